This design comes from an exercise in tuning for small area, a short achievable clock period and few clock cycles per item on the open sky130 flow, not from production work.
RTL that was checked went through simulation tests only; none was proved equivalent to the original.
The runs stand in the order in which they began. Some may have run side by side, so a run need not build on the results above it, and the first need not be the original design.
Some runs may be left out. An edit can pass the tests and still lose a function that they never use.
Function not checked in run 2: the RTL went through the layout flow alone.
Power figures rest on the tool's default switching activity, not on a simulated workload.

--- config.mk ---
export PLATFORM = sky130hd
export DESIGN_NAME = fpu_top
export DESIGN_NICKNAME = fpu_top
export VERILOG_FILES = /design/flow/design.v
export SDC_FILE = /design/flow/constraint.sdc
export NUM_CORES = 8
export LEC_CHECK = 0
export CAP_MARGIN = 20
export CORE_MARGIN = 2
export CORE_UTILIZATION = 40
export SLEW_MARGIN = 20
--- constraint.sdc ---
create_clock -name core_clock -period 17.5 [get_ports {clk}]
set_input_delay 3.5000 -clock core_clock [delete_from_list [all_inputs] [get_ports {clk}]]
set_output_delay 3.5000 -clock core_clock [all_outputs]
set_load 0.01 [all_outputs]
--- design.v ---
`default_nettype none
module fadd
   (  input wire [31:0]  x1,
      input wire [31:0]  x2,
		input wire         clk,
		input wire         rstn,
		input wire         enable_in,
		output wire        enable_out,
      output wire [31:0] y,
      output wire        ovf);
   wire s1 = x1[31:31];
   wire [7:0] e1 = x1[30:23];
   wire [22:0] m1 = x1[22:0];
   wire s2 = x2[31:31];
   wire [7:0] e2 = x2[30:23];
   wire [22:0] m2 = x2[22:0];
   wire [24:0] m1a = (e1 == 8'b0) ? {2'b0,m1} : {2'b1,m1};
   wire [24:0] m2a = (e2 == 8'b0) ? {2'b0,m2} : {2'b1,m2};
   wire [7:0] e1a = (e1 == 8'b0) ? 8'b1 : e1;
   wire [7:0] e2a = (e2 == 8'b0) ? 8'b1 : e2;
   wire [7:0] e2ai = ~e2a;
   wire [8:0] te = {1'b0,e1a}+{1'b0,e2ai};
   wire ce = (te[8:8] == 1'b1) ? 1'b0 : 1'b1;
   wire [8:0] te1 = te[8:0] + 9'b1;
   wire [8:0] te2 = ~te[8:0];
   wire [7:0] tde = (te[8:8] == 1'b1) ? te1[7:0] : te2[7:0];
   wire [4:0] de = (|(tde[7:5])) ? 5'd31 : tde[4:0];
   wire sel = (de[4:0] > 5'b0) ? ce : (m1a > m2a) ? 1'b0 : 1'b1;
	logic [24:0] m1a1;
	logic s21;
	logic s11;
	logic [4:0] de1;
	logic [22:0] m11;
	logic [7:0] e2a1;
	logic [22:0] m21;
	logic [7:0] e1a1;
	logic sel1;
	logic [7:0] e11;
	logic [24:0] m2a1;
	logic [7:0] e21;
	logic enable_in1;
	always @(posedge clk) begin
		m1a1 <= m1a;
		s21 <= s2;
		s11 <= s1;
		de1 <= de;
		m11 <= m1;
		e2a1 <= e2a;
		m21 <= m2;
		e1a1 <= e1a;
		sel1 <= sel;
		e11 <= e1;
		m2a1 <= m2a;
		e21 <= e2;
		enable_in1 <= rstn && enable_in;
	end
   wire [24:0] ms = (sel1 == 1'b0) ? m1a1 : m2a1;
   wire [24:0] mi = (sel1 == 1'b0) ? m2a1 : m1a1;
   wire [7:0] es = (sel1 == 1'b0) ? e1a1 : e2a1;
   wire ss = (sel1 == 1'b0) ? s11 : s21;
   wire [55:0] mie = {mi,31'b0};
   wire [55:0] mia = mie >> de1;
   wire tstck = |(mia[28:0]);
   wire [26:0] mye = (s11 == s21) ? {ms,2'b0} + mia[55:29] : {ms,2'b0} - mia[55:29];
   wire [7:0] esi = es + 8'b1;
   wire [7:0] eyd = (mye[26:26] == 1'b0) ? es : (esi == 8'd255) ? 8'd255 : esi;
   wire [26:0] myd = (mye[26:26] == 1'b0) ? mye : (esi == 8'd255) ? {2'b1,25'b0} : mye >> 1;
   wire stck = (mye[26:26] == 1'b0) ? tstck : (esi == 8'd255) ? 1'b0 : tstck | mye[0:0];
   wire [4:0] se = (myd[25:25]) ? 5'd0 :
                   (myd[24:24]) ? 5'd1 :
                   (myd[23:23]) ? 5'd2 :
                   (myd[22:22]) ? 5'd3 :
                   (myd[21:21]) ? 5'd4 :
                   (myd[20:20]) ? 5'd5 :
                   (myd[19:19]) ? 5'd6 :
                   (myd[18:18]) ? 5'd7 :
                   (myd[17:17]) ? 5'd8 :
                   (myd[16:16]) ? 5'd9 :
                   (myd[15:15]) ? 5'd10 :
                   (myd[14:14]) ? 5'd11 :
                   (myd[13:13]) ? 5'd12 :
                   (myd[12:12]) ? 5'd13 :
                   (myd[11:11]) ? 5'd14 :
                   (myd[10:10]) ? 5'd15 :
                   (myd[9:9]) ? 5'd16 :
                   (myd[8:8]) ? 5'd17 :
                   (myd[7:7]) ? 5'd18 :
                   (myd[6:6]) ? 5'd19 :
                   (myd[5:5]) ? 5'd20 :
                   (myd[4:4]) ? 5'd21 :
                   (myd[3:3]) ? 5'd22 :
                   (myd[2:2]) ? 5'd23 :
                   (myd[1:1]) ? 5'd24 :
                   (myd[0:0]) ? 5'd25 : 5'd27;
	logic stck1;
	logic [7:0] eyd1;
	logic ss1;
	logic s22;
	logic s12;
	logic [26:0] mye1;
	logic [22:0] m12;
	logic [7:0] esi1;
	logic [22:0] m22;
	logic [7:0] e12;
	logic [26:0] myd1;
	logic [4:0] se1;
	logic [7:0] e22;
	logic enable_in2;
	always @(posedge clk) begin
		stck1 <= stck;
		eyd1 <= eyd;
		ss1 <= ss;
		s22 <= s21;
		s12 <= s11;
		mye1 <= mye;
		m12 <= m11;
		esi1 <= esi;
		m22 <= m21;
		e12 <= e11;
		myd1 <= myd;
		se1 <= se;
		e22 <= e21;
		enable_in2 <= rstn && enable_in1;
	end
   wire [8:0] eyf = {1'b0,eyd1} - {4'b0,se1};
   wire [7:0] eyr = (eyf[8:8] == 1'b0 && eyf > 1'b0) ? eyf[7:0] : 8'b0;
   wire [26:0] myf = (eyf[8:8] == 1'b0 && eyf > 1'b0) ? myd1 << se1 : myd1 << (eyd1[4:0] - 5'b1);
   wire [24:0] myr = ((myf[1:1] == 1'b1 && myf[0:0] == 1'b0 && stck1 == 1'b0 && myf[2:2] == 1'b1) || (myf[1:1] == 1'b1 && myf[0:0] == 1'b0 && s12 == s22 && stck1 == 1'b1) || (myf[1:1] == 1'b1 && myf[0:0] == 1'b1)) ? myf[26:2] + 25'b1 : myf[26:2];
   wire [7:0] eyri = eyr + 8'b1;
   wire [7:0] ey = (myr[24:24] == 1'b1) ? eyri : (|myr[23:0] == 1'b0) ? 8'b0 : eyr;
   wire [22:0] my = (myr[24:24] == 1'b1) ? 23'b0 : (|myr[23:0] == 1'b0) ? 23'b0 : myr[22:0];
   wire sy = (ey == 8'b0 && my == 23'b0) ? s12 & s22 : ss1;
   wire nzm1 = |m12;
   wire nzm2 = |m22;
   assign y = (e12 == 8'd255 && e22 != 8'd255) ? {s12,8'd255,nzm1,m12[21:0]} :
              (e22 == 8'd255 && e12 != 8'd255) ? {s22,8'd255,nzm2,m22[21:0]} :
              (e12 == 8'd255 && e22 == 8'd255 && nzm2) ? {s22,8'd255,1'b1,m22[21:0]} :
              (e12 == 8'd255 && e22 == 8'd255 && nzm1) ? {s12,8'd255,1'b1,m12[21:0]} :
              (e12 == 8'd255 && e22 == 8'd255 && s12 == s22) ? {s12,8'd255,23'b0} :
              (e12 == 8'd255 && e22 == 8'd255) ? {1'b1,8'd255,1'b1,22'b0} : {sy,ey,my};
   assign ovf = (e12 < 8'd255 && e22 < 8'd255 && ((mye1[26:26] == 1'b1 && esi1 == 8'd255) || (myr[24:24] == 1'b1 && eyri == 8'd255))) ? 1'b1 : 1'b0;
	assign enable_out = enable_in2;
endmodule                                                                         
`default_nettype wire
`default_nettype none
module fsub
   (  input wire [31:0]  x1,
      input wire [31:0]  x2,
		input wire         clk,
		input wire         rstn,
		input wire         enable_in,
		output wire        enable_out,
      output wire [31:0] y,
      output wire        ovf);
   fadd u1(x1,{~x2[31:31],x2[30:0]},clk,rstn,enable_in,enable_out,y,ovf);
endmodule                                                                         
`default_nettype wire
`default_nettype none
module fmul
   (  input wire [31:0]  x1,
      input wire [31:0]  x2,
      output wire [31:0] y,
      output wire        ovf);
   wire [7:0] e1 = x1[30:23];
   wire [7:0] e2 = x2[30:23];
   wire [47:0] mye = {25'b1,x1[22:0]} * {25'b1,x2[22:0]};
   wire [9:0] ey = (mye[47:47] || &mye[46:22]) ? {2'b0,e1} + {2'b0,e2} - 10'd126 : {2'b0,e1} + {2'b0,e2} - 10'd127;
   wire [22:0] my = (mye[47:47]) ? ((&mye[46:23]) ? {23'b0} : (mye[23:23] && (mye[24:24] || |mye[22:0])) ? mye[46:24] + 23'b1 : mye[46:24]) :
                    ((&mye[45:22]) ? {23'b0} : (mye[22:22] && (mye[23:23] || |mye[21:0])) ? mye[45:23] + 23'b1 : mye[45:23]);
   wire sy = x1[31:31] ^ x2[31:31];
   assign y = (~&e1 && ~&e2 && ~|ey && &mye[46:23]) ? {sy,8'b1,23'b0} :  
              (~&e1 && ~&e2 && (ey[9:9] || ~|ey)) ? {sy,31'b0} :
              (~&e1 && ~&e2 && ey[8:8]) ? {sy,8'd255,23'b0} : {sy,ey[7:0],my};  
   assign ovf = (~&e1 && ~&e2 && ~ey[9:9] && ey[8:8]) ? 1'b1 : 1'b0;
endmodule                                                                         
`default_nettype wire
`default_nettype none
module finv
   (  input wire [31:0]  x,
		input wire clk,
      output wire [31:0] y,
      output wire        exception);
   wire s = x[31:31];
   wire [7:0] e = x[30:23];
   wire [23:0] ma = {1'b1,x[22:0]};
   wire [25:0] x_in = (ma[22:15] == 8'b00000000) ? {26'b11111111100000000011111111} :
                      (ma[22:15] == 8'b00000001) ? {26'b11111110100000100011110010} :
                      (ma[22:15] == 8'b00000010) ? {26'b11111101100001100011000010} :
                      (ma[22:15] == 8'b00000011) ? {26'b11111100100011000001010110} :
                      (ma[22:15] == 8'b00000100) ? {26'b11111011100100111110011001} :
                      (ma[22:15] == 8'b00000101) ? {26'b11111010100111011001110100} :
                      (ma[22:15] == 8'b00000110) ? {26'b11111001101010010011010000} :
                      (ma[22:15] == 8'b00000111) ? {26'b11111000101101101010011000} :
                      (ma[22:15] == 8'b00001000) ? {26'b11110111110001011110110110} :
                      (ma[22:15] == 8'b00001001) ? {26'b11110110110101110000010101} :
                      (ma[22:15] == 8'b00001010) ? {26'b11110101111010011110011111} :
                      (ma[22:15] == 8'b00001011) ? {26'b11110100111111101001000010} :
                      (ma[22:15] == 8'b00001100) ? {26'b11110100000101001111100111} :
                      (ma[22:15] == 8'b00001101) ? {26'b11110011001011010001111011} :
                      (ma[22:15] == 8'b00001110) ? {26'b11110010010001101111101011} :
                      (ma[22:15] == 8'b00001111) ? {26'b11110001011000101000100010} :
                      (ma[22:15] == 8'b00010000) ? {26'b11110000011111111100001111} :
                      (ma[22:15] == 8'b00010001) ? {26'b11101111100111101010011110} :
                      (ma[22:15] == 8'b00010010) ? {26'b11101110101111110010111100} :
                      (ma[22:15] == 8'b00010011) ? {26'b11101101111000010101010111} :
                      (ma[22:15] == 8'b00010100) ? {26'b11101101000001010001011110} :
                      (ma[22:15] == 8'b00010101) ? {26'b11101100001010100110111110} :
                      (ma[22:15] == 8'b00010110) ? {26'b11101011010100010101100110} :
                      (ma[22:15] == 8'b00010111) ? {26'b11101010011110011101000101} :
                      (ma[22:15] == 8'b00011000) ? {26'b11101001101000111101001001} :
                      (ma[22:15] == 8'b00011001) ? {26'b11101000110011110101100010} :
                      (ma[22:15] == 8'b00011010) ? {26'b11100111111111000110000000} :
                      (ma[22:15] == 8'b00011011) ? {26'b11100111001010101110010001} :
                      (ma[22:15] == 8'b00011100) ? {26'b11100110010110101110000111} :
                      (ma[22:15] == 8'b00011101) ? {26'b11100101100011000101010001} :
                      (ma[22:15] == 8'b00011110) ? {26'b11100100101111110011011111} :
                      (ma[22:15] == 8'b00011111) ? {26'b11100011111100111000100010} :
                      (ma[22:15] == 8'b00100000) ? {26'b11100011001010010100001011} :
                      (ma[22:15] == 8'b00100001) ? {26'b11100010011000000110001100} :
                      (ma[22:15] == 8'b00100010) ? {26'b11100001100110001110010100} :
                      (ma[22:15] == 8'b00100011) ? {26'b11100000110100101100010110} :
                      (ma[22:15] == 8'b00100100) ? {26'b11100000000011100000000011} :
                      (ma[22:15] == 8'b00100101) ? {26'b11011111010010101001001101} :
                      (ma[22:15] == 8'b00100110) ? {26'b11011110100010000111100110} :
                      (ma[22:15] == 8'b00100111) ? {26'b11011101110001111011000001} :
                      (ma[22:15] == 8'b00101000) ? {26'b11011101000010000011001111} :
                      (ma[22:15] == 8'b00101001) ? {26'b11011100010010100000000011} :
                      (ma[22:15] == 8'b00101010) ? {26'b11011011100011010001010000} :
                      (ma[22:15] == 8'b00101011) ? {26'b11011010110100010110101001} :
                      (ma[22:15] == 8'b00101100) ? {26'b11011010000101110000000001} :
                      (ma[22:15] == 8'b00101101) ? {26'b11011001010111011101001011} :
                      (ma[22:15] == 8'b00101110) ? {26'b11011000101001011101111011} :
                      (ma[22:15] == 8'b00101111) ? {26'b11010111111011110010000101} :
                      (ma[22:15] == 8'b00110000) ? {26'b11010111001110011001011011} :
                      (ma[22:15] == 8'b00110001) ? {26'b11010110100001010011110011} :
                      (ma[22:15] == 8'b00110010) ? {26'b11010101110100100000111111} :
                      (ma[22:15] == 8'b00110011) ? {26'b11010101001000000000110101} :
                      (ma[22:15] == 8'b00110100) ? {26'b11010100011011110011001000} :
                      (ma[22:15] == 8'b00110101) ? {26'b11010011101111110111101110} :
                      (ma[22:15] == 8'b00110110) ? {26'b11010011000100001110011011} :
                      (ma[22:15] == 8'b00110111) ? {26'b11010010011000110111000100} :
                      (ma[22:15] == 8'b00111000) ? {26'b11010001101101110001011101} :
                      (ma[22:15] == 8'b00111001) ? {26'b11010001000010111101011100} :
                      (ma[22:15] == 8'b00111010) ? {26'b11010000011000011010110111} :
                      (ma[22:15] == 8'b00111011) ? {26'b11001111101110001001100010} :
                      (ma[22:15] == 8'b00111100) ? {26'b11001111000100001001010011} :
                      (ma[22:15] == 8'b00111101) ? {26'b11001110011010011010000000} :
                      (ma[22:15] == 8'b00111110) ? {26'b11001101110000111011011110} :
                      (ma[22:15] == 8'b00111111) ? {26'b11001101000111101101100100} :
                      (ma[22:15] == 8'b01000000) ? {26'b11001100011110110000000111} :
                      (ma[22:15] == 8'b01000001) ? {26'b11001011110110000010111111} :
                      (ma[22:15] == 8'b01000010) ? {26'b11001011001101100110000000} :
                      (ma[22:15] == 8'b01000011) ? {26'b11001010100101011001000001} :
                      (ma[22:15] == 8'b01000100) ? {26'b11001001111101011011111010} :
                      (ma[22:15] == 8'b01000101) ? {26'b11001001010101101110100000} :
                      (ma[22:15] == 8'b01000110) ? {26'b11001000101110010000101010} :
                      (ma[22:15] == 8'b01000111) ? {26'b11001000000111000010001111} :
                      (ma[22:15] == 8'b01001000) ? {26'b11000111100000000011000111} :
                      (ma[22:15] == 8'b01001001) ? {26'b11000110111001010011001000} :
                      (ma[22:15] == 8'b01001010) ? {26'b11000110010010110010001001} :
                      (ma[22:15] == 8'b01001011) ? {26'b11000101101100100000000011} :
                      (ma[22:15] == 8'b01001100) ? {26'b11000101000110011100101011} :
                      (ma[22:15] == 8'b01001101) ? {26'b11000100100000100111111010} :
                      (ma[22:15] == 8'b01001110) ? {26'b11000011111011000001101000} :
                      (ma[22:15] == 8'b01001111) ? {26'b11000011010101101001101011} :
                      (ma[22:15] == 8'b01010000) ? {26'b11000010110000011111111100} :
                      (ma[22:15] == 8'b01010001) ? {26'b11000010001011100100010100} :
                      (ma[22:15] == 8'b01010010) ? {26'b11000001100110110110101001} :
                      (ma[22:15] == 8'b01010011) ? {26'b11000001000010010110110011} :
                      (ma[22:15] == 8'b01010100) ? {26'b11000000011110000100101100} :
                      (ma[22:15] == 8'b01010101) ? {26'b10111111111010000000001011} :
                      (ma[22:15] == 8'b01010110) ? {26'b10111111010110001001001001} :
                      (ma[22:15] == 8'b01010111) ? {26'b10111110110010011111011111} :
                      (ma[22:15] == 8'b01011000) ? {26'b10111110001111000011000100} :
                      (ma[22:15] == 8'b01011001) ? {26'b10111101101011110011110001} :
                      (ma[22:15] == 8'b01011010) ? {26'b10111101001000110001100000} :
                      (ma[22:15] == 8'b01011011) ? {26'b10111100100101111100001000} :
                      (ma[22:15] == 8'b01011100) ? {26'b10111100000011010011100011} :
                      (ma[22:15] == 8'b01011101) ? {26'b10111011100000110111101010} :
                      (ma[22:15] == 8'b01011110) ? {26'b10111010111110101000010110} :
                      (ma[22:15] == 8'b01011111) ? {26'b10111010011100100101100000} :
                      (ma[22:15] == 8'b01100000) ? {26'b10111001111010101111000001} :
                      (ma[22:15] == 8'b01100001) ? {26'b10111001011001000100110011} :
                      (ma[22:15] == 8'b01100010) ? {26'b10111000110111100110101110} :
                      (ma[22:15] == 8'b01100011) ? {26'b10111000010110010100101101} :
                      (ma[22:15] == 8'b01100100) ? {26'b10110111110101001110101000} :
                      (ma[22:15] == 8'b01100101) ? {26'b10110111010100010100011010} :
                      (ma[22:15] == 8'b01100110) ? {26'b10110110110011100101111011} :
                      (ma[22:15] == 8'b01100111) ? {26'b10110110010011000011000111} :
                      (ma[22:15] == 8'b01101000) ? {26'b10110101110010101011110110} :
                      (ma[22:15] == 8'b01101001) ? {26'b10110101010010100000000010} :
                      (ma[22:15] == 8'b01101010) ? {26'b10110100110010011111100110} :
                      (ma[22:15] == 8'b01101011) ? {26'b10110100010010101010011011} :
                      (ma[22:15] == 8'b01101100) ? {26'b10110011110011000000011100} :
                      (ma[22:15] == 8'b01101101) ? {26'b10110011010011100001100010} :
                      (ma[22:15] == 8'b01101110) ? {26'b10110010110100001101100111} :
                      (ma[22:15] == 8'b01101111) ? {26'b10110010010101000100100111} :
                      (ma[22:15] == 8'b01110000) ? {26'b10110001110110000110011011} :
                      (ma[22:15] == 8'b01110001) ? {26'b10110001010111010010111101} :
                      (ma[22:15] == 8'b01110010) ? {26'b10110000111000101010001001} :
                      (ma[22:15] == 8'b01110011) ? {26'b10110000011010001011111000} :
                      (ma[22:15] == 8'b01110100) ? {26'b10101111111011111000000110} :
                      (ma[22:15] == 8'b01110101) ? {26'b10101111011101101110101100} :
                      (ma[22:15] == 8'b01110110) ? {26'b10101110111111101111100110} :
                      (ma[22:15] == 8'b01110111) ? {26'b10101110100001111010101101} :
                      (ma[22:15] == 8'b01111000) ? {26'b10101110000100001111111110} :
                      (ma[22:15] == 8'b01111001) ? {26'b10101101100110101111010011} :
                      (ma[22:15] == 8'b01111010) ? {26'b10101101001001011000100110} :
                      (ma[22:15] == 8'b01111011) ? {26'b10101100101100001011110011} :
                      (ma[22:15] == 8'b01111100) ? {26'b10101100001111001000110101} :
                      (ma[22:15] == 8'b01111101) ? {26'b10101011110010001111100110} :
                      (ma[22:15] == 8'b01111110) ? {26'b10101011010101100000000010} :
                      (ma[22:15] == 8'b01111111) ? {26'b10101010111000111010000100} :
                      (ma[22:15] == 8'b10000000) ? {26'b10101010011100011101101000} :
                      (ma[22:15] == 8'b10000001) ? {26'b10101010000000001010101000} :
                      (ma[22:15] == 8'b10000010) ? {26'b10101001100100000000111111} :
                      (ma[22:15] == 8'b10000011) ? {26'b10101001001000000000101010} :
                      (ma[22:15] == 8'b10000100) ? {26'b10101000101100001001100011} :
                      (ma[22:15] == 8'b10000101) ? {26'b10101000010000011011100110} :
                      (ma[22:15] == 8'b10000110) ? {26'b10100111110100110110101111} :
                      (ma[22:15] == 8'b10000111) ? {26'b10100111011001011010111001} :
                      (ma[22:15] == 8'b10001000) ? {26'b10100110111110000111111111} :
                      (ma[22:15] == 8'b10001001) ? {26'b10100110100010111101111101} :
                      (ma[22:15] == 8'b10001010) ? {26'b10100110000111111100110000} :
                      (ma[22:15] == 8'b10001011) ? {26'b10100101101101000100010010} :
                      (ma[22:15] == 8'b10001100) ? {26'b10100101010010010100011111} :
                      (ma[22:15] == 8'b10001101) ? {26'b10100100110111101101010100} :
                      (ma[22:15] == 8'b10001110) ? {26'b10100100011101001110101100} :
                      (ma[22:15] == 8'b10001111) ? {26'b10100100000010111000100011} :
                      (ma[22:15] == 8'b10010000) ? {26'b10100011101000101010110100} :
                      (ma[22:15] == 8'b10010001) ? {26'b10100011001110100101011101} :
                      (ma[22:15] == 8'b10010010) ? {26'b10100010110100101000011000} :
                      (ma[22:15] == 8'b10010011) ? {26'b10100010011010110011100011} :
                      (ma[22:15] == 8'b10010100) ? {26'b10100010000001000110111000} :
                      (ma[22:15] == 8'b10010101) ? {26'b10100001100111100010010100} :
                      (ma[22:15] == 8'b10010110) ? {26'b10100001001110000101110100} :
                      (ma[22:15] == 8'b10010111) ? {26'b10100000110100110001010100} :
                      (ma[22:15] == 8'b10011000) ? {26'b10100000011011100100101111} :
                      (ma[22:15] == 8'b10011001) ? {26'b10100000000010100000000010} :
                      (ma[22:15] == 8'b10011010) ? {26'b10011111101001100011001010} :
                      (ma[22:15] == 8'b10011011) ? {26'b10011111010000101110000010} :
                      (ma[22:15] == 8'b10011100) ? {26'b10011110111000000000100111} :
                      (ma[22:15] == 8'b10011101) ? {26'b10011110011111011010110110} :
                      (ma[22:15] == 8'b10011110) ? {26'b10011110000110111100101011} :
                      (ma[22:15] == 8'b10011111) ? {26'b10011101101110100110000010} :
                      (ma[22:15] == 8'b10100000) ? {26'b10011101010110010110111001} :
                      (ma[22:15] == 8'b10100001) ? {26'b10011100111110001111001011} :
                      (ma[22:15] == 8'b10100010) ? {26'b10011100100110001110110101} :
                      (ma[22:15] == 8'b10100011) ? {26'b10011100001110010101110100} :
                      (ma[22:15] == 8'b10100100) ? {26'b10011011110110100100000100} :
                      (ma[22:15] == 8'b10100101) ? {26'b10011011011110111001100010} :
                      (ma[22:15] == 8'b10100110) ? {26'b10011011000111010110001100} :
                      (ma[22:15] == 8'b10100111) ? {26'b10011010101111111001111101} :
                      (ma[22:15] == 8'b10101000) ? {26'b10011010011000100100110010} :
                      (ma[22:15] == 8'b10101001) ? {26'b10011010000001010110101000} :
                      (ma[22:15] == 8'b10101010) ? {26'b10011001101010001111011101} :
                      (ma[22:15] == 8'b10101011) ? {26'b10011001010011001111001100} :
                      (ma[22:15] == 8'b10101100) ? {26'b10011000111100010101110011} :
                      (ma[22:15] == 8'b10101101) ? {26'b10011000100101100011001111} :
                      (ma[22:15] == 8'b10101110) ? {26'b10011000001110110111011100} :
                      (ma[22:15] == 8'b10101111) ? {26'b10010111111000010010011001} :
                      (ma[22:15] == 8'b10110000) ? {26'b10010111100001110100000000} :
                      (ma[22:15] == 8'b10110001) ? {26'b10010111001011011100010001} :
                      (ma[22:15] == 8'b10110010) ? {26'b10010110110101001011000111} :
                      (ma[22:15] == 8'b10110011) ? {26'b10010110011111000000100000} :
                      (ma[22:15] == 8'b10110100) ? {26'b10010110001000111100011010} :
                      (ma[22:15] == 8'b10110101) ? {26'b10010101110010111110110000} :
                      (ma[22:15] == 8'b10110110) ? {26'b10010101011101000111100001} :
                      (ma[22:15] == 8'b10110111) ? {26'b10010101000111010110101001} :
                      (ma[22:15] == 8'b10111000) ? {26'b10010100110001101100000110} :
                      (ma[22:15] == 8'b10111001) ? {26'b10010100011100000111110100} :
                      (ma[22:15] == 8'b10111010) ? {26'b10010100000110101001110011} :
                      (ma[22:15] == 8'b10111011) ? {26'b10010011110001010001111101} :
                      (ma[22:15] == 8'b10111100) ? {26'b10010011011100000000010010} :
                      (ma[22:15] == 8'b10111101) ? {26'b10010011000110110100101110} :
                      (ma[22:15] == 8'b10111110) ? {26'b10010010110001101111001110} :
                      (ma[22:15] == 8'b10111111) ? {26'b10010010011100101111110001} :
                      (ma[22:15] == 8'b11000000) ? {26'b10010010000111110110010010} :
                      (ma[22:15] == 8'b11000001) ? {26'b10010001110011000010110001} :
                      (ma[22:15] == 8'b11000010) ? {26'b10010001011110010101001010} :
                      (ma[22:15] == 8'b11000011) ? {26'b10010001001001101101011011} :
                      (ma[22:15] == 8'b11000100) ? {26'b10010000110101001011100001} :
                      (ma[22:15] == 8'b11000101) ? {26'b10010000100000101111011010} :
                      (ma[22:15] == 8'b11000110) ? {26'b10010000001100011001000100} :
                      (ma[22:15] == 8'b11000111) ? {26'b10001111111000001000011011} :
                      (ma[22:15] == 8'b11001000) ? {26'b10001111100011111101011110} :
                      (ma[22:15] == 8'b11001001) ? {26'b10001111001111111000001010} :
                      (ma[22:15] == 8'b11001010) ? {26'b10001110111011111000011101} :
                      (ma[22:15] == 8'b11001011) ? {26'b10001110100111111110010101} :
                      (ma[22:15] == 8'b11001100) ? {26'b10001110010100001001101110} :
                      (ma[22:15] == 8'b11001101) ? {26'b10001110000000011010101000} :
                      (ma[22:15] == 8'b11001110) ? {26'b10001101101100110000111111} :
                      (ma[22:15] == 8'b11001111) ? {26'b10001101011001001100110001} :
                      (ma[22:15] == 8'b11010000) ? {26'b10001101000101101101111100} :
                      (ma[22:15] == 8'b11010001) ? {26'b10001100110010010100011111} :
                      (ma[22:15] == 8'b11010010) ? {26'b10001100011111000000010101} :
                      (ma[22:15] == 8'b11010011) ? {26'b10001100001011110001011111} :
                      (ma[22:15] == 8'b11010100) ? {26'b10001011111000100111111000} :
                      (ma[22:15] == 8'b11010101) ? {26'b10001011100101100011100000} :
                      (ma[22:15] == 8'b11010110) ? {26'b10001011010010100100010100} :
                      (ma[22:15] == 8'b11010111) ? {26'b10001010111111101010010010} :
                      (ma[22:15] == 8'b11011000) ? {26'b10001010101100110101010111} :
                      (ma[22:15] == 8'b11011001) ? {26'b10001010011010000101100010} :
                      (ma[22:15] == 8'b11011010) ? {26'b10001010000111011010110001} :
                      (ma[22:15] == 8'b11011011) ? {26'b10001001110100110101000001} :
                      (ma[22:15] == 8'b11011100) ? {26'b10001001100010010100010001} :
                      (ma[22:15] == 8'b11011101) ? {26'b10001001001111111000011111} :
                      (ma[22:15] == 8'b11011110) ? {26'b10001000111101100001101000} :
                      (ma[22:15] == 8'b11011111) ? {26'b10001000101011001111101011} :
                      (ma[22:15] == 8'b11100000) ? {26'b10001000011001000010100110} :
                      (ma[22:15] == 8'b11100001) ? {26'b10001000000110111010010110} :
                      (ma[22:15] == 8'b11100010) ? {26'b10000111110100110110111010} :
                      (ma[22:15] == 8'b11100011) ? {26'b10000111100010111000010000} :
                      (ma[22:15] == 8'b11100100) ? {26'b10000111010000111110010110} :
                      (ma[22:15] == 8'b11100101) ? {26'b10000110111111001001001010} :
                      (ma[22:15] == 8'b11100110) ? {26'b10000110101101011000101010} :
                      (ma[22:15] == 8'b11100111) ? {26'b10000110011011101100110101} :
                      (ma[22:15] == 8'b11101000) ? {26'b10000110001010000101101000} :
                      (ma[22:15] == 8'b11101001) ? {26'b10000101111000100011000010} :
                      (ma[22:15] == 8'b11101010) ? {26'b10000101100111000101000001} :
                      (ma[22:15] == 8'b11101011) ? {26'b10000101010101101011100011} :
                      (ma[22:15] == 8'b11101100) ? {26'b10000101000100010110100111} :
                      (ma[22:15] == 8'b11101101) ? {26'b10000100110011000110001010} :
                      (ma[22:15] == 8'b11101110) ? {26'b10000100100001111010001011} :
                      (ma[22:15] == 8'b11101111) ? {26'b10000100010000110010101000} :
                      (ma[22:15] == 8'b11110000) ? {26'b10000011111111101111100000} :
                      (ma[22:15] == 8'b11110001) ? {26'b10000011101110110000110000} :
                      (ma[22:15] == 8'b11110010) ? {26'b10000011011101110110010111} :
                      (ma[22:15] == 8'b11110011) ? {26'b10000011001101000000010100} :
                      (ma[22:15] == 8'b11110100) ? {26'b10000010111100001110100100} :
                      (ma[22:15] == 8'b11110101) ? {26'b10000010101011100001000111} :
                      (ma[22:15] == 8'b11110110) ? {26'b10000010011010110111111010} :
                      (ma[22:15] == 8'b11110111) ? {26'b10000010001010010010111100} :
                      (ma[22:15] == 8'b11111000) ? {26'b10000001111001110010001011} :
                      (ma[22:15] == 8'b11111001) ? {26'b10000001101001010101100101} :
                      (ma[22:15] == 8'b11111010) ? {26'b10000001011000111101001010} :
                      (ma[22:15] == 8'b11111011) ? {26'b10000001001000101000110110} :
                      (ma[22:15] == 8'b11111100) ? {26'b10000000111000011000101010} :
                      (ma[22:15] == 8'b11111101) ? {26'b10000000101000001100100011} :
                      (ma[22:15] == 8'b11111110) ? {26'b10000000011000000100100000} : {26'b10000000001000000000100000};
   wire [49:0] k1 = {26'b0,ma} * {24'b0,x_in};
	logic [7:0] e1;
	logic s1;
	logic [25:0] x_in1;
	logic [49:0] k11;
	logic [31:0] x3;
	logic [23:0] ma1;
	always @(posedge clk) begin
		e1 <= e;
		s1 <= s;
		x_in1 <= x_in;
		k11 <= k1;
		x3 <= x;
		ma1 <= ma;
	end
   wire [25:0] l1 = ~k11[49:24] + {26'b1};
   wire [49:0] p1 = {25'b0,l1[25:1]} * {25'b0,x_in1[25:1]};
	logic [7:0] e2;
	logic s2;
	logic [49:0] p11;
	logic [23:0] ma2;
	logic [31:0] x4;
	always @(posedge clk) begin
		e2 <= e1;
		s2 <= s1;
		p11 <= p1;
		ma2 <= ma1;
		x4 <= x3;
	end
   wire [25:0] x_out1 = (p11[22:22] && (|p11[21:0] || p11[23:23])) ? {p11[48:23]} + 26'b1 : {p11[48:23]};
   wire [49:0] k2 = {26'b0,ma2} * {24'b0,x_out1};
	logic [25:0] x_out11;
	logic [49:0] k21;
	logic s3;
	logic [7:0] e3;
	logic [31:0] x5;
	always @(posedge clk) begin
		x_out11 <= x_out1;
		k21 <= k2;
		s3 <= s2;
		e3 <= e2;
		x5 <= x4;
	end
   wire [25:0] l2 = ~k21[49:24] + {26'b1};
   wire [49:0] p2 = {25'b0,l2[25:1]} * {25'b0,x_out11[25:1]};
   wire [25:0] x_out2 = (p2[22:22] && (|p2[21:0] || p2[23:23])) ? {p2[48:23]} + 26'b1 : {p2[48:23]};
   wire [22:0] my = (e3 == 8'd254) ? ((x_out2[3:3]) ? {1'b0,x_out2[25:4]} + 23'b1 : {1'b0,x_out2[25:4]}) :
                    (e3 == 8'd253) ? ((x_out2[2:2]) ? x_out2[25:3] + 23'b1 : x_out2[25:3]) :
                    (x_out2[1:1]) ? x_out2[24:2] + 23'b1 : x_out2[24:2];
   wire [7:0] ey = (e3 == 8'd254) ? 0 : 8'd253 - e3;
   wire [7:0] ey2 = (e3 == 8'd253) ? 0 : ey + 8'b1;
   wire nzm = |x5[22:0];
   assign y = (e3 == 8'd255 && nzm) ? {s3,8'd255,1'b1,x5[21:0]} :  
              (e3 == 8'd255 && ~nzm) ? {s3,8'd0,23'b0} :  
              (~|x5) ? {s3,8'd255,23'b0} :  
              (~|x5[22:0]) ? ((e3 == 8'd254) ? {s3,8'b0,1'b1,22'b0} : (e3 == 8'd253) ? {s3,8'b1,23'b0} : {s3,ey2,23'b0}) : {s3,ey,my};
   assign exception = (e3 == 8'd255 && nzm) ? 1'b1 : 1'b0;
endmodule
module fdiv
   (  input wire [31:0]  x1,
      input wire [31:0]  x2,
		input wire         clk,
		input wire         rstn,
		input wire         enable_in,
		output wire        enable_out,
      output wire [31:0] y,
      output wire        ovf);
   wire [9:0] e = {2'b0,x1[30:23]} - {2'b0,x2[30:23]};
   wire exception;
   wire [31:0] x2i;
   finv u1({x2[31:31],8'd127,x2[22:0]},clk,x2i,exception);
	logic [31:0] x11;
	logic [9:0] e4;
	logic enable_in1;
	always @(posedge clk) begin
		x11 <= x1;
		e4 <= e;
		enable_in1 <= rstn && enable_in;
	end
	logic [31:0] x12;
	logic [9:0] e5;
	logic enable_in2;
	always @(posedge clk) begin
		x12 <= x11;
		e5 <= e4;
		enable_in2 <= rstn && enable_in1;
	end
	logic [31:0] x13;
	logic [9:0] e6;
	logic enable_in3;
	always @(posedge clk) begin
		x13 <= x12;
		e6 <= e5;
		enable_in3 <= rstn && enable_in2;
	end
	logic [31:0] x14;
	logic [9:0] e7;
	logic enable_in4;
   logic [31:0] x2i1;
	always @(posedge clk) begin
		x14 <= x13;
		e7 <= e6;
		enable_in4 <= rstn && enable_in3;
      x2i1 <= x2i;
	end
   wire [31:0] my;
   fmul u2(x2i1,{x14[31:31],8'd127,x14[22:0]},my,ovf);
   wire [9:0] ey = e7 + {2'b0,my[30:23]};
   assign y = (ey[9:9]) ? {my[31:31],31'b0} :
              (ey[8:8]) ? {my[31:31],8'd255,23'b0} : {my[31:31],ey[7:0],my[22:0]};
	assign enable_out = enable_in4;
endmodule                                                                         
`default_nettype wire
`default_nettype none
module fsqrt
   (  input wire [31:0]  x,
		input wire         clk,
		input wire         rstn,
		input wire         enable_in,
		output wire        enable_out,
      output wire [31:0] y,
      output wire        exception);
   wire s = x[31:31];
   wire [7:0] e = x[30:23];
   wire [22:0] m = x[22:0];
   wire [24:0] ma = (|e && ~e[0:0]) ? {2'b1,m} : {1'b1,m,1'b0};
   wire [7:0] ea = {{1'b0,e[7:7]} + 2'd1,e[6:1]};
   wire [26:0] x_in = (ma[24:17] == 8'b1000000) ? 27'b101101000101000011111100000 :
                      (ma[24:17] == 8'b1000001) ? 27'b101100101110111101000001010 :
                      (ma[24:17] == 8'b1000010) ? 27'b101100011001010110001001000 :
                      (ma[24:17] == 8'b1000011) ? 27'b101100000100001110000110110 :
                      (ma[24:17] == 8'b1000100) ? 27'b101011101111100011110010010 :
                      (ma[24:17] == 8'b1000101) ? 27'b101011011011010110000111000 :
                      (ma[24:17] == 8'b1000110) ? 27'b101011000111100100000011101 :
                      (ma[24:17] == 8'b1000111) ? 27'b101010110100001100101010010 :
                      (ma[24:17] == 8'b1001000) ? 27'b101010100001001110111111101 :
                      (ma[24:17] == 8'b1001001) ? 27'b101010001110101010001011101 :
                      (ma[24:17] == 8'b1001010) ? 27'b101001111100011101011000101 :
                      (ma[24:17] == 8'b1001011) ? 27'b101001101010100111110011110 :
                      (ma[24:17] == 8'b1001100) ? 27'b101001011001001000101100001 :
                      (ma[24:17] == 8'b1001101) ? 27'b101001000111111111010011010 :
                      (ma[24:17] == 8'b1001110) ? 27'b101000110111001010111100110 :
                      (ma[24:17] == 8'b1001111) ? 27'b101000100110101010111110001 :
                      (ma[24:17] == 8'b1010000) ? 27'b101000010110011110101110110 :
                      (ma[24:17] == 8'b1010001) ? 27'b101000000110100101100111110 :
                      (ma[24:17] == 8'b1010010) ? 27'b100111110110111111000011111 :
                      (ma[24:17] == 8'b1010011) ? 27'b100111100111101010011111100 :
                      (ma[24:17] == 8'b1010100) ? 27'b100111011000100111011000100 :
                      (ma[24:17] == 8'b1010101) ? 27'b100111001001110101001110001 :
                      (ma[24:17] == 8'b1010110) ? 27'b100110111011010011100000111 :
                      (ma[24:17] == 8'b1010111) ? 27'b100110101101000001110010100 :
                      (ma[24:17] == 8'b1011000) ? 27'b100110011110111111100110001 :
                      (ma[24:17] == 8'b1011001) ? 27'b100110010001001100011111111 :
                      (ma[24:17] == 8'b1011010) ? 27'b100110000011101000000101001 :
                      (ma[24:17] == 8'b1011011) ? 27'b100101110110010001111011111 :
                      (ma[24:17] == 8'b1011100) ? 27'b100101101001001001101011100 :
                      (ma[24:17] == 8'b1011101) ? 27'b100101011100001110111100010 :
                      (ma[24:17] == 8'b1011110) ? 27'b100101001111100001010111001 :
                      (ma[24:17] == 8'b1011111) ? 27'b100101000011000000100101111 :
                      (ma[24:17] == 8'b1100000) ? 27'b100100110110101100010011011 :
                      (ma[24:17] == 8'b1100001) ? 27'b100100101010100100001011001 :
                      (ma[24:17] == 8'b1100010) ? 27'b100100011110100111111001001 :
                      (ma[24:17] == 8'b1100011) ? 27'b100100010010110111001010011 :
                      (ma[24:17] == 8'b1100100) ? 27'b100100000111010001101100100 :
                      (ma[24:17] == 8'b1100101) ? 27'b100011111011110111001101110 :
                      (ma[24:17] == 8'b1100110) ? 27'b100011110000100111011100101 :
                      (ma[24:17] == 8'b1100111) ? 27'b100011100101100010001000111 :
                      (ma[24:17] == 8'b1101000) ? 27'b100011011010100111000010011 :
                      (ma[24:17] == 8'b1101001) ? 27'b100011001111110101111001011 :
                      (ma[24:17] == 8'b1101010) ? 27'b100011000101001110011111001 :
                      (ma[24:17] == 8'b1101011) ? 27'b100010111010110000100101000 :
                      (ma[24:17] == 8'b1101100) ? 27'b100010110000011011111101000 :
                      (ma[24:17] == 8'b1101101) ? 27'b100010100110010000011001100 :
                      (ma[24:17] == 8'b1101110) ? 27'b100010011100001101101101011 :
                      (ma[24:17] == 8'b1101111) ? 27'b100010010010010011101011110 :
                      (ma[24:17] == 8'b1110000) ? 27'b100010001000100010001000100 :
                      (ma[24:17] == 8'b1110001) ? 27'b100001111110111000110111011 :
                      (ma[24:17] == 8'b1110010) ? 27'b100001110101010111101101000 :
                      (ma[24:17] == 8'b1110011) ? 27'b100001101011111110011110001 :
                      (ma[24:17] == 8'b1110100) ? 27'b100001100010101100111111101 :
                      (ma[24:17] == 8'b1110101) ? 27'b100001011001100011000111001 :
                      (ma[24:17] == 8'b1110110) ? 27'b100001010000100000101010010 :
                      (ma[24:17] == 8'b1110111) ? 27'b100001000111100101011111000 :
                      (ma[24:17] == 8'b1111000) ? 27'b100000111110110001011011111 :
                      (ma[24:17] == 8'b1111001) ? 27'b100000110110000100010111010 :
                      (ma[24:17] == 8'b1111010) ? 27'b100000101101011110001000000 :
                      (ma[24:17] == 8'b1111011) ? 27'b100000100100111110100101100 :
                      (ma[24:17] == 8'b1111100) ? 27'b100000011100100101100110111 :
                      (ma[24:17] == 8'b1111101) ? 27'b100000010100010011000011110 :
                      (ma[24:17] == 8'b1111110) ? 27'b100000001100000110110100010 :
                      (ma[24:17] == 8'b1111111) ? 27'b100000000100000000110000001 :
                      (ma[24:17] == 8'b10000000) ? 27'b11111111100000000101111110 :
                      (ma[24:17] == 8'b10000001) ? 27'b11111110100000110101011110 :
                      (ma[24:17] == 8'b10000010) ? 27'b11111101100010010011100110 :
                      (ma[24:17] == 8'b10000011) ? 27'b11111100100100011111011101 :
                      (ma[24:17] == 8'b10000100) ? 27'b11111011100111011000001011 :
                      (ma[24:17] == 8'b10000101) ? 27'b11111010101010111100111100 :
                      (ma[24:17] == 8'b10000110) ? 27'b11111001101111001100111010 :
                      (ma[24:17] == 8'b10000111) ? 27'b11111000110100000111010010 :
                      (ma[24:17] == 8'b10001000) ? 27'b11110111111001101011010011 :
                      (ma[24:17] == 8'b10001001) ? 27'b11110110111111111000001100 :
                      (ma[24:17] == 8'b10001010) ? 27'b11110110000110101101001101 :
                      (ma[24:17] == 8'b10001011) ? 27'b11110101001110001001101001 :
                      (ma[24:17] == 8'b10001100) ? 27'b11110100010110001100110011 :
                      (ma[24:17] == 8'b10001101) ? 27'b11110011011110110101111110 :
                      (ma[24:17] == 8'b10001110) ? 27'b11110010101000000100100000 :
                      (ma[24:17] == 8'b10001111) ? 27'b11110001110001110111101111 :
                      (ma[24:17] == 8'b10010000) ? 27'b11110000111100001111000011 :
                      (ma[24:17] == 8'b10010001) ? 27'b11110000000111001001110100 :
                      (ma[24:17] == 8'b10010010) ? 27'b11101111010010100111011011 :
                      (ma[24:17] == 8'b10010011) ? 27'b11101110011110100111010001 :
                      (ma[24:17] == 8'b10010100) ? 27'b11101101101011001000110011 :
                      (ma[24:17] == 8'b10010101) ? 27'b11101100111000001011011100 :
                      (ma[24:17] == 8'b10010110) ? 27'b11101100000101101110101001 :
                      (ma[24:17] == 8'b10010111) ? 27'b11101011010011110001111000 :
                      (ma[24:17] == 8'b10011000) ? 27'b11101010100010010100100101 :
                      (ma[24:17] == 8'b10011001) ? 27'b11101001110001010110010010 :
                      (ma[24:17] == 8'b10011010) ? 27'b11101001000000110110011110 :
                      (ma[24:17] == 8'b10011011) ? 27'b11101000010000110100101000 :
                      (ma[24:17] == 8'b10011100) ? 27'b11100111100001010000010100 :
                      (ma[24:17] == 8'b10011101) ? 27'b11100110110010001001000010 :
                      (ma[24:17] == 8'b10011110) ? 27'b11100110000011011110010101 :
                      (ma[24:17] == 8'b10011111) ? 27'b11100101010101001111110000 :
                      (ma[24:17] == 8'b10100000) ? 27'b11100100100111011100111000 :
                      (ma[24:17] == 8'b10100001) ? 27'b11100011111010000101010001 :
                      (ma[24:17] == 8'b10100010) ? 27'b11100011001101001000100000 :
                      (ma[24:17] == 8'b10100011) ? 27'b11100010100000100110001010 :
                      (ma[24:17] == 8'b10100100) ? 27'b11100001110100011101110111 :
                      (ma[24:17] == 8'b10100101) ? 27'b11100001001000101111001100 :
                      (ma[24:17] == 8'b10100110) ? 27'b11100000011101011001110001 :
                      (ma[24:17] == 8'b10100111) ? 27'b11011111110010011101001110 :
                      (ma[24:17] == 8'b10101000) ? 27'b11011111000111111001001100 :
                      (ma[24:17] == 8'b10101001) ? 27'b11011110011101101101010010 :
                      (ma[24:17] == 8'b10101010) ? 27'b11011101110011111001001011 :
                      (ma[24:17] == 8'b10101011) ? 27'b11011101001010011100100000 :
                      (ma[24:17] == 8'b10101100) ? 27'b11011100100001010110111100 :
                      (ma[24:17] == 8'b10101101) ? 27'b11011011111000101000001001 :
                      (ma[24:17] == 8'b10101110) ? 27'b11011011010000001111110010 :
                      (ma[24:17] == 8'b10101111) ? 27'b11011010101000001101100010 :
                      (ma[24:17] == 8'b10110000) ? 27'b11011010000000100001000110 :
                      (ma[24:17] == 8'b10110001) ? 27'b11011001011001001010001010 :
                      (ma[24:17] == 8'b10110010) ? 27'b11011000110010001000011011 :
                      (ma[24:17] == 8'b10110011) ? 27'b11011000001011011011100110 :
                      (ma[24:17] == 8'b10110100) ? 27'b11010111100101000011010111 :
                      (ma[24:17] == 8'b10110101) ? 27'b11010110111110111111011110 :
                      (ma[24:17] == 8'b10110110) ? 27'b11010110011001001111100111 :
                      (ma[24:17] == 8'b10110111) ? 27'b11010101110011110011100010 :
                      (ma[24:17] == 8'b10111000) ? 27'b11010101001110101010111110 :
                      (ma[24:17] == 8'b10111001) ? 27'b11010100101001110101101001 :
                      (ma[24:17] == 8'b10111010) ? 27'b11010100000101010011010100 :
                      (ma[24:17] == 8'b10111011) ? 27'b11010011100001000011101101 :
                      (ma[24:17] == 8'b10111100) ? 27'b11010010111101000110100101 :
                      (ma[24:17] == 8'b10111101) ? 27'b11010010011001011011101100 :
                      (ma[24:17] == 8'b10111110) ? 27'b11010001110110000010110100 :
                      (ma[24:17] == 8'b10111111) ? 27'b11010001010010111011101100 :
                      (ma[24:17] == 8'b11000000) ? 27'b11010000110000000110000110 :
                      (ma[24:17] == 8'b11000001) ? 27'b11010000001101100001110100 :
                      (ma[24:17] == 8'b11000010) ? 27'b11001111101011001110100111 :
                      (ma[24:17] == 8'b11000011) ? 27'b11001111001001001100010010 :
                      (ma[24:17] == 8'b11000100) ? 27'b11001110100111011010100110 :
                      (ma[24:17] == 8'b11000101) ? 27'b11001110000101111001010110 :
                      (ma[24:17] == 8'b11000110) ? 27'b11001101100100101000010101 :
                      (ma[24:17] == 8'b11000111) ? 27'b11001101000011100111010110 :
                      (ma[24:17] == 8'b11001000) ? 27'b11001100100010110110001011 :
                      (ma[24:17] == 8'b11001001) ? 27'b11001100000010010100101010 :
                      (ma[24:17] == 8'b11001010) ? 27'b11001011100010000010100100 :
                      (ma[24:17] == 8'b11001011) ? 27'b11001011000001111111101110 :
                      (ma[24:17] == 8'b11001100) ? 27'b11001010100010001011111100 :
                      (ma[24:17] == 8'b11001101) ? 27'b11001010000010100111000010 :
                      (ma[24:17] == 8'b11001110) ? 27'b11001001100011010000110101 :
                      (ma[24:17] == 8'b11001111) ? 27'b11001001000100001001001001 :
                      (ma[24:17] == 8'b11010000) ? 27'b11001000100101001111110011 :
                      (ma[24:17] == 8'b11010001) ? 27'b11001000000110100100101000 :
                      (ma[24:17] == 8'b11010010) ? 27'b11000111101000000111011110 :
                      (ma[24:17] == 8'b11010011) ? 27'b11000111001001111000001010 :
                      (ma[24:17] == 8'b11010100) ? 27'b11000110101011110110100000 :
                      (ma[24:17] == 8'b11010101) ? 27'b11000110001110000010011000 :
                      (ma[24:17] == 8'b11010110) ? 27'b11000101110000011011100111 :
                      (ma[24:17] == 8'b11010111) ? 27'b11000101010011000010000011 :
                      (ma[24:17] == 8'b11011000) ? 27'b11000100110101110101100011 :
                      (ma[24:17] == 8'b11011001) ? 27'b11000100011000110101111011 :
                      (ma[24:17] == 8'b11011010) ? 27'b11000011111100000011000101 :
                      (ma[24:17] == 8'b11011011) ? 27'b11000011011111011100110101 :
                      (ma[24:17] == 8'b11011100) ? 27'b11000011000011000011000011 :
                      (ma[24:17] == 8'b11011101) ? 27'b11000010100110110101100101 :
                      (ma[24:17] == 8'b11011110) ? 27'b11000010001010110100010100 :
                      (ma[24:17] == 8'b11011111) ? 27'b11000001101110111111000101 :
                      (ma[24:17] == 8'b11100000) ? 27'b11000001010011010101110001 :
                      (ma[24:17] == 8'b11100001) ? 27'b11000000110111111000001111 :
                      (ma[24:17] == 8'b11100010) ? 27'b11000000011100100110010111 :
                      (ma[24:17] == 8'b11100011) ? 27'b11000000000001100000000001 :
                      (ma[24:17] == 8'b11100100) ? 27'b10111111100110100101000100 :
                      (ma[24:17] == 8'b11100101) ? 27'b10111111001011110101011000 :
                      (ma[24:17] == 8'b11100110) ? 27'b10111110110001010000110110 :
                      (ma[24:17] == 8'b11100111) ? 27'b10111110010110110111010110 :
                      (ma[24:17] == 8'b11101000) ? 27'b10111101111100101000110000 :
                      (ma[24:17] == 8'b11101001) ? 27'b10111101100010100100111101 :
                      (ma[24:17] == 8'b11101010) ? 27'b10111101001000101011110110 :
                      (ma[24:17] == 8'b11101011) ? 27'b10111100101110111101010011 :
                      (ma[24:17] == 8'b11101100) ? 27'b10111100010101011001001101 :
                      (ma[24:17] == 8'b11101101) ? 27'b10111011111011111111011101 :
                      (ma[24:17] == 8'b11101110) ? 27'b10111011100010101111111100 :
                      (ma[24:17] == 8'b11101111) ? 27'b10111011001001101010100100 :
                      (ma[24:17] == 8'b11110000) ? 27'b10111010110000101111001101 :
                      (ma[24:17] == 8'b11110001) ? 27'b10111010010111111101110000 :
                      (ma[24:17] == 8'b11110010) ? 27'b10111001111111010110001000 :
                      (ma[24:17] == 8'b11110011) ? 27'b10111001100110111000001110 :
                      (ma[24:17] == 8'b11110100) ? 27'b10111001001110100011111011 :
                      (ma[24:17] == 8'b11110101) ? 27'b10111000110110011001001010 :
                      (ma[24:17] == 8'b11110110) ? 27'b10111000011110010111110011 :
                      (ma[24:17] == 8'b11110111) ? 27'b10111000000110011111110010 :
                      (ma[24:17] == 8'b11111000) ? 27'b10110111101110110000111111 :
                      (ma[24:17] == 8'b11111001) ? 27'b10110111010111001011010101 :
                      (ma[24:17] == 8'b11111010) ? 27'b10110110111111101110101110 :
                      (ma[24:17] == 8'b11111011) ? 27'b10110110101000011011000101 :
                      (ma[24:17] == 8'b11111100) ? 27'b10110110010001010000010100 :
                      (ma[24:17] == 8'b11111101) ? 27'b10110101111010001110010100 :
                      (ma[24:17] == 8'b11111110) ? 27'b10110101100011010101000001 : {1'b0,27'b10110101001100100100010101};
   wire [50:0] k1 = {26'b0,ma} * {23'b0,x_in};
	logic [24:0] ma1;
	logic [22:0] m3;
	logic [7:0] ea1;
	logic s1;
	logic [26:0] x_in1;
	logic [50:0] k11;
	logic [31:0] x1;
	logic [7:0] e1;
	logic enable_in1;
	always @(posedge clk) begin
		ma1 <= ma;
		m3 <= m;
		ea1 <= ea;
		s1 <= s;
		x_in1 <= x_in;
		k11 <= k1;
		x1 <= x;
		e1 <= e;
		enable_in1 <= rstn && enable_in;
	end
   wire [49:0] l1 = {25'b0,x_in1[26:2]} * {25'b0,x_in1[26:2]};
   wire [49:0] m1 = {25'b0,k11[50:26]} * {25'b0,l1[49:25]};
	logic [24:0] ma2;
	logic [22:0] m4;
	logic [7:0] ea2;
	logic [26:0] x_in2;
	logic s2;
	logic [49:0] m11;
	logic [31:0] x2;
	logic [7:0] e2;
	logic enable_in2;
	always @(posedge clk) begin
		ma2 <= ma1;
		m4 <= m3;
		ea2 <= ea1;
		x_in2 <= x_in1;
		s2 <= s1;
		m11 <= m1;
		x2 <= x1;
		e2 <= e1;
		enable_in2 <= rstn && enable_in1;
	end
   wire [29:0] n1 = {1'b0,x_in2,1'b0} + {2'b0,x_in2};
   wire [30:0] p1 = {n1,1'b0} - {1'b0,m11[49:20]};
   wire [26:0] x_out1 = (p1[1:1] && (p1[0:0] || p1[2:2])) ? {p1[28:2]} + 28'b1 : {p1[28:2]};
   wire [50:0] k2 = {26'b0,ma2} * {23'b0,x_out1};
   wire [49:0] l2 = {25'b0,x_out1[26:2]} * {25'b0,x_out1[26:2]};
	logic [7:0] e3;
	logic [26:0] x_out11;
	logic [22:0] m5;
	logic [7:0] ea3;
	logic [50:0] k21;
	logic s3;
	logic [49:0] l21;
	logic [31:0] x3;
	logic enable_in3;
	always @(posedge clk) begin
		e3 <= e2;
		x_out11 <= x_out1;
		m5 <= m4;
		ea3 <= ea2;
		k21 <= k2;
		s3 <= s2;
		l21 <= l2;
		x3 <= x2;
		enable_in3 <= rstn && enable_in2;
	end
   wire [49:0] m2 = {25'b0,k21[50:26]} * {25'b0,l21[49:25]};
   wire [29:0] n2 = {1'b0,x_out11,1'b0} + {2'b0,x_out11};
   wire [30:0] p2 = {n2,1'b0} - {1'b0,m2[49:20]};
   wire [26:0] x_out2 = (p2[1:1] && (p2[0:0] || p2[2:2])) ? {p2[28:2]} + 28'b1 : {p2[28:2]};
   wire [24:0] mye = (x_out2[26:26]) ? ((x_out2[2:2]) ? {1'b0,x_out2[26:3]}+25'b1 : {1'b0,x_out2[26:3]}) :
                     (x_out2[1:1]) ? {1'b0,x_out2[25:2]}+25'b1 : {1'b0,x_out2[25:2]};
   wire [22:0] my = (mye[24:24]) ? 23'b0 : mye[22:0];
   wire [7:0] eye = (x_out2[26:26]) ? 8'd254 - ea3 : 8'd253 - ea3;
   wire [7:0] ey = (mye[24:24]) ? eye+8'b1 : eye;
	logic [7:0] e4;
	logic [22:0] m6;
	logic s4;
	logic [7:0] ey1;
	logic [31:0] x4;
	logic [22:0] my1;
	logic enable_in4;
	always @(posedge clk) begin
		e4 <= e3;
		m6 <= m5;
		s4 <= s3;
		ey1 <= ey;
		x4 <= x3;
		my1 <= my;
		enable_in4 <= rstn && enable_in3;
	end
   wire [31:0] y_mul;
   wire ovf;
   fmul u3(x4,{s4,ey1,my1},y_mul,ovf);
   wire nzm = |m6;
   assign y = (e4 == 8'd255 && nzm) ? {s4,8'd255,1'b1,m6[21:0]} :  
              (s4 == 1'b0 && e4 == 8'd255 && ~nzm) ? {1'b0,8'd255,23'b0} :  
              (~|x4) ? {1'b0,8'b0,23'b0} :  
              (s4 == 1'b1 && ~|x4[30:0]) ? {1'b1,8'b0,23'b0} :  
              (s4 == 1'b1) ? {1'b1,8'd255,1'b1,22'b0} :  
              (x4[31:0] == 32'b111111100111011101011) ? {32'b11111011111110011101101100000} : y_mul;  
   assign exception = ((e4 == 8'd255 && nzm) || s4 == 1'b1 || ovf) ? 1'b1 : 1'b0;
	assign enable_out = enable_in4;
endmodule                                                                         
`default_nettype wire
`default_nettype none
module fsgnj
   (  input wire [31:0]  x1,
      input wire [31:0]  x2,
      output wire [31:0] y,
      output wire        exception);
   wire s1 = x1[31:31];
   wire [7:0] e1 = x1[30:23];
   wire [22:0] m1 = x1[22:0];
   wire s2 = x2[31:31];
   wire [7:0] e2 = x2[30:23];
   wire [22:0] m2 = x2[22:0];
   wire nzm1 = |m1;
   wire nzm2 = |m2;
   assign y = (e1 == 8'd255 && nzm1) ? {s1,8'd255,1'b1,m1[21:0]} :
              (e2 == 8'd255 && nzm2) ? {s2,8'd255,1'b1,m2[21:0]} :  
              {s2,e1,m1};
   assign exception = ((e1 == 8'd255 && nzm1) || (e2 == 8'd255 && nzm2)) ? 1'b1 : 1'b0;
endmodule                                                                         
`default_nettype wire
`default_nettype none
module fsgnjn
   (  input wire [31:0]  x1,
      input wire [31:0]  x2,
      output wire [31:0] y,
      output wire        exception);
   wire s1 = x1[31:31];
   wire [7:0] e1 = x1[30:23];
   wire [22:0] m1 = x1[22:0];
   wire s2 = x2[31:31];
   wire [7:0] e2 = x2[30:23];
   wire [22:0] m2 = x2[22:0];
   wire nzm1 = |m1;
   wire nzm2 = |m2;
   assign y = (e1 == 8'd255 && nzm1) ? {s1,8'd255,1'b1,m1[21:0]} :
              (e2 == 8'd255 && nzm2) ? {s2,8'd255,1'b1,m2[21:0]} :  
              {~s2,e1,m1};
   assign exception = ((e1 == 8'd255 && nzm1) || (e2 == 8'd255 && nzm2)) ? 1'b1 : 1'b0;
endmodule                                                                         
`default_nettype wire
`default_nettype none
module fsgnjx
   (  input wire [31:0]  x1,
      input wire [31:0]  x2,
      output wire [31:0] y,
      output wire        exception);
   wire s1 = x1[31:31];
   wire [7:0] e1 = x1[30:23];
   wire [22:0] m1 = x1[22:0];
   wire s2 = x2[31:31];
   wire [7:0] e2 = x2[30:23];
   wire [22:0] m2 = x2[22:0];
   wire nzm1 = |m1;
   wire nzm2 = |m2;
   wire sy = s1 ^ s2;
   assign y = (e1 == 8'd255 && nzm1) ? {s1,8'd255,1'b1,m1[21:0]} :
              (e2 == 8'd255 && nzm2) ? {s2,8'd255,1'b1,m2[21:0]} :  
              {sy,e1,m1};
   assign exception = ((e1 == 8'd255 && nzm1) || (e2 == 8'd255 && nzm2)) ? 1'b1 : 1'b0;
endmodule                                                                         
`default_nettype wire
`default_nettype none
module fcvtws
   (  input wire [31:0]  x,
      output wire [31:0] y,
      output wire        exception);
   wire s = x[31:31];
   wire [7:0] e = x[30:23];
   wire [55:0] m = {31'b0,1'b1,x[22:0],1'b0};
   wire [7:0] se = (e[7:7]) ? e - 8'd127 : 8'd127 - e;
   wire [55:0] myf = (e[7:7]) ? m << se : m >> se;
   wire [31:0] myr = (myf[23:23]) ? myf[55:24] + 32'b1 : myf[55:24];
   wire [31:0] my = (s) ? ~myr + 32'b1 : myr;
   assign y = my;
   assign exception = (e[7:7] && se > 8'd30 && ~(s && e == 8'd158 && ~|x[22:0])) ? 1'b1 : 1'b0;
endmodule                                                                         
`default_nettype wire
`default_nettype none
module fcvtsw
   (  input wire [31:0]  x,
      output wire [31:0] y);
   wire s = x[31:31];
   wire [31:0] m = (s) ? {1'b0,~x[30:0]} + 32'b1 : {1'b0,x[30:0]};
   wire my0 = ~|m[31:0];
   wire my1 = ~|m[31:1];
   wire my2 = ~|m[31:2];
   wire my3 = ~|m[31:3];
   wire my4 = ~|m[31:4];
   wire my5 = ~|m[31:5];
   wire my6 = ~|m[31:6];
   wire my7 = ~|m[31:7];
   wire my8 = ~|m[31:8];
   wire my9 = ~|m[31:9];
   wire my10 = ~|m[31:10];
   wire my11 = ~|m[31:11];
   wire my12 = ~|m[31:12];
   wire my13 = ~|m[31:13];
   wire my14 = ~|m[31:14];
   wire my15 = ~|m[31:15];
   wire my16 = ~|m[31:16];
   wire my17 = ~|m[31:17];
   wire my18 = ~|m[31:18];
   wire my19 = ~|m[31:19];
   wire my20 = ~|m[31:20];
   wire my21 = ~|m[31:21];
   wire my22 = ~|m[31:22];
   wire my23 = ~|m[31:23];
   wire my24 = ~|m[31:24];
   wire my25 = ~|m[31:25];
   wire my26 = ~|m[31:26];
   wire my27 = ~|m[31:27];
   wire my28 = ~|m[31:28];
   wire my29 = ~|m[31:29];
   wire my30 = ~|m[31:30];
   wire my31 = ~|m[31:31];
   wire [5:0] se = {4'b0,my0}+{4'b0,my1}+{4'b0,my2}+{4'b0,my3}+{4'b0,my4}+{4'b0,my5}+{4'b0,my6}+{4'b0,my7}+{4'b0,my8}+{4'b0,my9}+{4'b0,my10}+{4'b0,my11}+{4'b0,my12}+{4'b0,my13}+{4'b0,my14}+{4'b0,my15}+{4'b0,my16}+{4'b0,my17}+{4'b0,my18}+{4'b0,my19}+{4'b0,my20}+{4'b0,my21}+{4'b0,my22}+{4'b0,my23}+{4'b0,my24}+{4'b0,my25}+{4'b0,my26}+{4'b0,my27}+{4'b0,my28}+{4'b0,my29}+{4'b0,my30}+{4'b0,my31};
   wire [31:0] myf = m << se;
   wire [24:0] myr = (myf[7:7] && (|myf[6:0] || myf[8:8])) ? {1'b0,myf[31:8]} + 25'b1 : myf[31:8];
   wire [22:0] my = (myr[24:24]) ? 23'b0 : myr[22:0];
   wire [7:0] ey = (~|x) ? 8'b0 : (myr[24:24]) ? 8'd159 - {2'b0,se} : 8'd158 - {2'b0,se};
   assign y = {s,ey,my};
endmodule                                                                         
`default_nettype wire
`default_nettype none
module feq
   (  input wire [31:0]  x1,
      input wire [31:0]  x2,
      output wire        y,
      output wire        exception);
   wire [7:0] e1 = x1[30:23];
   wire [22:0] m1 = x1[22:0];
   wire [7:0] e2 = x2[30:23];
   wire [22:0] m2 = x2[22:0];
   wire yy = (x1 == x2) ? 1'b1 : 1'b0;
   wire nzm1 = |m1;
   wire nzm2 = |m2;
   assign y = (e2 == 8'd255 && nzm2) ? 1'b0 :
              (e1 == 8'd255 && nzm1) ? 1'b0 :  
              (e1 == 8'b0 && m1 == 8'b0 && e2 == 8'b0 && m2 == 8'b0) ? 1'b1 :  
              yy;
   assign exception = (e2 == 8'd255 && nzm2) ? 1'b1 :
                  (e1 == 8'd255 && nzm1) ? 1'b1 :  
                  1'b0;
endmodule                                                                         
`default_nettype wire
`default_nettype none
module fle
   (  input wire [31:0]  x1,
      input wire [31:0]  x2,
      output wire        y,
      output wire        exception);
   wire s1 = x1[31:31];
   wire [7:0] e1 = x1[30:23];
   wire [22:0] m1 = x1[22:0];
   wire s2 = x2[31:31];
   wire [7:0] e2 = x2[30:23];
   wire [22:0] m2 = x2[22:0];
   wire yy = (x1 <= x2) ? 1'b1 : 1'b0;
   wire nzm1 = |m1;
   wire nzm2 = |m2;
   assign y = (e2 == 8'd255 && nzm2) ? 1'b0 :
              (e1 == 8'd255 && nzm1) ? 1'b0 :  
              (e1 == 8'b0 && m1 == 8'b0 && e2 == 8'b0 && m2 == 8'b0) ? 1'b1 :  
              (e1 == 8'b0 && m1 == 8'b0 && e2 == 8'b0 && m2 == 8'b0) ? 1'b1 :  
              ((s1 == 1'b1 || s2 == 1'b1) && x1 != x2) ? ~yy :  
              yy;
   assign exception = (e2 == 8'd255 && nzm2) ? 1'b1 :
                  (e1 == 8'd255 && nzm1) ? 1'b1 :  
                  1'b0;
endmodule                                                                         
`default_nettype wire
`default_nettype none
module fpu
  (input wire        clk,
   input wire        rstn,
   input wire        enabled,
   input wire [13:0] op,
   input wire [31:0] rs1,
   input wire [31:0] frs1,
   input wire [31:0] frs2,
   output reg        completed,
   output reg [31:0] result);
   wire              i_fadd   = op[0];
   wire              i_fsub   = op[1];
   wire              i_fmul   = op[2];
   wire              i_fdiv   = op[3];
   wire              i_fsqrt  = op[4];
   wire              i_fsgnj  = op[5];
   wire              i_fsgnjn = op[6];
   wire              i_fsgnjx = op[7];
   wire              i_fcvtws = op[8];
   wire              i_fmvxw  = op[9];
   wire              i_feq    = op[10];
   wire              i_fle    = op[11];
   wire              i_fcvtsw = op[12];
   wire              i_fmvwx  = op[13];
   wire [31:0]       fadd_result;
   wire              fadd_ovf;
   wire              fadd_completed;
   fadd _fadd(.clk(clk), .rstn(rstn),
              .x1(frs1), .x2(frs2),
              .enable_in(enabled  && i_fadd),
              .enable_out(fadd_completed),
              .y(fadd_result), .ovf(fadd_ovf));
   wire [31:0]       fsub_result;
   wire              fsub_ovf;
   wire              fsub_completed;
   fsub _fsub(.clk(clk), .rstn(rstn),
              .x1(frs1), .x2(frs2),
              .enable_in(enabled  && i_fsub),
              .enable_out(fsub_completed),
              .y(fsub_result), .ovf(fsub_ovf));
   wire [31:0]       fmul_result;
   wire              fmul_ovf;
   wire              fmul_completed = enabled;
   fmul _fmul(.x1(frs1), .x2(frs2), .y(fmul_result), .ovf(fmul_ovf));
   wire [31:0]       fdiv_result;
   wire              fdiv_ovf;
   wire              fdiv_completed;
   fdiv _fdiv(.clk(clk), .rstn(rstn),
              .x1(frs1), .x2(frs2),
              .enable_in(enabled  && i_fdiv),
              .enable_out(fdiv_completed),
              .y(fdiv_result), .ovf(fdiv_ovf));
   wire [31:0]       fsqrt_result;
   wire              fsqrt_ovf;
   wire              fsqrt_completed;
   fsqrt _fsqrt(.clk(clk), .rstn(rstn),
                .x(frs1),
                .enable_in(enabled && i_fsqrt),
                .enable_out(fsqrt_completed),
                .y(fsqrt_result), .exception(fsqrt_ovf));
   wire [31:0]       fsgnj_result;
   wire              fsgnj_exception;
   wire              fsgnj_completed = enabled;
   fsgnj _fsgnj(.x1(frs1), .x2(frs2), .y(fsgnj_result), .exception(fsgnj_exception));
   wire [31:0]       fsgnjn_result;
   wire              fsgnjn_exception;
   wire              fsgnjn_completed = enabled;
   fsgnjn _fsgnjn(.x1(frs1), .x2(frs2), .y(fsgnjn_result), .exception(fsgnjn_exception));
   wire [31:0]       fsgnjx_result;
   wire              fsgnjx_exception;
   wire              fsgnjx_completed = enabled;
   fsgnjx _fsgnjx(.x1(frs1), .x2(frs2), .y(fsgnjx_result), .exception(fsgnjx_exception));
   wire [31:0]       fcvtws_result;
   wire              fcvtws_exception;
   wire              fcvtws_completed = enabled;
   fcvtws _fcvtws(.x(frs1), .y(fcvtws_result), .exception(fcvtws_exception));
   wire              feq_result;
   wire              feq_exception;
   wire              feq_completed = enabled;
   feq _feq(.x1(frs1), .x2(frs2), .y(feq_result), .exception(feq_exception));
   wire              fle_result;
   wire              fle_exception;
   wire              fle_completed = enabled;
   fle _fle(.x1(frs1), .x2(frs2), .y(fle_result), .exception(fle_exception));
   wire [31:0]       fcvtsw_result;
   wire              fcvtsw_completed = enabled;
   fcvtsw _fcvtsw(.x(rs1), .y(fcvtsw_result));
   wire              fmvxw_completed = enabled;
   wire              fmvwx_completed = enabled;
   wire [31:0]       _result = i_fadd? fadd_result:
                     i_fsub? fsub_result:
                     i_fmul? fmul_result:
                     i_fdiv? fdiv_result:
                     i_fsqrt? fsqrt_result:
                     i_fsgnj? fsgnj_result:
                     i_fsgnjn? fsgnjn_result:
                     i_fsgnjx? fsgnjx_result:
                     i_fcvtws? fcvtws_result:
                     i_fmvxw? frs1:
                     i_feq? {31'b0, feq_result}:
                     i_fle? {31'b0, fle_result}:
                     i_fcvtsw? fcvtsw_result:
                     i_fmvwx? rs1:
                     32'b0;
   wire              _completed = (i_fadd? fadd_completed:
                                   i_fsub? fsub_completed:
                                   i_fmul? fmul_completed:
                                   i_fdiv? fdiv_completed:
                                   i_fsqrt? fsqrt_completed:
                                   i_fsgnj? fsgnj_completed:
                                   i_fsgnjn? fsgnjn_completed:
                                   i_fsgnjx? fsgnjx_completed:
                                   i_fcvtws? fcvtws_completed:
                                   i_fmvxw? fmvxw_completed:
                                   i_feq? feq_completed:
                                   i_fle? fle_completed:
                                   i_fcvtsw? fcvtsw_completed:
                                   i_fmvwx? fmvwx_completed:
                                   1'b0);
   always @(posedge clk) begin
      if (rstn) begin
         if(enabled && !_completed) begin
            completed <= 1'b0;
         end else if (_completed) begin
            result <= _result;
            completed <= 1'b1;
         end
      end else begin
         completed <= 0;
      end
   end
endmodule
`default_nettype wire
`default_nettype none
module fpu_top
  (input wire         clk,
   input wire         rstn,
   input wire         start,
   input wire [3:0]   op,
   input wire [31:0]  a,
   input wire [31:0]  b,
   output wire        ready,
   output wire        done,
   output wire [31:0] result);
   reg                pending;
   reg [3:0]          op_q;
   reg [31:0]         a_q;
   reg [31:0]         b_q;
   wire               fpu_completed;
   assign done = pending && fpu_completed;
   assign ready = !pending || done;
   wire               accept = rstn && start && ready;
   wire [3:0]         op_s = accept ? op : op_q;
   wire [31:0]        a_s = accept ? a : a_q;
   wire [31:0]        b_s = accept ? b : b_q;
   wire [13:0]        op_onehot = (op_s < 4'd14) ? (14'b1 << op_s) : 14'b0;
   fpu _fpu(.clk(clk), .rstn(rstn),
            .enabled(accept),
            .op(op_onehot),
            .rs1(a_s),
            .frs1(a_s),
            .frs2(b_s),
            .completed(fpu_completed),
            .result(result));
   always @(posedge clk) begin
      if (!rstn) begin
         pending <= 1'b0;
      end else if (accept) begin
         pending <= 1'b1;
         op_q <= op;
         a_q <= a;
         b_q <= b;
      end else if (done) begin
         pending <= 1'b0;
      end
   end
endmodule
`default_nettype wire
--- run.sh ---
#!/bin/bash
# synth_recipe.tcl (not shown) runs the flow's synth.tcl, then flattens the netlist and writes it again
# the make line also repeats each setting of config.mk as NAME=value (left out here)
make -C /OpenROAD-flow-scripts/flow DESIGN_CONFIG=/design/flow/config.mk WORK_HOME=/design/flow/orfs CLKGATE_MAP_FILE= SYNTH_SCRIPT=/design/flow/synth_recipe.tcl finish
==> results.ini, run 1 <==
[setup_path]
type_of_element_launching_the_critical_path = primary input
worstPathMaxFanout = 24
slowest_cell_on_the_critical_path = sky130_fd_sc_hd__or4_1
r2r_cells = 57
critical_path_cell_count = 59
critical_path_required_ns = 18.36
critPathBufInv = 14
critical-path-max-stage-delay_ns = 0.58
family_with_the_most_delay_on_the_worst_path = compound AO/OA/AOI/OAI gates
cp_data_arrival_time_ns = 17.89
critPathKind = in -> reg
end_kind = flop

[timing]
final_number_of_hold_violating_endpoints = 0
relSlewSlack_pct = 12.4
finalCritPeriodShare_pct = 97.3
grt_setup_unrepaired = false
setup_viol = 0
worst_pin_slew_ns = 1.31
fin_skew_ns = 0.179
fin_hold_ws_ns = 0.290
setup_tns_ns = 0
timing.final.crit_period_ns = 17.02
max_freq_mhz = 58.8
finalMaxSlewViolations = 0

[yosys]
seq_area_frac_synth_pct = 5.96
synth_enable_flop_cells = 100
synth.lib_cells_used.distinct = 133
synth-seq-cells = 917
synth.cell_area_um2 = 325000
synth-main-ff-cell = sky130_fd_sc_hd__dfxtp_1
postSynthNetCount = 47774
synth-warning-count = 6
synthesis.area_per_instance_um2 = 8.46
synthesis.instances = 38416
synth-async-reset-ratio_pct = 0

[routing]
dr.pass1.iters = 10
detail_route.drc_violations = 0
number_of_violations_reported_at_the_end_of_detailed_routing_iteration_0 = 28294
routed_via_density = 5.69
number_of_nets_with_antenna_violations_after_routing = 0
total_vias_in_the_final_route = 284091
wl_per_cell_um = 27.2
finalWirelength_mm = 1360

[layout]
mostFrequentLayoutCell = sky130_fd_sc_hd__inv_1
instances_no_fill = 49913
share_of_final_layout_standard_cells_stronger_than_drive_strength_1_pct = 8.45
layout_common_cells = 7634 x sky130_fd_sc_hd__inv_1, 6703 x sky130_fd_sc_hd__fa_1, 5740 x sky130_fd_sc_hd__nand2_1
syn_to_final_growth_pct = 9.72
final_stage_net_count = 48264
fraction_of_the_core_area_covered_by_cells_at_the_end_of_the_flow_pct = 44.0

[placement]
numPortBuffers = 104
routabilityCongestion = 1.05
dp_cells = 49586
hpwl_mm = 1060

[grt]
grt_start_max_net_pins = 106
gr-total-overflow = 0
number_of_global_route_vias_before_repair = 299368
gr-usage-all-layers_pct = 32.8
first_pass_grt_wire_length_mm = 2010
initial_antenna_violation_count = 147

[floorplanning]
floorplan.io_pins = 105
die-area_um2 = 820000
placeableCoreArea_um2 = 811000
height_of_the_chip_um = 905
dieWidth_um = 905
rows = 331
floorplan.initialDensity_pct = 40.1

[clock_tree]
number_of_h_tree_levels = 4
clock_tree.buffer_depth = 4
clock_sink_count = 917
clkTransAtPathRegs_ns = 0.07
clock-root-buffer = sky130_fd_sc_hd__clkbuf_16
insertion_delay_ns = 1.02
cts_made_buffers = 136
tritoncts = done
cts.hold.buffers_added = 0

[flow_run]
number_of_maximum_capacitance_constraint_violations = 0

[min_path]
hold_depth = 0
holdCritPathClass = reg -> reg

[outcome]
run_status = no timing/DRC/antenna violations

registers in the layout (all words and copies together), names as in the netlist, 27 cells and up:
| name | cells |
|---|---|
| _fpu._fdiv.x13 | 32 |
| _fpu._fsqrt.x_out11 | 27 |
| a_q | 32 |
| _fpu._fsqrt.x_in1 | 27 |
| _fpu._fdiv.u1.p11 | 49 |
| _fpu.result | 32 |
| _fpu._fsqrt.m11 | 29 |
| b_q | 32 |
| _fpu._fsqrt.x_in2 | 27 |
| _fpu._fdiv.x14 | 32 |
synthesized netlist by cell type, types with 79 or more instances:
master                      instances  area, um2
sky130_fd_sc_hd__buf_1            234        878
sky130_fd_sc_hd__a221oi_1         106        928
sky130_fd_sc_hd__o2111ai_1         84        736
sky130_fd_sc_hd__nor4_1           193       1210
sky130_fd_sc_hd__o22ai_1          272       1700
sky130_fd_sc_hd__nand3_1          481       2410
sky130_fd_sc_hd__o21a_1           139       1040
sky130_fd_sc_hd__a31oi_1          173       1080
sky130_fd_sc_hd__o31ai_1           83        623
sky130_fd_sc_hd__a22oi_1          143       1070
sky130_fd_sc_hd__nand4_1          222       1390
sky130_fd_sc_hd__a21oi_1         1269       6350
sky130_fd_sc_hd__o21bai_1         106        796
sky130_fd_sc_hd__nor3_1           455       2280
sky130_fd_sc_hd__xnor2_1          784       6870
sky130_fd_sc_hd__mux2_2           124       1400
sky130_fd_sc_hd__dfxtp_1          817      16400
sky130_fd_sc_hd__fa_1            6703     134000
sky130_fd_sc_hd__inv_1           7650      28700
sky130_fd_sc_hd__o21ai_0          956       4780
sky130_fd_sc_hd__or3_1            119        744
sky130_fd_sc_hd__nor2_1          1985       7450
sky130_fd_sc_hd__clkbuf_1        1736       6520
sky130_fd_sc_hd__mux2i_1          252       2520
sky130_fd_sc_hd__edfxtp_1         100       3000
sky130_fd_sc_hd__and3_1           163       1020
sky130_fd_sc_hd__and2_1          2109      13200
sky130_fd_sc_hd__a211oi_1         155       1160
sky130_fd_sc_hd__nor2b_1          131        820
sky130_fd_sc_hd__ha_1            2584      32300
sky130_fd_sc_hd__or2_2             79        494
sky130_fd_sc_hd__nand2_1         5758      21600
sky130_fd_sc_hd__xor2_1           339       2970
sky130_fd_sc_hd__nand2b_1         145        907
sky130_fd_sc_hd__o211ai_1         169       1270
sky130_fd_sc_hd__a21o_1           251       1880
area by class of cell:
type	count	area [um2]
Tap cell	10822	13500
Clock inverter	69	697
Timing Repair Buffer	2419	19300
Sequential cell	917	19400
Multi-Input combinational cell	27733	271000
Clock buffer	171	3850
Antenna cell	83	208
Fill cell	80475	454000
Inverter	7699	28900
final timing paths:
path                    endpoint  slack (ns)                   from
max reg2reg  _fpu._fsqrt.m11[48]        0.86  _fpu._fsqrt.x_in1[10]
min             _fpu._fdiv.e5[6]        0.29       _fpu._fdiv.e4[6]
max          _fpu._fsqrt.k11[50]        0.48                  a[29]
min reg2reg     _fpu._fdiv.e5[6]        0.29       _fpu._fdiv.e4[6]
cell families after synthesis:
kind of cell             count (synthesis)  synth area share (%)
AO/OA/AOI/OAI                         4725                  9.48
XOR/XNOR                              1130                  3.07
adder cells (fa/ha/maj)               9288                  51.2
buffers and inverters                 9766                  11.4
flip-flops                             917                  5.96
multiplexers                           430                  1.57
other                                    1               0.00115
AND/OR/NAND/NOR                      12159                  17.3
metal layers:
layer  track usage (%)  part of all wire (%)
met3              8.45                    11
met5                 0                 0.037
met1              44.4                    41
met2              49.9                    43
met4              14.0                   5.3
what timing repair did:
action,CTS,global route
gates resized for setup,0,33
setup buffers,0,1
setup endpoints to repair,0,29
metrics by stage:
step / instance area, um2 / worst slack (ns)
2_1_floorplan: 325000 / 0.104
6_report: 357000 / 0.479
4_1_cts: 356000 / 0.137
3_3_place_gp: 352000 / -1.09
5_1_grt: 356000 / 0.00242
3_5_place_dp: 352000 / -0.775
Testbench counts, summed over its fixed seeds: cycles 51,184, ops 24,000.
Power of run 1 is left out: the tool's default activity adds up to more than one toggle a clock period on the data nets, which glitch-free logic cannot reach.
==> run 2: too many edits to list; what changed since run 1 <==
design.v: 1215 -> 1515 lines; modules unchanged: 5
  fadd: edited, 142 -> 87 lines
  fmul: edited, 17 -> 27 lines
  mul27x25: new, 1080 lines, shown in part
  tab_div: new, 3 lines
  tab_sqrt: new, 3 lines
  fcvtws: edited, 14 -> 11 lines
  fcvtsw: edited, 44 -> 18 lines
  fpu_top: edited, 43 -> 167 lines
  removed: fsub, finv, fdiv, fsqrt, fpu
  code outside the modules changed too, not shown
==> module fadd as of run 2 <==
module fadd
   (  input wire [31:0]  x1,
      input wire [31:0]  x2,
      output wire [31:0] y);
   wire s1 = x1[31];
   wire [7:0] e1 = x1[30:23];
   wire [22:0] m1 = x1[22:0];
   wire s2 = x2[31];
   wire [7:0] e2 = x2[30:23];
   wire [22:0] m2 = x2[22:0];
   wire e1z = ~|e1;
   wire e2z = ~|e2;
   wire [23:0] m1a = {~e1z, m1};
   wire [23:0] m2a = {~e2z, m2};
   wire [7:0] e1a = {e1[7:1], e1[0] | e1z};
   wire [7:0] e2a = {e2[7:1], e2[0] | e2z};
   wire eff_add = (s1 == s2);
   wire [8:0] d12 = {1'b0, e1a} - {1'b0, e2a};
   wire [8:0] d21 = {1'b0, e2a} - {1'b0, e1a};
   wire [7:0] tde = d21[8] ? d12[7:0] : d21[7:0];
   wire [4:0] de = (|tde[7:5]) ? 5'd31 : tde[4:0];
   wire sel = {e2a, m2a} >= {e1a, m1a};
   wire [23:0] ms = sel ? m2a : m1a;
   wire [23:0] mi = sel ? m1a : m2a;
   wire [7:0] es = sel ? e2a : e1a;
   wire ss = sel ? s2 : s1;
   wire [26:0] mie = {1'b0, mi, 2'b0};
   wire [26:0] mia = mie >> de;
   wire [26:0] lowmask = ~(27'h7ffffff << de);
   wire tstck = |(mie & lowmask);
   wire [26:0] mye = eff_add ? {1'b0, ms, 2'b0} + mia : {1'b0, ms, 2'b0} - mia;
   wire es254 = (es == 8'd254);
   wire esgt1 = |es[7:1];
   reg [25:0] fmyf;
   reg [7:0] feyd;
   reg fstck;
   reg fsh;
   always @(*) begin
      fsh = 1'b0;
      if (mye[26]) begin
         feyd = es254 ? 8'd255 : es + 8'd1;
         fmyf = es254 ? {1'b1, 25'b0} : mye[26:1];
         fstck = es254 ? 1'b0 : tstck | mye[0];
      end else if (!mye[25] && esgt1) begin
         fsh = 1'b1;
         feyd = es;
         fmyf = {mye[24:0], 1'b0};
         fstck = tstck;
      end else begin
         feyd = es;
         fmyf = mye[25:0];
         fstck = tstck;
      end
   end
   wire [7:0] feyr = fmyf[25] ? feyd - {7'b0, fsh} : 8'd0;
   wire rnd = fmyf[1] & (fmyf[0] | (~fstck & fmyf[2]) | (fstck & eff_add));
   wire [24:0] fmyr = {1'b0, fmyf[25:2]} + {24'b0, rnd};
   wire [7:0] fey = fmyr[24] ? feyr + 8'd1 : (~|fmyr[23:0]) ? 8'b0 : feyr;
   wire [26:0] mye_n = {1'b0, ms, 2'b0} - (de[0] ? {2'b0, mi, 1'b0} : {1'b0, mi, 2'b0});
   wire [25:0] marker = (es <= 8'd26) ? (26'd1 << (8'd26 - es)) : 26'd0;
   wire [25:0] lzin = mye_n[25:0] | marker;
   reg [4:0] sh;
   integer k;
   always @(*) begin
      sh = 5'd26;
      for (k = 0; k <= 25; k = k + 1)
        if (lzin[k]) sh = 5'd25 - k[4:0];
   end
   wire [25:0] nmyf = mye_n[25:0] << sh;
   wire [7:0] neyr = nmyf[25] ? es - {3'b0, sh} : 8'd0;
   wire [7:0] ney = (~|nmyf[25:2]) ? 8'b0 : neyr;
   wire near = ~eff_add & ~|de[4:1] & ~mye_n[25];
   wire [7:0] ey = near ? ney : fey;
   wire [22:0] my = near ? nmyf[24:2] : fmyr[22:0];
   wire zero = eff_add ? ~|m1a & ~|m2a : (e1a == e2a) & (m1a == m2a);
   wire sy = zero ? s1 & s2 : ss;
   wire nzm1 = |m1;
   wire nzm2 = |m2;
   wire i1 = &e1;
   wire i2 = &e2;
   assign y = (i1 && !i2) ? {s1,8'd255,nzm1,m1[21:0]} :
              (i2 && !i1) ? {s2,8'd255,nzm2,m2[21:0]} :
              (i1 && i2 && nzm2) ? {s2,8'd255,1'b1,m2[21:0]} :
              (i1 && i2 && nzm1) ? {s1,8'd255,1'b1,m1[21:0]} :
              (i1 && i2 && s1 == s2) ? {s1,8'd255,23'b0} :
              (i1 && i2) ? {1'b1,8'd255,1'b1,22'b0} : {sy,ey,my};
endmodule
==> module fmul as of run 2 <==
module fmul
   (  input wire [7:0]   e1,
      input wire [7:0]   e2,
      input wire         sy,
      input wire [47:0]  mye,
      output wire        c,
      output wire [31:0] y);
   wire [9:0] es = {2'b0,e1} + {2'b0,e2};
   wire [9:0] eA = es - 10'd126;
   wire [9:0] eB = es - 10'd127;
   wire fin = ~&e1 & ~&e2;
   wire zA = ~|eA, zB = ~|eB;
   wire uA = eA[9] | zA, uB = eB[9] | zB;
   assign c = mye[47] | &mye[46:22];
   wire [9:0] ey = c ? eA : eB;
   wire ez = c ? zA : zB;
   wire eu = c ? uA : uB;
   wire eo = c ? eA[8] : eB[8];
   wire r1 = mye[23] & (mye[24] | |mye[22:0]);
   wire r0 = mye[22] & (mye[23] | |mye[21:0]);
   wire [22:0] my1 = mye[46:24] + {22'b0, r1};
   wire [22:0] my0 = mye[45:23] + {22'b0, r0};
   wire [22:0] my = mye[47] ? my1 : my0;
   assign y = (fin && ez && &mye[46:23]) ? {sy,8'b1,23'b0} :
              (fin && eu) ? {sy,31'b0} :
              (fin && eo) ? {sy,8'd255,23'b0} : {sy,ey[7:0],my};
endmodule
==> module mul27x25 as of run 2, first 34 of 1080 lines <==
module mul27x25(input wire [26:0] a, input wire [24:0] b, output wire [51:0] p);
  wire one0 = b[0] ^ 1'b0;
  wire two0 = (b[1] & ~b[0] & ~1'b0) | (~b[1] & b[0] & 1'b0);
  wire neg0 = b[1];
  wire pp0_0 = ((one0 & a[0])) ^ neg0;
  wire pp0_1 = ((one0 & a[1]) | (two0 & a[0])) ^ neg0;
  wire pp0_2 = ((one0 & a[2]) | (two0 & a[1])) ^ neg0;
  wire pp0_3 = ((one0 & a[3]) | (two0 & a[2])) ^ neg0;
  wire pp0_4 = ((one0 & a[4]) | (two0 & a[3])) ^ neg0;
  wire pp0_5 = ((one0 & a[5]) | (two0 & a[4])) ^ neg0;
  wire pp0_6 = ((one0 & a[6]) | (two0 & a[5])) ^ neg0;
  wire pp0_7 = ((one0 & a[7]) | (two0 & a[6])) ^ neg0;
  wire pp0_8 = ((one0 & a[8]) | (two0 & a[7])) ^ neg0;
  wire pp0_9 = ((one0 & a[9]) | (two0 & a[8])) ^ neg0;
  wire pp0_10 = ((one0 & a[10]) | (two0 & a[9])) ^ neg0;
  wire pp0_11 = ((one0 & a[11]) | (two0 & a[10])) ^ neg0;
  wire pp0_12 = ((one0 & a[12]) | (two0 & a[11])) ^ neg0;
  wire pp0_13 = ((one0 & a[13]) | (two0 & a[12])) ^ neg0;
  wire pp0_14 = ((one0 & a[14]) | (two0 & a[13])) ^ neg0;
  wire pp0_15 = ((one0 & a[15]) | (two0 & a[14])) ^ neg0;
  wire pp0_16 = ((one0 & a[16]) | (two0 & a[15])) ^ neg0;
  wire pp0_17 = ((one0 & a[17]) | (two0 & a[16])) ^ neg0;
  wire pp0_18 = ((one0 & a[18]) | (two0 & a[17])) ^ neg0;
  wire pp0_19 = ((one0 & a[19]) | (two0 & a[18])) ^ neg0;
  wire pp0_20 = ((one0 & a[20]) | (two0 & a[19])) ^ neg0;
  wire pp0_21 = ((one0 & a[21]) | (two0 & a[20])) ^ neg0;
  wire pp0_22 = ((one0 & a[22]) | (two0 & a[21])) ^ neg0;
  wire pp0_23 = ((one0 & a[23]) | (two0 & a[22])) ^ neg0;
  wire pp0_24 = ((one0 & a[24]) | (two0 & a[23])) ^ neg0;
  wire pp0_25 = ((one0 & a[25]) | (two0 & a[24])) ^ neg0;
  wire pp0_26 = ((one0 & a[26]) | (two0 & a[25])) ^ neg0;
  wire pp0_27 = ((two0 & a[26])) ^ neg0;
  wire nneg0 = ~neg0;
  wire one1 = b[2] ^ b[1];
==> module tab_div as of run 2 <==
module tab_div(input wire [7:0] i, output wire [25:0] y);
   assign y = (i[7] ? (i[6] ? (i[5] ? (i[4] ? (i[3] ? (i[2] ? (i[1] ? (i[0] ? 26'h2008020 : 26'h2018120) : (i[0] ? 26'h2028323 : 26'h203862a)) : (i[1] ? (i[0] ? 26'h2048a36 : 26'h2058f4a) : (i[0] ? 26'h2069565 : 26'h2079c8b))) : (i[2] ? (i[1] ? (i[0] ? 26'h208a4bc : 26'h209adfa) : (i[0] ? 26'h20ab847 : 26'h20bc3a4)) : (i[1] ? (i[0] ? 26'h20cd014 : 26'h20ddd97) : (i[0] ? 26'h20eec30 : 26'h20ffbe0)))) : (i[3] ? (i[2] ? (i[1] ? (i[0] ? 26'h2110ca8 : 26'h2121e8b) : (i[0] ? 26'h213318a : 26'h21445a7)) : (i[1] ? (i[0] ? 26'h2155ae3 : 26'h2167141) : (i[0] ? 26'h21788c2 : 26'h218a168))) : (i[2] ? (i[1] ? (i[0] ? 26'h219bb35 : 26'h21ad62a) : (i[0] ? 26'h21bf24a : 26'h21d0f96)) : (i[1] ? (i[0] ? 26'h21e2e10 : 26'h21f4dba) : (i[0] ? 26'h2206e96 : 26'h22190a6))))) : (i[4] ? (i[3] ? (i[2] ? (i[1] ? (i[0] ? 26'h222b3eb : 26'h223d868) : (i[0] ? 26'h224fe1f : 26'h2262511)) : (i[1] ? (i[0] ? 26'h2274d41 : 26'h22876b1) : (i[0] ? 26'h229a162 : 26'h22acd57))) : (i[2] ? (i[1] ? (i[0] ? 26'h22bfa92 : 26'h22d2914) : (i[0] ? 26'h22e58e0 : 26'h22f89f8)) : (i[1] ? (i[0] ? 26'h230bc5f : 26'h231f015) : (i[0] ? 26'h233251f : 26'h2345b7c)))) : (i[3] ? (i[2] ? (i[1] ? (i[0] ? 26'h2359331 : 26'h236cc3f) : (i[0] ? 26'h23806a8 : 26'h239426e)) : (i[1] ? (i[0] ? 26'h23a7f95 : 26'h23bbe1d) : (i[0] ? 26'h23cfe0a : 26'h23e3f5e))) : (i[2] ? (i[1] ? (i[0] ? 26'h23f821b : 26'h240c644) : (i[0] ? 26'h2420bda : 26'h24352e1)) : (i[1] ? (i[0] ? 26'h2449b5b : 26'h245e54a) : (i[0] ? 26'h24730b1 : 26'h2487d92)))))) : (i[5] ? (i[4] ? (i[3] ? (i[2] ? (i[1] ? (i[0] ? 26'h249cbf1 : 26'h24b1bce) : (i[0] ? 26'h24c6d2e : 26'h24dc012)) : (i[1] ? (i[0] ? 26'h24f147d : 26'h2506a73) : (i[0] ? 26'h251c1f4 : 26'h2531b06))) : (i[2] ? (i[1] ? (i[0] ? 26'h25475a9 : 26'h255d1e1) : (i[0] ? 26'h2572fb0 : 26'h2588f1a)) : (i[1] ? (i[0] ? 26'h259f020 : 26'h25b52c7) : (i[0] ? 26'h25cb711 : 26'h25e1d00)))) : (i[3] ? (i[2] ? (i[1] ? (i[0] ? 26'h25f8499 : 26'h260eddc) : (i[0] ? 26'h26258cf : 26'h263c573)) : (i[1] ? (i[0] ? 26'h26533cc : 26'h266a3dd) : (i[0] ? 26'h26815a8 : 26'h2698932))) : (i[2] ? (i[1] ? (i[0] ? 26'h26afe7d : 26'h26c758c) : (i[0] ? 26'h26dee62 : 26'h26f6904)) : (i[1] ? (i[0] ? 26'h270e574 : 26'h27263b5) : (i[0] ? 26'h273e3cb : 26'h27565b9))))) : (i[4] ? (i[3] ? (i[2] ? (i[1] ? (i[0] ? 26'h276e982 : 26'h2786f2b) : (i[0] ? 26'h279f6b6 : 26'h27b8027)) : (i[1] ? (i[0] ? 26'h27d0b82 : 26'h27e98ca) : (i[0] ? 26'h2802802 : 26'h281b92f))) : (i[2] ? (i[1] ? (i[0] ? 26'h2834c54 : 26'h284e174) : (i[0] ? 26'h2867894 : 26'h28811b8)) : (i[1] ? (i[0] ? 26'h289ace3 : 26'h28b4a18) : (i[0] ? 26'h28ce95d : 26'h28e8ab4)))) : (i[3] ? (i[2] ? (i[1] ? (i[0] ? 26'h2902e23 : 26'h291d3ac) : (i[0] ? 26'h2937b54 : 26'h295251f)) : (i[1] ? (i[0] ? 26'h296d112 : 26'h2987f30) : (i[0] ? 26'h29a2f7d : 26'h29be1ff))) : (i[2] ? (i[1] ? (i[0] ? 26'h29d96b9 : 26'h29f4daf) : (i[0] ? 26'h2a106e6 : 26'h2a2c263)) : (i[1] ? (i[0] ? 26'h2a4802a : 26'h2a6403f) : (i[0] ? 26'h2a802a8 : 26'h2a9c768))))))) : (i[6] ? (i[5] ? (i[4] ? (i[3] ? (i[2] ? (i[1] ? (i[0] ? 26'h2ab8e84 : 26'h2ad5802) : (i[0] ? 26'h2af23e6 : 26'h2b0f235)) : (i[1] ? (i[0] ? 26'h2b2c2f3 : 26'h2b49626) : (i[0] ? 26'h2b66bd3 : 26'h2b843fe))) : (i[2] ? (i[1] ? (i[0] ? 26'h2ba1ead : 26'h2bbfbe6) : (i[0] ? 26'h2bddbac : 26'h2bfbe06)) : (i[1] ? (i[0] ? 26'h2c1a2f8 : 26'h2c38a89) : (i[0] ? 26'h2c574bd : 26'h2c7619b)))) : (i[3] ? (i[2] ? (i[1] ? (i[0] ? 26'h2c95127 : 26'h2cb4367) : (i[0] ? 26'h2cd3862 : 26'h2cf301c)) : (i[1] ? (i[0] ? 26'h2d12a9b : 26'h2d327e6) : (i[0] ? 26'h2d52802 : 26'h2d72af6))) : (i[2] ? (i[1] ? (i[0] ? 26'h2d930c7 : 26'h2db397b) : (i[0] ? 26'h2dd451a : 26'h2df53a8)) : (i[1] ? (i[0] ? 26'h2e1652d : 26'h2e379ae) : (i[0] ? 26'h2e59133 : 26'h2e7abc1))))) : (i[4] ? (i[3] ? (i[2] ? (i[1] ? (i[0] ? 26'h2e9c960 : 26'h2ebea16) : (i[0] ? 26'h2ee0dea : 26'h2f034e3)) : (i[1] ? (i[0] ? 26'h2f25f08 : 26'h2f48c60) : (i[0] ? 26'h2f6bcf1 : 26'h2f8f0c4))) : (i[2] ? (i[1] ? (i[0] ? 26'h2fb27df : 26'h2fd6249) : (i[0] ? 26'h2ffa00b : 26'h301e12c)) : (i[1] ? (i[0] ? 26'h30425b3 : 26'h3066da9) : (i[0] ? 26'h308b914 : 26'h30b07fc)))) : (i[3] ? (i[2] ? (i[1] ? (i[0] ? 26'h30d5a6b : 26'h30fb068) : (i[0] ? 26'h31209fa : 26'h314672b)) : (i[1] ? (i[0] ? 26'h316c803 : 26'h3192c89) : (i[0] ? 26'h31b94c8 : 26'h31e00c7))) : (i[2] ? (i[1] ? (i[0] ? 26'h320708f : 26'h322e42a) : (i[0] ? 26'h3255ba0 : 26'h327d6fa)) : (i[1] ? (i[0] ? 26'h32a5641 : 26'h32cd980) : (i[0] ? 26'h32f60bf : 26'h331ec07)))))) : (i[5] ? (i[4] ? (i[3] ? (i[2] ? (i[1] ? (i[0] ? 26'h3347b64 : 26'h3370ede) : (i[0] ? 26'h339a680 : 26'h33c4253)) : (i[1] ? (i[0] ? 26'h33ee262 : 26'h34186b7) : (i[0] ? 26'h3442f5c : 26'h346dc5d))) : (i[2] ? (i[1] ? (i[0] ? 26'h3498dc4 : 26'h34c439b) : (i[0] ? 26'h34efdee : 26'h351bcc8)) : (i[1] ? (i[0] ? 26'h3548035 : 26'h357483f) : (i[0] ? 26'h35a14f3 : 26'h35ce65b)))) : (i[3] ? (i[2] ? (i[1] ? (i[0] ? 26'h35fbc85 : 26'h362977b) : (i[0] ? 26'h365774b : 26'h3685c01)) : (i[1] ? (i[0] ? 26'h36b45a9 : 26'h36e3450) : (i[0] ? 26'h3712803 : 26'h37420cf))) : (i[2] ? (i[1] ? (i[0] ? 26'h3771ec1 : 26'h37a21e6) : (i[0] ? 26'h37d2a4d : 26'h3803803)) : (i[1] ? (i[0] ? 26'h3834b16 : 26'h3866394) : (i[0] ? 26'h389818c : 26'h38ca50b))))) : (i[4] ? (i[3] ? (i[2] ? (i[1] ? (i[0] ? 26'h38fce22 : 26'h392fcdf) : (i[0] ? 26'h3963151 : 26'h3996b87)) : (i[1] ? (i[0] ? 26'h39cab91 : 26'h39ff180) : (i[0] ? 26'h3a33d62 : 26'h3a68f49))) : (i[2] ? (i[1] ? (i[0] ? 26'h3a9e745 : 26'h3ad4566) : (i[0] ? 26'h3b0a9be : 26'h3b4145e)) : (i[1] ? (i[0] ? 26'h3b78557 : 26'h3bafcbc) : (i[0] ? 26'h3be7a9e : 26'h3c1ff0f)))) : (i[3] ? (i[2] ? (i[1] ? (i[0] ? 26'h3c58a22 : 26'h3c91beb) : (i[0] ? 26'h3ccb47b : 26'h3d053e7)) : (i[1] ? (i[0] ? 26'h3d3fa42 : 26'h3d7a79f) : (i[0] ? 26'h3db5c15 : 26'h3df17b6))) : (i[2] ? (i[1] ? (i[0] ? 26'h3e2da98 : 26'h3e6a4d0) : (i[0] ? 26'h3ea7674 : 26'h3ee4f99)) : (i[1] ? (i[0] ? 26'h3f23056 : 26'h3f618c2) : (i[0] ? 26'h3fa08f2 : 26'h3fe00ff))))))));
endmodule
==> module tab_sqrt as of run 2 <==
module tab_sqrt(input wire [7:0] i, output wire [26:0] y);
   assign y = (i[7] ? (i[6] ? (i[5] ? (i[4] ? (i[3] ? (i[2] ? (i[1] ? (i[0] ? 27'h2d4c915 : 27'h2d63541) : (i[0] ? 27'h2d7a394 : 27'h2d91414)) : (i[1] ? (i[0] ? 27'h2da86c5 : 27'h2dbfbae) : (i[0] ? 27'h2dd72d5 : 27'h2deec3f))) : (i[2] ? (i[1] ? (i[0] ? 27'h2e067f2 : 27'h2e1e5f3) : (i[0] ? 27'h2e3664a : 27'h2e4e8fb)) : (i[1] ? (i[0] ? 27'h2e66e0e : 27'h2e7f588) : (i[0] ? 27'h2e97f70 : 27'h2eb0bcd)))) : (i[3] ? (i[2] ? (i[1] ? (i[0] ? 27'h2ec9aa4 : 27'h2ee2bfc) : (i[0] ? 27'h2efbfdd : 27'h2f1564d)) : (i[1] ? (i[0] ? 27'h2f2ef53 : 27'h2f48af6) : (i[0] ? 27'h2f6293d : 27'h2f7ca30))) : (i[2] ? (i[1] ? (i[0] ? 27'h2f96dd6 : 27'h2fb1436) : (i[0] ? 27'h2fcbd58 : 27'h2fe6944)) : (i[1] ? (i[0] ? 27'h3001801 : 27'h301c997) : (i[0] ? 27'h3037e0f : 27'h3053571))))) : (i[4] ? (i[3] ? (i[2] ? (i[1] ? (i[0] ? 27'h306efc5 : 27'h308ad14) : (i[0] ? 27'h30a6d65 : 27'h30c30c3)) : (i[1] ? (i[0] ? 27'h30df735 : 27'h30fc0c5) : (i[0] ? 27'h3118d7b : 27'h3135d63))) : (i[2] ? (i[1] ? (i[0] ? 27'h3153083 : 27'h31706e7) : (i[0] ? 27'h318e098 : 27'h31abda0)) : (i[1] ? (i[0] ? 27'h31c9e0a : 27'h31e81de) : (i[0] ? 27'h3206928 : 27'h32253f3)))) : (i[3] ? (i[2] ? (i[1] ? (i[0] ? 27'h3244249 : 27'h3263435) : (i[0] ? 27'h32829c2 : 27'h32a22fc)) : (i[1] ? (i[0] ? 27'h32c1fee : 27'h32e20a4) : (i[0] ? 27'h330252a : 27'h3322d8b))) : (i[2] ? (i[1] ? (i[0] ? 27'h33439d6 : 27'h3364a15) : (i[0] ? 27'h3385e56 : 27'h33a76a6)) : (i[1] ? (i[0] ? 27'h33c9312 : 27'h33eb3a7) : (i[0] ? 27'h340d874 : 27'h3430186)))))) : (i[5] ? (i[4] ? (i[3] ? (i[2] ? (i[1] ? (i[0] ? 27'h3452eec : 27'h34760b4) : (i[0] ? 27'h34996ec : 27'h34bd1a5)) : (i[1] ? (i[0] ? 27'h34e10ed : 27'h35054d4) : (i[0] ? 27'h3529d69 : 27'h354eabe))) : (i[2] ? (i[1] ? (i[0] ? 27'h3573ce2 : 27'h35993e7) : (i[0] ? 27'h35befde : 27'h35e50d7)) : (i[1] ? (i[0] ? 27'h360b6e6 : 27'h363221b) : (i[0] ? 27'h365928a : 27'h3680846)))) : (i[3] ? (i[2] ? (i[1] ? (i[0] ? 27'h36a8362 : 27'h36d03f2) : (i[0] ? 27'h36f8a09 : 27'h37215bc)) : (i[1] ? (i[0] ? 27'h374a720 : 27'h3773e4b) : (i[0] ? 27'h379db52 : 27'h37c7e4c))) : (i[2] ? (i[1] ? (i[0] ? 27'h37f274e : 27'h381d671) : (i[0] ? 27'h3848bcc : 27'h3874777)) : (i[1] ? (i[0] ? 27'h38a098a : 27'h38cd220) : (i[0] ? 27'h38fa151 : 27'h3927738))))) : (i[4] ? (i[3] ? (i[2] ? (i[1] ? (i[0] ? 27'h39553f0 : 27'h3983795) : (i[0] ? 27'h39b2242 : 27'h39e1414)) : (i[1] ? (i[0] ? 27'h3a10d28 : 27'h3a40d9e) : (i[0] ? 27'h3a71592 : 27'h3aa2525))) : (i[2] ? (i[1] ? (i[0] ? 27'h3ad3c78 : 27'h3b05ba9) : (i[0] ? 27'h3b382dc : 27'h3b6b233)) : (i[1] ? (i[0] ? 27'h3b9e9d1 : 27'h3bd29db) : (i[0] ? 27'h3c07274 : 27'h3c3c3c3)))) : (i[3] ? (i[2] ? (i[1] ? (i[0] ? 27'h3c71def : 27'h3ca8120) : (i[0] ? 27'h3cded7e : 27'h3d16333)) : (i[1] ? (i[0] ? 27'h3d4e269 : 27'h3d86b4d) : (i[0] ? 27'h3dbfe0c : 27'h3df9ad3))) : (i[2] ? (i[1] ? (i[0] ? 27'h3e341d2 : 27'h3e6f33a) : (i[0] ? 27'h3eaaf3c : 27'h3ee760b)) : (i[1] ? (i[0] ? 27'h3f247dd : 27'h3f624e6) : (i[0] ? 27'h3fa0d5e : 27'h3fe017e))))))) : (i[6] ? (i[5] ? (i[4] ? (i[3] ? (i[2] ? (i[1] ? (i[0] ? 27'h4020181 : 27'h4060da2) : (i[0] ? 27'h40a261e : 27'h40e4b37)) : (i[1] ? (i[0] ? 27'h4127d2c : 27'h416bc40) : (i[0] ? 27'h41b08ba : 27'h41f62df))) : (i[2] ? (i[1] ? (i[0] ? 27'h423caf8 : 27'h4284152) : (i[0] ? 27'h42cc639 : 27'h43159fd)) : (i[1] ? (i[0] ? 27'h435fcf1 : 27'h43aaf68) : (i[0] ? 27'h43f71bb : 27'h4444444)))) : (i[3] ? (i[2] ? (i[1] ? (i[0] ? 27'h449275e : 27'h44e1b6b) : (i[0] ? 27'h45320cc : 27'h45837e8)) : (i[1] ? (i[0] ? 27'h45d6128 : 27'h4629cf9) : (i[0] ? 27'h467ebcb : 27'h46d4e13))) : (i[2] ? (i[1] ? (i[0] ? 27'h472c447 : 27'h4784ee5) : (i[0] ? 27'h47dee6e : 27'h483a364)) : (i[1] ? (i[0] ? 27'h4896e53 : 27'h48f4fc9) : (i[0] ? 27'h4954859 : 27'h49b589b))))) : (i[4] ? (i[3] ? (i[2] ? (i[1] ? (i[0] ? 27'h4a1812f : 27'h4a7c2b9) : (i[0] ? 27'h4ae1de2 : 27'h4b4935c)) : (i[1] ? (i[0] ? 27'h4bb23df : 27'h4c1d029) : (i[0] ? 27'h4c898ff : 27'h4cf7f31))) : (i[2] ? (i[1] ? (i[0] ? 27'h4d68394 : 27'h4dda707) : (i[0] ? 27'h4e4ea71 : 27'h4ec4ec4)) : (i[1] ? (i[0] ? 27'h4f3d4fc : 27'h4fb7e1f) : (i[0] ? 27'h5034b3e : 27'h50b3d76)))) : (i[3] ? (i[2] ? (i[1] ? (i[0] ? 27'h51355f1 : 27'h51b95e6) : (i[0] ? 27'h523fe9a : 27'h52c9161)) : (i[1] ? (i[0] ? 27'h5354f9e : 27'h53e3ac5) : (i[0] ? 27'h547545d : 27'h5509dfd))) : (i[2] ? (i[1] ? (i[0] ? 27'h55a1952 : 27'h563c81d) : (i[0] ? 27'h56dac38 : 27'h577c792)) : (i[1] ? (i[0] ? 27'h5821c36 : 27'h58cac48) : (i[0] ? 27'h5977a0a : 27'h5a287e0)))))) : (i[5] ? (i[4] ? (i[3] ? (i[2] ? (i[1] ? (i[0] ? 27'h3452eec : 27'h34760b4) : (i[0] ? 27'h34996ec : 27'h34bd1a5)) : (i[1] ? (i[0] ? 27'h34e10ed : 27'h35054d4) : (i[0] ? 27'h3529d69 : 27'h354eabe))) : (i[2] ? (i[1] ? (i[0] ? 27'h3573ce2 : 27'h35993e7) : (i[0] ? 27'h35befde : 27'h35e50d7)) : (i[1] ? (i[0] ? 27'h360b6e6 : 27'h363221b) : (i[0] ? 27'h365928a : 27'h3680846)))) : (i[3] ? (i[2] ? (i[1] ? (i[0] ? 27'h36a8362 : 27'h36d03f2) : (i[0] ? 27'h36f8a09 : 27'h37215bc)) : (i[1] ? (i[0] ? 27'h374a720 : 27'h3773e4b) : (i[0] ? 27'h379db52 : 27'h37c7e4c))) : (i[2] ? (i[1] ? (i[0] ? 27'h37f274e : 27'h381d671) : (i[0] ? 27'h3848bcc : 27'h3874777)) : (i[1] ? (i[0] ? 27'h38a098a : 27'h38cd220) : (i[0] ? 27'h38fa151 : 27'h3927738))))) : (i[4] ? (i[3] ? (i[2] ? (i[1] ? (i[0] ? 27'h39553f0 : 27'h3983795) : (i[0] ? 27'h39b2242 : 27'h39e1414)) : (i[1] ? (i[0] ? 27'h3a10d28 : 27'h3a40d9e) : (i[0] ? 27'h3a71592 : 27'h3aa2525))) : (i[2] ? (i[1] ? (i[0] ? 27'h3ad3c78 : 27'h3b05ba9) : (i[0] ? 27'h3b382dc : 27'h3b6b233)) : (i[1] ? (i[0] ? 27'h3b9e9d1 : 27'h3bd29db) : (i[0] ? 27'h3c07274 : 27'h3c3c3c3)))) : (i[3] ? (i[2] ? (i[1] ? (i[0] ? 27'h3c71def : 27'h3ca8120) : (i[0] ? 27'h3cded7e : 27'h3d16333)) : (i[1] ? (i[0] ? 27'h3d4e269 : 27'h3d86b4d) : (i[0] ? 27'h3dbfe0c : 27'h3df9ad3))) : (i[2] ? (i[1] ? (i[0] ? 27'h3e341d2 : 27'h3e6f33a) : (i[0] ? 27'h3eaaf3c : 27'h3ee760b)) : (i[1] ? (i[0] ? 27'h3f247dd : 27'h3f624e6) : (i[0] ? 27'h3fa0d5e : 27'h3fe017e))))))));
endmodule
==> module fcvtws as of run 2 <==
module fcvtws
   (  input wire [31:0]  x,
      output wire [31:0] y);
   wire s = x[31];
   wire [7:0] e = x[30:23];
   wire [8:0] sh = 9'd182 - {1'b0, e};
   wire [56:0] t = {1'b1, x[22:0], 33'b0};
   wire [56:0] z = (sh[8] || sh == 9'd0) ? 57'b0 : t >> sh;
   wire r = z[0];
   assign y = ({32{s}} ^ z[32:1]) + {31'b0, r ^ s};
endmodule
==> module fcvtsw as of run 2 <==
module fcvtsw
   (  input wire [31:0]  x,
      output wire [31:0] y);
   wire s = x[31];
   wire [31:0] m = (x ^ {32{s}}) + {31'b0, s};
   reg [5:0] se;
   integer k;
   always @(*) begin
      se = 6'd32;
      for (k = 0; k < 32; k = k + 1)
        if (m[k]) se = 6'd31 - k[5:0];
   end
   wire [31:0] myf = m << se;
   wire rnd = myf[7] & ((|myf[6:0]) | myf[8]);
   wire [24:0] myr = {1'b0, myf[31:8]} + {24'b0, rnd};
   wire [7:0] ey = (~|x) ? 8'b0 : (myr[24] ? 8'd159 : 8'd158) - {2'b0, se};
   assign y = {s, ey, myr[22:0]};
endmodule
==> module fpu_top as of run 2 <==
module fpu_top
  (input wire         clk,
   input wire         rstn,
   input wire         start,
   input wire [3:0]   op,
   input wire [31:0]  a,
   input wire [31:0]  b,
   output wire        ready,
   output wire        done,
   output wire [31:0] result);
   reg                busy;      
   reg                done_r;
   reg                sq;        
   reg [2:0]          cnt;
   reg [3:0]          opr;
   reg [31:0]         ra;
   reg [31:0]         rb;        
   reg [26:0]         X;
   reg [25:0]         K;
   assign ready = ~busy;
   assign done = done_r;
   wire               accept = rstn & start & ~busy;
   wire               op_div = (op == 4'd3);
   wire               op_sqrt = (op == 4'd4);
   wire [25:0]        tdiv_y;
   tab_div _tdiv(.i(b[22:15]), .y(tdiv_y));
   wire [24:0]        ma_in = (|a[30:23] && ~a[23]) ? {2'b01,a[22:0]} : {1'b1,a[22:0],1'b0};
   wire [26:0]        tsqrt_y;
   tab_sqrt _tsqrt(.i(ma_in[24:17]), .y(tsqrt_y));
   wire [24:0]        ma_r = (|ra[30:23] && ~ra[23]) ? {2'b01,ra[22:0]} : {1'b1,ra[22:0],1'b0};
   wire               m2z = ~|rb[22:0];
   wire [24:0]        mye_sq = X[26] ? {1'b0, X[26:3]} + {24'b0, X[2]} :
                               {1'b0, X[25:2]} + {24'b0, X[1]};
   wire [22:0]        my_sq = mye_sq[24] ? 23'b0 : mye_sq[22:0];
   wire [7:0]         ea_r = {{1'b0, ra[30]} + 2'd1, ra[29:24]};
   wire [7:0]         ey_sq = (X[26] ? 8'd254 - ea_r : 8'd253 - ea_r) + {7'b0, mye_sq[24]};
   reg [26:0]         mA;
   reg [24:0]         mB;
   wire [24:0]        negK = ~K[25:1] + {24'b0, ~K[0]};
   always @(*) begin
      if (!busy) begin
         mA = {4'b0001, ra[22:0]};
         mB = {2'b01, rb[22:0]};
      end else if (!sq) begin
         case (cnt)
           3'd1, 3'd3: begin mA = {1'b0, X[25:0]}; mB = {2'b01, rb[22:0]}; end
           3'd5: begin mA = {4'b0001, X[22:0]}; mB = {2'b01, ra[22:0]}; end
           default: begin mA = {2'b0, X[25:1]}; mB = negK; end
         endcase
      end else begin
         case (cnt)
           3'd1, 3'd4: begin mA = X; mB = ma_r; end
           3'd2, 3'd5: begin mA = {2'b0, X[26:2]}; mB = X[26:2]; end
           3'd3, 3'd6: begin mA = {2'b0, K[24:0]}; mB = rb[24:0]; end
           default: begin mA = {4'b0001, my_sq}; mB = {2'b01, ra[22:0]}; end
         endcase
      end
   end
   wire [51:0]        P;
   mul27x25 _mul(.a(mA), .b(mB), .p(P));
   wire               rP = P[22] & (|P[21:0] | P[23]);
   wire [25:0]        xo_div = P[48:23] + {25'b0, rP};
   wire               c0 = P[23] & rP;
   wire [23:0]        my_div = P[47:24] + {22'b0, c0, ~c0};
   wire [29:0]        n_sq = {1'b0, X, 1'b0} + {2'b0, X};
   wire [30:0]        p_sq = {n_sq, 1'b0} - {1'b0, P[49:20]};
   wire [26:0]        xo_sq = p_sq[28:2] + {26'b0, p_sq[1] & (p_sq[0] | p_sq[2])};
   reg [7:0]          fe1, fe2;
   reg                fsy;
   always @(*) begin
      if (!busy) begin
         fe1 = ra[30:23]; fe2 = rb[30:23]; fsy = ra[31] ^ rb[31];
      end else if (!sq) begin
         fe1 = m2z ? 8'd127 : 8'd126; fe2 = 8'd127; fsy = rb[31] ^ ra[31];
      end else begin
         fe1 = ra[30:23]; fe2 = ey_sq; fsy = 1'b0;
      end
   end
   wire [31:0]        fmul_y;
   wire               fmul_c;
   fmul _fmul(.e1(fe1), .e2(fe2), .sy(fsy), .mye(P[47:0]), .c(fmul_c), .y(fmul_y));
   wire [9:0]         q0 = {2'b0, ra[30:23]} - {2'b0, rb[30:23]} + {9'd63, m2z};
   wire [9:0]         q1 = q0 + 10'd1;
   wire [9:0]         ey_div = fmul_c ? q1 : q0;
   wire [31:0]        fdiv_y = ey_div[9] ? {fsy, 31'b0} :
                               ey_div[8] ? {fsy, 8'd255, 23'b0} :
                               {fsy, ey_div[7:0], fmul_y[22:0]};
   wire               nzm_r = |ra[22:0];
   wire [31:0]        fsqrt_y = (&ra[30:23] && nzm_r) ? {ra[31], 8'd255, 1'b1, ra[21:0]} :
                                (~ra[31] && &ra[30:23] && ~nzm_r) ? {1'b0, 8'd255, 23'b0} :
                                (~|ra) ? 32'b0 :
                                (ra[31] && ~|ra[30:0]) ? {1'b1, 31'b0} :
                                ra[31] ? {1'b1, 8'd255, 1'b1, 22'b0} :
                                (ra == 32'b111111100111011101011) ? 32'b11111011111110011101101100000 : fmul_y;
   wire [31:0]        fadd_y;
   fadd _fadd(.x1(ra), .x2({rb[31] ^ (opr == 4'd1), rb[30:0]}), .y(fadd_y));
   wire [31:0]        fsgnj_y, fsgnjn_y, fsgnjx_y, fcvtws_y, fcvtsw_y;
   wire               feq_y, fle_y;
   wire               e0, e1, e2, e4, e5;
   fsgnj _fsgnj(.x1(ra), .x2(rb), .y(fsgnj_y), .exception(e0));
   fsgnjn _fsgnjn(.x1(ra), .x2(rb), .y(fsgnjn_y), .exception(e1));
   fsgnjx _fsgnjx(.x1(ra), .x2(rb), .y(fsgnjx_y), .exception(e2));
   fcvtws _fcvtws(.x(ra), .y(fcvtws_y));
   feq _feq(.x1(ra), .x2(rb), .y(feq_y), .exception(e4));
   fle _fle(.x1(ra), .x2(rb), .y(fle_y), .exception(e5));
   fcvtsw _fcvtsw(.x(ra), .y(fcvtsw_y));
   reg [31:0]         one_y;
   always @(*) begin
      case (opr)
        4'd0, 4'd1: one_y = fadd_y;
        4'd2: one_y = fmul_y;
        4'd5: one_y = fsgnj_y;
        4'd6: one_y = fsgnjn_y;
        4'd7: one_y = fsgnjx_y;
        4'd8: one_y = fcvtws_y;
        4'd10: one_y = {31'b0, feq_y};
        4'd11: one_y = {31'b0, fle_y};
        4'd12: one_y = fcvtsw_y;
        default: one_y = ra;
      endcase
   end
   assign result = one_y;
   wire               last = sq ? (cnt == 3'd7) : (cnt == 3'd5);
   always @(posedge clk) begin
      if (!rstn) begin
         busy <= 1'b0;
         done_r <= 1'b0;
      end else if (accept) begin
         busy <= op_div | op_sqrt;
         done_r <= ~(op_div | op_sqrt);
      end else if (busy) begin
         if (last) begin
            busy <= 1'b0;
            done_r <= 1'b1;
         end
      end else begin
         done_r <= 1'b0;
      end
   end
   always @(posedge clk) begin
      if (accept) begin
         ra <= a;
         rb <= b;
         opr <= op;
         sq <= op_sqrt;
         cnt <= 3'd1;
         X <= op_div ? {1'b0, tdiv_y} : tsqrt_y;
      end else if (busy) begin
         cnt <= cnt + 3'd1;
         if (!sq) begin
            case (cnt)
              3'd1, 3'd3: K <= P[49:24];
              3'd2: X <= {1'b0, xo_div};
              3'd4: X <= {4'b0, m2z ? 23'b0 : my_div[23:1]};
              default: begin ra <= fdiv_y; opr <= 4'd9; end
            endcase
         end else begin
            case (cnt)
              3'd1, 3'd4: K <= {1'b0, P[50:26]};
              3'd2, 3'd5: rb[24:0] <= P[49:25];
              3'd3, 3'd6: X <= xo_sq;
              default: begin ra <= fsqrt_y; opr <= 4'd9; end
            endcase
         end
      end
   end
endmodule
--- a/config.mk
+++ b/config.mk
@@ -8,4 +8,6 @@
 export CAP_MARGIN = 20
 export CORE_MARGIN = 2
-export CORE_UTILIZATION = 40
+export CORE_UTILIZATION = 65
+export PLACE_DENSITY = 0.75
+export SETUP_SLACK_MARGIN = 5
 export SLEW_MARGIN = 20
==> run 2 against run 1 <==
Against the previous run:
- the run now fails in global routing (5_1_grt)
- synthesized cell count down 71%
- synthesized area shrank 77%
==> results.ini, run 2 <==
[placement]
dp_cells = 12280  ; was 49586
routabilityCongestion = 1.43  ; was 1.05
place_worst_setup_slack_ns = -0.298  ; was -0.775 ns
hpwl_mm = 293  ; was 1060 mm
numPortBuffers = 104  ; unchanged

[yosys]
synth_enable_flop_cells = 122  ; was 100
synthTopCellsByArea = sky130_fd_sc_hd__a21oi_1 8.0%, sky130_fd_sc_hd__fa_1 8.0%, sky130_fd_sc_hd__o21ai_0 7.8%  ; was sky130_fd_sc_hd__fa_1 41%, sky130_fd_sc_hd__ha_1 9.9%, sky130_fd_sc_hd__inv_1 8.8%
synth-main-ff-cell = sky130_fd_sc_hd__edfxtp_1  ; was sky130_fd_sc_hd__dfxtp_1
synthesis.area_per_instance_um2 = 6.54  ; was 8.46 um2
synth_most_common_cell = sky130_fd_sc_hd__a21oi_1  ; was sky130_fd_sc_hd__inv_1
postSynthNetCount = 12063  ; was 47774
portion_of_synthesized_cell_area_occupied_by_the_leading_cell_type_pct = 8.02  ; was 41.3%
seq_area_frac_synth_pct = 5.09  ; was 5.96%
synth-warning-count = 3  ; was 6
synth.cells.most_frequent = 1184 x sky130_fd_sc_hd__a21oi_1, 1160 x sky130_fd_sc_hd__nand2_1, 1150 x sky130_fd_sc_hd__o21ai_0  ; was 7650 x sky130_fd_sc_hd__inv_1, 6703 x sky130_fd_sc_hd__fa_1, 5758 x sky130_fd_sc_hd__nand2_1
synth.lib_cells_used.distinct = 112  ; was 133
synth-async-reset-ratio_pct = 0  ; unchanged
synth.cell_area_um2 = 73900  ; was 325000 um2
synth-seq-cells = 127  ; was 917
synthesis.instances = 11306  ; was 38416
synth_top_area_cell = sky130_fd_sc_hd__a21oi_1  ; was sky130_fd_sc_hd__fa_1

[floorplanning]
floorplan.initialDensity_pct = 65.6  ; was 40.1%
dieWidth_um = 341  ; was 905 um
rows = 123  ; was 331
floorplan.io_pins = 105  ; unchanged
height_of_the_chip_um = 341  ; was 905 um

[outcome]
firstError = [ERROR GRT-0232] Routing congestion too high. Check the congestion heatmap in the GUI.
run_status = did not finish  ; was no timing/DRC/antenna violations
stop_stage = global routing (5_1_grt)

[grt]
grt_start_max_net_pins = 212
gr-total-overflow = 17
gr-usage-all-layers_pct = 74.7

[clock_tree]
clock-root-buffer = sky130_fd_sc_hd__clkbuf_16  ; unchanged
cts.hold.buffers_added = 0  ; unchanged
number_of_h_tree_levels = 4  ; unchanged
clock_sink_count = 127  ; was 917
cts_made_buffers = 17  ; was 136
clock_tree.buffer_depth = 2  ; was 4

[run 2: changes by cell type after synthesis, moves of 1007 or more]
cell / change
sky130_fd_sc_hd__nand2_1: -4598
sky130_fd_sc_hd__fa_1: -6409
sky130_fd_sc_hd__nor2_1: -1007
sky130_fd_sc_hd__ha_1: -2192
sky130_fd_sc_hd__inv_1: -7098
sky130_fd_sc_hd__and2_1: -2037
[run 2: how the worst max path moves through the flow]
stage | to
detailed placement | result[18]
CTS | result[11]
floorplan | result[17]
global placement | result[20]
[run 2: metrics by stage]
| stage | setup TNS [ns] | cell area (um2) |
|---|---|---|
| 2_1_floorplan | 0 | 75100 |
| 3_5_place_dp | -1.83 | 77200 |
| 3_3_place_gp | -0.623 | 77200 |
| 4_1_cts | 0 | 81700 |
[run 2: kinds of logic after synthesis]
group	synth area share [%]
compound gates	39.2
flops	5.09
mux	3.79
buf+inv	8.40
fa+ha+maj	15.0
simple gates	22.4
xor+xnor	6.13
[run 2: layer usage]
layer / track usage [%] / overflow
met5: 39.0 / 0
met4: 65.7 / 7
met3: 61.1 / 0
met2: 86.9 / 9
met1: 79.6 / 1
[run 2: repair_timing]
| item | in CTS |
|---|---|
| endpoints found under the hold margin | 0 |
| gates resized for setup | 536 |
| setup endpoints to repair | 83 |
| setup buffers | 231 |
| cloned | 13 |
| pin swaps | 122 |
==> inputs of run 3 (changes only) <==
--- a/design.v
+++ b/design.v
@@ -1,7 +1,12 @@
 `default_nettype none
-module fadd
+module fadd_s1
    (  input wire [31:0]  x1,
       input wire [31:0]  x2,
-      output wire [31:0] y);
+      output wire [25:0] m,
+      output wire [7:0]  eyr,
+      output wire        rnd,
+      output wire        sy,
+      output wire        near,
+      output wire        neg);
    wire s1 = x1[31];
    wire [7:0] e1 = x1[30:23];
@@ -19,11 +24,16 @@
    wire [8:0] d12 = {1'b0, e1a} - {1'b0, e2a};
    wire [8:0] d21 = {1'b0, e2a} - {1'b0, e1a};
-   wire [7:0] tde = d21[8] ? d12[7:0] : d21[7:0];
+   wire e1gt = d21[8];
+   wire e2gt = d12[8];
+   wire [7:0] tde = e1gt ? d12[7:0] : d21[7:0];
    wire [4:0] de = (|tde[7:5]) ? 5'd31 : tde[4:0];
    wire sel = {e2a, m2a} >= {e1a, m1a};
-   wire [23:0] ms = sel ? m2a : m1a;
-   wire [23:0] mi = sel ? m1a : m2a;
-   wire [7:0] es = sel ? e2a : e1a;
    wire ss = sel ? s2 : s1;
+   wire zero = eff_add ? ~|m1a & ~|m2a : (e1a == e2a) & (m1a == m2a);
+   assign sy = zero ? s1 & s2 : ss;
+   wire fsel = e2gt | (~e1gt & (m2a[23] | ~m1a[23]));
+   wire [23:0] ms = fsel ? m2a : m1a;
+   wire [23:0] mi = fsel ? m1a : m2a;
+   wire [7:0] es = fsel ? e2a : e1a;
    wire [26:0] mie = {1'b0, mi, 2'b0};
    wire [26:0] mia = mie >> de;
@@ -34,46 +44,44 @@
    wire esgt1 = |es[7:1];
    reg [25:0] fmyf;
-   reg [7:0] feyd;
    reg fstck;
-   reg fsh;
    always @(*) begin
-      fsh = 1'b0;
       if (mye[26]) begin
-         feyd = es254 ? 8'd255 : es + 8'd1;
          fmyf = es254 ? {1'b1, 25'b0} : mye[26:1];
          fstck = es254 ? 1'b0 : tstck | mye[0];
       end else if (!mye[25] && esgt1) begin
-         fsh = 1'b1;
-         feyd = es;
          fmyf = {mye[24:0], 1'b0};
          fstck = tstck;
       end else begin
-         feyd = es;
          fmyf = mye[25:0];
          fstck = tstck;
       end
    end
-   wire [7:0] feyr = fmyf[25] ? feyd - {7'b0, fsh} : 8'd0;
-   wire rnd = fmyf[1] & (fmyf[0] | (~fstck & fmyf[2]) | (fstck & eff_add));
-   wire [24:0] fmyr = {1'b0, fmyf[25:2]} + {24'b0, rnd};
-   wire [7:0] fey = fmyr[24] ? feyr + 8'd1 : (~|fmyr[23:0]) ? 8'b0 : feyr;
-   wire [26:0] mye_n = {1'b0, ms, 2'b0} - (de[0] ? {2'b0, mi, 1'b0} : {1'b0, mi, 2'b0});
-   wire [25:0] marker = (es <= 8'd26) ? (26'd1 << (8'd26 - es)) : 26'd0;
-   wire [25:0] lzin = mye_n[25:0] | marker;
-   reg [4:0] sh;
-   integer k;
-   always @(*) begin
-      sh = 5'd26;
-      for (k = 0; k <= 25; k = k + 1)
-        if (lzin[k]) sh = 5'd25 - k[4:0];
-   end
-   wire [25:0] nmyf = mye_n[25:0] << sh;
-   wire [7:0] neyr = nmyf[25] ? es - {3'b0, sh} : 8'd0;
-   wire [7:0] ney = (~|nmyf[25:2]) ? 8'b0 : neyr;
-   wire near = ~eff_add & ~|de[4:1] & ~mye_n[25];
-   wire [7:0] ey = near ? ney : fey;
-   wire [22:0] my = near ? nmyf[24:2] : fmyr[22:0];
-   wire zero = eff_add ? ~|m1a & ~|m2a : (e1a == e2a) & (m1a == m2a);
-   wire sy = zero ? s1 & s2 : ss;
+   wire [7:0] es_p1 = es254 ? 8'd255 : es + 8'd1;
+   wire [7:0] es_m1 = es - 8'd1;
+   wire [7:0] feyr = mye[26] ? es_p1 : mye[25] ? es : (esgt1 & mye[24]) ? es_m1 : 8'd0;
+   assign near = ~eff_add & ~|de[4:1];
+   assign neg = mye[26];
+   assign m = near ? mye[25:0] : fmyf;
+   assign eyr = near ? es : feyr;
+   assign rnd = fmyf[1] & (fmyf[0] | (~fstck & fmyf[2]) | (fstck & eff_add));
+endmodule
+module fadd_s2
+   (  input wire [31:0]  x1,
+      input wire [31:0]  x2,
+      input wire [25:0]  m,
+      input wire [7:0]   eyr,
+      input wire         rnd,
+      input wire         sy,
+      output wire [31:0] y);
+   wire s1 = x1[31];
+   wire [7:0] e1 = x1[30:23];
+   wire [22:0] m1 = x1[22:0];
+   wire s2 = x2[31];
+   wire [7:0] e2 = x2[30:23];
+   wire [22:0] m2 = x2[22:0];
+   wire [24:0] myr;
+   inc_pfx #(25) _inc(.x({1'b0, m[25:2]}), .cin(rnd), .y(myr));
+   wire [7:0] ey = myr[24] ? eyr + 8'd1 : (~|myr[23:0]) ? 8'b0 : eyr;
+   wire [22:0] my = myr[22:0];
    wire nzm1 = |m1;
    wire nzm2 = |m2;
@@ -90,14 +98,14 @@
 `default_nettype none
 module fmul
-   (  input wire [7:0]   e1,
-      input wire [7:0]   e2,
+   (  input wire [9:0]   es,      
+      input wire         fin,     
       input wire         sy,
-      input wire [47:0]  mye,
+      input wire [31:0]  pr,
       output wire        c,
       output wire [31:0] y);
-   wire [9:0] es = {2'b0,e1} + {2'b0,e2};
+   wire [47:20] mye = pr[28:1];
+   wire st0 = pr[0] | mye[20] | mye[21];
    wire [9:0] eA = es - 10'd126;
    wire [9:0] eB = es - 10'd127;
-   wire fin = ~&e1 & ~&e2;
    wire zA = ~|eA, zB = ~|eB;
    wire uA = eA[9] | zA, uB = eB[9] | zB;
@@ -107,8 +115,9 @@
    wire eu = c ? uA : uB;
    wire eo = c ? eA[8] : eB[8];
-   wire r1 = mye[23] & (mye[24] | |mye[22:0]);
-   wire r0 = mye[22] & (mye[23] | |mye[21:0]);
-   wire [22:0] my1 = mye[46:24] + {22'b0, r1};
-   wire [22:0] my0 = mye[45:23] + {22'b0, r0};
+   wire r1 = mye[23] & (mye[24] | mye[22] | st0);
+   wire r0 = mye[22] & (mye[23] | st0);
+   wire [22:0] my1, my0;
+   inc_pfx #(23) _inc1(.x(mye[46:24]), .cin(r1), .y(my1));
+   inc_pfx #(23) _inc0(.x(mye[45:23]), .cin(r0), .y(my0));
    wire [22:0] my = mye[47] ? my1 : my0;
    assign y = (fin && ez && &mye[46:23]) ? {sy,8'b1,23'b0} :
@@ -1274,25 +1283,23 @@
    wire [56:0] z = (sh[8] || sh == 9'd0) ? 57'b0 : t >> sh;
    wire r = z[0];
-   assign y = ({32{s}} ^ z[32:1]) + {31'b0, r ^ s};
+   inc_pfx #(32) _inc(.x({32{s}} ^ z[32:1]), .cin(r ^ s), .y(y));
 endmodule
 `default_nettype wire
 `default_nettype none
-module fcvtsw
+module norm32
    (  input wire [31:0]  x,
-      output wire [31:0] y);
-   wire s = x[31];
-   wire [31:0] m = (x ^ {32{s}}) + {31'b0, s};
-   reg [5:0] se;
+      input wire         lim,
+      input wire [7:0]   limit,
+      output wire [31:0] y,
+      output reg [5:0]   sh);
+   wire [31:0] marker = (lim && limit <= 8'd32) ? (32'd1 << (8'd32 - limit)) : 32'd0;
+   wire [31:0] lzin = x | marker;
    integer k;
    always @(*) begin
-      se = 6'd32;
+      sh = 6'd32;
       for (k = 0; k < 32; k = k + 1)
-        if (m[k]) se = 6'd31 - k[5:0];
+        if (lzin[k]) sh = 6'd31 - k[5:0];
    end
-   wire [31:0] myf = m << se;
-   wire rnd = myf[7] & ((|myf[6:0]) | myf[8]);
-   wire [24:0] myr = {1'b0, myf[31:8]} + {24'b0, rnd};
-   wire [7:0] ey = (~|x) ? 8'b0 : (myr[24] ? 8'd159 : 8'd158) - {2'b0, se};
-   assign y = {s, ey, myr[22:0]};
+   assign y = x << sh;
 endmodule
 `default_nettype wire
@@ -1346,4 +1353,43 @@
 `default_nettype wire
 `default_nettype none
+module inc_pfx #(parameter W = 25)
+   (  input wire [W-1:0] x,
+      input wire         cin,
+      output wire [W-1:0] y);
+   wire [W-1:0] a1, a2, a3, a4, a5;
+   genvar i;
+   generate
+      for (i = 0; i < W; i = i + 1) begin : bt
+         if (i & 1) begin : l1
+            assign a1[i] = x[i] & x[i - 1];
+         end else begin : k1
+            assign a1[i] = x[i];
+         end
+         if (i & 2) begin : l2
+            assign a2[i] = a1[i] & a1[((i >> 1) << 1) - 1];
+         end else begin : k2
+            assign a2[i] = a1[i];
+         end
+         if (i & 4) begin : l3
+            assign a3[i] = a2[i] & a2[((i >> 2) << 2) - 1];
+         end else begin : k3
+            assign a3[i] = a2[i];
+         end
+         if (i & 8) begin : l4
+            assign a4[i] = a3[i] & a3[((i >> 3) << 3) - 1];
+         end else begin : k4
+            assign a4[i] = a3[i];
+         end
+         if (i & 16) begin : l5
+            assign a5[i] = a4[i] & a4[((i >> 4) << 4) - 1];
+         end else begin : k5
+            assign a5[i] = a4[i];
+         end
+      end
+   endgenerate
+   assign y = x ^ {a5[W-2:0] & {(W-1){cin}}, cin};
+endmodule
+`default_nettype wire
+`default_nettype none
 module fpu_top
   (input wire         clk,
@@ -1356,18 +1402,26 @@
    output wire        done,
    output wire [31:0] result);
-   reg                busy;      
+   reg                busy;
    reg                done_r;
-   reg                sq;        
-   reg [2:0]          cnt;
    reg [3:0]          opr;
+   reg [3:0]          cnt;
    reg [31:0]         ra;
-   reg [31:0]         rb;        
-   reg [26:0]         X;
-   reg [25:0]         K;
+   reg [31:0]         rb;
+   reg [26:0]         X;         
+   reg [24:0]         K;         
+   reg [31:0]         PR;        
+   reg [25:0]         M;         
+   reg [7:0]          EYR;
+   reg                RND, SY, NEG;
    assign ready = ~busy;
    assign done = done_r;
    wire               accept = rstn & start & ~busy;
    wire               op_div = (op == 4'd3);
-   wire               op_sqrt = (op == 4'd4);
+   wire               op_one = (op == 4'd5) | (op == 4'd6) | (op == 4'd7) | (op == 4'd8) | (op == 4'd9) |
+                               (op == 4'd10) | (op == 4'd11) | (op == 4'd13) | (op == 4'd14) | (op == 4'd15);
+   wire               o_add = (opr == 4'd0) | (opr == 4'd1);
+   wire               o_mul = (opr == 4'd2);
+   wire               o_div = (opr == 4'd3);
+   wire               o_sqrt = (opr == 4'd4);
    wire [25:0]        tdiv_y;
    tab_div _tdiv(.i(b[22:15]), .y(tdiv_y));
@@ -1375,8 +1429,21 @@
    wire [26:0]        tsqrt_y;
    tab_sqrt _tsqrt(.i(ma_in[24:17]), .y(tsqrt_y));
-   wire [24:0]        ma_r = (|ra[30:23] && ~ra[23]) ? {2'b01,ra[22:0]} : {1'b1,ra[22:0],1'b0};
+   wire [50:20]       P = PR[31:1];
+   wire               s20 = PR[0];
+   wire [24:0]        l_div = ~P[49:25] + {24'b0, ~P[24]};
+   wire               rP = P[22] & (P[21] | P[20] | s20 | P[23]);
+   wire [25:0]        xo_div = P[48:23] + {25'b0, rP};
+   wire               c0 = P[23] & rP;
+   wire [22:0]        my_div = P[47:25] + {22'b0, c0 | P[24]};
    wire               m2z = ~|rb[22:0];
-   wire [24:0]        mye_sq = X[26] ? {1'b0, X[26:3]} + {24'b0, X[2]} :
-                               {1'b0, X[25:2]} + {24'b0, X[1]};
+   wire [22:0]        x2i = m2z ? 23'b0 : my_div;
+   wire [29:0]        n_sq = {1'b0, X, 1'b0} + {2'b0, X};
+   wire [30:0]        p_sq = {n_sq, 1'b0} - {1'b0, P[49:20]};
+   wire [26:0]        xo_sq;
+   inc_pfx #(27) _incs(.x(p_sq[28:2]), .cin(p_sq[1] & (p_sq[0] | p_sq[2])), .y(xo_sq));
+   wire [24:0]        mye_sq1, mye_sq0;
+   inc_pfx #(25) _incq1(.x({1'b0, X[26:3]}), .cin(X[2]), .y(mye_sq1));
+   inc_pfx #(25) _incq0(.x({1'b0, X[25:2]}), .cin(X[1]), .y(mye_sq0));
+   wire [24:0]        mye_sq = X[26] ? mye_sq1 : mye_sq0;
    wire [22:0]        my_sq = mye_sq[24] ? 23'b0 : mye_sq[22:0];
    wire [7:0]         ea_r = {{1'b0, ra[30]} + 2'd1, ra[29:24]};
@@ -1384,53 +1451,47 @@
    reg [26:0]         mA;
    reg [24:0]         mB;
-   wire [24:0]        negK = ~K[25:1] + {24'b0, ~K[0]};
    always @(*) begin
-      if (!busy) begin
-         mA = {4'b0001, ra[22:0]};
-         mB = {2'b01, rb[22:0]};
-      end else if (!sq) begin
+      mA = {4'b0001, ra[22:0]};
+      mB = {2'b01, rb[22:0]};
+      if (o_div) begin
          case (cnt)
-           3'd1, 3'd3: begin mA = {1'b0, X[25:0]}; mB = {2'b01, rb[22:0]}; end
-           3'd5: begin mA = {4'b0001, X[22:0]}; mB = {2'b01, ra[22:0]}; end
-           default: begin mA = {2'b0, X[25:1]}; mB = negK; end
+           4'd1: begin mA = {1'b0, X[25:0]}; mB = {2'b01, rb[22:0]}; end
+           4'd3: begin mA = {1'b0, xo_div}; mB = {2'b01, rb[22:0]}; end
+           4'd5: begin mA = {4'b0001, x2i}; mB = {2'b01, ra[22:0]}; end
+           default: begin mA = {2'b0, l_div}; mB = X[25:1]; end
          endcase
-      end else begin
+      end else if (o_sqrt) begin
          case (cnt)
-           3'd1, 3'd4: begin mA = X; mB = ma_r; end
-           3'd2, 3'd5: begin mA = {2'b0, X[26:2]}; mB = X[26:2]; end
-           3'd3, 3'd6: begin mA = {2'b0, K[24:0]}; mB = rb[24:0]; end
+           4'd1, 4'd5: begin mA = X; mB = rb[24:0]; end
+           4'd2, 4'd6: begin mA = {2'b0, X[26:2]}; mB = X[26:2]; end
+           4'd3, 4'd7: begin mA = {2'b0, K}; mB = P[49:25]; end
            default: begin mA = {4'b0001, my_sq}; mB = {2'b01, ra[22:0]}; end
          endcase
       end
    end
-   wire [51:0]        P;
-   mul27x25 _mul(.a(mA), .b(mB), .p(P));
-   wire               rP = P[22] & (|P[21:0] | P[23]);
-   wire [25:0]        xo_div = P[48:23] + {25'b0, rP};
-   wire               c0 = P[23] & rP;
-   wire [23:0]        my_div = P[47:24] + {22'b0, c0, ~c0};
-   wire [29:0]        n_sq = {1'b0, X, 1'b0} + {2'b0, X};
-   wire [30:0]        p_sq = {n_sq, 1'b0} - {1'b0, P[49:20]};
-   wire [26:0]        xo_sq = p_sq[28:2] + {26'b0, p_sq[1] & (p_sq[0] | p_sq[2])};
+   wire [51:0]        Pm;
+   mul27x25 _mul(.a(mA), .b(mB), .p(Pm));
    reg [7:0]          fe1, fe2;
    reg                fsy;
    always @(*) begin
-      if (!busy) begin
-         fe1 = ra[30:23]; fe2 = rb[30:23]; fsy = ra[31] ^ rb[31];
-      end else if (!sq) begin
+      if (o_div) begin
          fe1 = m2z ? 8'd127 : 8'd126; fe2 = 8'd127; fsy = rb[31] ^ ra[31];
-      end else begin
+      end else if (o_sqrt) begin
          fe1 = ra[30:23]; fe2 = ey_sq; fsy = 1'b0;
+      end else begin
+         fe1 = ra[30:23]; fe2 = rb[30:23]; fsy = ra[31] ^ rb[31];
       end
    end
+   wire [9:0]         q0_n = {2'b0, ra[30:23]} - {2'b0, rb[30:23]} + {9'd63, m2z};
+   wire [21:0]        k_last = {~&fe1 & ~&fe2, fsy, q0_n, {2'b0, fe1} + {2'b0, fe2}};
    wire [31:0]        fmul_y;
    wire               fmul_c;
-   fmul _fmul(.e1(fe1), .e2(fe2), .sy(fsy), .mye(P[47:0]), .c(fmul_c), .y(fmul_y));
-   wire [9:0]         q0 = {2'b0, ra[30:23]} - {2'b0, rb[30:23]} + {9'd63, m2z};
+   fmul _fmul(.es(K[9:0]), .fin(K[21]), .sy(K[20]), .pr(PR), .c(fmul_c), .y(fmul_y));
+   wire [9:0]         q0 = K[19:10];
    wire [9:0]         q1 = q0 + 10'd1;
    wire [9:0]         ey_div = fmul_c ? q1 : q0;
-   wire [31:0]        fdiv_y = ey_div[9] ? {fsy, 31'b0} :
-                               ey_div[8] ? {fsy, 8'd255, 23'b0} :
-                               {fsy, ey_div[7:0], fmul_y[22:0]};
+   wire [31:0]        fdiv_y = ey_div[9] ? {K[20], 31'b0} :
+                               ey_div[8] ? {K[20], 8'd255, 23'b0} :
+                               {K[20], ey_div[7:0], fmul_y[22:0]};
    wire               nzm_r = |ra[22:0];
    wire [31:0]        fsqrt_y = (&ra[30:23] && nzm_r) ? {ra[31], 8'd255, 1'b1, ra[21:0]} :
@@ -1440,7 +1501,22 @@
                                 ra[31] ? {1'b1, 8'd255, 1'b1, 22'b0} :
                                 (ra == 32'b111111100111011101011) ? 32'b11111011111110011101101100000 : fmul_y;
+   wire [25:0]        s1_m;
+   wire [7:0]         s1_eyr;
+   wire               s1_rnd, s1_sy, s1_near, s1_neg;
+   fadd_s1 _fadd1(.x1(ra), .x2(rb), .m(s1_m), .eyr(s1_eyr), .rnd(s1_rnd), .sy(s1_sy),
+                  .near(s1_near), .neg(s1_neg));
+   wire               o_cvtsw = (opr == 4'd12);
+   wire [31:0]        nrm_v = o_cvtsw ? ra : {{6{NEG}}, M};
+   wire [31:0]        nrm_a;
+   inc_pfx #(32) _inca(.x(nrm_v ^ {32{nrm_v[31]}}), .cin(nrm_v[31]), .y(nrm_a));
+   wire [31:0]        nrm_y;
+   wire [5:0]         nrm_sh;
+   norm32 _norm(.x(o_cvtsw ? nrm_a : {nrm_a[25:0], 6'b0}), .lim(~o_cvtsw), .limit(EYR), .y(nrm_y), .sh(nrm_sh));
+   wire               nrm_rnd = nrm_y[7] & (nrm_y[6] | nrm_y[8] | |nrm_y[5:0]);
    wire [31:0]        fadd_y;
-   fadd _fadd(.x1(ra), .x2({rb[31] ^ (opr == 4'd1), rb[30:0]}), .y(fadd_y));
-   wire [31:0]        fsgnj_y, fsgnjn_y, fsgnjx_y, fcvtws_y, fcvtsw_y;
+   fadd_s2 _fadd2(.x1(ra), .x2(rb), .m(M), .eyr(EYR), .rnd(RND), .sy(SY), .y(fadd_y));
+   wire [31:0]        fcvtws_y;
+   fcvtws _fcvtws(.x(ra), .y(fcvtws_y));
+   wire [31:0]        fsgnj_y, fsgnjn_y, fsgnjx_y;
    wire               feq_y, fle_y;
    wire               e0, e1, e2, e4, e5;
@@ -1448,25 +1524,18 @@
    fsgnjn _fsgnjn(.x1(ra), .x2(rb), .y(fsgnjn_y), .exception(e1));
    fsgnjx _fsgnjx(.x1(ra), .x2(rb), .y(fsgnjx_y), .exception(e2));
-   fcvtws _fcvtws(.x(ra), .y(fcvtws_y));
    feq _feq(.x1(ra), .x2(rb), .y(feq_y), .exception(e4));
    fle _fle(.x1(ra), .x2(rb), .y(fle_y), .exception(e5));
-   fcvtsw _fcvtsw(.x(ra), .y(fcvtsw_y));
-   reg [31:0]         one_y;
-   always @(*) begin
-      case (opr)
-        4'd0, 4'd1: one_y = fadd_y;
-        4'd2: one_y = fmul_y;
-        4'd5: one_y = fsgnj_y;
-        4'd6: one_y = fsgnjn_y;
-        4'd7: one_y = fsgnjx_y;
-        4'd8: one_y = fcvtws_y;
-        4'd10: one_y = {31'b0, feq_y};
-        4'd11: one_y = {31'b0, fle_y};
-        4'd12: one_y = fcvtsw_y;
-        default: one_y = ra;
-      endcase
-   end
-   assign result = one_y;
-   wire               last = sq ? (cnt == 3'd7) : (cnt == 3'd5);
+   reg [10:0]         rs;
+   always @(posedge clk)
+     if (accept)
+       rs <= {op == 4'd8, op == 4'd0 || op == 4'd1 || op == 4'd12, op == 4'd2, op == 4'd3, op == 4'd4, op == 4'd5, op == 4'd6,
+              op == 4'd7, op == 4'd10, op == 4'd11,
+              op == 4'd9 || op == 4'd13 || op == 4'd14 || op == 4'd15};
+   assign result = ({32{rs[10]}} & fcvtws_y) | ({32{rs[9]}} & fadd_y) | ({32{rs[8]}} & fmul_y) | ({32{rs[7]}} & fdiv_y) |
+                   ({32{rs[6]}} & fsqrt_y) | ({32{rs[5]}} & fsgnj_y) | ({32{rs[4]}} & fsgnjn_y) |
+                   ({32{rs[3]}} & fsgnjx_y) | {31'b0, rs[2] & feq_y} | {31'b0, rs[1] & fle_y} |
+                   ({32{rs[0]}} & ra);
+   wire               last = o_div ? (cnt == 4'd5) : o_sqrt ? (cnt == 4'd9) :
+                             o_add ? (cnt == 4'd2) | ~s1_near : 1'b1;
    always @(posedge clk) begin
       if (!rstn) begin
@@ -1474,6 +1543,6 @@
          done_r <= 1'b0;
       end else if (accept) begin
-         busy <= op_div | op_sqrt;
-         done_r <= ~(op_div | op_sqrt);
+         busy <= ~op_one;
+         done_r <= op_one;
       end else if (busy) begin
          if (last) begin
@@ -1488,24 +1557,40 @@
       if (accept) begin
          ra <= a;
-         rb <= b;
+         rb <= (op == 4'd4) ? {7'b0, ma_in} : (op == 4'd12) ? {a[31], 31'b0} :
+               {b[31] ^ (op == 4'd1), b[30:0]};
          opr <= op;
-         sq <= op_sqrt;
-         cnt <= 3'd1;
+         cnt <= 4'd1;
          X <= op_div ? {1'b0, tdiv_y} : tsqrt_y;
       end else if (busy) begin
-         cnt <= cnt + 3'd1;
-         if (!sq) begin
-            case (cnt)
-              3'd1, 3'd3: K <= P[49:24];
-              3'd2: X <= {1'b0, xo_div};
-              3'd4: X <= {4'b0, m2z ? 23'b0 : my_div[23:1]};
-              default: begin ra <= fdiv_y; opr <= 4'd9; end
-            endcase
-         end else begin
+         cnt <= cnt + 4'd1;
+         if (o_mul | o_div | (o_sqrt & (cnt != 4'd4) & (cnt != 4'd8)))
+           PR <= {Pm[50:20], |Pm[19:0]};
+         if (o_add & (cnt == 4'd1)) begin
+            M <= s1_m;
+            EYR <= s1_eyr;
+            RND <= s1_rnd;
+            SY <= s1_sy;
+            NEG <= s1_neg;
+         end
+         if (o_add & (cnt == 4'd2)) begin
+            M <= nrm_y[31:6];
+            EYR <= nrm_y[31] ? EYR - {2'b0, nrm_sh} : 8'd0;
+            RND <= nrm_rnd;
+         end
+         if (o_cvtsw) begin
+            M <= nrm_y[31:6];
+            EYR <= 8'd158 - {2'b0, nrm_sh};
+            RND <= nrm_rnd;
+            SY <= ra[31];
+            ra <= {ra[31], 31'b0};
+         end
+         if (o_div & (cnt == 4'd3)) X <= {1'b0, xo_div};
+         if (o_mul | (o_div & (cnt == 4'd5))) K <= {3'b0, k_last};
+         if (o_sqrt) begin
             case (cnt)
-              3'd1, 3'd4: K <= {1'b0, P[50:26]};
-              3'd2, 3'd5: rb[24:0] <= P[49:25];
-              3'd3, 3'd6: X <= xo_sq;
-              default: begin ra <= fsqrt_y; opr <= 4'd9; end
+              4'd2, 4'd6: K <= P[50:26];
+              4'd4, 4'd8: X <= xo_sq;
+              4'd9: K <= {3'b0, k_last};
+              default: ;
             endcase
          end
==> flow/run.sh (new file) <==
#!/bin/bash
export SETUP_SLACK_MARGIN=9
bash standard.sh > standard.log 2>&1
==> standard.sh (new file) <==
#!/bin/bash
# synth_recipe.tcl (not shown) runs the flow's synth.tcl, then flattens the netlist and writes it again
# the make line also repeats each setting of config.mk as NAME=value (left out here)
make -C /OpenROAD-flow-scripts/flow DESIGN_CONFIG=/design/flow/config.mk WORK_HOME=/design/flow/orfs CLKGATE_MAP_FILE= SYNTH_SCRIPT=/design/flow/synth_recipe.tcl "${@:-finish}"
--- a/config.mk
+++ b/config.mk
@@ -8,6 +8,5 @@
 export CAP_MARGIN = 20
 export CORE_MARGIN = 2
-export CORE_UTILIZATION = 65
-export PLACE_DENSITY = 0.75
-export SETUP_SLACK_MARGIN = 5
+export CORE_UTILIZATION = 45
 export SLEW_MARGIN = 20
+export TNS_END_PERCENT = 10
removed: run.sh
==> run 3 against run 2 <==
Against the previous run:
- the run now finishes clean
- synthesized area is 2.0% lower
- synthesized cell count is 4.6% lower
==> results.ini, run 3 <==
[setup_path]
worst-r2r-setup-slack_ns = 7.90
slowest_cell_on_the_critical_path = sky130_fd_sc_hd__clkdlybuf4s50_1
critical_path_required_ns = 17.87
cp_data_arrival_time_ns = 9.97
path_common_cell = sky130_fd_sc_hd__o21ai_0
crit_chain = clkdlybuf4s50_1 > nor3_1 > a21oi_4 > buf_6 > mux2_2 > buf_4 > inv_2 > ha_1 > buf_4 > nand2_1 > o21ai_0 > nor2_1 > a211oi_1 > a31oi_1 > o21ai_0 > a211oi_1 > a21oi_1 > nor2_1 > a21oi_1 > o21ai_0
r2r_cells = 34
critPathKind = in -> reg
type_of_element_launching_the_critical_path = primary input
critical-path-max-stage-delay_ns = 0.86
worstPathMaxFanout = 32
end_kind = flop

[floorplanning]
dieWidth_um = 405  ; was 341 um
floorplan.io_pins = 105  ; unchanged
floorplan.initialDensity_pct = 45.2  ; was 65.6%
die-area_um2 = 164000
placeableCoreArea_um2 = 160000
height_of_the_chip_um = 405  ; was 341 um
rows = 147  ; was 123

[grt]
gr-total-overflow = 0
grt_start_max_net_pins = 82
number_of_global_route_vias_before_repair = 86539
initial_antenna_violation_count = 22
first_pass_grt_wire_length_mm = 629
gr-usage-all-layers_pct = 51.9

[flow_run]
number_of_maximum_capacitance_constraint_violations = 0

[yosys]
synthesis.instances = 10784  ; was 11306
synth.cell_area_um2 = 72400  ; was 73900 um2
synthTopCellsByArea = sky130_fd_sc_hd__edfxtp_1 8.3%, sky130_fd_sc_hd__fa_1 8.1%, sky130_fd_sc_hd__a21oi_1 8.0%  ; was sky130_fd_sc_hd__a21oi_1 8.0%, sky130_fd_sc_hd__fa_1 8.0%, sky130_fd_sc_hd__o21ai_0 7.8%
postSynthNetCount = 11509  ; was 12063
portion_of_synthesized_cell_area_occupied_by_the_leading_cell_type_pct = 8.29  ; was 8.02%
seq_area_frac_synth_pct = 8.46  ; was 5.09%
synth_top_area_cell = sky130_fd_sc_hd__edfxtp_1  ; was sky130_fd_sc_hd__a21oi_1
synth.lib_cells_used.distinct = 123  ; was 112
synth-main-ff-cell = sky130_fd_sc_hd__edfxtp_1  ; unchanged
synth_most_common_cell = sky130_fd_sc_hd__a21oi_1  ; unchanged
synth_enable_flop_cells = 200  ; was 122
synth.cells.most_frequent = 1155 x sky130_fd_sc_hd__a21oi_1, 1056 x sky130_fd_sc_hd__o21ai_0, 1029 x sky130_fd_sc_hd__nand2_1  ; was 1184 x sky130_fd_sc_hd__a21oi_1, 1160 x sky130_fd_sc_hd__nand2_1, 1150 x sky130_fd_sc_hd__o21ai_0
synthesis.area_per_instance_um2 = 6.72  ; was 6.54 um2
synth-seq-cells = 206  ; was 127
synth-warning-count = 3  ; unchanged
synth-async-reset-ratio_pct = 0  ; unchanged

[timing]
grt_setup_unrepaired = true
final_number_of_hold_violating_endpoints = 0
timing.final.crit_period_ns = 9.60
max_freq_mhz = 104
worst_pin_slew_ns = 1.34
relSlewSlack_pct = 10.4
setup_tns_ns = 0
fin_skew_ns = 0.0204
finalCritPeriodShare_pct = 54.9
setup_viol = 0
finalMaxSlewViolations = 0

[clock_tree]
clock_sink_count = 206  ; was 127
clkTransAtPathRegs_ns = 0.07
tritoncts = done
clock-root-buffer = sky130_fd_sc_hd__clkbuf_16  ; unchanged
insertion_delay_ns = 0.64
clock_tree.buffer_depth = 3  ; was 2
number_of_h_tree_levels = 1  ; was 4
cts_made_buffers = 27  ; was 17

[layout]
share_of_final_layout_standard_cells_stronger_than_drive_strength_1_pct = 13.4
n_fill_cell = 15999
instances_no_fill = 12644
syn_to_final_growth_pct = 12.9
top_regs = PR: 32 flops, ra: 32 flops, rb: 32 flops
layout_common_cells = 1103 x sky130_fd_sc_hd__a21oi_1, 999 x sky130_fd_sc_hd__o21ai_0, 993 x sky130_fd_sc_hd__nand2_1
final_stage_net_count = 11171
design_area_um2 = 81800
mostFrequentLayoutCell = sky130_fd_sc_hd__a21oi_1

[min_path]
hold_depth = 2
holdCritPathClass = reg -> reg

[pwr]
max-vdd-ir-drop_mv = 1.06
static-leakage-power_nw = 30.7
switching_portion_of_total_power_pct = 56.5
pwr-share-seq_pct = 6.0
p_per_area_nw_per_um2 = 220
power.share.clock_pct = 3.6
comb_power_share_pct = 90.4
power.net_switching_mw = 10.2
internal_power_mw = 7.82

[routing]
routed_via_density = 7.59
detail_route.drc_violations = 0
number_of_nets_with_antenna_violations_after_routing = 0
total_vias_in_the_final_route = 95913
finalWirelength_mm = 450
wl_per_cell_um = 35.6
dr.pass1.iters = 19
number_of_violations_reported_at_the_end_of_detailed_routing_iteration_0 = 19339

[placement]
dp_cells = 12288  ; was 12280
numPortBuffers = 104  ; unchanged
dpl-instance-area_um2 = 75200  ; was 77200 um2
routabilityCongestion = 1.11  ; was 1.43
hpwl_mm = 312  ; was 293 mm

[outcome]
run_status = no timing/DRC/antenna violations  ; was did not finish

[run 3: metrics by stage]
| step | utilization, % | worst slack [ns] | total power [mW] | hold WS, ns |
|---|---|---|---|---|
| CTS | 49.9 | 8.19 | 16.5 | 0.573 |
| global route | 51.0 | 7.85 | 19.1 | 0.585 |
| detailed placement | 47.0 | 5.96 | 14.6 | 0.556 |
| global placement | 46.9 | 6.12 | 14.5 | 0.540 |
| floorplan | - | 8.95 | 10.6 | 0.496 |
| finish | 51.1 | 7.90 | 18.0 | 0.569 |
[run 3: worst paths after layout]
check         start     end
max           a[26]    X[5]
min          PR[31]   K[24]
max reg2reg  opr[3]  PR[25]
min reg2reg  PR[31]   K[24]
[run 3: power by group through the flow]
stage | registers [mW] | clock network, mW | logic (mW)
after floorplan | 1.08 | 0 | 9.56
after global placement | 1.11 | 0 | 13.4
after CTS | 1.08 | 0.638 | 14.7
after global routing | 1.08 | 0.654 | 17.4
after detailed placement | 1.11 | 0 | 13.5
final | 1.08 | 0.642 | 16.3
[run 3: metal layers]
layer	wire, um	up-vias	global-route usage [%]
li1	-	39297	-
met1	158000	45097	63.6
met2	174000	9053	72.0
met3	74600	2454	22.0
met4	43100	12	37.2
met5	377	-	1.16
[run 3: cells by family (layout without fill, tap and decap cells)]
family	count (synthesis)	in the layout	share of synthesized area, %
AOI/OAI and AO/OA	4342	4343	38.5
xor gates and xnor gates	497	497	6.09
adders and majority gates	660	660	14.4
buffers and inverters	1714	1393	9.11
DFF	206	206	8.46
muxes	182	182	3.10
other	0	18	0
and+or+nand+nor	3183	3185	20.3
[run 3: cell type report]
cell class / instances / area, um2 / share of cell area, %
repair inverters: 2 / 18.8 / 0.0229
repair buffers: 730 / 6830 / 8.35
diodes: 18 / 45.0 / 0.0551
inverters: 612 / 2390 / 2.92
clock buffers: 30 / 687 / 0.840
clock inverters: 19 / 243 / 0.297
multi-input cells: 8867 / 62800 / 76.7
well taps: 2160 / 2700 / 3.30
flip-flops and latches: 206 / 6130 / 7.49
[run 3: critical path, delay by kind of cell]
kind | cells | cell delay [ns]
compound gates | 9 | 2.63
buf+inv | 5 | 2.52
simple gates | 4 | 0.55
mux | 1 | 0.40
fa+ha+maj | 1 | 0.27
[run 3: what timing repair did]
item / CTS / global route
pin swaps: 135 / 105
buffers inserted: 169 / 93
endpoints found under the setup margin: 124 / 122
gates cloned: 21 / 5
hold buffers: 0 / 0
resized for setup: 540 / 243
Testbench counts for the RTL of run 3, summed over its fixed seeds: cycles 57,182, ops 24,000.
==> inputs of run 4 (changes only) <==
--- a/design.v
+++ b/design.v
@@ -125,7 +125,7 @@
               (fin && eo) ? {sy,8'd255,23'b0} : {sy,ey[7:0],my};
 endmodule
-module mul27x25(input wire [26:0] a, input wire [24:0] b, output wire [51:0] p);
-  wire one0 = b[0] ^ 1'b0;
-  wire two0 = (b[1] & ~b[0] & ~1'b0) | (~b[1] & b[0] & 1'b0);
+module mul27x25(input wire [26:0] a, input wire [24:0] b, input wire cin, output wire [51:0] p);
+  wire one0 = b[0] ^ cin;
+  wire two0 = (b[1] & ~b[0] & ~cin) | (~b[1] & b[0] & cin);
   wire neg0 = b[1];
   wire pp0_0 = ((one0 & a[0])) ^ neg0;
@@ -1216,46 +1216,6 @@
    (  input wire [31:0]  x1,
       input wire [31:0]  x2,
-      output wire [31:0] y,
-      output wire        exception);
-   wire s1 = x1[31:31];
-   wire [7:0] e1 = x1[30:23];
-   wire [22:0] m1 = x1[22:0];
-   wire s2 = x2[31:31];
-   wire [7:0] e2 = x2[30:23];
-   wire [22:0] m2 = x2[22:0];
-   wire nzm1 = |m1;
-   wire nzm2 = |m2;
-   assign y = (e1 == 8'd255 && nzm1) ? {s1,8'd255,1'b1,m1[21:0]} :
-              (e2 == 8'd255 && nzm2) ? {s2,8'd255,1'b1,m2[21:0]} :  
-              {s2,e1,m1};
-   assign exception = ((e1 == 8'd255 && nzm1) || (e2 == 8'd255 && nzm2)) ? 1'b1 : 1'b0;
-endmodule                                                                         
-`default_nettype wire
-`default_nettype none
-module fsgnjn
-   (  input wire [31:0]  x1,
-      input wire [31:0]  x2,
-      output wire [31:0] y,
-      output wire        exception);
-   wire s1 = x1[31:31];
-   wire [7:0] e1 = x1[30:23];
-   wire [22:0] m1 = x1[22:0];
-   wire s2 = x2[31:31];
-   wire [7:0] e2 = x2[30:23];
-   wire [22:0] m2 = x2[22:0];
-   wire nzm1 = |m1;
-   wire nzm2 = |m2;
-   assign y = (e1 == 8'd255 && nzm1) ? {s1,8'd255,1'b1,m1[21:0]} :
-              (e2 == 8'd255 && nzm2) ? {s2,8'd255,1'b1,m2[21:0]} :  
-              {~s2,e1,m1};
-   assign exception = ((e1 == 8'd255 && nzm1) || (e2 == 8'd255 && nzm2)) ? 1'b1 : 1'b0;
-endmodule                                                                         
-`default_nettype wire
-`default_nettype none
-module fsgnjx
-   (  input wire [31:0]  x1,
-      input wire [31:0]  x2,
-      output wire [31:0] y,
-      output wire        exception);
+      input wire         sg,
+      output wire [31:0] y);
    wire s1 = x1[31:31];
    wire [7:0] e1 = x1[30:23];
@@ -1266,10 +1226,8 @@
    wire nzm1 = |m1;
    wire nzm2 = |m2;
-   wire sy = s1 ^ s2;
    assign y = (e1 == 8'd255 && nzm1) ? {s1,8'd255,1'b1,m1[21:0]} :
-              (e2 == 8'd255 && nzm2) ? {s2,8'd255,1'b1,m2[21:0]} :  
-              {sy,e1,m1};
-   assign exception = ((e1 == 8'd255 && nzm1) || (e2 == 8'd255 && nzm2)) ? 1'b1 : 1'b0;
-endmodule                                                                         
+              (e2 == 8'd255 && nzm2) ? {s2,8'd255,1'b1,m2[21:0]} :
+              {sg,e1,m1};
+endmodule
 `default_nettype wire
 `default_nettype none
@@ -1361,25 +1319,25 @@
    generate
       for (i = 0; i < W; i = i + 1) begin : bt
-         if (i & 1) begin : l1
+         if ((i & 1) != 0) begin : l1
             assign a1[i] = x[i] & x[i - 1];
          end else begin : k1
             assign a1[i] = x[i];
          end
-         if (i & 2) begin : l2
+         if ((i & 2) != 0) begin : l2
             assign a2[i] = a1[i] & a1[((i >> 1) << 1) - 1];
          end else begin : k2
             assign a2[i] = a1[i];
          end
-         if (i & 4) begin : l3
+         if ((i & 4) != 0) begin : l3
             assign a3[i] = a2[i] & a2[((i >> 2) << 2) - 1];
          end else begin : k3
             assign a3[i] = a2[i];
          end
-         if (i & 8) begin : l4
+         if ((i & 8) != 0) begin : l4
             assign a4[i] = a3[i] & a3[((i >> 3) << 3) - 1];
          end else begin : k4
             assign a4[i] = a3[i];
          end
-         if (i & 16) begin : l5
+         if ((i & 16) != 0) begin : l5
             assign a5[i] = a4[i] & a4[((i >> 4) << 4) - 1];
          end else begin : k5
@@ -1414,4 +1372,5 @@
    reg [7:0]          EYR;
    reg                RND, SY, NEG;
+   reg [10:0]         rs;        
    assign ready = ~busy;
    assign done = done_r;
@@ -1431,33 +1390,33 @@
    wire [50:20]       P = PR[31:1];
    wire               s20 = PR[0];
-   wire [24:0]        l_div = ~P[49:25] + {24'b0, ~P[24]};
    wire               rP = P[22] & (P[21] | P[20] | s20 | P[23]);
    wire [25:0]        xo_div = P[48:23] + {25'b0, rP};
    wire               c0 = P[23] & rP;
-   wire [22:0]        my_div = P[47:25] + {22'b0, c0 | P[24]};
+   wire               cx = c0 | P[24];
    wire               m2z = ~|rb[22:0];
-   wire [22:0]        x2i = m2z ? 23'b0 : my_div;
+   wire               x0 = m2z | (cx & &P[47:25]);
    wire [29:0]        n_sq = {1'b0, X, 1'b0} + {2'b0, X};
    wire [30:0]        p_sq = {n_sq, 1'b0} - {1'b0, P[49:20]};
    wire [26:0]        xo_sq;
    inc_pfx #(27) _incs(.x(p_sq[28:2]), .cin(p_sq[1] & (p_sq[0] | p_sq[2])), .y(xo_sq));
-   wire [24:0]        mye_sq1, mye_sq0;
-   inc_pfx #(25) _incq1(.x({1'b0, X[26:3]}), .cin(X[2]), .y(mye_sq1));
-   inc_pfx #(25) _incq0(.x({1'b0, X[25:2]}), .cin(X[1]), .y(mye_sq0));
-   wire [24:0]        mye_sq = X[26] ? mye_sq1 : mye_sq0;
-   wire [22:0]        my_sq = mye_sq[24] ? 23'b0 : mye_sq[22:0];
+   wire [22:0]        sq_base = X[26] ? X[25:3] : X[24:2];
+   wire               sq_c = X[26] ? X[2] : X[1];
+   wire               sq_z = sq_c & &sq_base;
+   wire               mye24 = X[26] ? (&X[26:3] & X[2]) : (&X[25:2] & X[1]);
    wire [7:0]         ea_r = {{1'b0, ra[30]} + 2'd1, ra[29:24]};
-   wire [7:0]         ey_sq = (X[26] ? 8'd254 - ea_r : 8'd253 - ea_r) + {7'b0, mye_sq[24]};
+   wire [7:0]         ey_sq = (X[26] ? 8'd254 - ea_r : 8'd253 - ea_r) + {7'b0, mye24};
    reg [26:0]         mA;
    reg [24:0]         mB;
+   reg                mC;
    always @(*) begin
       mA = {4'b0001, ra[22:0]};
       mB = {2'b01, rb[22:0]};
+      mC = 1'b0;
       if (o_div) begin
          case (cnt)
            4'd1: begin mA = {1'b0, X[25:0]}; mB = {2'b01, rb[22:0]}; end
            4'd3: begin mA = {1'b0, xo_div}; mB = {2'b01, rb[22:0]}; end
-           4'd5: begin mA = {4'b0001, x2i}; mB = {2'b01, ra[22:0]}; end
-           default: begin mA = {2'b0, l_div}; mB = X[25:1]; end
+           4'd5: begin mA = {4'b0001, ra[22:0]}; mB = {2'b01, x0 ? 23'b0 : P[47:25]}; mC = ~x0 & cx; end
+           default: begin mA = {2'b0, X[25:1]}; mB = ~P[49:25]; mC = ~P[24]; end
          endcase
       end else if (o_sqrt) begin
@@ -1466,10 +1425,10 @@
            4'd2, 4'd6: begin mA = {2'b0, X[26:2]}; mB = X[26:2]; end
            4'd3, 4'd7: begin mA = {2'b0, K}; mB = P[49:25]; end
-           default: begin mA = {4'b0001, my_sq}; mB = {2'b01, ra[22:0]}; end
+           default: begin mA = {4'b0001, ra[22:0]}; mB = {2'b01, sq_z ? 23'b0 : sq_base}; mC = ~sq_z & sq_c; end
          endcase
       end
    end
    wire [51:0]        Pm;
-   mul27x25 _mul(.a(mA), .b(mB), .p(Pm));
+   mul27x25 _mul(.a(mA), .b(mB), .cin(mC), .p(Pm));
    reg [7:0]          fe1, fe2;
    reg                fsy;
@@ -1518,13 +1477,11 @@
    wire [31:0]        fcvtws_y;
    fcvtws _fcvtws(.x(ra), .y(fcvtws_y));
-   wire [31:0]        fsgnj_y, fsgnjn_y, fsgnjx_y;
+   wire [31:0]        fsgnj_y;
    wire               feq_y, fle_y;
-   wire               e0, e1, e2, e4, e5;
-   fsgnj _fsgnj(.x1(ra), .x2(rb), .y(fsgnj_y), .exception(e0));
-   fsgnjn _fsgnjn(.x1(ra), .x2(rb), .y(fsgnjn_y), .exception(e1));
-   fsgnjx _fsgnjx(.x1(ra), .x2(rb), .y(fsgnjx_y), .exception(e2));
+   wire               e4, e5;
+   wire               sg = rs[5] ? rb[31] : rs[4] ? ~rb[31] : ra[31] ^ rb[31];
+   fsgnj _fsgnj(.x1(ra), .x2(rb), .sg(sg), .y(fsgnj_y));
    feq _feq(.x1(ra), .x2(rb), .y(feq_y), .exception(e4));
    fle _fle(.x1(ra), .x2(rb), .y(fle_y), .exception(e5));
-   reg [10:0]         rs;
    always @(posedge clk)
      if (accept)
@@ -1533,6 +1490,6 @@
               op == 4'd9 || op == 4'd13 || op == 4'd14 || op == 4'd15};
    assign result = ({32{rs[10]}} & fcvtws_y) | ({32{rs[9]}} & fadd_y) | ({32{rs[8]}} & fmul_y) | ({32{rs[7]}} & fdiv_y) |
-                   ({32{rs[6]}} & fsqrt_y) | ({32{rs[5]}} & fsgnj_y) | ({32{rs[4]}} & fsgnjn_y) |
-                   ({32{rs[3]}} & fsgnjx_y) | {31'b0, rs[2] & feq_y} | {31'b0, rs[1] & fle_y} |
+                   ({32{rs[6]}} & fsqrt_y) | ({32{rs[5] | rs[4] | rs[3]}} & fsgnj_y) |
+                   {31'b0, rs[2] & feq_y} | {31'b0, rs[1] & fle_y} |
                    ({32{rs[0]}} & ra);
    wire               last = o_div ? (cnt == 4'd5) : o_sqrt ? (cnt == 4'd9) :
==> run 4 against run 3 <==
Against the previous run:
- utilization is 1.5 points higher
- wire length shrank 5.3%
- fmax increased by 4.3%
- sequential share of layout area is 0.10 points higher
- register-to-register slack improved by 0.43 ns
- non-clock buffer count grew 96
- global-route usage down 0.45 points
- sequential power about the same
- clock-buffer cell count fell by 1
- combinational power shrank 3%
- synthesized area shrank 4.3%
- worst setup slack gained 0.40 ns
==> results.ini, run 4 <==
[routing]
total_vias_in_the_final_route = 92732  ; was 95913
number_of_nets_with_antenna_violations_after_routing = 0  ; unchanged
routed_via_density = 7.61  ; was 7.59
number_of_violations_reported_at_the_end_of_detailed_routing_iteration_0 = 18302  ; was 19339
wl_per_cell_um = 35.0  ; was 35.6 um
detail_route.drc_violations = 0  ; unchanged
finalWirelength_mm = 426  ; was 450 mm
dr.pass1.iters = 14  ; was 19

[yosys]
synth-async-reset-ratio_pct = 0  ; unchanged
synth.cells.most_frequent = 1141 x sky130_fd_sc_hd__a21oi_1, 1049 x sky130_fd_sc_hd__o21ai_0, 1024 x sky130_fd_sc_hd__nand2_1  ; was 1155 x sky130_fd_sc_hd__a21oi_1, 1056 x sky130_fd_sc_hd__o21ai_0, 1029 x sky130_fd_sc_hd__nand2_1
portion_of_synthesized_cell_area_occupied_by_the_leading_cell_type_pct = 8.66  ; was 8.29%
synth.lib_cells_used.distinct = 112  ; was 123
synthesis.instances = 10303  ; was 10784
synth_most_common_cell = sky130_fd_sc_hd__a21oi_1  ; unchanged
postSynthNetCount = 11021  ; was 11509
synthTopCellsByArea = sky130_fd_sc_hd__edfxtp_1 8.7%, sky130_fd_sc_hd__fa_1 8.4%, sky130_fd_sc_hd__a21oi_1 8.2%  ; was sky130_fd_sc_hd__edfxtp_1 8.3%, sky130_fd_sc_hd__fa_1 8.1%, sky130_fd_sc_hd__a21oi_1 8.0%
synth.cell_area_um2 = 69300  ; was 72400 um2
synthesis.area_per_instance_um2 = 6.73  ; was 6.72 um2
synth-seq-cells = 206  ; unchanged
synth-warning-count = 3  ; unchanged
seq_area_frac_synth_pct = 8.83  ; was 8.46%
synth_top_area_cell = sky130_fd_sc_hd__edfxtp_1  ; unchanged
synth_enable_flop_cells = 200  ; unchanged
synth-main-ff-cell = sky130_fd_sc_hd__edfxtp_1  ; unchanged

[grt]
number_of_global_route_vias_before_repair = 83897  ; was 86539
initial_antenna_violation_count = 21  ; was 22
gr-usage-all-layers_pct = 51.4  ; was 51.9%
grt_start_max_net_pins = 187  ; was 82
gr-total-overflow = 0  ; unchanged
first_pass_grt_wire_length_mm = 603  ; was 629 mm

[timing]
setup_viol = 0  ; unchanged
relSlewSlack_pct = 6.02  ; was 10.4%
final_number_of_hold_violating_endpoints = 0  ; unchanged
layout_setup_ws_ns = 8.30  ; was 7.90 ns
fin_hold_ws_ns = 0.558  ; was 0.569 ns
finalCritPeriodShare_pct = 52.6  ; was 54.9%
grt_setup_unrepaired = true  ; unchanged
fin_skew_ns = 0.0479  ; was 0.0204 ns
finalMaxSlewViolations = 0  ; unchanged
worst_pin_slew_ns = 1.39  ; was 1.34 ns
setup_tns_ns = 0  ; unchanged
max_freq_mhz = 109  ; was 104 MHz
timing.final.crit_period_ns = 9.20  ; was 9.60 ns

[floorplanning]
placeableCoreArea_um2 = 154000  ; was 160000 um2
rows = 144  ; was 147
dieWidth_um = 397  ; was 405 um
die-area_um2 = 157000  ; was 164000 um2
floorplan.initialDensity_pct = 45.2  ; about the same
height_of_the_chip_um = 397  ; was 405 um
floorplan.io_pins = 105  ; unchanged

[placement]
numPortBuffers = 104  ; unchanged
routabilityCongestion = 1.12  ; was 1.11
place_worst_setup_slack_ns = 6.35  ; was 5.96 ns
hpwl_mm = 289  ; was 312 mm

[layout]
n_fill_cell = 15231  ; was 15999
mostFrequentLayoutCell = sky130_fd_sc_hd__a21oi_1  ; unchanged
top_regs = PR: 32 flops, ra: 32 flops, rb: 32 flops  ; unchanged
share_of_final_layout_standard_cells_stronger_than_drive_strength_1_pct = 14.9  ; was 13.4%
syn_to_final_growth_pct = 16.4  ; was 12.9%
final-seq-area_um2 = 6130  ; about the same
final_stage_net_count = 10829  ; was 11171
layout_common_cells = 1084 x sky130_fd_sc_hd__a21oi_1, 991 x sky130_fd_sc_hd__nand2_1, 981 x sky130_fd_sc_hd__o21ai_0  ; was 1103 x sky130_fd_sc_hd__a21oi_1, 999 x sky130_fd_sc_hd__o21ai_0, 993 x sky130_fd_sc_hd__nand2_1
multiInputGateArea_um2 = 60900  ; was 62800 um2

[clock_tree]
cts_made_buffers = 27  ; unchanged
tritoncts = done  ; unchanged
clkTransAtPathRegs_ns = 0.07  ; about the same
insertion_delay_ns = 0.66  ; was 0.64 ns
clock_tree.buffer_depth = 3  ; unchanged
clock_sink_count = 206  ; unchanged
clock-root-buffer = sky130_fd_sc_hd__clkbuf_16  ; unchanged
number_of_h_tree_levels = 1  ; unchanged
cts.hold.buffers_added = 0  ; unchanged

[setup_path]
worstPathMaxFanout = 65  ; was 32
cp_data_arrival_time_ns = 9.71  ; was 9.97 ns
crit_chain = clkdlybuf4s50_1 > nor4_2 > a21o_4 > buf_6 > nand2_1 > a21boi_4 > buf_4 > buf_4 > nor2_1 > nor2_1 > a211oi_1 > a31oi_1 > a221oi_1 > o311ai_0 > a31oi_1  ; was clkdlybuf4s50_1 > nor3_1 > a21oi_4 > buf_6 > mux2_2 > buf_4 > inv_2 > ha_1 > buf_4 > nand2_1 > o21ai_0 > nor2_1 > a211oi_1 > a31oi_1 > o21ai_0 > a211oi_1 > a21oi_1 > nor2_1 > a21oi_1 > o21ai_0
slowest_cell_on_the_critical_path = sky130_fd_sc_hd__a221oi_1  ; was sky130_fd_sc_hd__clkdlybuf4s50_1
end_kind = flop  ; unchanged
critical-path-max-stage-delay_ns = 1.03  ; was 0.86 ns
worst-r2r-setup-slack_ns = 8.33  ; was 7.90 ns
type_of_element_launching_the_critical_path = primary input  ; unchanged
critical_path_required_ns = 18.01  ; was 17.87 ns
critPathKind = in -> reg  ; unchanged

[flow_run]
number_of_maximum_capacitance_constraint_violations = 0  ; unchanged

[pwr]
max-vdd-ir-drop_mv = 0.822  ; was 1.06 mV
static-leakage-power_nw = 30.3  ; was 30.7 nW
p_per_area_nw_per_um2 = 217  ; was 220 nW/um2

[outcome]
run_status = no timing/DRC/antenna violations  ; unchanged

[min_path]
holdCritPathClass = reg -> reg  ; unchanged

==> run 4: cell type report <==
cell class | count | area share (%)
clock inverters | 21 | 0.285
inverters | 550 | 2.71
repair buffers | 826 | 9.89
diodes | 14 | 0.0434
well taps | 2044 | 3.17
flip-flops and latches | 206 | 7.59
clock buffers | 29 | 0.847
multi-input cells | 8500 | 75.5
==> run 4: cells by family (layout without fill, tap and decap cells) <==
| group | after synthesis | in the layout | share of synthesized area [%] |
|---|---|---|---|
| buf+inv | 1608 | 1426 | 8.80 |
| compound gates | 4186 | 4188 | 38.7 |
| simple gates | 3038 | 3047 | 20.0 |
| other cells | 0 | 14 | 0 |
| mux | 203 | 203 | 3.57 |
| xor+xnor | 384 | 384 | 4.85 |
| flops | 206 | 206 | 8.83 |
| fa+ha+maj | 678 | 678 | 15.3 |
==> run 4: report_power, final <==
group / total, mW / switching (mW) / internal (mW)
clock: 0.622 / 0.288 / 0.334
combinational: 15.8 / 9.90 / 5.88
sequential: 1.07 / 0.0365 / 1.03
total: 17.5 / 10.2 / 7.25
==> run 4: what timing repair did <==
| action | in CTS | in global routing |
|---|---|---|
| setup endpoints to repair | 116 | 112 |
| gates resized for setup | 734 | 221 |
| cloned | 36 | 9 |
| pin swaps | 134 | 120 |
| buffers inserted | 226 | 107 |
==> run 4: routing by layer <==
metal,GRT usage [%],wire length (um),up-vias
met5,1.26,643,-
li1,-,-,37995
met1,65.2,152000,43574
met4,32.9,37500,28
met2,70.4,164000,8824
met3,22.1,72500,2311
==> run 4: worst paths after layout <==
kind               start     end  depth (start not counted)
setup / recovery   a[28]   X[15]                         15
setup reg to reg   X[22]  PR[28]                         35
hold reg to reg   done_r  done_r                          1
hold / removal    done_r  done_r                          1
==> run 4: metrics by stage <==
step | power (mW) | instance area [um2] | cells | utilization (%)
after global routing | 18.4 | 80700 | 12179 | 52.5
after detailed placement | 14.0 | 72200 | 11746 | 47.0
after CTS | 15.9 | 78600 | 12058 | 51.2
after floorplan | 9.80 | 69500 | 10303 | -
final | 17.5 | 80700 | 12190 | 52.6
after global placement | 14.1 | 72200 | 11746 | 47.0
==> run 4: worst max-delay path, delay by kind of cell <==
| family | cells | cell delay, ns |
|---|---|---|
| compound gates | 7 | 2.74 |
| buf+inv | 4 | 1.69 |
| simple gates | 4 | 1.72 |
Testbench counts for the RTL of run 4, summed over its fixed seeds: cycles 57,182, ops 24,000.
==> inputs of run 5 (changes only) <==
--- a/design.v
+++ b/design.v
@@ -34,10 +34,10 @@
    wire fsel = e2gt | (~e1gt & (m2a[23] | ~m1a[23]));
    wire [23:0] ms = fsel ? m2a : m1a;
-   wire [23:0] mi = fsel ? m1a : m2a;
    wire [7:0] es = fsel ? e2a : e1a;
-   wire [26:0] mie = {1'b0, mi, 2'b0};
-   wire [26:0] mia = mie >> de;
+   wire [26:0] mie1 = {1'b0, m1a, 2'b0};
+   wire [26:0] mie2 = {1'b0, m2a, 2'b0};
    wire [26:0] lowmask = ~(27'h7ffffff << de);
-   wire tstck = |(mie & lowmask);
+   wire [26:0] mia = fsel ? (mie1 >> de) : (mie2 >> de);
+   wire tstck = fsel ? |(mie1 & lowmask) : |(mie2 & lowmask);
    wire [26:0] mye = eff_add ? {1'b0, ms, 2'b0} + mia : {1'b0, ms, 2'b0} - mia;
    wire es254 = (es == 8'd254);
@@ -1377,5 +1377,5 @@
    wire               accept = rstn & start & ~busy;
    wire               op_div = (op == 4'd3);
-   wire               op_one = (op == 4'd5) | (op == 4'd6) | (op == 4'd7) | (op == 4'd8) | (op == 4'd9) |
+   wire               op_one = (op == 4'd5) | (op == 4'd6) | (op == 4'd7) | (op == 4'd9) |
                                (op == 4'd10) | (op == 4'd11) | (op == 4'd13) | (op == 4'd14) | (op == 4'd15);
    wire               o_add = (opr == 4'd0) | (opr == 4'd1);
@@ -1406,27 +1406,48 @@
    wire [7:0]         ea_r = {{1'b0, ra[30]} + 2'd1, ra[29:24]};
    wire [7:0]         ey_sq = (X[26] ? 8'd254 - ea_r : 8'd253 - ea_r) + {7'b0, mye24};
-   reg [26:0]         mA;
-   reg [24:0]         mB;
-   reg                mC;
+   reg [6:0]          sa, sb;
+   reg [2:0]          sc;
+   wire [26:0]        mA = ({27{sa[0]}} & {4'b0001, ra[22:0]}) |
+                           ({27{sa[1]}} & {1'b0, X[25:0]}) |
+                           ({27{sa[2]}} & {1'b0, xo_div}) |
+                           ({27{sa[3]}} & {2'b0, X[25:1]}) |
+                           ({27{sa[4]}} & X) |
+                           ({27{sa[5]}} & {2'b0, X[26:2]}) |
+                           ({27{sa[6]}} & {2'b0, K});
+   wire [24:0]        mB = ({25{sb[0]}} & {2'b01, rb[22:0]}) |
+                           ({25{sb[1]}} & {2'b01, x0 ? 23'b0 : P[47:25]}) |
+                           ({25{sb[2]}} & ~P[49:25]) |
+                           ({25{sb[3]}} & rb[24:0]) |
+                           ({25{sb[4]}} & X[26:2]) |
+                           ({25{sb[5]}} & P[49:25]) |
+                           ({25{sb[6]}} & {2'b01, sq_z ? 23'b0 : sq_base});
+   wire               mC = (sc[0] & ~x0 & cx) | (sc[1] & ~P[24]) | (sc[2] & ~sq_z & sq_c);
+   reg [6:0]          sa_n, sb_n;
+   reg [2:0]          sc_n;
    always @(*) begin
-      mA = {4'b0001, ra[22:0]};
-      mB = {2'b01, rb[22:0]};
-      mC = 1'b0;
-      if (o_div) begin
+      sa_n = 7'b0000001; sb_n = 7'b0000001; sc_n = 3'b000;         
+      if (accept) begin
+         if (op == 4'd3) begin sa_n = 7'b0000010; sb_n = 7'b0000001; end         
+         else if (op == 4'd4) begin sa_n = 7'b0010000; sb_n = 7'b0001000; end    
+      end else if (o_div) begin
          case (cnt)
-           4'd1: begin mA = {1'b0, X[25:0]}; mB = {2'b01, rb[22:0]}; end
-           4'd3: begin mA = {1'b0, xo_div}; mB = {2'b01, rb[22:0]}; end
-           4'd5: begin mA = {4'b0001, ra[22:0]}; mB = {2'b01, x0 ? 23'b0 : P[47:25]}; mC = ~x0 & cx; end
-           default: begin mA = {2'b0, X[25:1]}; mB = ~P[49:25]; mC = ~P[24]; end
+           4'd1, 4'd3: begin sa_n = 7'b0001000; sb_n = 7'b0000100; sc_n = 3'b010; end   
+           4'd2: begin sa_n = 7'b0000100; sb_n = 7'b0000001; end                      
+           default: begin sa_n = 7'b0000001; sb_n = 7'b0000010; sc_n = 3'b001; end    
          endcase
       end else if (o_sqrt) begin
          case (cnt)
-           4'd1, 4'd5: begin mA = X; mB = rb[24:0]; end
-           4'd2, 4'd6: begin mA = {2'b0, X[26:2]}; mB = X[26:2]; end
-           4'd3, 4'd7: begin mA = {2'b0, K}; mB = P[49:25]; end
-           default: begin mA = {4'b0001, ra[22:0]}; mB = {2'b01, sq_z ? 23'b0 : sq_base}; mC = ~sq_z & sq_c; end
+           4'd1, 4'd5: begin sa_n = 7'b0100000; sb_n = 7'b0010000; end    
+           4'd2, 4'd6: begin sa_n = 7'b1000000; sb_n = 7'b0100000; end    
+           4'd4: begin sa_n = 7'b0010000; sb_n = 7'b0001000; end          
+           default: begin sa_n = 7'b0000001; sb_n = 7'b1000000; sc_n = 3'b100; end   
          endcase
       end
    end
+   always @(posedge clk) begin
+      sa <= sa_n;
+      sb <= sb_n;
+      sc <= sc_n;
+   end
    wire [51:0]        Pm;
    mul27x25 _mul(.a(mA), .b(mB), .cin(mC), .p(Pm));
@@ -1486,8 +1507,8 @@
    always @(posedge clk)
      if (accept)
-       rs <= {op == 4'd8, op == 4'd0 || op == 4'd1 || op == 4'd12, op == 4'd2, op == 4'd3, op == 4'd4, op == 4'd5, op == 4'd6,
+       rs <= {1'b0, op == 4'd0 || op == 4'd1 || op == 4'd12, op == 4'd2, op == 4'd3, op == 4'd4, op == 4'd5, op == 4'd6,
               op == 4'd7, op == 4'd10, op == 4'd11,
-              op == 4'd9 || op == 4'd13 || op == 4'd14 || op == 4'd15};
-   assign result = ({32{rs[10]}} & fcvtws_y) | ({32{rs[9]}} & fadd_y) | ({32{rs[8]}} & fmul_y) | ({32{rs[7]}} & fdiv_y) |
+              op == 4'd8 || op == 4'd9 || op == 4'd13 || op == 4'd14 || op == 4'd15};
+   assign result = ({32{rs[9]}} & fadd_y) | ({32{rs[8]}} & fmul_y) | ({32{rs[7]}} & fdiv_y) |
                    ({32{rs[6]}} & fsqrt_y) | ({32{rs[5] | rs[4] | rs[3]}} & fsgnj_y) |
                    {31'b0, rs[2] & feq_y} | {31'b0, rs[1] & fle_y} |
@@ -1542,4 +1563,5 @@
             ra <= {ra[31], 31'b0};
          end
+         if (opr == 4'd8) ra <= fcvtws_y;
          if (o_div & (cnt == 4'd3)) X <= {1'b0, xo_div};
          if (o_mul | (o_div & (cnt == 4'd5))) K <= {3'b0, k_last};
==> run 5 against run 4 <==
Against the previous run:
- still clean
- utilization about the same
- critical path depth rose by 1
- non-clock buffer count increased by 17
- via count down 0.62%
- register-to-register slack improved by 0.20 ns
- hold slack got worse by 0.020 ns
- clock skew increased by 0.028 ns
- wire length down 1.1%
- synthesized cell count decreased by 0.98%
==> results.ini, run 5 <==
[outcome]
run_status = no timing/DRC/antenna violations  ; unchanged

[routing]
number_of_nets_with_antenna_violations_after_routing = 0  ; unchanged
wl_per_cell_um = 34.8  ; was 35.0 um
dr.pass1.iters = 22  ; was 14
total_vias_in_the_final_route = 92154  ; was 92732
routed_via_density = 7.61  ; about the same
finalWirelength_mm = 422  ; was 426 mm
detail_route.drc_violations = 0  ; unchanged
number_of_violations_reported_at_the_end_of_detailed_routing_iteration_0 = 18985  ; was 18302

[yosys]
synth.cell_area_um2 = 69200  ; was 69300 um2
postSynthNetCount = 10921  ; was 11021
synth_enable_flop_cells = 199  ; was 200
synth-main-ff-cell = sky130_fd_sc_hd__edfxtp_1  ; unchanged
synth.lib_cells_used.distinct = 113  ; was 112
synth.cells.most_frequent = 1083 x sky130_fd_sc_hd__o21ai_0, 1052 x sky130_fd_sc_hd__a21oi_1, 996 x sky130_fd_sc_hd__nand2_1  ; was 1141 x sky130_fd_sc_hd__a21oi_1, 1049 x sky130_fd_sc_hd__o21ai_0, 1024 x sky130_fd_sc_hd__nand2_1
synthesis.area_per_instance_um2 = 6.79  ; was 6.73 um2
seq_area_frac_synth_pct = 9.12  ; was 8.83%
synth-async-reset-ratio_pct = 0  ; unchanged
synth-seq-cells = 216  ; was 206
synthTopCellsByArea = sky130_fd_sc_hd__edfxtp_1 8.6%, sky130_fd_sc_hd__fa_1 8.4%, sky130_fd_sc_hd__o21ai_0 7.8%  ; was sky130_fd_sc_hd__edfxtp_1 8.7%, sky130_fd_sc_hd__fa_1 8.4%, sky130_fd_sc_hd__a21oi_1 8.2%
portion_of_synthesized_cell_area_occupied_by_the_leading_cell_type_pct = 8.63  ; was 8.66%
synth_most_common_cell = sky130_fd_sc_hd__o21ai_0  ; was sky130_fd_sc_hd__a21oi_1
synth-warning-count = 3  ; unchanged
synth_top_area_cell = sky130_fd_sc_hd__edfxtp_1  ; unchanged
synthesis.instances = 10202  ; was 10303

[setup_path]
r2r_cells = 34  ; was 35
end_kind = output port  ; was flop
cp_data_arrival_time_ns = 5.55  ; was 9.71 ns
worstPathMaxFanout = 15  ; was 65
type_of_element_launching_the_critical_path = flop  ; was primary input
critical_path_required_ns = 14.00  ; was 18.01 ns
critPathKind = reg -> out  ; was in -> reg

[layout]
n_fill_cell = 15061  ; was 15231
mostFrequentLayoutCell = sky130_fd_sc_hd__o21ai_0  ; was sky130_fd_sc_hd__a21oi_1
layout_common_cells = 1032 x sky130_fd_sc_hd__o21ai_0, 983 x sky130_fd_sc_hd__a21oi_1, 954 x sky130_fd_sc_hd__nand2_1  ; was 1084 x sky130_fd_sc_hd__a21oi_1, 991 x sky130_fd_sc_hd__nand2_1, 981 x sky130_fd_sc_hd__o21ai_0
design_area_um2 = 80100  ; was 80700 um2
share_of_final_layout_standard_cells_stronger_than_drive_strength_1_pct = 13.8  ; was 14.9%
syn_to_final_growth_pct = 15.7  ; was 16.4%
final-seq-area_um2 = 6320  ; was 6130 um2
multiInputGateArea_um2 = 59600  ; was 60900 um2
final_stage_net_count = 10768  ; was 10829
fraction_of_the_core_area_covered_by_cells_at_the_end_of_the_flow_pct = 52.6  ; about the same
top_regs = PR: 32 flops, ra: 32 flops, rb: 32 flops  ; unchanged

[grt]
initial_antenna_violation_count = 18  ; was 21
top_usage_layer_grt = met2  ; unchanged
gr-usage-all-layers_pct = 50.3  ; was 51.4%
grt_util_met1_pct = 61.8  ; was 65.2%
grt_use_met3_pct = 19.8  ; was 22.1%
grt_start_max_net_pins = 161  ; was 187
first_pass_grt_wire_length_mm = 593  ; was 603 mm
gr-total-overflow = 0  ; unchanged
number_of_global_route_vias_before_repair = 83665  ; was 83897
grt_use_met2_pct = 71.5  ; was 70.4%

[clock_tree]
cts_made_buffers = 30  ; was 27
clkTransAtPathRegs_ns = 0.06  ; was 0.07 ns
insertion_delay_ns = 0.69  ; was 0.66 ns
tritoncts = done  ; unchanged
cts.hold.buffers_added = 0  ; unchanged
clock_tree.buffer_depth = 3  ; unchanged
number_of_h_tree_levels = 1  ; unchanged
clock-root-buffer = sky130_fd_sc_hd__clkbuf_16  ; unchanged
clock_sink_count = 216  ; was 206

[timing]
timing.final.crit_period_ns = 9.05  ; was 9.20 ns
grt_setup_unrepaired = true  ; unchanged
finalMaxSlewViolations = 0  ; unchanged
worst_pin_slew_ns = 1.29  ; was 1.39 ns
max_freq_mhz = 110  ; was 109 MHz
final_number_of_hold_violating_endpoints = 0  ; unchanged
finalCritPeriodShare_pct = 51.7  ; was 52.6%
relSlewSlack_pct = 13.5  ; was 6.02%
setup_tns_ns = 0  ; unchanged
fin_skew_ns = 0.0763  ; was 0.0479 ns
setup_viol = 0  ; unchanged

[floorplanning]
rows = 143  ; was 144
floorplan.initialDensity_pct = 45.5  ; was 45.2%
die-area_um2 = 157000  ; about the same
dieWidth_um = 396  ; was 397 um
placeableCoreArea_um2 = 152000  ; was 154000 um2
floorplan.io_pins = 105  ; unchanged
height_of_the_chip_um = 396  ; was 397 um

[placement]
dpl-instance-area_um2 = 71600  ; was 72200 um2
routabilityCongestion = 1.10  ; was 1.12
hpwl_mm = 285  ; was 289 mm
numPortBuffers = 104  ; unchanged

[min_path]
holdCritPathClass = reg -> reg  ; unchanged
hold_depth = 2  ; was 1

[flow_run]
number_of_maximum_capacitance_constraint_violations = 0  ; unchanged

-- run 5: cell families after synthesis --
group,synth area share (%)
AO/OA/AOI/OAI,38.1
multiplexers,3.86
flip-flops,9.12
XOR/XNOR,5.30
AND/OR/NAND/NOR,19.9
buffers and inverters,8.72
adder cells (fa/ha/maj),14.9
-- run 5: timing repair --
action / CTS / global route
gates cloned: 43 / 23
gates resized for setup: 455 / 264
pin swaps: 63 / 115
buffers inserted: 214 / 146
setup endpoints to repair: 114 / 107
-- run 5: final timing paths --
| kind | slack (ns) | end | from |
|---|---|---|---|
| worst max-delay path | 8.45 | result[17] | PR[24] |
| worst min-delay path | 0.54 | K[24] | PR[31] |
| worst max register to register | 8.53 | PR[31] | PR[24] |
| worst min register to register | 0.54 | K[24] | PR[31] |
-- run 5: metal layers --
layer / vias up / part of all wire [%]
li1: 37707 / -
met1: 43164 / 35
met2: 8677 / 39
met3: 2578 / 16
met4: 28 / 9.6
met5: - / 0.13
-- run 5: worst max-delay path, stage by stage (launching register included) --
cell,delay (ns)
sky130_fd_sc_hd__edfxtp_1,0.60
sky130_fd_sc_hd__nand4_1,0.23
sky130_fd_sc_hd__nor4_4,0.33
sky130_fd_sc_hd__buf_4,0.23
sky130_fd_sc_hd__buf_4,0.18
sky130_fd_sc_hd__nand2_1,0.11
sky130_fd_sc_hd__nand2_1,0.27
sky130_fd_sc_hd__a21oi_1,0.11
sky130_fd_sc_hd__nand2_1,0.07
sky130_fd_sc_hd__nand2_1,0.05
sky130_fd_sc_hd__a21oi_1,0.53
sky130_fd_sc_hd__nand2b_1,0.26
sky130_fd_sc_hd__buf_4,0.33
sky130_fd_sc_hd__a211oi_2,0.11
sky130_fd_sc_hd__a222oi_1,0.42
sky130_fd_sc_hd__nand3_1,0.42
sky130_fd_sc_hd__clkdlybuf4s50_1,0.60
-- run 5: per-stage QoR --
step                      instances  hold slack [ns]  setup WS (ns)
after floorplan               10202            0.496           8.94
after global placement        11616            0.519           6.91
after detailed placement      11617            0.528           6.50
after CTS                     11930            0.545           8.78
after global routing          12103            0.567           8.30
final                         12111            0.537           8.45
-- run 5: area by class of cell --
| type | count | area share, % |
|---|---|---|
| Multi-Input combinational cell | 8418 | 74.4 |
| Timing Repair Buffer | 843 | 10.4 |
| Sequential cell | 216 | 7.89 |
| Tap cell | 2030 | 3.17 |
| Inverter | 538 | 2.65 |
| Clock buffer | 40 | 1.20 |
| Clock inverter | 16 | 0.200 |
| Antenna cell | 8 | 0.0250 |
| Timing Repair inverter | 2 | 0.0156 |
Testbench counts for the RTL of run 5, summed over its fixed seeds: cycles 58,171, ops 24,000.
Power of run 5 is not shown: default switching activity piles up to over one toggle a cycle in this logic, so the estimate is an artifact.
==> inputs of run 6 (changes only) <==
--- a/design.v
+++ b/design.v
@@ -1209,6 +1209,9 @@
    assign y = (i[7] ? (i[6] ? (i[5] ? (i[4] ? (i[3] ? (i[2] ? (i[1] ? (i[0] ? 26'h2008020 : 26'h2018120) : (i[0] ? 26'h2028323 : 26'h203862a)) : (i[1] ? (i[0] ? 26'h2048a36 : 26'h2058f4a) : (i[0] ? 26'h2069565 : 26'h2079c8b))) : (i[2] ? (i[1] ? (i[0] ? 26'h208a4bc : 26'h209adfa) : (i[0] ? 26'h20ab847 : 26'h20bc3a4)) : (i[1] ? (i[0] ? 26'h20cd014 : 26'h20ddd97) : (i[0] ? 26'h20eec30 : 26'h20ffbe0)))) : (i[3] ? (i[2] ? (i[1] ? (i[0] ? 26'h2110ca8 : 26'h2121e8b) : (i[0] ? 26'h213318a : 26'h21445a7)) : (i[1] ? (i[0] ? 26'h2155ae3 : 26'h2167141) : (i[0] ? 26'h21788c2 : 26'h218a168))) : (i[2] ? (i[1] ? (i[0] ? 26'h219bb35 : 26'h21ad62a) : (i[0] ? 26'h21bf24a : 26'h21d0f96)) : (i[1] ? (i[0] ? 26'h21e2e10 : 26'h21f4dba) : (i[0] ? 26'h2206e96 : 26'h22190a6))))) : (i[4] ? (i[3] ? (i[2] ? (i[1] ? (i[0] ? 26'h222b3eb : 26'h223d868) : (i[0] ? 26'h224fe1f : 26'h2262511)) : (i[1] ? (i[0] ? 26'h2274d41 : 26'h22876b1) : (i[0] ? 26'h229a162 : 26'h22acd57))) : (i[2] ? (i[1] ? (i[0] ? 26'h22bfa92 : 26'h22d2914) : (i[0] ? 26'h22e58e0 : 26'h22f89f8)) : (i[1] ? (i[0] ? 26'h230bc5f : 26'h231f015) : (i[0] ? 26'h233251f : 26'h2345b7c)))) : (i[3] ? (i[2] ? (i[1] ? (i[0] ? 26'h2359331 : 26'h236cc3f) : (i[0] ? 26'h23806a8 : 26'h239426e)) : (i[1] ? (i[0] ? 26'h23a7f95 : 26'h23bbe1d) : (i[0] ? 26'h23cfe0a : 26'h23e3f5e))) : (i[2] ? (i[1] ? (i[0] ? 26'h23f821b : 26'h240c644) : (i[0] ? 26'h2420bda : 26'h24352e1)) : (i[1] ? (i[0] ? 26'h2449b5b : 26'h245e54a) : (i[0] ? 26'h24730b1 : 26'h2487d92)))))) : (i[5] ? (i[4] ? (i[3] ? (i[2] ? (i[1] ? (i[0] ? 26'h249cbf1 : 26'h24b1bce) : (i[0] ? 26'h24c6d2e : 26'h24dc012)) : (i[1] ? (i[0] ? 26'h24f147d : 26'h2506a73) : (i[0] ? 26'h251c1f4 : 26'h2531b06))) : (i[2] ? (i[1] ? (i[0] ? 26'h25475a9 : 26'h255d1e1) : (i[0] ? 26'h2572fb0 : 26'h2588f1a)) : (i[1] ? (i[0] ? 26'h259f020 : 26'h25b52c7) : (i[0] ? 26'h25cb711 : 26'h25e1d00)))) : (i[3] ? (i[2] ? (i[1] ? (i[0] ? 26'h25f8499 : 26'h260eddc) : (i[0] ? 26'h26258cf : 26'h263c573)) : (i[1] ? (i[0] ? 26'h26533cc : 26'h266a3dd) : (i[0] ? 26'h26815a8 : 26'h2698932))) : (i[2] ? (i[1] ? (i[0] ? 26'h26afe7d : 26'h26c758c) : (i[0] ? 26'h26dee62 : 26'h26f6904)) : (i[1] ? (i[0] ? 26'h270e574 : 26'h27263b5) : (i[0] ? 26'h273e3cb : 26'h27565b9))))) : (i[4] ? (i[3] ? (i[2] ? (i[1] ? (i[0] ? 26'h276e982 : 26'h2786f2b) : (i[0] ? 26'h279f6b6 : 26'h27b8027)) : (i[1] ? (i[0] ? 26'h27d0b82 : 26'h27e98ca) : (i[0] ? 26'h2802802 : 26'h281b92f))) : (i[2] ? (i[1] ? (i[0] ? 26'h2834c54 : 26'h284e174) : (i[0] ? 26'h2867894 : 26'h28811b8)) : (i[1] ? (i[0] ? 26'h289ace3 : 26'h28b4a18) : (i[0] ? 26'h28ce95d : 26'h28e8ab4)))) : (i[3] ? (i[2] ? (i[1] ? (i[0] ? 26'h2902e23 : 26'h291d3ac) : (i[0] ? 26'h2937b54 : 26'h295251f)) : (i[1] ? (i[0] ? 26'h296d112 : 26'h2987f30) : (i[0] ? 26'h29a2f7d : 26'h29be1ff))) : (i[2] ? (i[1] ? (i[0] ? 26'h29d96b9 : 26'h29f4daf) : (i[0] ? 26'h2a106e6 : 26'h2a2c263)) : (i[1] ? (i[0] ? 26'h2a4802a : 26'h2a6403f) : (i[0] ? 26'h2a802a8 : 26'h2a9c768))))))) : (i[6] ? (i[5] ? (i[4] ? (i[3] ? (i[2] ? (i[1] ? (i[0] ? 26'h2ab8e84 : 26'h2ad5802) : (i[0] ? 26'h2af23e6 : 26'h2b0f235)) : (i[1] ? (i[0] ? 26'h2b2c2f3 : 26'h2b49626) : (i[0] ? 26'h2b66bd3 : 26'h2b843fe))) : (i[2] ? (i[1] ? (i[0] ? 26'h2ba1ead : 26'h2bbfbe6) : (i[0] ? 26'h2bddbac : 26'h2bfbe06)) : (i[1] ? (i[0] ? 26'h2c1a2f8 : 26'h2c38a89) : (i[0] ? 26'h2c574bd : 26'h2c7619b)))) : (i[3] ? (i[2] ? (i[1] ? (i[0] ? 26'h2c95127 : 26'h2cb4367) : (i[0] ? 26'h2cd3862 : 26'h2cf301c)) : (i[1] ? (i[0] ? 26'h2d12a9b : 26'h2d327e6) : (i[0] ? 26'h2d52802 : 26'h2d72af6))) : (i[2] ? (i[1] ? (i[0] ? 26'h2d930c7 : 26'h2db397b) : (i[0] ? 26'h2dd451a : 26'h2df53a8)) : (i[1] ? (i[0] ? 26'h2e1652d : 26'h2e379ae) : (i[0] ? 26'h2e59133 : 26'h2e7abc1))))) : (i[4] ? (i[3] ? (i[2] ? (i[1] ? (i[0] ? 26'h2e9c960 : 26'h2ebea16) : (i[0] ? 26'h2ee0dea : 26'h2f034e3)) : (i[1] ? (i[0] ? 26'h2f25f08 : 26'h2f48c60) : (i[0] ? 26'h2f6bcf1 : 26'h2f8f0c4))) : (i[2] ? (i[1] ? (i[0] ? 26'h2fb27df : 26'h2fd6249) : (i[0] ? 26'h2ffa00b : 26'h301e12c)) : (i[1] ? (i[0] ? 26'h30425b3 : 26'h3066da9) : (i[0] ? 26'h308b914 : 26'h30b07fc)))) : (i[3] ? (i[2] ? (i[1] ? (i[0] ? 26'h30d5a6b : 26'h30fb068) : (i[0] ? 26'h31209fa : 26'h314672b)) : (i[1] ? (i[0] ? 26'h316c803 : 26'h3192c89) : (i[0] ? 26'h31b94c8 : 26'h31e00c7))) : (i[2] ? (i[1] ? (i[0] ? 26'h320708f : 26'h322e42a) : (i[0] ? 26'h3255ba0 : 26'h327d6fa)) : (i[1] ? (i[0] ? 26'h32a5641 : 26'h32cd980) : (i[0] ? 26'h32f60bf : 26'h331ec07)))))) : (i[5] ? (i[4] ? (i[3] ? (i[2] ? (i[1] ? (i[0] ? 26'h3347b64 : 26'h3370ede) : (i[0] ? 26'h339a680 : 26'h33c4253)) : (i[1] ? (i[0] ? 26'h33ee262 : 26'h34186b7) : (i[0] ? 26'h3442f5c : 26'h346dc5d))) : (i[2] ? (i[1] ? (i[0] ? 26'h3498dc4 : 26'h34c439b) : (i[0] ? 26'h34efdee : 26'h351bcc8)) : (i[1] ? (i[0] ? 26'h3548035 : 26'h357483f) : (i[0] ? 26'h35a14f3 : 26'h35ce65b)))) : (i[3] ? (i[2] ? (i[1] ? (i[0] ? 26'h35fbc85 : 26'h362977b) : (i[0] ? 26'h365774b : 26'h3685c01)) : (i[1] ? (i[0] ? 26'h36b45a9 : 26'h36e3450) : (i[0] ? 26'h3712803 : 26'h37420cf))) : (i[2] ? (i[1] ? (i[0] ? 26'h3771ec1 : 26'h37a21e6) : (i[0] ? 26'h37d2a4d : 26'h3803803)) : (i[1] ? (i[0] ? 26'h3834b16 : 26'h3866394) : (i[0] ? 26'h389818c : 26'h38ca50b))))) : (i[4] ? (i[3] ? (i[2] ? (i[1] ? (i[0] ? 26'h38fce22 : 26'h392fcdf) : (i[0] ? 26'h3963151 : 26'h3996b87)) : (i[1] ? (i[0] ? 26'h39cab91 : 26'h39ff180) : (i[0] ? 26'h3a33d62 : 26'h3a68f49))) : (i[2] ? (i[1] ? (i[0] ? 26'h3a9e745 : 26'h3ad4566) : (i[0] ? 26'h3b0a9be : 26'h3b4145e)) : (i[1] ? (i[0] ? 26'h3b78557 : 26'h3bafcbc) : (i[0] ? 26'h3be7a9e : 26'h3c1ff0f)))) : (i[3] ? (i[2] ? (i[1] ? (i[0] ? 26'h3c58a22 : 26'h3c91beb) : (i[0] ? 26'h3ccb47b : 26'h3d053e7)) : (i[1] ? (i[0] ? 26'h3d3fa42 : 26'h3d7a79f) : (i[0] ? 26'h3db5c15 : 26'h3df17b6))) : (i[2] ? (i[1] ? (i[0] ? 26'h3e2da98 : 26'h3e6a4d0) : (i[0] ? 26'h3ea7674 : 26'h3ee4f99)) : (i[1] ? (i[0] ? 26'h3f23056 : 26'h3f618c2) : (i[0] ? 26'h3fa08f2 : 26'h3fe00ff))))))));
 endmodule
-module tab_sqrt(input wire [7:0] i, output wire [26:0] y);
-   assign y = (i[7] ? (i[6] ? (i[5] ? (i[4] ? (i[3] ? (i[2] ? (i[1] ? (i[0] ? 27'h2d4c915 : 27'h2d63541) : (i[0] ? 27'h2d7a394 : 27'h2d91414)) : (i[1] ? (i[0] ? 27'h2da86c5 : 27'h2dbfbae) : (i[0] ? 27'h2dd72d5 : 27'h2deec3f))) : (i[2] ? (i[1] ? (i[0] ? 27'h2e067f2 : 27'h2e1e5f3) : (i[0] ? 27'h2e3664a : 27'h2e4e8fb)) : (i[1] ? (i[0] ? 27'h2e66e0e : 27'h2e7f588) : (i[0] ? 27'h2e97f70 : 27'h2eb0bcd)))) : (i[3] ? (i[2] ? (i[1] ? (i[0] ? 27'h2ec9aa4 : 27'h2ee2bfc) : (i[0] ? 27'h2efbfdd : 27'h2f1564d)) : (i[1] ? (i[0] ? 27'h2f2ef53 : 27'h2f48af6) : (i[0] ? 27'h2f6293d : 27'h2f7ca30))) : (i[2] ? (i[1] ? (i[0] ? 27'h2f96dd6 : 27'h2fb1436) : (i[0] ? 27'h2fcbd58 : 27'h2fe6944)) : (i[1] ? (i[0] ? 27'h3001801 : 27'h301c997) : (i[0] ? 27'h3037e0f : 27'h3053571))))) : (i[4] ? (i[3] ? (i[2] ? (i[1] ? (i[0] ? 27'h306efc5 : 27'h308ad14) : (i[0] ? 27'h30a6d65 : 27'h30c30c3)) : (i[1] ? (i[0] ? 27'h30df735 : 27'h30fc0c5) : (i[0] ? 27'h3118d7b : 27'h3135d63))) : (i[2] ? (i[1] ? (i[0] ? 27'h3153083 : 27'h31706e7) : (i[0] ? 27'h318e098 : 27'h31abda0)) : (i[1] ? (i[0] ? 27'h31c9e0a : 27'h31e81de) : (i[0] ? 27'h3206928 : 27'h32253f3)))) : (i[3] ? (i[2] ? (i[1] ? (i[0] ? 27'h3244249 : 27'h3263435) : (i[0] ? 27'h32829c2 : 27'h32a22fc)) : (i[1] ? (i[0] ? 27'h32c1fee : 27'h32e20a4) : (i[0] ? 27'h330252a : 27'h3322d8b))) : (i[2] ? (i[1] ? (i[0] ? 27'h33439d6 : 27'h3364a15) : (i[0] ? 27'h3385e56 : 27'h33a76a6)) : (i[1] ? (i[0] ? 27'h33c9312 : 27'h33eb3a7) : (i[0] ? 27'h340d874 : 27'h3430186)))))) : (i[5] ? (i[4] ? (i[3] ? (i[2] ? (i[1] ? (i[0] ? 27'h3452eec : 27'h34760b4) : (i[0] ? 27'h34996ec : 27'h34bd1a5)) : (i[1] ? (i[0] ? 27'h34e10ed : 27'h35054d4) : (i[0] ? 27'h3529d69 : 27'h354eabe))) : (i[2] ? (i[1] ? (i[0] ? 27'h3573ce2 : 27'h35993e7) : (i[0] ? 27'h35befde : 27'h35e50d7)) : (i[1] ? (i[0] ? 27'h360b6e6 : 27'h363221b) : (i[0] ? 27'h365928a : 27'h3680846)))) : (i[3] ? (i[2] ? (i[1] ? (i[0] ? 27'h36a8362 : 27'h36d03f2) : (i[0] ? 27'h36f8a09 : 27'h37215bc)) : (i[1] ? (i[0] ? 27'h374a720 : 27'h3773e4b) : (i[0] ? 27'h379db52 : 27'h37c7e4c))) : (i[2] ? (i[1] ? (i[0] ? 27'h37f274e : 27'h381d671) : (i[0] ? 27'h3848bcc : 27'h3874777)) : (i[1] ? (i[0] ? 27'h38a098a : 27'h38cd220) : (i[0] ? 27'h38fa151 : 27'h3927738))))) : (i[4] ? (i[3] ? (i[2] ? (i[1] ? (i[0] ? 27'h39553f0 : 27'h3983795) : (i[0] ? 27'h39b2242 : 27'h39e1414)) : (i[1] ? (i[0] ? 27'h3a10d28 : 27'h3a40d9e) : (i[0] ? 27'h3a71592 : 27'h3aa2525))) : (i[2] ? (i[1] ? (i[0] ? 27'h3ad3c78 : 27'h3b05ba9) : (i[0] ? 27'h3b382dc : 27'h3b6b233)) : (i[1] ? (i[0] ? 27'h3b9e9d1 : 27'h3bd29db) : (i[0] ? 27'h3c07274 : 27'h3c3c3c3)))) : (i[3] ? (i[2] ? (i[1] ? (i[0] ? 27'h3c71def : 27'h3ca8120) : (i[0] ? 27'h3cded7e : 27'h3d16333)) : (i[1] ? (i[0] ? 27'h3d4e269 : 27'h3d86b4d) : (i[0] ? 27'h3dbfe0c : 27'h3df9ad3))) : (i[2] ? (i[1] ? (i[0] ? 27'h3e341d2 : 27'h3e6f33a) : (i[0] ? 27'h3eaaf3c : 27'h3ee760b)) : (i[1] ? (i[0] ? 27'h3f247dd : 27'h3f624e6) : (i[0] ? 27'h3fa0d5e : 27'h3fe017e))))))) : (i[6] ? (i[5] ? (i[4] ? (i[3] ? (i[2] ? (i[1] ? (i[0] ? 27'h4020181 : 27'h4060da2) : (i[0] ? 27'h40a261e : 27'h40e4b37)) : (i[1] ? (i[0] ? 27'h4127d2c : 27'h416bc40) : (i[0] ? 27'h41b08ba : 27'h41f62df))) : (i[2] ? (i[1] ? (i[0] ? 27'h423caf8 : 27'h4284152) : (i[0] ? 27'h42cc639 : 27'h43159fd)) : (i[1] ? (i[0] ? 27'h435fcf1 : 27'h43aaf68) : (i[0] ? 27'h43f71bb : 27'h4444444)))) : (i[3] ? (i[2] ? (i[1] ? (i[0] ? 27'h449275e : 27'h44e1b6b) : (i[0] ? 27'h45320cc : 27'h45837e8)) : (i[1] ? (i[0] ? 27'h45d6128 : 27'h4629cf9) : (i[0] ? 27'h467ebcb : 27'h46d4e13))) : (i[2] ? (i[1] ? (i[0] ? 27'h472c447 : 27'h4784ee5) : (i[0] ? 27'h47dee6e : 27'h483a364)) : (i[1] ? (i[0] ? 27'h4896e53 : 27'h48f4fc9) : (i[0] ? 27'h4954859 : 27'h49b589b))))) : (i[4] ? (i[3] ? (i[2] ? (i[1] ? (i[0] ? 27'h4a1812f : 27'h4a7c2b9) : (i[0] ? 27'h4ae1de2 : 27'h4b4935c)) : (i[1] ? (i[0] ? 27'h4bb23df : 27'h4c1d029) : (i[0] ? 27'h4c898ff : 27'h4cf7f31))) : (i[2] ? (i[1] ? (i[0] ? 27'h4d68394 : 27'h4dda707) : (i[0] ? 27'h4e4ea71 : 27'h4ec4ec4)) : (i[1] ? (i[0] ? 27'h4f3d4fc : 27'h4fb7e1f) : (i[0] ? 27'h5034b3e : 27'h50b3d76)))) : (i[3] ? (i[2] ? (i[1] ? (i[0] ? 27'h51355f1 : 27'h51b95e6) : (i[0] ? 27'h523fe9a : 27'h52c9161)) : (i[1] ? (i[0] ? 27'h5354f9e : 27'h53e3ac5) : (i[0] ? 27'h547545d : 27'h5509dfd))) : (i[2] ? (i[1] ? (i[0] ? 27'h55a1952 : 27'h563c81d) : (i[0] ? 27'h56dac38 : 27'h577c792)) : (i[1] ? (i[0] ? 27'h5821c36 : 27'h58cac48) : (i[0] ? 27'h5977a0a : 27'h5a287e0)))))) : (i[5] ? (i[4] ? (i[3] ? (i[2] ? (i[1] ? (i[0] ? 27'h3452eec : 27'h34760b4) : (i[0] ? 27'h34996ec : 27'h34bd1a5)) : (i[1] ? (i[0] ? 27'h34e10ed : 27'h35054d4) : (i[0] ? 27'h3529d69 : 27'h354eabe))) : (i[2] ? (i[1] ? (i[0] ? 27'h3573ce2 : 27'h35993e7) : (i[0] ? 27'h35befde : 27'h35e50d7)) : (i[1] ? (i[0] ? 27'h360b6e6 : 27'h363221b) : (i[0] ? 27'h365928a : 27'h3680846)))) : (i[3] ? (i[2] ? (i[1] ? (i[0] ? 27'h36a8362 : 27'h36d03f2) : (i[0] ? 27'h36f8a09 : 27'h37215bc)) : (i[1] ? (i[0] ? 27'h374a720 : 27'h3773e4b) : (i[0] ? 27'h379db52 : 27'h37c7e4c))) : (i[2] ? (i[1] ? (i[0] ? 27'h37f274e : 27'h381d671) : (i[0] ? 27'h3848bcc : 27'h3874777)) : (i[1] ? (i[0] ? 27'h38a098a : 27'h38cd220) : (i[0] ? 27'h38fa151 : 27'h3927738))))) : (i[4] ? (i[3] ? (i[2] ? (i[1] ? (i[0] ? 27'h39553f0 : 27'h3983795) : (i[0] ? 27'h39b2242 : 27'h39e1414)) : (i[1] ? (i[0] ? 27'h3a10d28 : 27'h3a40d9e) : (i[0] ? 27'h3a71592 : 27'h3aa2525))) : (i[2] ? (i[1] ? (i[0] ? 27'h3ad3c78 : 27'h3b05ba9) : (i[0] ? 27'h3b382dc : 27'h3b6b233)) : (i[1] ? (i[0] ? 27'h3b9e9d1 : 27'h3bd29db) : (i[0] ? 27'h3c07274 : 27'h3c3c3c3)))) : (i[3] ? (i[2] ? (i[1] ? (i[0] ? 27'h3c71def : 27'h3ca8120) : (i[0] ? 27'h3cded7e : 27'h3d16333)) : (i[1] ? (i[0] ? 27'h3d4e269 : 27'h3d86b4d) : (i[0] ? 27'h3dbfe0c : 27'h3df9ad3))) : (i[2] ? (i[1] ? (i[0] ? 27'h3e341d2 : 27'h3e6f33a) : (i[0] ? 27'h3eaaf3c : 27'h3ee760b)) : (i[1] ? (i[0] ? 27'h3f247dd : 27'h3f624e6) : (i[0] ? 27'h3fa0d5e : 27'h3fe017e))))))));
+module tab_sqrt_lo(input wire [5:0] i, output wire [26:0] y);
+   assign y = (i[5] ? (i[4] ? (i[3] ? (i[2] ? (i[1] ? (i[0] ? 27'h4020181 : 27'h4060da2) : (i[0] ? 27'h40a261e : 27'h40e4b37)) : (i[1] ? (i[0] ? 27'h4127d2c : 27'h416bc40) : (i[0] ? 27'h41b08ba : 27'h41f62df))) : (i[2] ? (i[1] ? (i[0] ? 27'h423caf8 : 27'h4284152) : (i[0] ? 27'h42cc639 : 27'h43159fd)) : (i[1] ? (i[0] ? 27'h435fcf1 : 27'h43aaf68) : (i[0] ? 27'h43f71bb : 27'h4444444)))) : (i[3] ? (i[2] ? (i[1] ? (i[0] ? 27'h449275e : 27'h44e1b6b) : (i[0] ? 27'h45320cc : 27'h45837e8)) : (i[1] ? (i[0] ? 27'h45d6128 : 27'h4629cf9) : (i[0] ? 27'h467ebcb : 27'h46d4e13))) : (i[2] ? (i[1] ? (i[0] ? 27'h472c447 : 27'h4784ee5) : (i[0] ? 27'h47dee6e : 27'h483a364)) : (i[1] ? (i[0] ? 27'h4896e53 : 27'h48f4fc9) : (i[0] ? 27'h4954859 : 27'h49b589b))))) : (i[4] ? (i[3] ? (i[2] ? (i[1] ? (i[0] ? 27'h4a1812f : 27'h4a7c2b9) : (i[0] ? 27'h4ae1de2 : 27'h4b4935c)) : (i[1] ? (i[0] ? 27'h4bb23df : 27'h4c1d029) : (i[0] ? 27'h4c898ff : 27'h4cf7f31))) : (i[2] ? (i[1] ? (i[0] ? 27'h4d68394 : 27'h4dda707) : (i[0] ? 27'h4e4ea71 : 27'h4ec4ec4)) : (i[1] ? (i[0] ? 27'h4f3d4fc : 27'h4fb7e1f) : (i[0] ? 27'h5034b3e : 27'h50b3d76)))) : (i[3] ? (i[2] ? (i[1] ? (i[0] ? 27'h51355f1 : 27'h51b95e6) : (i[0] ? 27'h523fe9a : 27'h52c9161)) : (i[1] ? (i[0] ? 27'h5354f9e : 27'h53e3ac5) : (i[0] ? 27'h547545d : 27'h5509dfd))) : (i[2] ? (i[1] ? (i[0] ? 27'h55a1952 : 27'h563c81d) : (i[0] ? 27'h56dac38 : 27'h577c792)) : (i[1] ? (i[0] ? 27'h5821c36 : 27'h58cac48) : (i[0] ? 27'h5977a0a : 27'h5a287e0))))));
+endmodule
+module tab_sqrt_hi(input wire [6:0] i, output wire [26:0] y);
+   assign y = (i[6] ? (i[5] ? (i[4] ? (i[3] ? (i[2] ? (i[1] ? (i[0] ? 27'h2d4c915 : 27'h2d63541) : (i[0] ? 27'h2d7a394 : 27'h2d91414)) : (i[1] ? (i[0] ? 27'h2da86c5 : 27'h2dbfbae) : (i[0] ? 27'h2dd72d5 : 27'h2deec3f))) : (i[2] ? (i[1] ? (i[0] ? 27'h2e067f2 : 27'h2e1e5f3) : (i[0] ? 27'h2e3664a : 27'h2e4e8fb)) : (i[1] ? (i[0] ? 27'h2e66e0e : 27'h2e7f588) : (i[0] ? 27'h2e97f70 : 27'h2eb0bcd)))) : (i[3] ? (i[2] ? (i[1] ? (i[0] ? 27'h2ec9aa4 : 27'h2ee2bfc) : (i[0] ? 27'h2efbfdd : 27'h2f1564d)) : (i[1] ? (i[0] ? 27'h2f2ef53 : 27'h2f48af6) : (i[0] ? 27'h2f6293d : 27'h2f7ca30))) : (i[2] ? (i[1] ? (i[0] ? 27'h2f96dd6 : 27'h2fb1436) : (i[0] ? 27'h2fcbd58 : 27'h2fe6944)) : (i[1] ? (i[0] ? 27'h3001801 : 27'h301c997) : (i[0] ? 27'h3037e0f : 27'h3053571))))) : (i[4] ? (i[3] ? (i[2] ? (i[1] ? (i[0] ? 27'h306efc5 : 27'h308ad14) : (i[0] ? 27'h30a6d65 : 27'h30c30c3)) : (i[1] ? (i[0] ? 27'h30df735 : 27'h30fc0c5) : (i[0] ? 27'h3118d7b : 27'h3135d63))) : (i[2] ? (i[1] ? (i[0] ? 27'h3153083 : 27'h31706e7) : (i[0] ? 27'h318e098 : 27'h31abda0)) : (i[1] ? (i[0] ? 27'h31c9e0a : 27'h31e81de) : (i[0] ? 27'h3206928 : 27'h32253f3)))) : (i[3] ? (i[2] ? (i[1] ? (i[0] ? 27'h3244249 : 27'h3263435) : (i[0] ? 27'h32829c2 : 27'h32a22fc)) : (i[1] ? (i[0] ? 27'h32c1fee : 27'h32e20a4) : (i[0] ? 27'h330252a : 27'h3322d8b))) : (i[2] ? (i[1] ? (i[0] ? 27'h33439d6 : 27'h3364a15) : (i[0] ? 27'h3385e56 : 27'h33a76a6)) : (i[1] ? (i[0] ? 27'h33c9312 : 27'h33eb3a7) : (i[0] ? 27'h340d874 : 27'h3430186)))))) : (i[5] ? (i[4] ? (i[3] ? (i[2] ? (i[1] ? (i[0] ? 27'h3452eec : 27'h34760b4) : (i[0] ? 27'h34996ec : 27'h34bd1a5)) : (i[1] ? (i[0] ? 27'h34e10ed : 27'h35054d4) : (i[0] ? 27'h3529d69 : 27'h354eabe))) : (i[2] ? (i[1] ? (i[0] ? 27'h3573ce2 : 27'h35993e7) : (i[0] ? 27'h35befde : 27'h35e50d7)) : (i[1] ? (i[0] ? 27'h360b6e6 : 27'h363221b) : (i[0] ? 27'h365928a : 27'h3680846)))) : (i[3] ? (i[2] ? (i[1] ? (i[0] ? 27'h36a8362 : 27'h36d03f2) : (i[0] ? 27'h36f8a09 : 27'h37215bc)) : (i[1] ? (i[0] ? 27'h374a720 : 27'h3773e4b) : (i[0] ? 27'h379db52 : 27'h37c7e4c))) : (i[2] ? (i[1] ? (i[0] ? 27'h37f274e : 27'h381d671) : (i[0] ? 27'h3848bcc : 27'h3874777)) : (i[1] ? (i[0] ? 27'h38a098a : 27'h38cd220) : (i[0] ? 27'h38fa151 : 27'h3927738))))) : (i[4] ? (i[3] ? (i[2] ? (i[1] ? (i[0] ? 27'h39553f0 : 27'h3983795) : (i[0] ? 27'h39b2242 : 27'h39e1414)) : (i[1] ? (i[0] ? 27'h3a10d28 : 27'h3a40d9e) : (i[0] ? 27'h3a71592 : 27'h3aa2525))) : (i[2] ? (i[1] ? (i[0] ? 27'h3ad3c78 : 27'h3b05ba9) : (i[0] ? 27'h3b382dc : 27'h3b6b233)) : (i[1] ? (i[0] ? 27'h3b9e9d1 : 27'h3bd29db) : (i[0] ? 27'h3c07274 : 27'h3c3c3c3)))) : (i[3] ? (i[2] ? (i[1] ? (i[0] ? 27'h3c71def : 27'h3ca8120) : (i[0] ? 27'h3cded7e : 27'h3d16333)) : (i[1] ? (i[0] ? 27'h3d4e269 : 27'h3d86b4d) : (i[0] ? 27'h3dbfe0c : 27'h3df9ad3))) : (i[2] ? (i[1] ? (i[0] ? 27'h3e341d2 : 27'h3e6f33a) : (i[0] ? 27'h3eaaf3c : 27'h3ee760b)) : (i[1] ? (i[0] ? 27'h3f247dd : 27'h3f624e6) : (i[0] ? 27'h3fa0d5e : 27'h3fe017e)))))));
 endmodule
 `default_nettype none
@@ -1386,6 +1389,8 @@
    tab_div _tdiv(.i(b[22:15]), .y(tdiv_y));
    wire [24:0]        ma_in = (|a[30:23] && ~a[23]) ? {2'b01,a[22:0]} : {1'b1,a[22:0],1'b0};
-   wire [26:0]        tsqrt_y;
-   tab_sqrt _tsqrt(.i(ma_in[24:17]), .y(tsqrt_y));
+   wire [26:0]        tsqrt_lo, tsqrt_hi;
+   tab_sqrt_lo _tsqlo(.i(a[22:17]), .y(tsqrt_lo));
+   tab_sqrt_hi _tsqhi(.i(a[22:16]), .y(tsqrt_hi));
+   wire [26:0]        tsqrt_y = (|a[30:23] && ~a[23]) ? tsqrt_lo : tsqrt_hi;
    wire [50:20]       P = PR[31:1];
    wire               s20 = PR[0];
==> run 6 against run 5 <==
Against the previous run:
- utilization shrank 1.7 points
- final cell count hardly changed
- fmax increased by 1.1%
- final area down 1.9%
==> results.ini, run 6 <==
[setup_path]
timing.rr.start = ra[27]  ; was PR[24]
r2r_cells = 43  ; was 34
cp_data_arrival_time_ns = 5.45  ; was 5.55 ns
critical_path_cell_count = 18  ; was 16
crit_chain = and3_1 > and3_1 > nand3_1 > nor2_4 > nand2_1 > nor2_1 > and4_1 > and3_1 > and3_1 > nand3_1 > nor2_4 > o221ai_1 > or2_2 > o211ai_1 > o31ai_1 > o21ai_0 > nand4_1 > dlygate4sd2_1  ; was nand4_1 > nor4_4 > buf_4 > buf_4 > nand2_1 > nand2_1 > a21oi_1 > nand2_1 > nand2_1 > a21oi_1 > nand2b_1 > buf_4 > a211oi_2 > a222oi_1 > nand3_1 > clkdlybuf4s50_1
critical-path-max-stage-delay_ns = 0.47  ; was 0.60 ns
critPathLaunch = M[3]  ; was PR[24]
worstPathMaxFanout = 6  ; was 15
critPathBufInv = 1  ; was 4
slowest_cell_on_the_critical_path = sky130_fd_sc_hd__edfxtp_1  ; unchanged
endpoint = result[30]  ; was result[17]
family_with_the_most_delay_on_the_worst_path = simple AND/OR/NAND/NOR gates  ; unchanged
type_of_element_launching_the_critical_path = flop  ; unchanged
end_of_the_worst_register_to_register_path = M[21]  ; was PR[31]
end_kind = output port  ; unchanged
worst-r2r-setup-slack_ns = 8.63  ; was 8.53 ns
path_common_cell = sky130_fd_sc_hd__and3_1  ; was sky130_fd_sc_hd__nand2_1
critical_path_required_ns = 14.00  ; about the same
critPathKind = reg -> out  ; unchanged

[routing]
number_of_violations_reported_at_the_end_of_detailed_routing_iteration_0 = 17268  ; was 18985
total_vias_in_the_final_route = 90772  ; was 92154
wl_per_cell_um = 33.7  ; was 34.8 um
detail_route.drc_violations = 0  ; unchanged
dr.pass1.iters = 12  ; was 22
number_of_nets_with_antenna_violations_after_routing = 0  ; unchanged
routed_via_density = 7.49  ; was 7.61
finalWirelength_mm = 409  ; was 422 mm

[floorplanning]
dieWidth_um = 398  ; was 396 um
floorplan.io_pins = 105  ; unchanged
placeableCoreArea_um2 = 154000  ; was 152000 um2
floorplan.initialDensity_pct = 45.3  ; was 45.5%
die-area_um2 = 159000  ; was 157000 um2
height_of_the_chip_um = 398  ; was 396 um
rows = 144  ; was 143

[yosys]
synthesis.instances = 10348  ; was 10202
synth.cell_area_um2 = 69900  ; was 69200 um2
portion_of_synthesized_cell_area_occupied_by_the_leading_cell_type_pct = 8.55  ; was 8.63%
synth-seq-cells = 216  ; unchanged
synth-warning-count = 3  ; unchanged
synth_xor_area_share_pct = 4.90  ; was 5.30%
area_fraction_in_compound_gates_after_synthesis_pct = 37.7  ; was 38.1%
synth.lib_cells_used.distinct = 126  ; was 113
synthSimpleGateAreaFrac_pct = 20.7  ; was 19.9%
synth.cells.most_frequent = 1091 x sky130_fd_sc_hd__o21ai_0, 1069 x sky130_fd_sc_hd__nand2_1, 1045 x sky130_fd_sc_hd__a21oi_1  ; was 1083 x sky130_fd_sc_hd__o21ai_0, 1052 x sky130_fd_sc_hd__a21oi_1, 996 x sky130_fd_sc_hd__nand2_1
synthesis.area_per_instance_um2 = 6.75  ; was 6.79 um2
synthAdderAreaFrac_pct = 14.8  ; was 14.9%
synth_top_area_cell = sky130_fd_sc_hd__edfxtp_1  ; unchanged
synth-async-reset-ratio_pct = 0  ; unchanged
yosys-mux-area-fraction_pct = 3.91  ; was 3.86%
synth_enable_flop_cells = 199  ; unchanged
postSynthNetCount = 11070  ; was 10921
synth_most_common_cell = sky130_fd_sc_hd__o21ai_0  ; unchanged
synth_top_family_by_area = compound AO/OA/AOI/OAI gates  ; unchanged
seq_area_frac_synth_pct = 9.04  ; was 9.12%
synth-main-ff-cell = sky130_fd_sc_hd__edfxtp_1  ; unchanged
synthTopCellsByArea = sky130_fd_sc_hd__edfxtp_1 8.5%, sky130_fd_sc_hd__fa_1 8.4%, sky130_fd_sc_hd__o21ai_0 7.8%  ; was sky130_fd_sc_hd__edfxtp_1 8.6%, sky130_fd_sc_hd__fa_1 8.4%, sky130_fd_sc_hd__o21ai_0 7.8%

[timing]
relSlewSlack_pct = 13.5  ; about the same
fin_skew_ns = 0.0583  ; was 0.0763 ns
finalCritPeriodShare_pct = 51.2  ; was 51.7%
timing.final.crit_period_ns = 8.95  ; was 9.05 ns
setup_viol = 0  ; unchanged
final_number_of_hold_violating_endpoints = 0  ; unchanged
grt_setup_unrepaired = true  ; unchanged
max_freq_mhz = 112  ; was 110 MHz
worst_pin_slew_ns = 1.29  ; about the same
finalMaxSlewViolations = 0  ; unchanged
setup_tns_ns = 0  ; unchanged

[grt]
grt_start_max_net_pins = 183  ; was 161
gr-total-overflow = 0  ; unchanged
gr-usage-all-layers_pct = 48.7  ; was 50.3%
initial_antenna_violation_count = 16  ; was 18
number_of_global_route_vias_before_repair = 81853  ; was 83665
first_pass_grt_wire_length_mm = 580  ; was 593 mm

[clock_tree]
cts.hold.buffers_added = 0  ; unchanged
clock-root-buffer = sky130_fd_sc_hd__clkbuf_16  ; unchanged
insertion_delay_ns = 0.68  ; was 0.69 ns
clkTransAtPathRegs_ns = 0.06  ; about the same
clock_tree.buffer_depth = 3  ; unchanged
cts_made_buffers = 30  ; unchanged
clock_sink_count = 216  ; unchanged
number_of_h_tree_levels = 1  ; unchanged
tritoncts = done  ; unchanged

[placement]
numPortBuffers = 104  ; unchanged
hpwl_mm = 282  ; was 285 mm
routabilityCongestion = 1.09  ; was 1.10

[layout]
share_of_final_layout_standard_cells_stronger_than_drive_strength_1_pct = 12.2  ; was 13.8%
top_regs = PR: 32 flops, ra: 32 flops, rb: 32 flops  ; unchanged
n_fill_cell = 15539  ; was 15061
layout_common_cells = 1039 x sky130_fd_sc_hd__o21ai_0, 1032 x sky130_fd_sc_hd__nand2_1, 998 x sky130_fd_sc_hd__a21oi_1  ; was 1032 x sky130_fd_sc_hd__o21ai_0, 983 x sky130_fd_sc_hd__a21oi_1, 954 x sky130_fd_sc_hd__nand2_1
final_stage_net_count = 10758  ; was 10768
mostFrequentLayoutCell = sky130_fd_sc_hd__o21ai_0  ; unchanged
syn_to_final_growth_pct = 12.4  ; was 15.7%

[outcome]
run_status = no timing/DRC/antenna violations  ; unchanged

[flow_run]
number_of_maximum_capacitance_constraint_violations = 0  ; unchanged

[min_path]
holdCritPathClass = reg -> reg  ; unchanged
holdCritStartpoint = PR[31]  ; unchanged

-- run 6: changes by cell type in the layout (fill, tap and decap cells not counted), sizes merged, moves of 25 or more --
cell and change:
nand2 +71, nand3 +52, a21o +26, o221ai -28, buf -109, o211ai -25
-- run 6: worst min path at each step --
stage                  end  slack [ns]  depth (start not counted)
global placement     K[24]        0.53                          2
floorplan           done_r        0.49                          2
CTS                  K[24]        0.54                          2
finish               K[24]        0.54                          2
global route         K[24]        0.57                          2
detailed placement   K[24]        0.53                          2
-- run 6: metal layers --
| layer | up-vias | part of all wire [%] | wire length (um) | GRT usage (%) |
|---|---|---|---|---|
| met1 | 42839 | 36 | 149000 | 62.9 |
| met2 | 8118 | 41 | 167000 | 71.0 |
| met4 | 14 | 8.2 | 33700 | 29.7 |
| met5 | - | 0.023 | 95 | 0 |
| li1 | 37775 | - | - | - |
| met3 | 2026 | 15 | 59400 | 14.5 |
-- run 6: logic make-up after synthesis --
kind of cell    Yosys count
compound gates         4108
simple gates           3123
buf+inv                1629
fa+ha+maj               651
xor+xnor                391
mux                     230
flops                   216
-- run 6: worst register-to-register path: cells and delay by family, from the launching register on --
kind / cells / cell delay, ns
adders and majority gates: 3 / 0.58
muxes: 2 / 0.54
and+or+nand+nor: 10 / 2.06
buffers and inverters: 8 / 0.94
DFF: 1 / 0.42
AOI/OAI and AO/OA: 20 / 4.16
-- run 6: final cells by class --
class,count,area (um2),share of cell area [%]
multi-input combinational,8509,59800,76.1
timing repair buffer,708,6700,8.53
sequential,216,6320,8.04
tap,2044,2560,3.26
inverter,568,2220,2.82
clock buffer,37,777,0.989
clock inverter,18,143,0.182
antenna,13,32.5,0.0414
timing repair inverter,3,15.0,0.0191
-- run 6: through the flow --
stage	instances	hold WS [ns]	cell area, um2	util (%)	setup WS (ns)
final	12116	0.543	78500	50.9	8.55
after global routing	12103	0.571	78500	50.9	8.42
after CTS	11994	0.544	76500	49.6	8.85
after detailed placement	11748	0.528	72100	46.7	6.77
after global placement	11748	0.527	72100	46.7	6.85
after floorplan	10348	0.489	70000	-	8.99
-- run 6: what timing repair did --
item / 4_1_cts / 5_1_grt
setup buffers: 165 / 99
pin swaps: 110 / 104
endpoints found under the setup margin: 99 / 93
endpoints found under the hold margin: 0 / 0
resized for setup: 407 / 222
cloned: 26 / 7
Testbench counts for the RTL of run 6, summed over its fixed seeds: cycles 58,171, ops 24,000.
Power of run 6 is not shown: the default activity estimate is doubtful for this run.
==> inputs of run 7 (changes only) <==
--- a/design.v
+++ b/design.v
@@ -44,16 +44,11 @@
    wire esgt1 = |es[7:1];
    reg [25:0] fmyf;
-   reg fstck;
    always @(*) begin
-      if (mye[26]) begin
+      if (mye[26])
          fmyf = es254 ? {1'b1, 25'b0} : mye[26:1];
-         fstck = es254 ? 1'b0 : tstck | mye[0];
-      end else if (!mye[25] && esgt1) begin
+      else if (!mye[25] && esgt1)
          fmyf = {mye[24:0], 1'b0};
-         fstck = tstck;
-      end else begin
+      else
          fmyf = mye[25:0];
-         fstck = tstck;
-      end
    end
    wire [7:0] es_p1 = es254 ? 8'd255 : es + 8'd1;
@@ -64,5 +59,9 @@
    assign m = near ? mye[25:0] : fmyf;
    assign eyr = near ? es : feyr;
-   assign rnd = fmyf[1] & (fmyf[0] | (~fstck & fmyf[2]) | (fstck & eff_add));
+   wire stck_r = tstck | mye[0];
+   wire rnd_r = ~es254 & mye[2] & (mye[1] | (~stck_r & mye[3]) | (stck_r & eff_add));
+   wire rnd_l = mye[0] & ((~tstck & mye[1]) | (tstck & eff_add));
+   wire rnd_0 = mye[1] & (mye[0] | (~tstck & mye[2]) | (tstck & eff_add));
+   assign rnd = mye[26] ? rnd_r : (!mye[25] && esgt1) ? rnd_l : rnd_0;
 endmodule
 module fadd_s2
@@ -1400,11 +1399,11 @@
    wire               cx = c0 | P[24];
    wire               m2z = ~|rb[22:0];
-   wire               x0 = m2z | (cx & &P[47:25]);
+   wire               x0 = m2z;
    wire [29:0]        n_sq = {1'b0, X, 1'b0} + {2'b0, X};
    wire [30:0]        p_sq = {n_sq, 1'b0} - {1'b0, P[49:20]};
    wire [26:0]        xo_sq;
    inc_pfx #(27) _incs(.x(p_sq[28:2]), .cin(p_sq[1] & (p_sq[0] | p_sq[2])), .y(xo_sq));
-   wire [22:0]        sq_base = X[26] ? X[25:3] : X[24:2];
-   wire               sq_c = X[26] ? X[2] : X[1];
+   wire [22:0]        sq_base = xo_sq[26] ? xo_sq[25:3] : xo_sq[24:2];
+   wire               sq_c = xo_sq[26] ? xo_sq[2] : xo_sq[1];
    wire               sq_z = sq_c & &sq_base;
    wire               mye24 = X[26] ? (&X[26:3] & X[2]) : (&X[25:2] & X[1]);
@@ -1426,6 +1425,6 @@
                            ({25{sb[4]}} & X[26:2]) |
                            ({25{sb[5]}} & P[49:25]) |
-                           ({25{sb[6]}} & {2'b01, sq_z ? 23'b0 : sq_base});
-   wire               mC = (sc[0] & ~x0 & cx) | (sc[1] & ~P[24]) | (sc[2] & ~sq_z & sq_c);
+                           ({25{sb[6]}} & {2'b01, K[22:0]});
+   wire               mC = (sc[0] & ~x0 & cx) | (sc[1] & ~P[24]) | (sc[2] & K[23]);
    reg [6:0]          sa_n, sb_n;
    reg [2:0]          sc_n;
@@ -1574,5 +1573,9 @@
             case (cnt)
               4'd2, 4'd6: K <= P[50:26];
-              4'd4, 4'd8: X <= xo_sq;
+              4'd4: X <= xo_sq;
+              4'd8: begin
+                 X <= xo_sq;
+                 K <= {1'b0, ~sq_z & sq_c, sq_z ? 23'b0 : sq_base};
+              end
               4'd9: K <= {3'b0, k_last};
               default: ;
==> run 7 against run 6 <==
Against the previous run:
- highest routed layer unchanged
- synthesized cell count rose by 2.5%
- utilization is 0.063 points higher
- final area up 2.6%
- clock-buffer cell count did not move
- synthesized area up 2.2%
- global-route usage grew 0.57 points
- fmax is 0.33% lower
- clock skew down 0.035 ns
- final cell count is 2.1% higher
- first-iteration DRC count grew 3.3%
- sequential share of layout area down 0.20 points
==> results.ini, run 7 <==
[outcome]
run_status = no timing/DRC/antenna violations  ; unchanged

[layout]
share_of_final_layout_standard_cells_stronger_than_drive_strength_1_pct = 12.4  ; was 12.2%
design_area_um2 = 80600  ; was 78500 um2
mostFrequentLayoutCell = sky130_fd_sc_hd__o21ai_0  ; unchanged
final_stage_net_count = 10980  ; was 10758
syn_to_final_growth_pct = 12.7  ; was 12.4%
n_fill_cell = 15949  ; was 15539
layout_common_cells = 1119 x sky130_fd_sc_hd__o21ai_0, 1078 x sky130_fd_sc_hd__a21oi_1, 981 x sky130_fd_sc_hd__nand2_1  ; was 1039 x sky130_fd_sc_hd__o21ai_0, 1032 x sky130_fd_sc_hd__nand2_1, 998 x sky130_fd_sc_hd__a21oi_1
top_regs = PR: 32 flops, ra: 32 flops, rb: 32 flops  ; unchanged

[setup_path]
critPathBufInv = 4  ; was 1
r2r_cells = 29  ; was 43
family_with_the_most_delay_on_the_worst_path = compound AO/OA/AOI/OAI gates  ; was simple AND/OR/NAND/NOR gates
slowest_cell_on_the_critical_path = sky130_fd_sc_hd__a221oi_2  ; was sky130_fd_sc_hd__edfxtp_1
critical-path-max-stage-delay_ns = 0.65  ; was 0.47 ns
critPathKind = reg -> out  ; unchanged
end_kind = output port  ; unchanged
cp_data_arrival_time_ns = 5.48  ; was 5.45 ns
critical_path_required_ns = 14.00  ; about the same
crit_chain = clkinv_4 > nor3_4 > nand2_1 > nor2_4 > nand3_2 > o21ai_1 > buf_6 > buf_4 > and3_1 > nand4_1 > xor2_2 > nand2_1 > a221oi_2 > o2111ai_1 > clkdlybuf4s50_1  ; was and3_1 > and3_1 > nand3_1 > nor2_4 > nand2_1 > nor2_1 > and4_1 > and3_1 > and3_1 > nand3_1 > nor2_4 > o221ai_1 > or2_2 > o211ai_1 > o31ai_1 > o21ai_0 > nand4_1 > dlygate4sd2_1
critical_path_cell_count = 15  ; was 18
type_of_element_launching_the_critical_path = flop  ; unchanged
worstPathMaxFanout = 9  ; was 6
path_common_cell = sky130_fd_sc_hd__nand2_1  ; was sky130_fd_sc_hd__and3_1

[flow_run]
number_of_maximum_capacitance_constraint_violations = 0  ; unchanged

[grt]
initial_antenna_violation_count = 28  ; was 16
grt_start_max_net_pins = 193  ; was 183
gr-total-overflow = 0  ; unchanged
gr-usage-all-layers_pct = 49.3  ; was 48.7%
number_of_global_route_vias_before_repair = 84717  ; was 81853
first_pass_grt_wire_length_mm = 599  ; was 580 mm

[routing]
dr.pass1.iters = 17  ; was 12
number_of_violations_reported_at_the_end_of_detailed_routing_iteration_0 = 17844  ; was 17268
wl_per_cell_um = 34.4  ; was 33.7 um
number_of_nets_with_antenna_violations_after_routing = 0  ; unchanged
total_vias_in_the_final_route = 93877  ; was 90772
routed_via_density = 7.59  ; was 7.49
detail_route.drc_violations = 0  ; unchanged
finalWirelength_mm = 425  ; was 409 mm

[placement]
hpwl_mm = 296  ; was 282 mm
numPortBuffers = 104  ; unchanged
routabilityCongestion = 1.08  ; was 1.09
dpl-instance-area_um2 = 73600  ; was 72100 um2

[clock_tree]
tritoncts = done  ; unchanged
cts_made_buffers = 31  ; was 30
clkTransAtPathRegs_ns = 0.06  ; about the same
clock_tree.buffer_depth = 3  ; unchanged
number_of_h_tree_levels = 1  ; unchanged
clock-root-buffer = sky130_fd_sc_hd__clkbuf_16  ; unchanged
cts.hold.buffers_added = 0  ; unchanged
clock_sink_count = 216  ; unchanged
insertion_delay_ns = 0.68  ; about the same

[yosys]
synth_enable_flop_cells = 199  ; unchanged
synth.lib_cells_used.distinct = 123  ; was 126
synth.cell_area_um2 = 71500  ; was 69900 um2
synth-warning-count = 3  ; unchanged
portion_of_synthesized_cell_area_occupied_by_the_leading_cell_type_pct = 8.36  ; was 8.55%
synth-main-ff-cell = sky130_fd_sc_hd__edfxtp_1  ; unchanged
synthTopCellsByArea = sky130_fd_sc_hd__edfxtp_1 8.4%, sky130_fd_sc_hd__fa_1 8.2%, sky130_fd_sc_hd__o21ai_0 8.0%  ; was sky130_fd_sc_hd__edfxtp_1 8.5%, sky130_fd_sc_hd__fa_1 8.4%, sky130_fd_sc_hd__o21ai_0 7.8%
synth-async-reset-ratio_pct = 0  ; unchanged
synthesis.instances = 10608  ; was 10348
seq_area_frac_synth_pct = 8.84  ; was 9.04%
synth-seq-cells = 216  ; unchanged
synth_most_common_cell = sky130_fd_sc_hd__o21ai_0  ; unchanged
synth_top_area_cell = sky130_fd_sc_hd__edfxtp_1  ; unchanged
synthesis.area_per_instance_um2 = 6.74  ; was 6.75 um2
postSynthNetCount = 11330  ; was 11070
synth.cells.most_frequent = 1146 x sky130_fd_sc_hd__o21ai_0, 1120 x sky130_fd_sc_hd__a21oi_1, 1014 x sky130_fd_sc_hd__nand2_1  ; was 1091 x sky130_fd_sc_hd__o21ai_0, 1069 x sky130_fd_sc_hd__nand2_1, 1045 x sky130_fd_sc_hd__a21oi_1

[timing]
max_freq_mhz = 111  ; was 112 MHz
fin_skew_ns = 0.0233  ; was 0.0583 ns
worst_pin_slew_ns = 1.28  ; was 1.29 ns
finalMaxSlewViolations = 0  ; unchanged
setup_tns_ns = 0  ; unchanged
timing.final.crit_period_ns = 8.98  ; was 8.95 ns
setup_viol = 0  ; unchanged
finalCritPeriodShare_pct = 51.3  ; was 51.2%
final_number_of_hold_violating_endpoints = 0  ; unchanged
relSlewSlack_pct = 13.9  ; was 13.5%
grt_setup_unrepaired = true  ; unchanged
fin_hold_ws_ns = 0.590  ; was 0.543 ns

[floorplanning]
dieWidth_um = 403  ; was 398 um
floorplan.io_pins = 105  ; unchanged
floorplan.initialDensity_pct = 45.2  ; was 45.3%
die-area_um2 = 162000  ; was 159000 um2
rows = 146  ; was 144
height_of_the_chip_um = 403  ; was 398 um
placeableCoreArea_um2 = 158000  ; was 154000 um2

[min_path]
hold_depth = 1  ; was 2
holdCritPathClass = reg -> reg  ; unchanged

-- run 7: kinds of logic (layout without fill, tap and decap cells) --
| group | count (synthesis) | after routing | synth area share, % |
|---|---|---|---|
| xor gates and xnor gates | 402 | 402 | 4.95 |
| other | 0 | 10 | 0 |
| and+or+nand+nor | 3146 | 3153 | 20.7 |
| buffers and inverters | 1664 | 1329 | 8.88 |
| adders and majority gates | 651 | 651 | 14.5 |
| AOI/OAI and AO/OA | 4303 | 4306 | 38.3 |
| muxes | 226 | 226 | 3.81 |
| DFF | 216 | 216 | 8.84 |
-- run 7: final timing paths --
kind	startpoint	end	slack, ns
worst max-delay path	PR[21]	result[29]	8.52
worst min register to register	K[24]	K[24]	0.59
worst max register to register	sa[5]	PR[31]	8.85
worst min-delay path	K[24]	K[24]	0.59
-- run 7: what timing repair did --
action                                  in CTS  in global routing
buffers inserted                           165                 96
gates cloned                                24                  9
resized for setup                          415                268
endpoints found under the setup margin      99                113
pin swaps                                   78                117
-- run 7: area by class of cell --
cell class / count / area, um2 / area share [%]
repair buffers: 706 / 6780 / 8.41
multi-input cells: 8738 / 61500 / 76.4
inverters: 563 / 2230 / 2.77
diodes: 10 / 25.0 / 0.0311
clock inverters: 21 / 267 / 0.331
flip-flops and latches: 216 / 6320 / 7.84
clock buffers: 37 / 818 / 1.02
well taps: 2072 / 2590 / 3.22
repair inverters: 2 / 10.0 / 0.0124
-- run 7: metrics by stage --
step / instances / setup WS (ns) / util (%)
finish: 12365 / 8.52 / 51.0
global route: 12356 / 8.62 / 51.0
CTS: 12247 / 8.73 / 49.6
detailed placement: 12000 / 6.29 / 46.6
global placement: 11998 / 6.40 / 46.6
floorplan: 10608 / 9.01 / -
-- run 7: worst reg2reg max path, delay by kind of cell (launching register included) --
family / cells / cell delay [ns]
compound gates: 12 / 3.25
buf+inv: 5 / 0.95
xor+xnor: 1 / 0.14
fa+ha+maj: 6 / 2.73
simple gates: 5 / 1.02
flops: 1 / 0.32
-- run 7: per-layer routing --
| layer | track usage, % | share of wire (%) | wire length [um] | up-vias |
|---|---|---|---|---|
| li1 | - | - | - | 38858 |
| met1 | 61.0 | 36 | 152000 | 44317 |
| met2 | 70.8 | 40 | 170000 | 8409 |
| met3 | 18.4 | 15 | 64500 | 2277 |
| met4 | 33.2 | 9.1 | 38700 | 16 |
| met5 | 0.0892 | 0.024 | 104 | - |
Testbench counts for the RTL of run 7, summed over its fixed seeds: cycles 58,171, ops 24,000.
Power of run 7 is not shown: the default activity estimate is doubtful for this run.
==> inputs of run 8 (changes only) <==
==> flow/run.sh (replaced) <==
#!/bin/bash
export SETUP_SLACK_MARGIN=9
export BUFFER_PORTS_ARGS="-buffer_cell sky130_fd_sc_hd__buf_4"
bash standard.sh > standard.log 2>&1
==> run 8 against run 7 <==
Against the previous run:
- clock skew increased by 0.024 ns
- flip-flop and latch count unchanged
- register-to-register slack lost 0.22 ns
- final cell count rose by 0.30%
- sequential share of layout area is essentially flat
- synthesized cell count is the same
==> results.ini, run 8 <==
[yosys]
synth-warning-count = 3  ; unchanged
synth.lib_cells_used.distinct = 123  ; unchanged
seq_area_frac_synth_pct = 8.84  ; unchanged
synth_xor_area_share_pct = 4.95  ; unchanged
portion_of_synthesized_cell_area_occupied_by_the_leading_cell_type_pct = 8.36  ; unchanged
yosys-mux-area-fraction_pct = 3.81  ; unchanged
postSynthNetCount = 11330  ; unchanged
synth-async-reset-ratio_pct = 0  ; unchanged
synth-main-ff-cell = sky130_fd_sc_hd__edfxtp_1  ; unchanged
area_fraction_in_compound_gates_after_synthesis_pct = 38.3  ; unchanged
synth_most_common_cell = sky130_fd_sc_hd__o21ai_0  ; unchanged
synth_enable_flop_cells = 199  ; unchanged
synthAdderAreaFrac_pct = 14.5  ; unchanged
synth.cell_area_um2 = 71500  ; unchanged
synth.cells.most_frequent = 1146 x sky130_fd_sc_hd__o21ai_0, 1120 x sky130_fd_sc_hd__a21oi_1, 1014 x sky130_fd_sc_hd__nand2_1  ; unchanged
synthTopCellsByArea = sky130_fd_sc_hd__edfxtp_1 8.4%, sky130_fd_sc_hd__fa_1 8.2%, sky130_fd_sc_hd__o21ai_0 8.0%  ; unchanged
synth-seq-cells = 216  ; unchanged
synthesis.area_per_instance_um2 = 6.74  ; unchanged
synth_top_family_by_area = compound AO/OA/AOI/OAI gates  ; unchanged
synthSimpleGateAreaFrac_pct = 20.7  ; unchanged
synth_top_area_cell = sky130_fd_sc_hd__edfxtp_1  ; unchanged
synthesis.instances = 10608  ; unchanged

[layout]
syn_to_final_growth_pct = 13.1  ; was 12.7%
layout_common_cells = 1115 x sky130_fd_sc_hd__o21ai_0, 1076 x sky130_fd_sc_hd__a21oi_1, 980 x sky130_fd_sc_hd__nand2_1  ; was 1119 x sky130_fd_sc_hd__o21ai_0, 1078 x sky130_fd_sc_hd__a21oi_1, 981 x sky130_fd_sc_hd__nand2_1
share_of_final_layout_standard_cells_stronger_than_drive_strength_1_pct = 13.5  ; was 12.4%
mostFrequentLayoutCell = sky130_fd_sc_hd__o21ai_0  ; unchanged
final_stage_net_count = 11015  ; was 10980
top_regs = PR: 32 flops, ra: 32 flops, rb: 32 flops  ; unchanged

[setup_path]
cp_data_arrival_time_ns = 5.43  ; was 5.48 ns
critical-path-max-stage-delay_ns = 0.83  ; was 0.65 ns
type_of_element_launching_the_critical_path = flop  ; unchanged
crit_chain = inv_1 > nor2_4 > nand3_2 > o21ai_1 > buf_4 > and3_1 > nand4_1 > xor2_1 > nand2_1 > a221oi_1 > o2111ai_1 > buf_4  ; was clkinv_4 > nor3_4 > nand2_1 > nor2_4 > nand3_2 > o21ai_1 > buf_6 > buf_4 > and3_1 > nand4_1 > xor2_2 > nand2_1 > a221oi_2 > o2111ai_1 > clkdlybuf4s50_1
critical_path_required_ns = 14.00  ; about the same
end_kind = output port  ; unchanged
critPathKind = reg -> out  ; unchanged
slowest_cell_on_the_critical_path = sky130_fd_sc_hd__a221oi_1  ; was sky130_fd_sc_hd__a221oi_2
worstPathMaxFanout = 16  ; was 9
path_common_cell = sky130_fd_sc_hd__buf_4  ; was sky130_fd_sc_hd__nand2_1

[routing]
wl_per_cell_um = 35.1  ; was 34.4 um
number_of_nets_with_antenna_violations_after_routing = 0  ; unchanged
met2_wirelength_mm = 173  ; was 170 mm
number_of_violations_reported_at_the_end_of_detailed_routing_iteration_0 = 18880  ; was 17844
detail_route.drc_violations = 0  ; unchanged
total_vias_in_the_final_route = 94810  ; was 93877
dr.max_layer_used = met5  ; unchanged
dr.pass1.iters = 30  ; was 17
finalWirelength_mm = 435  ; was 425 mm
met3WireLength_mm = 67.5  ; was 64.5 mm
met1_length_mm = 153  ; was 152 mm
routed_via_density = 7.64  ; was 7.59

[clock_tree]
clkTransAtPathRegs_ns = 0.08  ; was 0.06 ns
number_of_h_tree_levels = 1  ; unchanged
clock_tree.buffer_depth = 3  ; unchanged
clock_sink_count = 216  ; unchanged
clock-root-buffer = sky130_fd_sc_hd__clkbuf_16  ; unchanged
cts_made_buffers = 28  ; was 31
insertion_delay_ns = 0.65  ; was 0.68 ns
tritoncts = done  ; unchanged

[floorplanning]
floorplan.initialDensity_pct = 45.2  ; unchanged
dieWidth_um = 403  ; unchanged
floorplan.io_pins = 105  ; unchanged
die-area_um2 = 162000  ; unchanged
placeableCoreArea_um2 = 158000  ; unchanged
height_of_the_chip_um = 403  ; unchanged
rows = 146  ; unchanged

[timing]
finalMaxSlewViolations = 0  ; unchanged
setup_tns_ns = 0  ; unchanged
max_freq_mhz = 112  ; was 111 MHz
grt_setup_unrepaired = true  ; unchanged
worst_pin_slew_ns = 1.35  ; was 1.28 ns
final_number_of_hold_violating_endpoints = 0  ; unchanged
fin_skew_ns = 0.0475  ; was 0.0233 ns
finalCritPeriodShare_pct = 51.0  ; was 51.3%
setup_viol = 0  ; unchanged
timing.final.crit_period_ns = 8.93  ; was 8.98 ns
relSlewSlack_pct = 10.1  ; was 13.9%

[placement]
routabilityCongestion = 1.08  ; about the same
hpwl_mm = 299  ; was 296 mm
numPortBuffers = 104  ; unchanged

[grt]
gr-usage-all-layers_pct = 50.1  ; was 49.3%
gr-total-overflow = 0  ; unchanged
grt_start_max_net_pins = 168  ; was 193
initial_antenna_violation_count = 19  ; was 28
number_of_global_route_vias_before_repair = 85390  ; was 84717
first_pass_grt_wire_length_mm = 608  ; was 599 mm

[outcome]
run_status = no timing/DRC/antenna violations  ; unchanged

[flow_run]
number_of_maximum_capacitance_constraint_violations = 0  ; unchanged

[min_path]
holdCritPathClass = reg -> reg  ; unchanged

-- run 8: per-layer routing --
layer / global-route usage (%) / vias to the layer above
li1: - / 38931
met1: 61.8 / 44589
met2: 71.8 / 8757
met3: 19.2 / 2511
met4: 33.6 / 22
met5: 0.952 / -
-- run 8: area by class of cell --
type | count | area, um2
antenna | 15 | 37.5
clock buffer | 32 | 737
clock inverter | 20 | 193
fill | 15891 | 77200
inverter | 563 | 2240
multi-input combinational | 8737 | 61600
sequential | 216 | 6320
tap | 2072 | 2590
timing repair buffer | 744 | 7100
timing repair inverter | 3 | 15.0
-- run 8: kinds of logic after synthesis --
logic type      after synthesis
compound gates             4303
simple gates               3146
buf+inv                    1664
fa+ha+maj                   651
xor+xnor                    402
mux                         226
flops                       216
-- run 8: path summary, 6_finish.rpt --
path,from,endpoint,slack (ns),cells after the start
hold reg to reg,K[24],K[24],0.60,1
setup reg to reg,rb[4],PR[30],8.63,38
setup / recovery,PR[25],result[28],8.57,12
hold / removal,K[24],K[24],0.60,1
-- run 8: critical path: cells and delay by family (launching register included) --
family	cells	cell delay (ns)
flops	1	0.72
simple gates	5	1.05
buf+inv	3	0.97
xor+xnor	1	0.50
compound gates	3	1.54
-- run 8: what timing repair did --
action                     CTS  global route
gates cloned                26            18
hold buffers                 0             0
gates resized for setup    427           284
setup endpoints to repair   99           108
pin swaps                   66           126
setup buffers              160           139
-- run 8: per-stage QoR --
stage | std cells | util (%) | hold slack (ns) | area (um2) | worst slack, ns
global placement | 11986 | 46.3 | 0.550 | 73200 | 6.38
detailed placement | 11987 | 46.4 | 0.575 | 73300 | 6.11
CTS | 12225 | 49.3 | 0.596 | 78000 | 8.88
finish | 12402 | 51.2 | 0.604 | 80800 | 8.57
global route | 12390 | 51.1 | 0.628 | 80800 | 8.45
floorplan | 10608 | - | 0.512 | 71500 | 9.01
Power of run 8 is not shown: the default activity estimate is doubtful for this run.
==> inputs of run 9 (changes only) <==
==> design.v: back to that of run 6 <==
==> run 9 against run 8 <==
Against the previous run:
- via count is 4.8% lower
- flip-flop and latch count did not move
- global-route usage down 1.5 points
- synthesized area down 2.2%
==> results.ini, run 9 <==
[outcome]
run_status = no timing/DRC/antenna violations  ; unchanged

[grt]
initial_antenna_violation_count = 24  ; was 19
gr-usage-all-layers_pct = 48.5  ; was 50.1%
number_of_global_route_vias_before_repair = 81545  ; was 85390
gr-total-overflow = 0  ; unchanged
first_pass_grt_wire_length_mm = 578  ; was 608 mm
grt_start_max_net_pins = 159  ; was 168

[layout]
layout_common_cells = 1048 x sky130_fd_sc_hd__o21ai_0, 1044 x sky130_fd_sc_hd__nand2_1, 1002 x sky130_fd_sc_hd__a21oi_1  ; was 1115 x sky130_fd_sc_hd__o21ai_0, 1076 x sky130_fd_sc_hd__a21oi_1, 980 x sky130_fd_sc_hd__nand2_1
syn_to_final_growth_pct = 11.0  ; was 13.1%
final-seq-area_um2 = 6320  ; unchanged
multiInputGateArea_um2 = 59500  ; was 61600 um2
share_of_final_layout_standard_cells_stronger_than_drive_strength_1_pct = 12.4  ; was 13.5%
mostFrequentLayoutCell = sky130_fd_sc_hd__o21ai_0  ; unchanged
final_stage_net_count = 10715  ; was 11015
design_area_um2 = 77600  ; was 80800 um2
top_regs = PR: 32 flops, ra: 32 flops, rb: 32 flops  ; unchanged
n_fill_cell = 15752  ; was 15891

[min_path]
holdCritStartpoint = PR[31]  ; was K[24]
holdCritPathClass = reg -> reg  ; unchanged
timing.hold.worst_endpoint = K[24]  ; unchanged
hold_depth = 2  ; was 1

[timing]
fin_skew_ns = 0.0317  ; was 0.0475 ns
finalMaxSlewViolations = 0  ; unchanged
layout_setup_ws_ns = 8.43  ; was 8.57 ns
final_number_of_hold_violating_endpoints = 0  ; unchanged
worst_pin_slew_ns = 1.22  ; was 1.35 ns
finalCritPeriodShare_pct = 51.9  ; was 51.0%
grt_setup_unrepaired = true  ; unchanged
max_freq_mhz = 110  ; was 112 MHz
setup_viol = 0  ; unchanged
setup_tns_ns = 0  ; unchanged
relSlewSlack_pct = 17.9  ; was 10.1%
timing.final.crit_period_ns = 9.07  ; was 8.93 ns

[routing]
number_of_violations_reported_at_the_end_of_detailed_routing_iteration_0 = 17288  ; was 18880
total_vias_in_the_final_route = 90271  ; was 94810
finalWirelength_mm = 408  ; was 435 mm
dr.pass1.iters = 21  ; was 30
number_of_nets_with_antenna_violations_after_routing = 0  ; unchanged
detail_route.drc_violations = 0  ; unchanged
routed_via_density = 7.48  ; was 7.64
wl_per_cell_um = 33.8  ; was 35.1 um

[setup_path]
critPathBufInv = 3  ; unchanged
slowest_cell_on_the_critical_path = sky130_fd_sc_hd__a221oi_1  ; unchanged
crit_chain = nand4_1 > buf_4 > or2_2 > nor2_1 > nand2_1 > nor2_2 > a31oi_1 > buf_4 > nor2b_1 > and3_1 > nand3_1 > xor2_2 > nand3_1 > a221oi_1 > o2111ai_1 > buf_4  ; was inv_1 > nor2_4 > nand3_2 > o21ai_1 > buf_4 > and3_1 > nand4_1 > xor2_1 > nand2_1 > a221oi_1 > o2111ai_1 > buf_4
cp_data_arrival_time_ns = 5.57  ; was 5.43 ns
critical_path_required_ns = 14.00  ; about the same
worst-r2r-setup-slack_ns = 8.73  ; was 8.63 ns
worstPathMaxFanout = 11  ; was 16
r2r_cells = 31  ; was 38
timing.rr.start = X[3]  ; was rb[4]
path_common_cell = sky130_fd_sc_hd__buf_4  ; unchanged
critPathKind = reg -> out  ; unchanged
type_of_element_launching_the_critical_path = flop  ; unchanged
end_of_the_worst_register_to_register_path = PR[28]  ; was PR[30]
end_kind = output port  ; unchanged
family_with_the_most_delay_on_the_worst_path = simple AND/OR/NAND/NOR gates  ; was compound AO/OA/AOI/OAI gates
critical-path-max-stage-delay_ns = 0.67  ; was 0.83 ns

[placement]
place_worst_setup_slack_ns = 6.40  ; was 6.11 ns
routabilityCongestion = 1.07  ; was 1.08
dpl-instance-area_um2 = 71800  ; was 73300 um2
numPortBuffers = 104  ; unchanged
hpwl_mm = 284  ; was 299 mm

[floorplanning]
floorplan.io_pins = 105  ; unchanged
height_of_the_chip_um = 398  ; was 403 um
die-area_um2 = 159000  ; was 162000 um2
dieWidth_um = 398  ; was 403 um
rows = 144  ; was 146
floorplan.initialDensity_pct = 45.3  ; was 45.2%
placeableCoreArea_um2 = 154000  ; was 158000 um2

[clock_tree]
insertion_delay_ns = 0.68  ; was 0.65 ns
clock_sink_count = 216  ; unchanged
clock_tree.buffer_depth = 3  ; unchanged
tritoncts = done  ; unchanged
cts.hold.buffers_added = 0  ; unchanged
number_of_h_tree_levels = 1  ; unchanged
cts_made_buffers = 30  ; was 28
clkTransAtPathRegs_ns = 0.06  ; was 0.08 ns
clock-root-buffer = sky130_fd_sc_hd__clkbuf_16  ; unchanged

[yosys]
synthTopCellsByArea = sky130_fd_sc_hd__edfxtp_1 8.5%, sky130_fd_sc_hd__fa_1 8.4%, sky130_fd_sc_hd__o21ai_0 7.8%  ; was sky130_fd_sc_hd__edfxtp_1 8.4%, sky130_fd_sc_hd__fa_1 8.2%, sky130_fd_sc_hd__o21ai_0 8.0%
synth-seq-cells = 216  ; unchanged
synth.cell_area_um2 = 69900  ; was 71500 um2
synth-warning-count = 3  ; unchanged
synthesis.area_per_instance_um2 = 6.75  ; was 6.74 um2
portion_of_synthesized_cell_area_occupied_by_the_leading_cell_type_pct = 8.55  ; was 8.36%
synthesis.instances = 10348  ; was 10608
synth.lib_cells_used.distinct = 126  ; was 123
synth-async-reset-ratio_pct = 0  ; unchanged
synth-main-ff-cell = sky130_fd_sc_hd__edfxtp_1  ; unchanged
seq_area_frac_synth_pct = 9.04  ; was 8.84%
synth_enable_flop_cells = 199  ; unchanged
synth_top_area_cell = sky130_fd_sc_hd__edfxtp_1  ; unchanged
synth.cells.most_frequent = 1091 x sky130_fd_sc_hd__o21ai_0, 1069 x sky130_fd_sc_hd__nand2_1, 1045 x sky130_fd_sc_hd__a21oi_1  ; was 1146 x sky130_fd_sc_hd__o21ai_0, 1120 x sky130_fd_sc_hd__a21oi_1, 1014 x sky130_fd_sc_hd__nand2_1
postSynthNetCount = 11070  ; was 11330
synth_most_common_cell = sky130_fd_sc_hd__o21ai_0  ; unchanged

[flow_run]
number_of_maximum_capacitance_constraint_violations = 0  ; unchanged

==> run 9: changes by cell type in the layout (fill, tap and decap cells not counted), moves of 22 or more <==
cell and delta:
sky130_fd_sc_hd__nand2_1 +64, sky130_fd_sc_hd__o21ai_0 -67, sky130_fd_sc_hd__o31ai_1 -28, sky130_fd_sc_hd__a21o_1 +25, sky130_fd_sc_hd__a21oi_1 -74, sky130_fd_sc_hd__nand4_1 -22
sky130_fd_sc_hd__nor2_1 +34, sky130_fd_sc_hd__o22ai_1 -28, sky130_fd_sc_hd__a22oi_1 -38, sky130_fd_sc_hd__buf_4 -48
==> run 9: per-stage QoR <==
step	instances	util, %	hold slack [ns]
final	12072	50.3	0.542
after CTS	11978	49.4	0.541
after global placement	11734	46.5	0.522
after floorplan	10348	-	0.489
after detailed placement	11735	46.5	0.526
after global routing	12061	50.3	0.596
==> run 9: kinds of logic (layout without fill, tap and decap cells) <==
logic type      count (synthesis)  after routing  share of synthesized area, %
xor+xnor                      391            391                          4.90
compound gates               4108           4110                          37.7
flops                         216            216                          9.04
other cells                     0             11                             0
mux                           230            230                          3.91
simple gates                 3123           3132                          20.7
buf+inv                      1629           1287                          8.93
fa+ha+maj                     651            651                          14.8
==> run 9: worst max-delay path by stage <==
stage                 end   start  cells past startpoint
6_report       result[24]  PR[21]                     16
5_1_grt            PR[29]   X[26]                     36
4_1_cts        result[24]  PR[20]                     16
3_5_place_dp       PR[29]  PR[20]                     33
3_3_place_gp       PR[29]  PR[20]                     33
2_1_floorplan      PR[28]   X[26]                     38
==> run 9: cell type report <==
class / instances / area share, %
Timing Repair inverter: 3 / 0.0194
Clock inverter: 22 / 0.332
Inverter: 568 / 2.86
Clock buffer: 34 / 1.04
Timing Repair Buffer: 660 / 7.63
Antenna cell: 11 / 0.0355
Sequential cell: 216 / 8.14
Multi-Input combinational cell: 8514 / 76.6
Tap cell: 2044 / 3.30
==> run 9: worst min-delay path, cell delays in order, from the launching register on <==
cell and delay, ns:
sky130_fd_sc_hd__edfxtp_1 0.33, sky130_fd_sc_hd__nand2_1 0.04, sky130_fd_sc_hd__o21ai_0 0.06
==> run 9: timing repair <==
item / in CTS / in global routing
endpoints found under the setup margin: 99 / 91
gates resized for setup: 367 / 159
pin swaps: 73 / 92
gates cloned: 21 / 12
setup buffers: 166 / 67
==> run 9: layer usage <==
layer / share of wire [%] / vias up / GRT usage (%)
met3: 14 / 1912 / 14.3
li1: - / 37725 / -
met1: 36 / 42825 / 62.1
met2: 41 / 7793 / 70.9
met5: 0.028 / - / 0
met4: 8.6 / 16 / 31.2
Testbench counts for the RTL of run 9, summed over its fixed seeds: cycles 58,171, ops 24,000.
Power of run 9 is not shown: the default activity estimate is doubtful for this run.
==> inputs of run 10 (changes only) <==
--- a/config.mk
+++ b/config.mk
@@ -6,4 +6,5 @@
 export NUM_CORES = 8
 export LEC_CHECK = 0
+export ABC_AREA = 1
 export CAP_MARGIN = 20
 export CORE_MARGIN = 2
==> run 10 against run 9 <==
Against the previous run:
- the layout now fails its checks (max-capacitance violations, max-slew violations)
- fmax increased by 2.3%
- global-route usage increased by 1.6 points
- critical path depth increased by 34
- utilization increased by 2.0 points
- synthesized area decreased by 11%
- critical path type is now reg -> reg
- largest cell class unchanged
- highest routed layer unchanged
==> results.ini, run 10 <==
[layout]
mostFrequentLayoutCell = sky130_fd_sc_hd__nand2_1  ; was sky130_fd_sc_hd__o21ai_0
final_stage_net_count = 10790  ; was 10715
layout_common_cells = 1874 x sky130_fd_sc_hd__nand2_1, 1152 x sky130_fd_sc_hd__inv_1, 870 x sky130_fd_sc_hd__o21ai_0  ; was 1048 x sky130_fd_sc_hd__o21ai_0, 1044 x sky130_fd_sc_hd__nand2_1, 1002 x sky130_fd_sc_hd__a21oi_1
share_of_final_layout_standard_cells_stronger_than_drive_strength_1_pct = 12.6  ; was 12.4%
syn_to_final_growth_pct = 15.6  ; was 11.0%
top_regs = PR: 32 flops, ra: 32 flops, rb: 32 flops  ; unchanged
n_fill_cell = 13956  ; was 15752

[setup_path]
critPathKind = reg -> reg  ; was reg -> out
path_common_cell = sky130_fd_sc_hd__nand2_1  ; was sky130_fd_sc_hd__buf_4
critical-path-max-stage-delay_ns = 1.16  ; was 0.67 ns
worst-r2r-setup-slack_ns = 8.63  ; was 8.73 ns
worstPathMaxFanout = 7  ; was 11
slowest_cell_on_the_critical_path = sky130_fd_sc_hd__mux2i_1  ; was sky130_fd_sc_hd__a221oi_1
critical_path_required_ns = 17.98  ; was 14.00 ns
end_kind = flop  ; was output port
cp_data_arrival_time_ns = 9.35  ; was 5.57 ns
type_of_element_launching_the_critical_path = flop  ; unchanged

[timing]
timing.final.crit_period_ns = 8.87  ; was 9.07 ns
grt_setup_unrepaired = true  ; unchanged
final_number_of_hold_violating_endpoints = 0  ; unchanged
fin_skew_ns = 0.0391  ; was 0.0317 ns
setup_viol = 0  ; unchanged
relSlewSlack_pct = -0.470  ; was 17.9%
finalMaxSlewViolations = 1  ; was 0
worst_pin_slew_ns = 1.47  ; was 1.22 ns
max_freq_mhz = 113  ; was 110 MHz
finalCritPeriodShare_pct = 50.7  ; was 51.9%
setup_tns_ns = 0  ; unchanged

[clock_tree]
clock-root-buffer = sky130_fd_sc_hd__clkbuf_16  ; unchanged
clock_tree.buffer_depth = 3  ; unchanged
cts_made_buffers = 29  ; was 30
insertion_delay_ns = 0.66  ; was 0.68 ns
tritoncts = done  ; unchanged
number_of_h_tree_levels = 1  ; unchanged
clkTransAtPathRegs_ns = 0.06  ; about the same
clock_sink_count = 216  ; unchanged

[min_path]
holdCritPathClass = reg -> reg  ; unchanged

[placement]
routabilityCongestion = 1.22  ; was 1.07
hpwl_mm = 269  ; was 284 mm
numPortBuffers = 104  ; unchanged

[grt]
initial_antenna_violation_count = 31  ; was 24
grt_use_met2_pct = 72.7  ; was 70.9%
grt_util_met1_pct = 59.6  ; was 62.1%
grt_start_max_net_pins = 100  ; was 159
top_usage_layer_grt = met2  ; unchanged
gr-total-overflow = 0  ; unchanged
first_pass_grt_wire_length_mm = 523  ; was 578 mm
grt_use_met3_pct = 16.8  ; was 14.3%
gr-usage-all-layers_pct = 50.1  ; was 48.5%
number_of_global_route_vias_before_repair = 74173  ; was 81545

[yosys]
synth.cells.most_frequent = 1923 x sky130_fd_sc_hd__nand2_1, 1203 x sky130_fd_sc_hd__inv_1, 936 x sky130_fd_sc_hd__o21ai_0  ; was 1091 x sky130_fd_sc_hd__o21ai_0, 1069 x sky130_fd_sc_hd__nand2_1, 1045 x sky130_fd_sc_hd__a21oi_1
synth_most_common_cell = sky130_fd_sc_hd__nand2_1  ; was sky130_fd_sc_hd__o21ai_0
synth_top_area_cell = sky130_fd_sc_hd__nand2_1  ; was sky130_fd_sc_hd__edfxtp_1
postSynthNetCount = 10616  ; was 11070
synth-async-reset-ratio_pct = 0  ; unchanged
synth-seq-cells = 216  ; unchanged
synth.lib_cells_used.distinct = 88  ; was 126
synth_enable_flop_cells = 199  ; unchanged
synth-warning-count = 3  ; unchanged
synth.cell_area_um2 = 62000  ; was 69900 um2
seq_area_frac_synth_pct = 10.2  ; was 9.04%
synthTopCellsByArea = sky130_fd_sc_hd__nand2_1 12%, sky130_fd_sc_hd__edfxtp_1 9.6%, sky130_fd_sc_hd__fa_1 9.4%  ; was sky130_fd_sc_hd__edfxtp_1 8.5%, sky130_fd_sc_hd__fa_1 8.4%, sky130_fd_sc_hd__o21ai_0 7.8%
synthesis.instances = 9894  ; was 10348
synthesis.area_per_instance_um2 = 6.27  ; was 6.75 um2
synth-main-ff-cell = sky130_fd_sc_hd__edfxtp_1  ; unchanged
portion_of_synthesized_cell_area_occupied_by_the_leading_cell_type_pct = 11.6  ; was 8.55%

[flow_run]
number_of_maximum_capacitance_constraint_violations = 1  ; was 0

[floorplanning]
dieWidth_um = 375  ; was 398 um
floorplan.io_pins = 105  ; unchanged
placeableCoreArea_um2 = 137000  ; was 154000 um2
floorplan.initialDensity_pct = 45.2  ; was 45.3%
die-area_um2 = 141000  ; was 159000 um2
height_of_the_chip_um = 375  ; was 398 um
rows = 136  ; was 144

[routing]
dr.pass1.iters = 13  ; was 21
number_of_violations_reported_at_the_end_of_detailed_routing_iteration_0 = 14506  ; was 17288
routed_via_density = 6.86  ; was 7.48
finalWirelength_mm = 378  ; was 408 mm
detail_route.drc_violations = 0  ; unchanged
total_vias_in_the_final_route = 81728  ; was 90271
number_of_nets_with_antenna_violations_after_routing = 0  ; unchanged
wl_per_cell_um = 31.7  ; was 33.8 um

[outcome]
layout_checks_that_failed = max-capacitance violations, max-slew violations
run_status = finished with violations  ; was no timing/DRC/antenna violations

[run 10: cell type report]
type                    count  area (um2)  share of cell area, %
diodes                     25        62.6                 0.0872
clock buffers              33         751                   1.05
clock inverters            21         194                  0.270
inverters                1309        5190                   7.23
multi-input cells        7817       50600                   70.6
flip-flops and latches    216        6320                   8.81
well taps                1794        2240                   3.13
repair buffers            691        6320                   8.81
repair inverters            4        36.3                 0.0506
[run 10: metrics by stage]
step | std cells | hold WS (ns) | worst slack [ns] | cell area [um2] | utilization, %
after floorplan | 9894 | 0.500 | 9.02 | 62000 | -
after global placement | 11461 | 0.518 | 6.13 | 64700 | 47.2
after detailed placement | 11461 | 0.553 | 5.98 | 64700 | 47.2
after CTS | 11607 | 0.563 | 8.73 | 67100 | 48.9
after global routing | 11886 | 0.573 | 8.34 | 71700 | 52.3
final | 11910 | 0.577 | 8.63 | 71700 | 52.3
[run 10: kinds of logic after synthesis]
group                    Yosys count  synth area share (%)
AO/OA/AOI/OAI                   2806                  27.3
XOR/XNOR                         614                  8.70
adder cells (fa/ha/maj)          651                  16.7
buffers and inverters           1869                  11.7
flip-flops                       216                  10.2
multiplexers                      20                 0.323
AND/OR/NAND/NOR                 3718                  25.2
[run 10: critical path: cells and delay by family, from the launching register on]
| kind | cells | cell delay (ns) |
|---|---|---|
| AO/OA/AOI/OAI | 17 | 2.57 |
| AND/OR/NAND/NOR | 20 | 2.33 |
| multiplexers | 1 | 1.16 |
| buffers and inverters | 8 | 1.06 |
| adder cells (fa/ha/maj) | 3 | 0.88 |
| flip-flops | 1 | 0.43 |
| XOR/XNOR | 1 | 0.27 |
[run 10: final timing paths]
path                from  endpoint  cells past startpoint
setup reg to reg  rb[25]    EYR[4]                     50
hold / removal    cnt[3]    cnt[3]                      2
setup / recovery  rb[25]    EYR[4]                     50
hold reg to reg   cnt[3]    cnt[3]                      2
[run 10: routing by layer]
layer | vias to the layer above | wire [um]
met5 | - | 89
met4 | 14 | 41600
met2 | 7297 | 152000
met3 | 2245 | 54700
met1 | 37944 | 130000
li1 | 34228 | -
[run 10: repair_timing]
action / 4_1_cts / 5_1_grt
setup buffers: 86 / 243
endpoints found under the setup margin: 98 / 92
hold buffers: 0 / 0
gates resized for setup: 178 / 492
hold endpoints to repair: 0 / 0
cloned: 6 / 31
pin swaps: 19 / 189
Power of run 10 is left out: the tool's default activity adds up to more than one toggle a clock period on the data nets, which glitch-free logic cannot reach.
==> inputs of run 11 (changes only) <==
==> design.v: back to that of run 7 <==
==> flow/run.sh (replaced) <==
#!/bin/bash
export SETUP_SLACK_MARGIN=10.5
export BUFFER_PORTS_ARGS="-buffer_cell sky130_fd_sc_hd__buf_4"
bash standard.sh > standard.log 2>&1
==> run 11 against run 10 <==
Against the previous run:
- now clean on timing, DRC and antenna
- non-clock buffer count is 22 lower
- fmax is 7.1% higher
- sequential share of layout area is 0.18 points lower
- clock skew is 0.0019 ns lower
- flip-flop and latch count stayed put
- global-route usage is 1.5 points higher
- hold slack worse by 0.033 ns
- final cell count is 2.7% higher
- synthesized cell count is 2.7% higher
- register-to-register slack better by 0.65 ns
- critical endpoint is now result[13]
==> results.ini, run 11 <==
[outcome]
run_status = no timing/DRC/antenna violations  ; was finished with violations

[clock_tree]
cts.hold.buffers_added = 0  ; unchanged
insertion_delay_ns = 0.68  ; was 0.66 ns
clock-root-buffer = sky130_fd_sc_hd__clkbuf_16  ; unchanged
clock_tree.buffer_depth = 3  ; unchanged
clkTransAtPathRegs_ns = 0.06  ; about the same
tritoncts = done  ; unchanged
clock_sink_count = 216  ; unchanged
cts_made_buffers = 31  ; was 29
number_of_h_tree_levels = 1  ; unchanged

[timing]
worst_pin_slew_ns = 1.25  ; was 1.47 ns
max_freq_mhz = 121  ; was 113 MHz
setup_viol = 0  ; unchanged
grt_setup_unrepaired = true  ; unchanged
setup_tns_ns = 0  ; unchanged
timing.final.crit_period_ns = 8.28  ; was 8.87 ns
fin_skew_ns = 0.0372  ; was 0.0391 ns
finalMaxSlewViolations = 0  ; was 1
finalCritPeriodShare_pct = 47.3  ; was 50.7%
relSlewSlack_pct = 15.9  ; was -0.470%
final_number_of_hold_violating_endpoints = 0  ; unchanged

[floorplanning]
floorplan.initialDensity_pct = 45.3  ; was 45.2%
placeableCoreArea_um2 = 140000  ; was 137000 um2
height_of_the_chip_um = 379  ; was 375 um
dieWidth_um = 379  ; was 375 um
die-area_um2 = 144000  ; was 141000 um2
floorplan.io_pins = 105  ; unchanged
rows = 137  ; was 136

[min_path]
holdCritPathClass = reg -> reg  ; unchanged

[yosys]
synthesis.instances = 10161  ; was 9894
synth-seq-cells = 216  ; unchanged
synth.cells.most_frequent = 1937 x sky130_fd_sc_hd__nand2_1, 1295 x sky130_fd_sc_hd__inv_1, 975 x sky130_fd_sc_hd__o21ai_0  ; was 1923 x sky130_fd_sc_hd__nand2_1, 1203 x sky130_fd_sc_hd__inv_1, 936 x sky130_fd_sc_hd__o21ai_0
synthesis.area_per_instance_um2 = 6.23  ; was 6.27 um2
seq_area_frac_synth_pct = 9.98  ; was 10.2%
synth-warning-count = 3  ; unchanged
postSynthNetCount = 10883  ; was 10616
synth_top_area_cell = sky130_fd_sc_hd__nand2_1  ; unchanged
synthTopCellsByArea = sky130_fd_sc_hd__nand2_1 11%, sky130_fd_sc_hd__edfxtp_1 9.4%, sky130_fd_sc_hd__fa_1 9.2%  ; was sky130_fd_sc_hd__nand2_1 12%, sky130_fd_sc_hd__edfxtp_1 9.6%, sky130_fd_sc_hd__fa_1 9.4%
synth_enable_flop_cells = 199  ; unchanged
synth.cell_area_um2 = 63300  ; was 62000 um2
synth_most_common_cell = sky130_fd_sc_hd__nand2_1  ; unchanged
synth.lib_cells_used.distinct = 86  ; was 88
synth-async-reset-ratio_pct = 0  ; unchanged
synth-main-ff-cell = sky130_fd_sc_hd__edfxtp_1  ; unchanged
portion_of_synthesized_cell_area_occupied_by_the_leading_cell_type_pct = 11.5  ; was 11.6%

[layout]
fraction_of_the_core_area_covered_by_cells_at_the_end_of_the_flow_pct = 52.5  ; was 52.3%
mostFrequentLayoutCell = sky130_fd_sc_hd__nand2_1  ; unchanged
share_of_final_layout_standard_cells_stronger_than_drive_strength_1_pct = 13.4  ; was 12.6%
final_stage_net_count = 11038  ; was 10790
design_area_um2 = 73300  ; was 71700 um2
multiInputGateArea_um2 = 51900  ; was 50600 um2
n_fill_cell = 14031  ; was 13956
top_regs = PR: 32 flops, ra: 32 flops, rb: 32 flops  ; unchanged
final-seq-area_um2 = 6320  ; about the same
layout_common_cells = 1866 x sky130_fd_sc_hd__nand2_1, 1246 x sky130_fd_sc_hd__inv_1, 896 x sky130_fd_sc_hd__o21ai_0  ; was 1874 x sky130_fd_sc_hd__nand2_1, 1152 x sky130_fd_sc_hd__inv_1, 870 x sky130_fd_sc_hd__o21ai_0
syn_to_final_growth_pct = 15.8  ; was 15.6%

[setup_path]
path_common_cell = sky130_fd_sc_hd__buf_4  ; was sky130_fd_sc_hd__nand2_1
slowest_cell_on_the_critical_path = sky130_fd_sc_hd__edfxtp_1  ; was sky130_fd_sc_hd__mux2i_1
worstPathMaxFanout = 50  ; was 7
type_of_element_launching_the_critical_path = flop  ; unchanged
crit_chain = buf_4 > buf_4 > inv_2 > nor2_1 > nand4_1 > buf_4 > inv_1 > nand2_1 > buf_12 > nor2_1 > nand2_2 > inv_1 > nor2_4 > inv_1 > nand2_1 > a21oi_1 > a211oi_2 > o221ai_1 > buf_4
critPathKind = reg -> out  ; was reg -> reg
critical-path-max-stage-delay_ns = 0.47  ; was 1.16 ns
end_kind = output port  ; was flop
critPathBufInv = 9  ; was 8
critical_path_required_ns = 14.00  ; was 17.98 ns
cp_data_arrival_time_ns = 4.78  ; was 9.35 ns
family_with_the_most_delay_on_the_worst_path = buffers and inverters  ; was compound AO/OA/AOI/OAI gates
worst-r2r-setup-slack_ns = 9.28  ; was 8.63 ns

[grt]
first_pass_grt_wire_length_mm = 544  ; was 523 mm
initial_antenna_violation_count = 32  ; was 31
number_of_global_route_vias_before_repair = 76962  ; was 74173
gr-usage-all-layers_pct = 51.6  ; was 50.1%
gr-total-overflow = 0  ; unchanged
grt_start_max_net_pins = 95  ; was 100

[routing]
finalWirelength_mm = 390  ; was 378 mm
total_vias_in_the_final_route = 84373  ; was 81728
number_of_nets_with_antenna_violations_after_routing = 0  ; unchanged
routed_via_density = 6.90  ; was 6.86
wl_per_cell_um = 31.9  ; was 31.7 um
dr.pass1.iters = 13  ; unchanged
detail_route.drc_violations = 0  ; unchanged
number_of_violations_reported_at_the_end_of_detailed_routing_iteration_0 = 14645  ; was 14506

[placement]
numPortBuffers = 104  ; unchanged
hpwl_mm = 285  ; was 269 mm
dpl-instance-area_um2 = 66300  ; was 64700 um2
routabilityCongestion = 1.16  ; was 1.22

[flow_run]
number_of_maximum_capacitance_constraint_violations = 0  ; was 1

==> run 11: changes by cell type in the layout (fill, tap and decap cells not counted), sizes merged, moves of 11 or more <==
cell,previous run,this run
a21oi,627,686
a22oi,30,14
inv,1227,1340
nand2,1945,1975
nand4,105,123
nor2,905,891
o2111ai,88,99
o211ai,112,140
o21ai,1024,1092
o221ai,91,76
o31ai,55,41
xor2,536,522
==> run 11: final timing paths <==
| kind | start | endpoint | depth (start not counted) |
|---|---|---|---|
| worst max-delay path | ra[29] | result[13] | 19 |
| worst min-delay path | cnt[3] | cnt[3] | 2 |
| worst max register to register | rb[27] | M[16] | 51 |
| worst min register to register | cnt[3] | cnt[3] | 2 |
==> run 11: cells by family (layout without fill, tap and decap cells) <==
kind of cell	count (synthesis)	count (layout)	synth area share, %
fa+ha+maj	651	651	16.3
simple gates	3757	3770	25.2
other cells	0	15	0
xor+xnor	600	600	8.34
flops	216	216	9.98
buf+inv	1988	2154	12.1
mux	20	20	0.316
compound gates	2929	2930	27.7
==> run 11: timing repair <==
action                                  CTS  global route
gates cloned                             19            18
endpoints found under the setup margin  127           134
gates resized for setup                 480           243
pin swaps                               116           117
buffers inserted                        217            95
==> run 11: layout make-up <==
type,instances,area share [%]
repair inverters,9,0.0939
diodes,15,0.0512
inverters,1418,7.61
multi-input cells,7971,70.8
flip-flops and latches,216,8.63
clock buffers,45,1.26
well taps,1876,3.20
clock inverters,13,0.167
repair buffers,669,8.14
==> run 11: metrics by stage <==
stage | worst slack, ns | hold slack [ns] | cells
after floorplan | 10.22 | 0.504 | 10161
after global placement | 7.58 | 0.517 | 11808
after detailed placement | 7.45 | 0.537 | 11809
after CTS | 9.52 | 0.544 | 12103
after global routing | 8.88 | 0.592 | 12218
final | 9.22 | 0.543 | 12232
==> run 11: per-layer routing <==
layer | GRT usage, % | vias to the layer above | share of wire [%]
met5 | 1.48 | - | 0.10
met4 | 44.4 | 30 | 11
met3 | 17.5 | 2401 | 15
met2 | 73.8 | 7789 | 40
met1 | 61.5 | 39101 | 34
li1 | - | 35052 | -
==> run 11: worst register-to-register path, delay by kind of cell, from the launching register on <==
| kind | cells | cell delay [ns] |
|---|---|---|
| AOI/OAI and AO/OA | 21 | 3.37 |
| and+or+nand+nor | 18 | 2.31 |
| buffers and inverters | 8 | 1.03 |
| adders and majority gates | 3 | 0.80 |
| DFF | 1 | 0.47 |
| xor gates and xnor gates | 1 | 0.11 |
Testbench counts for the RTL of run 11, summed over its fixed seeds: cycles 58,171, ops 24,000.
Power of run 11 is left out for the same reason.
==> inputs of run 12 (changes only) <==
==> design.v: back to that of run 5 <==
==> run 12 against run 11 <==
Against the previous run:
- still clean on timing, DRC and antenna
- die area is 2.0% lower
- hold slack better by 0.0064 ns
- register-to-register slack worse by 0.25 ns
- clock-buffer cell count is 11 lower
- fmax is 4.7% lower
- non-clock buffer count is 68 lower
- sequential share of layout area is 0.29 points higher
- first-iteration DRC count is 0.72% higher
- final cell count is 3.0% lower
- critical path depth is 6 lower
- synthesized area is 2.1% lower
- final area is 3.3% lower
- critical path type unchanged
==> results.ini, run 12 <==
[routing]
number_of_violations_reported_at_the_end_of_detailed_routing_iteration_0 = 14751  ; was 14645
number_of_nets_with_antenna_violations_after_routing = 0  ; unchanged
total_vias_in_the_final_route = 82476  ; was 84373
detail_route.drc_violations = 0  ; unchanged
wl_per_cell_um = 32.6  ; was 31.9 um
finalWirelength_mm = 387  ; was 390 mm
routed_via_density = 6.95  ; was 6.90
dr.pass1.iters = 12  ; was 13

[clock_tree]
tritoncts = done  ; unchanged
clock-root-buffer = sky130_fd_sc_hd__clkbuf_16  ; unchanged
cts_made_buffers = 29  ; was 31
clock_tree.buffer_depth = 3  ; unchanged
clkTransAtPathRegs_ns = 0.06  ; about the same
number_of_h_tree_levels = 1  ; unchanged
insertion_delay_ns = 0.64  ; was 0.68 ns
clock_sink_count = 216  ; unchanged
cts.hold.buffers_added = 0  ; unchanged

[setup_path]
critical_path_required_ns = 14.00  ; about the same
critPathKind = reg -> out  ; unchanged
end_kind = output port  ; unchanged
cp_data_arrival_time_ns = 5.19  ; was 4.78 ns
worstPathMaxFanout = 10  ; was 50
worst-r2r-setup-slack_ns = 9.03  ; was 9.28 ns
type_of_element_launching_the_critical_path = flop  ; unchanged

[yosys]
synth-seq-cells = 216  ; unchanged
synth_top_area_cell = sky130_fd_sc_hd__nand2_1  ; unchanged
synth-warning-count = 3  ; unchanged
synth.lib_cells_used.distinct = 86  ; unchanged
synth.cells.most_frequent = 1891 x sky130_fd_sc_hd__nand2_1, 1253 x sky130_fd_sc_hd__inv_1, 1001 x sky130_fd_sc_hd__o21ai_0  ; was 1937 x sky130_fd_sc_hd__nand2_1, 1295 x sky130_fd_sc_hd__inv_1, 975 x sky130_fd_sc_hd__o21ai_0
synth.cell_area_um2 = 62000  ; was 63300 um2
synthTopCellsByArea = sky130_fd_sc_hd__nand2_1 11%, sky130_fd_sc_hd__edfxtp_1 9.6%, sky130_fd_sc_hd__fa_1 9.4%  ; was sky130_fd_sc_hd__nand2_1 11%, sky130_fd_sc_hd__edfxtp_1 9.4%, sky130_fd_sc_hd__fa_1 9.2%
synth_most_common_cell = sky130_fd_sc_hd__nand2_1  ; unchanged
synth-main-ff-cell = sky130_fd_sc_hd__edfxtp_1  ; unchanged
synthesis.instances = 9942  ; was 10161
portion_of_synthesized_cell_area_occupied_by_the_leading_cell_type_pct = 11.5  ; about the same
synthesis.area_per_instance_um2 = 6.23  ; about the same
seq_area_frac_synth_pct = 10.2  ; was 9.98%
synth-async-reset-ratio_pct = 0  ; unchanged
postSynthNetCount = 10661  ; was 10883
synth_enable_flop_cells = 199  ; unchanged

[timing]
fin_skew_ns = 0.0354  ; was 0.0372 ns
final_number_of_hold_violating_endpoints = 0  ; unchanged
finalCritPeriodShare_pct = 49.7  ; was 47.3%
fin_hold_ws_ns = 0.550  ; was 0.543 ns
relSlewSlack_pct = 16.3  ; was 15.9%
grt_setup_unrepaired = true  ; unchanged
worst_pin_slew_ns = 1.25  ; about the same
setup_tns_ns = 0  ; unchanged
max_freq_mhz = 115  ; was 121 MHz
timing.final.crit_period_ns = 8.69  ; was 8.28 ns
finalMaxSlewViolations = 0  ; unchanged
setup_viol = 0  ; unchanged

[layout]
mostFrequentLayoutCell = sky130_fd_sc_hd__nand2_1  ; unchanged
share_of_final_layout_standard_cells_stronger_than_drive_strength_1_pct = 12.0  ; was 13.4%
top_regs = PR: 32 flops, ra: 32 flops, rb: 32 flops  ; unchanged
final_stage_net_count = 10749  ; was 11038
syn_to_final_growth_pct = 14.3  ; was 15.8%
layout_common_cells = 1820 x sky130_fd_sc_hd__nand2_1, 1213 x sky130_fd_sc_hd__inv_1, 929 x sky130_fd_sc_hd__o21ai_0  ; was 1866 x sky130_fd_sc_hd__nand2_1, 1246 x sky130_fd_sc_hd__inv_1, 896 x sky130_fd_sc_hd__o21ai_0
instances_no_fill = 11868  ; was 12232
n_fill_cell = 13781  ; was 14031

[grt]
first_pass_grt_wire_length_mm = 538  ; was 544 mm
number_of_global_route_vias_before_repair = 75950  ; was 76962
initial_antenna_violation_count = 33  ; was 32
gr-total-overflow = 0  ; unchanged
grt_util_met1_pct = 60.7  ; was 61.5%
gr-usage-all-layers_pct = 51.8  ; was 51.6%
grt_use_met2_pct = 75.0  ; was 73.8%
top_usage_layer_grt = met2  ; unchanged
grt_start_max_net_pins = 114  ; was 95
grt_use_met3_pct = 19.3  ; was 17.5%

[outcome]
run_status = no timing/DRC/antenna violations  ; unchanged

[placement]
numPortBuffers = 104  ; unchanged
routabilityCongestion = 1.16  ; about the same
dp_cells = 11492  ; was 11809
hpwl_mm = 277  ; was 285 mm

[floorplanning]
floorplan.io_pins = 105  ; unchanged
die-area_um2 = 141000  ; was 144000 um2
floorplan.initialDensity_pct = 45.2  ; was 45.3%
placeableCoreArea_um2 = 137000  ; was 140000 um2
dieWidth_um = 375  ; was 379 um
rows = 136  ; was 137
height_of_the_chip_um = 375  ; was 379 um

[flow_run]
number_of_maximum_capacitance_constraint_violations = 0  ; unchanged

[min_path]
holdCritPathClass = reg -> reg  ; unchanged

==> run 12: layer usage <==
layer,vias to the layer above,wire length [um]
met5,-,226
li1,34148,-
met1,38163,131000
met4,36,43400
met2,7642,155000
met3,2487,57400
==> run 12: cell type report <==
class | instances | area (um2) | share of cell area (%)
diodes | 23 | 57.6 | 0.0813
clock buffers | 34 | 754 | 1.07
clock inverters | 18 | 161 | 0.228
inverters | 1348 | 5310 | 7.50
multi-input cells | 7828 | 50700 | 71.6
flip-flops and latches | 216 | 6320 | 8.92
well taps | 1794 | 2240 | 3.17
repair buffers | 601 | 5230 | 7.38
repair inverters | 6 | 32.5 | 0.0459
==> run 12: cell families (layout without fill, tap and decap cells) <==
kind of cell / count (synthesis) / in the layout / synth area share (%)
buffers and inverters: 1917 / 2007 / 11.9
AND/OR/NAND/NOR: 3715 / 3733 / 25.4
other: 0 / 23 / 0
flip-flops: 216 / 216 / 10.2
XOR/XNOR: 613 / 613 / 8.69
multiplexers: 14 / 14 / 0.226
AO/OA/AOI/OAI: 2819 / 2820 / 27.0
adder cells (fa/ha/maj): 648 / 648 / 16.6
==> run 12: worst max-delay path: stages, from the launching register on <==
cell	delay (ns)
sky130_fd_sc_hd__edfxtp_1	0.68
sky130_fd_sc_hd__nor4_2	0.38
sky130_fd_sc_hd__nand4_1	0.14
sky130_fd_sc_hd__nand2b_4	0.23
sky130_fd_sc_hd__buf_4	0.23
sky130_fd_sc_hd__nand2_1	0.20
sky130_fd_sc_hd__inv_1	0.13
sky130_fd_sc_hd__nor2_1	0.70
sky130_fd_sc_hd__nand3_1	0.59
sky130_fd_sc_hd__nand2_1	0.24
sky130_fd_sc_hd__a41oi_1	0.09
sky130_fd_sc_hd__o21ai_0	0.26
sky130_fd_sc_hd__o2111ai_1	0.37
sky130_fd_sc_hd__buf_4	0.29
==> run 12: final timing paths <==
check,startpoint,endpoint,cells after the start
hold reg to reg,cnt[3],cnt[3],2
setup reg to reg,sb[3],PR[31],43
setup / recovery,rb[11],result[31],13
hold / removal,cnt[3],cnt[3],2
==> run 12: metrics by stage <==
step | worst slack (ns) | cell area [um2] | util, %
2_1_floorplan | 10.23 | 62300 | -
3_3_place_gp | 6.95 | 64800 | 47.3
3_5_place_dp | 6.81 | 64800 | 47.3
4_1_cts | 9.04 | 67700 | 49.4
5_1_grt | 8.80 | 70800 | 51.6
6_report | 8.81 | 70800 | 51.6
==> run 12: what timing repair did <==
item                       in CTS  in global routing
resized for setup             254                343
hold endpoints to repair        0                  0
setup endpoints to repair     122                125
setup buffers                  97                155
cloned                         20                 21
pin swaps                      40                157
Testbench counts for the RTL of run 12, summed over its fixed seeds: cycles 58,171, ops 24,000.
Power of run 12 is left out for the same reason.
==> inputs of run 13 (changes only) <==
==> design.v: back to that of run 7 <==
--- a/config.mk
+++ b/config.mk
@@ -7,7 +7,7 @@
 export LEC_CHECK = 0
 export ABC_AREA = 1
-export CAP_MARGIN = 20
+export CAP_MARGIN = 40
 export CORE_MARGIN = 2
 export CORE_UTILIZATION = 45
-export SLEW_MARGIN = 20
+export SLEW_MARGIN = 40
 export TNS_END_PERCENT = 10
==> run 13 against run 12 <==
Against the previous run:
- hold slack worse by 0.0078 ns
- worst setup slack improved by 0.28 ns
- register-to-register slack improved by 0.06 ns
- non-clock buffer count grew 62
- synthesized area up 2.1%
- flip-flop and latch count unchanged
- first-iteration DRC count rose by 2.8%
- wire length grew 2.0%
- clock-buffer cell count fell by 1
- synthesized cell count increased by 2.2%
- clock skew is 0.015 ns higher
- critical endpoint is now M[16]
- largest cell class unchanged
- highest routed layer unchanged
==> results.ini, run 13 <==
[outcome]
run_status = no timing/DRC/antenna violations  ; unchanged

[floorplanning]
floorplan.initialDensity_pct = 45.3  ; was 45.2%
height_of_the_chip_um = 379  ; was 375 um
floorplan.io_pins = 105  ; unchanged
placeableCoreArea_um2 = 140000  ; was 137000 um2
dieWidth_um = 379  ; was 375 um
die-area_um2 = 144000  ; was 141000 um2
rows = 137  ; was 136

[layout]
layout_common_cells = 1854 x sky130_fd_sc_hd__nand2_1, 1240 x sky130_fd_sc_hd__inv_1, 877 x sky130_fd_sc_hd__o21ai_0  ; was 1820 x sky130_fd_sc_hd__nand2_1, 1213 x sky130_fd_sc_hd__inv_1, 929 x sky130_fd_sc_hd__o21ai_0
share_of_final_layout_standard_cells_stronger_than_drive_strength_1_pct = 13.9  ; was 12.0%
final_stage_net_count = 11029  ; was 10749
n_fill_cell = 13974  ; was 13781
syn_to_final_growth_pct = 16.3  ; was 14.3%
final-seq-area_um2 = 6320  ; about the same
mostFrequentLayoutCell = sky130_fd_sc_hd__nand2_1  ; unchanged
multiInputGateArea_um2 = 52200  ; was 50700 um2
top_regs = PR: 32 flops, ra: 32 flops, rb: 32 flops  ; unchanged

[grt]
number_of_global_route_vias_before_repair = 77372  ; was 75950
gr-total-overflow = 0  ; unchanged
grt_start_max_net_pins = 95  ; was 114
gr-usage-all-layers_pct = 52.2  ; was 51.8%
initial_antenna_violation_count = 21  ; was 33
first_pass_grt_wire_length_mm = 549  ; was 538 mm

[clock_tree]
number_of_h_tree_levels = 1  ; unchanged
cts.hold.buffers_added = 0  ; unchanged
insertion_delay_ns = 0.69  ; was 0.64 ns
clock_sink_count = 216  ; unchanged
clock-root-buffer = sky130_fd_sc_hd__clkbuf_16  ; unchanged
clock_tree.buffer_depth = 3  ; unchanged
tritoncts = done  ; unchanged
cts_made_buffers = 30  ; was 29
clkTransAtPathRegs_ns = 0.07  ; was 0.06 ns

[setup_path]
cp_data_arrival_time_ns = 8.93  ; was 5.19 ns
critical-path-max-stage-delay_ns = 0.49  ; was 0.70 ns
critPathLaunch = rb[27]  ; was rb[11]
slowest_cell_on_the_critical_path = sky130_fd_sc_hd__edfxtp_1  ; was sky130_fd_sc_hd__nor2_1
critical_path_required_ns = 18.02  ; was 14.00 ns
end_kind = flop  ; was output port
worstPathMaxFanout = 6  ; was 10
path_common_cell = sky130_fd_sc_hd__nand2_1
critPathKind = reg -> reg  ; was reg -> out
timing.rr.start = rb[27]  ; was sb[3]
type_of_element_launching_the_critical_path = flop  ; unchanged

[routing]
dr.pass1.iters = 12  ; unchanged
detail_route.drc_violations = 0  ; unchanged
routed_via_density = 6.92  ; was 6.95
number_of_nets_with_antenna_violations_after_routing = 0  ; unchanged
total_vias_in_the_final_route = 84569  ; was 82476
wl_per_cell_um = 32.3  ; was 32.6 um
finalWirelength_mm = 394  ; was 387 mm
number_of_violations_reported_at_the_end_of_detailed_routing_iteration_0 = 15167  ; was 14751

[yosys]
synth.lib_cells_used.distinct = 86  ; unchanged
synth-async-reset-ratio_pct = 0  ; unchanged
synthesis.instances = 10161  ; was 9942
synth_enable_flop_cells = 199  ; unchanged
synth-warning-count = 3  ; unchanged
synthTopCellsByArea = sky130_fd_sc_hd__nand2_1 11%, sky130_fd_sc_hd__edfxtp_1 9.4%, sky130_fd_sc_hd__fa_1 9.2%  ; was sky130_fd_sc_hd__nand2_1 11%, sky130_fd_sc_hd__edfxtp_1 9.6%, sky130_fd_sc_hd__fa_1 9.4%
postSynthNetCount = 10883  ; was 10661
synth_most_common_cell = sky130_fd_sc_hd__nand2_1  ; unchanged
synth_top_area_cell = sky130_fd_sc_hd__nand2_1  ; unchanged
synth.cells.most_frequent = 1937 x sky130_fd_sc_hd__nand2_1, 1295 x sky130_fd_sc_hd__inv_1, 975 x sky130_fd_sc_hd__o21ai_0  ; was 1891 x sky130_fd_sc_hd__nand2_1, 1253 x sky130_fd_sc_hd__inv_1, 1001 x sky130_fd_sc_hd__o21ai_0
synth-main-ff-cell = sky130_fd_sc_hd__edfxtp_1  ; unchanged
synth.cell_area_um2 = 63300  ; was 62000 um2
synth-seq-cells = 216  ; unchanged
seq_area_frac_synth_pct = 9.98  ; was 10.2%
portion_of_synthesized_cell_area_occupied_by_the_leading_cell_type_pct = 11.5  ; about the same
synthesis.area_per_instance_um2 = 6.23  ; about the same

[timing]
relSlewSlack_pct = 31.8  ; was 16.3%
final_number_of_hold_violating_endpoints = 0  ; unchanged
timing.final.crit_period_ns = 8.41  ; was 8.69 ns
fin_skew_ns = 0.0504  ; was 0.0354 ns
finalMaxSlewViolations = 0  ; unchanged
setup_tns_ns = 0  ; unchanged
worst_pin_slew_ns = 1.02  ; was 1.25 ns
max_freq_mhz = 119  ; was 115 MHz
grt_setup_unrepaired = true  ; unchanged
finalCritPeriodShare_pct = 48.0  ; was 49.7%
setup_viol = 0  ; unchanged

[min_path]
holdCritStartpoint = cnt[3]  ; unchanged
holdCritPathClass = reg -> reg  ; unchanged

[flow_run]
number_of_maximum_capacitance_constraint_violations = 0  ; unchanged

[placement]
numPortBuffers = 104  ; unchanged
hpwl_mm = 285  ; was 277 mm
routabilityCongestion = 1.16  ; about the same

## run 13: per-layer routing
| metal | vias to the layer above | share of wire [%] | global-route usage [%] |
|---|---|---|---|
| li1 | 35000 | - | - |
| met1 | 39136 | 34 | 61.9 |
| met2 | 7992 | 40 | 74.8 |
| met3 | 2423 | 15 | 18.6 |
| met4 | 18 | 11 | 44.0 |
| met5 | - | 0.031 | 0.240 |
## run 13: through the flow
step | setup WS [ns] | hold WS, ns | area (um2) | std cells | utilization (%)
finish | 9.09 | 0.542 | 73600 | 12219 | 52.7
floorplan | 10.22 | 0.504 | 63600 | 10161 | -
detailed placement | 7.46 | 0.530 | 66400 | 11812 | 47.6
global placement | 7.58 | 0.517 | 66300 | 11808 | 47.5
global route | 8.75 | 0.588 | 73600 | 12207 | 52.7
CTS | 9.53 | 0.540 | 71900 | 12117 | 51.5
## run 13: cell families (layout without fill, tap and decap cells)
kind of cell             count (synthesis)  count (layout)  share of synthesized area [%]
AND/OR/NAND/NOR                       3757            3768                           25.2
buffers and inverters                 1988            2145                           12.1
AO/OA/AOI/OAI                         2929            2930                           27.7
flip-flops                             216             216                           9.98
XOR/XNOR                               600             600                           8.34
other                                    0              13                              0
adder cells (fa/ha/maj)                651             651                           16.3
multiplexers                            20              20                          0.316
## run 13: critical path, delay by kind of cell (launching register included)
family / cells / cell delay (ns)
flip-flops: 1 / 0.49
XOR/XNOR: 1 / 0.20
AND/OR/NAND/NOR: 17 / 2.19
buffers and inverters: 8 / 1.21
AO/OA/AOI/OAI: 21 / 3.32
adder cells (fa/ha/maj): 3 / 0.82
## run 13: worst paths after layout
| check | to | cells after the start | slack (ns) |
|---|---|---|---|
| max | M[16] | 50 | 9.09 |
| min | cnt[3] | 2 | 0.54 |
| max reg2reg | M[16] | 50 | 9.09 |
| min reg2reg | cnt[3] | 2 | 0.54 |
## run 13: cell type report
cell class	instances	area share (%)
repair buffers	663	8.20
clock buffers	33	1.04
multi-input cells	7969	70.9
well taps	1876	3.19
clock inverters	22	0.393
flip-flops and latches	216	8.59
repair inverters	9	0.0935
inverters	1418	7.52
diodes	13	0.0442
## run 13: what timing repair did
item                                    in CTS  in global routing
endpoints found under the setup margin     127                130
gates cloned                                30                 13
setup buffers                              220                 75
gates resized for setup                    522                227
pin swaps                                  142                135
Testbench counts for the RTL of run 13, summed over its fixed seeds: cycles 58,171, ops 24,000.
Power of run 13 is left out for the same reason.
==> inputs of run 14 (changes only) <==
==> flow/run.sh (replaced) <==
#!/bin/bash
export SETUP_SLACK_MARGIN=10
export BUFFER_PORTS_ARGS="-buffer_cell sky130_fd_sc_hd__buf_4"
bash standard.sh > standard.log 2>&1
--- a/config.mk
+++ b/config.mk
@@ -7,7 +7,7 @@
 export LEC_CHECK = 0
 export ABC_AREA = 1
-export CAP_MARGIN = 40
+export CAP_MARGIN = 20
 export CORE_MARGIN = 2
 export CORE_UTILIZATION = 45
-export SLEW_MARGIN = 40
+export SLEW_MARGIN = 20
 export TNS_END_PERCENT = 10
==> run 14 against run 13 <==
Against the previous run:
- still clean
- final cell count grew 0.45%
- global-route usage up 0.74 points
- hold slack better by 0.028 ns
- clock skew fell by 0.019 ns
- worst setup slack better by 0.057 ns
- final area fell by 0.57%
- largest cell class unchanged
- wire length rose by 0.95%
- flip-flop and latch count unchanged
- synthesized area stayed put
- sequential share of layout area is essentially flat
- utilization shrank 0.30 points
- register-to-register slack better by 0.06 ns
==> results.ini, run 14 <==
[layout]
multiInputGateArea_um2 = 51800  ; was 52200 um2
layout_common_cells = 1876 x sky130_fd_sc_hd__nand2_1, 1250 x sky130_fd_sc_hd__inv_1, 892 x sky130_fd_sc_hd__o21ai_0  ; was 1854 x sky130_fd_sc_hd__nand2_1, 1240 x sky130_fd_sc_hd__inv_1, 877 x sky130_fd_sc_hd__o21ai_0
fraction_of_the_core_area_covered_by_cells_at_the_end_of_the_flow_pct = 52.4  ; was 52.7%
syn_to_final_growth_pct = 15.7  ; was 16.3%
mostFrequentLayoutCell = sky130_fd_sc_hd__nand2_1  ; unchanged
instances_no_fill = 12274  ; was 12219
final-seq-area_um2 = 6320  ; unchanged
n_fill_cell = 13946  ; was 13974
share_of_final_layout_standard_cells_stronger_than_drive_strength_1_pct = 13.5  ; was 13.9%
final_stage_net_count = 11087  ; was 11029
top_regs = PR: 32 flops, ra: 32 flops, rb: 32 flops  ; unchanged

[routing]
dr.pass1.iters = 13  ; was 12
number_of_violations_reported_at_the_end_of_detailed_routing_iteration_0 = 15636  ; was 15167
finalWirelength_mm = 398  ; was 394 mm
detail_route.drc_violations = 0  ; unchanged
number_of_nets_with_antenna_violations_after_routing = 0  ; unchanged
wl_per_cell_um = 32.4  ; was 32.3 um
total_vias_in_the_final_route = 85102  ; was 84569
routed_via_density = 6.93  ; was 6.92

[floorplanning]
floorplan.initialDensity_pct = 45.3  ; unchanged
die-area_um2 = 144000  ; unchanged
placeableCoreArea_um2 = 140000  ; unchanged
dieWidth_um = 379  ; unchanged
rows = 137  ; unchanged
floorplan.io_pins = 105  ; unchanged
height_of_the_chip_um = 379  ; unchanged

[yosys]
postSynthNetCount = 10883  ; unchanged
seq_area_frac_synth_pct = 9.98  ; unchanged
synth-seq-cells = 216  ; unchanged
synth-async-reset-ratio_pct = 0  ; unchanged
portion_of_synthesized_cell_area_occupied_by_the_leading_cell_type_pct = 11.5  ; unchanged
synth-main-ff-cell = sky130_fd_sc_hd__edfxtp_1  ; unchanged
synthesis.instances = 10161  ; unchanged
synth.lib_cells_used.distinct = 86  ; unchanged
synth_most_common_cell = sky130_fd_sc_hd__nand2_1  ; unchanged
synth.cell_area_um2 = 63300  ; unchanged
synthTopCellsByArea = sky130_fd_sc_hd__nand2_1 11%, sky130_fd_sc_hd__edfxtp_1 9.4%, sky130_fd_sc_hd__fa_1 9.2%  ; unchanged
synth-warning-count = 3  ; unchanged
synth.cells.most_frequent = 1937 x sky130_fd_sc_hd__nand2_1, 1295 x sky130_fd_sc_hd__inv_1, 975 x sky130_fd_sc_hd__o21ai_0  ; unchanged
synth_enable_flop_cells = 199  ; unchanged
synth_top_area_cell = sky130_fd_sc_hd__nand2_1  ; unchanged
synthesis.area_per_instance_um2 = 6.23  ; unchanged

[timing]
setup_viol = 0  ; unchanged
relSlewSlack_pct = 11.9  ; was 31.8%
finalMaxSlewViolations = 0  ; unchanged
timing.final.crit_period_ns = 8.35  ; was 8.41 ns
fin_skew_ns = 0.0314  ; was 0.0504 ns
finalCritPeriodShare_pct = 47.7  ; was 48.0%
setup_tns_ns = 0  ; unchanged
max_freq_mhz = 120  ; was 119 MHz
final_number_of_hold_violating_endpoints = 0  ; unchanged
worst_pin_slew_ns = 1.31  ; was 1.02 ns
grt_setup_unrepaired = true  ; unchanged

[grt]
number_of_global_route_vias_before_repair = 78812  ; was 77372
grt_start_max_net_pins = 72  ; was 95
gr-total-overflow = 0  ; unchanged
gr-usage-all-layers_pct = 52.9  ; was 52.2%
first_pass_grt_wire_length_mm = 556  ; was 549 mm
initial_antenna_violation_count = 26  ; was 21

[placement]
hpwl_mm = 289  ; was 285 mm
routabilityCongestion = 1.17  ; was 1.16
numPortBuffers = 104  ; unchanged
dp_cells = 11816  ; was 11812

[min_path]
holdCritPathClass = reg -> reg  ; unchanged

[outcome]
run_status = no timing/DRC/antenna violations  ; unchanged

[clock_tree]
clock_sink_count = 216  ; unchanged
clock-root-buffer = sky130_fd_sc_hd__clkbuf_16  ; unchanged
clkTransAtPathRegs_ns = 0.07  ; about the same
number_of_h_tree_levels = 1  ; unchanged
cts_made_buffers = 28  ; was 30
clock_tree.buffer_depth = 3  ; unchanged
insertion_delay_ns = 0.66  ; was 0.69 ns
tritoncts = done  ; unchanged

[setup_path]
critPathKind = reg -> reg  ; unchanged
worstPathMaxFanout = 26  ; was 6
type_of_element_launching_the_critical_path = flop  ; unchanged
critPathBufInv = 18  ; was 8
path_common_cell = sky130_fd_sc_hd__buf_4  ; was sky130_fd_sc_hd__nand2_1
cp_data_arrival_time_ns = 8.81  ; was 8.93 ns
slowest_cell_on_the_critical_path = sky130_fd_sc_hd__edfxtp_1  ; unchanged
family_with_the_most_delay_on_the_worst_path = buffers and inverters  ; was compound AO/OA/AOI/OAI gates
critical_path_required_ns = 17.96  ; was 18.02 ns
critical-path-max-stage-delay_ns = 0.84  ; was 0.49 ns
end_kind = flop  ; unchanged

[flow_run]
number_of_maximum_capacitance_constraint_violations = 0  ; unchanged

## run 14: cell type report
cell class	instances	area share, %
timing repair inverter	7	0.0735
antenna	11	0.0376
timing repair buffer	726	8.43
clock inverter	22	0.309
inverter	1418	7.56
clock buffer	30	0.968
sequential	216	8.64
multi-input combinational	7968	70.8
tap	1876	3.21
## run 14: worst paths after layout
kind               start      to  slack, ns  depth (start not counted)
hold reg to reg   cnt[3]  cnt[3]       0.57                          2
hold / removal    cnt[3]  cnt[3]       0.57                          2
setup reg to reg  PR[19]   PR[1]       9.15                         34
setup / recovery  PR[19]   PR[1]       9.15                         34
## run 14: repair_timing
action                                  4_1_cts  5_1_grt
pin swaps                                   151       70
gates resized for setup                     577      143
gates cloned                                 24        6
hold buffers                                  0        0
setup buffers                               318       46
endpoints found under the setup margin      124      125
## run 14: metrics by stage
stage               instance area, um2  setup WS, ns  hold WS (ns)
floorplan                        63300          9.99         0.504
global placement                 66200          7.20         0.521
detailed placement               66200          7.08         0.552
CTS                              72100          9.61         0.559
global route                     73200          9.02         0.612
finish                           73200          9.15         0.570
## run 14: metal layers
metal / track usage, % / routed length (um)
met3: 19.2 / 60700
met4: 46.6 / 47200
met1: 62.2 / 134000
met5: 0 / 245
met2: 75.5 / 156000
## run 14: logic make-up after synthesis
group,Yosys count,share of synthesized area (%)
simple gates,3757,25.2
compound gates,2929,27.7
buf+inv,1988,12.1
fa+ha+maj,651,16.3
xor+xnor,600,8.34
flops,216,9.98
mux,20,0.316
## run 14: worst min-delay path, stage by stage (launching register included)
cell	delay, ns
sky130_fd_sc_hd__dfxtp_1	0.33
sky130_fd_sc_hd__a21oi_1	0.13
sky130_fd_sc_hd__nor3_1	0.07
Power of run 14 is left out for the same reason.
==> inputs of run 15 (changes only) <==
==> flow/run.sh (replaced) <==
#!/bin/bash
export SETUP_SLACK_MARGIN=10.5
export BUFFER_PORTS_ARGS="-buffer_cell sky130_fd_sc_hd__buf_4"
bash standard.sh > standard.log 2>&1
--- a/config.mk
+++ b/config.mk
@@ -9,5 +9,5 @@
 export CAP_MARGIN = 20
 export CORE_MARGIN = 2
-export CORE_UTILIZATION = 45
+export CORE_UTILIZATION = 42
 export SLEW_MARGIN = 20
 export TNS_END_PERCENT = 10
==> run 15 against run 14 <==
Against the previous run:
- first-iteration DRC count is 13% lower
- critical path depth is 7 lower
- global-route usage is 2.5 points lower
- flip-flop and latch count stayed put
- wire length is 1.9% higher
- sequential share of layout area is 0.065 points lower
- final cell count is 1.0% higher
- synthesized area stayed put
- critical endpoint is now PR[28]
==> results.ini, run 15 <==
[setup_path]
worst-r2r-setup-slack_ns = 9.18  ; was 9.15 ns
type_of_element_launching_the_critical_path = flop  ; unchanged
timing.rr.start = PR[19]  ; unchanged
end_of_the_worst_register_to_register_path = PR[28]  ; was PR[1]
critPathKind = reg -> reg  ; unchanged
r2r_cells = 27  ; was 34
end_kind = flop  ; unchanged
worstPathMaxFanout = 26  ; unchanged
cp_data_arrival_time_ns = 8.72  ; was 8.81 ns
endpoint = PR[28]  ; was PR[1]
critPathLaunch = PR[19]  ; unchanged
critical_path_required_ns = 17.90  ; was 17.96 ns

[timing]
setup_tns_ns = 0  ; unchanged
finalMaxSlewViolations = 0  ; unchanged
setup_viol = 0  ; unchanged
grt_setup_unrepaired = true  ; unchanged
max_freq_mhz = 120  ; about the same
relSlewSlack_pct = 15.1  ; was 11.9%
finalCritPeriodShare_pct = 47.6  ; was 47.7%
worst_pin_slew_ns = 1.26  ; was 1.31 ns
final_number_of_hold_violating_endpoints = 0  ; unchanged
timing.final.crit_period_ns = 8.32  ; was 8.35 ns
fin_skew_ns = 0.0330  ; was 0.0314 ns

[clock_tree]
number_of_h_tree_levels = 1  ; unchanged
cts_made_buffers = 30  ; was 28
clock_sink_count = 216  ; unchanged
clock_tree.buffer_depth = 3  ; unchanged
clkTransAtPathRegs_ns = 0.06  ; was 0.07 ns
tritoncts = done  ; unchanged
clock-root-buffer = sky130_fd_sc_hd__clkbuf_16  ; unchanged
insertion_delay_ns = 0.68  ; was 0.66 ns

[floorplanning]
floorplan.io_pins = 105  ; unchanged
placeableCoreArea_um2 = 150000  ; was 140000 um2
height_of_the_chip_um = 392  ; was 379 um
dieWidth_um = 392  ; was 379 um
rows = 142  ; was 137
die-area_um2 = 154000  ; was 144000 um2
floorplan.initialDensity_pct = 42.2  ; was 45.3%

[grt]
first_pass_grt_wire_length_mm = 565  ; was 556 mm
gr-usage-all-layers_pct = 50.4  ; was 52.9%
grt_start_max_net_pins = 96  ; was 72
gr-total-overflow = 0  ; unchanged
number_of_global_route_vias_before_repair = 77701  ; was 78812
initial_antenna_violation_count = 24  ; was 26

[yosys]
synth-seq-cells = 216  ; unchanged
synth_top_area_cell = sky130_fd_sc_hd__nand2_1  ; unchanged
synth.lib_cells_used.distinct = 86  ; unchanged
synth-warning-count = 3  ; unchanged
synth_most_common_cell = sky130_fd_sc_hd__nand2_1  ; unchanged
synth.cells.most_frequent = 1937 x sky130_fd_sc_hd__nand2_1, 1295 x sky130_fd_sc_hd__inv_1, 975 x sky130_fd_sc_hd__o21ai_0  ; unchanged
synth.cell_area_um2 = 63300  ; unchanged
synth-main-ff-cell = sky130_fd_sc_hd__edfxtp_1  ; unchanged
synthTopCellsByArea = sky130_fd_sc_hd__nand2_1 11%, sky130_fd_sc_hd__edfxtp_1 9.4%, sky130_fd_sc_hd__fa_1 9.2%  ; unchanged
portion_of_synthesized_cell_area_occupied_by_the_leading_cell_type_pct = 11.5  ; unchanged
synth-async-reset-ratio_pct = 0  ; unchanged
synth_enable_flop_cells = 199  ; unchanged
postSynthNetCount = 10883  ; unchanged
synthesis.area_per_instance_um2 = 6.23  ; unchanged
synthesis.instances = 10161  ; unchanged
seq_area_frac_synth_pct = 9.98  ; unchanged

[flow_run]
number_of_maximum_capacitance_constraint_violations = 0  ; unchanged

[layout]
instances_no_fill = 12398  ; was 12274
mostFrequentLayoutCell = sky130_fd_sc_hd__nand2_1  ; unchanged
final_stage_net_count = 11066  ; was 11087
fraction_of_the_core_area_covered_by_cells_at_the_end_of_the_flow_pct = 49.2  ; was 52.4%
share_of_final_layout_standard_cells_stronger_than_drive_strength_1_pct = 13.6  ; was 13.5%
layout_common_cells = 1878 x sky130_fd_sc_hd__nand2_1, 1237 x sky130_fd_sc_hd__inv_1, 886 x sky130_fd_sc_hd__o21ai_0  ; was 1876 x sky130_fd_sc_hd__nand2_1, 1250 x sky130_fd_sc_hd__inv_1, 892 x sky130_fd_sc_hd__o21ai_0
top_regs = PR: 32 flops, ra: 32 flops, rb: 32 flops  ; unchanged
syn_to_final_growth_pct = 16.5  ; was 15.7%

[routing]
routed_via_density = 6.75  ; was 6.93
dr.pass1.iters = 8  ; was 13
total_vias_in_the_final_route = 83678  ; was 85102
detail_route.drc_violations = 0  ; unchanged
wl_per_cell_um = 32.7  ; was 32.4 um
number_of_nets_with_antenna_violations_after_routing = 0  ; unchanged
number_of_violations_reported_at_the_end_of_detailed_routing_iteration_0 = 13585  ; was 15636
finalWirelength_mm = 406  ; was 398 mm

[placement]
numPortBuffers = 104  ; unchanged
dp_cells = 11958  ; was 11816
routabilityCongestion = 1.13  ; was 1.17
hpwl_mm = 298  ; was 289 mm

[outcome]
run_status = no timing/DRC/antenna violations  ; unchanged

[min_path]
holdCritPathClass = reg -> reg  ; unchanged
holdCritStartpoint = cnt[3]  ; unchanged

==> run 15: timing repair <==
item | in CTS | in global routing
pin swaps | 96 | 117
hold buffers | 0 | 0
endpoints found under the setup margin | 136 | 144
cloned | 29 | 14
setup buffers | 220 | 105
resized for setup | 509 | 249
==> run 15: through the flow <==
stage / worst slack [ns] / cell area (um2) / hold WS (ns)
finish: 9.18 / 73700 / 0.537
floorplan: 10.22 / 63600 / 0.504
global route: 8.96 / 73700 / 0.583
CTS: 9.44 / 71700 / 0.536
detailed placement: 7.44 / 66600 / 0.527
global placement: 7.39 / 66500 / 0.518
==> run 15: worst min path at each step <==
| stage | endpoint | slack, ns | cells past startpoint |
|---|---|---|---|
| after global routing | cnt[3] | 0.58 | 2 |
| after CTS | cnt[3] | 0.54 | 2 |
| after floorplan | cnt[3] | 0.50 | 2 |
| after detailed placement | cnt[3] | 0.53 | 2 |
| after global placement | cnt[3] | 0.52 | 2 |
| final | cnt[3] | 0.54 | 2 |
==> run 15: per-layer routing <==
metal  vias to the layer above  share of wire (%)  track usage [%]
met5                         -              0.053            0.383
met4                        16                 11             41.5
met3                      2143                 14             17.5
met2                      7302                 40             72.7
met1                     39135                 35             60.1
li1                      35082                  -                -
==> run 15: cells by family (layout without fill, tap and decap cells) <==
family	count (synthesis)	in the layout	share of synthesized area (%)
AOI/OAI and AO/OA	2929	2931	27.7
xor gates and xnor gates	600	600	8.34
adders and majority gates	651	651	16.3
buffers and inverters	1988	2184	12.1
DFF	216	216	9.98
muxes	20	20	0.316
other	0	15	0
and+or+nand+nor	3757	3765	25.2
==> run 15: area by class of cell <==
class / count / area, um2
Clock buffer: 32 / 758
Fill cell: 15477 / 76100
Antenna cell: 15 / 37.5
Timing Repair inverter: 14 / 118
Sequential cell: 216 / 6320
Tap cell: 2016 / 2520
Clock inverter: 23 / 183
Inverter: 1418 / 5610
Timing Repair Buffer: 697 / 6270
Multi-Input combinational cell: 7967 / 51900
==> run 15: worst max-delay path, cell delays in order (launching register included) <==
cell and delay, ns:
sky130_fd_sc_hd__edfxtp_1 0.72, sky130_fd_sc_hd__clkinv_2 0.42, sky130_fd_sc_hd__nor3_4 0.29, sky130_fd_sc_hd__nor3b_2 0.35
sky130_fd_sc_hd__xor2_1 0.58, sky130_fd_sc_hd__o211ai_1 0.19, sky130_fd_sc_hd__clkinv_1 0.08, sky130_fd_sc_hd__buf_4 0.41
sky130_fd_sc_hd__o22ai_1 0.18, sky130_fd_sc_hd__xor2_1 0.20, sky130_fd_sc_hd__fa_1 0.56, sky130_fd_sc_hd__fa_1 0.52
sky130_fd_sc_hd__inv_1 0.06, sky130_fd_sc_hd__fa_1 0.54, sky130_fd_sc_hd__inv_1 0.06, sky130_fd_sc_hd__fa_1 0.50
sky130_fd_sc_hd__fa_1 0.43, sky130_fd_sc_hd__ha_1 0.39, sky130_fd_sc_hd__nand2_1 0.12, sky130_fd_sc_hd__nor2_1 0.22
sky130_fd_sc_hd__inv_1 0.08, sky130_fd_sc_hd__nor3_1 0.25, sky130_fd_sc_hd__inv_1 0.10, sky130_fd_sc_hd__nor4_2 0.24
sky130_fd_sc_hd__nand3_1 0.17, sky130_fd_sc_hd__nand2_2 0.14, sky130_fd_sc_hd__a211oi_1 0.10, sky130_fd_sc_hd__xnor2_1 0.14
Power of run 15 is left out for the same reason.
==> inputs of run 16 (changes only) <==
--- a/config.mk
+++ b/config.mk
@@ -9,5 +9,6 @@
 export CAP_MARGIN = 20
 export CORE_MARGIN = 2
-export CORE_UTILIZATION = 42
+export CORE_UTILIZATION = 45
+export PLACE_DENSITY = 0.7
 export SLEW_MARGIN = 20
 export TNS_END_PERCENT = 10
==> run 16 against run 15 <==
Against the previous run:
- now fails the layout checks on max-capacitance violations, max-slew violations
- global-route usage rose by 4.8 points
- fmax up 0.18%
- worst setup slack better by 0.015 ns
- critical endpoint is now EYR[1]
- largest cell class unchanged
==> results.ini, run 16 <==
[outcome]
run_status = finished with violations  ; was no timing/DRC/antenna violations
layout_checks_that_failed = max-capacitance violations, max-slew violations

[placement]
routabilityCongestion = 1.20  ; was 1.13
numPortBuffers = 104  ; unchanged
hpwl_mm = 298  ; about the same

[grt]
first_pass_grt_wire_length_mm = 578  ; was 565 mm
grt_use_met3_pct = 24.5  ; was 17.5%
number_of_global_route_vias_before_repair = 80520  ; was 77701
initial_antenna_violation_count = 48  ; was 24
grt_start_max_net_pins = 88  ; was 96
gr-total-overflow = 0  ; unchanged
top_usage_layer_grt = met2  ; unchanged
grt_util_met1_pct = 62.9  ; was 60.1%
grt_use_met2_pct = 77.9  ; was 72.7%
gr-usage-all-layers_pct = 55.2  ; was 50.4%

[routing]
routed_via_density = 7.06  ; was 6.75
number_of_nets_with_antenna_violations_after_routing = 0  ; unchanged
dr.pass1.iters = 22  ; was 8
detail_route.drc_violations = 0  ; unchanged
total_vias_in_the_final_route = 86380  ; was 83678
wl_per_cell_um = 33.8  ; was 32.7 um
finalWirelength_mm = 414  ; was 406 mm
number_of_violations_reported_at_the_end_of_detailed_routing_iteration_0 = 16903  ; was 13585

[timing]
finalMaxSlewViolations = 5  ; was 0
timing.final.crit_period_ns = 8.31  ; was 8.32 ns
setup_viol = 0  ; unchanged
setup_tns_ns = 0  ; unchanged
finalCritPeriodShare_pct = 47.5  ; was 47.6%
relSlewSlack_pct = -11.5  ; was 15.1%
grt_setup_unrepaired = true  ; unchanged
fin_skew_ns = 0.0356  ; was 0.0330 ns
max_freq_mhz = 120  ; about the same
final_number_of_hold_violating_endpoints = 0  ; unchanged
worst_pin_slew_ns = 1.66  ; was 1.26 ns

[floorplanning]
dieWidth_um = 379  ; was 392 um
die-area_um2 = 144000  ; was 154000 um2
placeableCoreArea_um2 = 140000  ; was 150000 um2
height_of_the_chip_um = 379  ; was 392 um
floorplan.initialDensity_pct = 45.3  ; was 42.2%
rows = 137  ; was 142
floorplan.io_pins = 105  ; unchanged

[yosys]
synth_top_area_cell = sky130_fd_sc_hd__nand2_1  ; unchanged
synth-seq-cells = 216  ; unchanged
portion_of_synthesized_cell_area_occupied_by_the_leading_cell_type_pct = 11.5  ; unchanged
synth-warning-count = 3  ; unchanged
synth.lib_cells_used.distinct = 86  ; unchanged
synth-main-ff-cell = sky130_fd_sc_hd__edfxtp_1  ; unchanged
postSynthNetCount = 10883  ; unchanged
synthesis.area_per_instance_um2 = 6.23  ; unchanged
synth.cells.most_frequent = 1937 x sky130_fd_sc_hd__nand2_1, 1295 x sky130_fd_sc_hd__inv_1, 975 x sky130_fd_sc_hd__o21ai_0  ; unchanged
synth-async-reset-ratio_pct = 0  ; unchanged
seq_area_frac_synth_pct = 9.98  ; unchanged
synth.cell_area_um2 = 63300  ; unchanged
synthesis.instances = 10161  ; unchanged
synth_enable_flop_cells = 199  ; unchanged
synthTopCellsByArea = sky130_fd_sc_hd__nand2_1 11%, sky130_fd_sc_hd__edfxtp_1 9.4%, sky130_fd_sc_hd__fa_1 9.2%  ; unchanged
synth_most_common_cell = sky130_fd_sc_hd__nand2_1  ; unchanged

[clock_tree]
clock_tree.buffer_depth = 3  ; unchanged
cts_made_buffers = 28  ; was 30
insertion_delay_ns = 0.66  ; was 0.68 ns
cts.hold.buffers_added = 0  ; unchanged
clock-root-buffer = sky130_fd_sc_hd__clkbuf_16  ; unchanged
tritoncts = done  ; unchanged
clock_sink_count = 216  ; unchanged
number_of_h_tree_levels = 1  ; unchanged
clkTransAtPathRegs_ns = 0.07  ; was 0.06 ns

[setup_path]
worstPathMaxFanout = 31  ; was 26
type_of_element_launching_the_critical_path = flop  ; unchanged
critical_path_required_ns = 17.91  ; was 17.90 ns
end_kind = flop  ; unchanged
slowest_cell_on_the_critical_path = sky130_fd_sc_hd__edfxtp_1  ; unchanged
cp_data_arrival_time_ns = 8.72  ; about the same
critical-path-max-stage-delay_ns = 0.41  ; was 0.72 ns
path_common_cell = sky130_fd_sc_hd__nand2_1  ; was sky130_fd_sc_hd__fa_1
critPathKind = reg -> reg  ; unchanged

[flow_run]
number_of_maximum_capacitance_constraint_violations = 1  ; was 0

[layout]
syn_to_final_growth_pct = 16.1  ; was 16.5%
mostFrequentLayoutCell = sky130_fd_sc_hd__nand2_1  ; unchanged
layout_common_cells = 1879 x sky130_fd_sc_hd__nand2_1, 1245 x sky130_fd_sc_hd__inv_1, 876 x sky130_fd_sc_hd__o21ai_0  ; was 1878 x sky130_fd_sc_hd__nand2_1, 1237 x sky130_fd_sc_hd__inv_1, 886 x sky130_fd_sc_hd__o21ai_0
share_of_final_layout_standard_cells_stronger_than_drive_strength_1_pct = 13.4  ; was 13.6%
top_regs = PR: 32 flops, ra: 32 flops, rb: 32 flops  ; unchanged
final_stage_net_count = 11035  ; was 11066

[min_path]
holdCritPathClass = reg -> reg  ; unchanged

run 16: cell counts after synthesis:
Identical to the previous run, type by type.
run 16: timing repair:
| item | 4_1_cts | 5_1_grt |
|---|---|---|
| pin swaps | 144 | 90 |
| resized for setup | 581 | 187 |
| endpoints found under the setup margin | 136 | 146 |
| gates cloned | 33 | 7 |
| buffers inserted | 251 | 50 |
run 16: final timing paths:
kind / startpoint / depth (start not counted) / end / slack [ns]
worst max register to register: ra[24] / 48 / EYR[1] / 9.19
worst min register to register: cnt[3] / 2 / cnt[3] / 0.57
worst max-delay path: ra[24] / 48 / EYR[1] / 9.19
worst min-delay path: cnt[3] / 2 / cnt[3] / 0.57
run 16: logic make-up after synthesis:
kind of cell | Yosys count | synth area share, %
and+or+nand+nor | 3757 | 25.2
AOI/OAI and AO/OA | 2929 | 27.7
adders and majority gates | 651 | 16.3
xor gates and xnor gates | 600 | 8.34
buffers and inverters | 1988 | 12.1
DFF | 216 | 9.98
muxes | 20 | 0.316
run 16: critical path: cells and delay by family, from the launching register on:
kind | cells | cell delay (ns)
compound gates | 20 | 3.36
xor+xnor | 1 | 0.27
fa+ha+maj | 4 | 1.01
buf+inv | 10 | 1.54
flops | 1 | 0.41
mux | 1 | 0.21
simple gates | 12 | 1.21
run 16: cell type report:
type / count / area [um2]
Antenna cell: 33 / 82.6
Clock buffer: 29 / 726
Clock inverter: 22 / 226
Fill cell: 13777 / 66100
Inverter: 1418 / 5590
Multi-Input combinational cell: 7963 / 51900
Sequential cell: 216 / 6320
Tap cell: 1876 / 2350
Timing Repair Buffer: 673 / 6140
Timing Repair inverter: 13 / 92.6
run 16: through the flow:
stage / setup WS, ns / instances / cell area [um2] / util (%) / hold WS (ns)
final: 9.19 / 12243 / 73400 / 52.6 / 0.574
after global routing: 8.81 / 12217 / 73400 / 52.6 / 0.599
after CTS: 9.63 / 12147 / 72100 / 51.6 / 0.559
after detailed placement: 7.70 / 11812 / 66300 / 47.5 / 0.544
after global placement: 7.98 / 11810 / 66300 / 47.5 / 0.512
after floorplan: 10.22 / 10161 / 63600 / - / 0.504
run 16: routing by layer:
layer / vias up / wire [um]
li1: 35052 / -
met1: 39751 / 137000
met2: 8573 / 161000
met3: 2964 / 66200
met4: 40 / 49500
met5: - / 250
Power of run 16 is left out for the same reason.

## port drivers added, routing unchanged
The flow's constraints put no driver on any port. The routed layouts listed below were extracted and timed again, unchanged, in two steps.
Step 1, drivers: a clkbuf_16 drives clk and a buf_2 each remaining input, both assumed.
Step 2, shift: input delay + t, output delay - t, t = (earliest + latest rising clock arrival at the registers) / 2. This alone moves slack from input paths to output paths.
Three values: no drivers, after step 1, after step 2; two values: the first two.
run | shift t [ns] | setup WS [ns] | hold WS [ns] | worst register clock-pin slew, ns
run 1 | 1.091 | 0.479 / 0.608 / -0.483 | 0.290 / 0.290 / 0.290 | 0.08 / 0.08
run 3 | 0.710 | 7.897 / 7.845 / 7.233 | 0.569 / 0.569 / 0.569 | 0.08 / 0.08
run 4 | 0.732 | 8.295 / 8.216 / 7.627 | 0.558 / 0.558 / 0.558 | 0.08 / 0.08
run 5 | 0.722 | 8.450 / 8.381 / 7.858 | 0.537 / 0.537 / 0.537 | 0.08 / 0.08
run 6 | 0.732 | 8.546 / 8.467 / 7.977 | 0.543 / 0.543 / 0.543 | 0.08 / 0.08
run 7 | 0.772 | 8.516 / 8.408 / 7.985 | 0.590 / 0.590 / 0.590 | 0.08 / 0.08
run 8 | 0.731 | 8.574 / 8.471 / 8.626 | 0.604 / 0.604 / 0.604 | 0.08 / 0.08
run 9 | 0.740 | 8.425 / 8.346 / 8.728 | 0.542 / 0.542 / 0.542 | 0.08 / 0.08
run 10 | 0.720 | 8.629 / 8.629 / 8.629 | 0.577 / 0.577 / 0.577 | 0.08 / 0.08
run 11 | 0.760 | 9.220 / 9.127 / 8.733 | 0.543 / 0.543 / 0.543 | 0.08 / 0.08
run 12 | 0.706 | 8.809 / 8.729 / 8.238 | 0.550 / 0.550 / 0.550 | 0.07 / 0.07
run 13 | 0.743 | 9.094 / 9.078 / 8.891 | 0.542 / 0.542 / 0.542 | 0.08 / 0.08
run 14 | 0.720 | 9.151 / 9.145 / 9.042 | 0.570 / 0.570 / 0.570 | 0.07 / 0.07
run 15 | 0.746 | 9.179 / 9.094 / 8.613 | 0.537 / 0.537 / 0.537 | 0.09 / 0.09
run 16 | 0.716 | 9.194 / 9.147 / 8.805 | 0.574 / 0.574 / 0.574 | 0.10 / 0.10
With both steps, setup timing fails in run 1, where it was met with ideal ports. For run 1, which loses most, drivers alone change the setup slack by +0.129 ns; drivers and shift together by -0.962 ns.
